This is an optimization exercise on Yosys and OpenROAD, whose aim is a short achievable clock period, not a production implementation. RTL that was checked went through simulation tests only; none was proved equivalent to the original. Order is by start time. A run may have started before the one above it ended, and the first run may already hold edits. The series may have gaps, and a smaller design here may also do less where the tests do not look. Function not checked in runs 2, 3, 5 to 12 and 14 to 22: the RTL went through the layout flow alone. The clock cells of runs 6, 18 to 20 and 24 to 37 come from the design's own scripts or RTL, not from TritonCTS. The flow treats the clock pin as an ideal source. Dropping or thinning the clock tree relies on that and would not hold on a real chip.

==> design/flow/design.v <==
module alu (
    input [7:0] operand1,
    input [7:0] operand2,
    input [2:0] operation,
    input enable,
    output reg [7:0] result
);
    always @(*) begin
        result = 8'b00000000;
        if (enable) begin
            case (operation)
                3'b011: result = operand1 + operand2;
                3'b100: result = operand1 - operand2;
                default: result = 8'b00000000;  
            endcase
        end
    end  
endmodule
module register (
    input clk,
    input write_enable,
    input [3:0] read_reg1,
    input [7:0] write_data,
    output reg [7:0] read_data1
);
    reg [7:0] reg_file [7:0];
    always @(posedge clk) begin
        if (!read_reg1[3])
            reg_file[read_reg1[2:0]] <= write_data;
    end
    always @(*) begin
        read_data1 = read_reg1[3] ? 8'h00 : reg_file[read_reg1[2:0]];
    end
endmodule
module memory (
    input wire clk,
    input wire write_enable,   
    input wire [7:0] addr,     
    input wire [7:0] data_in,  
    output wire [7:0] data_out  
);
    reg [7:0] mem [255:0];
    reg [7:0] data_hold;
    always @(posedge clk) begin
        if (write_enable) begin
            mem[addr] <= data_in;
        end else begin
            data_hold <= mem[addr];
        end
    end
    assign data_out = write_enable ? data_hold : mem[addr];
endmodule
module cpu (
    input wire clk,               
    input wire reset,             
    input wire [15:0] instr,      
    output reg [7:0] result       
);
    wire [7:0] operand1;          
    reg [7:0] operand2;           
    wire [7:0] alu_result;        
    reg [2:0] alu_op;             
    reg [3:0] dest_reg;           
    reg [7:0] reg_write_data;     
    reg [7:0] addr;               
    reg write_enable;             
    wire [7:0] data_out;         
    memory mem_inst (
        .clk(clk),
        .write_enable(write_enable),
        .addr(addr),
        .data_in(reg_write_data),
        .data_out(data_out)
    );
    register reg_file (
        .clk(clk),
        .write_enable(write_enable),
        .read_reg1(dest_reg),     
        .write_data(reg_write_data),
        .read_data1(operand1)
    );
    alu alu_inst (
        .operand1(operand1),
        .operand2(operand2),
        .operation(alu_op),
        .enable(1'b1),             
        .result(alu_result)
    );
    always @(*) begin
        alu_op = instr[14:12];    
    end
    always @(posedge clk or posedge reset) begin
        if (reset) begin
            result <= 8'b0;
            write_enable <= 0;
        end else begin
            case (alu_op)
                3'b000: begin  
                    write_enable <= 1;
                end
                3'b001: begin  
                    write_enable <= 1;
                end
                3'b010: begin  
                    write_enable <= 0;          
                    result <= data_out;  
                end
                3'b011: begin  
                    write_enable <= 1;
                    result <= alu_result;
                end
                default: begin
                    write_enable <= 0;
                end
            endcase
        end
    end
    always @(posedge clk) begin
        if (!reset) begin
            case (alu_op)
                3'b000: begin  
                    dest_reg <= instr[11:8]; 
                    reg_write_data <= instr[7:0];
                end
                3'b001: begin  
                    addr <= instr[7:0];
                    dest_reg <= instr[11:8];
                    reg_write_data <= operand1;
                end
                3'b010: begin  
                    addr <= instr[7:0];         
                    dest_reg <= instr[11:8];
                    reg_write_data <=data_out;     
                end
                3'b011: begin  
                    dest_reg <= instr[11:8]; 
                    operand2 <= instr[7:0];    
                    reg_write_data <=alu_result;
                end
                default: begin
                end
            endcase
        end
    end
endmodule
==> design/flow/run.sh <==
#!/bin/bash
# synth_recipe.tcl (not shown) runs the flow's synth.tcl, then flattens the netlist and writes it again
# the make line also repeats each setting of config.mk as NAME=value (left out here)
make -C /OpenROAD-flow-scripts/flow DESIGN_CONFIG=/design/flow/config.mk WORK_HOME=/design/flow/orfs CLKGATE_MAP_FILE= SYNTH_SCRIPT=/design/flow/synth_recipe.tcl finish
==> design/flow/config.mk <==
export PLATFORM = sky130hd
export DESIGN_NAME = cpu
export DESIGN_NICKNAME = cpu
export VERILOG_FILES = /design/flow/design.v
export SDC_FILE = /design/flow/constraint.sdc
export NUM_CORES = 8
export LEC_CHECK = 0
export CAP_MARGIN = 20
export CORE_MARGIN = 2
export CORE_UTILIZATION = 40
export SETUP_SLACK_MARGIN = 1.2
export SLEW_MARGIN = 20
==> design/flow/constraint.sdc <==
create_clock -name core_clock -period 4.0 [get_ports {clk}]
set_input_delay 0.8000 -clock core_clock [delete_from_list [all_inputs] [get_ports {clk}]]
set_output_delay 0.8000 -clock core_clock [all_outputs]
set_load 0.01 [all_outputs]
==> notes.md, run 1 <==
Result of the run -> timing/DRC/antenna clean
CTS max path bufs -> 3
Average instance area after synthesis -> 21.6 sq um
Worst Path Buf+Inv -> 2
Layout cells sized above 1 -> 34.6%
Max stage delay on crit path -> 0.56 ns
RSZ-0062 raised after global routing -> yes
Max Cap Viol -> 0
CP delay by family, top -> multiplexers
Post-synth EDFFs -> 2140
Num CTS Buffers -> 214
Cell taking the most area after synthesis -> edfxtp_1
Multi-input gate area -> 19700 sq um
Async SR Flop Fraction -> 0.415%
Worst R2R End -> reg_write_data[5]$_DFFE_PP_
CTS tree -> done
Total Wirelength -> 223 mm
Via density -> 5.77
Register area -> 64900 sq um
CP Launch Type -> flop
CP endpoint -> reg_write_data[5]$_DFFE_PP_
DRT Pass-1 Iters -> 7
First-pass GRT wire length -> 318 mm
Area Growth Syn to Fin -> 18.3%
Sequential area share after synthesis -> 76.6%
CP Max Fanout -> 5
Grt met1 use -> 29.1%
Yosys reg bits -> 2168
Worst EP required -> 4.59 ns
Mapped Area -> 84600 sq um
Initial Util -> 40.3%
Mapped Cells -> 3926
Core Region -> 210000 sq um
H-tree levels -> 4
Post-synth top cells -> edfxtp_1 (2140), mux4_2 (561), nor2_1 (312), nand2_1 (135), mux2i_1 (127)
Rows -> 168
Met2 Usage GRT -> 32.2%
Max reg flops -> 2048
Top reg by flops -> mem_inst.mem
Worst Reg-to-Reg Cells -> 10
Skew-Pair Late Insertion Delay -> 0.86 ns
Most common cell in the synthesized netlist -> edfxtp_1
Critical path cell sequence -> buf_12 > buf_12 > mux4_2 > mux4_2 > mux2_4 > a221oi_4 > a41oi_4 > a32o_2 > o21bai_4 > o211ai_2
Met3 usage -> 3.87%
Synth Warn # -> 4
Die height -> 464 um
Die footprint -> 215000 sq um
GPL Wtd Cong -> 0.889
Via count -> 42200
Stages on the worst setup path -> 10
Die width -> 464 um
Setup Crit Path Kind -> reg2reg
Wire length per cell -> 30.5 um
Top flip-flop cell by instance count after synthesis -> edfxtp_1
Worst Setup End Kind -> flop
CTS root buf -> clkbuf_16
GRT overflow -> 0
Post-DP HPWL -> 137 mm
Final hold slack -> 0.297 ns
DRC -> 0
Fin crit share -> 85.0%
Initial antenna violation count -> 9
Initial DRC count -> 5311
Syn_nets -> 3952
Top cells by area, synth -> edfxtp_1 (76%), mux4_2 (15%), mux2i_1 (1.5%)
Hold/Removal Path Class -> in2async
Gr busiest metal -> met2
Fmax -> 294 MHz
Crit path time final -> 3.40 ns
Final hold viol count -> 0
FILL cells -> 17000
Port-buffer cells -> 24
Largest net degree at the start of global routing -> 153
Vias in the first global route -> 42200
Top-area cell type share of the netlist area -> 75.9%
Total Routing Usage GR -> 20.6%
Clock Sink Count -> 2168
Max stage delay cell, worst path -> mux4_2
Setup Viol. Count Final -> 0
Fin. max-slew vios -> 0
Antenna-violating nets left -> 0
Clock-pin slew on the worst setup and hold paths -> 0.06 ns
CP arrival -> 3.99 ns
# nets final -> 4342
Ports -> 26
Worst Tran Pin Value -> 1.08 ns
Yosys cell types -> 71
R2r setup slk -> 0.60 ns
Relative slew slack -> 28.1%
Clk_skew -> 0.0483 ns
[worst min path at each step]
stage	from	to	slack [ns]	depth (start not counted)
finish	reset	result[1]$_DFFE_PP0P_	0.30	2
global route	reset	result[1]$_DFFE_PP0P_	0.30	2
CTS	reset	result[1]$_DFFE_PP0P_	0.23	2
detailed placement	mem_inst.data_hold[6]$_DFF_P_	mem_inst.data_hold[6]$_DFF_P_	0.45	2
global placement	mem_inst.data_hold[6]$_DFF_P_	mem_inst.data_hold[6]$_DFF_P_	0.44	2
floorplan	mem_inst.data_hold[6]$_DFF_P_	mem_inst.data_hold[6]$_DFF_P_	0.42	2
[area by class of cell]
class,instances,area share (%)
inverters,17,0.0837
repair buffers,401,5.01
clock inverters,142,1.42
well taps,2805,3.50
flip-flops and latches,2168,64.8
clock buffers,259,5.55
diodes,2,0.00500
multi-input cells,1514,19.6
[cells by family after synthesis]
logic type      synth area share, %
compound gates                 1.74
xor+xnor                     0.0828
fa+ha+maj                     0.127
buf+inv                        1.70
flops                          76.6
mux                            16.8
simple gates                   2.94
[what timing repair did]
action | in CTS | in global routing
setup endpoints to repair | 1258 | 1072
cloned | 32 | 1
buffers inserted | 71 | 27
pin swaps | 27 | 26
hold buffers | 0 | 0
resized for setup | 277 | 175
endpoints found under the hold margin | 0 | 0
[per-stage QoR]
step	setup TNS [ns]	instances	instance area [sq um]	utilization [%]	setup slack, ns
6_report	0	7308	100000	47.7	0.599
5_1_grt	0	7308	100000	47.7	0.581
4_1_cts	0	7278	99300	47.3	0.612
3_5_place_dp	0	6774	89500	42.6	0.253
3_3_place_gp	0	6773	89500	42.6	0.282
2_1_floorplan	-330.70	3926	84600	-	-0.157
[worst register-to-register path: stages (launching register included)]
cell and delay (ns):
dfxtp_4 0.41, buf_12 0.15, buf_12 0.14, mux4_2 0.57
mux4_2 0.49, mux2_4 0.34, a221oi_4 0.31, a41oi_4 0.11
a32o_2 0.38, o21bai_4 0.13, o211ai_2 0.10
[per-layer routing]
layer  up-vias  share of wire [%]
li1      17200                  -
met5         -             0.0058
met3       337                7.8
met2      1763                 48
met1     22900                 41
met4         2                3.4
[placed cells by master, fill, tap and decap left out, types with 61 or more instances in the layout]
cell,instances
buf_12,61
buf_4,239
clkbuf_16,215
clkinv_1,63
edfxtp_1,2140
mux2i_1,107
mux4_2,564
nand2_1,117
nor2_1,133
nor2_2,143
Power of run 1 is not shown: the default activity estimate is doubtful for this run.
==> inputs of run 2 (changes only) <==
==> design/flow/design.v (replaced) <==
module alu (
    input  wire [7:0] operand1,
    input  wire [7:0] operand2,
    output wire [7:0] result
);
    assign result = operand1 + operand2;
endmodule
module register (
    input  wire       clk,
    input  wire [7:0] dsel,       
    input  wire [7:0] wdata,      
    input  wire       new_d,      
    input  wire [3:0] rd,         
    output reg  [7:0] op1
);
    reg [7:0] r [0:7];
    integer i;
    always @(posedge clk)
        for (i = 0; i < 8; i = i + 1)
            if (dsel[i]) r[i] <= wdata;
    wire       byp  = dsel[rd[2:0]];
    wire [7:0] rnew = rd[3] ? 8'h00 : (byp ? wdata : r[rd[2:0]]);
    wire [7:0] rold = (|dsel) ? wdata : 8'h00;
    always @(posedge clk)
        op1 <= new_d ? rnew : rold;
endmodule
module memory (
    input  wire        clk,
    input  wire        we,         
    input  wire [15:0] wsel,       
    input  wire [15:0] lo_oh,      
    input  wire [3:0]  lo,         
    input  wire [3:0]  hi,         
    input  wire [7:0]  wdata,      
    input  wire        new_a,      
    input  wire [3:0]  lo_new,     
    output wire [7:0]  data_out    
);
    reg [7:0] mem [0:255];
    reg [7:0] p [0:15];
    reg [7:0] hold;
    integer i, j;
    always @(posedge clk)
        for (i = 0; i < 256; i = i + 1)
            if (wsel[i >> 4] && lo_oh[i & 15]) mem[i] <= wdata;
    wire lo_hit = (lo == lo_new);
    always @(posedge clk)
        for (j = 0; j < 16; j = j + 1)
            if (new_a)
                p[j] <= (wsel[j] && lo_hit) ? wdata : mem[{j[3:0], lo_new}];
            else if (wsel[j])
                p[j] <= wdata;
    assign data_out = we ? hold : p[hi];
    always @(posedge clk)
        hold <= data_out;
endmodule
module cpu (
    input wire clk,               
    input wire reset,             
    input wire [15:0] instr,      
    output reg [7:0] result       
);
    wire [2:0] op  = instr[14:12];
    wire [3:0] rd  = instr[11:8];
    wire [7:0] imm = instr[7:0];
    wire is_li  = (op == 3'b000);
    wire is_st  = (op == 3'b001);
    wire is_ld  = (op == 3'b010);
    wire is_add = (op == 3'b011);
    wire we_nx  = is_li | is_st | is_add;
    reg        write_enable;      
    reg [15:0] wsel;              
    reg [3:0]  a_hi, a_lo;        
    reg [15:0] a_lo_oh;           
    reg [7:0]  dsel;              
    reg [7:0]  reg_write_data;    
    reg [7:0]  operand2;          
    wire [7:0] operand1;          
    wire [7:0] data_out;          
    wire [7:0] alu_result;        
    wire new_a = !reset && (is_st || is_ld);
    wire new_d = !reset && !op[2];
    wire [3:0] hi_nx = new_a ? imm[7:4] : a_hi;
    memory mem_inst (
        .clk(clk), .we(write_enable), .wsel(wsel), .lo_oh(a_lo_oh),
        .lo(a_lo), .hi(a_hi), .wdata(reg_write_data),
        .new_a(new_a), .lo_new(imm[3:0]), .data_out(data_out)
    );
    register reg_file (
        .clk(clk), .dsel(dsel), .wdata(reg_write_data),
        .new_d(new_d), .rd(rd), .op1(operand1)
    );
    alu alu_inst (.operand1(operand1), .operand2(operand2), .result(alu_result));
    always @(posedge clk or posedge reset) begin
        if (reset) begin
            result <= 8'b0;
            write_enable <= 1'b0;
            wsel <= 16'b0;
        end else begin
            write_enable <= we_nx;
            wsel <= we_nx ? (16'b1 << hi_nx) : 16'b0;
            if (is_ld)  result <= data_out;
            if (is_add) result <= alu_result;
        end
    end
    always @(posedge clk) begin
        if (!reset) begin
            case (op)
                3'b000: reg_write_data <= imm;
                3'b001: reg_write_data <= operand1;
                3'b010: reg_write_data <= data_out;
                3'b011: begin
                    reg_write_data <= alu_result;
                    operand2 <= imm;
                end
                default: ;
            endcase
            if (new_d) dsel <= rd[3] ? 8'b0 : (8'b1 << rd[2:0]);
            if (new_a) begin
                a_hi <= imm[7:4];
                a_lo <= imm[3:0];
                a_lo_oh <= 16'b1 << imm[3:0];
            end
        end
    end
endmodule
--- a/design/flow/config.mk
+++ b/design/flow/config.mk
@@ -6,7 +6,8 @@
 export NUM_CORES = 8
 export LEC_CHECK = 0
+export ABC_CLOCK_PERIOD_IN_PS = 1600
 export CAP_MARGIN = 20
 export CORE_MARGIN = 2
 export CORE_UTILIZATION = 40
-export SETUP_SLACK_MARGIN = 1.2
+export SETUP_SLACK_MARGIN = 2.4
 export SLEW_MARGIN = 20
==> run 2 against run 1 <==
Still clean. Die area grew 6.4%. Worst setup slack gained 0.83 ns. Worst hold slack lost 0.021 ns. Non-clock buffer count grew 505. Critical endpoint is now reg_write_data[1]$_DFFE_PP_.
==> notes.md, run 2 <==
Async SR Flop Fraction -> 1.07%
Worst Tran Pin Value -> 1.11 ns
Worst Setup End Kind -> flop
Average instance area after synthesis -> 16.6 sq um
Port-buffer cells -> 24
Final hold viol count -> 0
Simple-gate portion of the synthesized area -> 5.90%
Top-area cell type share of the netlist area -> 76.3%
Post-synth EDFFs -> 2288
Worst EP required -> 4.64 ns
Mux share of post-synthesis cell area -> 2.21%
CP Launch Type -> flop
Mapped Cells -> 5435
Yosys cell types -> 92
Yosys reg bits -> 2329
Hold/Removal Path Class -> in2async
Setup Crit Path Kind -> reg2reg
Final hold slack -> 0.276 ns
Die footprint -> 229000 sq um
Synth Area in XOR/XNOR -> 0.0972%
CTS max path bufs -> 3
DRT Pass-1 Iters -> 6
Die width -> 479 um
RR Startpoint -> a_hi[0]$_DFFE_PN_
DRC -> 0
CTS root buf -> clkbuf_16
Dpl ws -> 0.410 ns
Largest family of logic cells by synthesized area -> compound AO/OA/AOI/OAI gates
Setup WS post-layout -> 1.42 ns
CP arrival -> 3.22 ns
CTS tree -> done
CP Max Fanout -> 9
Via density -> 6.62
Initial DRC count -> 11900
Clk_skew -> 0.0601 ns
Vias in the first global route -> 57300
Final Cell Area -> 116000 sq um
Skew-Pair Late Insertion Delay -> 0.92 ns
First-pass GRT wire length -> 500 mm
Fin crit share -> 64.4%
Most common cell in the synthesized netlist -> edfxtp_1
Post-synth top cells -> edfxtp_1 (2288), a22oi_1 (454), nand2_1 (268), and2_1 (267), nor2_1 (202)
Area Growth Syn to Fin -> 28.5%
Clock Sink Count -> 2329
Post-DP HPWL -> 212 mm
Worst Reg-to-Reg Cells -> 9
Syn_nets -> 5461
Sequential area share after synthesis -> 77.3%
RSZ-0062 raised after global routing -> yes
Relative slew slack -> 26.0%
Crit path time final -> 2.58 ns
Initial antenna violation count -> 44
Synth Warn # -> 6
Setup Viol. Count Final -> 0
Total Wirelength -> 380 mm
Top cells by area, synth -> edfxtp_1 (76%), a22oi_1 (3.8%), and2_1 (1.9%)
Initial Util -> 40.1%
Rows -> 174
Compound-Gate Fraction of Synth Area -> 12.1%
Max Cap Viol -> 0
Most common cell after layout, fill and taps aside -> edfxtp_1
Mapped Area -> 90100 sq um
Antenna-violating nets left -> 0
Placed Area -> 96000 sq um
Worst R2R End -> reg_write_data[1]$_DFFE_PP_
R2r setup slk -> 1.42 ns
Ports -> 26
Result of the run -> timing/DRC/antenna clean
Num CTS Buffers -> 227
Fin. max-slew vios -> 0
H-tree levels -> 4
Die height -> 479 um
Top flip-flop cell by instance count after synthesis -> edfxtp_1
Cell taking the most area after synthesis -> edfxtp_1
Adder-cell share of the synthesized area -> 0.119%
GRT overflow -> 0
Via count -> 62400
Top reg by flops -> mem_inst.mem
Max reg flops -> 2048
Largest net degree at the start of global routing -> 165
GPL Wtd Cong -> 0.988
Core Region -> 224000 sq um
Cts hold-fix bufs -> 0
Wire length per cell -> 40.3 um
Layout cells sized above 1 -> 34.5%
Commonest cells after routing, fill and taps aside -> edfxtp_1 (2288), buf_4 (458), a22oi_1 (400)
# nets final -> 6237
Total Routing Usage GR -> 31.9%
Fmax -> 388 MHz
Clock-pin slew on the worst setup and hold paths -> 0.07 ns
==> run 2: cell count changes in the layout (fill, tap and decap cells not counted), moves of 121 or more <==
cell      delta
a22o_1     +121
mux4_2     -556
edfxtp_1   +148
a22oi_1    +345
buf_4      +219
and2_2     +186
buf_6      +135
==> run 2: timing repair <==
| action | 4_1_cts | 5_1_grt |
|---|---|---|
| setup endpoints to repair | 3305 | 869 |
| resized for setup | 1096 | 459 |
| pin swaps | 328 | 288 |
| cloned | 63 | 10 |
| setup buffers | 366 | 95 |
==> run 2: how the worst max path moves through the flow <==
stage | start | end | slack (ns) | cells past startpoint
6_report | a_hi[0]$_DFFE_PN_ | reg_write_data[1]$_DFFE_PP_ | 1.42 | 9
5_1_grt | a_hi[1]$_DFFE_PN_ | reg_write_data[1]$_DFFE_PP_ | 1.44 | 9
4_1_cts | a_hi[2]$_DFFE_PN_ | reg_write_data[1]$_DFFE_PP_ | 1.54 | 9
3_5_place_dp | instr[3] | mem_inst.p[15][3]$_DFFE_PP_ | 0.41 | 9
3_3_place_gp | instr[3] | mem_inst.p[15][3]$_DFFE_PP_ | 0.44 | 9
2_1_floorplan | reg_write_data[0]$_DFFE_PP_ | mem_inst.mem[0][0]$_DFFE_PP_ | -0.17 | 0
==> run 2: layer usage <==
| metal | vias to the layer above | wire length [um] | track usage (%) |
|---|---|---|---|
| met3 | 1256 | 62200 | 11.4 |
| met4 | 34 | 28300 | 19.9 |
| li1 | 23700 | - | - |
| met2 | 5909 | 159000 | 45.0 |
| met5 | - | 351 | 0.435 |
| met1 | 31500 | 130000 | 41.8 |
==> run 2: final cells by class <==
cell class / instances / area, sq um
Antenna cell: 37 / 92.6
Clock buffer: 292 / 5970
Clock inverter: 128 / 1540
Fill cell: 17700 / 109000
Inverter: 28 / 146
Multi-Input combinational cell: 2719 / 23400
Sequential cell: 2329 / 69700
Tap cell: 2992 / 3740
Timing Repair Buffer: 906 / 11200
==> run 2: critical path, stage by stage, from the launching register on <==
cell      delay, ns
edfxtp_1       0.43
buf_12         0.18
buf_12         0.14
and4b_2        0.27
a311oi_2       0.22
a41oi_2        0.12
o31ai_4        0.43
buf_4          0.20
a311o_1        0.22
o221ai_2       0.11
==> run 2: metrics by stage <==
step                      instances  setup TNS (ns)  utilization, %
after detailed placement       8440               0            42.8
after floorplan                5435         -375.57               -
after global routing           9399               0            51.6
final                          9431               0            51.6
after CTS                      9289               0            50.1
after global placement         8438               0            42.7
==> run 2: cell families (layout without fill, tap and decap cells) <==
| kind of cell | after synthesis | count (layout) |
|---|---|---|
| xor gates and xnor gates | 10 | 10 |
| muxes | 178 | 178 |
| DFF | 2329 | 2329 |
| adders and majority gates | 8 | 8 |
| buffers and inverters | 399 | 1354 |
| and+or+nand+nor | 1028 | 1040 |
| AOI/OAI and AO/OA | 1483 | 1483 |
| other | 0 | 37 |
Power of run 2 is not shown: the default activity estimate is doubtful for this run.
==> inputs of run 3 (changes only) <==
==> design/flow/design.v (replaced) <==
module alu (
    input  wire [7:0] operand1,
    input  wire [7:0] operand2,
    output wire [7:0] result
);
    assign result = operand1 + operand2;
endmodule
module register (
    input  wire       clk,
    input  wire [7:0] dsel,       
    input  wire [7:0] wdata,      
    input  wire       new_d,      
    input  wire [3:0] rd,         
    output reg  [7:0] op1
);
    reg [7:0] r [0:7];
    integer i;
    always @(posedge clk)
        for (i = 0; i < 8; i = i + 1)
            if (dsel[i]) r[i] <= wdata;
    wire       byp  = dsel[rd[2:0]];
    wire [7:0] rnew = rd[3] ? 8'h00 : (byp ? wdata : r[rd[2:0]]);
    wire [7:0] rold = (|dsel) ? wdata : 8'h00;
    always @(posedge clk)
        op1 <= new_d ? rnew : rold;
endmodule
module memory #(
    parameter LB = 4,
    parameter NP = 1 << (8 - LB),
    parameter NL = 1 << LB
) (
    input  wire          clk,
    input  wire          reset,
    input  wire          we,         
    input  wire [NP-1:0] wsel,       
    input  wire [NL-1:0] lo_oh,      
    input  wire [NP-1:0] rsel,       
    input  wire [NP-1:0] hi_oh,      
    input  wire [7:0]    wdata,      
    input  wire          new_a,      
    input  wire [LB-1:0] lo_new,     
    output reg  [7:0]    data_out,   
    output reg  [7:0]    hold        
);
    reg [7:0] mem [0:255];
    reg [7:0] pk [0:NP-1];
    reg [7:0] pq [0:NP-1];
    integer i, j;
    always @(posedge clk)
        for (i = 0; i < 256; i = i + 1)
            if (wsel[i / NL] && lo_oh[i % NL]) mem[i] <= wdata;
    wire [NL-1:0] new_oh = {{(NL-1){1'b0}}, 1'b1} << lo_new;
    wire          lo_hit = |(lo_oh & new_oh);
    reg  [7:0]    p_nx [0:NP-1];
    always @(*)
        for (j = 0; j < NP; j = j + 1)
            if (new_a)
                p_nx[j] = (wsel[j] && lo_hit) ? wdata : mem[(j << LB) | lo_new];
            else
                p_nx[j] = wsel[j] ? wdata : pk[j];
    always @(posedge clk)
        for (j = 0; j < NP; j = j + 1) begin
            pk[j] <= p_nx[j];
            pq[j] <= p_nx[j];
        end
    always @(*) begin
        data_out = we ? hold : 8'h00;
        for (j = 0; j < NP; j = j + 1)
            data_out = data_out | (pq[j] & {8{rsel[j]}});
    end
    reg [7:0] m_at_a;
    always @(*) begin
        m_at_a = 8'h00;
        for (j = 0; j < NP; j = j + 1)
            m_at_a = m_at_a | (pq[j] & {8{hi_oh[j]}});
    end
    always @(posedge clk)
        hold <= reset ? m_at_a : data_out;
endmodule
module cpu (
    input wire clk,               
    input wire reset,             
    input wire [15:0] instr,      
    output reg [7:0] result       
);
    localparam LB = 4;
    localparam NP = 1 << (8 - LB);
    localparam NL = 1 << LB;
    wire [2:0] op  = instr[14:12];
    wire [3:0] rd  = instr[11:8];
    wire [7:0] imm = instr[7:0];
    wire is_li  = (op == 3'b000);
    wire is_st  = (op == 3'b001);
    wire is_ld  = (op == 3'b010);
    wire is_add = (op == 3'b011);
    wire we_nx  = is_li | is_st | is_add;
    reg          write_enable;    
    reg [NP-1:0] wsel;            
    reg [NP-1:0] rsel;            
    reg [NP-1:0] a_hi_oh;         
    reg [NL-1:0] a_lo_oh;         
    reg [7:0]    dsel;            
    reg [7:0]    w_reg;           
    reg          w_ld;            
    reg [7:0]    operand2;        
    reg [7:0]    operand2_q;      
    wire [7:0]   operand1;        
    wire [7:0]   data_out;        
    wire [7:0]   alu_result;      
    wire [7:0]   hold;            
    wire new_a = !reset && (is_st || is_ld);
    wire new_d = !reset && !op[2];
    wire [NP-1:0] hi_nx = new_a ? ({{(NP-1){1'b0}}, 1'b1} << imm[7:LB]) : a_hi_oh;
    wire [7:0] reg_write_data = w_ld ? hold : w_reg;
    memory #(.LB(LB)) mem_inst (
        .clk(clk), .reset(reset), .we(write_enable), .wsel(wsel),
        .lo_oh(a_lo_oh), .rsel(rsel), .hi_oh(a_hi_oh), .wdata(reg_write_data),
        .new_a(new_a), .lo_new(imm[LB-1:0]), .data_out(data_out), .hold(hold)
    );
    register reg_file (
        .clk(clk), .dsel(dsel), .wdata(reg_write_data),
        .new_d(new_d), .rd(rd), .op1(operand1)
    );
    alu alu_inst (.operand1(operand1), .operand2(operand2_q), .result(alu_result));
    always @(posedge clk or posedge reset) begin
        if (reset) begin
            result <= 8'b0;
            write_enable <= 1'b0;
            wsel <= {NP{1'b0}};
        end else begin
            write_enable <= we_nx;
            wsel <= we_nx ? hi_nx : {NP{1'b0}};
            if (is_ld)  result <= data_out;
            if (is_add) result <= alu_result;
        end
    end
    always @(posedge clk) begin
        rsel <= reset ? a_hi_oh : (we_nx ? {NP{1'b0}} : hi_nx);
        w_ld <= !reset && is_ld;
        operand2_q <= (!reset && is_add) ? imm : operand2;
    end
    always @(posedge clk) begin
        if (!reset) begin
            case (op)
                3'b000: w_reg <= imm;
                3'b001: w_reg <= operand1;
                3'b011: begin
                    w_reg <= alu_result;
                    operand2 <= imm;
                end
                default: w_reg <= reg_write_data;
            endcase
            if (new_d) dsel <= rd[3] ? 8'b0 : (8'b1 << rd[2:0]);
            if (new_a) begin
                a_hi_oh <= hi_nx;
                a_lo_oh <= {{(NL-1){1'b0}}, 1'b1} << imm[LB-1:0];
            end
        end else
            w_reg <= reg_write_data;
    end
endmodule
==> run 3 against run 2 <==
Area after synthesis grew 0.31%. Routed wire length grew 8.4%. Non-clock buffer count grew 177. Core utilization grew 2.5 points. Still clean on timing, DRC and antenna. Fmax grew 3.0%.
==> notes.md, run 3 <==
Top cells by area, synth -> edfxtp_1 (76%), a22oi_1 (3.8%), a22o_1 (2.3%)
Core Region -> 225000 sq um
DRC -> 0
Max stage delay cell, worst path -> or4_4
CP delay by family, top -> compound AO/OA/AOI/OAI gates
Num CTS Buffers -> 225
Port-buffer cells -> 24
Commonest cells after routing, fill and taps aside -> edfxtp_1 (2288), a22oi_1 (454), buf_4 (333)
Final Cell Area -> 122000 sq um
Fmax -> 400 MHz
Top flip-flop cell by instance count after synthesis -> edfxtp_1
Final hold viol count -> 0
Max Cap Viol -> 0
Yosys cell types -> 72
Initial DRC count -> 12900
Fin crit share -> 62.5%
CP Max Fanout -> 16
Dpl ws -> -0.0329 ns
Vias in the first global route -> 59500
Clock-pin slew on the worst setup and hold paths -> 0.07 ns
Worst Tran Pin Value -> 1.12 ns
Top-area cell type share of the netlist area -> 76.0%
Clock Sink Count -> 2362
Setup Crit Path Kind -> reg2reg
Fin util -> 54.1%
Wire length per cell -> 43.4 um
Via density -> 6.88
Max reg flops -> 2048
Mapped Cells -> 5275
Synth Warn # -> 8
CP Launch Type -> flop
CTS tree -> done
Hold/Removal Path Class -> in2async
Via count -> 65200
Initial antenna violation count -> 51
CP arrival -> 3.12 ns
Result of the run -> timing/DRC/antenna clean
Area Growth Syn to Fin -> 34.5%
CTS max path bufs -> 3
Average instance area after synthesis -> 17.1 sq um
Most common cell in the synthesized netlist -> edfxtp_1
Mapped Area -> 90400 sq um
Setup Viol. Count Final -> 0
Rows -> 174
Placed Area -> 96600 sq um
Post-DP HPWL -> 215 mm
H-tree levels -> 4
Async SR Flop Fraction -> 1.06%
Worst EP required -> 4.62 ns
Cell taking the most area after synthesis -> edfxtp_1
Die height -> 479 um
# nets final -> 6232
Worst Setup End Kind -> flop
Max stage delay on crit path -> 0.44 ns
Layout cells sized above 1 -> 33.0%
DRT Pass-1 Iters -> 10
Die width -> 479 um
First-pass GRT wire length -> 535 mm
Ports -> 26
Setup WS post-layout -> 1.50 ns
Sequential area share after synthesis -> 77.8%
Total Wirelength -> 412 mm
Total Routing Usage GR -> 34.5%
Largest net degree at the start of global routing -> 66
CTS root buf -> clkbuf_16
Crit path time final -> 2.50 ns
Post-synth top cells -> edfxtp_1 (2288), a22oi_1 (462), and2_1 (262), clkbuf_1 (257), a22o_1 (241)
Worst Path Buf+Inv -> 2
Skew-Pair Late Insertion Delay -> 0.92 ns
Antenna-violating nets left -> 0
RSZ-0062 raised after global routing -> yes
GRT overflow -> 0
Relative slew slack -> 25.2%
GPL Wtd Cong -> 0.998
Most common cell after layout, fill and taps aside -> edfxtp_1
Die footprint -> 230000 sq um
Yosys reg bits -> 2362
Critical path cell sequence -> a32o_1 > a2111o_1 > or4_4 > buf_12 > o21a_4 > buf_4 > mux2i_1
Post-synth EDFFs -> 2288
Initial Util -> 40.2%
Top reg by flops -> mem_inst.mem
Fin. max-slew vios -> 0
Syn_nets -> 5301
Clk_skew -> 0.0551 ns
run 3: cell count changes after synthesis, moves of 50 or more:
cell	delta
a221oi_1	+93
o21ai_1	-50
nand2_1	-162
mux2i_1	+117
a22o_1	+113
buf_2	-76
buf_4	-51
clkbuf_1	+116
a21oi_1	-56
o22ai_1	-81
run 3: final cells by class:
class                           instances  area (sq um)
Tap cell                             2992          3740
Antenna cell                           91           228
Sequential cell                      2362         70400
Clock inverter                        133          1320
Clock buffer                          283          6010
Timing Repair inverter                  3          22.5
Fill cell                           16900        103000
Multi-Input combinational cell       2491         20900
Timing Repair Buffer                 1083         18800
Inverter                               40           220
run 3: final timing paths:
check / start / cells after the start / slack, ns / endpoint
min in group core_clock: operand2[3]$_DFFE_PP_ / 1 / 0.47 / operand2_q[3]$_DFF_P_
max reg2reg: a_lo_oh[13]$_DFFE_PP_ / 7 / 1.50 / mem_inst.pk[14][6]$_DFFE_PP_
max in group asynchronous: reset / 5 / 3.21 / wsel[4]$_DFF_PP0_
min reg2reg: operand2[3]$_DFFE_PP_ / 1 / 0.47 / operand2_q[3]$_DFF_P_
min: reset / 4 / 0.30 / result[7]$_DFFE_PP0P_
max: a_lo_oh[13]$_DFFE_PP_ / 7 / 1.50 / mem_inst.pk[14][6]$_DFFE_PP_
run 3: timing repair:
item / CTS / global route
pin swaps: 78 / 56
setup endpoints to repair: 4559 / 2946
gates cloned: 293 / 34
resized for setup: 1154 / 305
buffers inserted: 311 / 91
hold buffers: 0 / 0
run 3: metrics by stage:
stage               instances  hold WS [ns]  setup TNS, ns
global route             9413         0.313              0
finish                   9478         0.303              0
CTS                      9262         0.471              0
floorplan                5275         0.449              0
global placement         8241         0.459         -0.339
detailed placement       8242         0.460        -0.0329
run 3: per-layer routing:
layer / share of wire [%] / wire length [um] / track usage (%) / vias up
met4: 7.4 / 30600 / 20.9 / 30
met2: 42 / 174000 / 49.3 / 6740
met1: 34 / 139000 / 44.0 / 32900
met5: 0.093 / 381 / 0.249 / -
met3: 17 / 68100 / 13.6 / 1621
li1: - / - / - / 23900
run 3: logic make-up (layout without fill, tap and decap cells):
family          after synthesis  count (layout)  share of synthesized area [%]
xor+xnor                      6               6                         0.0581
flops                      2362            2362                           77.8
simple gates                791             794                           4.64
fa+ha+maj                     8               8                          0.119
buf+inv                     425            1542                           1.89
other cells                   0              91                              0
compound gates             1406            1406                           12.2
mux                         277             277                           3.34
run 3: worst min-delay path: stages:
cell,delay [ns]
dlymetal6s2s_1,0.15
buf_6,0.24
clkinvlp_4,0.18
buf_4,0.14
Power of run 3 is not shown: the default activity estimate is doubtful for this run.
==> inputs of run 4 (changes only) <==
==> design/flow/design.v (replaced) <==
module alu (
    input  wire [7:0] operand1,
    input  wire [7:0] operand2,
    output wire [7:0] result
);
    assign result = operand1 + operand2;
endmodule
module register (
    input  wire       clk,
    input  wire [7:0] dsel,       
    input  wire [7:0] wdata,      
    input  wire       new_d,      
    input  wire [3:0] rd,         
    output reg  [7:0] op1
);
    reg [7:0] r [0:7];
    integer i;
    always @(posedge clk)
        for (i = 0; i < 8; i = i + 1)
            if (dsel[i]) r[i] <= wdata;
    wire       byp  = dsel[rd[2:0]];
    wire [7:0] rnew = rd[3] ? 8'h00 : (byp ? wdata : r[rd[2:0]]);
    wire [7:0] rold = (|dsel) ? wdata : 8'h00;
    always @(posedge clk)
        op1 <= new_d ? rnew : rold;
endmodule
module memory #(
    parameter LB = 4,
    parameter NP = 1 << (8 - LB),
    parameter NL = 1 << LB
) (
    input  wire          clk,
    input  wire [NP-1:0] wsel,       
    input  wire [NL-1:0] lo_oh,      
    input  wire [7:0]    wdata,      
    input  wire [LB-1:0] lo_new,     
    input  wire [NP-1:0] s_new,      
    input  wire          s_old,      
    input  wire          s_wb,       
    input  wire          we,         
    output reg  [7:0]    data_out,   
    output reg  [7:0]    hold        
);
    reg [7:0] mem [0:255];
    reg [7:0] pn [0:NP-1];
    reg [7:0] ma_old;
    reg [7:0] wb;
    integer i, j;
    always @(posedge clk)
        for (i = 0; i < 256; i = i + 1)
            if (wsel[i / NL] && lo_oh[i % NL]) mem[i] <= wdata;
    always @(posedge clk)
        for (j = 0; j < NP; j = j + 1)
            pn[j] <= mem[(j << LB) | lo_new];
    reg [7:0] m_at_a;
    always @(*) begin
        m_at_a = (ma_old & {8{s_old}}) | (wb & {8{s_wb}});
        for (j = 0; j < NP; j = j + 1)
            m_at_a = m_at_a | (pn[j] & {8{s_new[j]}});
    end
    always @(*) begin
        data_out = (ma_old & {8{s_old & !we}}) | (wb & {8{s_wb & !we}}) | (hold & {8{we}});
        for (j = 0; j < NP; j = j + 1)
            data_out = data_out | (pn[j] & {8{s_new[j] & !we}});
    end
    always @(posedge clk) begin
        ma_old <= m_at_a;
        wb <= wdata;
        hold <= data_out;
    end
endmodule
module cpu (
    input wire clk,               
    input wire reset,             
    input wire [15:0] instr,      
    output reg [7:0] result       
);
    localparam LB = 4;
    localparam NP = 1 << (8 - LB);
    localparam NL = 1 << LB;
    wire [2:0] op  = instr[14:12];
    wire [3:0] rd  = instr[11:8];
    wire [7:0] imm = instr[7:0];
    wire is_li  = (op == 3'b000);
    wire is_st  = (op == 3'b001);
    wire is_ld  = (op == 3'b010);
    wire is_add = (op == 3'b011);
    wire we_nx  = is_li | is_st | is_add;
    reg          write_enable;    
    reg [7:0]    addr;            
    reg [NP-1:0] wsel;            
    reg [NP-1:0] a_hi_oh;         
    reg [NL-1:0] a_lo_oh;         
    reg [NP-1:0] s_new;           
    reg          s_old, s_wb;
    reg [7:0]    dsel;            
    reg [7:0]    reg_write_data;  
    reg [7:0]    operand2;        
    reg [7:0]    operand2_q;      
    wire [7:0]   operand1;        
    wire [7:0]   data_out;        
    wire [7:0]   alu_result;      
    wire [7:0]   hold;            
    wire new_a = !reset && (is_st || is_ld);
    wire new_d = !reset && !op[2];
    wire          a_hit  = write_enable && (addr == imm);
    wire          sel_wb = new_a ? a_hit : write_enable;
    wire [NP-1:0] hi_new = {{(NP-1){1'b0}}, 1'b1} << imm[7:LB];
    memory #(.LB(LB)) mem_inst (
        .clk(clk), .wsel(wsel), .lo_oh(a_lo_oh),
        .wdata(reg_write_data), .lo_new(imm[LB-1:0]),
        .s_new(s_new), .s_old(s_old), .s_wb(s_wb),
        .we(write_enable),
        .data_out(data_out), .hold(hold)
    );
    register reg_file (
        .clk(clk), .dsel(dsel), .wdata(reg_write_data),
        .new_d(new_d), .rd(rd), .op1(operand1)
    );
    alu alu_inst (.operand1(operand1), .operand2(operand2_q), .result(alu_result));
    always @(posedge clk or posedge reset) begin
        if (reset) begin
            result <= 8'b0;
            write_enable <= 1'b0;
            wsel <= {NP{1'b0}};
        end else begin
            write_enable <= we_nx;
            wsel <= we_nx ? (new_a ? hi_new : a_hi_oh) : {NP{1'b0}};
            if (is_ld)  result <= data_out;
            if (is_add) result <= alu_result;
        end
    end
    always @(posedge clk) begin
        s_new <= (new_a && !sel_wb) ? hi_new : {NP{1'b0}};
        s_old <= !new_a && !sel_wb;
        s_wb  <= sel_wb;
        operand2_q <= (!reset && is_add) ? imm : operand2;
    end
    always @(posedge clk) begin
        if (!reset) begin
            case (op)
                3'b000: reg_write_data <= imm;
                3'b001: reg_write_data <= operand1;
                3'b010: reg_write_data <= data_out;
                3'b011: begin
                    reg_write_data <= alu_result;
                    operand2 <= imm;
                end
                default: ;
            endcase
            if (new_d) dsel <= rd[3] ? 8'b0 : (8'b1 << rd[2:0]);
            if (new_a) begin
                addr <= imm;
                a_hi_oh <= hi_new;
                a_lo_oh <= {{(NL-1){1'b0}}, 1'b1} << imm[LB-1:0];
            end
        end
    end
endmodule
==> run 4 against run 3 <==
Synthesized cell count is 7.1% lower. Critical path type unchanged. Largest cell class unchanged. Area after synthesis decreased by 3.8%. Worst setup slack improved by 0.21 ns. Register-to-register slack improved by 0.21 ns. Core utilization down 2.6 points.
==> notes.md, run 4 <==
Clock-pin slew on the worst setup and hold paths -> 0.07 ns
Gr busiest metal -> met2
Via density -> 6.41
Initial Util -> 40.1%
GRT overflow -> 0
Mapped Cells -> 4901
Fmax -> 437 MHz
Skew-Pair Late Insertion Delay -> 0.90 ns
Clock Sink Count -> 2387
Hold/Removal Path Class -> in2async
Dpl ws -> 0.540 ns
Top cells by area, synth -> edfxtp_1 (75%), a22oi_1 (6.3%), dfxtp_1 (4.3%)
Max Cap Viol -> 0
CTS max path bufs -> 3
CTS tree -> done
CP arrival -> 2.90 ns
Top-area cell type share of the netlist area -> 75.1%
CP Max Fanout -> 5
Met3 usage -> 9.03%
First-pass GRT wire length -> 435 mm
Total Wirelength -> 328 mm
Final hold viol count -> 0
Top flip-flop cell by instance count after synthesis -> edfxtp_1
FILL cells -> 16900
Fin util -> 51.5%
Initial DRC count -> 9234
Vias in the first global route -> 51800
Cell taking the most area after synthesis -> edfxtp_1
Placed Area -> 91800 sq um
Core Region -> 217000 sq um
GPL Wtd Cong -> 0.942
Post-DP HPWL -> 169 mm
Sequential area share after synthesis -> 80.1%
Commonest cells after routing, fill and taps aside -> edfxtp_1 (2176), a22oi_1 (525), buf_4 (380)
DRT Pass-1 Iters -> 9
Dpl cells -> 7679
Async SR Flop Fraction -> 1.05%
Setup Viol. Count Final -> 0
Num CTS Buffers -> 229
Register area -> 69800 sq um
Initial antenna violation count -> 26
Final Cell Area -> 112000 sq um
Setup Crit Path Kind -> reg2reg
Yosys cell types -> 80
Max reg flops -> 2048
Die footprint -> 221000 sq um
DRC -> 0
Worst Tran Pin Value -> 1.23 ns
Area Growth Syn to Fin -> 28.4%
Die height -> 470 um
Top reg by flops -> mem_inst.mem
Relative slew slack -> 18.0%
Total Routing Usage GR -> 28.4%
Worst Setup End Kind -> flop
Worst EP required -> 4.61 ns
Mapped Area -> 87000 sq um
CTS root buf -> clkbuf_16
Port-buffer cells -> 24
Die width -> 470 um
Average instance area after synthesis -> 17.7 sq um
Fin crit share -> 57.2%
Most common cell in the synthesized netlist -> edfxtp_1
Most common cell after layout, fill and taps aside -> edfxtp_1
Post-synth EDFFs -> 2176
Largest net degree at the start of global routing -> 160
Antenna-violating nets left -> 0
Cts hold-fix bufs -> 0
Multi-input gate area -> 18900 sq um
H-tree levels -> 4
Wire length per cell -> 37.5 um
Ports -> 26
Fin. max-slew vios -> 0
Rows -> 171
Clk_skew -> 0.0425 ns
Layout Cells excl Fill -> 8749
Met2 Usage GRT -> 42.2%
Result of the run -> timing/DRC/antenna clean
Yosys reg bits -> 2387
CP Launch Type -> flop
Post-synth top cells -> edfxtp_1 (2176), a22oi_1 (726), and2_1 (280), dfxtp_1 (186), buf_2 (161)
Syn_nets -> 4927
# nets final -> 5696
Crit path time final -> 2.29 ns
Via count -> 56100
Synth Warn # -> 6
Grt met1 use -> 37.7%
Setup WS post-layout -> 1.71 ns
Layout cells sized above 1 -> 33.7%
RSZ-0062 raised after global routing -> yes
==> run 4: cell count changes in the layout (fill, tap and decap cells not counted), sizes merged, moves of 44 or more <==
cell    before   now
a221oi     201    86
edfxtp    2288  2176
o21ai      103    37
diode       91    20
a22oi      462   726
a22o       241   145
a222oi      88    44
nor2       161    87
nand4       18   158
buf       1041   828
dfxtp       49   186
nand3       87    27
mux2i      202    40
==> run 4: worst paths after layout <==
kind                                  startpoint                          end  slack (ns)  depth (start not counted)
setup / recovery             s_new[1]$_SDFF_PN0_  reg_write_data[6]$_DFFE_PP_        1.71                          5
hold / removal                             reset       write_enable$_DFF_PP0_        0.35                          2
setup reg to reg             s_new[1]$_SDFF_PN0_  reg_write_data[6]$_DFFE_PP_        1.71                          5
hold reg to reg            operand2[5]$_DFFE_PP_        operand2_q[5]$_DFF_P_        0.47                          1
max in group asynchronous                  reset       write_enable$_DFF_PP0_        3.00                          2
min in group core_clock                 instr[1]    mem_inst.pn[0][6]$_DFF_P_        0.44                          3
==> run 4: stage by stage <==
step,setup TNS (ns),hold WS (ns)
global placement,0,0.455
CTS,0,0.326
floorplan,-393.40,0.439
global route,0,0.371
detailed placement,0,0.461
finish,0,0.347
==> run 4: what timing repair did <==
action                      CTS  global route
resized for setup           969           368
setup buffers               398           129
gates cloned                 76            11
pin swaps                   317           237
setup endpoints to repair  3343           873
==> run 4: cell families (layout without fill, tap and decap cells) <==
logic type      count (synthesis)  count (layout)  share of synthesized area [%]
other cells                     0              20                              0
xor+xnor                       13              13                          0.131
buf+inv                       350            1314                           1.94
compound gates               1265            1265                           11.3
flops                        2387            2387                           80.1
fa+ha+maj                       8               8                          0.124
simple gates                  803             813                           5.31
mux                            75              75                           1.02
==> run 4: layer usage <==
layer,vias up,wire length (um)
met3,940,48800
met4,16,20400
met5,-,113
li1,21800,-
met2,4555,142000
met1,28800,117000
==> run 4: area by class of cell <==
type | instances | share of cell area [%]
Inverter | 18 | 0.0840
Antenna cell | 20 | 0.0448
Timing Repair inverter | 1 | 0.00784
Tap cell | 2854 | 3.20
Timing Repair Buffer | 859 | 10.3
Multi-Input combinational cell | 2174 | 17.0
Sequential cell | 2387 | 62.5
Clock inverter | 132 | 1.28
Clock buffer | 304 | 5.64
==> run 4: worst max-delay path, stage by stage, from the launching register on <==
cell	delay, ns
dfxtp_4	0.39
a22oi_2	0.39
nand2_1	0.14
or4_4	0.51
and3_4	0.20
o32a_1	0.36
Power of run 4 is not shown: the default activity estimate is doubtful for this run.
==> inputs of run 5 (changes only) <==
--- a/design/flow/design.v
+++ b/design/flow/design.v
@@ -1,8 +1,14 @@
 module alu (
-    input  wire [7:0] operand1,
-    input  wire [7:0] operand2,
+    input  wire [7:0] g,
+    input  wire [7:0] p,
     output wire [7:0] result
 );
-    assign result = operand1 + operand2;
+    wire [7:0] g1, p1, g2, p2, g3;
+    assign g1 = g | (p & {g[6:0], 1'b0});
+    assign p1 = p & {p[6:0], 1'b1};
+    assign g2 = g1 | (p1 & {g1[5:0], 2'b0});
+    assign p2 = p1 & {p1[5:0], 2'b11};
+    assign g3 = g2 | (p2 & {g2[3:0], 4'b0});
+    assign result = p ^ {g3[6:0], 1'b0};
 endmodule
 module register (
@@ -12,5 +18,6 @@
     input  wire       new_d,      
     input  wire [3:0] rd,         
-    output reg  [7:0] op1
+    output reg  [7:0] op1,
+    output wire [7:0] op1_nx
 );
     reg [7:0] r [0:7];
@@ -22,6 +29,7 @@
     wire [7:0] rnew = rd[3] ? 8'h00 : (byp ? wdata : r[rd[2:0]]);
     wire [7:0] rold = (|dsel) ? wdata : 8'h00;
+    assign op1_nx = new_d ? rnew : rold;
     always @(posedge clk)
-        op1 <= new_d ? rnew : rold;
+        op1 <= op1_nx;
 endmodule
 module memory #(
@@ -97,5 +105,6 @@
     reg [7:0]    reg_write_data;  
     reg [7:0]    operand2;        
-    reg [7:0]    operand2_q;      
+    reg [7:0]    add_g, add_p;    
+    wire [7:0]   op1_nx;          
     wire [7:0]   operand1;        
     wire [7:0]   data_out;        
@@ -116,7 +125,8 @@
     register reg_file (
         .clk(clk), .dsel(dsel), .wdata(reg_write_data),
-        .new_d(new_d), .rd(rd), .op1(operand1)
+        .new_d(new_d), .rd(rd), .op1(operand1), .op1_nx(op1_nx)
     );
-    alu alu_inst (.operand1(operand1), .operand2(operand2_q), .result(alu_result));
+    alu alu_inst (.g(add_g), .p(add_p), .result(alu_result));
+    wire [7:0] b_nx = (!reset && is_add) ? imm : operand2;
     always @(posedge clk or posedge reset) begin
         if (reset) begin
@@ -135,5 +145,6 @@
         s_old <= !new_a && !sel_wb;
         s_wb  <= sel_wb;
-        operand2_q <= (!reset && is_add) ? imm : operand2;
+        add_g <= op1_nx & b_nx;
+        add_p <= op1_nx ^ b_nx;
     end
     always @(posedge clk) begin
--- a/design/flow/config.mk
+++ b/design/flow/config.mk
@@ -9,5 +9,7 @@
 export CAP_MARGIN = 20
 export CORE_MARGIN = 2
-export CORE_UTILIZATION = 40
+export CORE_UTILIZATION = 65
+export CTS_CLUSTER_DIAMETER = 60
+export CTS_CLUSTER_SIZE = 30
 export SETUP_SLACK_MARGIN = 2.4
 export SLEW_MARGIN = 20
==> run 5 against run 4 <==
Still clean. Synthesized cell count shrank 0.96%. Count of clock-buffer cells in the layout shrank 148. Critical path depth grew 6. Via count grew 4.8%. Final area shrank 2.4%. Area after synthesis is essentially flat. Worst hold slack lost 0.056 ns. Routed wire length grew 5.5%. Clock skew shrank 0.011 ns. Core utilization grew 30 points. Register-to-register slack gained 0.09 ns. Non-clock buffer count grew 47. Highest routed layer unchanged.
==> notes.md, run 5 <==
Crit path from -> instr[3]
DR top layer -> met5
Max reg flops -> 2048
Clock Sink Count -> 2394
# nets final -> 5608
CTS max path bufs -> 3
Die width -> 370 um
Metal3 WL -> 62.9 mm
Via density -> 7.84
Yosys reg bits -> 2394
Worst EP required -> 4.44 ns
Syn_nets -> 4880
Cell taking the most area after synthesis -> edfxtp_1
Average instance area after synthesis -> 17.9 sq um
Initial antenna violation count -> 48
Cts hold-fix bufs -> 0
CP arrival -> 2.94 ns
CP Max Fanout -> 5
Initial Util -> 65.4%
Setup TNS -> 0 ns
Final hold viol count -> 0
Port-buffer cells -> 24
HP Start -> instr[1]
Sequential area share after synthesis -> 80.2%
Vias in the first global route -> 52600
CP endpoint -> mem_inst.pn[3][6]$_DFF_P_
GPL Wtd Cong -> 1.00
Clock-pin slew on the worst setup and hold paths -> 0.09 ns
CP Launch Type -> input pin
Yosys cell types -> 83
Most common cell in the synthesized netlist -> edfxtp_1
CTS root buf -> clkbuf_16
RR Startpoint -> mem_inst.pn[2][2]$_DFF_P_
Hold/Removal Path Class -> in2reg
Largest net degree at the start of global routing -> 165
Async SR Flop Fraction -> 1.04%
Fmax -> 400 MHz
Result of the run -> timing/DRC/antenna clean
Most common cell after layout, fill and taps aside -> edfxtp_1
Mapped Area -> 87100 sq um
Post-DP HPWL -> 171 mm
M1 WL -> 109 mm
Fin. max-slew vios -> 0
Initial DRC count -> 12600
Post-synth EDFFs -> 2176
Synth Warn # -> 6
First-pass GRT wire length -> 445 mm
Relative slew slack -> 31.4%
Antenna-violating nets left -> 0
Setup Viol. Count Final -> 0
CTS tree -> done
Die height -> 370 um
Worst Reg-to-Reg Cells -> 7
Ports -> 26
R2r setup slk -> 1.80 ns
Worst Tran Pin Value -> 1.03 ns
Commonest cells after routing, fill and taps aside -> edfxtp_1 (2176), a22oi_1 (418), buf_4 (403)
Core Region -> 133000 sq um
Metal2 WL -> 141 mm
Via count -> 58800
RSZ-0062 raised after global routing -> yes
H-tree levels -> 4
Top reg by flops -> mem_inst.mem
Layout cells sized above 1 -> 33.5%
Mapped Cells -> 4854
Top-area cell type share of the netlist area -> 75.1%
Die footprint -> 137000 sq um
DRC -> 0
Total Wirelength -> 346 mm
Crit path time final -> 2.50 ns
Setup Crit Path Kind -> in2reg
Wire length per cell -> 46.1 um
Top cells by area, synth -> edfxtp_1 (75%), dfxtp_1 (4.4%), a22oi_1 (4.3%)
Top flip-flop cell by instance count after synthesis -> edfxtp_1
Total Routing Usage GR -> 48.9%
Fin crit share -> 62.6%
Area Growth Syn to Fin -> 25.2%
FILL cells -> 6396
Post-synth top cells -> edfxtp_1 (2176), a22oi_1 (503), and2_1 (287), a22o_1 (248), dfxtp_1 (193)
Clk_skew -> 0.0314 ns
Skew-Pair Late Insertion Delay -> 0.83 ns
Num CTS Buffers -> 144
Max Cap Viol -> 0
DRT Pass-1 Iters -> 9
Worst Setup End Kind -> flop
Worst R2R End -> reg_write_data[2]$_DFFE_PP_
Rows -> 134
GRT overflow -> 0
==> run 5: cell count changes after synthesis, moves of 18 or more <==
cell / previous run / this run
nand3_1: 27 / 46
a22o_1: 145 / 248
nand4_1: 158 / 95
o21ai_0: 28 / 64
nor2_1: 84 / 102
nand2_1: 114 / 78
a222oi_1: 44 / 78
clkbuf_1: 116 / 134
a22oi_1: 726 / 503
a221oi_1: 85 / 187
==> run 5: final cells by class <==
type                    count  area [sq um]  share of cell area [%]
clock buffers             156          3700                    3.40
diodes                     40           100                  0.0919
repair buffers            906         12100                    11.1
flip-flops and latches   2394         69900                    64.2
clock inverters            99          1280                    1.18
multi-input cells        2125         19500                    17.9
well taps                1768          2210                    2.03
inverters                  11          70.1                  0.0643
==> run 5: through the flow <==
stage	hold slack, ns	cells	setup slack [ns]	cell area [sq um]	util (%)
after floorplan	0.421	4854	-0.186	87100	-
after global routing	0.267	7464	1.59	109000	81.8
after detailed placement	0.463	6554	0.380	90600	68.1
after global placement	0.459	6554	0.377	90600	68.1
after CTS	0.244	7291	1.80	105000	79.2
final	0.291	7499	1.50	109000	81.8
==> run 5: timing repair <==
item,in CTS,in global routing
setup buffers,403,156
cloned,79,12
endpoints found under the hold margin,0,0
resized for setup,1060,367
pin swaps,318,276
endpoints found under the setup margin,3826,781
==> run 5: cells by family (layout without fill, tap and decap cells) <==
kind of cell	count (synthesis)	after routing	synth area share, %
buffers and inverters	337	1172	1.77
adder cells (fa/ha/maj)	8	8	0.115
multiplexers	85	85	1.12
AND/OR/NAND/NOR	710	712	4.60
other	0	40	0
flip-flops	2394	2394	80.2
XOR/XNOR	15	15	0.151
AO/OA/AOI/OAI	1305	1305	12.0
==> run 5: critical path: stages <==
cell	delay (ns)
buf_16	0.13
buf_16	0.13
buf_12	0.12
nor4bb_4	0.05
buf_6	0.13
buf_12	0.15
buf_12	0.13
a22o_4	0.26
a221oi_4	0.21
o2111a_1	0.22
nand4_1	0.58
==> run 5: how the worst min path moves through the flow <==
stage                                endpoint  slack (ns)  cells after the start
finish                      addr[1]$_DFFE_PP_        0.29                      1
global route                addr[1]$_DFFE_PP_        0.27                      1
CTS                         addr[1]$_DFFE_PP_        0.24                      1
detailed placement  mem_inst.pn[0][1]$_DFF_P_        0.46                      1
global placement    mem_inst.pn[0][1]$_DFF_P_        0.46                      1
floorplan           mem_inst.pn[4][6]$_DFF_P_        0.42                      2
==> run 5: layer usage <==
metal / GRT usage (%) / vias up
li1: - / 21600
met1: 62.9 / 29100
met2: 67.0 / 6202
met3: 21.4 / 1799
met4: 33.7 / 54
met5: 1.01 / -
Power of run 5 is not shown: the default activity estimate is doubtful for this run.
==> inputs of run 6 (changes only) <==
==> design/flow/flow/run.sh (new file) <==
#!/bin/bash
# The standard layout, with the clock tree built by flow/mcts.tcl (a
# recursive-bisection tree of clkbuf_16 buffers) in place of TritonCTS.
set -euo pipefail
export PRE_CTS_TCL="$PWD/flow/mcts.tcl"
bash standard.sh > standard.log 2>&1
==> design/flow/flow/mcts.tcl (new file) <==
# Clock tree built by recursive bisection of the clock sinks: leaf buffers
# drive about MCTS_LEAF flip-flops each, every upper level drives about
# MCTS_FAN buffers, and one root buffer is the only load of the clock port.
# Sourced as ORFS's PRE_CTS_TCL hook: it replaces clock_tree_synthesis.

proc mcts_env {name default} {
  if {[info exists ::env($name)] && $::env($name) ne ""} { return $::env($name) }
  return $default
}

# Split items ({x y payload} triples) into k groups of near-equal size,
# cutting along the longer side of their bounding box.
proc mcts_bisect {items k} {
  if {$k <= 1} { return [list $items] }
  set xs {}; set ys {}
  foreach it $items { lappend xs [lindex $it 0]; lappend ys [lindex $it 1] }
  set xs [lsort -real $xs]; set ys [lsort -real $ys]
  set dx [expr {[lindex $xs end] - [lindex $xs 0]}]
  set dy [expr {[lindex $ys end] - [lindex $ys 0]}]
  set idx [expr {$dx >= $dy ? 0 : 1}]
  set sorted [lsort -real -index $idx $items]
  set k1 [expr {$k / 2}]
  set k2 [expr {$k - $k1}]
  set n [llength $sorted]
  set n1 [expr {int(round(double($n) * $k1 / $k))}]
  set a [lrange $sorted 0 [expr {$n1 - 1}]]
  set b [lrange $sorted $n1 end]
  return [concat [mcts_bisect $a $k1] [mcts_bisect $b $k2]]
}

proc mcts_centroid {group} {
  set sx 0.0; set sy 0.0
  foreach it $group { set sx [expr {$sx + [lindex $it 0]}]; set sy [expr {$sy + [lindex $it 1]}] }
  set n [llength $group]
  return [list [expr {$sx / $n}] [expr {$sy / $n}]]
}

proc mcts_build {} {
  set leaf [mcts_env MCTS_LEAF 24]
  set fan [mcts_env MCTS_FAN 10]
  set bufname [mcts_env MCTS_BUF sky130_fd_sc_hd__clkbuf_16]
  set block [ord::get_db_block]
  set master [[ord::get_db] findMaster $bufname]
  set clkport [mcts_env MCTS_CLOCK_PORT clk]
  set clk [$block findNet $clkport]
  set items {}
  foreach it [$clk getITerms] {
    set bb [[$it getInst] getBBox]
    lappend items [list [expr {([$bb xMin] + [$bb xMax]) / 2.0}] [expr {([$bb yMin] + [$bb yMax]) / 2.0}] $it]
  }
  set n [llength $items]
  puts "mcts: $n clock sinks on $clkport"
  foreach it $items { [lindex $it 2] disconnect }
  set level 0
  set per $leaf
  while {1} {
    set k [expr {int(ceil(double([llength $items]) / $per))}]
    if {$k < 1} { set k 1 }
    set groups [mcts_bisect $items $k]
    set next {}
    set i 0
    foreach g $groups {
      set c [mcts_centroid $g]
      set name "mcts_l${level}_$i"
      set inst [odb::dbInst_create $block $master $name]
      $inst setLocation [expr {int([lindex $c 0])}] [expr {int([lindex $c 1])}]
      $inst setPlacementStatus PLACED
      set net [odb::dbNet_create $block "${name}_net"]
      $net setSigType CLOCK
      [$inst findITerm X] connect $net
      foreach it $g {
        set p [lindex $it 2]
        if {[string match "*dbITerm*" $p]} { $p connect $net } else { [$p findITerm A] connect $net }
      }
      lappend next [list [lindex $c 0] [lindex $c 1] $inst]
      incr i
    }
    puts "mcts: level $level has $k buffers"
    incr level
    set items $next
    set per $fan
    if {[llength $items] == 1} { break }
  }
  [[lindex [lindex $items 0] 2] findITerm A] connect $clk
}

rename clock_tree_synthesis mcts_orig_clock_tree_synthesis
proc clock_tree_synthesis {args} { mcts_build }
==> design/flow/standard.sh (new file) <==
#!/bin/bash
# synth_recipe.tcl (not shown) runs the flow's synth.tcl, then flattens the netlist and writes it again
# the make line also repeats each setting of config.mk as NAME=value (left out here)
make -C /OpenROAD-flow-scripts/flow DESIGN_CONFIG=/design/flow/config.mk WORK_HOME=/design/flow/orfs CLKGATE_MAP_FILE= SYNTH_SCRIPT=/design/flow/synth_recipe.tcl "${@:-finish}"
==> design/flow/config.mk (replaced) <==
export PLATFORM = sky130hd
export DESIGN_NAME = cpu
export DESIGN_NICKNAME = cpu
export VERILOG_FILES = /design/flow/design.v
export SDC_FILE = /design/flow/constraint.sdc
export NUM_CORES = 8
export LEC_CHECK = 0
export CAP_MARGIN = 20
export CORE_MARGIN = 2
export CORE_UTILIZATION = 65
export SETUP_SLACK_MARGIN = 2.4
export SLEW_MARGIN = 20
removed: design/flow/run.sh
==> run 6 against run 5 <==
Now fails the layout checks on hold timing. Core utilization down 1.7 points. Flip-flop and latch count did not move. Worst hold slack got worse by 0.32 ns. Sequential share of layout area rose by 1.3 points. First-iteration DRC count is 5.3% lower. Final cell count decreased by 1.9%. Die area unchanged. Routed wire length fell by 2.2%. Area after synthesis is the same.
==> notes.md, run 6 <==
Final Cell Area -> 107000 sq um
Top reg by flops -> mem_inst.mem
Initial DRC count -> 11900
Layout cells sized above 1 -> 32.4%
Core Region -> 133000 sq um
Syn_nets -> 4880
Initial Util -> 65.4%
Cell taking the most area after synthesis -> edfxtp_1
Sequential area share after synthesis -> 80.2%
Via count -> 57400
Clock-pin slew on the worst setup and hold paths -> 0.11 ns
Worst EP required -> 4.60 ns
Port-buffer cells -> 24
Fin. max-slew vios -> 0
Result of the run -> failed layout checks
CP Launch Type -> input pin
# nets final -> 5574
Yosys cell types -> 83
Mapped Area -> 87100 sq um
Crit path time final -> 2.38 ns
Fin crit share -> 59.4%
Mapped Cells -> 4854
Register area -> 69900 sq um
Post-synth EDFFs -> 2176
RR Startpoint -> s_new[2]$_SDFF_PN0_
Failed Checks -> hold timing
Worst Tran Pin Value -> 1.00 ns
Placed Area -> 90600 sq um
Via density -> 7.81
Largest net degree at the start of global routing -> 165
CP Max Fanout -> 6
Antenna-violating nets left -> 0
Hold/Removal Path Class -> in2async
CP endpoint -> mem_inst.pn[1][7]$_DFF_P_
Relative slew slack -> 33.2%
Setup Viol. Count Final -> 0
Worst R2R End -> reg_write_data[4]$_DFFE_PP_
Initial antenna violation count -> 33
Rows -> 134
Total Routing Usage GR -> 47.1%
Yosys reg bits -> 2394
Clk_skew -> 0.0389 ns
Multi-input gate area -> 19600 sq um
Top-area cell type share of the netlist area -> 75.1%
Post-DP HPWL -> 171 mm
First-pass GRT wire length -> 433 mm
Average instance area after synthesis -> 17.9 sq um
Vias in the first global route -> 51400
Most common cell after layout, fill and taps aside -> edfxtp_1
Most common cell in the synthesized netlist -> edfxtp_1
Post-synth top cells -> edfxtp_1 (2176), a22oi_1 (503), and2_1 (287), a22o_1 (248), dfxtp_1 (193)
Cts hold-fix bufs -> 0
Die width -> 370 um
DRC -> 0
Worst Setup End Kind -> flop
RSZ-0062 raised after global routing -> yes
R2r setup slk -> 1.68 ns
Max Cap Viol -> 0
Top flip-flop cell by instance count after synthesis -> edfxtp_1
Worst Reg-to-Reg Cells -> 7
Synth Warn # -> 6
Skew-Pair Late Insertion Delay -> 0.82 ns
Crit path from -> instr[0]
Wire length per cell -> 46.0 um
Area Growth Syn to Fin -> 22.6%
GPL Wtd Cong -> 1.00
FILL cells -> 6742
Top cells by area, synth -> edfxtp_1 (75%), dfxtp_1 (4.4%), a22oi_1 (4.3%)
Async SR Flop Fraction -> 1.04%
Setup Crit Path Kind -> in2reg
Final hold slack -> -0.0322 ns
Final hold viol count -> 10
Commonest cells after routing, fill and taps aside -> edfxtp_1 (2176), a22oi_1 (438), buf_4 (413)
Max reg flops -> 2048
Ports -> 26
GRT overflow -> 0
Fmax -> 421 MHz
DRT Pass-1 Iters -> 9
CP arrival -> 2.98 ns
Die footprint -> 137000 sq um
Total Wirelength -> 338 mm
Die height -> 370 um
run 6: area by class of cell:
cell class | count | area share (%)
buffer | 111 | 2.60
timing repair buffer | 901 | 11.2
inverter | 11 | 0.0809
antenna | 45 | 0.106
sequential | 2394 | 65.5
multi-input combinational | 2127 | 18.4
timing repair inverter | 2 | 0.0164
tap | 1768 | 2.07
run 6: per-layer routing:
metal  GRT usage (%)  vias up  wire, um
li1                -    21300         -
met1            63.4    28600    108000
met2            65.6     6029    140000
met3            16.3     1467     59800
met4            30.9       43     29800
met5           0.350        -       767
run 6: worst min path at each step:
stage | slack, ns | start | depth (start not counted) | to
floorplan | 0.42 | mem_inst.mem[74][6]$_DFFE_PP_ | 2 | mem_inst.pn[4][6]$_DFF_P_
detailed placement | 0.46 | mem_inst.mem[0][1]$_DFFE_PP_ | 1 | mem_inst.pn[0][1]$_DFF_P_
finish | -0.03 | reset | 2 | wsel[1]$_DFF_PP0_
global route | 0.02 | reset | 2 | wsel[1]$_DFF_PP0_
global placement | 0.46 | mem_inst.mem[0][1]$_DFFE_PP_ | 1 | mem_inst.pn[0][1]$_DFF_P_
CTS | 0.46 | mem_inst.mem[0][1]$_DFFE_PP_ | 1 | mem_inst.pn[0][1]$_DFF_P_
run 6: kinds of logic (layout without fill, tap and decap cells):
kind of cell / count (synthesis) / count (layout) / share of synthesized area (%)
buffers and inverters: 337 / 1025 / 1.77
DFF: 2394 / 2394 / 80.2
adders and majority gates: 8 / 8 / 0.115
other: 0 / 45 / 0
xor gates and xnor gates: 15 / 15 / 0.151
and+or+nand+nor: 710 / 714 / 4.60
AOI/OAI and AO/OA: 1305 / 1305 / 12.0
muxes: 85 / 85 / 1.12
run 6: per-stage QoR:
step / setup WS, ns / TNS [ns] / cells / util [%]
2_1_floorplan: -0.186 / -393.65 / 4854 / -
3_3_place_gp: 0.377 / 0 / 6554 / 68.1
3_5_place_dp: 0.380 / 0 / 6554 / 68.1
4_1_cts: 1.16 / 0 / 7116 / 77.1
5_1_grt: 1.67 / 0 / 7315 / 80.1
6_report: 1.62 / 0 / 7359 / 80.1
run 6: timing repair:
item                        CTS  global route
cloned                       72            23
pin swaps                   278           264
setup buffers               379           175
resized for setup          1050           431
setup endpoints to repair  3776          1013
run 6: worst max-delay path, cell delays in order:
cell and delay (ns):
buf_16 0.15, buf_4 0.16, clkinvlp_4 0.07, buf_6 0.18, buf_4 0.17, nor2_2 0.06
a22o_1 0.18, a222oi_1 0.50, buf_4 0.24, and3_4 0.18, nand4_1 0.25
Power of run 6 is not shown: the default activity estimate is doubtful for this run.
==> inputs of run 7 (changes only) <==
--- a/design/flow/design.v
+++ b/design/flow/design.v
@@ -15,4 +15,6 @@
     input  wire       clk,
     input  wire [7:0] dsel,       
+    input  wire [2:0] dlow,       
+    input  wire       dvalid,     
     input  wire [7:0] wdata,      
     input  wire       new_d,      
@@ -26,7 +28,7 @@
         for (i = 0; i < 8; i = i + 1)
             if (dsel[i]) r[i] <= wdata;
-    wire       byp  = dsel[rd[2:0]];
+    wire       byp  = dvalid && (dlow == rd[2:0]);
     wire [7:0] rnew = rd[3] ? 8'h00 : (byp ? wdata : r[rd[2:0]]);
-    wire [7:0] rold = (|dsel) ? wdata : 8'h00;
+    wire [7:0] rold = dvalid ? wdata : 8'h00;
     assign op1_nx = new_d ? rnew : rold;
     always @(posedge clk)
@@ -84,5 +86,5 @@
     output reg [7:0] result       
 );
-    localparam LB = 4;
+    localparam LB = 3;
     localparam NP = 1 << (8 - LB);
     localparam NL = 1 << LB;
@@ -103,4 +105,6 @@
     reg          s_old, s_wb;
     reg [7:0]    dsel;            
+    reg [3:0]    dest_reg;        
+    reg [3:0]    dest_q;          
     reg [7:0]    reg_write_data;  
     reg [7:0]    operand2;        
@@ -124,5 +128,5 @@
     );
     register reg_file (
-        .clk(clk), .dsel(dsel), .wdata(reg_write_data),
+        .clk(clk), .dsel(dsel), .dlow(dest_q[2:0]), .dvalid(!dest_q[3]), .wdata(reg_write_data),
         .new_d(new_d), .rd(rd), .op1(operand1), .op1_nx(op1_nx)
     );
@@ -147,4 +151,5 @@
         add_g <= op1_nx & b_nx;
         add_p <= op1_nx ^ b_nx;
+        dest_q <= new_d ? rd : dest_reg;
     end
     always @(posedge clk) begin
@@ -160,5 +165,8 @@
                 default: ;
             endcase
-            if (new_d) dsel <= rd[3] ? 8'b0 : (8'b1 << rd[2:0]);
+            if (new_d) begin
+                dsel <= rd[3] ? 8'b0 : (8'b1 << rd[2:0]);
+                dest_reg <= rd;
+            end
             if (new_a) begin
                 addr <= imm;
==> design/flow/run.sh (new file) <==
#!/bin/bash
# synth_recipe.tcl (not shown) runs the flow's synth.tcl, then flattens the netlist and writes it again
# the make line also repeats each setting of config.mk as NAME=value (left out here)
make -C /OpenROAD-flow-scripts/flow DESIGN_CONFIG=/design/flow/config.mk WORK_HOME=/design/flow/orfs CLKGATE_MAP_FILE= SYNTH_SCRIPT=/design/flow/synth_recipe.tcl finish
removed: design/flow/flow/run.sh
removed: design/flow/flow/mcts.tcl
removed: design/flow/standard.sh
==> run 7 against run 6 <==
Now clean on timing, DRC and antenna. Sequential share of layout area is 4.5 points higher. Worst setup slack worse by 0.038 ns. Critical path depth is 3 lower. Core utilization is 3.6 points lower. First-iteration DRC count is 31% lower. Register-to-register slack worse by 0.095 ns. Via count is 11% lower. Final cell count is 0.54% lower. Critical path type is now reg2reg.
==> notes.md, run 7 <==
Port-buffer cells -> 24
Crit path time final -> 2.42 ns
Simple-gate portion of the synthesized area -> 5.14%
Hold Crit Depth -> 1
HP Start -> instr[0]
# nets final -> 5334
Relative slew slack -> 39.3%
Final Cell Area -> 105000 sq um
Hold/Removal Path Class -> in2reg
CP Launch Type -> flop
Setup Viol. Count Final -> 0
Die width -> 376 um
First-pass GRT wire length -> 361 mm
Final hold slack -> 0.175 ns
Commonest cells after routing, fill and taps aside -> edfxtp_1 (2188), a22oi_1 (1034), dfxtp_1 (305)
Antenna-violating nets left -> 0
Result of the run -> timing/DRC/antenna clean
Yosys reg bits -> 2570
Worst Path Buf+Inv -> 2
Adder-cell share of the synthesized area -> 0.111%
Worst Setup End Kind -> flop
Top reg by flops -> mem_inst.mem
Mapped Cells -> 5052
Largest family of logic cells by synthesized area -> compound AO/OA/AOI/OAI gates
Total Wirelength -> 258 mm
CP arrival -> 2.99 ns
Die footprint -> 142000 sq um
Fin crit share -> 60.4%
Num CTS Buffers -> 235
Most common cell in the synthesized netlist -> edfxtp_1
H-tree levels -> 4
CTS max path bufs -> 3
Post-synth top cells -> edfxtp_1 (2188), a22oi_1 (1122), dfxtp_1 (341), and2_1 (290), nand4_1 (279)
Worst Reg-to-Reg Cells -> 8
Total Routing Usage GR -> 36.4%
Layout cells sized above 1 -> 22.5%
Critical path cell sequence -> buf_12 > a22oi_2 > nand4_1 > nor4_2 > nand4_1 > buf_6 > a221oi_4 > a31oi_1
Syn_nets -> 5078
Max stage delay cell, worst path -> dfxtp_4
Cell taking the most area after synthesis -> edfxtp_1
Top cells by area, synth -> edfxtp_1 (73%), a22oi_1 (9.4%), dfxtp_1 (7.6%)
Final hold viol count -> 0
CTS root buf -> clkbuf_16
Largest net degree at the start of global routing -> 218
Synth Warn # -> 6
Initial DRC count -> 8242
Top cell by count, worst path -> nand4_1
CP delay by family, top -> compound AO/OA/AOI/OAI gates
Placed Area -> 93100 sq um
Fin util -> 76.5%
Post-DP HPWL -> 141 mm
Skew-Pair Late Insertion Delay -> 0.85 ns
Worst Tran Pin Value -> 0.910 ns
Clock-pin slew on the worst setup and hold paths -> 0.06 ns
Mux share of post-synthesis cell area -> 0.638%
RR Startpoint -> s_new[16]$_SDFF_PN0_
Most common cell after layout, fill and taps aside -> edfxtp_1
Sequential area share after synthesis -> 81.7%
Average instance area after synthesis -> 17.8 sq um
Fin. max-slew vios -> 0
Area Growth Syn to Fin -> 16.9%
DRT Pass-1 Iters -> 7
Stages on the worst setup path -> 8
CTS tree -> done
Cts hold-fix bufs -> 0
Via count -> 51200
Vias in the first global route -> 48700
Initial Util -> 65.5%
Setup Crit Path Kind -> reg2reg
Compound-Gate Fraction of Synth Area -> 10.6%
RSZ-0062 raised after global routing -> yes
Fmax -> 414 MHz
Clk_skew -> 0.0273 ns
GRT overflow -> 0
FILL cells -> 7648
GPL Wtd Cong -> 0.946
Async SR Flop Fraction -> 1.60%
Top-area cell type share of the netlist area -> 73.0%
Rows -> 136
Post-synth EDFFs -> 2188
Die height -> 376 um
Mapped Area -> 90100 sq um
Initial antenna violation count -> 15
Worst EP required -> 4.57 ns
Synth Area in XOR/XNOR -> 0.175%
Ports -> 26
DRC -> 0
CP Max Fanout -> 4
Max stage delay on crit path -> 0.38 ns
Core Region -> 137000 sq um
Via density -> 6.99
Yosys cell types -> 68
R2r setup slk -> 1.58 ns
Max reg flops -> 2048
Max Cap Viol -> 0
Wire length per cell -> 35.3 um
Crit path from -> s_new[16]$_SDFF_PN0_
Top flip-flop cell by instance count after synthesis -> edfxtp_1
Clock Sink Count -> 2570
-- run 7: worst reg2reg max path, delay by kind of cell, from the launching register on --
| kind | cells | cell delay [ns] |
|---|---|---|
| buf+inv | 2 | 0.34 |
| flops | 1 | 0.38 |
| simple gates | 3 | 0.57 |
| compound gates | 3 | 0.85 |
-- run 7: logic make-up after synthesis --
| group | Yosys count |
|---|---|
| adder cells (fa/ha/maj) | 8 |
| AND/OR/NAND/NOR | 800 |
| buffers and inverters | 339 |
| XOR/XNOR | 18 |
| multiplexers | 44 |
| flip-flops | 2570 |
| AO/OA/AOI/OAI | 1273 |
-- run 7: metal layers --
metal	wire (um)	GRT usage, %	up-vias
met1	96100	52.1	26100
met4	12600	15.5	6
met5	109	0	-
met2	117000	54.0	3328
met3	31800	9.37	597
li1	-	-	21100
-- run 7: cell type report --
cell class | instances | area [sq um] | area share (%)
Antenna cell | 3 | 7.51 | 0.00713
Clock inverter | 124 | 1470 | 1.40
Timing Repair inverter | 1 | 8.76 | 0.00832
Timing Repair Buffer | 339 | 4580 | 4.35
Multi-Input combinational cell | 2145 | 16600 | 15.8
Sequential cell | 2570 | 73700 | 70.0
Clock buffer | 327 | 6570 | 6.24
Tap cell | 1794 | 2240 | 2.13
Inverter | 16 | 106 | 0.101
-- run 7: stage by stage --
stage	setup slack [ns]	TNS, ns	cells
5_1_grt	1.55	0	7318
3_5_place_dp	0.642	0	6711
2_1_floorplan	-0.187	-393.50	5052
4_1_cts	1.74	0	7288
6_report	1.58	0	7319
3_3_place_gp	0.642	0	6711
-- run 7: repair_timing --
item / in CTS / in global routing
setup endpoints to repair: 3121 / 862
resized for setup: 571 / 228
setup buffers: 100 / 24
gates cloned: 26 / 4
endpoints found under the hold margin: 0 / 0
pin swaps: 82 / 59
-- run 7: final timing paths --
check	to
hold reg to reg	mem_inst.pn[0][3]$_DFF_P_
max in group asynchronous	wsel[28]$_DFF_PP0_
setup reg to reg	reg_write_data[3]$_DFFE_PP_
hold / removal	addr[0]$_DFFE_PP_
setup / recovery	reg_write_data[3]$_DFFE_PP_
min in group asynchronous	wsel[31]$_DFF_PP0_
Power of run 7 is not shown: the default activity estimate is doubtful for this run.
==> inputs of run 8 (changes only) <==
--- a/design/flow/design.v
+++ b/design/flow/design.v
@@ -86,5 +86,5 @@
     output reg [7:0] result       
 );
-    localparam LB = 3;
+    localparam LB = 4;
     localparam NP = 1 << (8 - LB);
     localparam NL = 1 << LB;
==> run 8 against run 7 <==
Global-route usage increased by 11 points. Largest cell class unchanged. Core utilization is 6.8 points higher. Routed wire length is 29% higher. Clock skew rose by 0.0067 ns. Final area rose by 5.6%. Fmax is 3.0% lower. Sequential share of layout area decreased by 6.9 points. Synthesized cell count down 2.6%. Critical endpoint is now result[5]$_DFFE_PP0P_. Worst setup slack got worse by 0.075 ns. Count of clock-buffer cells in the layout grew 8.
==> notes.md, run 8 <==
Syn_nets -> 4948
Result of the run -> timing/DRC/antenna clean
Mapped Area -> 87300 sq um
CTS root buf -> clkbuf_16
Worst Path Buf+Inv -> 0
Worst EP required -> 4.74 ns
Max stage delay on crit path -> 0.57 ns
Port-buffer cells -> 24
Crit path time final -> 2.49 ns
Setup Crit Path Kind -> reg2reg
Cell taking the most area after synthesis -> edfxtp_1
Synth Warn # -> 6
GPL Wtd Cong -> 0.980
Clock-pin slew on the worst setup and hold paths -> 0.07 ns
GRT overflow -> 0
CP Launch Type -> flop
Sequential area share after synthesis -> 80.2%
Worst Reg-to-Reg Cells -> 6
# nets final -> 5760
Largest net degree at the start of global routing -> 189
Via density -> 7.55
Commonest cells after routing, fill and taps aside -> edfxtp_1 (2180), a22oi_1 (402), buf_4 (396)
Mapped Cells -> 4922
Post-DP HPWL -> 166 mm
CTS max path bufs -> 3
Final hold viol count -> 0
Fin. max-slew vios -> 0
Wire length per cell -> 42.8 um
Die footprint -> 137000 sq um
Top flip-flop cell by instance count after synthesis -> edfxtp_1
Yosys cell types -> 78
DRT Pass-1 Iters -> 10
Async SR Flop Fraction -> 1.04%
Fmax -> 402 MHz
CP arrival -> 3.23 ns
CP Max Fanout -> 5
Setup Viol. Count Final -> 0
Post-synth EDFFs -> 2180
Die height -> 370 um
Core Region -> 133000 sq um
Clock Sink Count -> 2402
Skew-Pair Late Insertion Delay -> 0.89 ns
Worst Setup End Kind -> flop
CTS tree -> done
First-pass GRT wire length -> 434 mm
Clk_skew -> 0.0340 ns
Critical path cell sequence -> a22o_4 > a221oi_4 > and3_4 > nand4_4 > mux2_4 > a221o_1
Total Routing Usage GR -> 47.0%
Hold Crit Depth -> 2
Post-synth top cells -> edfxtp_1 (2180), a22oi_1 (538), and2_1 (279), dfxtp_1 (197), a22o_1 (178)
Area Growth Syn to Fin -> 27.3%
Register area -> 70100 sq um
Ports -> 26
Relative slew slack -> 25.2%
Most common cell in the synthesized netlist -> edfxtp_1
Antenna-violating nets left -> 0
FILL cells -> 6121
Max Cap Viol -> 0
Initial DRC count -> 12100
Worst Tran Pin Value -> 1.12 ns
Die width -> 370 um
Fin crit share -> 62.3%
H-tree levels -> 4
CP delay by family, top -> compound AO/OA/AOI/OAI gates
Most common cell after layout, fill and taps aside -> edfxtp_1
Via count -> 58600
DRC -> 0
Yosys reg bits -> 2402
Initial antenna violation count -> 39
Rows -> 134
Top reg by flops -> mem_inst.mem
Layout cells sized above 1 -> 34.5%
Placed Area -> 90800 sq um
Num CTS Buffers -> 224
Total Wirelength -> 332 mm
Top cells by area, synth -> edfxtp_1 (75%), a22oi_1 (4.6%), dfxtp_1 (4.5%)
Final hold slack -> 0.292 ns
RSZ-0062 raised after global routing -> yes
Hold/Removal Path Class -> in2reg
Final Cell Area -> 111000 sq um
Top-area cell type share of the netlist area -> 75.0%
Max reg flops -> 2048
Initial Util -> 65.5%
Average instance area after synthesis -> 17.7 sq um
Vias in the first global route -> 53100
Max stage delay cell, worst path -> a221oi_4
Stages on the worst setup path -> 6
Multi-input gate area -> 19400 sq um
Cts hold-fix bufs -> 0
[run 8: cell count changes in the layout (fill, tap and decap cells not counted), moves of 108 or more]
cell / change
a22oi_1: -632
buf_4: +247
nand4_1: -167
a22o_1: +161
dfxtp_1: -130
buf_6: +108
[run 8: final timing paths]
| path | slack, ns | from | to |
|---|---|---|---|
| setup / recovery | 1.51 | s_new[1]$_SDFF_PN0_ | result[5]$_DFFE_PP0P_ |
| hold / removal | 0.29 | instr[5] | addr[5]$_DFFE_PP_ |
| setup reg to reg | 1.51 | s_new[1]$_SDFF_PN0_ | result[5]$_DFFE_PP0P_ |
| hold reg to reg | 0.48 | result[7]$_DFFE_PP0P_ | result[7]$_DFFE_PP0P_ |
| max in group asynchronous | 2.69 | reset | write_enable$_DFF_PP0_ |
| min in group asynchronous | 0.49 | reset | result[2]$_DFFE_PP0P_ |
[run 8: cell families after synthesis]
logic type | count (synthesis) | share of synthesized area (%)
AND/OR/NAND/NOR | 801 | 5.07
AO/OA/AOI/OAI | 1233 | 11.0
buffers and inverters | 326 | 1.74
XOR/XNOR | 18 | 0.181
flip-flops | 2402 | 80.2
multiplexers | 134 | 1.66
adder cells (fa/ha/maj) | 8 | 0.115
[run 8: cell type report]
| cell class | count | area share [%] |
|---|---|---|
| Clock buffer | 335 | 5.89 |
| Tap cell | 1768 | 1.99 |
| Timing Repair Buffer | 899 | 10.6 |
| Timing Repair inverter | 1 | 0.00788 |
| Clock inverter | 92 | 0.780 |
| Sequential cell | 2402 | 63.1 |
| Multi-Input combinational cell | 2194 | 17.4 |
| Antenna cell | 57 | 0.128 |
| Inverter | 12 | 0.0687 |
[run 8: layer usage]
metal  GRT usage (%)  wire length (um)  vias up
met4            33.2             30000       26
met1            61.8            107000    29100
met3            18.3             56100     1623
li1                -                 -    21900
met2            64.6            138000     5947
met5           0.524               586        -
[run 8: per-stage QoR]
step / TNS [ns] / setup WS [ns] / instances / util, %
final: 0 / 1.51 / 7760 / 83.4
after floorplan: -393.50 / -0.187 / 4922 / -
after CTS: 0 / 1.76 / 7541 / 81.0
after global placement: 0 / 0.385 / 6625 / 68.1
after detailed placement: 0 / 0.374 / 6627 / 68.1
after global routing: 0 / 1.28 / 7713 / 83.3
[run 8: what timing repair did]
action | 4_1_cts | 5_1_grt
endpoints found under the hold margin | 0 | 0
pin swaps | 336 | 215
cloned | 60 | 12
endpoints found under the setup margin | 2993 | 850
buffers inserted | 427 | 150
resized for setup | 1116 | 387
Power of run 8 is not shown: the default activity estimate is doubtful for this run.
==> inputs of run 9 (changes only) <==
--- a/design/flow/design.v
+++ b/design/flow/design.v
@@ -15,5 +15,4 @@
     input  wire       clk,
     input  wire [7:0] dsel,       
-    input  wire [2:0] dlow,       
     input  wire       dvalid,     
     input  wire [7:0] wdata,      
@@ -28,5 +27,5 @@
         for (i = 0; i < 8; i = i + 1)
             if (dsel[i]) r[i] <= wdata;
-    wire       byp  = dvalid && (dlow == rd[2:0]);
+    wire       byp  = dsel[rd[2:0]];
     wire [7:0] rnew = rd[3] ? 8'h00 : (byp ? wdata : r[rd[2:0]]);
     wire [7:0] rold = dvalid ? wdata : 8'h00;
@@ -86,5 +85,5 @@
     output reg [7:0] result       
 );
-    localparam LB = 4;
+    localparam LB = 3;
     localparam NP = 1 << (8 - LB);
     localparam NL = 1 << LB;
@@ -105,7 +104,9 @@
     reg          s_old, s_wb;
     reg [7:0]    dsel;            
-    reg [3:0]    dest_reg;        
-    reg [3:0]    dest_q;          
-    reg [7:0]    reg_write_data;  
+    reg          dvalid;          
+    reg [7:0]    w_reg;           
+    reg          w_h, w_s;        
+    reg [7:0]    sumr;            
+    wire [7:0]   reg_write_data;  
     reg [7:0]    operand2;        
     reg [7:0]    add_g, add_p;    
@@ -128,8 +129,9 @@
     );
     register reg_file (
-        .clk(clk), .dsel(dsel), .dlow(dest_q[2:0]), .dvalid(!dest_q[3]), .wdata(reg_write_data),
+        .clk(clk), .dsel(dsel), .dvalid(dvalid), .wdata(reg_write_data),
         .new_d(new_d), .rd(rd), .op1(operand1), .op1_nx(op1_nx)
     );
     alu alu_inst (.g(add_g), .p(add_p), .result(alu_result));
+    assign reg_write_data = w_h ? hold : (w_s ? sumr : w_reg);
     wire [7:0] b_nx = (!reset && is_add) ? imm : operand2;
     always @(posedge clk or posedge reset) begin
@@ -151,21 +153,15 @@
         add_g <= op1_nx & b_nx;
         add_p <= op1_nx ^ b_nx;
-        dest_q <= new_d ? rd : dest_reg;
+        sumr  <= alu_result;
+        w_h   <= !reset && is_ld;
+        w_s   <= !reset && is_add;
+        w_reg <= (!reset && is_li) ? imm : ((!reset && is_st) ? operand1 : reg_write_data);
     end
     always @(posedge clk) begin
         if (!reset) begin
-            case (op)
-                3'b000: reg_write_data <= imm;
-                3'b001: reg_write_data <= operand1;
-                3'b010: reg_write_data <= data_out;
-                3'b011: begin
-                    reg_write_data <= alu_result;
-                    operand2 <= imm;
-                end
-                default: ;
-            endcase
+            if (is_add) operand2 <= imm;
             if (new_d) begin
                 dsel <= rd[3] ? 8'b0 : (8'b1 << rd[2:0]);
-                dest_reg <= rd;
+                dvalid <= !rd[3];
             end
             if (new_a) begin
==> run 9 against run 8 <==
Area after synthesis grew 3.2%. Still clean on timing, DRC and antenna. Die area up 3.1%. Count of clock-buffer cells in the layout up 21. First-iteration DRC count decreased by 5.8%. Register-to-register slack worse by 0.07 ns. Synthesized cell count increased by 3.8%. Sequential share of layout area shrank 0.37 points. Non-clock buffer count is 41 lower. Routed wire length grew 3.0%.
==> notes.md, run 9 <==
Result of the run -> timing/DRC/antenna clean
CTS root buf -> clkbuf_16
# nets final -> 5911
Crit path time final -> 2.56 ns
Skew-Pair Late Insertion Delay -> 0.89 ns
Final hold slack -> 0.188 ns
Worst EP required -> 4.74 ns
RSZ-0062 raised after global routing -> yes
CTS max path bufs -> 3
Via density -> 7.56
Fin crit share -> 64.0%
Mapped Cells -> 5109
Most common cell after layout, fill and taps aside -> edfxtp_1
Sequential area share after synthesis -> 81.6%
Fmax -> 390 MHz
Clk_skew -> 0.0447 ns
Most common cell in the synthesized netlist -> edfxtp_1
DRT Pass-1 Iters -> 9
First-pass GRT wire length -> 435 mm
Port-buffer cells -> 24
Setup TNS -> 0 ns
Setup Viol. Count Final -> 0
CTS tree -> done
Core Region -> 137000 sq um
Yosys reg bits -> 2573
Clock-pin slew on the worst setup and hold paths -> 0.06 ns
Num CTS Buffers -> 237
Syn_nets -> 5135
Average instance area after synthesis -> 17.6 sq um
Rows -> 136
Initial Util -> 65.5%
Initial DRC count -> 11400
Relative slew slack -> 33.5%
Commonest cells after routing, fill and taps aside -> edfxtp_1 (2177), a22oi_1 (1052), dfxtp_1 (327)
H-tree levels -> 4
Cell taking the most area after synthesis -> edfxtp_1
Clock Sink Count -> 2573
Top-area cell type share of the netlist area -> 72.6%
Post-DP HPWL -> 142 mm
Max Cap Viol -> 0
Async SR Flop Fraction -> 1.59%
GPL Wtd Cong -> 0.940
CP Launch Type -> flop
Post-synth EDFFs -> 2177
Setup Crit Path Kind -> reg2reg
Die width -> 376 um
CP arrival -> 3.30 ns
Worst Tran Pin Value -> 0.997 ns
CP Max Fanout -> 3
DRC -> 0
Area Growth Syn to Fin -> 30.3%
Ports -> 26
Die height -> 376 um
Antenna-violating nets left -> 0
Top flip-flop cell by instance count after synthesis -> edfxtp_1
FILL cells -> 5680
Fin. max-slew vios -> 0
Vias in the first global route -> 54500
Layout cells sized above 1 -> 28.6%
Yosys cell types -> 55
Final hold viol count -> 0
Post-synth top cells -> edfxtp_1 (2177), a22oi_1 (1128), dfxtp_1 (355), and2_1 (293)
Top reg by flops -> mem_inst.mem
GRT overflow -> 0
Top cells by area, synth -> edfxtp_1 (73%), a22oi_1 (9.4%), dfxtp_1 (7.9%)
Total Routing Usage GR -> 45.1%
Via count -> 60000
Max reg flops -> 2048
Hold/Removal Path Class -> in2async
Initial antenna violation count -> 41
Worst Reg-to-Reg Cells -> 6
Mapped Area -> 90100 sq um
Cts hold-fix bufs -> 0
Synth Warn # -> 6
Wire length per cell -> 43.0 um
Largest net degree at the start of global routing -> 66
Total Wirelength -> 342 mm
Die footprint -> 142000 sq um
Worst Setup End Kind -> flop
[run 9: layout make-up]
class	count	area [sq um]	area share [%]
timing repair buffer	858	16500	14.0
clock inverter	95	861	0.734
timing repair inverter	5	38.8	0.0331
sequential	2573	73600	62.7
multi-input combinational	2185	17000	14.5
clock buffer	356	6870	5.86
antenna	51	128	0.109
inverter	25	149	0.127
tap	1794	2240	1.91
[run 9: repair_timing]
item / in CTS / in global routing
pin swaps: 59 / 62
hold endpoints to repair: 0 / 0
setup endpoints to repair: 4317 / 2787
cloned: 263 / 83
setup buffers: 242 / 83
gates resized for setup: 1001 / 323
[run 9: path summary, 6_finish.rpt]
check	from	endpoint	slack, ns
setup / recovery	mem_inst.pn[7][2]$_DFF_P_	result[2]$_DFFE_PP0P_	1.44
hold / removal	reset	wsel[15]$_DFF_PP0_	0.19
setup reg to reg	mem_inst.pn[7][2]$_DFF_P_	result[2]$_DFFE_PP0P_	1.44
hold reg to reg	add_p[0]$_DFF_P_	sumr[0]$_DFF_P_	0.40
max in group asynchronous	reset	wsel[23]$_DFF_PP0_	2.99
min in group core_clock	instr[1]	operand2[1]$_DFFE_PP_	0.28
[run 9: per-layer routing]
layer / vias to the layer above / part of all wire, % / global-route usage, %
met3: 1587 / 17 / 16.2
met1: 29600 / 31 / 59.2
met2: 6285 / 43 / 64.1
met5: - / 0.16 / 0.652
li1: 22600 / - / -
met4: 32 / 8.9 / 29.8
[run 9: logic make-up (layout without fill, tap and decap cells)]
| logic type | Yosys count | in the layout | share of synthesized area, % |
|---|---|---|---|
| AO/OA/AOI/OAI | 1273 | 1274 | 10.6 |
| XOR/XNOR | 13 | 13 | 0.126 |
| adder cells (fa/ha/maj) | 8 | 8 | 0.111 |
| buffers and inverters | 353 | 1339 | 1.53 |
| flip-flops | 2573 | 2573 | 81.6 |
| multiplexers | 60 | 60 | 0.817 |
| other | 0 | 51 | 0 |
| AND/OR/NAND/NOR | 829 | 830 | 5.21 |
[run 9: worst max-delay path: stages (launching register included)]
cell	delay [ns]
dfxtp_1	0.40
a22oi_2	0.63
nand4_1	0.38
nor4_2	0.39
nand4_1	0.19
buf_6	0.22
o221a_4	0.21
[run 9: per-stage QoR]
| stage | util [%] | instance area (sq um) | setup slack [ns] | instances |
|---|---|---|---|---|
| 4_1_cts | 82.6 | 114000 | 1.75 | 7725 |
| 3_3_place_gp | 67.9 | 93300 | 0.522 | 6769 |
| 5_1_grt | 85.2 | 117000 | 1.64 | 7893 |
| 2_1_floorplan | - | 90100 | 0.204 | 5109 |
| 3_5_place_dp | 67.9 | 93300 | 0.453 | 6769 |
| 6_report | 85.3 | 117000 | 1.44 | 7942 |
Power of run 9 is not shown: the default activity estimate is doubtful for this run.
==> inputs of run 10 (changes only) <==
--- a/design/flow/design.v
+++ b/design/flow/design.v
@@ -15,4 +15,5 @@
     input  wire       clk,
     input  wire [7:0] dsel,       
+    input  wire [2:0] dlow,       
     input  wire       dvalid,     
     input  wire [7:0] wdata,      
@@ -27,5 +28,5 @@
         for (i = 0; i < 8; i = i + 1)
             if (dsel[i]) r[i] <= wdata;
-    wire       byp  = dsel[rd[2:0]];
+    wire       byp  = dvalid && (dlow == rd[2:0]);
     wire [7:0] rnew = rd[3] ? 8'h00 : (byp ? wdata : r[rd[2:0]]);
     wire [7:0] rold = dvalid ? wdata : 8'h00;
@@ -68,9 +69,6 @@
             m_at_a = m_at_a | (pn[j] & {8{s_new[j]}});
     end
-    always @(*) begin
-        data_out = (ma_old & {8{s_old & !we}}) | (wb & {8{s_wb & !we}}) | (hold & {8{we}});
-        for (j = 0; j < NP; j = j + 1)
-            data_out = data_out | (pn[j] & {8{s_new[j] & !we}});
-    end
+    always @(*)
+        data_out = we ? hold : m_at_a;
     always @(posedge clk) begin
         ma_old <= m_at_a;
@@ -104,8 +102,8 @@
     reg          s_old, s_wb;
     reg [7:0]    dsel;            
-    reg          dvalid;          
+    reg [3:0]    dest_reg;        
+    reg [3:0]    dest_q;          
     reg [7:0]    w_reg;           
-    reg          w_h, w_s;        
-    reg [7:0]    sumr;            
+    reg          w_h;             
     wire [7:0]   reg_write_data;  
     reg [7:0]    operand2;        
@@ -129,9 +127,9 @@
     );
     register reg_file (
-        .clk(clk), .dsel(dsel), .dvalid(dvalid), .wdata(reg_write_data),
+        .clk(clk), .dsel(dsel), .dlow(dest_q[2:0]), .dvalid(!dest_q[3]), .wdata(reg_write_data),
         .new_d(new_d), .rd(rd), .op1(operand1), .op1_nx(op1_nx)
     );
     alu alu_inst (.g(add_g), .p(add_p), .result(alu_result));
-    assign reg_write_data = w_h ? hold : (w_s ? sumr : w_reg);
+    assign reg_write_data = w_h ? hold : w_reg;
     wire [7:0] b_nx = (!reset && is_add) ? imm : operand2;
     always @(posedge clk or posedge reset) begin
@@ -153,15 +151,23 @@
         add_g <= op1_nx & b_nx;
         add_p <= op1_nx ^ b_nx;
-        sumr  <= alu_result;
-        w_h   <= !reset && is_ld;
-        w_s   <= !reset && is_add;
-        w_reg <= (!reset && is_li) ? imm : ((!reset && is_st) ? operand1 : reg_write_data);
+        dest_q <= new_d ? rd : dest_reg;
+        w_h <= !reset && is_ld;
     end
     always @(posedge clk) begin
-        if (!reset) begin
-            if (is_add) operand2 <= imm;
+        if (reset)
+            w_reg <= reg_write_data;
+        else begin
+            case (op)
+                3'b000: w_reg <= imm;
+                3'b001: w_reg <= operand1;
+                3'b011: begin
+                    w_reg <= alu_result;
+                    operand2 <= imm;
+                end
+                default: w_reg <= reg_write_data;
+            endcase
             if (new_d) begin
                 dsel <= rd[3] ? 8'b0 : (8'b1 << rd[2:0]);
-                dvalid <= !rd[3];
+                dest_reg <= rd;
             end
             if (new_a) begin
==> run 10 against run 9 <==
Still clean. Via count up 6.3%. Critical path depth up 1. Final area up 3.1%. Flip-flop and latch count down 2. Final cell count up 2.4%. Worst hold slack worse by 0.14 ns. Worst setup slack better by 0.17 ns. Synthesized cell count up 0.22%. Area after synthesis up 0.25%. Sequential share of layout area down 1.9 points. Core utilization up 2.6 points.
==> notes.md, run 10 <==
Most common cell after layout, fill and taps aside -> edfxtp_1
Initial Util -> 65.6%
Top-area cell type share of the netlist area -> 72.5%
Final hold viol count -> 0
Syn_nets -> 5146
Clock Sink Count -> 2571
Top flip-flop cell by instance count after synthesis -> edfxtp_1
Worst Path Buf+Inv -> 2
Worst Setup End Kind -> flop
Antenna-violating nets left -> 0
CP Max Fanout -> 4
Max stage delay cell, worst path -> a22oi_2
Max Cap Viol -> 0
DRC -> 0
Die height -> 377 um
CP Launch Type -> flop
Synth Warn # -> 6
Average instance area after synthesis -> 17.6 sq um
Die width -> 377 um
Hold/Removal Path Class -> in2async
Ports -> 26
Critical path cell sequence -> buf_12 > buf_6 > a22oi_2 > nand4_1 > nor2_4 > nand4_1 > a22o_1
Crit path time final -> 2.39 ns
Initial antenna violation count -> 46
Skew-Pair Late Insertion Delay -> 0.93 ns
Die footprint -> 142000 sq um
GRT overflow -> 0
Fin crit share -> 59.7%
CP delay by family, top -> simple AND/OR/NAND/NOR gates
DRT Pass-1 Iters -> 14
Commonest cells after routing, fill and taps aside -> edfxtp_1 (2180), a22oi_1 (984), buf_16 (365)
Port-buffer cells -> 24
Setup Crit Path Kind -> reg2reg
Post-DP HPWL -> 148 mm
Num CTS Buffers -> 237
Core Region -> 138000 sq um
GPL Wtd Cong -> 0.969
Largest net degree at the start of global routing -> 78
Top cell by count, worst path -> nand4_1
Fmax -> 419 MHz
Mapped Area -> 90300 sq um
Total Wirelength -> 375 mm
CTS root buf -> clkbuf_16
Mapped Cells -> 5120
Relative slew slack -> 23.9%
Via count -> 63800
Initial DRC count -> 12200
Max stage delay on crit path -> 0.43 ns
CTS max path bufs -> 3
First-pass GRT wire length -> 467 mm
Via density -> 7.85
CTS tree -> done
Setup Viol. Count Final -> 0
Clk_skew -> 0.0580 ns
Top cells by area, synth -> edfxtp_1 (73%), a22oi_1 (9.3%), dfxtp_1 (7.8%)
Area Growth Syn to Fin -> 34.0%
RSZ-0062 raised after global routing -> yes
Post-synth top cells -> edfxtp_1 (2180), a22oi_1 (1118), dfxtp_1 (350), and2_1 (290), nand4_1 (275)
Result of the run -> timing/DRC/antenna clean
Yosys reg bits -> 2571
Most common cell in the synthesized netlist -> edfxtp_1
Worst Tran Pin Value -> 1.14 ns
Cell taking the most area after synthesis -> edfxtp_1
Rows -> 136
Fin. max-slew vios -> 0
Max reg flops -> 2048
H-tree levels -> 4
Top reg by flops -> mem_inst.mem
Total Routing Usage GR -> 48.7%
Async SR Flop Fraction -> 1.59%
Sequential area share after synthesis -> 81.4%
Vias in the first global route -> 57300
Post-synth EDFFs -> 2180
Worst EP required -> 4.77 ns
CP arrival -> 3.16 ns
Clock-pin slew on the worst setup and hold paths -> 0.07 ns
# nets final -> 6093
Layout cells sized above 1 -> 31.1%
Cts hold-fix bufs -> 0
Yosys cell types -> 67
Setup TNS -> 0 ns
Wire length per cell -> 46.1 um
[run 10: cell families (layout without fill, tap and decap cells)]
kind of cell,Yosys count,count (layout),synth area share [%]
buffers and inverters,363,1496,1.79
AND/OR/NAND/NOR,817,819,5.19
AO/OA/AOI/OAI,1302,1302,10.8
adder cells (fa/ha/maj),8,8,0.111
flip-flops,2571,2571,81.4
XOR/XNOR,14,14,0.136
multiplexers,45,63,0.592
other,0,64,0
[run 10: timing repair]
item	in CTS	in global routing
endpoints found under the setup margin	4049	2864
cloned	333	58
buffers inserted	325	116
pin swaps	101	112
gates resized for setup	1080	458
[run 10: area by class of cell]
cell class              count  area, sq um
clock buffers             345         6830
well taps                1794         2240
repair inverters            4         31.3
inverters                  35          188
multi-input cells        2206        17700
fillers                  5068        16700
diodes                     64          160
flip-flops and latches   2571        73600
clock inverters           100          883
repair buffers           1012        19300
[run 10: worst paths after layout]
kind / from / end / slack [ns] / cells past startpoint
setup reg to reg: s_new[6]$_SDFF_PN0_ / result[3]$_DFFE_PP0P_ / 1.61 / 7
max in group asynchronous: reset / wsel[14]$_DFF_PP0_ / 3.32 / 3
min in group core_clock: reset / w_h$_DFF_P_ / 0.08 / 2
setup / recovery: s_new[6]$_SDFF_PN0_ / result[3]$_DFFE_PP0P_ / 1.61 / 7
hold / removal: reset / result[7]$_DFFE_PP0P_ / 0.05 / 3
hold reg to reg: mem_inst.mem[115][3]$_DFFE_PP_ / mem_inst.pn[14][3]$_DFF_P_ / 0.47 / 2
[run 10: worst register-to-register path: stages (launching register included)]
cell and delay (ns):
dfxtp_4 0.35, buf_12 0.15, buf_6 0.13, a22oi_2 0.43, nand4_1 0.24, nor2_4 0.22
nand4_1 0.38, a22o_1 0.36
[run 10: routing by layer]
| metal | global-route usage [%] | vias to the layer above | share of wire [%] |
|---|---|---|---|
| met4 | 34.8 | 34 | 11 |
| met1 | 60.6 | 31100 | 30 |
| li1 | - | 23000 | - |
| met2 | 69.0 | 7499 | 42 |
| met3 | 20.2 | 2201 | 17 |
| met5 | 1.34 | - | 0.36 |
[run 10: per-stage QoR]
step	util [%]	hold slack (ns)	setup WS, ns	cells	area (sq um)
after CTS	85.0	0.329	1.74	7893	117000
final	87.9	0.0513	1.61	8131	121000
after global placement	68.0	0.451	0.595	6790	93600
after detailed placement	68.0	0.458	0.559	6790	93600
after floorplan	-	0.431	0.656	5120	90400
after global routing	87.8	0.0702	1.70	8081	121000
Power of run 10 is not shown: the default activity estimate is doubtful for this run.
==> inputs of run 11 (changes only) <==
--- a/design/flow/config.mk
+++ b/design/flow/config.mk
@@ -8,5 +8,5 @@
 export CAP_MARGIN = 20
 export CORE_MARGIN = 2
-export CORE_UTILIZATION = 65
+export CORE_UTILIZATION = 40
 export SETUP_SLACK_MARGIN = 2.4
 export SLEW_MARGIN = 20
==> run 11 against run 10 <==
Largest cell class unchanged. Count of clock-buffer cells in the layout fell by 11. Sequential share of layout area fell by 0.13 points. Synthesized cell count unchanged. Still clean on timing, DRC and antenna. Non-clock buffer count fell by 68. Area after synthesis unchanged. Flip-flop and latch count stayed put. Critical path depth down 1. Final cell count increased by 14%. Via count is 7.1% lower. Final area up 0.20%. First-iteration DRC count fell by 16%.
==> notes.md, run 11 <==
Rows -> 174
CTS root buf -> clkbuf_16
Post-synth top cells -> edfxtp_1 (2180), a22oi_1 (1118), dfxtp_1 (350), and2_1 (290), nand4_1 (275)
FILL cells -> 16700
Total Routing Usage GR -> 28.2%
Result of the run -> timing/DRC/antenna clean
Mapped Area -> 90300 sq um
Die width -> 479 um
GPL Wtd Cong -> 0.930
First-pass GRT wire length -> 452 mm
Num CTS Buffers -> 239
Top-area cell type share of the netlist area -> 72.5%
Worst Tran Pin Value -> 0.926 ns
Initial Util -> 40.2%
Setup Crit Path Kind -> reg2reg
Initial antenna violation count -> 35
Post-synth EDFFs -> 2180
Syn_nets -> 5146
Die height -> 479 um
Fin crit share -> 60.5%
Cts hold-fix bufs -> 0
Clock Sink Count -> 2571
Met2 Usage GRT -> 41.4%
Via count -> 59300
Worst EP required -> 4.74 ns
CP Launch Type -> flop
Final hold viol count -> 0
Hold/Removal Path Class -> in2async
# nets final -> 6051
Top flip-flop cell by instance count after synthesis -> edfxtp_1
Setup TNS -> 0 ns
GRT overflow -> 0
Synth Warn # -> 6
DRC -> 0
Worst Reg-to-Reg Cells -> 6
Final Cell Area -> 121000 sq um
Met3 usage -> 10.3%
CP Max Fanout -> 8
Fmax -> 414 MHz
Port-buffer cells -> 24
Worst Setup End Kind -> flop
DRT Pass-1 Iters -> 9
Fin. max-slew vios -> 0
Sequential area share after synthesis -> 81.4%
H-tree levels -> 4
Top reg by flops -> mem_inst.mem
CTS tree -> done
Via density -> 6.39
Average instance area after synthesis -> 17.6 sq um
Top cells by area, synth -> edfxtp_1 (73%), a22oi_1 (9.3%), dfxtp_1 (7.8%)
Max reg flops -> 2048
Crit path time final -> 2.42 ns
Gr busiest metal -> met2
CP arrival -> 3.16 ns
Wire length per cell -> 37.3 um
Yosys cell types -> 67
Final hold slack -> 0.0806 ns
Grt met1 use -> 36.2%
Post-DP HPWL -> 148 mm
Initial DRC count -> 10200
Area Growth Syn to Fin -> 34.3%
Yosys reg bits -> 2571
CTS max path bufs -> 3
Mapped Cells -> 5120
Async SR Flop Fraction -> 1.59%
Most common cell in the synthesized netlist -> edfxtp_1
Relative slew slack -> 38.3%
Total Wirelength -> 346 mm
Clk_skew -> 0.0675 ns
Largest net degree at the start of global routing -> 78
Cell taking the most area after synthesis -> edfxtp_1
Antenna-violating nets left -> 0
Most common cell after layout, fill and taps aside -> edfxtp_1
Placed Area -> 94800 sq um
Vias in the first global route -> 55000
Skew-Pair Late Insertion Delay -> 0.92 ns
Setup Viol. Count Final -> 0
Ports -> 26
Layout cells sized above 1 -> 30.0%
Die footprint -> 230000 sq um
Core Region -> 225000 sq um
Commonest cells after routing, fill and taps aside -> edfxtp_1 (2180), a22oi_1 (1045), buf_16 (321)
Clock-pin slew on the worst setup and hold paths -> 0.07 ns
RSZ-0062 raised after global routing -> yes
Max Cap Viol -> 0
run 11: kinds of logic after synthesis:
kind of cell    count (synthesis)  share of synthesized area, %
flops                        2571                          81.4
compound gates               1302                          10.8
simple gates                  817                          5.19
buf+inv                       363                          1.79
mux                            45                         0.592
xor+xnor                       14                         0.136
fa+ha+maj                       8                         0.111
run 11: layer usage:
| metal | wire (um) | part of all wire, % |
|---|---|---|
| met1 | 118000 | 34 |
| met2 | 149000 | 43 |
| met3 | 53900 | 16 |
| met5 | 338 | 0.098 |
| met4 | 24000 | 7.0 |
run 11: metrics by stage:
step	std cells	setup WS (ns)	utilization (%)
3_5_place_dp	7977	0.490	42.2
4_1_cts	9079	1.75	52.5
2_1_floorplan	5120	0.656	-
6_report	9276	1.58	54.0
3_3_place_gp	7977	0.520	42.2
5_1_grt	9242	1.70	53.9
run 11: final cells by class:
| class | instances | area [sq um] | share of cell area, % |
|---|---|---|---|
| sequential | 2571 | 73600 | 60.7 |
| timing repair buffer | 944 | 17800 | 14.7 |
| multi-input combinational | 2232 | 17800 | 14.7 |
| clock buffer | 334 | 6650 | 5.48 |
| tap | 2992 | 3740 | 3.09 |
| clock inverter | 125 | 1340 | 1.10 |
| inverter | 35 | 198 | 0.163 |
| antenna | 41 | 103 | 0.0846 |
| timing repair inverter | 2 | 18.8 | 0.0155 |
run 11: worst max-delay path: stages (launching register included):
cell and delay (ns):
dfxtp_2 0.43, a22oi_1 0.79, nand3_1 0.20, nor4_2 0.27
buf_4 0.23, a311o_1 0.26, o211ai_1 0.11
run 11: path summary, 6_finish.rpt:
| kind | start | end | slack, ns |
|---|---|---|---|
| worst max-delay path | s_new[9]$_SDFF_PN0_ | result[7]$_DFFE_PP0P_ | 1.58 |
| worst min-delay path | reset | result[0]$_DFFE_PP0P_ | 0.08 |
| min in group core_clock | reset | w_h$_DFF_P_ | 0.14 |
| max in group asynchronous | reset | wsel[18]$_DFF_PP0_ | 3.32 |
| worst min register to register | mem_inst.mem[139][4]$_DFFE_PP_ | mem_inst.pn[17][4]$_DFF_P_ | 0.43 |
| worst max register to register | s_new[9]$_SDFF_PN0_ | result[7]$_DFFE_PP0P_ | 1.58 |
run 11: repair_timing:
item	in CTS	in global routing
gates resized for setup	1109	333
pin swaps	61	71
gates cloned	327	67
setup buffers	316	89
endpoints found under the setup margin	4229	2856
Power of run 11 is not shown: the default activity estimate is doubtful for this run.
==> inputs of run 12 (changes only) <==
--- a/design/flow/design.v
+++ b/design/flow/design.v
@@ -69,6 +69,9 @@
             m_at_a = m_at_a | (pn[j] & {8{s_new[j]}});
     end
-    always @(*)
-        data_out = we ? hold : m_at_a;
+    always @(*) begin
+        data_out = (ma_old & {8{s_old & !we}}) | (wb & {8{s_wb & !we}}) | (hold & {8{we}});
+        for (j = 0; j < NP; j = j + 1)
+            data_out = data_out | (pn[j] & {8{s_new[j] & !we}});
+    end
     always @(posedge clk) begin
         ma_old <= m_at_a;
@@ -104,7 +107,5 @@
     reg [3:0]    dest_reg;        
     reg [3:0]    dest_q;          
-    reg [7:0]    w_reg;           
-    reg          w_h;             
-    wire [7:0]   reg_write_data;  
+    reg [7:0]    reg_write_data;  
     reg [7:0]    operand2;        
     reg [7:0]    add_g, add_p;    
@@ -131,5 +132,4 @@
     );
     alu alu_inst (.g(add_g), .p(add_p), .result(alu_result));
-    assign reg_write_data = w_h ? hold : w_reg;
     wire [7:0] b_nx = (!reset && is_add) ? imm : operand2;
     always @(posedge clk or posedge reset) begin
@@ -152,18 +152,16 @@
         add_p <= op1_nx ^ b_nx;
         dest_q <= new_d ? rd : dest_reg;
-        w_h <= !reset && is_ld;
     end
     always @(posedge clk) begin
-        if (reset)
-            w_reg <= reg_write_data;
-        else begin
+        if (!reset) begin
             case (op)
-                3'b000: w_reg <= imm;
-                3'b001: w_reg <= operand1;
+                3'b000: reg_write_data <= imm;
+                3'b001: reg_write_data <= operand1;
+                3'b010: reg_write_data <= data_out;
                 3'b011: begin
-                    w_reg <= alu_result;
+                    reg_write_data <= alu_result;
                     operand2 <= imm;
                 end
-                default: w_reg <= reg_write_data;
+                default: ;
             endcase
             if (new_d) begin
==> run 12 against run 11 <==
Critical endpoint unchanged. Still clean on timing, DRC and antenna. Largest cell class unchanged. Critical path depth grew 2. First-iteration DRC count shrank 33%. Non-clock buffer count shrank 630. Final area shrank 12%. Sequential share of layout area grew 8.2 points. Synthesized cell count shrank 1.3%.
==> notes.md, run 12 <==
Max reg flops -> 2048
Rows -> 174
CTS tree -> done
Hold/Removal Path Class -> in2reg
Sequential area share after synthesis -> 81.7%
Top-area cell type share of the netlist area -> 73.0%
Die width -> 478 um
Worst R2R End -> result[7]$_DFFE_PP0P_
Worst Reg-to-Reg Cells -> 8
Clk_skew -> 0.0674 ns
Initial DRC count -> 6854
Adder-cell share of the synthesized area -> 0.111%
Crit path time final -> 2.53 ns
Skew-Pair Late Insertion Delay -> 0.95 ns
GPL Wtd Cong -> 0.923
Fin. max-slew vios -> 0
Top flip-flop cell by instance count after synthesis -> edfxtp_1
Synth Warn # -> 6
Final Cell Area -> 107000 sq um
CP Max Fanout -> 4
Core Region -> 224000 sq um
Metal3 WL -> 27.2 mm
Die footprint -> 229000 sq um
Die height -> 478 um
Setup Viol. Count Final -> 0
Antenna-violating nets left -> 0
Via density -> 5.95
RR Startpoint -> s_new[28]$_SDFF_PN0_
Largest family of logic cells by synthesized area -> compound AO/OA/AOI/OAI gates
Ports -> 26
Final hold slack -> 0.253 ns
Commonest cells after routing, fill and taps aside -> edfxtp_1 (2188), a22oi_1 (1042), dfxtp_1 (311)
DRT Pass-1 Iters -> 8
Post-synth top cells -> edfxtp_1 (2188), a22oi_1 (1122), dfxtp_1 (341), and2_1 (290), nand4_1 (279)
R2r setup slk -> 1.47 ns
Num CTS Buffers -> 274
Mux share of post-synthesis cell area -> 0.638%
Largest net degree at the start of global routing -> 194
CP arrival -> 3.30 ns
H-tree levels -> 5
Average instance area after synthesis -> 17.8 sq um
Syn_nets -> 5078
Synth Area in XOR/XNOR -> 0.175%
Result of the run -> timing/DRC/antenna clean
GRT overflow -> 0
Yosys reg bits -> 2570
Compound-Gate Fraction of Synth Area -> 10.6%
Max Cap Viol -> 0
Worst Tran Pin Value -> 1.10 ns
Simple-gate portion of the synthesized area -> 5.14%
Fin crit share -> 63.2%
Yosys cell types -> 68
Most common cell in the synthesized netlist -> edfxtp_1
Fmax -> 395 MHz
Placed Area -> 94500 sq um
Most common cell after layout, fill and taps aside -> edfxtp_1
CTS root buf -> clkbuf_16
Top reg by flops -> mem_inst.mem
Relative slew slack -> 26.7%
Layout cells sized above 1 -> 21.4%
FILL cells -> 18600
Metal2 WL -> 118 mm
CTS max path bufs -> 4
Initial Util -> 40.2%
Wire length per cell -> 30.8 um
Port-buffer cells -> 24
Via count -> 50600
Initial antenna violation count -> 22
Vias in the first global route -> 48700
Worst Setup End Kind -> flop
CP endpoint -> result[7]$_DFFE_PP0P_
Setup Crit Path Kind -> reg2reg
# nets final -> 5348
CP Launch Type -> flop
Clock-pin slew on the worst setup and hold paths -> 0.06 ns
Worst EP required -> 4.77 ns
Top cells by area, synth -> edfxtp_1 (73%), a22oi_1 (9.4%), dfxtp_1 (7.6%)
Post-synth EDFFs -> 2188
DR top layer -> met5
Cell taking the most area after synthesis -> edfxtp_1
Mapped Cells -> 5052
Total Routing Usage GR -> 22.2%
First-pass GRT wire length -> 366 mm
Crit path from -> s_new[28]$_SDFF_PN0_
Area Growth Syn to Fin -> 18.7%
Clock Sink Count -> 2570
Async SR Flop Fraction -> 1.60%
Post-DP HPWL -> 145 mm
RSZ-0062 raised after global routing -> yes
Total Wirelength -> 262 mm
M1 WL -> 104 mm
DRC -> 0
Final hold viol count -> 0
Mapped Area -> 90100 sq um
-- run 12: worst min-delay path by stage --
stage                                        start  slack, ns  depth (start not counted)                         end
detailed placement  mem_inst.mem[241][3]$_DFFE_PP_       0.46                          2  mem_inst.pn[30][3]$_DFF_P_
CTS                                       instr[2]       0.24                          2           addr[2]$_DFFE_PP_
global placement     mem_inst.mem[15][4]$_DFFE_PP_       0.45                          2   mem_inst.pn[1][4]$_DFF_P_
floorplan             mem_inst.mem[0][3]$_DFFE_PP_       0.43                          2   mem_inst.pn[0][3]$_DFF_P_
global route                              instr[2]       0.23                          2           addr[2]$_DFFE_PP_
finish                                    instr[2]       0.25                          2           addr[2]$_DFFE_PP_
-- run 12: worst max-delay path, cell delays in order, from the launching register on --
cell,delay (ns)
dfxtp_4,0.40
a22oi_2,0.44
nand4_1,0.35
nor4_4,0.27
nand4_2,0.18
buf_6,0.22
buf_6,0.12
a222oi_1,0.25
o21ai_1,0.11
-- run 12: timing repair --
item / in CTS / in global routing
endpoints found under the setup margin: 2873 / 828
cloned: 24 / 11
endpoints found under the hold margin: 0 / 0
buffers inserted: 92 / 13
hold buffers: 0 / 0
gates resized for setup: 480 / 205
pin swaps: 89 / 50
-- run 12: cell type report --
| class | instances | area, sq um | area share, % |
|---|---|---|---|
| inverters | 16 | 86.3 | 0.0808 |
| diodes | 6 | 15.0 | 0.0141 |
| flip-flops and latches | 2570 | 73600 | 68.9 |
| well taps | 2992 | 3740 | 3.50 |
| clock buffers | 383 | 7800 | 7.30 |
| multi-input cells | 2145 | 16300 | 15.2 |
| repair buffers | 314 | 4460 | 4.17 |
| repair inverters | 1 | 8.76 | 0.00820 |
| clock inverters | 88 | 846 | 0.791 |
-- run 12: logic make-up (layout without fill, tap and decap cells) --
| kind of cell | after synthesis | count (layout) |
|---|---|---|
| xor gates and xnor gates | 18 | 18 |
| muxes | 44 | 44 |
| AOI/OAI and AO/OA | 1273 | 1273 |
| adders and majority gates | 8 | 8 |
| DFF | 2570 | 2570 |
| buffers and inverters | 339 | 802 |
| other | 0 | 6 |
| and+or+nand+nor | 800 | 802 |
-- run 12: stage by stage --
| step | TNS, ns | cells | worst slack, ns | utilization (%) |
|---|---|---|---|---|
| 2_1_floorplan | -393.50 | 5052 | -0.187 | - |
| 3_3_place_gp | 0 | 7898 | 0.640 | 42.2 |
| 3_5_place_dp | 0 | 7898 | 0.656 | 42.2 |
| 4_1_cts | 0 | 8485 | 1.66 | 47.2 |
| 5_1_grt | 0 | 8510 | 1.52 | 47.6 |
| 6_report | 0 | 8515 | 1.47 | 47.7 |
-- run 12: layer usage --
layer | vias up | track usage, %
met5 | - | 0
met4 | 8 | 9.76
met3 | 547 | 5.29
met2 | 2790 | 33.6
met1 | 26100 | 30.6
li1 | 21200 | -
Power of run 12 is not shown: the default activity estimate is doubtful for this run.
==> inputs of run 13 (changes only) <==
==> design/flow/design.v: back to that of run 4 <==
--- a/design/flow/config.mk
+++ b/design/flow/config.mk
@@ -9,4 +9,4 @@
 export CORE_MARGIN = 2
 export CORE_UTILIZATION = 40
-export SETUP_SLACK_MARGIN = 2.4
+export SETUP_SLACK_MARGIN = 1.8
 export SLEW_MARGIN = 20
==> run 13 against run 12 <==
Still clean on timing, DRC and antenna. Count of clock-buffer cells in the layout is 79 lower. Routed wire length is 8.2% higher. Via count is 1.1% higher.
==> notes.md, run 13 <==
Mapped Cells -> 4901
Initial antenna violation count -> 16
Top reg by flops -> mem_inst.mem
Num CTS Buffers -> 229
Mapped Area -> 87000 sq um
Most common cell after layout, fill and taps aside -> edfxtp_1
Fin. max-slew vios -> 0
H-tree levels -> 4
Total Wirelength -> 284 mm
Ports -> 26
Yosys cell types -> 80
Worst EP required -> 4.62 ns
Met3 usage -> 6.07%
CTS tree -> done
CTS root buf -> clkbuf_16
Most common cell in the synthesized netlist -> edfxtp_1
Antenna-violating nets left -> 0
Commonest cells after routing, fill and taps aside -> edfxtp_1 (2176), a22oi_1 (705), and2_1 (272)
Via count -> 51200
Final hold viol count -> 0
Clock-pin slew on the worst setup and hold paths -> 0.07 ns
Grt met1 use -> 34.5%
GRT overflow -> 0
Async SR Flop Fraction -> 1.05%
Crit path time final -> 2.33 ns
# nets final -> 5160
Average instance area after synthesis -> 17.7 sq um
RSZ-0062 raised after global routing -> yes
Yosys reg bits -> 2387
Met2 Usage GRT -> 38.3%
Top cells by area, synth -> edfxtp_1 (75%), a22oi_1 (6.3%), dfxtp_1 (4.3%)
Post-synth EDFFs -> 2176
Initial DRC count -> 7847
Clk_skew -> 0.0394 ns
FILL cells -> 18100
Largest net degree at the start of global routing -> 204
Max reg flops -> 2048
CP Max Fanout -> 8
Vias in the first global route -> 48300
Top-area cell type share of the netlist area -> 75.1%
Wire length per cell -> 34.6 um
Hold/Removal Path Class -> in2reg
First-pass GRT wire length -> 389 mm
Port-buffer cells -> 24
Cell taking the most area after synthesis -> edfxtp_1
Via density -> 6.24
Rows -> 171
Setup TNS -> 0 ns
Syn_nets -> 4927
DRC -> 0
CP arrival -> 2.95 ns
Relative slew slack -> 31.6%
Clock Sink Count -> 2387
Fmax -> 429 MHz
Gr busiest metal -> met2
Setup Crit Path Kind -> reg2reg
Total Routing Usage GR -> 25.0%
Initial Util -> 40.1%
Synth Warn # -> 6
Post-synth top cells -> edfxtp_1 (2176), a22oi_1 (726), and2_1 (280), dfxtp_1 (186), buf_2 (161)
Max Cap Viol -> 0
Die height -> 470 um
Setup Viol. Count Final -> 0
Skew-Pair Late Insertion Delay -> 0.90 ns
CTS max path bufs -> 3
Worst Tran Pin Value -> 1.03 ns
Die width -> 470 um
Worst Setup End Kind -> flop
Top flip-flop cell by instance count after synthesis -> edfxtp_1
Core Region -> 217000 sq um
CP Launch Type -> flop
Area Growth Syn to Fin -> 15.8%
Fin crit share -> 58.3%
Die footprint -> 221000 sq um
Sequential area share after synthesis -> 80.1%
Post-DP HPWL -> 169 mm
GPL Wtd Cong -> 0.942
DRT Pass-1 Iters -> 6
Layout cells sized above 1 -> 15.4%
Result of the run -> timing/DRC/antenna clean
## run 13: per-stage QoR
step / std cells / area (sq um) / setup slack [ns] / util (%) / hold WS (ns)
after floorplan: 4901 / 87000 / -0.186 / - / 0.439
after global placement: 7675 / 91700 / 0.583 / 42.3 / 0.455
after detailed placement: 7679 / 91800 / 0.540 / 42.3 / 0.461
after CTS: 8178 / 100000 / 1.66 / 46.3 / 0.391
after global routing: 8194 / 101000 / 1.66 / 46.5 / 0.358
final: 8204 / 101000 / 1.67 / 46.5 / 0.399
## run 13: final timing paths
path	start	endpoint	slack, ns	cells after the start
worst max-delay path	s_new[1]$_SDFF_PN0_	reg_write_data[6]$_DFFE_PP_	1.67	5
worst min-delay path	instr[1]	mem_inst.pn[0][6]$_DFF_P_	0.40	3
worst max register to register	s_new[1]$_SDFF_PN0_	reg_write_data[6]$_DFFE_PP_	1.67	5
worst min register to register	operand2[5]$_DFFE_PP_	operand2_q[5]$_DFF_P_	0.47	1
max in group asynchronous	reset	write_enable$_DFF_PP0_	2.66	2
min in group asynchronous	reset	write_enable$_DFF_PP0_	0.70	2
## run 13: repair_timing
action | 4_1_cts | 5_1_grt
gates cloned | 9 | 1
setup endpoints to repair | 248 | 137
buffers inserted | 54 | 14
hold buffers | 0 | 0
pin swaps | 22 | 18
resized for setup | 103 | 49
## run 13: worst max-delay path, stage by stage (launching register included)
cell and delay, ns:
dfxtp_4 0.42, a22oi_2 0.41, nand2_1 0.14, or4_4 0.49
and3_1 0.23, o32a_1 0.36
## run 13: cells by family (layout without fill, tap and decap cells)
group	Yosys count	in the layout	synth area share, %
flip-flops	2387	2387	80.1
AO/OA/AOI/OAI	1265	1265	11.3
AND/OR/NAND/NOR	803	810	5.31
buffers and inverters	350	781	1.94
multiplexers	75	75	1.02
XOR/XNOR	13	13	0.131
adder cells (fa/ha/maj)	8	8	0.124
other	0	11	0
## run 13: layout make-up
class,instances,area [sq um],area share [%]
antenna,11,27.5,0.0273
clock buffer,304,6300,6.26
inverter,18,81.3,0.0807
clock inverter,132,1430,1.42
tap,2854,3570,3.55
sequential,2387,69700,69.2
multi-input combinational,2171,16100,15.9
timing repair buffer,327,3520,3.49
## run 13: per-layer routing
| metal | wire length (um) | vias up |
|---|---|---|
| met3 | 34100 | 577 |
| li1 | - | 20700 |
| met1 | 109000 | 26600 |
| met2 | 128000 | 3346 |
| met4 | 11900 | 16 |
| met5 | 121 | - |
Power of run 13 is not shown: the default activity estimate is doubtful for this run.
==> inputs of run 14 (changes only) <==
==> design/flow/design.v: back to that of run 10 <==
==> run 14 against run 13 <==
Still clean on timing, DRC and antenna. Synthesized cell count increased by 4.5%. Die area grew 3.8%. Flip-flop and latch count rose by 184. Non-clock buffer count shrank 91. Critical path depth unchanged. Sequential share of layout area is 1.7 points higher. First-iteration DRC count down 17%. Final cell count rose by 3.5%. Critical endpoint is now result[3]$_DFFE_PP0P_.
==> notes.md, run 14 <==
Result of the run -> timing/DRC/antenna clean
H-tree levels -> 4
Initial DRC count -> 6512
Skew-Pair Late Insertion Delay -> 0.90 ns
Worst EP required -> 4.77 ns
Die footprint -> 230000 sq um
Via density -> 5.88
Final hold viol count -> 0
CTS max path bufs -> 3
Yosys reg bits -> 2571
Yosys cell types -> 67
Mapped Area -> 90300 sq um
Largest net degree at the start of global routing -> 155
Layout cells sized above 1 -> 12.8%
Setup TNS -> 0 ns
Synth Warn # -> 6
FILL cells -> 18900
Fmax -> 422 MHz
Die height -> 479 um
Async SR Flop Fraction -> 1.59%
Worst Hold Endpoint -> operand2[2]$_DFFE_PP_
Clk_skew -> 0.0525 ns
Average instance area after synthesis -> 17.6 sq um
Worst R2R End -> result[3]$_DFFE_PP0P_
DRT Pass-1 Iters -> 7
Most common cell after layout, fill and taps aside -> edfxtp_1
CP Launch Type -> flop
Hold/Removal Path Class -> in2reg
Total Routing Usage GR -> 21.8%
Initial Util -> 40.2%
Via count -> 49900
Max Cap Viol -> 0
Total Wirelength -> 255 mm
Worst Setup End Kind -> flop
HP Start -> instr[2]
Worst Reg-to-Reg Cells -> 5
Die width -> 479 um
Fin. max-slew vios -> 0
Max reg flops -> 2048
CP Max Fanout -> 8
R2r setup slk -> 1.63 ns
Port-buffer cells -> 24
Initial antenna violation count -> 13
Core Region -> 225000 sq um
Ports -> 26
Sequential area share after synthesis -> 81.4%
RR Startpoint -> s_new[15]$_SDFF_PN0_
Most common cell in the synthesized netlist -> edfxtp_1
RSZ-0062 raised after global routing -> yes
Setup Crit Path Kind -> reg2reg
GPL Wtd Cong -> 0.930
Num CTS Buffers -> 239
Cts hold-fix bufs -> 0
Area Growth Syn to Fin -> 14.9%
Syn_nets -> 5146
Clock-pin slew on the worst setup and hold paths -> 0.06 ns
CP arrival -> 3.13 ns
Wire length per cell -> 30.1 um
Hold Crit Depth -> 1
Top cells by area, synth -> edfxtp_1 (73%), a22oi_1 (9.3%), dfxtp_1 (7.8%)
Vias in the first global route -> 48000
Crit path time final -> 2.37 ns
Post-DP HPWL -> 148 mm
Commonest cells after routing, fill and taps aside -> edfxtp_1 (2180), a22oi_1 (1086), dfxtp_1 (337)
Worst Tran Pin Value -> 1.09 ns
Post-synth top cells -> edfxtp_1 (2180), a22oi_1 (1118), dfxtp_1 (350), and2_1 (290), nand4_1 (275)
Antenna-violating nets left -> 0
Setup Viol. Count Final -> 0
Top reg by flops -> mem_inst.mem
Cell taking the most area after synthesis -> edfxtp_1
First-pass GRT wire length -> 361 mm
Post-synth EDFFs -> 2180
Top flip-flop cell by instance count after synthesis -> edfxtp_1
Rows -> 174
Relative slew slack -> 27.1%
# nets final -> 5299
CTS root buf -> clkbuf_16
Mapped Cells -> 5120
Top-area cell type share of the netlist area -> 72.5%
CTS tree -> done
Fin crit share -> 59.2%
Clock Sink Count -> 2571
GRT overflow -> 0
DRC -> 0
Fin util -> 46.2%
## run 14: changes by cell type in the layout (fill, tap and decap cells not counted), moves of 22 or more
cell / previous run / this run
a21oi_1: 70 / 31
a221oi_1: 81 / 13
a222oi_1: 44 / 0
a22o_1: 145 / 12
a22oi_1: 705 / 1086
buf_4: 224 / 147
dfxtp_1: 168 / 337
mux2i_1: 40 / 18
nand2_1: 112 / 85
nand4_1: 158 / 275
nor3_1: 37 / 12
o2111a_1: 27 / 0
o31ai_1: 6 / 33
## run 14: worst max-delay path, stage by stage, from the launching register on
cell	delay (ns)
dfxtp_1	0.49
a22oi_1	0.59
nand4_1	0.30
nor2_2	0.22
nand4_1	0.32
a22o_1	0.32
## run 14: per-stage QoR
step	instance area (sq um)	hold slack [ns]	setup WS, ns	cells
2_1_floorplan	90400	0.431	0.656	5120
3_3_place_gp	94800	0.454	0.520	7977
3_5_place_dp	94800	0.448	0.490	7977
4_1_cts	103000	0.223	1.75	8471
5_1_grt	104000	0.265	1.69	8483
6_report	104000	0.302	1.63	8490
## run 14: worst max path at each step
stage / start / end / slack (ns) / depth (start not counted)
floorplan: w_h$_DFF_P_ / mem_inst.mem[0][7]$_DFFE_PP_ / 0.66 / 3
global placement: instr[1] / mem_inst.pn[25][5]$_DFF_P_ / 0.52 / 6
detailed placement: instr[1] / mem_inst.pn[7][1]$_DFF_P_ / 0.49 / 6
CTS: result[5]$_DFFE_PP0P_ / result[5] / 1.75 / 1
global route: s_new[6]$_SDFF_PN0_ / result[3]$_DFFE_PP0P_ / 1.69 / 6
finish: s_new[15]$_SDFF_PN0_ / result[3]$_DFFE_PP0P_ / 1.63 / 5
## run 14: cell type report
cell class	instances	area [sq um]	area share (%)
Clock buffer	334	6650	6.41
Sequential cell	2571	73500	70.9
Multi-Input combinational cell	2189	15700	15.1
Tap cell	2992	3740	3.61
Timing Repair inverter	1	5.00	0.00483
Timing Repair Buffer	236	2570	2.48
Inverter	35	166	0.160
Antenna cell	7	17.5	0.0169
Clock inverter	125	1340	1.29
## run 14: logic make-up (layout without fill, tap and decap cells)
logic type               count (synthesis)  count (layout)  share of synthesized area [%]
multiplexers                            45              46                          0.592
buffers and inverters                  363             731                           1.79
XOR/XNOR                                14              14                          0.136
flip-flops                            2571            2571                           81.4
other                                    0               7                              0
AO/OA/AOI/OAI                         1302            1302                           10.8
AND/OR/NAND/NOR                        817             819                           5.19
adder cells (fa/ha/maj)                  8               8                          0.111
## run 14: timing repair
action / CTS / global route
setup endpoints to repair: 1877 / 215
resized for setup: 98 / 52
cloned: 6 / 0
setup buffers: 29 / 12
pin swaps: 6 / 10
## run 14: per-layer routing
| metal | GRT usage, % | vias to the layer above | part of all wire [%] |
|---|---|---|---|
| met5 | 0 | - | 0.018 |
| met1 | 30.4 | 25800 | 41 |
| met4 | 7.65 | 8 | 3.6 |
| met2 | 33.8 | 2506 | 46 |
| met3 | 4.77 | 451 | 9.4 |
| li1 | - | 21200 | - |
Power of run 14 is not shown: the default activity estimate is doubtful for this run.
==> inputs of run 15 (changes only) <==
--- a/design/flow/design.v
+++ b/design/flow/design.v
@@ -69,6 +69,9 @@
             m_at_a = m_at_a | (pn[j] & {8{s_new[j]}});
     end
-    always @(*)
-        data_out = we ? hold : m_at_a;
+    always @(*) begin
+        data_out = (ma_old & {8{s_old & !we}}) | (wb & {8{s_wb & !we}}) | (hold & {8{we}});
+        for (j = 0; j < NP; j = j + 1)
+            data_out = data_out | (pn[j] & {8{s_new[j] & !we}});
+    end
     always @(posedge clk) begin
         ma_old <= m_at_a;
@@ -104,7 +107,5 @@
     reg [3:0]    dest_reg;        
     reg [3:0]    dest_q;          
-    reg [7:0]    w_reg;           
-    reg          w_h;             
-    wire [7:0]   reg_write_data;  
+    reg [7:0]    reg_write_data;  
     reg [7:0]    operand2;        
     reg [7:0]    add_g, add_p;    
@@ -131,5 +132,4 @@
     );
     alu alu_inst (.g(add_g), .p(add_p), .result(alu_result));
-    assign reg_write_data = w_h ? hold : w_reg;
     wire [7:0] b_nx = (!reset && is_add) ? imm : operand2;
     always @(posedge clk or posedge reset) begin
@@ -152,18 +152,16 @@
         add_p <= op1_nx ^ b_nx;
         dest_q <= new_d ? rd : dest_reg;
-        w_h <= !reset && is_ld;
     end
     always @(posedge clk) begin
-        if (reset)
-            w_reg <= reg_write_data;
-        else begin
+        if (!reset) begin
             case (op)
-                3'b000: w_reg <= imm;
-                3'b001: w_reg <= operand1;
+                3'b000: reg_write_data <= imm;
+                3'b001: reg_write_data <= operand1;
+                3'b010: reg_write_data <= data_out;
                 3'b011: begin
-                    w_reg <= alu_result;
+                    reg_write_data <= alu_result;
                     operand2 <= imm;
                 end
-                default: w_reg <= reg_write_data;
+                default: ;
             endcase
             if (new_d) begin
==> run 15 against run 14 <==
Die area fell by 0.24%. Non-clock buffer count fell by 3. First-iteration DRC count fell by 3.8%. Synthesized cell count fell by 1.3%. Worst setup slack got worse by 0.26 ns. Flip-flop and latch count fell by 1. Sequential share of layout area fell by 0.35 points. Critical path depth rose by 3. Critical endpoint is now result[7]$_DFFE_PP0P_. Largest cell class unchanged.
==> notes.md, run 15 <==
Worst Setup End Kind -> flop
CP arrival -> 3.39 ns
Largest family of logic cells by synthesized area -> compound AO/OA/AOI/OAI gates
Yosys reg bits -> 2570
Cell taking the most area after synthesis -> edfxtp_1
Layout cells sized above 1 -> 14.0%
Via count -> 49100
Clock-pin slew on the worst setup and hold paths -> 0.06 ns
Post-synth top cells -> edfxtp_1 (2188), a22oi_1 (1122), dfxtp_1 (341), and2_1 (290), nand4_1 (279)
Ports -> 26
Rows -> 174
H-tree levels -> 5
Total Routing Usage GR -> 21.2%
Die height -> 478 um
Average instance area after synthesis -> 17.8 sq um
Top reg by flops -> mem_inst.mem
Via density -> 5.82
Yosys cell types -> 68
Fmax -> 381 MHz
Initial Util -> 40.2%
Setup TNS -> 0 ns
Worst EP required -> 4.77 ns
Relative slew slack -> 22.8%
Adder-cell share of the synthesized area -> 0.111%
CTS root buf -> clkbuf_16
Simple-gate portion of the synthesized area -> 5.14%
Sequential area share after synthesis -> 81.7%
RSZ-0062 raised after global routing -> yes
Top cells by area, synth -> edfxtp_1 (73%), a22oi_1 (9.4%), dfxtp_1 (7.6%)
Post-synth EDFFs -> 2188
Num CTS Buffers -> 274
Skew-Pair Late Insertion Delay -> 0.95 ns
Total Wirelength -> 249 mm
Final hold slack -> 0.425 ns
Initial DRC count -> 6266
GRT overflow -> 0
Worst Path Buf+Inv -> 2
Fin. max-slew vios -> 0
Max reg flops -> 2048
Top cell by count, worst path -> buf_6
Crit path time final -> 2.62 ns
Die footprint -> 229000 sq um
Antenna-violating nets left -> 0
Post-DP HPWL -> 145 mm
Most common cell after layout, fill and taps aside -> edfxtp_1
Commonest cells after routing, fill and taps aside -> edfxtp_1 (2188), a22oi_1 (1084), dfxtp_1 (313)
CP Launch Type -> flop
CTS max path bufs -> 4
DRT Pass-1 Iters -> 6
CP delay by family, top -> simple AND/OR/NAND/NOR gates
Max stage delay on crit path -> 0.44 ns
Synth Warn # -> 6
Largest net degree at the start of global routing -> 194
Final hold viol count -> 0
# nets final -> 5264
Compound-Gate Fraction of Synth Area -> 10.6%
First-pass GRT wire length -> 353 mm
Wire length per cell -> 29.5 um
Setup Viol. Count Final -> 0
Mux share of post-synthesis cell area -> 0.638%
Die width -> 478 um
Vias in the first global route -> 47900
Mapped Area -> 90100 sq um
Top-area cell type share of the netlist area -> 73.0%
Fin crit share -> 65.6%
Max stage delay cell, worst path -> a22oi_2
Worst Tran Pin Value -> 1.16 ns
CP Max Fanout -> 5
CTS tree -> done
Synth Area in XOR/XNOR -> 0.175%
Initial antenna violation count -> 16
Setup Crit Path Kind -> reg2reg
Clk_skew -> 0.0636 ns
Core Region -> 224000 sq um
DRC -> 0
Result of the run -> timing/DRC/antenna clean
Top flip-flop cell by instance count after synthesis -> edfxtp_1
Critical path cell sequence -> a22oi_2 > nand4_1 > nor4_4 > nand4_2 > buf_6 > buf_6 > a222oi_1 > o21ai_1
Most common cell in the synthesized netlist -> edfxtp_1
Port-buffer cells -> 24
GPL Wtd Cong -> 0.923
Syn_nets -> 5078
Async SR Flop Fraction -> 1.60%
Hold/Removal Path Class -> in2reg
Mapped Cells -> 5052
Max Cap Viol -> 0
Clock Sink Count -> 2570
Area Growth Syn to Fin -> 15.9%
[run 15: path summary, 6_finish.rpt]
kind	endpoint	slack, ns	from	cells past startpoint
setup / recovery	result[7]$_DFFE_PP0P_	1.38	s_new[28]$_SDFF_PN0_	8
min in group asynchronous	wsel[4]$_DFF_PP0_	0.75	reset	2
setup reg to reg	result[7]$_DFFE_PP0P_	1.38	s_new[28]$_SDFF_PN0_	8
hold / removal	addr[2]$_DFFE_PP_	0.43	instr[2]	2
hold reg to reg	mem_inst.pn[26][3]$_DFF_P_	0.44	mem_inst.mem[210][3]$_DFFE_PP_	2
max in group asynchronous	wsel[22]$_DFF_PP0_	2.58	reset	3
[run 15: final cells by class]
type | instances | area (sq um)
Sequential cell | 2570 | 73600
Tap cell | 2992 | 3740
Clock buffer | 383 | 7800
Timing Repair Buffer | 233 | 2800
Multi-Input combinational cell | 2143 | 15400
Antenna cell | 10 | 25.0
Inverter | 16 | 92.6
Fill cell | 18900 | 120000
Clock inverter | 88 | 846
[run 15: per-stage QoR]
stage,area [sq um],worst slack (ns),utilization [%],cells
4_1_cts,104000,1.66,46.4,8413
3_5_place_dp,94500,0.656,42.2,7898
3_3_place_gp,94500,0.640,42.2,7898
5_1_grt,104000,1.45,46.5,8426
6_report,104000,1.38,46.5,8435
2_1_floorplan,90100,-0.187,-,5052
[run 15: cell families after synthesis]
family | count (synthesis)
flip-flops | 2570
AO/OA/AOI/OAI | 1273
AND/OR/NAND/NOR | 800
buffers and inverters | 339
multiplexers | 44
XOR/XNOR | 18
adder cells (fa/ha/maj) | 8
[run 15: routing by layer]
| layer | GRT usage [%] | routed length [um] | part of all wire (%) | up-vias |
|---|---|---|---|---|
| li1 | - | - | - | 21000 |
| met1 | 29.2 | 99100 | 40 | 25200 |
| met2 | 32.3 | 113000 | 46 | 2512 |
| met3 | 5.00 | 25200 | 10 | 510 |
| met4 | 9.22 | 11200 | 4.5 | 2 |
| met5 | 0 | 15 | 0.0060 | - |
[run 15: what timing repair did]
item,4_1_cts,5_1_grt
hold buffers,0,0
setup buffers,43,11
pin swaps,42,25
cloned,1,1
setup endpoints to repair,264,173
gates resized for setup,149,42
Power of run 15 is not shown: the default activity estimate is doubtful for this run.
==> inputs of run 16 (changes only) <==
==> design/flow/design.v (replaced) <==
module alu (
    input  wire [7:0] g,
    input  wire [7:0] p,
    output wire [7:0] result
);
    wire [7:0] g1, p1, g2, p2, g3;
    assign g1 = g | (p & {g[6:0], 1'b0});
    assign p1 = p & {p[6:0], 1'b1};
    assign g2 = g1 | (p1 & {g1[5:0], 2'b0});
    assign p2 = p1 & {p1[5:0], 2'b11};
    assign g3 = g2 | (p2 & {g2[3:0], 4'b0});
    assign result = p ^ {g3[6:0], 1'b0};
endmodule
module register (
    input  wire       clk,
    input  wire       reset,
    input  wire [7:0] dsel,       
    input  wire       dvalid,     
    input  wire       wdata,      
    input  wire       new_d,      
    input  wire [3:0] rd,         
    input  wire       byp,        
    input  wire       is_add,     
    input  wire       imm_b,      
    output reg        op1,        
    output reg        add_g,
    output reg        add_p
);
    reg [7:0] r;
    reg       operand2;           
    integer i;
    always @(posedge clk)
        for (i = 0; i < 8; i = i + 1)
            if (dsel[i]) r[i] <= wdata;
    wire rnew   = !rd[3] && (byp ? wdata : r[rd[2:0]]);
    wire rold   = dvalid && wdata;
    wire op1_nx = new_d ? rnew : rold;
    wire b_nx   = (!reset && is_add) ? imm_b : operand2;
    always @(posedge clk) begin
        op1 <= op1_nx;
        add_g <= op1_nx & b_nx;
        add_p <= op1_nx ^ b_nx;
        if (!reset && is_add) operand2 <= imm_b;
    end
endmodule
module memory #(
    parameter LB = 3,
    parameter NP = 1 << (8 - LB),
    parameter NL = 1 << LB
) (
    input  wire          clk,
    input  wire          reset,
    input  wire [7:0]    imm,        
    input  wire          imm_b,      
    input  wire          is_li,      
    input  wire          is_st,
    input  wire          is_ld,
    input  wire          is_add,
    input  wire          we_nx,      
    input  wire          new_a,      
    input  wire          sel_wb,     
    input  wire [NP-1:0] a_hi_oh,    
    input  wire          op1,        
    input  wire          sum,        
    output wire          wdata,      
    output reg           result      
);
    reg          mem [0:255];
    reg [NP-1:0] pn;
    reg [NP-1:0] s_new;           
    reg          s_old, s_wb;     
    reg [NP-1:0] wsel;            
    reg [NL-1:0] lo_oh;           
    reg          we;              
    reg          hold;            
    reg          ma_old, wb;
    reg          w_reg;           
    reg          w_h;             
    integer i, j;
    assign wdata = w_h ? hold : w_reg;
    always @(posedge clk)
        for (i = 0; i < 256; i = i + 1)
            if (wsel[i / NL] && lo_oh[i % NL]) mem[i] <= wdata;
    wire [LB-1:0] lo_new = imm[LB-1:0];
    wire [NP-1:0] hi_new = {{(NP-1){1'b0}}, 1'b1} << imm[7:LB];
    always @(posedge clk)
        for (j = 0; j < NP; j = j + 1)
            pn[j] <= mem[(j << LB) | lo_new];
    wire m_at_a   = |(pn & s_new) | (ma_old & s_old) | (wb & s_wb);
    wire data_out = we ? hold : m_at_a;      
    always @(posedge clk) begin
        hold <= data_out;
        ma_old <= m_at_a;
        wb <= wdata;
        s_new <= (new_a && !sel_wb) ? hi_new : {NP{1'b0}};
        s_old <= !new_a && !sel_wb;
        s_wb <= sel_wb;
        w_h <= !reset && is_ld;
        if (new_a) lo_oh <= {{(NL-1){1'b0}}, 1'b1} << lo_new;
        if (reset)
            w_reg <= wdata;
        else if (is_li)
            w_reg <= imm_b;
        else if (is_st)
            w_reg <= op1;
        else if (is_add)
            w_reg <= sum;
        else
            w_reg <= wdata;
    end
    always @(posedge clk or posedge reset) begin
        if (reset) begin
            we <= 1'b0;
            wsel <= {NP{1'b0}};
            result <= 1'b0;
        end else begin
            we <= we_nx;
            wsel <= we_nx ? (new_a ? hi_new : a_hi_oh) : {NP{1'b0}};
            if (is_ld)  result <= data_out;
            if (is_add) result <= sum;
        end
    end
endmodule
module cpu (
    input wire clk,               
    input wire reset,             
    input wire [15:0] instr,      
    output wire [7:0] result      
);
    localparam LB = 3;
    localparam NP = 1 << (8 - LB);
    wire [2:0] op  = instr[14:12];
    wire [3:0] rd  = instr[11:8];
    wire [7:0] imm = instr[7:0];
    wire is_li  = (op == 3'b000);
    wire is_st  = (op == 3'b001);
    wire is_ld  = (op == 3'b010);
    wire is_add = (op == 3'b011);
    wire we_nx  = is_li | is_st | is_add;
    wire new_a = !reset && (is_st || is_ld);
    wire new_d = !reset && !op[2];
    reg          write_enable;    
    reg [7:0]    addr;            
    reg [NP-1:0] a_hi_oh;         
    reg [7:0]    dsel;            
    reg [3:0]    dest_reg;        
    reg [3:0]    dest_q;          
    wire a_hit  = write_enable && (addr == imm);
    wire sel_wb = new_a ? a_hit : write_enable;
    wire dvalid = !dest_q[3];
    wire byp    = dvalid && (dest_q[2:0] == rd[2:0]);
    wire [7:0] wdata, operand1, add_g, add_p, alu_result;
    alu alu_inst (.g(add_g), .p(add_p), .result(alu_result));
    genvar b;
    generate
        for (b = 0; b < 8; b = b + 1) begin : bit_slice
            memory #(.LB(LB)) mem_inst (
                .clk(clk), .reset(reset), .imm(imm), .imm_b(imm[b]),
                .is_li(is_li), .is_st(is_st), .is_ld(is_ld), .is_add(is_add),
                .we_nx(we_nx), .new_a(new_a), .sel_wb(sel_wb), .a_hi_oh(a_hi_oh),
                .op1(operand1[b]), .sum(alu_result[b]),
                .wdata(wdata[b]), .result(result[b])
            );
            register reg_file (
                .clk(clk), .reset(reset), .dsel(dsel), .dvalid(dvalid),
                .wdata(wdata[b]), .new_d(new_d), .rd(rd), .byp(byp),
                .is_add(is_add), .imm_b(imm[b]),
                .op1(operand1[b]), .add_g(add_g[b]), .add_p(add_p[b])
            );
        end
    endgenerate
    always @(posedge clk or posedge reset) begin
        if (reset)
            write_enable <= 1'b0;
        else
            write_enable <= we_nx;
    end
    always @(posedge clk) begin
        dest_q <= new_d ? rd : dest_reg;
        if (new_d) begin
            dsel <= rd[3] ? 8'b0 : (8'b1 << rd[2:0]);
            dest_reg <= rd;
        end
        if (new_a) begin
            addr <= imm;
            a_hi_oh <= {{(NP-1){1'b0}}, 1'b1} << imm[7:LB];
        end
    end
endmodule
--- a/design/flow/config.mk
+++ b/design/flow/config.mk
@@ -9,4 +9,5 @@
 export CORE_MARGIN = 2
 export CORE_UTILIZATION = 40
-export SETUP_SLACK_MARGIN = 1.8
+export SETUP_SLACK_MARGIN = 2.4
 export SLEW_MARGIN = 20
+export SYNTH_HIERARCHICAL = 1
==> run 16 against run 15 <==
Non-clock buffer count is 248 higher. Sequential share of layout area is 11 points lower. Final area is 38% higher. Worst hold slack worse by 0.30 ns. Count of clock-buffer cells in the layout is 114 higher. Core utilization is 1.1 points higher. Routed wire length is 47% higher. Register-to-register slack better by 0.36 ns. Fmax is 8.2% higher. Worst setup slack better by 0.20 ns. Critical endpoint is now result[0].
==> notes.md, run 16 <==
Crit path time final -> 2.42 ns
Mapped Cells -> 8956
Initial antenna violation count -> 23
First-pass GRT wire length -> 521 mm
Max Cap Viol -> 0
Rows -> 202
GPL Wtd Cong -> 0.834
Largest net degree at the start of global routing -> 167
Max reg flops -> 2048
Fin util -> 47.7%
Clock Sink Count -> 3100
Clk_skew -> 0.0821 ns
Average instance area after synthesis -> 13.6 sq um
Commonest cells after routing, fill and taps aside -> and2_1 (2304), edfxtp_1 (2228), a22oi_1 (1090)
Port-buffer cells -> 24
Wire length per cell -> 27.1 um
Relative slew slack -> 48.3%
CP Launch Type -> flop
Layout cells sized above 1 -> 17.0%
Worst Tran Pin Value -> 0.775 ns
Fin. max-slew vios -> 0
Fmax -> 413 MHz
Cts hold-fix bufs -> 0
RSZ-0062 raised after global routing -> yes
Initial Util -> 40.2%
Die width -> 556 um
Setup Viol. Count Final -> 0
Post-DP HPWL -> 185 mm
H-tree levels -> 5
Hold/Removal Path Class -> in2async
Most common cell after layout, fill and taps aside -> and2_1
GRT overflow -> 0
CTS max path bufs -> 4
Core Region -> 303000 sq um
Dpl ws -> 0.437 ns
Via count -> 77000
Critical path cell sequence -> buf_6
CP delay by family, top -> flip-flops
Worst EP required -> 3.20 ns
Die footprint -> 309000 sq um
Setup WS post-layout -> 1.58 ns
Max stage delay on crit path -> 0.50 ns
CTS tree -> done
Synth Warn # -> 10
Initial DRC count -> 8798
Final hold viol count -> 0
DRC -> 0
Area Growth Syn to Fin -> 18.7%
CP Max Fanout -> 2
Syn_nets -> 8983
# nets final -> 9294
Register area -> 85800 sq um
Via density -> 5.69
Result of the run -> timing/DRC/antenna clean
Worst Path Buf+Inv -> 1
FILL cells -> 25900
Clock-pin slew on the worst setup and hold paths -> 0.06 ns
CTS root buf -> clkbuf_16
DRT Pass-1 Iters -> 6
Max stage delay cell, worst path -> dfrtp_2
Skew-Pair Late Insertion Delay -> 0.98 ns
Multi-input gate area -> 36000 sq um
CP arrival -> 1.62 ns
Mapped Area -> 122000 sq um
Die height -> 556 um
Ports -> 26
Total Routing Usage GR -> 22.9%
Top reg by flops -> bit_slice.mem_inst.mem
Worst Setup End Kind -> output pin
Antenna-violating nets left -> 0
Vias in the first global route -> 75600
Num CTS Buffers -> 336
Fin crit share -> 60.6%
Setup Crit Path Kind -> reg2out
Total Wirelength -> 366 mm
run 16: final timing paths:
check                                                         start                                       end  slack, ns  depth (start not counted)
max                        bit_slice[0].mem_inst.result$_DFFE_PP0P_                                 result[0]       1.58                          1
min                                                           reset                    write_enable$_DFF_PP0_       0.12                          3
max reg2reg                     bit_slice[0].reg_file.add_g$_DFF_P_       bit_slice[7].mem_inst.w_reg$_DFF_P_       1.74                         12
min reg2reg                bit_slice[6].mem_inst.mem[148]$_DFFE_PP_      bit_slice[6].mem_inst.pn[18]$_DFF_P_       0.43                          2
max in group asynchronous                                     reset  bit_slice[3].mem_inst.wsel[27]$_DFF_PP0_       3.10                          4
min in group core_clock                                    instr[9]                     dest_reg[1]$_DFFE_PP_       0.37                          1
run 16: final cells by class:
| class | instances | area share, % |
|---|---|---|
| Timing Repair Buffer | 481 | 3.87 |
| Sequential cell | 3100 | 59.4 |
| Antenna cell | 12 | 0.0208 |
| Tap cell | 3978 | 3.45 |
| Clock inverter | 107 | 0.717 |
| Multi-Input combinational cell | 5064 | 25.0 |
| Clock buffer | 497 | 6.80 |
| Inverter | 284 | 0.738 |
run 16: per-layer routing:
layer | GRT usage [%] | wire [um] | share of wire [%]
met2 | 36.7 | 169000 | 46
met5 | 0 | 51 | 0.014
met1 | 31.2 | 150000 | 41
met3 | 3.86 | 31000 | 8.5
met4 | 8.79 | 16300 | 4.5
run 16: metrics by stage:
| stage | hold slack [ns] | cell area, sq um | instances | setup TNS, ns |
|---|---|---|---|---|
| final | 0.124 | 144000 | 13500 | 0 |
| after global routing | 0.0951 | 144000 | 13500 | 0 |
| after CTS | 0.0812 | 142000 | 13400 | 0 |
| after detailed placement | 0.458 | 127000 | 12700 | 0 |
| after global placement | 0.455 | 127000 | 12700 | 0 |
| after floorplan | 0.444 | 122000 | 8956 | -521.27 |
run 16: timing repair:
action | in CTS | in global routing
pin swaps | 126 | 107
gates cloned | 48 | 13
endpoints found under the setup margin | 2687 | 929
setup buffers | 124 | 60
resized for setup | 504 | 381
Power of run 16 is not shown: the default activity estimate is doubtful for this run.
==> inputs of run 17 (changes only) <==
--- a/design/flow/config.mk
+++ b/design/flow/config.mk
@@ -8,5 +8,5 @@
 export CAP_MARGIN = 20
 export CORE_MARGIN = 2
-export CORE_UTILIZATION = 40
+export CORE_UTILIZATION = 65
 export SETUP_SLACK_MARGIN = 2.4
 export SLEW_MARGIN = 20
==> run 17 against run 16 <==
Still clean on timing, DRC and antenna. Critical path depth is the same. Final area shrank 1.8%. Clock skew shrank 0.049 ns. Worst setup slack gained 0.027 ns. Register-to-register slack lost 0.02 ns. Area after synthesis is the same. Non-clock buffer count grew 11. Core utilization grew 29 points. Final cell count shrank 11%. First-iteration DRC count grew 12%. Routed wire length shrank 5.2%. Synthesized cell count is the same. Critical endpoint is now result[3].
==> notes.md, run 17 <==
Mapped Area -> 122000 sq um
RSZ-0062 raised after global routing -> yes
Clock Sink Count -> 3100
Layout Cells excl Fill -> 12000
DRT Pass-1 Iters -> 8
Synth Warn # -> 10
GPL Wtd Cong -> 0.881
Worst Path Buf+Inv -> 1
Port-buffer cells -> 24
Via count -> 77300
Most common cell after layout, fill and taps aside -> and2_1
Fin. max-slew vios -> 0
Worst Tran Pin Value -> 1.20 ns
Via density -> 6.45
Clock-pin slew on the worst setup and hold paths -> 0.06 ns
Die width -> 437 um
Syn_nets -> 8983
Fmax -> 417 MHz
Average instance area after synthesis -> 13.6 sq um
Initial DRC count -> 9831
Max reg flops -> 2048
Setup Crit Path Kind -> reg2out
Worst Reg-to-Reg Cells -> 11
Skew-Pair Late Insertion Delay -> 0.96 ns
DRC -> 0
Clk_skew -> 0.0333 ns
Area Growth Syn to Fin -> 16.5%
Dpl cells -> 11200
CP arrival -> 1.60 ns
Initial antenna violation count -> 20
Cts hold-fix bufs -> 0
Critical path cell sequence -> buf_6
Worst EP required -> 3.20 ns
Ports -> 26
Die height -> 437 um
Worst Setup End Kind -> output pin
Commonest cells after routing, fill and taps aside -> and2_1 (2303), edfxtp_1 (2228), a22oi_1 (1100)
Stages on the worst setup path -> 1
Vias in the first global route -> 75100
Rows -> 158
Core Region -> 186000 sq um
Hold/Removal Path Class -> in2async
CP Max Fanout -> 2
FILL cells -> 11200
Wire length per cell -> 28.9 um
Initial Util -> 65.5%
Die footprint -> 191000 sq um
CTS max path bufs -> 4
GRT overflow -> 0
Setup Viol. Count Final -> 0
Crit path time final -> 2.40 ns
CP delay by family, top -> flip-flops
Max stage delay cell, worst path -> dfrtp_2
Antenna-violating nets left -> 0
CP Launch Type -> flop
First-pass GRT wire length -> 494 mm
Post-DP HPWL -> 178 mm
Fin crit share -> 59.9%
Relative slew slack -> 19.6%
Max Cap Viol -> 0
Top reg by flops -> bit_slice.mem_inst.mem
Total Wirelength -> 347 mm
Final hold viol count -> 0
Total Routing Usage GR -> 35.4%
CTS tree -> done
Num CTS Buffers -> 319
Result of the run -> timing/DRC/antenna clean
CTS root buf -> clkbuf_16
Layout cells sized above 1 -> 16.5%
H-tree levels -> 5
# nets final -> 9284
Mapped Cells -> 8956
Max stage delay on crit path -> 0.49 ns
Largest net degree at the start of global routing -> 127
## run 17: final cells by class
| class | count | area [sq um] | share of cell area [%] |
|---|---|---|---|
| Antenna cell | 18 | 45.0 | 0.0318 |
| Clock buffer | 461 | 9140 | 6.45 |
| Clock inverter | 104 | 907 | 0.640 |
| Inverter | 284 | 1070 | 0.752 |
| Multi-Input combinational cell | 5060 | 36100 | 25.5 |
| Sequential cell | 3100 | 85800 | 60.5 |
| Tap cell | 2480 | 3100 | 2.19 |
| Timing Repair Buffer | 492 | 5560 | 3.92 |
## run 17: path summary, 6_finish.rpt
path                                                                from                                        to  slack, ns
worst min register to register   bit_slice[6].mem_inst.mem[34]$_DFFE_PP_       bit_slice[6].mem_inst.pn[4]$_DFF_P_       0.47
worst max register to register       bit_slice[0].reg_file.add_g$_DFF_P_       bit_slice[6].mem_inst.w_reg$_DFF_P_       1.72
worst min-delay path                                               reset  bit_slice[3].mem_inst.result$_DFFE_PP0P_       0.14
worst max-delay path            bit_slice[3].mem_inst.result$_DFFE_PP0P_                                 result[3]       1.60
max in group asynchronous                                          reset  bit_slice[5].mem_inst.wsel[31]$_DFF_PP0_       3.09
min in group core_clock                                            reset         bit_slice[1].mem_inst.w_h$_DFF_P_       0.25
## run 17: timing repair
| action | CTS | global route |
|---|---|---|
| endpoints found under the setup margin | 2651 | 1291 |
| resized for setup | 308 | 601 |
| setup buffers | 126 | 72 |
| pin swaps | 76 | 137 |
| hold endpoints to repair | 0 | 0 |
| gates cloned | 37 | 17 |
## run 17: per-layer routing
| metal | up-vias | wire length [um] | GRT usage [%] |
|---|---|---|---|
| met5 | - | 70 | 0 |
| met1 | 39200 | 133000 | 48.9 |
| li1 | 33300 | - | - |
| met4 | 10 | 17100 | 15.4 |
| met2 | 4054 | 161000 | 55.1 |
| met3 | 768 | 35600 | 6.98 |
## run 17: per-stage QoR
stage	TNS [ns]	utilization, %	cell area, sq um	hold slack (ns)	worst slack [ns]
floorplan	-521.27	-	122000	0.444	-1.10
global placement	0	67.5	125000	0.455	0.549
detailed placement	0	67.5	125000	0.457	0.525
CTS	0	74.4	138000	0.107	1.55
global route	0	76.3	142000	0.128	1.58
finish	0	76.4	142000	0.142	1.60
Power of run 17 is not shown: the default activity estimate is doubtful for this run.
==> inputs of run 18 (changes only) <==
==> design/flow/flow/run.sh (new file) <==
#!/bin/bash
# The standard layout, with the clock tree built by flow/mcts.tcl in place
# of TritonCTS: leaf clkbuf_16 buffers drive about 24 flip-flops each, two
# levels of clkbuf_16 above them share the fanout evenly, and the 4 top
# buffers hang on the clock port. Everything else is standard.sh.
set -euo pipefail
export PRE_CTS_TCL="$PWD/flow/mcts.tcl"
export MCTS_LEAF=24 MCTS_LEVELS=2 MCTS_ROOTS=4
bash standard.sh > standard.log 2>&1
==> design/flow/flow/mcts.tcl (new file) <==
# Clock tree built by recursive bisection of the clock sinks: leaf buffers
# drive about MCTS_LEAF flip-flops each, MCTS_LEVELS levels of buffers
# above them share the fanout evenly, and the top level, of at most
# MCTS_ROOTS buffers, hangs on the clock port.
# Sourced as ORFS's PRE_CTS_TCL hook: it replaces clock_tree_synthesis.

proc mcts_env {name default} {
  if {[info exists ::env($name)] && $::env($name) ne ""} { return $::env($name) }
  return $default
}

# Split items ({x y payload} triples) into k groups of near-equal size,
# cutting along the longer side of their bounding box.
proc mcts_bisect {items k} {
  if {$k <= 1} { return [list $items] }
  set xs {}; set ys {}
  foreach it $items { lappend xs [lindex $it 0]; lappend ys [lindex $it 1] }
  set xs [lsort -real $xs]; set ys [lsort -real $ys]
  set dx [expr {[lindex $xs end] - [lindex $xs 0]}]
  set dy [expr {[lindex $ys end] - [lindex $ys 0]}]
  set idx [expr {$dx >= $dy ? 0 : 1}]
  set sorted [lsort -real -index $idx $items]
  set k1 [expr {$k / 2}]
  set k2 [expr {$k - $k1}]
  set n [llength $sorted]
  set n1 [expr {int(round(double($n) * $k1 / $k))}]
  set a [lrange $sorted 0 [expr {$n1 - 1}]]
  set b [lrange $sorted $n1 end]
  return [concat [mcts_bisect $a $k1] [mcts_bisect $b $k2]]
}

proc mcts_centroid {group} {
  set sx 0.0; set sy 0.0
  foreach it $group { set sx [expr {$sx + [lindex $it 0]}]; set sy [expr {$sy + [lindex $it 1]}] }
  set n [llength $group]
  return [list [expr {$sx / $n}] [expr {$sy / $n}]]
}

proc mcts_build {} {
  set leaf [mcts_env MCTS_LEAF 24]
  set levels [mcts_env MCTS_LEVELS 1]
  set roots [mcts_env MCTS_ROOTS 4]
  set bufname [mcts_env MCTS_BUF sky130_fd_sc_hd__clkbuf_16]
  set block [ord::get_db_block]
  set master [[ord::get_db] findMaster $bufname]
  set clkport [mcts_env MCTS_CLOCK_PORT clk]
  set clk [$block findNet $clkport]
  set items {}
  foreach it [$clk getITerms] {
    set bb [[$it getInst] getBBox]
    lappend items [list [expr {([$bb xMin] + [$bb xMax]) / 2.0}] [expr {([$bb yMin] + [$bb yMax]) / 2.0}] $it]
  }
  set n [llength $items]
  puts "mcts: $n clock sinks on $clkport"
  foreach it $items { [lindex $it 2] disconnect }
  set nleaf [expr {int(ceil(double($n) / $leaf))}]
  set fan [expr {int(ceil(pow(double($nleaf) / $roots, 1.0 / $levels)))}]
  if {$fan < 2} { set fan 2 }
  set level 0
  set per $leaf
  while {1} {
    set k [expr {int(ceil(double([llength $items]) / $per))}]
    if {$k < 1} { set k 1 }
    set groups [mcts_bisect $items $k]
    set next {}
    set i 0
    foreach g $groups {
      set c [mcts_centroid $g]
      set name "mcts_l${level}_$i"
      set inst [odb::dbInst_create $block $master $name]
      $inst setLocation [expr {int([lindex $c 0])}] [expr {int([lindex $c 1])}]
      $inst setPlacementStatus PLACED
      set net [odb::dbNet_create $block "${name}_net"]
      $net setSigType CLOCK
      [$inst findITerm X] connect $net
      foreach it $g {
        set p [lindex $it 2]
        if {[string match "*dbITerm*" $p]} { $p connect $net } else { [$p findITerm A] connect $net }
      }
      lappend next [list [lindex $c 0] [lindex $c 1] $inst]
      incr i
    }
    puts "mcts: level $level has $k buffers"
    incr level
    set items $next
    set per $fan
    if {[llength $items] <= $roots} { break }
  }
  foreach it $items { [[lindex $it 2] findITerm A] connect $clk }
}

rename clock_tree_synthesis mcts_orig_clock_tree_synthesis
proc clock_tree_synthesis {args} { mcts_build }
==> design/flow/standard.sh (new file) <==
#!/bin/bash
# synth_recipe.tcl (not shown) runs the flow's synth.tcl, then flattens the netlist and writes it again
# the make line also repeats each setting of config.mk as NAME=value (left out here)
make -C /OpenROAD-flow-scripts/flow DESIGN_CONFIG=/design/flow/config.mk WORK_HOME=/design/flow/orfs CLKGATE_MAP_FILE= SYNTH_SCRIPT=/design/flow/synth_recipe.tcl "${@:-finish}"
removed: design/flow/run.sh
==> run 18 against run 17 <==
Still clean on timing, DRC and antenna. Area after synthesis unchanged. Synthesized cell count unchanged. Register-to-register slack got worse by 0.07 ns. Critical endpoint is now bit_slice[6].mem_inst.w_reg$_DFF_P_.
==> notes.md, run 18 <==
CP Launch Type -> flop
Fmax -> 426 MHz
Die footprint -> 191000 sq um
GPL Wtd Cong -> 0.881
Setup Crit Path Kind -> reg2reg
Via count -> 85700
Top cell by count, worst path -> o21ai_2
# nets final -> 9668
Hold/Removal Path Class -> in2async
Worst EP required -> 4.58 ns
CP arrival -> 2.93 ns
Top reg by flops -> bit_slice.mem_inst.mem
Fin util -> 82.1%
Worst Reg-to-Reg Cells -> 11
Die width -> 437 um
DRC -> 0
Crit path from -> bit_slice[0].reg_file.add_g$_DFF_P_
Max reg flops -> 2048
Syn_nets -> 8983
Crit path time final -> 2.35 ns
Cts hold-fix bufs -> 0
R2r setup slk -> 1.65 ns
Setup Viol. Count Final -> 0
Via density -> 7.03
Max stage delay on crit path -> 0.47 ns
Die height -> 437 um
Ports -> 26
Clk_skew -> 0.0883 ns
First-pass GRT wire length -> 581 mm
Skew-Pair Late Insertion Delay -> 0.69 ns
Worst R2R End -> bit_slice[6].mem_inst.w_reg$_DFF_P_
Fin. max-slew vios -> 0
Max stage delay cell, worst path -> or4b_4
Clock-pin slew on the worst setup and hold paths -> 0.10 ns
Max Cap Viol -> 0
Initial Util -> 65.5%
Rows -> 158
Total Routing Usage GR -> 42.6%
Average instance area after synthesis -> 13.6 sq um
Wire length per cell -> 35.7 um
Fin crit share -> 58.7%
Core Region -> 186000 sq um
Largest net degree at the start of global routing -> 127
Worst Tran Pin Value -> 1.20 ns
Initial DRC count -> 13000
Mapped Cells -> 8956
Synth Warn # -> 10
DRT Pass-1 Iters -> 8
Total Wirelength -> 436 mm
Area Growth Syn to Fin -> 25.3%
Port-buffer cells -> 24
CP Max Fanout -> 2
Antenna-violating nets left -> 0
Worst Setup End Kind -> flop
Commonest cells after routing, fill and taps aside -> and2_1 (2228), edfxtp_1 (2228), a22oi_1 (649)
Final hold viol count -> 0
Post-DP HPWL -> 178 mm
Vias in the first global route -> 80600
Result of the run -> timing/DRC/antenna clean
Relative slew slack -> 20.3%
RR Startpoint -> bit_slice[0].reg_file.add_g$_DFF_P_
Initial antenna violation count -> 44
Layout cells sized above 1 -> 27.2%
Critical path cell sequence -> ha_4 > o21a_1 > o21ai_2 > and2b_2 > or4b_4 > o311ai_4 > nand2b_4 > o21ai_2 > o21ai_1 > mux2i_1 > a21oi_1
GRT overflow -> 0
RSZ-0062 raised after global routing -> yes
Mapped Area -> 122000 sq um
-- run 18: layout make-up --
class                   instances  area [sq um]
inverters                     284          1070
diodes                         71           178
multi-input cells            5063         41300
plain buffers                 156          3900
repair buffers               1036         17100
flip-flops and latches       3100         85800
well taps                    2480          3100
fillers                      9053         33200
-- run 18: worst max-delay path by stage --
| stage | end | slack [ns] | cells past startpoint |
|---|---|---|---|
| final | bit_slice[6].mem_inst.w_reg$_DFF_P_ | 1.65 | 11 |
| after global routing | bit_slice[6].mem_inst.w_reg$_DFF_P_ | 1.61 | 11 |
| after CTS | bit_slice[1].mem_inst.s_new[19]$_SDFF_PN0_ | 1.39 | 11 |
| after detailed placement | bit_slice[6].mem_inst.wsel[14]$_DFF_PP0_ | 0.52 | 8 |
| after global placement | bit_slice[4].mem_inst.wsel[14]$_DFF_PP0_ | 0.55 | 8 |
| after floorplan | bit_slice[0].mem_inst.wsel[14]$_DFF_PP0_ | -1.10 | 5 |
-- run 18: routing by layer --
| layer | GRT usage (%) | routed length, um |
|---|---|---|
| met1 | 55.8 | 145000 |
| met2 | 62.9 | 189000 |
| met3 | 12.6 | 63300 |
| met4 | 26.9 | 38500 |
| met5 | 0 | 385 |
-- run 18: metrics by stage --
| step | instances | area, sq um | worst slack, ns | TNS (ns) | hold slack [ns] |
|---|---|---|---|---|---|
| after detailed placement | 11200 | 125000 | 0.525 | 0 | 0.457 |
| after floorplan | 8956 | 122000 | -1.10 | -521.27 | 0.444 |
| final | 12200 | 152000 | 1.65 | 0 | 0.386 |
| after global routing | 12100 | 152000 | 1.61 | 0 | 0.419 |
| after global placement | 11200 | 125000 | 0.549 | 0 | 0.455 |
| after CTS | 11900 | 146000 | 1.39 | 0 | 0.461 |
-- run 18: timing repair --
action,in CTS,in global routing
gates resized for setup,1741,810
cloned,232,25
setup endpoints to repair,2982,1988
setup buffers,356,184
pin swaps,609,439
-- run 18: critical path: cells and delay by family (launching register included) --
kind,cells,cell delay [ns]
simple gates,3,0.82
mux,1,0.10
fa+ha+maj,1,0.16
compound gates,6,0.80
flops,1,0.36
Power of run 18 is not shown: the default activity estimate is doubtful for this run.
==> inputs of run 19 (changes only) <==
==> design/flow/flow/run.sh (replaced) <==
#!/bin/bash
# The standard layout, with the clock tree built by flow/mcts.tcl in place
# of TritonCTS: leaf clkbuf_16 buffers drive about 24 flip-flops each, one
# level of clkbuf_16 above them shares the fanout evenly, and the 4 top
# buffers hang on the clock port. Everything else is standard.sh.
set -euo pipefail
export PRE_CTS_TCL="$PWD/flow/mcts.tcl"
export MCTS_LEAF=24 MCTS_LEVELS=1 MCTS_ROOTS=4
bash standard.sh > standard.log 2>&1
==> run 19 against run 18 <==
Critical path depth did not move. Still clean on timing, DRC and antenna. Final area grew 0.96%. Worst hold slack worse by 0.083 ns.
==> notes.md, run 19 <==
Initial antenna violation count -> 40
First-pass GRT wire length -> 597 mm
Vias in the first global route -> 81900
Average instance area after synthesis -> 13.6 sq um
Max stage delay on crit path -> 0.51 ns
Initial DRC count -> 13300
Die height -> 437 um
Fin crit share -> 59.9%
M1 WL -> 148 mm
Setup TNS -> 0 ns
Total Routing Usage GR -> 44.1%
Top reg by flops -> bit_slice.mem_inst.mem
Relative slew slack -> 28.2%
Setup Viol. Count Final -> 0
# nets final -> 9708
DRT Pass-1 Iters -> 8
Mapped Area -> 122000 sq um
Die width -> 437 um
Synth Warn # -> 10
Die footprint -> 191000 sq um
Top cell by count, worst path -> o21ai_1
Via density -> 7.12
Cts hold-fix bufs -> 0
Skew-Pair Late Insertion Delay -> 0.75 ns
Commonest cells after routing, fill and taps aside -> and2_1 (2228), edfxtp_1 (2228), a22oi_2 (581)
DRC -> 0
Ports -> 26
Setup Crit Path Kind -> reg2reg
Wire length per cell -> 36.7 um
Largest net degree at the start of global routing -> 127
Worst Path Buf+Inv -> 0
Final hold viol count -> 0
RSZ-0062 raised after global routing -> yes
Layout cells sized above 1 -> 28.6%
Total Wirelength -> 448 mm
Mapped Cells -> 8956
Result of the run -> timing/DRC/antenna clean
Core Region -> 186000 sq um
CP Launch Type -> flop
Initial Util -> 65.5%
Fmax -> 417 MHz
Worst Setup End Kind -> flop
GRT overflow -> 0
Clock-pin slew on the worst setup and hold paths -> 0.12 ns
Area Growth Syn to Fin -> 26.5%
Dpl cells -> 11200
Max reg flops -> 2048
Max stage delay cell, worst path -> or4b_4
Worst Tran Pin Value -> 1.08 ns
Fin. max-slew vios -> 0
Clk_skew -> 0.0508 ns
Rows -> 158
CP delay by family, top -> simple AND/OR/NAND/NOR gates
R2r setup slk -> 1.60 ns
Critical path cell sequence -> ha_4 > o21a_1 > o21ai_1 > and2b_2 > or4b_4 > o311ai_4 > nand2b_4 > o21ai_2 > o21ai_1 > mux2i_1 > a21oi_1
GPL Wtd Cong -> 0.881
Post-DP HPWL -> 178 mm
CP arrival -> 3.07 ns
DR top layer -> met5
Hold/Removal Path Class -> in2async
Crit path time final -> 2.40 ns
Layout Cells excl Fill -> 12200
Metal2 WL -> 195 mm
FILL cells -> 8794
Port-buffer cells -> 24
Worst EP required -> 4.67 ns
Metal3 WL -> 65.5 mm
Antenna-violating nets left -> 0
Syn_nets -> 8983
CP Max Fanout -> 2
Via count -> 87100
Max Cap Viol -> 0
run 19: what timing repair did:
| item | 4_1_cts | 5_1_grt |
|---|---|---|
| setup endpoints to repair | 2970 | 1895 |
| gates resized for setup | 1890 | 810 |
| buffers inserted | 394 | 178 |
| cloned | 271 | 16 |
| pin swaps | 632 | 466 |
run 19: metal layers:
| layer | global-route usage [%] | vias up |
|---|---|---|
| met5 | 0 | - |
| met4 | 28.2 | 26 |
| met3 | 14.5 | 2183 |
| met2 | 64.5 | 7692 |
| met1 | 56.9 | 43000 |
| li1 | - | 34200 |
run 19: tightest hold or removal path, delay by kind of cell:
| kind | cells | cell delay (ns) |
|---|---|---|
| buffers and inverters | 3 | 0.69 |
run 19: per-stage QoR:
step / util [%] / area, sq um / setup WS, ns / hold WS [ns]
CTS: 79.8 / 148000 / 1.40 / 0.461
floorplan: - / 122000 / -1.10 / 0.444
global route: 82.8 / 154000 / 1.59 / 0.329
global placement: 67.5 / 125000 / 0.549 / 0.455
finish: 82.9 / 154000 / 1.60 / 0.303
detailed placement: 67.5 / 125000 / 0.525 / 0.457
run 19: path summary, 6_finish.rpt:
path | depth (start not counted) | from | end
worst max-delay path | 11 | bit_slice[1].reg_file.add_p$_DFF_P_ | bit_slice[6].mem_inst.w_reg$_DFF_P_
worst min-delay path | 3 | reset | bit_slice[3].mem_inst.result$_DFFE_PP0P_
worst max register to register | 11 | bit_slice[1].reg_file.add_p$_DFF_P_ | bit_slice[6].mem_inst.w_reg$_DFF_P_
worst min register to register | 2 | bit_slice[4].mem_inst.mem[20]$_DFFE_PP_ | bit_slice[4].mem_inst.pn[2]$_DFF_P_
max in group asynchronous | 4 | reset | bit_slice[2].mem_inst.wsel[1]$_DFF_PP0_
min in group core_clock | 2 | reset | bit_slice[1].mem_inst.w_h$_DFF_P_
run 19: area by class of cell:
class	count	area, sq um	share of cell area [%]
diodes	72	180	0.117
plain buffers	134	3350	2.18
inverters	284	1070	0.695
multi-input cells	5063	41800	27.2
flip-flops and latches	3100	85800	55.8
well taps	2480	3100	2.02
repair buffers	1098	18500	12.1
Power of run 19 is not shown: the default activity estimate is doubtful for this run.
==> inputs of run 20 (changes only) <==
--- a/design/flow/design.v
+++ b/design/flow/design.v
@@ -51,14 +51,6 @@
     input  wire          clk,
     input  wire          reset,
-    input  wire [7:0]    imm,        
+    input  wire [14:0]   instr,      
     input  wire          imm_b,      
-    input  wire          is_li,      
-    input  wire          is_st,
-    input  wire          is_ld,
-    input  wire          is_add,
-    input  wire          we_nx,      
-    input  wire          new_a,      
-    input  wire          sel_wb,     
-    input  wire [NP-1:0] a_hi_oh,    
     input  wire          op1,        
     input  wire          sum,        
@@ -66,17 +58,27 @@
     output reg           result      
 );
+    wire [2:0] op  = instr[14:12];
+    wire [7:0] imm = instr[7:0];
+    wire is_li  = (op == 3'b000);
+    wire is_st  = (op == 3'b001);
+    wire is_ld  = (op == 3'b010);
+    wire is_add = (op == 3'b011);
+    wire new_a  = !reset && (is_st || is_ld);
     reg          mem [0:255];
     reg [NP-1:0] pn;
     reg [NP-1:0] s_new;           
     reg          s_old, s_wb;     
+    reg [7:0]    addr;            
+    reg [NP-1:0] a_hi_oh;         
+    reg [NL-1:0] lo_oh;           
     reg [NP-1:0] wsel;            
-    reg [NL-1:0] lo_oh;           
     reg          we;              
     reg          hold;            
     reg          ma_old, wb;
+    reg          sumr;            
     reg          w_reg;           
-    reg          w_h;             
+    reg          w_h, w_s;        
     integer i, j;
-    assign wdata = w_h ? hold : w_reg;
+    assign wdata = w_h ? hold : (w_s ? sumr : w_reg);
     always @(posedge clk)
         for (i = 0; i < 256; i = i + 1)
@@ -87,23 +89,26 @@
         for (j = 0; j < NP; j = j + 1)
             pn[j] <= mem[(j << LB) | lo_new];
-    wire m_at_a   = |(pn & s_new) | (ma_old & s_old) | (wb & s_wb);
+    wire m_at_a   = s_wb ? wb : (|(pn & s_new) | (ma_old & s_old));
     wire data_out = we ? hold : m_at_a;      
+    wire a_hit = we && (addr == imm);
     always @(posedge clk) begin
         hold <= data_out;
         ma_old <= m_at_a;
         wb <= wdata;
-        s_new <= (new_a && !sel_wb) ? hi_new : {NP{1'b0}};
-        s_old <= !new_a && !sel_wb;
-        s_wb <= sel_wb;
+        sumr <= sum;
+        s_new <= new_a ? hi_new : {NP{1'b0}};
+        s_old <= !new_a;
+        s_wb <= new_a ? a_hit : we;
         w_h <= !reset && is_ld;
-        if (new_a) lo_oh <= {{(NL-1){1'b0}}, 1'b1} << lo_new;
-        if (reset)
-            w_reg <= wdata;
-        else if (is_li)
+        w_s <= !reset && is_add;
+        if (new_a) begin
+            addr <= imm;
+            a_hi_oh <= hi_new;
+            lo_oh <= {{(NL-1){1'b0}}, 1'b1} << lo_new;
+        end
+        if (!reset && is_li)
             w_reg <= imm_b;
-        else if (is_st)
+        else if (!reset && is_st)
             w_reg <= op1;
-        else if (is_add)
-            w_reg <= sum;
         else
             w_reg <= wdata;
@@ -115,6 +120,6 @@
             result <= 1'b0;
         end else begin
-            we <= we_nx;
-            wsel <= we_nx ? (new_a ? hi_new : a_hi_oh) : {NP{1'b0}};
+            we <= is_li | is_st | is_add;
+            wsel <= is_st ? hi_new : ((is_li | is_add) ? a_hi_oh : {NP{1'b0}});
             if (is_ld)  result <= data_out;
             if (is_add) result <= sum;
@@ -129,23 +134,12 @@
 );
     localparam LB = 3;
-    localparam NP = 1 << (8 - LB);
     wire [2:0] op  = instr[14:12];
     wire [3:0] rd  = instr[11:8];
     wire [7:0] imm = instr[7:0];
-    wire is_li  = (op == 3'b000);
-    wire is_st  = (op == 3'b001);
-    wire is_ld  = (op == 3'b010);
     wire is_add = (op == 3'b011);
-    wire we_nx  = is_li | is_st | is_add;
-    wire new_a = !reset && (is_st || is_ld);
-    wire new_d = !reset && !op[2];
-    reg          write_enable;    
-    reg [7:0]    addr;            
-    reg [NP-1:0] a_hi_oh;         
+    wire new_d  = !reset && !op[2];
     reg [7:0]    dsel;            
     reg [3:0]    dest_reg;        
     reg [3:0]    dest_q;          
-    wire a_hit  = write_enable && (addr == imm);
-    wire sel_wb = new_a ? a_hit : write_enable;
     wire dvalid = !dest_q[3];
     wire byp    = dvalid && (dest_q[2:0] == rd[2:0]);
@@ -156,7 +150,5 @@
         for (b = 0; b < 8; b = b + 1) begin : bit_slice
             memory #(.LB(LB)) mem_inst (
-                .clk(clk), .reset(reset), .imm(imm), .imm_b(imm[b]),
-                .is_li(is_li), .is_st(is_st), .is_ld(is_ld), .is_add(is_add),
-                .we_nx(we_nx), .new_a(new_a), .sel_wb(sel_wb), .a_hi_oh(a_hi_oh),
+                .clk(clk), .reset(reset), .instr(instr[14:0]), .imm_b(imm[b]),
                 .op1(operand1[b]), .sum(alu_result[b]),
                 .wdata(wdata[b]), .result(result[b])
@@ -170,10 +162,4 @@
         end
     endgenerate
-    always @(posedge clk or posedge reset) begin
-        if (reset)
-            write_enable <= 1'b0;
-        else
-            write_enable <= we_nx;
-    end
     always @(posedge clk) begin
         dest_q <= new_d ? rd : dest_reg;
@@ -182,8 +168,4 @@
             dest_reg <= rd;
         end
-        if (new_a) begin
-            addr <= imm;
-            a_hi_oh <= {{(NP-1){1'b0}}, 1'b1} << imm[7:LB];
-        end
     end
 endmodule
==> design/flow/flow/run.sh (replaced) <==
#!/bin/bash
# The standard layout, with the clock tree built by flow/mcts.tcl in place
# of TritonCTS: leaf clkbuf_16 buffers drive about 24 flip-flops each, two
# levels of clkbuf_16 above them share the fanout evenly, and the 4 top
# buffers hang on the clock port. Everything else is standard.sh.
set -euo pipefail
export PRE_CTS_TCL="$PWD/flow/mcts.tcl"
export MCTS_LEAF=24 MCTS_LEVELS=2 MCTS_ROOTS=4
bash standard.sh > standard.log 2>&1
==> run 20 against run 19 <==
Fmax up 5.6%. Highest routed layer unchanged. Worst hold slack better by 0.15 ns. Routed wire length up 1.3%. Still clean on timing, DRC and antenna. Critical path type unchanged.
==> notes.md, run 20 <==
Mapped Area -> 130000 sq um
RSZ-0062 raised after global routing -> yes
CP Launch Type -> flop
Max stage delay on crit path -> 0.47 ns
Final hold slack -> 0.451 ns
Top reg by flops -> bit_slice.mem_inst.mem
Clock-pin slew on the worst setup and hold paths -> 0.12 ns
Die footprint -> 204000 sq um
Max reg flops -> 2048
Die width -> 452 um
CP arrival -> 2.82 ns
Die height -> 452 um
Vias in the first global route -> 88800
Clk_skew -> 0.0631 ns
Setup Crit Path Kind -> reg2reg
Area Growth Syn to Fin -> 29.2%
Fin crit share -> 56.7%
GRT overflow -> 0
Result of the run -> timing/DRC/antenna clean
Crit path time final -> 2.27 ns
Final hold viol count -> 0
Fmax -> 441 MHz
Max stage delay cell, worst path -> or4b_4
First-pass GRT wire length -> 616 mm
GPL Wtd Cong -> 0.809
Initial antenna violation count -> 26
Syn_nets -> 9248
Port-buffer cells -> 24
Wire length per cell -> 35.1 um
Post-DP HPWL -> 163 mm
Worst Tran Pin Value -> 0.796 ns
Fin. max-slew vios -> 0
Total Wirelength -> 454 mm
Rows -> 164
Critical path cell sequence -> ha_4 > o21a_4 > o21ai_2 > and2b_2 > or4b_4 > o311ai_4 > nand2_1 > o221a_1 > a21bo_1
DRT Pass-1 Iters -> 10
Setup TNS -> 0 ns
Relative slew slack -> 46.9%
Most common cell after layout, fill and taps aside -> edfxtp_1
Worst EP required -> 4.55 ns
Mapped Cells -> 9221
Worst Setup End Kind -> flop
Commonest cells after routing, fill and taps aside -> edfxtp_1 (2508), and2_1 (2048), dfxtp_1 (601)
Cts hold-fix bufs -> 0
Initial DRC count -> 13300
# nets final -> 10300
Max Cap Viol -> 0
Skew-Pair Late Insertion Delay -> 0.65 ns
Total Routing Usage GR -> 41.6%
Largest net degree at the start of global routing -> 141
Hold/Removal Path Class -> reg2reg
Synth Warn # -> 10
Layout cells sized above 1 -> 31.3%
Ports -> 26
Via count -> 90900
Initial Util -> 65.3%
Average instance area after synthesis -> 14.1 sq um
Core Region -> 199000 sq um
CP Max Fanout -> 2
DRC -> 0
Via density -> 7.02
Setup Viol. Count Final -> 0
Antenna-violating nets left -> 0
[run 20: per-stage QoR]
| step | utilization, % | area, sq um | setup slack [ns] | cells |
|---|---|---|---|---|
| CTS | 82.2 | 164000 | 1.56 | 12800 |
| global route | 84.4 | 168000 | 1.70 | 12900 |
| detailed placement | 67.4 | 134000 | 0.719 | 11600 |
| global placement | 67.4 | 134000 | 0.772 | 11600 |
| floorplan | - | 130000 | 0.221 | 9221 |
| finish | 84.4 | 168000 | 1.73 | 13000 |
[run 20: final timing paths]
check                                                         startpoint                                        to  slack [ns]  depth (start not counted)
min in group asynchronous                                          reset        bit_slice[2].mem_inst.we$_DFF_PP0_        0.59                          4
max in group asynchronous                                          reset  bit_slice[5].mem_inst.wsel[23]$_DFF_PP0_        2.86                          8
worst max register to register       bit_slice[1].reg_file.add_p$_DFF_P_  bit_slice[6].mem_inst.result$_DFFE_PP0P_        1.73                          9
worst min-delay path            bit_slice[7].mem_inst.mem[203]$_DFFE_PP_      bit_slice[7].mem_inst.pn[25]$_DFF_P_        0.45                          2
worst min register to register  bit_slice[7].mem_inst.mem[203]$_DFFE_PP_      bit_slice[7].mem_inst.pn[25]$_DFF_P_        0.45                          2
worst max-delay path                 bit_slice[1].reg_file.add_p$_DFF_P_  bit_slice[6].mem_inst.result$_DFFE_PP0P_        1.73                          9
[run 20: per-layer routing]
layer	part of all wire (%)	global-route usage, %
met5	0.029	0
met1	33	54.0
met3	13	8.38
met4	8.8	26.3
met2	45	65.1
[run 20: repair_timing]
| action | CTS | global route |
|---|---|---|
| pin swaps | 735 | 361 |
| resized for setup | 2676 | 634 |
| buffers inserted | 704 | 126 |
| setup endpoints to repair | 4629 | 2915 |
| cloned | 325 | 27 |
[run 20: final cells by class]
class / count / area [sq um]
buffer: 170 / 4250
sequential: 3395 / 94500
antenna: 12 / 30.0
tap: 2656 / 3320
multi-input combinational: 5145 / 42500
fill: 8867 / 31100
timing repair inverter: 18 / 263
timing repair buffer: 1414 / 22800
inverter: 146 / 694
[run 20: critical path: cells and delay by family, from the launching register on]
kind	cells	cell delay, ns
AO/OA/AOI/OAI	5	0.89
AND/OR/NAND/NOR	3	0.73
flip-flops	1	0.36
adder cells (fa/ha/maj)	1	0.17
Power of run 20 is not shown: the default activity estimate is doubtful for this run.
==> inputs of run 21 (changes only) <==
==> design/flow/run.sh (new file) <==
#!/bin/bash
# synth_recipe.tcl (not shown) runs the flow's synth.tcl, then flattens the netlist and writes it again
# the make line also repeats each setting of config.mk as NAME=value (left out here)
make -C /OpenROAD-flow-scripts/flow DESIGN_CONFIG=/design/flow/config.mk WORK_HOME=/design/flow/orfs CLKGATE_MAP_FILE= SYNTH_SCRIPT=/design/flow/synth_recipe.tcl finish
removed: design/flow/flow/run.sh
removed: design/flow/flow/mcts.tcl
removed: design/flow/standard.sh
==> run 21 against run 20 <==
Final area fell by 12%. Final cell count fell by 4.4%. Highest routed layer is now met4. Critical path type is now reg2out. Largest cell class unchanged. Global-route usage fell by 11 points. Area after synthesis did not move. Worst setup slack got worse by 0.11 ns. Via count fell by 14%. Register-to-register slack improved by 0.07 ns. Worst hold slack got worse by 0.28 ns. Core utilization fell by 10 points. Fmax fell by 4.5%. Critical path depth fell by 8. Routed wire length fell by 30%.
==> notes.md, run 21 <==
Worst Tran Pin Value -> 0.869 ns
Fin. max-slew vios -> 0
Setup Viol. Count Final -> 0
CP Launch Type -> flop
First-pass GRT wire length -> 473 mm
Vias in the first global route -> 77300
Clock-pin slew on the worst setup and hold paths -> 0.06 ns
Most common cell after layout, fill and taps aside -> edfxtp_1
Top reg by flops -> bit_slice.mem_inst.mem
Post-DP HPWL -> 163 mm
Mapped Area -> 130000 sq um
Ports -> 26
Num CTS Buffers -> 346
Rows -> 164
CTS max path bufs -> 4
Skew-Pair Late Insertion Delay -> 0.94 ns
Critical path cell sequence -> buf_6
Max stage delay cell, worst path -> dfrtp_2
Worst Path Buf+Inv -> 1
CTS tree -> done
Worst EP required -> 3.20 ns
R2r setup slk -> 1.80 ns
Die footprint -> 204000 sq um
CP delay by family, top -> flip-flops
Hold/Removal Path Class -> in2async
Max Cap Viol -> 0
CP arrival -> 1.58 ns
Initial Util -> 65.3%
Setup TNS -> 0 ns
CTS root buf -> clkbuf_16
Via count -> 77700
Fin crit share -> 59.4%
Dpl ws -> 0.719 ns
Die width -> 452 um
# nets final -> 9480
Synth Warn # -> 10
Final hold slack -> 0.176 ns
Worst Setup End Kind -> output pin
Clk_skew -> 0.0352 ns
Crit path time final -> 2.38 ns
GPL Wtd Cong -> 0.809
Layout cells sized above 1 -> 12.0%
Setup Crit Path Kind -> reg2out
Initial DRC count -> 8626
Largest net degree at the start of global routing -> 141
Commonest cells after routing, fill and taps aside -> edfxtp_1 (2508), and2_1 (2056), a22oi_1 (1048)
Final hold viol count -> 0
GRT overflow -> 0
Wire length per cell -> 25.7 um
Max stage delay on crit path -> 0.49 ns
Total Wirelength -> 318 mm
Relative slew slack -> 42.1%
Result of the run -> timing/DRC/antenna clean
Via density -> 6.28
Multi-input gate area -> 34300 sq um
FILL cells -> 12800
H-tree levels -> 5
Area Growth Syn to Fin -> 13.7%
DRT Pass-1 Iters -> 7
Setup WS post-layout -> 1.62 ns
Fmax -> 421 MHz
Antenna-violating nets left -> 0
Initial antenna violation count -> 9
RR Startpoint -> bit_slice[0].reg_file.add_g$_DFF_P_
Die height -> 452 um
Worst Reg-to-Reg Cells -> 9
Clock Sink Count -> 3395
RSZ-0062 raised after global routing -> yes
Register area -> 94500 sq um
DRC -> 0
Core Region -> 199000 sq um
Port-buffer cells -> 24
Syn_nets -> 9248
Average instance area after synthesis -> 14.1 sq um
Mapped Cells -> 9221
CP Max Fanout -> 2
Max reg flops -> 2048
Total Routing Usage GR -> 30.7%
Worst R2R End -> bit_slice[6].mem_inst.result$_DFFE_PP0P_
==> run 21: timing repair <==
action / in CTS / in global routing
setup endpoints to repair: 4151 / 2153
hold buffers: 0 / 0
buffers inserted: 101 / 37
cloned: 17 / 14
pin swaps: 66 / 50
gates resized for setup: 216 / 98
==> run 21: layer usage <==
metal	GRT usage, %	share of wire, %
met5	0	0
met4	10.2	3.1
met3	4.42	7.6
met2	50.3	49
met1	42.8	41
==> run 21: stage by stage <==
step                utilization [%]  instance area, sq um  cells
CTS                            73.8                147000  12300
detailed placement             67.4                134000  11600
floorplan                         -                130000   9221
finish                         74.3                148000  12400
global placement               67.4                134000  11600
global route                   74.3                148000  12400
==> run 21: final cells by class <==
cell class | count | share of cell area, %
antenna | 6 | 0.0101
clock buffer | 501 | 6.68
clock inverter | 115 | 0.627
inverter | 146 | 0.394
multi-input combinational | 5136 | 23.1
sequential | 3395 | 63.8
tap | 2656 | 2.24
timing repair buffer | 427 | 3.14
timing repair inverter | 1 | 0.00338
==> run 21: how the worst max path moves through the flow <==
stage / from / to / slack, ns / cells after the start
floorplan: bit_slice[0].mem_inst.w_s$_DFF_P_ / bit_slice[0].reg_file.add_p$_DFF_P_ / 0.22 / 5
global placement: instr[12] / bit_slice[2].mem_inst.a_hi_oh[3]$_DFFE_PP_ / 0.77 / 5
detailed placement: instr[12] / bit_slice[6].mem_inst.lo_oh[4]$_SDFFCE_PN0P_ / 0.72 / 5
CTS: bit_slice[3].mem_inst.result$_DFFE_PP0P_ / result[3] / 1.56 / 1
global route: bit_slice[3].mem_inst.result$_DFFE_PP0P_ / result[3] / 1.59 / 1
finish: bit_slice[3].mem_inst.result$_DFFE_PP0P_ / result[3] / 1.62 / 1
Power of run 21 is not shown: the default activity estimate is doubtful for this run.
==> inputs of run 22 (changes only) <==
--- a/design/flow/design.v
+++ b/design/flow/design.v
@@ -2,13 +2,38 @@
     input  wire [7:0] g,
     input  wire [7:0] p,
-    output wire [7:0] result
-);
-    wire [7:0] g1, p1, g2, p2, g3;
-    assign g1 = g | (p & {g[6:0], 1'b0});
-    assign p1 = p & {p[6:0], 1'b1};
-    assign g2 = g1 | (p1 & {g1[5:0], 2'b0});
-    assign p2 = p1 & {p1[5:0], 2'b11};
-    assign g3 = g2 | (p2 & {g2[3:0], 4'b0});
-    assign result = p ^ {g3[6:0], 1'b0};
+    output wire [7:0] carry
+);
+    wire [7:0] g1, p1, g2, p2, g3, p3;
+    genvar i;
+    generate
+        for (i = 0; i < 8; i = i + 1) begin : prefix
+            if (i >= 1) begin : l1
+                alu_pg c (.gh(g[i]), .ph(p[i]), .gl(g[i-1]), .pl(p[i-1]), .g(g1[i]), .p(p1[i]));
+            end else begin : l1_pass
+                assign g1[i] = g[i];
+                assign p1[i] = p[i];
+            end
+            if (i >= 2) begin : l2
+                alu_pg c (.gh(g1[i]), .ph(p1[i]), .gl(g1[i-2]), .pl(p1[i-2]), .g(g2[i]), .p(p2[i]));
+            end else begin : l2_pass
+                assign g2[i] = g1[i];
+                assign p2[i] = p1[i];
+            end
+            if (i >= 4) begin : l3
+                alu_pg c (.gh(g2[i]), .ph(p2[i]), .gl(g2[i-4]), .pl(p2[i-4]), .g(g3[i]), .p(p3[i]));
+            end else begin : l3_pass
+                assign g3[i] = g2[i];
+                assign p3[i] = p2[i];
+            end
+        end
+    endgenerate
+    assign carry = {g3[6:0], 1'b0};
+endmodule
+module alu_pg (
+    input  wire gh, ph, gl, pl,
+    output wire g, p
+);
+    assign g = gh | (ph & gl);
+    assign p = ph & pl;
 endmodule
 module register (
@@ -16,9 +41,7 @@
     input  wire       reset,
     input  wire [7:0] dsel,       
-    input  wire       dvalid,     
     input  wire       wdata,      
     input  wire       new_d,      
     input  wire [3:0] rd,         
-    input  wire       byp,        
     input  wire       is_add,     
     input  wire       imm_b,      
@@ -28,4 +51,5 @@
 );
     reg [7:0] r;
+    reg [3:0] dest;               
     reg       operand2;           
     integer i;
@@ -33,14 +57,26 @@
         for (i = 0; i < 8; i = i + 1)
             if (dsel[i]) r[i] <= wdata;
+    wire dvalid = !dest[3];
+    wire byp    = dvalid && (dest[2:0] == rd[2:0]);
     wire rnew   = !rd[3] && (byp ? wdata : r[rd[2:0]]);
     wire rold   = dvalid && wdata;
     wire op1_nx = new_d ? rnew : rold;
     wire b_nx   = (!reset && is_add) ? imm_b : operand2;
+    wire p_nx;
+    register_xor px (.a(op1_nx), .b(b_nx), .y(p_nx));
     always @(posedge clk) begin
         op1 <= op1_nx;
         add_g <= op1_nx & b_nx;
-        add_p <= op1_nx ^ b_nx;
+        add_p <= p_nx;
+        if (new_d) dest <= rd;
         if (!reset && is_add) operand2 <= imm_b;
     end
+endmodule
+module register_xor (
+    input  wire a,
+    input  wire b,
+    output wire y
+);
+    assign y = a ^ b;
 endmodule
 module memory #(
@@ -54,5 +90,6 @@
     input  wire          imm_b,      
     input  wire          op1,        
-    input  wire          sum,        
+    input  wire          add_p,      
+    input  wire          carry,      
     output wire          wdata,      
     output reg           result      
@@ -81,4 +118,5 @@
     integer i, j;
     assign wdata = w_h ? hold : (w_s ? sumr : w_reg);
+    wire sum = add_p ^ carry;                
     always @(posedge clk)
         for (i = 0; i < 256; i = i + 1)
@@ -114,4 +152,9 @@
             w_reg <= wdata;
     end
+    wire res_nx;
+    resmux rmux (
+        .is_add(is_add), .add_p(add_p), .carry(carry),
+        .other(is_ld ? data_out : result), .out(res_nx)
+    );
     always @(posedge clk or posedge reset) begin
         if (reset) begin
@@ -122,8 +165,18 @@
             we <= is_li | is_st | is_add;
             wsel <= is_st ? hi_new : ((is_li | is_add) ? a_hi_oh : {NP{1'b0}});
-            if (is_ld)  result <= data_out;
-            if (is_add) result <= sum;
+            result <= res_nx;
         end
     end
+endmodule
+module resmux (
+    input  wire is_add,
+    input  wire add_p,
+    input  wire carry,
+    input  wire other,
+    output wire out
+);
+    wire if_c0 = is_add ? add_p : other;
+    wire if_c1 = is_add ? !add_p : other;
+    assign out = carry ? if_c1 : if_c0;
 endmodule
 module cpu (
@@ -140,10 +193,6 @@
     wire new_d  = !reset && !op[2];
     reg [7:0]    dsel;            
-    reg [3:0]    dest_reg;        
-    reg [3:0]    dest_q;          
-    wire dvalid = !dest_q[3];
-    wire byp    = dvalid && (dest_q[2:0] == rd[2:0]);
-    wire [7:0] wdata, operand1, add_g, add_p, alu_result;
-    alu alu_inst (.g(add_g), .p(add_p), .result(alu_result));
+    wire [7:0] wdata, operand1, add_g, add_p, carry;
+    alu alu_inst (.g(add_g), .p(add_p), .carry(carry));
     genvar b;
     generate
@@ -151,10 +200,10 @@
             memory #(.LB(LB)) mem_inst (
                 .clk(clk), .reset(reset), .instr(instr[14:0]), .imm_b(imm[b]),
-                .op1(operand1[b]), .sum(alu_result[b]),
+                .op1(operand1[b]), .add_p(add_p[b]), .carry(carry[b]),
                 .wdata(wdata[b]), .result(result[b])
             );
             register reg_file (
-                .clk(clk), .reset(reset), .dsel(dsel), .dvalid(dvalid),
-                .wdata(wdata[b]), .new_d(new_d), .rd(rd), .byp(byp),
+                .clk(clk), .reset(reset), .dsel(dsel),
+                .wdata(wdata[b]), .new_d(new_d), .rd(rd),
                 .is_add(is_add), .imm_b(imm[b]),
                 .op1(operand1[b]), .add_g(add_g[b]), .add_p(add_p[b])
@@ -162,10 +211,5 @@
         end
     endgenerate
-    always @(posedge clk) begin
-        dest_q <= new_d ? rd : dest_reg;
-        if (new_d) begin
-            dsel <= rd[3] ? 8'b0 : (8'b1 << rd[2:0]);
-            dest_reg <= rd;
-        end
-    end
-endmodule
+    always @(posedge clk)
+        if (new_d) dsel <= rd[3] ? 8'b0 : (8'b1 << rd[2:0]);
+endmodule
==> run 22 against run 21 <==
Flip-flop and latch count is 28 higher. Global-route usage grew 0.053 points. Non-clock buffer count is 35 higher. Sequential share of layout area shrank 0.095 points. Critical path type unchanged.
==> notes.md, run 22 <==
Vias in the first global route -> 78700
DRT Pass-1 Iters -> 6
CTS max path bufs -> 4
Setup TNS -> 0 ns
Average instance area after synthesis -> 13.8 sq um
CP Launch Type -> flop
Clk_skew -> 0.0354 ns
Die width -> 455 um
Initial antenna violation count -> 18
CP delay by family, top -> flip-flops
Num CTS Buffers -> 350
CTS root buf -> clkbuf_16
Worst Setup End Kind -> output pin
Crit path time final -> 2.39 ns
Core Region -> 202000 sq um
Antenna-violating nets left -> 0
Largest net degree at the start of global routing -> 134
Initial Util -> 65.4%
Worst EP required -> 3.20 ns
Commonest cells after routing, fill and taps aside -> edfxtp_1 (2536), and2_1 (2064), a22oi_1 (1064)
Final hold viol count -> 0
Initial DRC count -> 9082
Die footprint -> 207000 sq um
Setup Viol. Count Final -> 0
Die height -> 455 um
Max Cap Viol -> 0
Worst Path Buf+Inv -> 1
Critical path cell sequence -> buf_6
# nets final -> 9802
Mapped Area -> 132000 sq um
CP Max Fanout -> 2
GRT overflow -> 0
Port-buffer cells -> 24
Result of the run -> timing/DRC/antenna clean
DRC -> 0
Max reg flops -> 2048
Clock-pin slew on the worst setup and hold paths -> 0.06 ns
Clock Sink Count -> 3423
GPL Wtd Cong -> 0.792
Skew-Pair Late Insertion Delay -> 0.95 ns
Rows -> 165
Via count -> 79800
Syn_nets -> 9630
Worst Tran Pin Value -> 0.827 ns
Fin. max-slew vios -> 0
Most common cell after layout, fill and taps aside -> edfxtp_1
Layout cells sized above 1 -> 11.6%
Total Routing Usage GR -> 30.8%
Post-DP HPWL -> 162 mm
Ports -> 26
CP arrival -> 1.59 ns
Setup WS post-layout -> 1.61 ns
CTS tree -> done
H-tree levels -> 5
Cts hold-fix bufs -> 0
Setup Crit Path Kind -> reg2out
Area Growth Syn to Fin -> 13.2%
Max stage delay on crit path -> 0.49 ns
Wire length per cell -> 25.4 um
Synth Warn # -> 10
Mapped Cells -> 9612
Relative slew slack -> 44.9%
Dpl ws -> 0.777 ns
Via density -> 6.26
Total Wirelength -> 323 mm
Fmax -> 418 MHz
First-pass GRT wire length -> 481 mm
Hold/Removal Path Class -> in2async
Top reg by flops -> bit_slice.mem_inst.mem
RSZ-0062 raised after global routing -> yes
Max stage delay cell, worst path -> dfrtp_2
FILL cells -> 13100
Fin crit share -> 59.9%
-- run 22: per-stage QoR --
step,hold slack [ns],area (sq um),std cells,utilization [%]
after floorplan,0.431,132000,9612,-
after global placement,0.447,136000,11900,67.3
after CTS,0.156,149000,12700,73.7
after global routing,0.190,150000,12700,74.0
final,0.193,150000,12700,74.0
after detailed placement,0.445,136000,11900,67.3
-- run 22: metal layers --
layer	share of wire [%]	GRT usage, %	vias up
li1	-	-	35600
met1	41	44.0	40300
met2	48	50.2	3313
met3	8.5	4.12	568
met4	2.5	8.39	0
met5	0	0	-
-- run 22: final timing paths --
check	startpoint	depth (start not counted)	endpoint	slack, ns
worst max-delay path	bit_slice[2].mem_inst.result$_DFF_PP0_	1	result[2]	1.61
worst min-delay path	reset	3	bit_slice[6].mem_inst.we$_DFF_PP0_	0.19
worst max register to register	bit_slice[3].mem_inst.s_new[15]$_SDFF_PN0_	7	bit_slice[3].mem_inst.result$_DFF_PP0_	2.00
worst min register to register	bit_slice[3].mem_inst.wb$_DFF_P_	2	bit_slice[3].mem_inst.ma_old$_DFF_P_	0.45
max in group asynchronous	reset	5	bit_slice[2].mem_inst.wsel[10]$_DFF_PP0_	2.91
min in group core_clock	instr[8]	1	bit_slice[0].reg_file.dest[0]$_DFFE_PP_	0.23
-- run 22: repair_timing --
item,CTS,global route
hold endpoints to repair,0,0
pin swaps,68,33
gates resized for setup,181,84
endpoints found under the setup margin,4114,1422
setup buffers,119,25
cloned,20,11
-- run 22: final cells by class --
type                       count  area, sq um  area share [%]
antenna                        5         12.5         0.00836
timing repair buffer         462         4890            3.27
multi-input combinational   5498        35000            23.4
sequential                  3423        95300            63.7
clock inverter                99          835           0.558
tap                         2672         3340            2.23
timing repair inverter         1         3.75         0.00251
clock buffer                 530        10000            6.70
inverter                      48          208           0.139
-- run 22: worst register-to-register path: cells and delay by family, from the launching register on --
family / cells / cell delay [ns]
simple gates: 3 / 0.87
flops: 1 / 0.31
compound gates: 4 / 0.70
Power of run 22 is not shown: the default activity estimate is doubtful for this run.
==> inputs of run 23 (changes only) <==
--- a/design/flow/design.v
+++ b/design/flow/design.v
@@ -127,10 +127,31 @@
         for (j = 0; j < NP; j = j + 1)
             pn[j] <= mem[(j << LB) | lo_new];
-    wire m_at_a   = s_wb ? wb : (|(pn & s_new) | (ma_old & s_old));
-    wire data_out = we ? hold : m_at_a;      
+    wire [NP/2-1:0] x_pair;
+    wire [NP/8-1:0] x_oct;
+    genvar k;
+    generate
+        for (k = 0; k < NP / 2; k = k + 1) begin : pair
+            memory_ao22n g (.a(pn[2*k]), .b(s_new[2*k]), .c(pn[2*k+1]), .d(s_new[2*k+1]), .y(x_pair[k]));
+        end
+        for (k = 0; k < NP / 8; k = k + 1) begin : oct
+            memory_nand4 g (.a(x_pair[4*k]), .b(x_pair[4*k+1]), .c(x_pair[4*k+2]), .d(x_pair[4*k+3]), .y(x_oct[k]));
+        end
+    endgenerate
+    wire x_lo_n, x_hi_n, x;
+    memory_nor3 x_lo (.a(x_oct[0]), .b(x_oct[1]), .c(ma_old & s_old), .y(x_lo_n));
+    memory_nor2 x_hi (.a(x_oct[2]), .b(x_oct[3]), .y(x_hi_n));
+    memory_nand2 x_all (.a(x_lo_n), .b(x_hi_n), .y(x));
+    wire hold_nx, ma_nx, res_nx;
+    memory_sel hsel (.x(x), .sx(!we && !s_wb), .e(we ? hold : (s_wb && wb)), .out(hold_nx));
+    memory_sel msel (.x(x), .sx(!s_wb), .e(s_wb && wb), .out(ma_nx));
+    memory_res rsel (
+        .x(x), .sx(!is_add && is_ld && !we && !s_wb),
+        .e(!is_add && (is_ld ? (we ? hold : (s_wb && wb)) : result)),
+        .carry(carry), .a0(is_add && add_p), .a1(is_add && !add_p), .out(res_nx)
+    );
     wire a_hit = we && (addr == imm);
     always @(posedge clk) begin
-        hold <= data_out;
-        ma_old <= m_at_a;
+        hold <= hold_nx;
+        ma_old <= ma_nx;
         wb <= wdata;
         sumr <= sum;
@@ -152,9 +173,4 @@
             w_reg <= wdata;
     end
-    wire res_nx;
-    resmux rmux (
-        .is_add(is_add), .add_p(add_p), .carry(carry),
-        .other(is_ld ? data_out : result), .out(res_nx)
-    );
     always @(posedge clk or posedge reset) begin
         if (reset) begin
@@ -169,14 +185,24 @@
     end
 endmodule
-module resmux (
-    input  wire is_add,
-    input  wire add_p,
-    input  wire carry,
-    input  wire other,
-    output wire out
-);
-    wire if_c0 = is_add ? add_p : other;
-    wire if_c1 = is_add ? !add_p : other;
-    assign out = carry ? if_c1 : if_c0;
+module memory_ao22n (input wire a, b, c, d, output wire y);
+    assign y = !((a & b) | (c & d));
+endmodule
+module memory_nand4 (input wire a, b, c, d, output wire y);
+    assign y = !(a & b & c & d);
+endmodule
+module memory_nor3 (input wire a, b, c, output wire y);
+    assign y = !(a | b | c);
+endmodule
+module memory_nor2 (input wire a, b, output wire y);
+    assign y = !(a | b);
+endmodule
+module memory_nand2 (input wire a, b, output wire y);
+    assign y = !(a & b);
+endmodule
+module memory_sel (input wire x, sx, e, output wire out);
+    assign out = (x & sx) | e;
+endmodule
+module memory_res (input wire x, sx, e, carry, a0, a1, output wire out);
+    assign out = (x & sx) | e | (carry ? a1 : a0);
 endmodule
 module cpu (
==> run 23 against run 22 <==
First-iteration DRC count down 13%. Core utilization is 0.63 points lower. Worst setup slack worse by 0.0041 ns. Still clean. Critical path depth did not move. Synthesized cell count rose by 5.2%. Register-to-register slack gained 0.22 ns.
==> notes.md, run 23 <==
Result of the run -> timing/DRC/antenna clean
Synth Warn # -> 10
Max Cap Viol -> 0
Largest net degree at the start of global routing -> 161
CP arrival -> 1.60 ns
Final hold viol count -> 0
Top reg by flops -> bit_slice.mem_inst.mem
Mapped Area -> 139000 sq um
Skew-Pair Late Insertion Delay -> 0.96 ns
Hold/Removal Path Class -> in2async
Clk_skew -> 0.0330 ns
First-pass GRT wire length -> 489 mm
Average instance area after synthesis -> 13.7 sq um
# nets final -> 10300
Clock Sink Count -> 3423
Ports -> 26
CP Launch Type -> flop
Post-DP HPWL -> 178 mm
CTS root buf -> clkbuf_16
Crit path time final -> 2.40 ns
Fmax -> 417 MHz
Syn_nets -> 10100
Critical path cell sequence -> buf_6
H-tree levels -> 5
Worst Setup End Kind -> output pin
Setup Viol. Count Final -> 0
Worst Reg-to-Reg Cells -> 6
Max stage delay on crit path -> 0.50 ns
Via count -> 81300
FILL cells -> 13900
GRT overflow -> 0
Max reg flops -> 2048
Setup Crit Path Kind -> reg2out
CTS tree -> done
CTS max path bufs -> 4
Total Wirelength -> 323 mm
Initial antenna violation count -> 13
Initial DRC count -> 7857
Relative slew slack -> 33.6%
Die footprint -> 218000 sq um
Die width -> 466 um
Worst EP required -> 3.20 ns
Initial Util -> 65.5%
Vias in the first global route -> 81500
DRT Pass-1 Iters -> 8
Setup TNS -> 0 ns
Mapped Cells -> 10100
Max stage delay cell, worst path -> dfrtp_2
CP Max Fanout -> 2
Worst Path Buf+Inv -> 1
Fin. max-slew vios -> 0
Most common cell after layout, fill and taps aside -> edfxtp_1
Layout cells sized above 1 -> 14.5%
DRC -> 0
Num CTS Buffers -> 353
R2r setup slk -> 2.22 ns
CP delay by family, top -> flip-flops
GPL Wtd Cong -> 0.800
Wire length per cell -> 24.2 um
Worst R2R End -> bit_slice[3].reg_file.add_g$_DFF_P_
Worst Tran Pin Value -> 0.995 ns
Via density -> 6.09
Fin crit share -> 60.0%
Area Growth Syn to Fin -> 12.2%
Clock-pin slew on the worst setup and hold paths -> 0.06 ns
Core Region -> 212000 sq um
Commonest cells after routing, fill and taps aside -> edfxtp_1 (2536), and2_1 (2069), nand2_1 (800)
RR Startpoint -> bit_slice[3].reg_file.r[7]$_DFFE_PP_
Total Routing Usage GR -> 29.4%
Rows -> 169
Port-buffer cells -> 24
RSZ-0062 raised after global routing -> yes
Antenna-violating nets left -> 0
Die height -> 466 um
-- run 23: worst max path at each step --
stage	startpoint	end	cells past startpoint	slack (ns)
global placement	instr[2]	bit_slice[0].mem_inst.pn[15]$_DFF_P_	6	0.86
finish	bit_slice[5].mem_inst.result$_DFF_PP0_	result[5]	1	1.60
CTS	bit_slice[5].mem_inst.result$_DFF_PP0_	result[5]	1	1.55
global route	bit_slice[5].mem_inst.result$_DFF_PP0_	result[5]	1	1.56
detailed placement	instr[2]	bit_slice[0].mem_inst.pn[3]$_DFF_P_	6	0.82
floorplan	bit_slice[0].mem_inst.w_s$_DFF_P_	bit_slice[0].reg_file.add_p$_DFF_P_	6	0.37
-- run 23: final cells by class --
cell class | count | area, sq um | share of cell area, %
sequential | 3423 | 95300 | 61.1
multi-input combinational | 5954 | 40700 | 26.1
clock buffer | 541 | 10300 | 6.63
timing repair buffer | 462 | 4970 | 3.19
tap | 2821 | 3530 | 2.26
clock inverter | 92 | 708 | 0.454
inverter | 64 | 289 | 0.185
antenna | 9 | 22.5 | 0.0145
-- run 23: repair_timing --
item,in CTS,in global routing
hold buffers,1,0
buffers inserted,95,45
cloned,17,9
gates resized for setup,166,87
endpoints found under the setup margin,3871,1317
hold endpoints to repair,2,0
pin swaps,17,14
-- run 23: through the flow --
stage | util (%) | std cells | cell area (sq um) | hold WS [ns] | setup WS (ns)
after CTS | 73.0 | 13300 | 155000 | 0.169 | 1.55
after detailed placement | 67.0 | 12600 | 142000 | 0.456 | 0.817
after global placement | 67.0 | 12600 | 142000 | 0.451 | 0.861
after global routing | 73.4 | 13400 | 156000 | 0.182 | 1.56
final | 73.4 | 13400 | 156000 | 0.192 | 1.60
after floorplan | - | 10100 | 139000 | 0.441 | 0.375
-- run 23: routing by layer --
metal,share of wire [%],GRT usage (%),wire length [um],vias to the layer above
met5,0.0081,0,26,-
met4,2.6,7.74,8440,4
met3,6.3,3.89,20300,556
met2,49,49.5,159000,2528
met1,42,40.8,135000,41500
li1,-,-,-,36800
Power of run 23 is not shown: the default activity estimate is doubtful for this run.
==> inputs of run 24 (changes only) <==
==> design/flow/flow/run.sh (new file) <==
#!/bin/bash
# The standard layout, with the clock tree built by flow/mcts.tcl in place
# of TritonCTS: leaf clkbuf_16 buffers drive about 20 flip-flops each, two
# levels of clkbuf_16 above them share the fanout evenly, and the 4 top
# buffers hang on the clock port. Everything else is standard.sh.
set -euo pipefail
export PRE_CTS_TCL="$PWD/flow/mcts.tcl"
export MCTS_LEAF=20 MCTS_LEVELS=2 MCTS_ROOTS=4
bash standard.sh > standard.log 2>&1
==> design/flow/flow/mcts.tcl: back to that of run 18 <==
==> design/flow/standard.sh (new file) <==
#!/bin/bash
# synth_recipe.tcl (not shown) runs the flow's synth.tcl, then flattens the netlist and writes it again
# the make line also repeats each setting of config.mk as NAME=value (left out here)
make -C /OpenROAD-flow-scripts/flow DESIGN_CONFIG=/design/flow/config.mk WORK_HOME=/design/flow/orfs CLKGATE_MAP_FILE= SYNTH_SCRIPT=/design/flow/synth_recipe.tcl "${@:-finish}"
removed: design/flow/run.sh
==> run 24 against run 23 <==
Flip-flop and latch count unchanged. Synthesized cell count unchanged. First-iteration DRC count up 51%. Critical path depth unchanged. Final area up 14%. Global-route usage up 8.5 points. Core utilization up 10 points. Routed wire length up 35%. Worst hold slack worse by 0.063 ns. Fmax up 14%. Clock skew up 0.017 ns. Via count up 14%.
==> notes.md, run 24 <==
Worst EP required -> 3.20 ns
CP Launch Type -> flop
Synth Warn # -> 10
Syn_nets -> 10100
First-pass GRT wire length -> 610 mm
Clock-pin slew on the worst setup and hold paths -> 0.08 ns
Max stage delay on crit path -> 0.50 ns
GPL Wtd Cong -> 0.800
Top reg by flops -> bit_slice.mem_inst.mem
Mapped Cells -> 10100
Critical path cell sequence -> buf_6
DRT Pass-1 Iters -> 6
Die height -> 466 um
Average instance area after synthesis -> 13.7 sq um
Layout Cells excl Fill -> 14100
Total Wirelength -> 436 mm
Stages on the worst setup path -> 1
Core Region -> 212000 sq um
Worst Path Buf+Inv -> 1
Fmax -> 473 MHz
Crit path from -> bit_slice[5].mem_inst.result$_DFF_PP0_
Fin crit share -> 52.8%
Via density -> 6.60
CP endpoint -> result[5]
Setup Viol. Count Final -> 0
Total Routing Usage GR -> 37.8%
RR Startpoint -> bit_slice[3].mem_inst.pn[14]$_DFF_P_
Worst Setup End Kind -> output pin
Initial antenna violation count -> 11
Largest net degree at the start of global routing -> 146
Clk_skew -> 0.0499 ns
Worst Reg-to-Reg Cells -> 6
Fin util -> 83.8%
CP Max Fanout -> 2
Die width -> 466 um
Result of the run -> timing/DRC/antenna clean
Wire length per cell -> 30.9 um
Worst R2R End -> bit_slice[3].mem_inst.result$_DFF_PP0_
Vias in the first global route -> 92200
Most common cell after layout, fill and taps aside -> edfxtp_1
CP arrival -> 1.31 ns
Die footprint -> 218000 sq um
Max stage delay cell, worst path -> dfrtp_2
DRC -> 0
Ports -> 26
Final hold viol count -> 0
R2r setup slk -> 2.03 ns
Fin. max-slew vios -> 0
Dpl cells -> 12600
GRT overflow -> 0
Hold/Removal Path Class -> in2async
RSZ-0062 raised after global routing -> yes
Crit path time final -> 2.11 ns
Max Cap Viol -> 0
Rows -> 169
Port-buffer cells -> 24
Area Growth Syn to Fin -> 28.0%
Setup Crit Path Kind -> reg2out
Layout cells sized above 1 -> 33.9%
Mapped Area -> 139000 sq um
Max reg flops -> 2048
Initial DRC count -> 11800
Commonest cells after routing, fill and taps aside -> edfxtp_1 (2536), and2_1 (2065), dfxtp_1 (608)
CP delay by family, top -> flip-flops
Antenna-violating nets left -> 0
Skew-Pair Late Insertion Delay -> 0.65 ns
Relative slew slack -> 56.6%
Setup TNS -> 0 ns
Worst Tran Pin Value -> 0.650 ns
Post-DP HPWL -> 178 mm
Initial Util -> 65.5%
# nets final -> 11300
Via count -> 93100
==> run 24: cell types whose count changed in the layout (fill, tap and decap cells not counted), sizes merged, moves of 5 or more <==
cell    previous run  this run
bufbuf             8        28
bufinv            11         3
clkbuf           551       223
or2               16        33
nand2b            64        70
buf              442      1547
diode              9         4
clkinv            81        10
==> run 24: routing by layer <==
metal  routed length, um  part of all wire, %  vias up  global-route usage (%)
li1                    -                    -    38700                       -
met1              153000                   35    47100                    48.9
met2              207000                   48     5683                    62.0
met3               44500                   10     1585                    6.63
met4               31100                  7.1        4                    19.4
met5                  27               0.0062        -                       0
==> run 24: area by class of cell <==
type                            instances  area (sq um)
Buffer                                201          5030
Sequential cell                      3423         95300
Timing Repair inverter                 10          98.8
Antenna cell                            4          10.0
Fill cell                            9919         34400
Timing Repair Buffer                 1597         23300
Inverter                               64           464
Tap cell                             2821          3530
Multi-Input combinational cell       5983         50200
==> run 24: worst min-delay path by stage <==
stage                                                   from                                      to  slack (ns)  cells past startpoint
detailed placement   bit_slice[0].mem_inst.mem[11]$_DFFE_PP_     bit_slice[0].mem_inst.pn[1]$_DFF_P_        0.46                      1
global route                                           reset  bit_slice[5].mem_inst.result$_DFF_PP0_        0.13                      2
global placement    bit_slice[6].mem_inst.mem[189]$_DFFE_PP_    bit_slice[6].mem_inst.pn[23]$_DFF_P_        0.45                      2
CTS                  bit_slice[0].mem_inst.mem[11]$_DFFE_PP_     bit_slice[0].mem_inst.pn[1]$_DFF_P_        0.46                      1
floorplan           bit_slice[0].mem_inst.mem[189]$_DFFE_PP_    bit_slice[0].mem_inst.pn[23]$_DFF_P_        0.44                      2
finish                                                 reset  bit_slice[5].mem_inst.result$_DFF_PP0_        0.13                      2
==> run 24: what timing repair did <==
| action | in CTS | in global routing |
|---|---|---|
| setup buffers | 915 | 147 |
| cloned | 258 | 21 |
| pin swaps | 582 | 267 |
| gates resized for setup | 2769 | 724 |
| hold buffers | 0 | 0 |
| setup endpoints to repair | 4597 | 1902 |
==> run 24: stage by stage <==
step           worst slack [ns]  hold WS [ns]  instance area, sq um
5_1_grt                    1.87         0.129                178000
3_5_place_dp              0.817         0.456                142000
3_3_place_gp              0.861         0.451                142000
6_report                   1.89         0.129                178000
4_1_cts                    1.54         0.456                173000
2_1_floorplan             0.375         0.441                139000
Power of run 24 is not shown: the default activity estimate is doubtful for this run.
==> inputs of run 25 (changes only) <==
--- a/design/flow/design.v
+++ b/design/flow/design.v
@@ -93,5 +93,5 @@
     input  wire          carry,      
     output wire          wdata,      
-    output reg           result      
+    output wire          res_nx      
 );
     wire [2:0] op  = instr[14:12];
@@ -111,4 +111,5 @@
     reg [NP-1:0] wsel;            
     reg          we;              
+    reg          result;          
     reg          hold;            
     reg          ma_old, wb;
@@ -142,5 +143,5 @@
     memory_nor2 x_hi (.a(x_oct[2]), .b(x_oct[3]), .y(x_hi_n));
     memory_nand2 x_all (.a(x_lo_n), .b(x_hi_n), .y(x));
-    wire hold_nx, ma_nx, res_nx;
+    wire hold_nx, ma_nx;
     memory_sel hsel (.x(x), .sx(!we && !s_wb), .e(we ? hold : (s_wb && wb)), .out(hold_nx));
     memory_sel msel (.x(x), .sx(!s_wb), .e(s_wb && wb), .out(ma_nx));
@@ -210,5 +211,5 @@
     input wire reset,             
     input wire [15:0] instr,      
-    output wire [7:0] result      
+    output reg  [7:0] result      
 );
     localparam LB = 3;
@@ -219,5 +220,5 @@
     wire new_d  = !reset && !op[2];
     reg [7:0]    dsel;            
-    wire [7:0] wdata, operand1, add_g, add_p, carry;
+    wire [7:0] wdata, operand1, add_g, add_p, carry, res_nx;
     alu alu_inst (.g(add_g), .p(add_p), .carry(carry));
     genvar b;
@@ -227,5 +228,5 @@
                 .clk(clk), .reset(reset), .instr(instr[14:0]), .imm_b(imm[b]),
                 .op1(operand1[b]), .add_p(add_p[b]), .carry(carry[b]),
-                .wdata(wdata[b]), .result(result[b])
+                .wdata(wdata[b]), .res_nx(res_nx[b])
             );
             register reg_file (
@@ -239,3 +240,8 @@
     always @(posedge clk)
         if (new_d) dsel <= rd[3] ? 8'b0 : (8'b1 << rd[2:0]);
-endmodule
+    always @(posedge clk or posedge reset)
+        if (reset)
+            result <= 8'b0;
+        else
+            result <= res_nx;
+endmodule
==> run 25 against run 24 <==
Synthesized cell count about the same. Via count increased by 2.3%. Critical path depth stayed put. Register-to-register slack improved by 0.04 ns. First-iteration DRC count grew 6.2%. Core utilization increased by 1.2 points. Worst setup slack got worse by 0.080 ns. Fmax fell by 3.7%.
==> notes.md, run 25 <==
Initial DRC count -> 12600
Die width -> 467 um
Worst Tran Pin Value -> 0.747 ns
Layout cells sized above 1 -> 35.0%
Layout Cells excl Fill -> 14200
Worst EP required -> 3.20 ns
Rows -> 169
Antenna-violating nets left -> 0
Largest net degree at the start of global routing -> 210
Fmax -> 456 MHz
M1 WL -> 158 mm
Most common cell after layout, fill and taps aside -> edfxtp_1
Max reg flops -> 2048
Commonest cells after routing, fill and taps aside -> edfxtp_1 (2536), and2_1 (2064), buf_4 (617)
Initial Util -> 65.5%
Mapped Area -> 139000 sq um
Max stage delay cell, worst path -> dfrtp_2
Clk_skew -> 0.0631 ns
Total Wirelength -> 452 mm
Area Growth Syn to Fin -> 29.7%
Crit path time final -> 2.19 ns
Final hold viol count -> 0
Dpl cells -> 12600
Fin crit share -> 54.8%
Ports -> 26
Via count -> 95200
Port-buffer cells -> 24
Synth Warn # -> 10
Setup Viol. Count Final -> 0
Relative slew slack -> 50.2%
Hold/Removal Path Class -> in2async
DR top layer -> met5
# nets final -> 11400
DRT Pass-1 Iters -> 6
Setup TNS -> 0 ns
Cts hold-fix bufs -> 0
Die height -> 467 um
Worst Setup End Kind -> output pin
Vias in the first global route -> 93900
RSZ-0062 raised after global routing -> yes
Fin. max-slew vios -> 0
Fin util -> 84.9%
Critical path cell sequence -> buf_6
Core Region -> 213000 sq um
FILL cells -> 9357
Syn_nets -> 10100
Setup Crit Path Kind -> reg2out
CP Launch Type -> flop
Post-DP HPWL -> 178 mm
Wire length per cell -> 31.7 um
Clock-pin slew on the worst setup and hold paths -> 0.10 ns
Max Cap Viol -> 0
DRC -> 0
GRT overflow -> 0
Initial antenna violation count -> 15
Worst Path Buf+Inv -> 1
Total Routing Usage GR -> 39.2%
Max stage delay on crit path -> 0.59 ns
Mapped Cells -> 10100
First-pass GRT wire length -> 627 mm
Top reg by flops -> bit_slice.mem_inst.mem
Skew-Pair Late Insertion Delay -> 0.65 ns
Via density -> 6.69
CP delay by family, top -> flip-flops
Metal2 WL -> 209 mm
Average instance area after synthesis -> 13.7 sq um
GPL Wtd Cong -> 0.804
Metal3 WL -> 54.9 mm
Result of the run -> timing/DRC/antenna clean
Die footprint -> 218000 sq um
CP arrival -> 1.39 ns
CP Max Fanout -> 1
==> run 25: cell count changes in the layout (fill, tap and decap cells not counted), moves of 31 or more <==
cell | before | now
nand2_2 | 65 | 96
nand2_1 | 591 | 551
o21ai_1 | 9 | 41
o21ai_0 | 105 | 73
buf_16 | 233 | 293
==> run 25: what timing repair did <==
item | 4_1_cts | 5_1_grt
pin swaps | 593 | 323
setup buffers | 957 | 149
gates resized for setup | 2943 | 747
gates cloned | 300 | 21
setup endpoints to repair | 4383 | 1875
==> run 25: metal layers <==
layer / vias up / global-route usage, %
li1: 39000 / -
met1: 47800 / 51.9
met2: 6638 / 61.6
met3: 1813 / 8.74
met4: 2 / 19.6
met5: - / 0
==> run 25: stage by stage <==
stage | area (sq um) | setup slack (ns) | hold WS (ns)
2_1_floorplan | 139000 | 0.375 | 0.441
3_3_place_gp | 143000 | 0.746 | 0.454
3_5_place_dp | 143000 | 0.744 | 0.458
4_1_cts | 176000 | 1.62 | 0.458
5_1_grt | 180000 | 1.84 | 0.448
6_report | 181000 | 1.81 | 0.430
==> run 25: path summary, 6_finish.rpt <==
check                                                         from                                       end  slack, ns  cells after the start
setup / recovery                               result[3]$_DFF_PP0_                                 result[3]       1.81                      1
hold / removal                                               reset  bit_slice[5].mem_inst.wsel[20]$_DFF_PP0_       0.43                      4
setup reg to reg              bit_slice[5].mem_inst.pn[22]$_DFF_P_                       result[5]$_DFF_PP0_       2.07                      6
hold reg to reg            bit_slice[7].mem_inst.mem[75]$_DFFE_PP_       bit_slice[7].mem_inst.pn[9]$_DFF_P_       0.47                      1
max in group asynchronous                                    reset  bit_slice[0].mem_inst.wsel[30]$_DFF_PP0_       3.00                      5
min in group core_clock                                  instr[11]   bit_slice[7].reg_file.dest[3]$_DFFE_PP_       0.46                      1
==> run 25: cell type report <==
type	count	area (sq um)	area share, %
flip-flops and latches	3431	95500	52.9
multi-input cells	5984	50200	27.8
repair buffers	1712	25700	14.2
plain buffers	201	5030	2.79
well taps	2821	3530	1.96
inverters	65	445	0.247
repair inverters	8	87.6	0.0485
diodes	20	50.0	0.0277
Power of run 25 is not shown: the default activity estimate is doubtful for this run.
==> inputs of run 26 (changes only) <==
--- a/design/flow/design.v
+++ b/design/flow/design.v
@@ -93,5 +93,5 @@
     input  wire          carry,      
     output wire          wdata,      
-    output wire          res_nx      
+    output reg           result      
 );
     wire [2:0] op  = instr[14:12];
@@ -111,5 +111,4 @@
     reg [NP-1:0] wsel;            
     reg          we;              
-    reg          result;          
     reg          hold;            
     reg          ma_old, wb;
@@ -143,5 +142,5 @@
     memory_nor2 x_hi (.a(x_oct[2]), .b(x_oct[3]), .y(x_hi_n));
     memory_nand2 x_all (.a(x_lo_n), .b(x_hi_n), .y(x));
-    wire hold_nx, ma_nx;
+    wire hold_nx, ma_nx, res_nx;
     memory_sel hsel (.x(x), .sx(!we && !s_wb), .e(we ? hold : (s_wb && wb)), .out(hold_nx));
     memory_sel msel (.x(x), .sx(!s_wb), .e(s_wb && wb), .out(ma_nx));
@@ -211,5 +210,5 @@
     input wire reset,             
     input wire [15:0] instr,      
-    output reg  [7:0] result      
+    output wire [7:0] result      
 );
     localparam LB = 3;
@@ -220,5 +219,5 @@
     wire new_d  = !reset && !op[2];
     reg [7:0]    dsel;            
-    wire [7:0] wdata, operand1, add_g, add_p, carry, res_nx;
+    wire [7:0] wdata, operand1, add_g, add_p, carry;
     alu alu_inst (.g(add_g), .p(add_p), .carry(carry));
     genvar b;
@@ -228,5 +227,5 @@
                 .clk(clk), .reset(reset), .instr(instr[14:0]), .imm_b(imm[b]),
                 .op1(operand1[b]), .add_p(add_p[b]), .carry(carry[b]),
-                .wdata(wdata[b]), .res_nx(res_nx[b])
+                .wdata(wdata[b]), .result(result[b])
             );
             register reg_file (
@@ -240,8 +239,3 @@
     always @(posedge clk)
         if (new_d) dsel <= rd[3] ? 8'b0 : (8'b1 << rd[2:0]);
-    always @(posedge clk or posedge reset)
-        if (reset)
-            result <= 8'b0;
-        else
-            result <= res_nx;
-endmodule
+endmodule
--- a/design/flow/config.mk
+++ b/design/flow/config.mk
@@ -8,6 +8,6 @@
 export CAP_MARGIN = 20
 export CORE_MARGIN = 2
-export CORE_UTILIZATION = 65
-export SETUP_SLACK_MARGIN = 2.4
+export CORE_UTILIZATION = 72
+export SETUP_SLACK_MARGIN = 2.2
 export SLEW_MARGIN = 20
 export SYNTH_HIERARCHICAL = 1
==> run 26 against run 25 <==
Area after synthesis down 0.15%. First-iteration DRC count up 34%. Flip-flop and latch count down 8. Critical path type unchanged. Register-to-register slack worse by 0.10 ns. Die area down 9.8%. Synthesized cell count about the same.
==> notes.md, run 26 <==
Result of the run -> timing/DRC/antenna clean
Critical path cell sequence -> buf_6
Worst Reg-to-Reg Cells -> 2
Worst Tran Pin Value -> 1.05 ns
CP arrival -> 1.36 ns
Crit path from -> bit_slice[7].mem_inst.result$_DFF_PP0_
Worst EP required -> 3.20 ns
Max reg flops -> 2048
Most common cell after layout, fill and taps aside -> edfxtp_1
Total Wirelength -> 496 mm
Worst Setup End Kind -> output pin
Die width -> 443 um
Rows -> 161
Fmax -> 463 MHz
Clk_skew -> 0.0853 ns
Layout cells sized above 1 -> 32.0%
Worst Path Buf+Inv -> 1
Antenna-violating nets left -> 0
Setup Viol. Count Final -> 0
First-pass GRT wire length -> 667 mm
Mapped Area -> 139000 sq um
Commonest cells after routing, fill and taps aside -> edfxtp_1 (2536), and2_1 (2066), dfxtp_1 (613)
Max Cap Viol -> 0
RR Startpoint -> bit_slice[7].mem_inst.lo_oh[2]$_SDFFCE_PP0P_
Total Routing Usage GR -> 46.4%
Final hold viol count -> 0
Initial antenna violation count -> 25
Setup TNS -> 0 ns
Port-buffer cells -> 24
Post-DP HPWL -> 176 mm
GPL Wtd Cong -> 0.819
Core Region -> 192000 sq um
Vias in the first global route -> 99500
DRC -> 0
# nets final -> 11200
Fin. max-slew vios -> 0
Mapped Cells -> 10100
Clock-pin slew on the worst setup and hold paths -> 0.09 ns
Max stage delay cell, worst path -> dfrtp_2
DRT Pass-1 Iters -> 12
Via density -> 7.31
Syn_nets -> 10100
Skew-Pair Late Insertion Delay -> 0.68 ns
Via count -> 100000
Max stage delay on crit path -> 0.52 ns
Setup Crit Path Kind -> reg2out
Initial DRC count -> 16900
Hold/Removal Path Class -> in2async
Initial Util -> 72.3%
R2r setup slk -> 1.97 ns
Area Growth Syn to Fin -> 25.8%
Largest net degree at the start of global routing -> 266
Average instance area after synthesis -> 13.7 sq um
CP delay by family, top -> flip-flops
Ports -> 26
Stages on the worst setup path -> 1
RSZ-0062 raised after global routing -> yes
CP Launch Type -> flop
CP Max Fanout -> 2
Synth Warn # -> 10
Die footprint -> 197000 sq um
Die height -> 443 um
Wire length per cell -> 36.2 um
Fin crit share -> 54.0%
Top reg by flops -> bit_slice.mem_inst.mem
GRT overflow -> 0
Crit path time final -> 2.16 ns
Relative slew slack -> 29.8%
run 26: metrics by stage:
| stage | instance area [sq um] | utilization [%] | worst slack [ns] | std cells | hold WS [ns] |
|---|---|---|---|---|---|
| 2_1_floorplan | 139000 | - | 0.375 | 10100 | 0.441 |
| 3_3_place_gp | 142000 | 73.8 | 0.990 | 12300 | 0.450 |
| 3_5_place_dp | 142000 | 73.8 | 0.949 | 12300 | 0.458 |
| 4_1_cts | 173000 | 90.1 | 1.54 | 13600 | 0.458 |
| 5_1_grt | 175000 | 90.9 | 1.87 | 13700 | 0.254 |
| 6_report | 175000 | 90.9 | 1.84 | 13700 | 0.237 |
run 26: timing repair:
action                                  4_1_cts  5_1_grt
endpoints found under the hold margin         0        0
buffers inserted                            826       87
hold buffers                                  0        0
gates cloned                                277        3
endpoints found under the setup margin     3513     1735
resized for setup                          2935      216
pin swaps                                   545       81
run 26: final timing paths:
kind | end
max | result[7]
min | bit_slice[6].mem_inst.we$_DFF_PP0_
max reg2reg | bit_slice[7].mem_inst.mem[170]$_DFFE_PP_
min reg2reg | bit_slice[1].mem_inst.pn[25]$_DFF_P_
max in group asynchronous | bit_slice[4].mem_inst.wsel[26]$_DFF_PP0_
min in group core_clock | bit_slice[1].mem_inst.pn[25]$_DFF_P_
run 26: cell type report:
class	instances	area, sq um
Sequential cell	3423	95300
Antenna cell	25	62.6
Buffer	201	5030
Inverter	64	479
Tap cell	2526	3160
Timing Repair Buffer	1455	21600
Timing Repair inverter	10	106
Fill cell	6266	17400
Multi-Input combinational cell	5982	49000
run 26: metal layers:
metal / track usage (%) / part of all wire (%) / up-vias
li1: - / - / 38300
met1: 57.1 / 30 / 48500
met2: 71.4 / 44 / 9895
met3: 12.7 / 15 / 3273
met4: 33.5 / 10 / 14
met5: 0 / 0.018 / -
run 26: worst register-to-register path, stage by stage, from the launching register on:
cell and delay, ns:
edfxtp_1 1.05, buf_4 0.42, and2_1 0.23
Power of run 26 is not shown: the default activity estimate is doubtful for this run.
==> inputs of run 27 (changes only) <==
==> design/flow/flow/run.sh (replaced) <==
#!/bin/bash
# The standard layout, with the clock tree built by flow/mcts.tcl in place
# of TritonCTS: leaf clkbuf_16 buffers drive about 16 flip-flops each, two
# levels of clkbuf_16 above them share the fanout evenly, and the 4 top
# buffers hang on the clock port. Everything else is standard.sh.
set -euo pipefail
export PRE_CTS_TCL="$PWD/flow/mcts.tcl"
export MCTS_LEAF=16 MCTS_LEVELS=2 MCTS_ROOTS=4
bash standard.sh > standard.log 2>&1
--- a/design/flow/config.mk
+++ b/design/flow/config.mk
@@ -8,6 +8,6 @@
 export CAP_MARGIN = 20
 export CORE_MARGIN = 2
-export CORE_UTILIZATION = 72
-export SETUP_SLACK_MARGIN = 2.2
+export CORE_UTILIZATION = 65
+export SETUP_SLACK_MARGIN = 2.4
 export SLEW_MARGIN = 20
 export SYNTH_HIERARCHICAL = 1
==> run 27 against run 26 <==
Register-to-register slack improved by 0.35 ns. Fmax increased by 1.8%. Sequential share of layout area decreased by 1.2 points. First-iteration DRC count decreased by 33%. Worst hold slack got worse by 0.022 ns. Largest cell class unchanged.
==> notes.md, run 27 <==
Crit path time final -> 2.12 ns
Relative slew slack -> 59.0%
Port-buffer cells -> 24
Initial DRC count -> 11200
Worst Setup End Kind -> output pin
Worst Tran Pin Value -> 0.614 ns
Setup WS post-layout -> 1.88 ns
CP Max Fanout -> 2
Max reg flops -> 2048
Average instance area after synthesis -> 13.7 sq um
Rows -> 169
GPL Wtd Cong -> 0.800
Fin crit share -> 53.0%
Setup Crit Path Kind -> reg2out
Max stage delay on crit path -> 0.51 ns
Largest net degree at the start of global routing -> 146
Commonest cells after routing, fill and taps aside -> edfxtp_1 (2536), and2_1 (2066), nand2_1 (653)
CP delay by family, top -> flip-flops
Post-DP HPWL -> 178 mm
Setup TNS -> 0 ns
Via density -> 6.61
Dpl ws -> 0.817 ns
Dpl cells -> 12600
Synth Warn # -> 10
Final Cell Area -> 179000 sq um
DRT Pass-1 Iters -> 6
Skew-Pair Late Insertion Delay -> 0.66 ns
GRT overflow -> 0
Initial Util -> 65.5%
Placed Area -> 142000 sq um
Hold/Removal Path Class -> in2async
Clk_skew -> 0.0443 ns
CP Launch Type -> flop
Top reg by flops -> bit_slice.mem_inst.mem
Layout cells sized above 1 -> 33.2%
First-pass GRT wire length -> 625 mm
Wire length per cell -> 31.1 um
Initial antenna violation count -> 13
Max Cap Viol -> 0
Setup Viol. Count Final -> 0
CP arrival -> 1.32 ns
Syn_nets -> 10100
Mapped Area -> 139000 sq um
Die footprint -> 218000 sq um
Die height -> 466 um
Antenna-violating nets left -> 0
Total Wirelength -> 441 mm
Mapped Cells -> 10100
Final hold viol count -> 0
Clock-pin slew on the worst setup and hold paths -> 0.07 ns
Core Region -> 212000 sq um
Layout Cells excl Fill -> 14200
Worst EP required -> 3.20 ns
Total Routing Usage GR -> 39.0%
R2r setup slk -> 2.32 ns
Ports -> 26
DRC -> 0
RSZ-0062 raised after global routing -> yes
Result of the run -> timing/DRC/antenna clean
Critical path cell sequence -> buf_6
# nets final -> 11400
Worst Path Buf+Inv -> 1
Most common cell after layout, fill and taps aside -> edfxtp_1
Vias in the first global route -> 94500
Fin. max-slew vios -> 0
Via count -> 93800
Max stage delay cell, worst path -> dfrtp_2
Die width -> 466 um
FILL cells -> 9888
Area Growth Syn to Fin -> 28.5%
Fmax -> 472 MHz
-- run 27: worst register-to-register path: stages (launching register included) --
cell and delay (ns):
edfxtp_1 0.42, xor2_1 0.18, nor4_2 0.39, a2bb2oi_1 0.33
nor2_2 0.11, xor2_1 0.15
-- run 27: layout make-up --
| cell class | instances | area [sq um] | area share [%] |
|---|---|---|---|
| multi-input cells | 5999 | 49400 | 27.7 |
| repair inverters | 10 | 98.8 | 0.0553 |
| diodes | 12 | 30.0 | 0.0168 |
| repair buffers | 1609 | 23700 | 13.3 |
| plain buffers | 245 | 6130 | 3.43 |
| well taps | 2821 | 3530 | 1.98 |
| inverters | 64 | 409 | 0.229 |
| flip-flops and latches | 3423 | 95300 | 53.3 |
-- run 27: timing repair --
item,in CTS,in global routing
resized for setup,2796,464
pin swaps,623,171
buffers inserted,929,131
gates cloned,288,21
setup endpoints to repair,4595,1578
hold buffers,0,0
-- run 27: worst paths after layout --
check                                                      endpoint  depth (start not counted)                                startpoint
min in group core_clock        bit_slice[4].mem_inst.pn[27]$_DFF_P_                          1  bit_slice[4].mem_inst.mem[219]$_DFFE_PP_
setup / recovery                                          result[5]                          1    bit_slice[5].mem_inst.result$_DFF_PP0_
hold reg to reg                bit_slice[4].mem_inst.pn[27]$_DFF_P_                          1  bit_slice[4].mem_inst.mem[219]$_DFFE_PP_
hold / removal                   bit_slice[5].mem_inst.we$_DFF_PP0_                          2                                     reset
max in group asynchronous  bit_slice[4].mem_inst.wsel[26]$_DFF_PP0_                          5                                     reset
setup reg to reg                bit_slice[7].reg_file.add_p$_DFF_P_                          5   bit_slice[7].reg_file.dest[1]$_DFFE_PP_
-- run 27: per-stage QoR --
stage	util (%)	hold WS, ns
final	84.1	0.215
after global routing	84.1	0.215
after floorplan	-	0.441
after global placement	67.0	0.451
after detailed placement	67.0	0.456
after CTS	82.5	0.456
-- run 27: metal layers --
metal | GRT usage, % | vias up | wire length (um)
li1 | - | 38900 | -
met1 | 50.0 | 47400 | 155000
met5 | 0 | - | 28
met3 | 6.95 | 1715 | 45500
met2 | 62.9 | 5840 | 208000
met4 | 22.8 | 6 | 32900
Power of run 27 is not shown: the default activity estimate is doubtful for this run.
==> inputs of run 28 (changes only) <==
==> design/flow/flow/run.sh (replaced) <==
#!/bin/bash
# The standard layout, with the clock tree built by flow/mcts.tcl in place
# of TritonCTS: leaf clkbuf_16 buffers drive about 16 flip-flops each, two
# levels of clkbuf_16 above them share the fanout evenly, and the 4 top
# buffers hang on the clock port. Before it builds the tree, mcts.tcl moves
# each output port's buffer next to the flip-flop that drives it.
# Everything else is standard.sh.
set -euo pipefail
export PRE_CTS_TCL="$PWD/flow/mcts.tcl"
export MCTS_LEAF=16 MCTS_LEVELS=2 MCTS_ROOTS=4 MCTS_OUTBUF=1
bash standard.sh > standard.log 2>&1
--- a/design/flow/flow/mcts.tcl
+++ b/design/flow/flow/mcts.tcl
@@ -90,4 +90,34 @@
 }
 
+# Move each output port's buffer next to the flip-flop that drives it, so
+# that the flip-flop sees a short wire and the buffer drives the long one to
+# the pin. Detailed placement legalizes the moves.
+proc mcts_outbufs {} {
+  set block [ord::get_db_block]
+  foreach bt [$block getBTerms] {
+    if {[$bt getIoType] ne "OUTPUT"} { continue }
+    set net [$bt getNet]
+    if {$net eq "NULL"} { continue }
+    foreach it [$net getITerms] {
+      if {![$it isOutputSignal]} { continue }
+      set buf [$it getInst]
+      set a [$buf findITerm A]
+      if {$a eq "NULL"} { continue }
+      set anet [$a getNet]
+      if {$anet eq "NULL"} { continue }
+      foreach d [$anet getITerms] {
+        if {![$d isOutputSignal]} { continue }
+        set loc [[$d getInst] getLocation]
+        $buf setLocation [lindex $loc 0] [lindex $loc 1]
+        $buf setPlacementStatus PLACED
+        puts "mcts: [$bt getName] buffer [$buf getName] moved next to [[$d getInst] getName]"
+      }
+    }
+  }
+}
+
 rename clock_tree_synthesis mcts_orig_clock_tree_synthesis
-proc clock_tree_synthesis {args} { mcts_build }
+proc clock_tree_synthesis {args} {
+  if {[mcts_env MCTS_OUTBUF 0]} { mcts_outbufs }
+  mcts_build
+}
==> run 28 against run 27 <==
Still clean on timing, DRC and antenna. Final area hardly changed. Sequential share of layout area hardly changed. Area after synthesis stayed put. Worst hold slack worse by 0.0051 ns. Final cell count is 0.11% lower. Register-to-register slack worse by 0.06 ns.
==> notes.md, run 28 <==
Result of the run -> timing/DRC/antenna clean
Mapped Cells -> 10100
Worst Tran Pin Value -> 0.660 ns
Cts hold-fix bufs -> 0
Syn_nets -> 10100
Post-DP HPWL -> 178 mm
Most common cell after layout, fill and taps aside -> edfxtp_1
FILL cells -> 9870
Clock-pin slew on the worst setup and hold paths -> 0.07 ns
First-pass GRT wire length -> 624 mm
GPL Wtd Cong -> 0.800
Die width -> 466 um
Max stage delay on crit path -> 0.41 ns
Fin. max-slew vios -> 0
Vias in the first global route -> 94400
Via count -> 93400
Ports -> 26
Largest net degree at the start of global routing -> 146
CP Launch Type -> flop
Die height -> 466 um
Total Wirelength -> 439 mm
Setup TNS -> 0 ns
Stages on the worst setup path -> 1
Commonest cells after routing, fill and taps aside -> edfxtp_1 (2536), and2_1 (2064), nand2_1 (648)
Layout cells sized above 1 -> 33.3%
# nets final -> 11400
Register area -> 95300 sq um
Fmax -> 494 MHz
Top reg by flops -> bit_slice.mem_inst.mem
Hold/Removal Path Class -> in2async
Average instance area after synthesis -> 13.7 sq um
Worst EP required -> 3.20 ns
Initial DRC count -> 11400
Die footprint -> 218000 sq um
Core Region -> 212000 sq um
Initial antenna violation count -> 20
Final hold viol count -> 0
Critical path cell sequence -> buf_6
Setup Viol. Count Final -> 0
Max stage delay cell, worst path -> dfrtp_1
Area Growth Syn to Fin -> 28.6%
CP arrival -> 1.23 ns
DRC -> 0
Worst Reg-to-Reg Cells -> 6
Crit path time final -> 2.03 ns
Via density -> 6.59
Initial Util -> 65.5%
Worst Path Buf+Inv -> 1
Skew-Pair Late Insertion Delay -> 0.66 ns
Fin crit share -> 50.7%
Port-buffer cells -> 24
Setup WS post-layout -> 1.97 ns
Max Cap Viol -> 0
Wire length per cell -> 31.0 um
Crit path from -> bit_slice[1].mem_inst.result$_DFF_PP0_
GRT overflow -> 0
Synth Warn # -> 10
Rows -> 169
Multi-input gate area -> 49600 sq um
CP Max Fanout -> 2
Total Routing Usage GR -> 38.9%
Max reg flops -> 2048
RSZ-0062 raised after global routing -> yes
RR Startpoint -> bit_slice[4].mem_inst.pn[8]$_DFF_P_
CP delay by family, top -> flip-flops
Mapped Area -> 139000 sq um
Dpl ws -> 0.817 ns
Clk_skew -> 0.0446 ns
Setup Crit Path Kind -> reg2out
Antenna-violating nets left -> 0
Relative slew slack -> 56.0%
Worst Setup End Kind -> output pin
DRT Pass-1 Iters -> 6
run 28: path summary, 6_finish.rpt:
path                       slack, ns                                  endpoint
max in group asynchronous       3.02  bit_slice[4].mem_inst.wsel[11]$_DFF_PP0_
min in group core_clock         0.45      bit_slice[4].mem_inst.pn[27]$_DFF_P_
setup / recovery                1.97                                 result[1]
hold reg to reg                 0.45      bit_slice[4].mem_inst.pn[27]$_DFF_P_
hold / removal                  0.21        bit_slice[5].mem_inst.we$_DFF_PP0_
setup reg to reg                2.26    bit_slice[4].mem_inst.result$_DFF_PP0_
run 28: through the flow:
step | std cells | util [%] | area [sq um] | hold slack (ns)
floorplan | 10100 | - | 139000 | 0.441
global placement | 12600 | 67.0 | 142000 | 0.451
detailed placement | 12600 | 67.0 | 142000 | 0.456
CTS | 14000 | 82.4 | 175000 | 0.456
global route | 14200 | 84.1 | 179000 | 0.219
finish | 14200 | 84.2 | 179000 | 0.210
run 28: layer usage:
| layer | part of all wire [%] | global-route usage [%] | vias up |
|---|---|---|---|
| met5 | 0.015 | 0 | - |
| met2 | 47 | 62.5 | 5791 |
| li1 | - | - | 38900 |
| met1 | 35 | 49.7 | 47000 |
| met4 | 7.4 | 22.9 | 10 |
| met3 | 11 | 7.50 | 1728 |
run 28: repair_timing:
| action | CTS | global route |
|---|---|---|
| setup endpoints to repair | 4595 | 1684 |
| cloned | 288 | 21 |
| setup buffers | 917 | 133 |
| pin swaps | 619 | 159 |
| gates resized for setup | 2794 | 531 |
run 28: final cells by class:
class | instances | area share [%]
Sequential cell | 3423 | 53.3
Multi-Input combinational cell | 5998 | 27.8
Timing Repair Buffer | 1600 | 13.2
Buffer | 245 | 3.43
Tap cell | 2821 | 1.98
Inverter | 64 | 0.229
Timing Repair inverter | 10 | 0.0581
Antenna cell | 6 | 0.00840
Power of run 28 is not shown: the default activity estimate is doubtful for this run.
==> inputs of run 29 (changes only) <==
--- a/design/flow/design.v
+++ b/design/flow/design.v
@@ -93,5 +93,5 @@
     input  wire          carry,      
     output wire          wdata,      
-    output reg           result      
+    output wire          res_nx      
 );
     wire [2:0] op  = instr[14:12];
@@ -111,4 +111,5 @@
     reg [NP-1:0] wsel;            
     reg          we;              
+    reg          result;          
     reg          hold;            
     reg          ma_old, wb;
@@ -142,5 +143,5 @@
     memory_nor2 x_hi (.a(x_oct[2]), .b(x_oct[3]), .y(x_hi_n));
     memory_nand2 x_all (.a(x_lo_n), .b(x_hi_n), .y(x));
-    wire hold_nx, ma_nx, res_nx;
+    wire hold_nx, ma_nx;
     memory_sel hsel (.x(x), .sx(!we && !s_wb), .e(we ? hold : (s_wb && wb)), .out(hold_nx));
     memory_sel msel (.x(x), .sx(!s_wb), .e(s_wb && wb), .out(ma_nx));
@@ -210,5 +211,5 @@
     input wire reset,             
     input wire [15:0] instr,      
-    output wire [7:0] result      
+    output reg  [7:0] result      
 );
     localparam LB = 3;
@@ -219,5 +220,5 @@
     wire new_d  = !reset && !op[2];
     reg [7:0]    dsel;            
-    wire [7:0] wdata, operand1, add_g, add_p, carry;
+    wire [7:0] wdata, operand1, add_g, add_p, carry, res_nx;
     alu alu_inst (.g(add_g), .p(add_p), .carry(carry));
     genvar b;
@@ -227,5 +228,5 @@
                 .clk(clk), .reset(reset), .instr(instr[14:0]), .imm_b(imm[b]),
                 .op1(operand1[b]), .add_p(add_p[b]), .carry(carry[b]),
-                .wdata(wdata[b]), .result(result[b])
+                .wdata(wdata[b]), .res_nx(res_nx[b])
             );
             register reg_file (
@@ -239,3 +240,8 @@
     always @(posedge clk)
         if (new_d) dsel <= rd[3] ? 8'b0 : (8'b1 << rd[2:0]);
-endmodule
+    always @(posedge clk or posedge reset)
+        if (reset)
+            result <= 8'b0;
+        else
+            result <= res_nx;
+endmodule
--- a/design/flow/config.mk
+++ b/design/flow/config.mk
@@ -8,5 +8,5 @@
 export CAP_MARGIN = 20
 export CORE_MARGIN = 2
-export CORE_UTILIZATION = 65
+export CORE_UTILIZATION = 72
 export SETUP_SLACK_MARGIN = 2.4
 export SLEW_MARGIN = 20
==> run 29 against run 28 <==
Still clean. Sequential share of layout area down 0.78 points. Die area shrank 9.5%. Fmax is 16% lower. Flip-flop and latch count grew 8. Final cell count decreased by 1.2%. Worst hold slack lost 0.15 ns. Critical path type is now in2reg. Largest cell class unchanged.
==> notes.md, run 29 <==
Initial DRC count -> 23200
Ports -> 26
Post-DP HPWL -> 178 mm
Fmax -> 417 MHz
Wire length per cell -> 43.2 um
Worst EP required -> 4.54 ns
Max Cap Viol -> 0
Antenna-violating nets left -> 0
Multi-input gate area -> 51400 sq um
Final Cell Area -> 182000 sq um
Most common cell after layout, fill and taps aside -> edfxtp_1
DRT Pass-1 Iters -> 11
Worst Setup End Kind -> flop
Via density -> 8.00
Result of the run -> timing/DRC/antenna clean
Fin. max-slew vios -> 0
# nets final -> 11400
Relative slew slack -> 24.9%
Crit path time final -> 2.40 ns
DRC -> 0
GPL Wtd Cong -> 0.845
Average instance area after synthesis -> 13.7 sq um
Vias in the first global route -> 101000
Fin crit share -> 60.0%
Skew-Pair Late Insertion Delay -> 0.73 ns
Max reg flops -> 2048
Hold/Removal Path Class -> in2async
Total Wirelength -> 605 mm
Setup TNS -> 0 ns
Layout cells sized above 1 -> 36.0%
Largest net degree at the start of global routing -> 145
Synth Warn # -> 10
Setup Crit Path Kind -> in2reg
Placed Area -> 142000 sq um
Clk_skew -> 0.101 ns
Initial Util -> 72.3%
Die width -> 444 um
Setup Viol. Count Final -> 0
Port-buffer cells -> 24
Rows -> 161
Met3 usage -> 13.8%
Via count -> 112000
Top reg by flops -> bit_slice.mem_inst.mem
CP arrival -> 2.94 ns
CP Max Fanout -> 7
Area Growth Syn to Fin -> 30.6%
Mapped Area -> 139000 sq um
Grt met1 use -> 57.6%
Die height -> 444 um
GRT overflow -> 0
Syn_nets -> 10100
Final hold viol count -> 0
CP Launch Type -> input pin
Cts hold-fix bufs -> 0
Met2 Usage GRT -> 72.0%
Worst Tran Pin Value -> 1.12 ns
Core Region -> 192000 sq um
Register area -> 95500 sq um
First-pass GRT wire length -> 678 mm
Commonest cells after routing, fill and taps aside -> edfxtp_1 (2536), and2_1 (2066), buf_4 (635)
Die footprint -> 197000 sq um
Gr busiest metal -> met2
Mapped Cells -> 10100
FILL cells -> 4338
Initial antenna violation count -> 44
Total Routing Usage GR -> 47.1%
Clock-pin slew on the worst setup and hold paths -> 0.08 ns
RSZ-0062 raised after global routing -> yes
## run 29: path summary, 6_finish.rpt
| path | slack [ns] | start | depth (start not counted) | end |
|---|---|---|---|---|
| hold / removal | 0.06 | reset | 2 | bit_slice[7].mem_inst.result$_DFF_PP0_ |
| max in group asynchronous | 2.95 | reset | 4 | bit_slice[4].mem_inst.wsel[31]$_DFF_PP0_ |
| min in group core_clock | 0.42 | reset | 2 | bit_slice[7].mem_inst.w_h$_DFF_P_ |
| setup reg to reg | 1.62 | bit_slice[5].mem_inst.pn[8]$_DFF_P_ | 6 | result[5]$_DFF_PP0_ |
| hold reg to reg | 0.48 | bit_slice[1].mem_inst.mem[147]$_DFFE_PP_ | 1 | bit_slice[1].mem_inst.pn[18]$_DFF_P_ |
| setup / recovery | 1.60 | instr[2] | 8 | bit_slice[6].mem_inst.pn[8]$_DFF_P_ |
## run 29: final cells by class
type / instances / share of cell area, %
inverter: 65 / 0.224
tap: 2526 / 1.74
multi-input combinational: 5993 / 28.3
buffer: 246 / 3.39
sequential: 3431 / 52.5
timing repair buffer: 1683 / 13.7
timing repair inverter: 3 / 0.0165
antenna: 51 / 0.0702
## run 29: routing by layer
metal,share of wire (%),vias to the layer above
met5,0.19,-
met4,13,39
met3,18,6130
met2,41,14900
met1,27,52000
li1,-,39000
## run 29: per-stage QoR
| stage | hold WS (ns) | std cells | setup slack, ns | util, % |
|---|---|---|---|---|
| finish | 0.0575 | 14000 | 1.60 | 94.5 |
| global route | 0.0779 | 14000 | 1.73 | 94.4 |
| CTS | 0.459 | 13700 | 1.63 | 91.1 |
| detailed placement | 0.460 | 12300 | 0.967 | 73.9 |
| global placement | 0.451 | 12300 | 0.972 | 73.9 |
| floorplan | 0.441 | 10100 | 0.375 | - |
## run 29: critical path, stage by stage
cell	delay, ns
buf_16	0.26
buf_6	0.16
buf_6	0.10
buf_16	0.12
buf_4	0.11
mux2_4	0.32
a221oi_2	0.73
o22ai_1	0.27
## run 29: repair_timing
item	4_1_cts	5_1_grt
pin swaps	554	314
setup endpoints to repair	4377	2076
cloned	298	32
gates resized for setup	2898	873
buffers inserted	892	200
Power of run 29 is not shown: the default activity estimate is doubtful for this run.
==> inputs of run 30 (changes only) <==
==> design/flow/flow/run.sh (replaced) <==
#!/bin/bash
# The standard layout, with the clock tree built by flow/mcts.tcl in place
# of TritonCTS: leaf clkbuf_16 buffers drive about 20 flip-flops each, two
# levels of clkbuf_16 above them share the fanout evenly, and the 4 top
# buffers hang on the clock port. Before it builds the tree, mcts.tcl moves
# each output port's buffer next to the flip-flop that drives it.
# Everything else is standard.sh.
set -euo pipefail
export PRE_CTS_TCL="$PWD/flow/mcts.tcl"
export MCTS_LEAF=20 MCTS_LEVELS=2 MCTS_ROOTS=4 MCTS_OUTBUF=1
bash standard.sh > standard.log 2>&1
--- a/design/flow/config.mk
+++ b/design/flow/config.mk
@@ -8,5 +8,5 @@
 export CAP_MARGIN = 20
 export CORE_MARGIN = 2
-export CORE_UTILIZATION = 72
+export CORE_UTILIZATION = 65
 export SETUP_SLACK_MARGIN = 2.4
 export SLEW_MARGIN = 20
==> run 30 against run 29 <==
Clock skew fell by 0.034 ns. Worst hold slack better by 0.40 ns. Synthesized cell count stayed put. Register-to-register slack improved by 0.52 ns. Final cell count up 1.7%. Via count is 15% lower. Global-route usage is 7.4 points lower. Routed wire length is 24% lower. Worst setup slack better by 0.41 ns. Core utilization is 9.1 points lower. First-iteration DRC count shrank 45%. Critical path type is now reg2out.
==> notes.md, run 30 <==
Result of the run -> timing/DRC/antenna clean
# nets final -> 11400
Worst R2R End -> bit_slice[7].reg_file.add_p$_DFF_P_
Antenna-violating nets left -> 0
Max stage delay on crit path -> 0.39 ns
First-pass GRT wire length -> 634 mm
Max reg flops -> 2048
Most common cell after layout, fill and taps aside -> edfxtp_1
Initial antenna violation count -> 17
Clk_skew -> 0.0673 ns
Wire length per cell -> 32.2 um
Met3 usage -> 8.28%
Initial Util -> 65.5%
Vias in the first global route -> 94600
CP delay by family, top -> flip-flops
Post-DP HPWL -> 178 mm
Via density -> 6.72
RR Startpoint -> bit_slice[7].mem_inst.w_s$_DFF_P_
Skew-Pair Late Insertion Delay -> 0.66 ns
Relative slew slack -> 47.8%
Syn_nets -> 10100
Commonest cells after routing, fill and taps aside -> edfxtp_1 (2536), and2_1 (2064), buf_4 (609)
Via count -> 95600
Synth Warn # -> 10
Top reg by flops -> bit_slice.mem_inst.mem
Placed Area -> 143000 sq um
DRC -> 0
Core Region -> 213000 sq um
Clock-pin slew on the worst setup and hold paths -> 0.09 ns
RSZ-0062 raised after global routing -> yes
Hold/Removal Path Class -> in2async
Mapped Area -> 139000 sq um
DRT Pass-1 Iters -> 6
Met2 Usage GRT -> 61.6%
Worst Reg-to-Reg Cells -> 7
Setup TNS -> 0 ns
Total Routing Usage GR -> 39.7%
Final Cell Area -> 181000 sq um
Worst EP required -> 3.20 ns
Setup Crit Path Kind -> reg2out
Worst Tran Pin Value -> 0.783 ns
Fin. max-slew vios -> 0
Port-buffer cells -> 24
Crit path time final -> 1.99 ns
Setup Viol. Count Final -> 0
Final hold viol count -> 0
Critical path cell sequence -> buf_6
Worst Setup End Kind -> output pin
Rows -> 169
Area Growth Syn to Fin -> 30.3%
CP Launch Type -> flop
Fmax -> 502 MHz
GRT overflow -> 0
Layout cells sized above 1 -> 35.9%
Die height -> 467 um
Mapped Cells -> 10100
Grt met1 use -> 53.1%
Die footprint -> 218000 sq um
Gr busiest metal -> met2
FILL cells -> 9144
Average instance area after synthesis -> 13.7 sq um
Max stage delay cell, worst path -> dfrtp_1
GPL Wtd Cong -> 0.804
CP Max Fanout -> 1
Ports -> 26
Fin crit share -> 49.8%
CP arrival -> 1.19 ns
Worst Path Buf+Inv -> 1
Initial DRC count -> 12700
Final hold slack -> 0.456 ns
Largest net degree at the start of global routing -> 210
R2r setup slk -> 2.14 ns
Total Wirelength -> 459 mm
Max Cap Viol -> 0
Die width -> 467 um
run 30: how the worst max path moves through the flow:
stage / endpoint / cells past startpoint / startpoint
2_1_floorplan: bit_slice[0].reg_file.add_p$_DFF_P_ / 6 / bit_slice[0].mem_inst.w_s$_DFF_P_
3_3_place_gp: bit_slice[4].mem_inst.pn[11]$_DFF_P_ / 7 / instr[0]
3_5_place_dp: bit_slice[4].mem_inst.pn[11]$_DFF_P_ / 7 / instr[0]
4_1_cts: bit_slice[5].mem_inst.pn[18]$_DFF_P_ / 7 / instr[2]
5_1_grt: result[5] / 1 / result[5]$_DFF_PP0_
6_report: result[3] / 1 / result[3]$_DFF_PP0_
run 30: layer usage:
layer  vias up  wire, um
met4         8     32400
met3      1911     55500
met1     48000    160000
met2      6675    211000
li1      39000         -
met5         -        45
run 30: final cells by class:
cell class / count / area [sq um] / share of cell area, %
sequential: 3431 / 95500 / 52.7
multi-input combinational: 5987 / 50800 / 28.0
timing repair buffer: 1714 / 25900 / 14.3
buffer: 201 / 5030 / 2.77
tap: 2821 / 3530 / 1.95
inverter: 65 / 450 / 0.248
timing repair inverter: 7 / 76.3 / 0.0421
antenna: 9 / 22.5 / 0.0124
run 30: stage by stage:
| stage | setup WS, ns | util (%) | cells |
|---|---|---|---|
| after CTS | 1.62 | 82.9 | 14100 |
| after global placement | 0.746 | 67.1 | 12600 |
| after detailed placement | 0.744 | 67.1 | 12600 |
| after floorplan | 0.375 | - | 10100 |
| after global routing | 2.00 | 85.3 | 14200 |
| final | 2.01 | 85.3 | 14200 |
run 30: timing repair:
| action | 4_1_cts | 5_1_grt |
|---|---|---|
| setup buffers | 962 | 137 |
| gates resized for setup | 2985 | 841 |
| hold buffers | 0 | 0 |
| endpoints found under the setup margin | 4383 | 1902 |
| pin swaps | 572 | 293 |
| gates cloned | 312 | 20 |
Power of run 30 is not shown: the default activity estimate is doubtful for this run.
==> inputs of run 31 (changes only) <==
==> design/flow/flow/run.sh (replaced) <==
#!/bin/bash
# The standard layout, with the clock tree built by flow/mcts.tcl in place
# of TritonCTS: leaf clkbuf_16 buffers drive about 12 flip-flops each, two
# levels of clkbuf_16 above them share the fanout evenly, and the 4 top
# buffers hang on the clock port. Before it builds the tree, mcts.tcl moves
# each output port's buffer next to the flip-flop that drives it.
# Everything else is standard.sh.
set -euo pipefail
export PRE_CTS_TCL="$PWD/flow/mcts.tcl"
export MCTS_LEAF=12 MCTS_LEVELS=2 MCTS_ROOTS=4 MCTS_OUTBUF=1
bash standard.sh > standard.log 2>&1
==> run 31 against run 30 <==
Fmax decreased by 1.1%. Critical path type unchanged. Final cell count increased by 0.45%. Still clean. Worst hold slack got worse by 0.055 ns. Highest routed layer unchanged. Area after synthesis unchanged. Largest cell class unchanged.
==> notes.md, run 31 <==
Skew-Pair Late Insertion Delay -> 0.69 ns
CP endpoint -> result[3]
Critical path cell sequence -> buf_6
Max stage delay on crit path -> 0.39 ns
Antenna-violating nets left -> 0
Multi-input gate area -> 50200 sq um
Cts hold-fix bufs -> 0
Fin crit share -> 50.4%
Max reg flops -> 2048
GRT overflow -> 0
Crit path time final -> 2.01 ns
Initial Util -> 65.5%
Relative slew slack -> 46.9%
Worst Tran Pin Value -> 0.797 ns
Via count -> 96500
Rows -> 169
Clock-pin slew on the worst setup and hold paths -> 0.07 ns
DRC -> 0
Ports -> 26
Synth Warn # -> 10
Worst R2R End -> bit_slice[6].reg_file.add_p$_DFF_P_
Setup TNS -> 0 ns
CP delay by family, top -> flip-flops
Die width -> 467 um
Worst Setup End Kind -> output pin
Vias in the first global route -> 96200
Final hold viol count -> 0
Setup Viol. Count Final -> 0
CP Max Fanout -> 1
Hold/Removal Path Class -> in2async
Fmax -> 496 MHz
RSZ-0062 raised after global routing -> yes
Stages on the worst setup path -> 1
GPL Wtd Cong -> 0.804
Die height -> 467 um
Core Region -> 213000 sq um
Crit path from -> result[3]$_DFF_PP0_
Max Cap Viol -> 0
Total Routing Usage GR -> 40.0%
Mapped Cells -> 10100
CP arrival -> 1.21 ns
Commonest cells after routing, fill and taps aside -> edfxtp_1 (2536), and2_1 (2065), dfxtp_1 (605)
Clk_skew -> 0.0507 ns
RR Startpoint -> bit_slice[6].mem_inst.w_s$_DFF_P_
Max stage delay cell, worst path -> dfrtp_1
FILL cells -> 9070
Initial antenna violation count -> 21
Most common cell after layout, fill and taps aside -> edfxtp_1
Area Growth Syn to Fin -> 31.3%
Top reg by flops -> bit_slice.mem_inst.mem
Setup Crit Path Kind -> reg2out
Fin. max-slew vios -> 0
CP Launch Type -> flop
Port-buffer cells -> 24
# nets final -> 11500
Initial DRC count -> 13100
Post-DP HPWL -> 178 mm
R2r setup slk -> 2.18 ns
Worst Path Buf+Inv -> 1
Syn_nets -> 10100
Via density -> 6.75
Average instance area after synthesis -> 13.7 sq um
Total Wirelength -> 465 mm
First-pass GRT wire length -> 639 mm
Wire length per cell -> 32.5 um
Worst Reg-to-Reg Cells -> 6
Worst EP required -> 3.20 ns
Layout cells sized above 1 -> 35.3%
Register area -> 95500 sq um
Result of the run -> timing/DRC/antenna clean
Mapped Area -> 139000 sq um
DRT Pass-1 Iters -> 8
Die footprint -> 218000 sq um
Largest net degree at the start of global routing -> 210
run 31: per-stage QoR:
stage | hold slack, ns | cell area [sq um] | util [%] | worst slack, ns | std cells
finish | 0.401 | 183000 | 86.0 | 1.99 | 14300
global route | 0.389 | 183000 | 86.0 | 1.99 | 14300
CTS | 0.458 | 179000 | 84.1 | 1.62 | 14100
detailed placement | 0.458 | 143000 | 67.1 | 0.744 | 12600
global placement | 0.454 | 143000 | 67.1 | 0.746 | 12600
floorplan | 0.441 | 139000 | - | 0.375 | 10100
run 31: area by class of cell:
type                    count  share of cell area [%]
flip-flops and latches   3431                    52.2
multi-input cells        5988                    27.5
repair buffers           1641                    13.6
plain buffers             322                    4.41
well taps                2821                    1.93
inverters                  65                   0.244
repair inverters           10                  0.0575
diodes                     21                  0.0288
run 31: worst min-delay path by stage:
stage	from	depth (start not counted)	slack (ns)	to
after floorplan	bit_slice[0].mem_inst.mem[189]$_DFFE_PP_	2	0.44	bit_slice[0].mem_inst.pn[23]$_DFF_P_
final	reset	4	0.40	bit_slice[1].mem_inst.result$_DFF_PP0_
after global routing	reset	4	0.39	bit_slice[1].mem_inst.result$_DFF_PP0_
after detailed placement	bit_slice[1].mem_inst.mem[115]$_DFFE_PP_	1	0.46	bit_slice[1].mem_inst.pn[14]$_DFF_P_
after CTS	bit_slice[1].mem_inst.mem[115]$_DFFE_PP_	1	0.46	bit_slice[1].mem_inst.pn[14]$_DFF_P_
after global placement	bit_slice[1].mem_inst.mem[219]$_DFFE_PP_	1	0.45	bit_slice[1].mem_inst.pn[27]$_DFF_P_
run 31: layer usage:
| metal | wire [um] | track usage, % | vias up | share of wire, % |
|---|---|---|---|---|
| li1 | - | - | 39100 | - |
| met1 | 159000 | 52.2 | 48000 | 34 |
| met2 | 212000 | 62.0 | 7277 | 46 |
| met3 | 57900 | 9.32 | 2081 | 12 |
| met4 | 35900 | 23.3 | 10 | 7.7 |
| met5 | 65 | 0 | - | 0.014 |
run 31: repair_timing:
action,in CTS,in global routing
setup buffers,912,126
pin swaps,605,245
gates cloned,312,12
endpoints found under the setup margin,4381,1740
hold endpoints to repair,0,0
gates resized for setup,2940,694
Power of run 31 is not shown: the default activity estimate is doubtful for this run.
==> inputs of run 32 (changes only) <==
==> design/flow/flow/run.sh (replaced) <==
#!/bin/bash
# The standard layout, with the clock tree built by flow/mcts.tcl in place
# of TritonCTS: leaf clkbuf_16 buffers drive about 20 flip-flops each, two
# levels of clkbuf_16 above them share the fanout evenly, and the 4 top
# buffers hang on the clock port. Before it builds the tree, mcts.tcl moves
# each output port's flip-flop and buffer to the port's pin.
# Everything else is standard.sh.
set -euo pipefail
export PRE_CTS_TCL="$PWD/flow/mcts.tcl"
export MCTS_LEAF=20 MCTS_LEVELS=2 MCTS_ROOTS=4 MCTS_OUTBUF=2
bash standard.sh > standard.log 2>&1
--- a/design/flow/flow/mcts.tcl
+++ b/design/flow/flow/mcts.tcl
@@ -92,11 +92,19 @@
 # Move each output port's buffer next to the flip-flop that drives it, so
 # that the flip-flop sees a short wire and the buffer drives the long one to
-# the pin. Detailed placement legalizes the moves.
-proc mcts_outbufs {} {
+# the pin (MCTS_OUTBUF 1); or move both to the pin, where the wire before the
+# flip-flop is long instead (MCTS_OUTBUF 2). Detailed placement legalizes
+# the moves.
+proc mcts_outbufs {mode} {
   set block [ord::get_db_block]
+  set core [$block getCoreArea]
   foreach bt [$block getBTerms] {
     if {[$bt getIoType] ne "OUTPUT"} { continue }
     set net [$bt getNet]
     if {$net eq "NULL"} { continue }
+    set pb [$bt getBBox]
+    set px [expr {([$pb xMin] + [$pb xMax]) / 2}]
+    set py [expr {([$pb yMin] + [$pb yMax]) / 2}]
+    set px [expr {max([$core xMin], min([$core xMax] - 5000, $px))}]
+    set py [expr {max([$core yMin], min([$core yMax] - 3000, $py))}]
     foreach it [$net getITerms] {
       if {![$it isOutputSignal]} { continue }
@@ -108,8 +116,15 @@
       foreach d [$anet getITerms] {
         if {![$d isOutputSignal]} { continue }
-        set loc [[$d getInst] getLocation]
-        $buf setLocation [lindex $loc 0] [lindex $loc 1]
+        set ff [$d getInst]
+        if {$mode == 2} {
+          $ff setLocation $px $py
+          $ff setPlacementStatus PLACED
+          $buf setLocation $px $py
+        } else {
+          set loc [$ff getLocation]
+          $buf setLocation [lindex $loc 0] [lindex $loc 1]
+        }
         $buf setPlacementStatus PLACED
-        puts "mcts: [$bt getName] buffer [$buf getName] moved next to [[$d getInst] getName]"
+        puts "mcts: [$bt getName] buffer [$buf getName] and [$ff getName] placed (mode $mode)"
       }
     }
@@ -119,5 +134,6 @@
 rename clock_tree_synthesis mcts_orig_clock_tree_synthesis
 proc clock_tree_synthesis {args} {
-  if {[mcts_env MCTS_OUTBUF 0]} { mcts_outbufs }
+  set ob [mcts_env MCTS_OUTBUF 0]
+  if {$ob} { mcts_outbufs $ob }
   mcts_build
 }
==> run 32 against run 31 <==
Clock skew is 0.050 ns higher. Final cell count is 0.36% lower. Highest routed layer unchanged. Via count is 0.56% lower. Final area is 0.98% lower. Die area stayed put. Still clean on timing, DRC and antenna. Critical path depth stayed put. Sequential share of layout area is 0.53 points higher. Worst setup slack better by 0.020 ns. Global-route usage is 0.33 points higher. Register-to-register slack better by 0.06 ns.
==> notes.md, run 32 <==
GPL Wtd Cong -> 0.804
Relative slew slack -> 49.5%
Placed Area -> 143000 sq um
Area Growth Syn to Fin -> 30.0%
Worst Path Buf+Inv -> 1
Top reg by flops -> bit_slice.mem_inst.mem
Max stage delay on crit path -> 0.38 ns
Cts hold-fix bufs -> 0
Via density -> 6.73
First-pass GRT wire length -> 643 mm
DRT Pass-1 Iters -> 9
Vias in the first global route -> 95100
Crit path from -> result[5]$_DFF_PP0_
Max stage delay cell, worst path -> dfrtp_1
Die width -> 467 um
Fin util -> 85.2%
Setup Viol. Count Final -> 0
CP Launch Type -> flop
RSZ-0062 raised after global routing -> yes
Initial DRC count -> 13100
Hold/Removal Path Class -> in2async
CP Max Fanout -> 1
Worst Tran Pin Value -> 0.757 ns
Rows -> 169
Die height -> 467 um
Fin crit share -> 49.9%
Skew-Pair Late Insertion Delay -> 0.70 ns
Largest net degree at the start of global routing -> 210
Final hold viol count -> 0
Fmax -> 501 MHz
RR Startpoint -> bit_slice[4].reg_file.r[7]$_DFFE_PP_
Ports -> 26
Mapped Cells -> 10100
Syn_nets -> 10100
Via count -> 95900
Average instance area after synthesis -> 13.7 sq um
Layout cells sized above 1 -> 34.8%
Result of the run -> timing/DRC/antenna clean
Total Wirelength -> 463 mm
Clock-pin slew on the worst setup and hold paths -> 0.09 ns
Crit path time final -> 2.00 ns
Most common cell after layout, fill and taps aside -> edfxtp_1
Total Routing Usage GR -> 40.4%
Core Region -> 213000 sq um
R2r setup slk -> 2.24 ns
Wire length per cell -> 32.5 um
Commonest cells after routing, fill and taps aside -> edfxtp_1 (2536), and2_1 (2067), buf_4 (598)
Critical path cell sequence -> clkbuf_2
Fin. max-slew vios -> 0
CP delay by family, top -> flip-flops
Setup TNS -> 0 ns
Synth Warn # -> 10
GRT overflow -> 0
Initial Util -> 65.5%
Post-DP HPWL -> 178 mm
Port-buffer cells -> 24
Setup Crit Path Kind -> reg2out
# nets final -> 11400
Mapped Area -> 139000 sq um
Worst Reg-to-Reg Cells -> 5
Worst Setup End Kind -> output pin
Max reg flops -> 2048
Final Cell Area -> 181000 sq um
Antenna-violating nets left -> 0
Stages on the worst setup path -> 1
Worst R2R End -> bit_slice[4].reg_file.add_p$_DFF_P_
CP arrival -> 1.20 ns
Max Cap Viol -> 0
Initial antenna violation count -> 20
Worst EP required -> 3.20 ns
DRC -> 0
CP endpoint -> result[5]
Clk_skew -> 0.100 ns
Die footprint -> 218000 sq um
run 32: per-layer routing:
metal  up-vias  global-route usage [%]  part of all wire (%)
li1      39000                       -                     -
met1     48200                    53.1                    35
met2      6829                    62.3                    46
met3      1943                    9.78                    13
met4        16                    22.2                   7.1
met5         -                       0                 0.023
run 32: worst min-delay path by stage:
stage,from,end,cells after the start
after CTS,bit_slice[1].mem_inst.mem[115]$_DFFE_PP_,bit_slice[1].mem_inst.pn[14]$_DFF_P_,1
after global routing,reset,bit_slice[6].mem_inst.wsel[1]$_DFF_PP0_,3
after detailed placement,bit_slice[1].mem_inst.mem[115]$_DFFE_PP_,bit_slice[1].mem_inst.pn[14]$_DFF_P_,1
after floorplan,bit_slice[0].mem_inst.mem[189]$_DFFE_PP_,bit_slice[0].mem_inst.pn[23]$_DFF_P_,2
final,reset,bit_slice[6].mem_inst.wsel[1]$_DFF_PP0_,3
after global placement,bit_slice[1].mem_inst.mem[219]$_DFFE_PP_,bit_slice[1].mem_inst.pn[27]$_DFF_P_,1
run 32: final cells by class:
| type | instances | area [sq um] |
|---|---|---|
| repair inverters | 9 | 93.8 |
| fillers | 9319 | 31500 |
| well taps | 2821 | 3530 |
| repair buffers | 1713 | 26300 |
| multi-input cells | 5992 | 50100 |
| plain buffers | 201 | 5030 |
| diodes | 15 | 37.5 |
| inverters | 65 | 458 |
| flip-flops and latches | 3431 | 95500 |
run 32: tightest hold or removal path, cell delays in order:
cell,delay [ns]
bufbuf_16,0.29
clkinvlp_4,0.14
buf_4,0.16
run 32: metrics by stage:
stage,hold WS [ns],instances,setup slack (ns)
finish,0.368,14200,2.00
global route,0.383,14200,1.99
CTS,0.458,14100,1.65
detailed placement,0.458,12600,0.744
global placement,0.454,12600,0.746
floorplan,0.441,10100,0.375
run 32: what timing repair did:
item | in CTS | in global routing
resized for setup | 3056 | 554
gates cloned | 333 | 17
pin swaps | 627 | 225
setup endpoints to repair | 4386 | 1694
setup buffers | 971 | 116
Power of run 32 is not shown: the default activity estimate is doubtful for this run.
==> inputs of run 33 (changes only) <==
==> design/flow/flow/run.sh (replaced) <==
#!/bin/bash
# The standard layout, with the clock tree built by flow/mcts.tcl in place
# of TritonCTS: leaf clkbuf_16 buffers drive about 16 flip-flops each, two
# levels of clkbuf_16 above them share the fanout evenly, and the 4 top
# buffers hang on the clock port. Before it builds the tree, mcts.tcl moves
# each output port's flip-flop and buffer to the port's pin.
# Everything else is standard.sh.
set -euo pipefail
export PRE_CTS_TCL="$PWD/flow/mcts.tcl"
export MCTS_LEAF=16 MCTS_LEVELS=2 MCTS_ROOTS=4 MCTS_OUTBUF=2
bash standard.sh > standard.log 2>&1
==> run 33 against run 32 <==
First-iteration DRC count down 6.8%. Register-to-register slack about the same. Worst hold slack worse by 0.022 ns. Flip-flop and latch count unchanged. Critical path depth unchanged. Area after synthesis unchanged. Final cell count down 0.31%. Synthesized cell count unchanged. Critical endpoint unchanged. Largest cell class unchanged. Highest routed layer unchanged.
==> notes.md, run 33 <==
Result of the run -> timing/DRC/antenna clean
Mapped Cells -> 10100
Hold/Removal Path Class -> in2async
Max stage delay cell, worst path -> dfrtp_1
Rows -> 169
Top reg by flops -> bit_slice.mem_inst.mem
DRT Pass-1 Iters -> 6
Setup TNS -> 0 ns
Max reg flops -> 2048
Total Routing Usage GR -> 39.3%
Layout cells sized above 1 -> 33.7%
Setup Viol. Count Final -> 0
Synth Warn # -> 10
Worst Setup End Kind -> output pin
Average instance area after synthesis -> 13.7 sq um
Die height -> 467 um
FILL cells -> 9558
Initial DRC count -> 12200
Vias in the first global route -> 94200
CP Max Fanout -> 1
Syn_nets -> 10100
Relative slew slack -> 47.6%
GPL Wtd Cong -> 0.804
Commonest cells after routing, fill and taps aside -> edfxtp_1 (2536), and2_1 (2066), nand2_1 (629)
Clk_skew -> 0.0563 ns
Initial Util -> 65.5%
CP delay by family, top -> flip-flops
Final hold viol count -> 0
Largest net degree at the start of global routing -> 210
RSZ-0062 raised after global routing -> yes
Most common cell after layout, fill and taps aside -> edfxtp_1
Port-buffer cells -> 24
Mapped Area -> 139000 sq um
Critical path cell sequence -> clkbuf_2
Max stage delay on crit path -> 0.38 ns
Worst EP required -> 3.20 ns
Worst Tran Pin Value -> 0.786 ns
Crit path time final -> 1.97 ns
Max Cap Viol -> 0
Cts hold-fix bufs -> 0
Fin util -> 84.6%
CP Launch Type -> flop
Worst Path Buf+Inv -> 1
Via count -> 94700
CP arrival -> 1.17 ns
Core Region -> 213000 sq um
Area Growth Syn to Fin -> 29.1%
Initial antenna violation count -> 22
Die footprint -> 218000 sq um
Fmax -> 508 MHz
Die width -> 467 um
First-pass GRT wire length -> 629 mm
Setup Crit Path Kind -> reg2out
Ports -> 26
Total Wirelength -> 450 mm
Fin crit share -> 49.2%
Skew-Pair Late Insertion Delay -> 0.64 ns
Post-DP HPWL -> 178 mm
Clock-pin slew on the worst setup and hold paths -> 0.07 ns
DRC -> 0
# nets final -> 11400
GRT overflow -> 0
Wire length per cell -> 31.7 um
Fin. max-slew vios -> 0
Antenna-violating nets left -> 0
Via density -> 6.67
[run 33: through the flow]
step	cells	worst slack [ns]	instance area (sq um)	hold slack (ns)
6_report	14200	2.03	180000	0.346
5_1_grt	14200	2.01	180000	0.364
4_1_cts	14000	1.67	176000	0.458
3_5_place_dp	12600	0.744	143000	0.458
3_3_place_gp	12600	0.746	143000	0.454
2_1_floorplan	10100	0.375	139000	0.441
[run 33: what timing repair did]
item	in CTS	in global routing
cloned	297	45
buffers inserted	865	139
setup endpoints to repair	4392	1715
pin swaps	574	175
gates resized for setup	2891	488
endpoints found under the hold margin	0	0
[run 33: per-layer routing]
layer | vias to the layer above | global-route usage, % | wire length (um)
li1 | 38900 | - | -
met1 | 47400 | 52.2 | 157000
met2 | 6565 | 60.8 | 206000
met3 | 1781 | 8.78 | 55000
met4 | 20 | 21.5 | 30900
met5 | - | 0 | 518
[run 33: worst paths after layout]
kind                                                     startpoint                                  endpoint  slack, ns  depth (start not counted)
max in group asynchronous                                     reset  bit_slice[0].mem_inst.wsel[18]$_DFF_PP0_       2.99                          5
setup / recovery                                result[5]$_DFF_PP0_                                 result[5]       2.03                          1
hold reg to reg            bit_slice[0].mem_inst.mem[147]$_DFFE_PP_      bit_slice[0].mem_inst.pn[18]$_DFF_P_       0.47                          1
setup reg to reg                  bit_slice[5].mem_inst.w_s$_DFF_P_       bit_slice[5].reg_file.add_p$_DFF_P_       2.24                          7
min in group core_clock                                    instr[8]   bit_slice[3].reg_file.dest[0]$_DFFE_PP_       0.45                          1
hold / removal                                                reset  bit_slice[5].mem_inst.wsel[18]$_DFF_PP0_       0.35                          3
[run 33: layout make-up]
class / instances / area (sq um) / area share [%]
well taps: 2821 / 3530 / 1.96
diodes: 17 / 42.5 / 0.0237
inverters: 65 / 452 / 0.251
plain buffers: 246 / 6160 / 3.43
repair inverters: 9 / 96.3 / 0.0536
flip-flops and latches: 3431 / 95500 / 53.1
repair buffers: 1629 / 24700 / 13.7
multi-input cells: 5985 / 49200 / 27.4
Power of run 33 is not shown: the default activity estimate is doubtful for this run.
==> inputs of run 34 (changes only) <==
--- a/design/flow/design.v
+++ b/design/flow/design.v
@@ -104,5 +104,4 @@
     reg          mem [0:255];
     reg [NP-1:0] pn;
-    reg [NP-1:0] s_new;           
     reg          s_old, s_wb;     
     reg [7:0]    addr;            
@@ -133,5 +132,5 @@
     generate
         for (k = 0; k < NP / 2; k = k + 1) begin : pair
-            memory_ao22n g (.a(pn[2*k]), .b(s_new[2*k]), .c(pn[2*k+1]), .d(s_new[2*k+1]), .y(x_pair[k]));
+            memory_ao22n g (.a(pn[2*k]), .b(a_hi_oh[2*k]), .c(pn[2*k+1]), .d(a_hi_oh[2*k+1]), .y(x_pair[k]));
         end
         for (k = 0; k < NP / 8; k = k + 1) begin : oct
@@ -140,13 +139,14 @@
     endgenerate
     wire x_lo_n, x_hi_n, x;
-    memory_nor3 x_lo (.a(x_oct[0]), .b(x_oct[1]), .c(ma_old & s_old), .y(x_lo_n));
+    memory_nor2 x_lo (.a(x_oct[0]), .b(x_oct[1]), .y(x_lo_n));
     memory_nor2 x_hi (.a(x_oct[2]), .b(x_oct[3]), .y(x_hi_n));
     memory_nand2 x_all (.a(x_lo_n), .b(x_hi_n), .y(x));
+    wire ma_kept = s_wb ? wb : (s_old && ma_old);
     wire hold_nx, ma_nx;
-    memory_sel hsel (.x(x), .sx(!we && !s_wb), .e(we ? hold : (s_wb && wb)), .out(hold_nx));
-    memory_sel msel (.x(x), .sx(!s_wb), .e(s_wb && wb), .out(ma_nx));
+    memory_sel hsel (.x(x), .sx(!we && !s_wb && !s_old), .e(we ? hold : ma_kept), .out(hold_nx));
+    memory_sel msel (.x(x), .sx(!s_wb && !s_old), .e(ma_kept), .out(ma_nx));
     memory_res rsel (
-        .x(x), .sx(!is_add && is_ld && !we && !s_wb),
-        .e(!is_add && (is_ld ? (we ? hold : (s_wb && wb)) : result)),
+        .x(x), .sx(!is_add && is_ld && !we && !s_wb && !s_old),
+        .e(!is_add && (is_ld ? (we ? hold : ma_kept) : result)),
         .carry(carry), .a0(is_add && add_p), .a1(is_add && !add_p), .out(res_nx)
     );
@@ -157,5 +157,4 @@
         wb <= wdata;
         sumr <= sum;
-        s_new <= new_a ? hi_new : {NP{1'b0}};
         s_old <= !new_a;
         s_wb <= new_a ? a_hit : we;
@@ -191,7 +190,4 @@
 module memory_nand4 (input wire a, b, c, d, output wire y);
     assign y = !(a & b & c & d);
-endmodule
-module memory_nor3 (input wire a, b, c, output wire y);
-    assign y = !(a | b | c);
 endmodule
 module memory_nor2 (input wire a, b, output wire y);
==> design/flow/flow/run.sh (replaced) <==
#!/bin/bash
# The standard layout, with the clock tree built by flow/mcts.tcl in place
# of TritonCTS: leaf clkbuf_16 buffers drive about 16 flip-flops each; one
# clkbuf_16 per cell of a 6 x 6 grid over the core drives the leaf buffers
# in that cell; and one clkbuf_16 per quarter of the grid, on the clock
# port, drives those. Before it builds the tree, mcts.tcl moves each output
# port's flip-flop and buffer to the port's pin.
# Everything else is standard.sh.
set -euo pipefail
export PRE_CTS_TCL="$PWD/flow/mcts.tcl"
export MCTS_LEAF=16 MCTS_GRID=6 MCTS_ROOTS=4 MCTS_OUTBUF=2
bash standard.sh > standard.log 2>&1
--- a/design/flow/flow/mcts.tcl
+++ b/design/flow/flow/mcts.tcl
@@ -35,4 +35,54 @@
   set n [llength $group]
   return [list [expr {$sx / $n}] [expr {$sy / $n}]]
+}
+
+# Upper levels on a grid: the leaf buffers go to the cell of a g x g grid
+# over the core they sit in, one buffer per non-empty cell drives them, and
+# each quarter of the grid has one top buffer on the clock port.
+proc mcts_grid_top {block master clk items g} {
+  set core [$block getCoreArea]
+  set x0 [$core xMin]; set y0 [$core yMin]
+  set w [expr {double([$core xMax] - $x0)}]; set h [expr {double([$core yMax] - $y0)}]
+  array set cell {}
+  foreach it $items {
+    set cx [expr {min($g - 1, int(([lindex $it 0] - $x0) / $w * $g))}]
+    set cy [expr {min($g - 1, int(([lindex $it 1] - $y0) / $h * $g))}]
+    lappend cell($cx,$cy) $it
+  }
+  array set quad {}
+  set i 0
+  foreach key [lsort [array names cell]] {
+    lassign [split $key ,] cx cy
+    set grp $cell($key)
+    set c [mcts_centroid $grp]
+    set name "mcts_l1_$i"
+    set inst [odb::dbInst_create $block $master $name]
+    $inst setLocation [expr {int([lindex $c 0])}] [expr {int([lindex $c 1])}]
+    $inst setPlacementStatus PLACED
+    set net [odb::dbNet_create $block "${name}_net"]
+    $net setSigType CLOCK
+    [$inst findITerm X] connect $net
+    foreach it $grp { [[lindex $it 2] findITerm A] connect $net }
+    set q "[expr {$cx * 2 / $g}],[expr {$cy * 2 / $g}]"
+    lappend quad($q) [list [lindex $c 0] [lindex $c 1] $inst]
+    incr i
+  }
+  puts "mcts: level 1 has $i buffers on a $g x $g grid"
+  set i 0
+  foreach q [lsort [array names quad]] {
+    set grp $quad($q)
+    set c [mcts_centroid $grp]
+    set name "mcts_l2_$i"
+    set inst [odb::dbInst_create $block $master $name]
+    $inst setLocation [expr {int([lindex $c 0])}] [expr {int([lindex $c 1])}]
+    $inst setPlacementStatus PLACED
+    set net [odb::dbNet_create $block "${name}_net"]
+    $net setSigType CLOCK
+    [$inst findITerm X] connect $net
+    foreach it $grp { [[lindex $it 2] findITerm A] connect $net }
+    [$inst findITerm A] connect $clk
+    incr i
+  }
+  puts "mcts: level 2 has $i buffers"
 }
 
@@ -85,4 +135,8 @@
     set items $next
     set per $fan
+    if {[mcts_env MCTS_GRID 0] > 0} {
+      mcts_grid_top $block $master $clk $items [mcts_env MCTS_GRID 0]
+      return
+    }
     if {[llength $items] <= $roots} { break }
   }
==> run 34 against run 33 <==
Clock skew grew 0.014 ns. Final area shrank 6.3%. Flip-flop and latch count shrank 256. Register-to-register slack lost 0.10 ns. Sequential share of layout area grew 0.54 points. Via count shrank 5.0%. Die area shrank 5.7%. Critical path depth is the same. Worst hold slack lost 0.084 ns. Final cell count shrank 7.1%.
==> notes.md, run 34 <==
Result of the run -> timing/DRC/antenna clean
Hold/Removal Path Class -> in2async
Average instance area after synthesis -> 13.9 sq um
Max stage delay cell, worst path -> dfrtp_1
Max Cap Viol -> 0
Worst R2R End -> bit_slice[0].reg_file.add_p$_DFF_P_
Max stage delay on crit path -> 0.38 ns
Fin util -> 84.1%
Final hold viol count -> 0
Worst Setup End Kind -> output pin
Total Routing Usage GR -> 39.6%
DRC -> 0
Setup TNS -> 0 ns
Worst Tran Pin Value -> 0.780 ns
CP arrival -> 1.15 ns
Setup Crit Path Kind -> reg2out
First-pass GRT wire length -> 597 mm
Syn_nets -> 9431
Core Region -> 200000 sq um
CP Launch Type -> flop
Setup Viol. Count Final -> 0
Fin. max-slew vios -> 0
# nets final -> 10500
Mapped Area -> 131000 sq um
Top reg by flops -> bit_slice.mem_inst.mem
Crit path time final -> 1.95 ns
Final hold slack -> 0.262 ns
R2r setup slk -> 2.14 ns
Initial Util -> 65.5%
Die height -> 453 um
Wire length per cell -> 32.8 um
Critical path cell sequence -> clkbuf_2
Rows -> 164
Fin crit share -> 48.8%
Port-buffer cells -> 24
Via count -> 90000
Skew-Pair Late Insertion Delay -> 0.68 ns
Die footprint -> 205000 sq um
RR Startpoint -> bit_slice[0].reg_file.r[3]$_DFFE_PP_
Ports -> 26
Relative slew slack -> 48.0%
Worst Reg-to-Reg Cells -> 5
Crit path from -> result[4]$_DFF_PP0_
Clk_skew -> 0.0698 ns
Vias in the first global route -> 89300
Mapped Cells -> 9413
Setup WS post-layout -> 2.05 ns
Worst EP required -> 3.20 ns
Area Growth Syn to Fin -> 28.4%
CP delay by family, top -> flip-flops
Dpl ws -> 0.980 ns
Die width -> 453 um
Commonest cells after routing, fill and taps aside -> edfxtp_1 (2536), and2_1 (2076), buf_4 (496)
Stages on the worst setup path -> 1
Worst Path Buf+Inv -> 1
Total Wirelength -> 432 mm
Clock-pin slew on the worst setup and hold paths -> 0.07 ns
Largest net degree at the start of global routing -> 143
Synth Warn # -> 10
Initial antenna violation count -> 17
DRT Pass-1 Iters -> 9
GRT overflow -> 0
GPL Wtd Cong -> 0.837
Antenna-violating nets left -> 0
Fmax -> 512 MHz
Initial DRC count -> 12900
Most common cell after layout, fill and taps aside -> edfxtp_1
RSZ-0062 raised after global routing -> yes
CP Max Fanout -> 1
Layout cells sized above 1 -> 32.0%
Via density -> 6.82
Post-DP HPWL -> 171 mm
Max reg flops -> 2048
## run 34: worst min-delay path: stages
cell and delay [ns]:
buf_16 0.13, buf_6 0.19, inv_1 0.13
## run 34: worst max path at each step
stage | to | slack (ns)
global placement | bit_slice[3].mem_inst.pn[30]$_DFF_P_ | 1.01
finish | result[4] | 2.05
global route | result[4] | 2.04
CTS | bit_slice[7].mem_inst.wsel[11]$_DFF_PP0_ | 1.71
detailed placement | bit_slice[5].mem_inst.a_hi_oh[8]$_DFFE_PP_ | 0.98
floorplan | bit_slice[0].reg_file.add_p$_DFF_P_ | 0.37
## run 34: metal layers
layer / GRT usage (%) / vias up / part of all wire (%)
met2: 62.8 / 6583 / 46
met1: 52.1 / 44900 / 34
met5: 0 / - / 0.016
met3: 7.27 / 1829 / 12
li1: - / 36600 / -
met4: 21.9 / 10 / 7.9
## run 34: final cells by class
| cell class | instances | area (sq um) |
|---|---|---|
| Inverter | 41 | 251 |
| Timing Repair Buffer | 1405 | 21600 |
| Sequential cell | 3175 | 90400 |
| Multi-Input combinational cell | 5662 | 46700 |
| Timing Repair inverter | 7 | 62.6 |
| Buffer | 239 | 5980 |
| Fill cell | 9165 | 31800 |
| Tap cell | 2656 | 3320 |
| Antenna cell | 7 | 17.5 |
## run 34: timing repair
action | CTS | global route
buffers inserted | 724 | 108
setup endpoints to repair | 4323 | 1853
gates cloned | 314 | 25
resized for setup | 2572 | 512
hold buffers | 0 | 0
pin swaps | 608 | 237
## run 34: metrics by stage
| step | cell area (sq um) | std cells |
|---|---|---|
| 2_1_floorplan | 131000 | 9413 |
| 3_3_place_gp | 135000 | 11800 |
| 3_5_place_dp | 135000 | 11800 |
| 4_1_cts | 165000 | 13100 |
| 5_1_grt | 168000 | 13200 |
| 6_report | 168000 | 13200 |
Power of run 34 is not shown: the default activity estimate is doubtful for this run.
==> inputs of run 35 (changes only) <==
==> design/flow/flow/run.sh (replaced) <==
#!/bin/bash
# The standard layout, with the clock tree built by flow/mcts.tcl in place
# of TritonCTS: leaf clkbuf_16 buffers drive about 16 flip-flops each, two
# levels of clkbuf_16 above them share the fanout evenly, and the 4 top
# buffers hang on the clock port. Before it builds the tree, mcts.tcl moves
# each output port's flip-flop and buffer to the port's pin.
# Everything else is standard.sh.
set -euo pipefail
export PRE_CTS_TCL="$PWD/flow/mcts.tcl"
export MCTS_LEAF=16 MCTS_LEVELS=2 MCTS_ROOTS=4 MCTS_OUTBUF=2
bash standard.sh > standard.log 2>&1
--- a/design/flow/flow/mcts.tcl
+++ b/design/flow/flow/mcts.tcl
@@ -35,54 +35,4 @@
   set n [llength $group]
   return [list [expr {$sx / $n}] [expr {$sy / $n}]]
-}
-
-# Upper levels on a grid: the leaf buffers go to the cell of a g x g grid
-# over the core they sit in, one buffer per non-empty cell drives them, and
-# each quarter of the grid has one top buffer on the clock port.
-proc mcts_grid_top {block master clk items g} {
-  set core [$block getCoreArea]
-  set x0 [$core xMin]; set y0 [$core yMin]
-  set w [expr {double([$core xMax] - $x0)}]; set h [expr {double([$core yMax] - $y0)}]
-  array set cell {}
-  foreach it $items {
-    set cx [expr {min($g - 1, int(([lindex $it 0] - $x0) / $w * $g))}]
-    set cy [expr {min($g - 1, int(([lindex $it 1] - $y0) / $h * $g))}]
-    lappend cell($cx,$cy) $it
-  }
-  array set quad {}
-  set i 0
-  foreach key [lsort [array names cell]] {
-    lassign [split $key ,] cx cy
-    set grp $cell($key)
-    set c [mcts_centroid $grp]
-    set name "mcts_l1_$i"
-    set inst [odb::dbInst_create $block $master $name]
-    $inst setLocation [expr {int([lindex $c 0])}] [expr {int([lindex $c 1])}]
-    $inst setPlacementStatus PLACED
-    set net [odb::dbNet_create $block "${name}_net"]
-    $net setSigType CLOCK
-    [$inst findITerm X] connect $net
-    foreach it $grp { [[lindex $it 2] findITerm A] connect $net }
-    set q "[expr {$cx * 2 / $g}],[expr {$cy * 2 / $g}]"
-    lappend quad($q) [list [lindex $c 0] [lindex $c 1] $inst]
-    incr i
-  }
-  puts "mcts: level 1 has $i buffers on a $g x $g grid"
-  set i 0
-  foreach q [lsort [array names quad]] {
-    set grp $quad($q)
-    set c [mcts_centroid $grp]
-    set name "mcts_l2_$i"
-    set inst [odb::dbInst_create $block $master $name]
-    $inst setLocation [expr {int([lindex $c 0])}] [expr {int([lindex $c 1])}]
-    $inst setPlacementStatus PLACED
-    set net [odb::dbNet_create $block "${name}_net"]
-    $net setSigType CLOCK
-    [$inst findITerm X] connect $net
-    foreach it $grp { [[lindex $it 2] findITerm A] connect $net }
-    [$inst findITerm A] connect $clk
-    incr i
-  }
-  puts "mcts: level 2 has $i buffers"
 }
 
@@ -135,8 +85,4 @@
     set items $next
     set per $fan
-    if {[mcts_env MCTS_GRID 0] > 0} {
-      mcts_grid_top $block $master $clk $items [mcts_env MCTS_GRID 0]
-      return
-    }
     if {[llength $items] <= $roots} { break }
   }
==> run 35 against run 34 <==
Sequential share of layout area increased by 0.79 points. Routed wire length down 3.6%. Critical path depth is the same. Die area unchanged. Register-to-register slack improved by 0.03 ns. Worst hold slack improved by 0.0042 ns. Clock skew grew 0.042 ns. Final cell count is 0.51% lower. Area after synthesis unchanged. Via count shrank 1.5%. First-iteration DRC count decreased by 11%. Critical endpoint is now result[6].
==> notes.md, run 35 <==
Result of the run -> timing/DRC/antenna clean
Setup Crit Path Kind -> reg2out
Crit path time final -> 1.96 ns
CP delay by family, top -> flip-flops
Fin crit share -> 49.0%
Fmax -> 510 MHz
CP arrival -> 1.16 ns
Initial antenna violation count -> 11
Worst Tran Pin Value -> 0.703 ns
Largest net degree at the start of global routing -> 143
Dpl ws -> 0.980 ns
Worst Path Buf+Inv -> 1
CP Launch Type -> flop
Top reg by flops -> bit_slice.mem_inst.mem
Final hold viol count -> 0
Cts hold-fix bufs -> 0
Dpl cells -> 11800
Mapped Area -> 131000 sq um
Initial DRC count -> 11600
Fin. max-slew vios -> 0
Clk_skew -> 0.112 ns
GPL Wtd Cong -> 0.837
R2r setup slk -> 2.17 ns
Rows -> 164
Die footprint -> 205000 sq um
Worst R2R End -> bit_slice[4].reg_file.add_p$_DFF_P_
Most common cell after layout, fill and taps aside -> edfxtp_1
Ports -> 26
Max stage delay on crit path -> 0.36 ns
Max reg flops -> 2048
Critical path cell sequence -> clkbuf_2
Worst Setup End Kind -> output pin
# nets final -> 10500
First-pass GRT wire length -> 580 mm
Vias in the first global route -> 87200
Total Routing Usage GR -> 38.3%
Antenna-violating nets left -> 0
Via count -> 88600
Wire length per cell -> 31.8 um
DRC -> 0
Max stage delay cell, worst path -> dfrtp_1
Via density -> 6.75
Setup Viol. Count Final -> 0
Commonest cells after routing, fill and taps aside -> edfxtp_1 (2536), and2_1 (2074), buf_4 (504)
Layout cells sized above 1 -> 30.3%
Hold/Removal Path Class -> in2async
Average instance area after synthesis -> 13.9 sq um
DRT Pass-1 Iters -> 7
Port-buffer cells -> 24
Worst EP required -> 3.20 ns
Max Cap Viol -> 0
RR Startpoint -> bit_slice[4].reg_file.dest[2]$_DFFE_PP_
FILL cells -> 9646
GRT overflow -> 0
Synth Warn # -> 10
Syn_nets -> 9431
Worst Reg-to-Reg Cells -> 5
Setup TNS -> 0 ns
Core Region -> 200000 sq um
Area Growth Syn to Fin -> 26.5%
Mapped Cells -> 9413
Total Wirelength -> 417 mm
Post-DP HPWL -> 171 mm
Relative slew slack -> 53.1%
Skew-Pair Late Insertion Delay -> 0.69 ns
Die width -> 453 um
Initial Util -> 65.5%
Final hold slack -> 0.266 ns
CP Max Fanout -> 1
Setup WS post-layout -> 2.04 ns
RSZ-0062 raised after global routing -> yes
Die height -> 453 um
Clock-pin slew on the worst setup and hold paths -> 0.07 ns
Layout Cells excl Fill -> 13100
[run 35: worst register-to-register path, cell delays in order, from the launching register on]
cell and delay, ns:
edfxtp_1 0.39, xor2_1 0.16, nor4_2 0.44, a2bb2oi_1 0.38, nor2_2 0.12, xor2_1 0.17
[run 35: stage by stage]
stage               instance area [sq um]  util (%)
floorplan                          131000         -
global placement                   135000      67.3
detailed placement                 135000      67.3
CTS                                162000      80.9
global route                       166000      82.9
finish                             166000      82.9
[run 35: cell type report]
| cell class | instances | area, sq um | area share, % |
|---|---|---|---|
| sequential | 3175 | 90400 | 54.5 |
| multi-input combinational | 5666 | 45700 | 27.6 |
| timing repair buffer | 1342 | 20400 | 12.3 |
| buffer | 228 | 5710 | 3.44 |
| tap | 2656 | 3320 | 2.00 |
| inverter | 41 | 244 | 0.147 |
| timing repair inverter | 7 | 65.1 | 0.0392 |
| antenna | 10 | 25.0 | 0.0151 |
[run 35: worst max path at each step]
stage	cells past startpoint	startpoint	slack, ns	endpoint
after floorplan	6	bit_slice[0].mem_inst.w_s$_DFF_P_	0.37	bit_slice[0].reg_file.add_p$_DFF_P_
after global placement	6	instr[0]	1.01	bit_slice[3].mem_inst.pn[30]$_DFF_P_
after detailed placement	6	instr[13]	0.98	bit_slice[5].mem_inst.a_hi_oh[8]$_DFFE_PP_
after CTS	9	instr[1]	1.71	bit_slice[6].mem_inst.pn[0]$_DFF_P_
after global routing	1	result[6]$_DFF_PP0_	2.02	result[6]
final	1	result[6]$_DFF_PP0_	2.04	result[6]
[run 35: layer usage]
metal	global-route usage, %	vias up	part of all wire, %
met5	0	-	0.0067
met4	19.7	4	6.8
met3	7.45	1533	11
met2	60.8	5843	47
met1	50.7	44700	35
li1	-	36500	-
[run 35: what timing repair did]
action                                  in CTS  in global routing
pin swaps                                  513                160
gates cloned                               290                 39
setup buffers                              652                131
endpoints found under the hold margin        0                  0
endpoints found under the setup margin    4315               2159
resized for setup                         2303                470
Power of run 35 is not shown: the default activity estimate is doubtful for this run.
==> inputs of run 36 (changes only) <==
--- a/design/flow/design.v
+++ b/design/flow/design.v
@@ -42,7 +42,6 @@
     input  wire [7:0] dsel,       
     input  wire       wdata,      
-    input  wire       new_d,      
+    input  wire [2:0] op,         
     input  wire [3:0] rd,         
-    input  wire       is_add,     
     input  wire       imm_b,      
     output reg        op1,        
@@ -50,4 +49,6 @@
     output reg        add_p
 );
+    wire new_d  = !reset && !op[2];      
+    wire is_add = (op == 3'b011);        
     reg [7:0] r;
     reg [3:0] dest;               
@@ -213,5 +214,4 @@
     wire [3:0] rd  = instr[11:8];
     wire [7:0] imm = instr[7:0];
-    wire is_add = (op == 3'b011);
     wire new_d  = !reset && !op[2];
     reg [7:0]    dsel;            
@@ -228,6 +228,5 @@
             register reg_file (
                 .clk(clk), .reset(reset), .dsel(dsel),
-                .wdata(wdata[b]), .new_d(new_d), .rd(rd),
-                .is_add(is_add), .imm_b(imm[b]),
+                .wdata(wdata[b]), .op(op), .rd(rd), .imm_b(imm[b]),
                 .op1(operand1[b]), .add_g(add_g[b]), .add_p(add_p[b])
             );
==> design/flow/flow/run.sh (replaced) <==
#!/bin/bash
# The standard layout, with the clock tree built by flow/mcts.tcl in place
# of TritonCTS: leaf clkbuf_16 buffers drive about 16 flip-flops each, a
# level of clkbuf_16 above them drives about 8 leaf buffers each, and one
# clkbuf_16 per quarter of the core, on the clock port, drives the buffers
# of that level in its quarter. Before it builds the tree, mcts.tcl moves
# each output port's flip-flop and buffer to the port's pin.
# Everything else is standard.sh.
set -euo pipefail
export PRE_CTS_TCL="$PWD/flow/mcts.tcl"
export MCTS_LEAF=16 MCTS_LEVELS=2 MCTS_ROOTS=4 MCTS_QUADROOT=1 MCTS_OUTBUF=2
bash standard.sh > standard.log 2>&1
--- a/design/flow/flow/mcts.tcl
+++ b/design/flow/flow/mcts.tcl
@@ -35,4 +35,83 @@
   set n [llength $group]
   return [list [expr {$sx / $n}] [expr {$sy / $n}]]
+}
+
+# Upper levels on a grid: the leaf buffers go to the cell of a g x g grid
+# over the core they sit in, one buffer per non-empty cell drives them, and
+# each quarter of the grid has one top buffer on the clock port.
+proc mcts_grid_top {block master clk items g} {
+  set core [$block getCoreArea]
+  set x0 [$core xMin]; set y0 [$core yMin]
+  set w [expr {double([$core xMax] - $x0)}]; set h [expr {double([$core yMax] - $y0)}]
+  array set cell {}
+  foreach it $items {
+    set cx [expr {min($g - 1, int(([lindex $it 0] - $x0) / $w * $g))}]
+    set cy [expr {min($g - 1, int(([lindex $it 1] - $y0) / $h * $g))}]
+    lappend cell($cx,$cy) $it
+  }
+  array set quad {}
+  set i 0
+  foreach key [lsort [array names cell]] {
+    lassign [split $key ,] cx cy
+    set grp $cell($key)
+    set c [mcts_centroid $grp]
+    set name "mcts_l1_$i"
+    set inst [odb::dbInst_create $block $master $name]
+    $inst setLocation [expr {int([lindex $c 0])}] [expr {int([lindex $c 1])}]
+    $inst setPlacementStatus PLACED
+    set net [odb::dbNet_create $block "${name}_net"]
+    $net setSigType CLOCK
+    [$inst findITerm X] connect $net
+    foreach it $grp { [[lindex $it 2] findITerm A] connect $net }
+    set q "[expr {$cx * 2 / $g}],[expr {$cy * 2 / $g}]"
+    lappend quad($q) [list [lindex $c 0] [lindex $c 1] $inst]
+    incr i
+  }
+  puts "mcts: level 1 has $i buffers on a $g x $g grid"
+  set i 0
+  foreach q [lsort [array names quad]] {
+    set grp $quad($q)
+    set c [mcts_centroid $grp]
+    set name "mcts_l2_$i"
+    set inst [odb::dbInst_create $block $master $name]
+    $inst setLocation [expr {int([lindex $c 0])}] [expr {int([lindex $c 1])}]
+    $inst setPlacementStatus PLACED
+    set net [odb::dbNet_create $block "${name}_net"]
+    $net setSigType CLOCK
+    [$inst findITerm X] connect $net
+    foreach it $grp { [[lindex $it 2] findITerm A] connect $net }
+    [$inst findITerm A] connect $clk
+    incr i
+  }
+  puts "mcts: level 2 has $i buffers"
+}
+
+# Top level by quarters of the core: one buffer on the clock port drives
+# the buffers of the level below that sit in its quarter.
+proc mcts_quad_roots {block master clk items} {
+  set core [$block getCoreArea]
+  set mx [expr {([$core xMin] + [$core xMax]) / 2.0}]
+  set my [expr {([$core yMin] + [$core yMax]) / 2.0}]
+  array set quad {}
+  foreach it $items {
+    set q "[expr {[lindex $it 0] >= $mx}],[expr {[lindex $it 1] >= $my}]"
+    lappend quad($q) $it
+  }
+  set i 0
+  foreach q [lsort [array names quad]] {
+    set grp $quad($q)
+    set c [mcts_centroid $grp]
+    set name "mcts_l[expr {[mcts_env MCTS_LEVELS 1]}]_$i"
+    set inst [odb::dbInst_create $block $master $name]
+    $inst setLocation [expr {int([lindex $c 0])}] [expr {int([lindex $c 1])}]
+    $inst setPlacementStatus PLACED
+    set net [odb::dbNet_create $block "${name}_net"]
+    $net setSigType CLOCK
+    [$inst findITerm X] connect $net
+    foreach it $grp { [[lindex $it 2] findITerm A] connect $net }
+    [$inst findITerm A] connect $clk
+    puts "mcts: top buffer $name drives [llength $grp]"
+    incr i
+  }
 }
 
@@ -85,4 +164,12 @@
     set items $next
     set per $fan
+    if {[mcts_env MCTS_GRID 0] > 0} {
+      mcts_grid_top $block $master $clk $items [mcts_env MCTS_GRID 0]
+      return
+    }
+    if {[mcts_env MCTS_QUADROOT 0] && $level == $levels} {
+      mcts_quad_roots $block $master $clk $items
+      return
+    }
     if {[llength $items] <= $roots} { break }
   }
--- a/design/flow/config.mk
+++ b/design/flow/config.mk
@@ -8,5 +8,5 @@
 export CAP_MARGIN = 20
 export CORE_MARGIN = 2
-export CORE_UTILIZATION = 65
+export CORE_UTILIZATION = 68
 export SETUP_SLACK_MARGIN = 2.4
 export SLEW_MARGIN = 20
==> run 36 against run 35 <==
Core utilization is 5.4 points higher. Via count is 4.9% higher. Worst setup slack better by 0.025 ns. Synthesized cell count hardly changed. Flip-flop and latch count stayed put. Global-route usage is 3.0 points higher.
==> notes.md, run 36 <==
Initial antenna violation count -> 22
Core Region -> 192000 sq um
Die height -> 443 um
CP arrival -> 1.14 ns
Crit path time final -> 1.94 ns
Total Wirelength -> 449 mm
Initial DRC count -> 12700
Relative slew slack -> 50.6%
Synth Warn # -> 10
Fin util -> 88.4%
Post-DP HPWL -> 171 mm
Register area -> 90400 sq um
Via count -> 93000
Mapped Cells -> 9412
Setup Viol. Count Final -> 0
Worst Path Buf+Inv -> 1
Most common cell after layout, fill and taps aside -> edfxtp_1
Via density -> 7.07
Clk_skew -> 0.0767 ns
Worst Setup End Kind -> output pin
Antenna-violating nets left -> 0
Final hold viol count -> 0
Top reg by flops -> bit_slice.mem_inst.mem
CP delay by family, top -> flip-flops
Vias in the first global route -> 89700
Fmax -> 517 MHz
Initial Util -> 68.2%
Die footprint -> 196000 sq um
Setup TNS -> 0 ns
Port-buffer cells -> 24
Layout cells sized above 1 -> 34.2%
Worst EP required -> 3.20 ns
Max stage delay on crit path -> 0.39 ns
DRT Pass-1 Iters -> 6
Clock-pin slew on the worst setup and hold paths -> 0.08 ns
Ports -> 26
GPL Wtd Cong -> 0.836
Average instance area after synthesis -> 13.9 sq um
CP Launch Type -> flop
Result of the run -> timing/DRC/antenna clean
Max reg flops -> 2048
# nets final -> 10600
Wire length per cell -> 34.1 um
Max stage delay cell, worst path -> dfrtp_1
Fin crit share -> 48.4%
Fin. max-slew vios -> 0
Commonest cells after routing, fill and taps aside -> edfxtp_1 (2536), and2_1 (2072), buf_4 (552)
Max Cap Viol -> 0
Largest net degree at the start of global routing -> 135
First-pass GRT wire length -> 598 mm
Hold/Removal Path Class -> in2async
GRT overflow -> 0
Mapped Area -> 131000 sq um
Setup Crit Path Kind -> reg2out
Area Growth Syn to Fin -> 29.5%
Total Routing Usage GR -> 41.3%
Worst Tran Pin Value -> 0.739 ns
Syn_nets -> 9430
R2r setup slk -> 2.17 ns
CP Max Fanout -> 1
Rows -> 161
Die width -> 443 um
Multi-input gate area -> 48400 sq um
Critical path cell sequence -> buf_6
DRC -> 0
FILL cells -> 7495
Skew-Pair Late Insertion Delay -> 0.68 ns
RSZ-0062 raised after global routing -> yes
-- run 36: final timing paths --
kind / cells after the start / startpoint / to
worst min register to register: 2 / bit_slice[2].mem_inst.mem[134]$_DFFE_PP_ / bit_slice[2].mem_inst.pn[16]$_DFF_P_
worst max register to register: 5 / bit_slice[0].reg_file.r[7]$_DFFE_PP_ / bit_slice[0].reg_file.add_p$_DFF_P_
min in group core_clock: 1 / instr[8] / bit_slice[1].reg_file.dest[0]$_DFFE_PP_
worst max-delay path: 1 / result[6]$_DFF_PP0_ / result[6]
max in group asynchronous: 3 / reset / bit_slice[2].mem_inst.wsel[24]$_DFF_PP0_
worst min-delay path: 3 / reset / bit_slice[0].mem_inst.result$_DFF_PP0_
-- run 36: routing by layer --
metal	vias up	global-route usage, %	routed length [um]
li1	36800	-	-
met1	45900	54.3	147000
met2	7974	65.2	205000
met3	2298	8.22	59000
met4	8	23.3	38100
met5	-	0	57
-- run 36: repair_timing --
item                                    in CTS  in global routing
setup buffers                              744                172
hold buffers                                 0                  0
cloned                                     296                 28
resized for setup                         2809                707
pin swaps                                  820                301
endpoints found under the setup margin    4568               2229
-- run 36: final cells by class --
cell class / instances / area share [%]
antenna: 17 / 0.0251
buffer: 228 / 3.36
inverter: 41 / 0.154
multi-input combinational: 5672 / 28.5
sequential: 3175 / 53.2
tap: 2526 / 1.86
timing repair buffer: 1479 / 12.9
timing repair inverter: 6 / 0.0309
-- run 36: metrics by stage --
step                area [sq um]  setup slack (ns)  hold slack (ns)  cells
detailed placement        135000             0.924            0.437  11700
floorplan                 131000             0.159            0.418   9412
global placement          135000             0.820            0.428  11700
global route              170000              2.05            0.302  13100
CTS                       165000              1.65            0.438  12900
finish                    170000              2.06            0.293  13100
Power of run 36 is not shown: the default activity estimate is doubtful for this run.
==> inputs of run 37 (changes only) <==
--- a/design/flow/config.mk
+++ b/design/flow/config.mk
@@ -8,5 +8,5 @@
 export CAP_MARGIN = 20
 export CORE_MARGIN = 2
-export CORE_UTILIZATION = 68
+export CORE_UTILIZATION = 65
 export SETUP_SLACK_MARGIN = 2.4
 export SLEW_MARGIN = 20
==> run 37 against run 36 <==
Flip-flop and latch count unchanged. Final area about the same. Clock skew decreased by 0.025 ns. Still clean. Core utilization decreased by 3.4 points. Routed wire length decreased by 1.1%. Sequential share of layout area about the same. Area after synthesis unchanged. Fmax increased by 0.39%. Worst setup slack improved by 0.0076 ns. Via count decreased by 1.4%.
==> notes.md, run 37 <==
Result of the run -> timing/DRC/antenna clean
Average instance area after synthesis -> 13.9 sq um
CP Max Fanout -> 1
Metal2 WL -> 202 mm
DRT Pass-1 Iters -> 6
Cts hold-fix bufs -> 0
Commonest cells after routing, fill and taps aside -> edfxtp_1 (2536), and2_1 (2075), buf_4 (521)
Initial DRC count -> 13100
Area Growth Syn to Fin -> 29.5%
Post-DP HPWL -> 168 mm
Metal3 WL -> 56.7 mm
DRC -> 0
CP arrival -> 1.13 ns
Max reg flops -> 2048
RSZ-0062 raised after global routing -> yes
Layout Cells excl Fill -> 13300
Die footprint -> 205000 sq um
Max stage delay cell, worst path -> dfrtp_1
Setup Viol. Count Final -> 0
Mapped Area -> 131000 sq um
Clock-pin slew on the worst setup and hold paths -> 0.07 ns
Fmax -> 519 MHz
Max stage delay on crit path -> 0.37 ns
Via density -> 6.90
Worst EP required -> 3.20 ns
Die height -> 453 um
Critical path cell sequence -> clkbuf_2
Skew-Pair Late Insertion Delay -> 0.65 ns
Crit path time final -> 1.93 ns
Total Wirelength -> 444 mm
Via count -> 91600
Port-buffer cells -> 24
Max Cap Viol -> 0
Setup TNS -> 0 ns
GRT overflow -> 0
Setup Crit Path Kind -> reg2out
Worst Path Buf+Inv -> 1
M1 WL -> 148 mm
Largest net degree at the start of global routing -> 135
# nets final -> 10600
Hold/Removal Path Class -> in2async
Initial antenna violation count -> 16
DR top layer -> met5
Core Region -> 200000 sq um
Clk_skew -> 0.0521 ns
R2r setup slk -> 2.08 ns
Total Routing Usage GR -> 40.9%
First-pass GRT wire length -> 613 mm
Wire length per cell -> 33.4 um
Worst Tran Pin Value -> 0.651 ns
Relative slew slack -> 56.6%
CP Launch Type -> flop
Synth Warn # -> 10
Vias in the first global route -> 90400
GPL Wtd Cong -> 0.823
Most common cell after layout, fill and taps aside -> edfxtp_1
Fin. max-slew vios -> 0
CP delay by family, top -> flip-flops
Final hold viol count -> 0
Syn_nets -> 9430
Top reg by flops -> bit_slice.mem_inst.mem
Dpl cells -> 11800
Fin crit share -> 48.2%
Rows -> 164
Layout cells sized above 1 -> 34.0%
Die width -> 453 um
Mapped Cells -> 9412
Initial Util -> 65.6%
Antenna-violating nets left -> 0
Worst Setup End Kind -> output pin
Ports -> 26
## run 37: final timing paths
| check | from | end | cells past startpoint |
|---|---|---|---|
| setup / recovery | result[3]$_DFF_PP0_ | result[3] | 1 |
| hold / removal | reset | bit_slice[5].mem_inst.result$_DFF_PP0_ | 3 |
| setup reg to reg | bit_slice[1].mem_inst.a_hi_oh[20]$_DFFE_PP_ | result[1]$_DFF_PP0_ | 6 |
| hold reg to reg | bit_slice[4].mem_inst.mem[198]$_DFFE_PP_ | bit_slice[4].mem_inst.pn[24]$_DFF_P_ | 2 |
| max in group asynchronous | reset | bit_slice[4].mem_inst.wsel[24]$_DFF_PP0_ | 4 |
| min in group core_clock | bit_slice[4].mem_inst.mem[198]$_DFFE_PP_ | bit_slice[4].mem_inst.pn[24]$_DFF_P_ | 2 |
## run 37: cell type report
type,instances,area (sq um)
timing repair inverter,5,47.5
inverter,41,274
buffer,228,5710
antenna,19,47.5
tap,2656,3320
multi-input combinational,5660,47400
timing repair buffer,1493,22800
fill,8750,30200
sequential,3175,90400
## run 37: routing by layer
| layer | up-vias | global-route usage, % |
|---|---|---|
| li1 | 36800 | - |
| met1 | 45600 | 52.4 |
| met2 | 7075 | 64.2 |
| met3 | 2182 | 9.42 |
| met4 | 16 | 24.1 |
| met5 | - | 0 |
## run 37: per-stage QoR
step | worst slack (ns) | hold slack (ns) | cell area [sq um] | util (%)
finish | 2.07 | 0.447 | 170000 | 84.9
global route | 2.06 | 0.449 | 170000 | 84.9
CTS | 1.64 | 0.433 | 166000 | 83.0
detailed placement | 0.802 | 0.429 | 135000 | 67.2
global placement | 0.824 | 0.426 | 134000 | 67.2
floorplan | 0.159 | 0.418 | 131000 | -
## run 37: worst min-delay path, cell delays in order
cell	delay (ns)
buf_16	0.14
bufbuf_16	0.33
inv_1	0.14
## run 37: repair_timing
item / CTS / global route
endpoints found under the setup margin: 4567 / 2094
setup buffers: 763 / 153
gates resized for setup: 2880 / 481
pin swaps: 798 / 254
gates cloned: 327 / 34
Power of run 37 is not shown: the default activity estimate is doubtful for this run.
==> inputs of run 38 (changes only) <==
--- a/design/flow/config.mk
+++ b/design/flow/config.mk
@@ -9,5 +9,5 @@
 export CORE_MARGIN = 2
 export CORE_UTILIZATION = 65
-export SETUP_SLACK_MARGIN = 2.4
+export SETUP_SLACK_MARGIN = 3.0
 export SLEW_MARGIN = 20
 export SYNTH_HIERARCHICAL = 1
==> run 38 against run 37 <==
The flow now stops in global routing. Area after synthesis is the same. Synthesized cell count is the same.
==> notes.md, run 38 <==
Port-buffer cells -> 24
Ports -> 26
Result of the run -> aborted with a tool error
Die width -> 453 um
Worst setup endpoint GRT -> result[3]$_DFF_PP0_/D
Failed at -> global routing
Die height -> 453 um
Average instance area after synthesis -> 13.9 sq um
Kind of the worst endpoint -> register data pin
Synth Warn # -> 10
Rows -> 164
Cts hold-fix bufs -> 0
Mapped Cells -> 9412
Stop Error -> [ERROR DPL-0038] Utilization greater than 100%, impossible to legalize
Mapped Area -> 131000 sq um
Initial Util -> 65.6%
Syn_nets -> 9430
GPL Wtd Cong -> 0.823
Largest net degree at the start of global routing -> 130
Post-DP HPWL -> 168 mm
-- run 38: worst min-delay path by stage --
stage | depth (start not counted) | startpoint | to | slack, ns
after global placement | 2 | bit_slice[1].mem_inst.mem[102]$_DFFE_PP_ | bit_slice[1].mem_inst.pn[12]$_DFF_P_ | 0.43
after detailed placement | 2 | bit_slice[0].mem_inst.mem[166]$_DFFE_PP_ | bit_slice[0].mem_inst.pn[20]$_DFF_P_ | 0.43
after floorplan | 2 | bit_slice[0].mem_inst.mem[102]$_DFFE_PP_ | bit_slice[0].mem_inst.pn[12]$_DFF_P_ | 0.42
after CTS | 2 | bit_slice[7].mem_inst.mem[70]$_DFFE_PP_ | bit_slice[7].mem_inst.pn[8]$_DFF_P_ | 0.43
-- run 38: what timing repair did --
item | 4_1_cts
endpoints found under the setup margin | 5989
gates resized for setup | 4918
buffers inserted | 1195
gates cloned | 736
pin swaps | 831
-- run 38: stage by stage --
stage	setup WS (ns)	util, %	cells	area, sq um	hold slack (ns)
floorplan	0.159	-	9412	131000	0.418
global placement	0.824	67.2	11700	134000	0.426
CTS	1.64	93.6	13900	187000	0.433
detailed placement	0.802	67.2	11800	135000	0.429

-- separate check: timing with driven ports --
Ports are ideal in the flow. The routed layouts listed here were re-timed in OpenROAD.
Step 1, drivers: a clkbuf_16 drives clk and a buf_2 each remaining input, both assumed.
Step 2 times the ports against the registers' clock, not the clock port: input delays grow and output delays shrink by t, the midpoint of the rising clock arrivals with the driver on.
a / b / c = ideal ports / drivers / drivers and shift; a / b = the first two.
run	t, ns	slack for setup (ns)	worst hold slack (ns)	latest minus earliest clock arrival (ns)	worst slew at a driven data input, ns
run 1	0.929	0.599 / 0.599 / 0.599	0.297 / 0.233 / 0.471	0.062 / 0.062	0.04
run 2	0.981	1.424 / 1.424 / 0.511	0.276 / 0.204 / 0.463	0.063 / 0.064	0.37
run 3	0.974	1.501 / 1.227 / 0.252	0.303 / 0.244 / 0.470	0.057 / 0.057	0.46
run 4	0.961	1.711 / 1.711 / 0.894	0.347 / 0.278 / 0.467	0.049 / 0.049	0.34
run 5	0.899	1.498 / 1.186 / 0.287	0.291 / 0.322 / 0.481	0.046 / 0.046	0.49
run 6	0.898	1.623 / 1.420 / 0.522	-0.032 / -0.087 / 0.484	0.052 / 0.052	0.42
run 7	0.917	1.585 / 1.585 / 1.332	0.175 / 0.156 / 0.466	0.031 / 0.032	0.06
run 8	0.951	1.510 / 1.389 / 0.438	0.292 / 0.232 / 0.482	0.037 / 0.038	0.38
run 9	0.946	1.438 / 1.438 / 0.786	0.188 / 0.126 / 0.404	0.047 / 0.047	0.05
run 10	0.983	1.611 / 1.611 / 0.930	0.051 / 0.004 / 0.469	0.069 / 0.068	0.04
run 11	0.976	1.582 / 1.582 / 1.347	0.081 / 0.017 / 0.432	0.079 / 0.079	0.09
run 12	0.990	1.470 / 1.470 / 1.398	0.253 / 0.203 / 0.443	0.068 / 0.069	0.04
run 13	0.960	1.670 / 1.670 / 0.776	0.399 / 0.368 / 0.471	0.049 / 0.049	0.08
run 14	0.967	1.632 / 1.632 / 0.921	0.302 / 0.229 / 0.427	0.061 / 0.061	0.08
run 15	0.992	1.377 / 1.377 / 0.840	0.425 / 0.379 / 0.441	0.070 / 0.069	0.03
run 16	1.051	1.576 / 1.466 / 0.840	0.124 / 0.040 / 0.426	0.088 / 0.088	0.19
run 17	1.039	1.603 / 1.505 / 0.839	0.142 / 0.065 / 0.465	0.035 / 0.036	0.18
run 18	0.862	1.653 / 1.634 / 1.004	0.386 / 0.183 / 0.430	0.118 / 0.119	0.25
run 19	0.964	1.603 / 1.567 / 0.902	0.303 / 0.101 / 0.474	0.056 / 0.055	0.26
run 20	0.844	1.731 / 1.650 / 1.086	0.451 / 0.425 / 0.451	0.080 / 0.081	0.60
run 21	1.014	1.624 / 1.535 / 1.006	0.176 / 0.120 / 0.442	0.038 / 0.037	0.37
run 22	1.024	1.605 / 1.513 / 1.221	0.193 / 0.124 / 0.455	0.045 / 0.045	0.37
run 23	1.044	1.601 / 1.503 / 1.128	0.192 / 0.188 / 0.463	0.033 / 0.033	0.37
run 24	0.827	1.888 / 1.678 / 1.078	0.129 / 0.032 / 0.459	0.074 / 0.074	0.64
run 25	0.853	1.807 / 1.581 / 0.843	0.430 / 0.344 / 0.468	0.092 / 0.093	0.95
run 26	0.859	1.841 / 1.597 / 0.738	0.237 / 0.147 / 0.462	0.102 / 0.101	0.96
run 27	0.855	1.879 / 1.657 / 1.003	0.215 / 0.165 / 0.461	0.066 / 0.065	0.80
run 28	0.848	1.974 / 1.760 / 0.932	0.210 / 0.162 / 0.454	0.064 / 0.064	0.79
run 29	0.924	1.599 / 1.071 / 0.146	0.057 / -0.085 / 0.484	0.153 / 0.153	0.99
run 30	0.850	2.007 / 1.674 / 0.824	0.456 / 0.352 / 0.470	0.074 / 0.074	1.01
run 31	0.881	1.985 / 1.691 / 0.810	0.401 / 0.331 / 0.470	0.068 / 0.068	0.94
run 32	0.861	2.005 / 1.701 / 0.840	0.368 / 0.306 / 0.421	0.106 / 0.106	0.93
run 33	0.858	2.030 / 1.745 / 0.887	0.346 / 0.290 / 0.475	0.090 / 0.090	0.95
run 34	0.847	2.048 / 1.644 / 0.798	0.262 / 0.179 / 0.424	0.082 / 0.081	1.11
run 35	0.852	2.040 / 1.738 / 0.886	0.266 / 0.150 / 0.448	0.121 / 0.121	0.99
run 36	0.852	2.065 / 1.822 / 0.970	0.293 / 0.299 / 0.450	0.098 / 0.098	0.79
run 37	0.835	2.072 / 1.753 / 0.918	0.447 / 0.374 / 0.447	0.068 / 0.068	0.86
The setup slack of run 29, which loses most, moves by -0.528 ns with the drivers and by -1.453 ns with both steps.
